From an optimization exercise on the open Yosys and OpenROAD flow, aimed at small area, a short achievable clock period and few clock cycles per item; shortcuts taken in it are not production practice. RTL that was checked went through simulation tests only; none was proved equivalent to the original. Order is by start time. A run may have started before the one above it ended, and the first run may already hold edits. Not every run is shown, and edits may drop behaviour that the tests do not exercise. The RTL of runs 1 to 3, 7 to 11, 15, 21, 23, 26, 27, 30, 32 to 34, 38, 40, 41 and 46 was laid out without a check of its function. Power is estimated from default activity; no workload was simulated.

==> run.sh <==
#!/bin/bash
# synth_recipe.tcl (not shown) runs the flow's synth.tcl, then flattens the netlist and writes it again
# the make line also repeats each setting of config.mk as NAME=value (left out here)
make -C /OpenROAD-flow-scripts/flow DESIGN_CONFIG=/design/flow/config.mk WORK_HOME=/design/flow/orfs CLKGATE_MAP_FILE= SYNTH_SCRIPT=/design/flow/synth_recipe.tcl finish
==> config.mk <==
export PLATFORM = sky130hd
export DESIGN_NAME = multiplier
export DESIGN_NICKNAME = multiplier
export VERILOG_FILES = /design/flow/design.v
export SDC_FILE = /design/flow/constraint.sdc
export NUM_CORES = 4
export LEC_CHECK = 0
export CAP_MARGIN = 20
export CORE_MARGIN = 2
export CORE_UTILIZATION = 40
export SLEW_MARGIN = 20
==> constraint.sdc <==
create_clock -name core_clock -period 8.0 [get_ports {clk}]
set_input_delay 1.6000 -clock core_clock [delete_from_list [all_inputs] [get_ports {clk}]]
set_output_delay 1.6000 -clock core_clock [all_outputs]
set_load 0.01 [all_outputs]
==> design.v <==
module multiplier #(MANT_BITS=23, EXP_BITS=8)(
	input wire clk,
	input wire reset_n,
	input wire input_valid,
	input logic [EXP_BITS+MANT_BITS:0] in_a,
	input logic [EXP_BITS+MANT_BITS:0] in_b,
	output logic [EXP_BITS+MANT_BITS:0] data_out,
	output logic output_valid
);
enum logic [2:0]{
	WAIT 		= 3'b000,
	INIT 		= 3'b001,
	CALC_EXP 	= 3'b010,
	INC_EXP 	= 3'b011,
	OVERFLOW 	= 3'b100,
	DATA_OUT 	= 3'b101,
	CHECK		= 3'b110,
	CALC_MANT 	= 3'b111
} ps, ns;
logic [EXP_BITS+MANT_BITS:0] data_a;
logic [EXP_BITS+MANT_BITS:0] data_b;
logic [EXP_BITS:0] exp;  
logic [((MANT_BITS+1)*2)-1:0] mant;	 
wire exp_a_0;
wire exp_b_0;
wire need_to_shift;
logic signed [EXP_BITS+1:0] e1;  
logic signed [EXP_BITS+1:0] e2;	 
always_ff @ (posedge clk)
begin
	if(ps == WAIT)
		output_valid <= 0;
	else if(ps == INIT)
	begin
		data_a <= in_a;
		data_b <= in_b;
		exp <= 0;
		mant <= 0;
	end
	else if(ps == CALC_MANT)
	begin
		mant <= {exp_a_0,data_a[MANT_BITS-1:0]} * {exp_b_0,data_b[MANT_BITS-1:0]};
	end
	else if(ps == CALC_EXP)
	begin
		if(((e1 + e2) >= 2**(EXP_BITS-1)) || (e1 == 2**(EXP_BITS-1)) || (e2 == 2**(EXP_BITS-1)))
			exp <= 2**(EXP_BITS+1)-1;
		else if(mant == 0 && (data_a[EXP_BITS+MANT_BITS-1:MANT_BITS] == 0 || data_b[EXP_BITS+MANT_BITS-1:MANT_BITS] == 0))
			exp <= 0;
		else if(((e1+e2) > 2-2**(EXP_BITS-1)) && ((e1+e2) < 2**(EXP_BITS))) 
			exp <= e1 + e2 + 2**(EXP_BITS-1)-1;
		else if(((e1 + e2) == 2-2**(EXP_BITS-1)) && (mant[((MANT_BITS+1)*2)-1:((MANT_BITS+1)*2)-2] == 2'b00))
			exp <= 0;
		else if(((e1 + e2) == 2-2**(EXP_BITS-1)) && (mant[((MANT_BITS+1)*2)-1:((MANT_BITS+1)*2)-2] != 2'b00))
			exp <= 1;
		else
		begin
			exp <= 0;
			mant <= 0;
		end
		data_out[EXP_BITS+MANT_BITS] <= data_a[EXP_BITS+MANT_BITS] ^ data_b[EXP_BITS+MANT_BITS];
	end
	else if(ps == INC_EXP)
	begin
		if(mant[((MANT_BITS+1)*2)-1] == 1)
		begin
			exp <= exp + 1;
			mant <= mant >> 1;
		end
		else
		begin
			exp <= exp - 1;
			mant <= mant << 1;
		end
	end
	else if(ps == OVERFLOW)
	begin
		exp <= 2**(EXP_BITS)-1;
		mant <= 0;
	end
	else if(ps == DATA_OUT)
	begin
		data_out[EXP_BITS+MANT_BITS-1:0] <= {exp[EXP_BITS-1:0],mant[(MANT_BITS*2)-1:MANT_BITS]};
		output_valid <= 1;
	end
end
always_comb
begin
	if(data_a[EXP_BITS+MANT_BITS-1:MANT_BITS] != 0)
		e1 = data_a[EXP_BITS+MANT_BITS-1:MANT_BITS] - (2**(EXP_BITS-1)-1);
	else
		e1 = 2-2**(EXP_BITS-1);
end
always_comb
begin
	if(data_b[EXP_BITS+MANT_BITS-1:MANT_BITS] != 0)
		e2 = data_b[EXP_BITS+MANT_BITS-1:MANT_BITS] - (2**(EXP_BITS-1)-1);
	else
		e2 = 2-2**(EXP_BITS-1);
end
assign need_to_shift = ((mant[((MANT_BITS+1)*2)-1:((MANT_BITS+1)*2)-2] != 2'b01) && (exp[EXP_BITS-1:0] != 0)) || ((mant[((MANT_BITS+1)*2)-1:((MANT_BITS+1)*2)-2] != 2'b00) && (exp[EXP_BITS-1:0] == 0));
assign exp_a_0 = | data_a[EXP_BITS+MANT_BITS-1:MANT_BITS];
assign exp_b_0 = | data_b[EXP_BITS+MANT_BITS-1:MANT_BITS];
always_comb
begin
	case(ps)
		WAIT:
			if(input_valid)
				ns = INIT;
			else
				ns = WAIT;
		INIT:
			ns = CALC_MANT;
		CALC_MANT:
			ns = CALC_EXP;
		CALC_EXP:
			ns = CHECK;
		CHECK:
			if(need_to_shift && !exp[EXP_BITS])
				ns = INC_EXP;
			else if(exp[EXP_BITS])
				ns = OVERFLOW;
			else
				ns = DATA_OUT;
		INC_EXP:
			if(exp[EXP_BITS])
				ns = OVERFLOW;
			else if(need_to_shift && !exp[EXP_BITS] && !((mant[((MANT_BITS+1)*2)-1:((MANT_BITS+1)*2)-3] == 3'b001) || (mant[((MANT_BITS+1)*2)-1] == 1)))
				ns = INC_EXP;
			else
				ns = DATA_OUT;
		OVERFLOW:
			ns = DATA_OUT;
		DATA_OUT:	
			ns = WAIT;
	endcase
end
always_ff @ (posedge clk, negedge reset_n)
begin
	if(!reset_n)
		ps <= WAIT;
	else
		ps <= ns;
end
endmodule
==> flow_metrics.tcl, run 1 <==
set metrics [dict create \
    tns_ns 0 \
    cts.sinks 157 \
    overflow 0 \
    drt_iter0_drc 1264 \
    place_hpwl_mm 56.1 \
    synth-edff-count 153 \
    slew_headroom_pct 34.2 \
    setup_slack_ns 0.366 \
    nNetsFinal 3525 \
    clk_latency_ns 0.51 \
    grt_max_degree 60 \
    cp_slowest_cell "edfxtp_1" \
    postLayoutCoreUtil_pct 44.8 \
    dp_slack_ns 0.246 \
    path_clk_slew_ns 0.08 \
    synth_cell_types 79 \
    ff2ff_setup_slack_ns 0.37 \
    drv_cap 0 \
    crit_path_end_kind "register" \
    dieArea_um2 67700 \
    outcome "finished clean" \
    worst_slew_pin_slew_ns 0.986 \
    holdBufCountCts 0 \
    antenna_found_initial 0 \
    wl_per_cell_um 18.7 \
    netlist_instances 2719 \
    via_count 18921 \
    start_util_pct 40.6 \
    holdCritStartpoint "output_valid" \
    crit_type "reg2reg" \
    antennaDiodeCount 0 \
    cts_max_level 4 \
    crit_fanout 16 \
    place_area_um2 28400 \
    seq_area_frac_synth_pct 17.9 \
    crit_arrival_ns 7.87 \
    cts_buffer_depth 2 \
    path_cells "buf_4 > nand2_1 > fa_1 > inv_1 > fa_1 > inv_1 > fa_1 > fa_1 > fa_1 > fa_1 > fa_1 > inv_1 > ha_1 > nand4_1 > nor4_4 > nand3_1 > o221ai_2 > o211a_1 > nand2_1 > o41ai_2 > mux2i_1 > o221ai_1" \
    ff2ff_path_depth 22 \
    cp.required_ns 8.23 \
    place.gp.congestion 0.864 \
    fillerInstances 6217 \
    io_pins 100 \
    numCtsBuffers 17 \
    setup_viol 0 \
    syn-cell-area_um2 26300 \
    holdPathEnd "output_valid" \
    reg2reg_from "data_b[9]" \
    finalWirelength_mm 68.1 \
    hold_viol 0 \
    drtPass1Iterations 5 \
    rows 93 \
    grt_pass1_vias 20891 \
    timing.fmax_mhz 131 \
    fin_skew_ns 0.0179 \
    cp_common_cell "fa_1" \
    numPortBuffers 99 \
    rr_endpoint "mant[47]" \
    ys_ff_latch 157 \
    dieWidth_um 260 \
    drive_gt1_share_pct 5.09 \
    max_stage_delay_ns 0.80 \
    seqCellArea_um2 4690 \
    final_max_slew_viol_count 0 \
    drtAntennaViolNets 0 \
    crit_start "data_b[9]" \
    via_per_inst 5.19 \
    grt_pass1_wl_mm 112 \
    critPathLaunchType "register" \
    drc 0 \
    synthFlopType "edfxtp_1" \
    cts_root_buffer "clkbuf_16" \
    hold_depth 2 \
    ys_async_sr_fraction_pct 1.91 \
    fp.dieH_um 260 \
    syn_area_per_cell_um2 9.66 \
    finalCritPeriodShare_pct 95.4 \
    area_growth_pct 10.5 \
    multiInputGateArea_um2 19100 \
    hold_path.class "reg2reg" \
    min_period_ns 7.63 \
    cts_tree "done" \
    grt_use_total_pct 21.3 \
    synth_warnings 1 \
    fin_area_um2 29000 \
    coreArea_um2 64700 \
]
layout by cell type (no fill, tap or decap), drive strengths merged, types with 10 or more instances in the layout:
master	Yosys	routed
inv	533	539
fa	484	484
nand2	412	412
and2	219	219
ha	196	196
edfxtp	153	153
clkdlybuf4s50	0	99
buf	11	76
a21oi	70	70
nor2	61	61
o21ai	52	52
xnor2	43	43
mux2i	40	40
a21o	35	35
nand3	27	27
xor2	27	27
o22ai	26	26
a211oi	23	23
nor4	20	20
clkbuf	124	18
nor2b	15	15
nand2b	14	14
nor3	13	13
nand4	11	11
a31oi	10	10
layout make-up:
type / count / area share [%]
timing repair buffer: 175 / 5.42
multi-input combinational: 1894 / 65.9
sequential: 157 / 16.2
clock buffer: 18 / 1.48
tap: 855 / 3.69
clock inverter: 14 / 0.466
inverter: 533 / 6.90
registers in the layout (all words and copies together) (netlist names):
register      flops
ps                3
data_b           32
data_out         32
output_valid      1
mant             48
exp               9
data_a           32
routing by layer:
metal,global-route usage (%),vias up,part of all wire [%]
li1,-,8594,-
met5,0,-,0
met1,27.3,9817,42
met4,6.65,0,2.3
met2,37.7,428,52
met3,2.37,82,4.2
worst max-delay path, delay by kind of cell (launching register included):
| family | cells | cell delay, ns |
|---|---|---|
| flip-flops | 1 | 0.80 |
| AO/OA/AOI/OAI | 4 | 0.97 |
| adder cells (fa/ha/maj) | 8 | 3.97 |
| AND/OR/NAND/NOR | 5 | 0.91 |
| multiplexers | 1 | 0.24 |
| buffers and inverters | 4 | 0.48 |
what timing repair did:
item | CTS | global route
setup buffers | 0 | 2
setup endpoints to repair | 0 | 1
gates resized for setup | 0 | 4
cells in the mapped netlist (3+ instances only):
master    instances  area, um^2
a31oi_1          10        62.6
nand2b_1         14        87.6
xnor2_1          42         368
o221ai_1          5        43.8
buf_2             5        25.0
clkbuf_1        124         465
o21bai_1          8        60.1
nand4_1          11        68.8
or2_2             4        25.0
nor3_1           13        65.1
edfxtp_1        153        4590
o31ai_1           3        22.5
a21oi_1          70         350
xor2_1           27         236
buf_1             6        22.5
mux2i_1          40         400
o21a_1            6        45.0
o22ai_1          25         156
and3_1            6        37.5
ha_1            196        2450
nor4_1           18         113
and4_1            3        26.3
a221o_1           3        30.0
a211o_1           3        26.3
o211a_1           4        40.0
o21ai_1          10        50.1
a21o_1           35         263
and2_1          219        1370
o21ai_0          40         200
nand2_1         410        1540
o211ai_1          3        22.5
inv_1           533        2000
nor3b_1           4        30.0
dfrtp_1           3        75.1
nor2b_1          15        93.8
mux2_2            5        56.3
fa_1            484        9690
nand3_1          27         135
a211oi_1         22         165
nor2_1           59         221
metrics by stage:
step	cells	hold slack, ns
floorplan	2719	0.457
global placement	3611	0.460
detailed placement	3612	0.476
CTS	3644	0.490
global route	3646	0.520
finish	3646	0.486
logic make-up (layout without fill, tap and decap cells):
family	after synthesis	count (layout)	share of synthesized area, %
xor+xnor	70	70	2.36
simple gates	820	820	15.1
flops	157	157	17.9
buf+inv	668	740	9.57
mux	45	45	1.74
fa+ha+maj	680	680	46.2
compound gates	279	279	7.18
how the worst max path moves through the flow:
stage | endpoint | slack, ns | cells after the start
after detailed placement | mant[47] | 0.25 | 25
final | mant[47] | 0.37 | 22
after CTS | mant[47] | 0.27 | 25
after floorplan | mant[47] | 0.54 | 26
after global placement | mant[47] | 0.36 | 25
after global routing | mant[47] | -0.05 | 25
Power of run 1 is left out: the tool's default activity adds up to more than one toggle a clock period on the data nets, which glitch-free logic cannot reach.
==> inputs of run 2 (changes only) <==
==> design.v (replaced) <==
module multiplier #(MANT_BITS=23, EXP_BITS=8)(
	input wire clk,
	input wire reset_n,
	input wire input_valid,
	input logic [EXP_BITS+MANT_BITS:0] in_a,
	input logic [EXP_BITS+MANT_BITS:0] in_b,
	output logic [EXP_BITS+MANT_BITS:0] data_out,
	output logic output_valid
);
logic [7:0] ea, eb;
logic za, zb;
logic [23:0] ma, mb;
logic [9:0] esum;           
logic [4:0] la, lb, k;
logic [8:0] cap;
logic [47:0] p;
logic [23:0] sa, sb;
logic inf, zero, s126;
logic [7:0] eo;
logic [22:0] mo;
assign ea = in_a[30:23];
assign eb = in_b[30:23];
assign za = (ea == 0);
assign zb = (eb == 0);
assign ma = {~za, in_a[22:0]};
assign mb = {~zb, in_b[22:0]};
assign esum = {2'b0, ea | {7'b0, za}} + {2'b0, eb | {7'b0, zb}};
always_comb begin
	la = 0;
	for (int i = 0; i < 24; i++) if (ma[i]) la = 5'(23 - i);
	lb = 0;
	for (int i = 0; i < 24; i++) if (mb[i]) lb = 5'(23 - i);
end
assign s126 = (esum == 128);
assign cap = s126 ? 9'd0 : 9'(esum - 126);    
assign k = 5'((za ? la : lb) > cap ? cap : (za ? la : lb));
assign sa = ma << (za ? k : 5'd0);
assign sb = mb << (za ? 5'd0 : k);
assign p = sa * sb;
assign inf = (ea == 8'hff) || (eb == 8'hff) || (esum >= 382);
assign zero = (za && in_a[22:0] == 0) || (zb && in_b[22:0] == 0) || (esum < 128);
assign eo = (s126 && !p[47] && !p[46]) ? 8'd0 : 8'(esum - 127 - k + p[47]);
assign mo = p[47] ? p[46:24] : p[45:23];
always_ff @(posedge clk) begin
	data_out[31] <= in_a[31] ^ in_b[31];
	data_out[30:0] <= inf ? {8'hff, 23'd0} : zero ? 31'd0 : {eo, mo};
end
always_ff @(posedge clk, negedge reset_n) begin
	if (!reset_n)
		output_valid <= 1'b0;
	else
		output_valid <= input_valid;
end
endmodule
==> run 2 against run 1 <==
Now fails the layout checks on negative setup slack. Core utilization rose by 12 points. Flip-flop and latch count down 124. Sequential share of layout area shrank 14 points. Design area rose by 13%. Critical endpoint is now data_out[30]. Highest routed layer unchanged.
==> flow_metrics.tcl, run 2 <==
set metrics [dict create \
    layout_common_cells "buf_4 (701), inv_1 (547), fa_1 (462), nand2_1 (377), nor2_1 (327)" \
    via_per_inst 5.15 \
    grt_pass1_vias 24589 \
    fp.dieH_um 245 \
    ys_async_sr_fraction_pct 3.03 \
    crit_type "in2reg" \
    hold_path.class "in2async" \
    worst_slew_pin_slew_ns 0.917 \
    synth_cell_types 85 \
    holdBufCountCts 0 \
    path_clk_slew_ns 0.05 \
    dieArea_um2 60200 \
    reg.largest.list "data_out: 32 flops, output_valid: 1 flops" \
    via_count 22532 \
    yosys.area_share.simple_pct 18.4 \
    cp.required_ns 8.11 \
    syn-cell-area_um2 23300 \
    antenna_found_initial 0 \
    yosys-top-cells-count "inv_1 (560), fa_1 (484), nand2_1 (389)" \
    ys_ff_latch 33 \
    drc 0 \
    place_hpwl_mm 72.3 \
    cts.sinks 33 \
    final_max_slew_viol_count 0 \
    max_stage_delay_ns 0.56 \
    synth_top_area_share_pct 41.6 \
    finalCritPeriodShare_pct 180 \
    numPortBuffers 99 \
    synth_warnings 1 \
    start_util_pct 40.4 \
    dp_slack_ns -7.58 \
    io_pins 100 \
    hold_viol 0 \
    area_growth_pct 40.7 \
    cts_buffer_depth 2 \
    drt_iter0_drc 1466 \
    synth_top_area_cell "fa_1" \
    crit_arrival_ns 14.53 \
    drtPass1Iterations 5 \
    crit_path_end_kind "register" \
    layout_commonest_cell "buf_4" \
    timing.critical_path.buf_inv 15 \
    grt_max_degree 30 \
    synthFlopType "dfxtp_1" \
    cp_common_cell "inv_2" \
    place_area_um2 30400 \
    cts_tree "done" \
    netlist_instances 2864 \
    synth_xor_area_share_pct 1.35 \
    crit_fanout 4 \
    cp_slowest_cell "fa_1" \
    grt_use_total_pct 28.5 \
    rows 88 \
    overflow 0 \
    seq_area_frac_synth_pct 2.85 \
    check-failures "negative setup slack" \
    outcome "failed layout checks" \
    timing.fmax_mhz 69.4 \
    drive_gt1_share_pct 30.5 \
    critPathLaunchType "primary input" \
    synthAdderAreaFrac_pct 52.2 \
    rsz0062_at_grt "yes" \
    synth_top_family_by_area "adder cells" \
    place.gp.congestion 0.990 \
    coreArea_um2 57700 \
    grt_pass1_wl_mm 134 \
    setup_viol 31 \
    slew_headroom_pct 38.4 \
    min_period_ns 14.42 \
    cts_root_buffer "clkbuf_16" \
    regMostFlops "data_out" \
    cts_max_level 2 \
    drtAntennaViolNets 0 \
    yosysMostFrequentCell "inv_1" \
    synth-edff-count 0 \
    setup_slack_ns -6.42 \
    drv_cap 0 \
    finalWirelength_mm 84.2 \
    synth_area_leaders "fa_1 (42%), ha_1 (11%), inv_1 (9.0%)" \
    largest_register_ffs 32 \
    nNetsFinal 4356 \
    postLayoutCoreUtil_pct 56.8 \
    dieWidth_um 245 \
    numCtsBuffers 5 \
    antennaDiodeCount 0 \
    wl_per_cell_um 19.3 \
    syn_area_per_cell_um2 8.14 \
    synth_compound_area_share_pct 8.73 \
    cpLargestDelayFamily "adder cells" \
    fin_area_um2 32800 \
    synth.area.mux_share_pct 5.09 \
]
==> run 2: cell count changes after synthesis, moves of 23 or more <==
cell      delta
a21oi_1     +27
and2_1     -199
dfxtp_1     +31
edfxtp_1   -153
inv_1       +27
mux2i_1     +64
nand2b_1    +24
nor2_1     +308
o22ai_1     -23
==> run 2: cells by family after synthesis <==
kind of cell / count (synthesis)
compound gates: 308
xor+xnor: 35
fa+ha+maj: 682
buf+inv: 697
flops: 33
mux: 116
simple gates: 993
==> run 2: timing repair <==
action                     in CTS  in global routing
resized for setup             297                111
pin swaps                     131                118
setup endpoints to repair      31                 31
cloned                          3                  0
setup buffers                  75                 32
==> run 2: worst paths after layout <==
kind	slack [ns]	depth (start not counted)	to	start
max in group asynchronous	6.44	1	output_valid	reset_n
min	1.46	1	output_valid	reset_n
max	-6.42	73	data_out[30]	in_b[23]
min in group core_clock	1.77	1	output_valid	input_valid
==> run 2: cell type report <==
| cell class | count | area (um^2) |
|---|---|---|
| timing repair buffer | 870 | 7350 |
| clock inverter | 2 | 10.0 |
| inverter | 563 | 2110 |
| clock buffer | 6 | 129 |
| tap | 765 | 957 |
| sequential | 33 | 666 |
| fill | 5241 | 24900 |
| multi-input combinational | 2134 | 21600 |
==> run 2: per-stage QoR <==
stage	std cells	TNS [ns]	hold WS (ns)
floorplan	2864	-174.11	1.30
global placement	4264	-201.50	1.75
detailed placement	4264	-211.04	1.75
CTS	4347	-172.41	1.46
global route	4373	-189.70	1.46
finish	4373	-174.94	1.46
==> run 2: per-layer routing <==
metal / vias up / track usage, % / routed length [um]
met5: - / 0 / 0
met4: 0 / 8.79 / 3320
met3: 182 / 3.23 / 5410
met2: 752 / 48.6 / 40000
met1: 11271 / 37.8 / 35500
li1: 10327 / - / -
Power of run 2 is left out for the same reason.
## Run 3: large edit since run 2, in outline
design.v: 54 -> 1041 lines; modules unchanged: 0
  multiplier: edited, 54 -> 1041 lines, shown in part
==> module multiplier, changes in run 3, first 55 of 1069 lines <==
@@ -7,48 +7,1035 @@
 	output logic [EXP_BITS+MANT_BITS:0] data_out,
 	output logic output_valid
 );
+localparam [1:0] IDLE = 2'd0, SHIFT = 2'd1, MUL = 2'd2;
+logic [1:0] st;
 logic [7:0] ea, eb;
 logic za, zb;
-logic [23:0] ma, mb;
-logic [9:0] esum;           
-logic [4:0] la, lb, k;
-logic [8:0] cap;
-logic [47:0] p;
-logic [23:0] sa, sb;
-logic inf, zero, s126;
-logic [7:0] eo;
-logic [22:0] mo;
+logic [9:0] esum;               
+logic slow;
 assign ea = in_a[30:23];
 assign eb = in_b[30:23];
-assign za = (ea == 0);
-assign zb = (eb == 0);
-assign ma = {~za, in_a[22:0]};
-assign mb = {~zb, in_b[22:0]};
+assign za = (ea == 8'd0);
+assign zb = (eb == 8'd0);
 assign esum = {2'b0, ea | {7'b0, za}} + {2'b0, eb | {7'b0, zb}};
-always_comb begin
-	la = 0;
-	for (int i = 0; i < 24; i++) if (ma[i]) la = 5'(23 - i);
-	lb = 0;
-	for (int i = 0; i < 24; i++) if (mb[i]) lb = 5'(23 - i);
+assign slow = (za & ~zb & (|in_a[22:0])) | (zb & ~za & (|in_b[22:0]));
+logic [23:0] sh;                
+logic        sh_a;              
+logic [8:0]  e;                 
+logic        s126_r;
+wire shifting = (st == SHIFT) && !sh[23] && !e[8] && !s126_r;
+always_ff @(posedge clk) begin
+	if (st == IDLE) begin
+		sh <= {1'b0, za ? in_a[22:0] : in_b[22:0]};
+		sh_a <= za;
+	end else if (shifting)
+		sh <= sh << 1;
 end
-assign s126 = (esum == 128);
-assign cap = s126 ? 9'd0 : 9'(esum - 126);    
-assign k = 5'((za ? la : lb) > cap ? cap : (za ? la : lb));
-assign sa = ma << (za ? k : 5'd0);
-assign sb = mb << (za ? 5'd0 : k);
-assign p = sa * sb;
-assign inf = (ea == 8'hff) || (eb == 8'hff) || (esum >= 382);
-assign zero = (za && in_a[22:0] == 0) || (zb && in_b[22:0] == 0) || (esum < 128);
-assign eo = (s126 && !p[47] && !p[46]) ? 8'd0 : 8'(esum - 127 - k + p[47]);
==> run 3 against run 2 <==
Now clean on timing, DRC and antenna. Synthesized cell count is 8.9% higher. Setup slack better by 7.2 ns. Worst hold slack worse by 0.85 ns. Highest routed layer unchanged. Non-clock buffer count is 598 lower. Sequential share of layout area is 6.4 points higher. Critical path depth is 54 lower.
==> flow_metrics.tcl, run 3 <==
set metrics [dict create \
    reg.largest.list "ra: 25 flops, rb: 25 flops, sh: 24 flops" \
    via_per_inst 6.88 \
    synth_cell_types 77 \
    stdcell_count 3825 \
    antenna_found_initial 2 \
    numCtsBuffers 9 \
    numPortBuffers 99 \
    fp.dieH_um 247 \
    timing.fmax_mhz 138 \
    place_hpwl_mm 81.2 \
    outcome "finished clean" \
    ir_drop_uv 369 \
    cts.sinks 92 \
    grt_use_total_pct 35.4 \
    finalCritPeriodShare_pct 90.6 \
    cts_max_level 3 \
    grt_pass1_vias 24720 \
    rows 89 \
    grt_max_degree 57 \
    ff2ff_setup_slack_ns 0.91 \
    hold_viol 0 \
    leakage_nw 10.3 \
    tns_ns 0 \
    postCtsResizedCells 0 \
    nNetsFinal 3463 \
    dieArea_um2 61000 \
    synth_top_area_cell "fa_1" \
    io_pins 100 \
    critPathLaunchType "primary input" \
    overflow 0 \
    path_clk_slew_ns 0.10 \
    crit_fanout 26 \
    place.gp.congestion 1.05 \
    via_count 26325 \
    start_util_pct 40.3 \
    synthFlopType "dfxtp_1" \
    fin_total_pwr_mw 7.59 \
    drtPass1Iterations 9 \
    hold_path.class "reg2reg" \
    syn_area_per_cell_um2 7.58 \
    place_inst 3807 \
    postCtsSetupBuffers 0 \
    powerDensity_nw_per_um2 292 \
    drc 0 \
    cts_buffer_depth 2 \
    synth_top_area_share_pct 20.6 \
    drive_gt1_share_pct 9.93 \
    drt_iter0_drc 3955 \
    fin_skew_ns 0.0310 \
    grt_pass1_wl_mm 162 \
    ys_async_sr_fraction_pct 3.26 \
    final_max_slew_viol_count 0 \
    layout_common_cells "a21oi_1 (442), o21ai_0 (323), inv_1 (262), fa_1 (243), o22ai_1 (210)" \
    crit_arrival_ns 7.60 \
    worst_slew_pin_slew_ns 0.999 \
    yosys-top-cells-count "a21oi_1 (443), o21ai_0 (324), inv_1 (262)" \
    rsz0062_at_grt "no" \
    finalWirelength_mm 109 \
    antennaDiodeCount 0 \
    seq_area_frac_synth_pct 9.30 \
    synth_warnings 1 \
    cts_root_buffer "clkbuf_16" \
    netlist_instances 3118 \
    clk_latency_ns 0.42 \
    layout_commonest_cell "a21oi_1" \
    slew_headroom_pct 33.4 \
    crit_path_end_kind "register" \
    ys_ff_latch 92 \
    drv_cap 0 \
    wl_per_cell_um 28.6 \
    synth-edff-count 34 \
    cp.required_ns 8.36 \
    coreArea_um2 58700 \
    area_growth_pct 10.0 \
    yosysMostFrequentCell "a21oi_1" \
    drtAntennaViolNets 0 \
    crit_type "in2reg" \
    setup_viol 0 \
    synth_area_leaders "fa_1 (21%), a21oi_1 (9.4%), o21ai_0 (6.9%)" \
    dieWidth_um 247 \
    cts_tree "done" \
    holdBufCountCts 0 \
    min_period_ns 7.25 \
    syn-cell-area_um2 23600 \
]
[run 3: critical path: stages]
cell             delay, ns
clkdlybuf4s50_1       0.54
mux2i_4               0.12
inv_2                 0.50
nor2_1                0.27
a221oi_1              0.64
fa_1                  0.53
fa_1                  0.44
fa_1                  0.54
inv_1                 0.09
fa_1                  0.55
inv_1                 0.04
ha_1                  0.28
ha_1                  0.29
nand3_1               0.08
nor2_1                0.14
nand3_1               0.11
a2111oi_0             0.46
o221ai_1              0.20
a21oi_1               0.15
[run 3: final cells by class]
| class | count | area (um^2) |
|---|---|---|
| multi-input combinational | 2402 | 19100 |
| clock inverter | 6 | 72.6 |
| sequential | 92 | 2200 |
| inverter | 270 | 1010 |
| tap | 773 | 967 |
| timing repair buffer | 272 | 2350 |
| clock buffer | 10 | 250 |
| fill | 5904 | 32700 |
[run 3: kinds of logic (layout without fill, tap and decap cells)]
| logic type | Yosys count | in the layout | share of synthesized area (%) |
|---|---|---|---|
| AOI/OAI and AO/OA | 1342 | 1342 | 34.7 |
| xor gates and xnor gates | 77 | 77 | 2.89 |
| adders and majority gates | 349 | 349 | 26.2 |
| buffers and inverters | 624 | 558 | 11.0 |
| DFF | 92 | 92 | 9.30 |
| muxes | 130 | 130 | 6.27 |
| and+or+nand+nor | 504 | 504 | 9.65 |
[run 3: final timing paths]
path / endpoint / start / depth (start not counted)
max in group asynchronous: st[1] / reset_n / 1
min: sh[23] / sh[23] / 2
max: rc / in_b[1] / 19
max reg2reg: rc / st[0] / 21
min in group asynchronous: st[0] / reset_n / 1
min reg2reg: sh[23] / sh[23] / 2
[run 3: layer usage]
| metal | track usage [%] | wire, um | up-vias | part of all wire (%) |
|---|---|---|---|---|
| met5 | 0 | 0 | - | 0 |
| met4 | 21.7 | 8200 | 0 | 7.5 |
| met3 | 7.45 | 12800 | 442 | 12 |
| met2 | 53.2 | 46400 | 2044 | 42 |
| met1 | 46.4 | 42100 | 12597 | 38 |
| li1 | - | - | 11242 | - |
[run 3: per-stage QoR]
| stage | cell area, um^2 | worst slack, ns | hold WS (ns) | util, % |
|---|---|---|---|---|
| after floorplan | 23600 | 1.40 | 0.513 | - |
| after global routing | 26000 | 0.507 | 0.648 | 44.3 |
| after CTS | 25900 | 0.781 | 0.612 | 44.2 |
| final | 26000 | 0.755 | 0.613 | 44.3 |
| after detailed placement | 25600 | 0.327 | 0.598 | 43.6 |
| after global placement | 25600 | 0.539 | 0.583 | 43.6 |
[run 3: power breakdown]
group | internal [mW] | switching (mW)
combinational | 2.69 | 3.62
clock | 0.266 | 0.227
sequential | 0.702 | 0.0878
total | 3.65 | 3.93
## Run 4: large edit since run 3, in outline
design.v: 1041 -> 1661 lines; modules unchanged: 0
  multiplier: edited, 1041 -> 1661 lines, shown in part
==> module multiplier as of run 4, first 60 of 1661 lines <==
module multiplier #(MANT_BITS=23, EXP_BITS=8)(
	input wire clk,
	input wire reset_n,
	input wire input_valid,
	input logic [EXP_BITS+MANT_BITS:0] in_a,
	input logic [EXP_BITS+MANT_BITS:0] in_b,
	output logic [EXP_BITS+MANT_BITS:0] data_out,
	output logic output_valid
);
localparam [1:0] IDLE = 2'd0, SHIFT = 2'd1, MUL = 2'd2;
logic [1:0] st;
logic [7:0] ea, eb;
logic za, zb;
logic [9:0] esum;               
logic slow;
assign ea = in_a[30:23];
assign eb = in_b[30:23];
assign za = (ea == 8'd0);
assign zb = (eb == 8'd0);
assign esum = {2'b0, ea | {7'b0, za}} + {2'b0, eb | {7'b0, zb}};
assign slow = (za & ~zb & (|in_a[22:0])) | (zb & ~za & (|in_b[22:0]));
logic [23:0] sh;                
logic        sh_a;              
logic [8:0]  e;                 
logic        s126_r;
wire shifting = (st == SHIFT) && !sh[23] && !e[8] && !s126_r;
always_ff @(posedge clk) begin
	if (st == IDLE) begin
		sh <= {1'b0, za ? in_a[22:0] : in_b[22:0]};
		sh_a <= za;
	end else if (shifting)
		sh <= sh << 1;
end
wire use_sh = (st == MUL);
wire [23:0] x = (use_sh && sh_a) ? sh : {~za, in_a[22:0]};
wire [23:0] y = (use_sh && !sh_a) ? sh : {~zb, in_b[22:0]};
	wire pp1 = x[0] & y[0];
	wire pp2 = x[0] & y[1];
	wire pp3 = x[0] & y[2];
	wire pp4 = x[0] & y[3];
	wire pp5 = x[0] & y[4];
	wire pp6 = x[0] & y[5];
	wire pp7 = x[0] & y[6];
	wire pp8 = x[0] & y[7];
	wire pp9 = x[0] & y[8];
	wire pp10 = x[0] & y[9];
	wire pp11 = x[0] & y[10];
	wire pp12 = x[0] & y[11];
	wire pp13 = x[0] & y[12];
	wire pp14 = x[0] & y[13];
	wire pp15 = x[0] & y[14];
	wire pp16 = x[0] & y[15];
	wire pp17 = x[0] & y[16];
	wire pp18 = x[0] & y[17];
	wire pp19 = x[0] & y[18];
	wire pp20 = x[0] & y[19];
	wire pp21 = x[0] & y[20];
	wire pp22 = x[0] & y[21];
	wire pp23 = x[0] & y[22];
	wire pp24 = x[0] & y[23];
==> run 4 against run 3 <==
Setup slack better by 0.053 ns. Worst hold slack worse by 0.025 ns. Clock skew is 0.0072 ns lower.
==> flow_metrics.tcl, run 4 <==
set metrics [dict create \
    reg2reg_from "st[1]" \
    dieWidth_um 235 \
    drv_cap 0 \
    cp_common_cell "fa_1" \
    postCtsSetupBuffers 0 \
    io_pins 100 \
    min_period_ns 7.19 \
    coreArea_um2 52600 \
    cts_max_level 3 \
    ff2ff_setup_slack_ns 1.32 \
    timing.fmax_mhz 139 \
    nNetsFinal 3148 \
    grt_max_degree 56 \
    finalCritPeriodShare_pct 89.9 \
    antenna_found_initial 0 \
    postCtsResizedCells 0 \
    yosysMostFrequentCell "inv_1" \
    ys_ff_latch 90 \
    drt_iter0_drc 1715 \
    tns_ns 0 \
    holdPathEnd "sh[23]" \
    cts_tree "done" \
    synth_cell_types 72 \
    cp_slowest_cell "mux2i_2" \
    cts_root_buffer "clkbuf_16" \
    slew_headroom_pct 35.0 \
    overflow 0 \
    cts_buffer_depth 2 \
    wl_per_cell_um 23.5 \
    hold_viol 0 \
    drc 0 \
    crit_arrival_ns 7.45 \
    numPortBuffers 99 \
    drive_gt1_share_pct 6.43 \
    crit_type "in2reg" \
    holdCritStartpoint "sh[23]" \
    grt_pass1_wl_mm 116 \
    synth-edff-count 34 \
    place_hpwl_mm 58.1 \
    ys_async_sr_fraction_pct 3.33 \
    max_stage_delay_ns 0.57 \
    path_clk_slew_ns 0.08 \
    rr_endpoint "rc" \
    drtPass1Iterations 6 \
    clk_latency_ns 0.38 \
    netlist_instances 2437 \
    finalWirelength_mm 75.3 \
    crit_fanout 14 \
    cp.required_ns 8.26 \
    reg.largest.list "ra: 24 flops, rb: 24 flops, sh: 24 flops" \
    cts.sinks 90 \
    ff2ff_path_depth 19 \
    area_growth_pct 10.9 \
    hold_path.class "reg2reg" \
    start_util_pct 40.5 \
    final_max_slew_viol_count 0 \
    stdcell_count 3209 \
    holdBufCountCts 0 \
    layout_common_cells "inv_1 (512), fa_1 (486), nor2_1 (470), nand2_1 (264), clkdlybuf4s50_1 (99)" \
    timing.hold.ws_ns 0.588 \
    fin_skew_ns 0.0237 \
    place.gp.congestion 0.999 \
    dieArea_um2 55000 \
    synth_area_leaders "fa_1 (46%), inv_1 (9.0%), nor2_1 (8.3%)" \
    place_inst 3192 \
    grt_pass1_vias 19146 \
    yosys-top-cells-count "inv_1 (512), fa_1 (486), nor2_1 (470)" \
    via_per_inst 5.49 \
    worst_slew_pin_slew_ns 0.971 \
    synth_warnings 1 \
    drtAntennaViolNets 0 \
    syn-cell-area_um2 21300 \
    synthFlopType "dfxtp_1" \
    postLayoutCoreUtil_pct 44.9 \
    syn_area_per_cell_um2 8.72 \
    hold_depth 2 \
    seq_area_frac_synth_pct 10.1 \
    synth_top_area_share_pct 45.8 \
    critPathLaunchType "primary input" \
    layout_commonest_cell "inv_1" \
    crit_path_end_kind "register" \
    rsz0062_at_grt "no" \
    rows 84 \
    grt_use_total_pct 28.8 \
    path_cells "clkdlybuf4s50_1 > mux2i_2 > buf_4 > nor2_1 > fa_1 > inv_1 > fa_1 > fa_1 > fa_1 > inv_1 > fa_1 > inv_1 > fa_1 > inv_1 > ha_1 > ha_1 > a2111oi_0 > a21oi_1" \
    synth_top_area_cell "fa_1" \
    setup_viol 0 \
    fp.dieH_um 235 \
    via_count 17610 \
    numCtsBuffers 9 \
    outcome "finished clean" \
]
## run 4: cell types whose count changed after synthesis, moves of 54 or more
cell      previous run  this run
a21oi_1            443        56
nor2_1             149       470
o21ai_0            324        16
inv_1              262       512
fa_1               243       486
o22ai_1            210         3
clkbuf_1           190        74
o221ai_1           115         0
buf_2              119        19
a221oi_1            77         0
nand2_1            193       264
a22oi_1             54         0
## run 4: worst max path at each step
stage | from | to | slack, ns
final | in_b[12] | rc | 0.81
after global routing | in_b[12] | rc | 0.56
after CTS | in_b[5] | rc | 0.82
after detailed placement | in_b[5] | rc | 0.43
after global placement | in_b[12] | rc | 0.44
after floorplan | in_a[19] | rc | 1.30
## run 4: metal layers
layer | routed length [um] | global-route usage [%]
met1 | 29600 | 37.0
met2 | 34800 | 46.5
met3 | 7220 | 6.61
met4 | 3670 | 12.7
met5 | 0 | 0
## run 4: final cells by class
type,instances,area [um^2]
clock buffer,10,230
tap,688,861
clock inverter,6,66.3
antenna,1,2.50
timing repair buffer,165,1500
multi-input combinational,1734,16800
sequential,90,2160
inverter,515,1930
fill,5124,29000
## run 4: stage by stage
stage / cell area [um^2] / setup WS [ns]
after floorplan: 21300 / 1.30
after global placement: 23300 / 0.442
after detailed placement: 23300 / 0.434
after CTS: 23600 / 0.818
after global routing: 23600 / 0.559
final: 23600 / 0.807
## run 4: cell families after synthesis
| kind of cell | share of synthesized area [%] |
|---|---|
| flops | 10.1 |
| xor+xnor | 1.61 |
| mux | 4.65 |
| fa+ha+maj | 50.5 |
| simple gates | 16.6 |
| compound gates | 5.57 |
| buf+inv | 11.0 |
## run 4: worst max-delay path: cells and delay by family
family | cells | cell delay [ns]
and+or+nand+nor | 1 | 0.11
buffers and inverters | 6 | 1.10
muxes | 1 | 0.57
adders and majority gates | 8 | 3.55
AOI/OAI and AO/OA | 2 | 0.49
Testbench counts for the RTL of run 4, summed over its fixed seeds: cycles 3,200, items 3,200.
Power of run 4 is not shown: the default activity estimate is doubtful for this run.
==> inputs of run 5 (changes only) <==
--- a/config.mk
+++ b/config.mk
@@ -8,4 +8,5 @@
 export CAP_MARGIN = 20
 export CORE_MARGIN = 2
 export CORE_UTILIZATION = 40
+export SETUP_SLACK_MARGIN = 1.0
 export SLEW_MARGIN = 20
==> run 5 against run 4 <==
Sequential share of layout area fell by 0.066 points. Cell count barely moved. Clock skew rose by 0.00098 ns. Synthesized cell count did not move. Routed wire length barely moved. Non-clock buffer count rose by 2. Clock-buffer cell count did not move. Global-route usage barely moved. Critical path type unchanged.
==> flow_metrics.tcl, run 5 <==
set metrics [dict create \
    synthFlopType "dfxtp_1" \
    hold_path.class "reg2reg" \
    via_count 17650 \
    ff2ff_setup_slack_ns 1.53 \
    top_layer_used "met4" \
    io_pins 100 \
    crit_type "in2reg" \
    layout_commonest_cell "inv_1" \
    grt_max_degree 56 \
    seqCellArea_um2 2160 \
    crit_arrival_ns 7.17 \
    synth-edff-count 34 \
    fin_skew_ns 0.0247 \
    path_cells "clkdlybuf4s50_1 > mux2i_1 > nor2_1 > fa_1 > inv_1 > fa_1 > fa_1 > fa_1 > fa_1 > inv_1 > ha_1 > ha_1 > ha_1 > a21o_1 > a21oi_1 > nor2b_1 > o311ai_1 > a21oi_1" \
    numCtsBuffers 9 \
    finalWirelength_mm 75.3 \
    wl_per_cell_um 23.5 \
    postLayoutCoreUtil_pct 45.2 \
    reg2reg_from "st[0]" \
    fp.dieH_um 235 \
    holdCritStartpoint "sh[23]" \
    crit_fanout 4 \
    netlist_instances 2437 \
    drt_iter0_drc 1671 \
    fillerInstances 5110 \
    dp_slack_ns 0.434 \
    synth_warnings 1 \
    multiInputGateArea_um2 17000 \
    numPortBuffers 99 \
    nNetsFinal 3150 \
    ys_async_sr_fraction_pct 3.33 \
    cp_common_cell "fa_1" \
    rsz0062_at_grt "yes" \
    min_period_ns 6.91 \
    synth_area_leaders "fa_1 (46%), inv_1 (9.0%), nor2_1 (8.3%)" \
    max_stage_delay_ns 0.58 \
    antenna_found_initial 0 \
    timing.fmax_mhz 145 \
    yosys-top-cells-count "inv_1 (512), fa_1 (486), nor2_1 (470)" \
    place_hpwl_mm 58.1 \
    drive_gt1_share_pct 6.70 \
    drc 0 \
    via_per_inst 5.50 \
    yosysMostFrequentCell "inv_1" \
    worst_slew_pin_slew_ns 0.956 \
    seq_area_frac_synth_pct 10.1 \
    timing.critical_path.buf_inv 3 \
    cts_max_level 3 \
    cpLargestDelayFamily "adder cells" \
    finalCritPeriodShare_pct 86.3 \
    crit_path_end_kind "register" \
    hold_viol 0 \
    path_clk_slew_ns 0.08 \
    cts_root_buffer "clkbuf_16" \
    start_util_pct 40.5 \
    synth_top_area_share_pct 45.8 \
    critPathLaunchType "primary input" \
    place.gp.congestion 0.999 \
    area_growth_pct 11.7 \
    clk_latency_ns 0.39 \
    drtAntennaViolNets 0 \
    tns_ns 0 \
    final_max_slew_viol_count 0 \
    cp.required_ns 8.26 \
    setup_viol 0 \
    grt_pass1_wl_mm 116 \
    syn_area_per_cell_um2 8.72 \
    grt_use_total_pct 28.8 \
    crit_start "in_b[14]" \
    timing.hold.ws_ns 0.585 \
    synth_top_area_cell "fa_1" \
    setup_slack_ns 1.09 \
    cts.sinks 90 \
    dr_wl_met2_mm 34.8 \
    layout_common_cells "inv_1 (512), fa_1 (486), nor2_1 (470), nand2_1 (264), clkdlybuf4s50_1 (98)" \
    dieWidth_um 235 \
    reg.largest.list "ra: 24 flops, rb: 24 flops, sh: 24 flops" \
    outcome "finished clean" \
    cts_tree "done" \
    cts_buffer_depth 2 \
    holdBufCountCts 0 \
    drv_cap 0 \
    slew_headroom_pct 36.0 \
    grt_pass1_vias 19155 \
    overflow 0 \
    wl_met3_mm 7.29 \
    rows 84 \
    ys_ff_latch 90 \
    coreArea_um2 52600 \
    m1WireLength_mm 29.4 \
    cp_slowest_cell "fa_1" \
    dieArea_um2 55000 \
    syn-cell-area_um2 21300 \
    synth_cell_types 72 \
    drtPass1Iterations 5 \
]
run 5: cell count changes in the layout (fill, tap and decap cells not counted), sizes merged:
cell,change
buf,+2
clkdlybuf4s50,-1
dlymetal6s2s,+1
run 5: worst paths after layout:
kind | cells after the start | end
worst min register to register | 2 | sh[23]
min in group asynchronous | 1 | output_valid
worst max-delay path | 18 | rc
worst min-delay path | 2 | sh[23]
max in group asynchronous | 1 | st[1]
worst max register to register | 19 | rc
run 5: stage by stage:
step | instance area [um^2] | std cells
after floorplan | 21300 | 2437
after global placement | 23300 | 3192
after detailed placement | 23300 | 3192
after CTS | 23600 | 3208
after global routing | 23700 | 3210
final | 23700 | 3211
run 5: layout make-up:
class	instances	area share (%)
timing repair buffer	167	6.50
clock buffer	10	0.970
clock inverter	6	0.279
tap	688	3.63
multi-input combinational	1734	71.4
antenna	1	0.0105
sequential	90	9.09
inverter	515	8.14
run 5: timing repair:
| action | in CTS | in global routing |
|---|---|---|
| gates resized for setup | 2 | 29 |
| buffers inserted | 0 | 2 |
| pin swaps | 0 | 0 |
| endpoints found under the setup margin | 1 | 4 |
| cloned | 0 | 0 |
run 5: cells by family (layout without fill, tap and decap cells):
family,after synthesis,after routing,synth area share [%]
adder cells (fa/ha/maj),566,566,50.5
XOR/XNOR,39,39,1.61
flip-flops,90,90,10.1
multiplexers,93,93,4.65
AND/OR/NAND/NOR,858,858,16.6
buffers and inverters,613,698,11.0
AO/OA/AOI/OAI,178,178,5.57
other,0,1,0
run 5: layer usage:
metal | vias to the layer above | global-route usage (%)
met4 | 0 | 12.8
met3 | 229 | 6.61
li1 | 7487 | -
met2 | 957 | 46.4
met5 | - | 0
met1 | 8977 | 37.0
run 5: tightest hold or removal path, stage by stage (launching register included):
cell and delay [ns]:
dfxtp_1 0.37, nor2_1 0.13, nor2_1 0.04
Power of run 5 is not shown: the default activity estimate is doubtful for this run.
==> inputs of run 6 (changes only) <==
--- a/config.mk
+++ b/config.mk
@@ -8,5 +8,5 @@
 export CAP_MARGIN = 20
 export CORE_MARGIN = 2
 export CORE_UTILIZATION = 40
-export SETUP_SLACK_MARGIN = 1.0
+export SETUP_SLACK_MARGIN = 2.0
 export SLEW_MARGIN = 20
==> run 6 against run 5 <==
Via count grew 5.2%. Worst hold slack lost 0.0084 ns. Synthesized cell count is the same. Maximum frequency grew 14%. Routed wire length grew 1.1%. Cell count grew 5.5%. Non-clock buffer count grew 175. Critical path depth shrank 2. Design area grew 11%. Clock-buffer cell count is the same.
==> flow_metrics.tcl, run 6 <==
set metrics [dict create \
    via_count 18572 \
    dieWidth_um 235 \
    grt_use_total_pct 29.0 \
    crit_type "in2reg" \
    overflow 0 \
    critPathLaunchType "primary input" \
    via_per_inst 5.48 \
    max_stage_delay_ns 0.55 \
    fp.dieH_um 235 \
    grt_pass1_vias 20161 \
    cts_max_level 3 \
    drc 0 \
    holdCritStartpoint "st[1]" \
    drtAntennaViolNets 0 \
    reg2reg_from "st[1]" \
    wl_per_cell_um 22.5 \
    holdPathEnd "st[1]" \
    synth.area.mux_share_pct 4.65 \
    path_clk_slew_ns 0.09 \
    cp_slowest_cell "fa_1" \
    ff2ff_setup_slack_ns 2.02 \
    seq_area_frac_synth_pct 10.1 \
    drtPass1Iterations 6 \
    ys_ff_latch 90 \
    grt_pass1_wl_mm 118 \
    dieArea_um2 55000 \
    drive_gt1_share_pct 18.0 \
    hold_viol 0 \
    drt_iter0_drc 1701 \
    finalWirelength_mm 76.2 \
    setup_viol 0 \
    coreArea_um2 52600 \
    drv_cap 0 \
    cts_root_buffer "clkbuf_16" \
    reg.largest.list "ra: 24 flops, rb: 24 flops, sh: 24 flops" \
    numCtsBuffers 9 \
    tns_ns 0 \
    place.gp.congestion 1.01 \
    crit_fanout 8 \
    ys_async_sr_fraction_pct 3.33 \
    synth_top_family_by_area "adder cells" \
    rsz0062_at_grt "yes" \
    rows 84 \
    path_cells "clkdlybuf4s15_2 > mux2_4 > nand2_1 > fa_1 > fa_1 > fa_1 > inv_1 > fa_2 > fa_1 > inv_1 > fa_1 > inv_2 > ha_4 > ha_4 > a2111oi_4 > a21oi_1" \
    io_pins 100 \
    min_period_ns 6.07 \
    synth_cell_types 72 \
    clk_latency_ns 0.41 \
    holdBufCountCts 0 \
    netlist_instances 2437 \
    fin_skew_ns 0.0211 \
    cp_common_cell "fa_1" \
    synth_warnings 1 \
    rr_endpoint "rc" \
    hold_depth 1 \
    cts.sinks 90 \
    finalCritPeriodShare_pct 75.8 \
    antenna_found_initial 2 \
    slew_headroom_pct 37.3 \
    synth_top_area_share_pct 45.8 \
    synth_xor_area_share_pct 1.61 \
    yosys.area_share.simple_pct 16.6 \
    crit_path_end_kind "register" \
    synth_top_area_cell "fa_1" \
    crit_arrival_ns 6.36 \
    worst_slew_pin_slew_ns 0.939 \
    yosys-top-cells-count "inv_1 (512), fa_1 (486), nor2_1 (470)" \
    synth_compound_area_share_pct 5.57 \
    layout_common_cells "inv_1 (507), nor2_1 (459), fa_1 (450), nand2_1 (263), buf_4 (186)" \
    cts_tree "done" \
    fillerInstances 4845 \
    synth-edff-count 34 \
    nNetsFinal 3328 \
    timing.fmax_mhz 165 \
    synth_area_leaders "fa_1 (46%), inv_1 (9.0%), nor2_1 (8.3%)" \
    syn_area_per_cell_um2 8.72 \
    final_max_slew_viol_count 0 \
    synthFlopType "dfxtp_1" \
    outcome "finished clean" \
    yosysMostFrequentCell "inv_1" \
    place_hpwl_mm 56.4 \
    grt_max_degree 56 \
    layout_commonest_cell "inv_1" \
    cp.required_ns 8.29 \
    start_util_pct 40.5 \
    ff2ff_path_depth 20 \
    cts_buffer_depth 2 \
    numPortBuffers 99 \
    synthAdderAreaFrac_pct 50.5 \
    hold_path.class "reg2reg" \
    area_growth_pct 24.0 \
    syn-cell-area_um2 21300 \
]
run 6: layout make-up:
type	instances	area (um^2)	share of cell area (%)
multi-input combinational	1736	17800	67.5
sequential	90	2160	8.19
clock buffer	10	229	0.868
timing repair buffer	342	3270	12.4
tap	688	861	3.26
antenna	1	2.50	0.00949
clock inverter	6	97.6	0.370
timing repair inverter	1	6.26	0.0237
inverter	515	1950	7.38
run 6: per-stage QoR:
step	instances	instance area, um^2	util [%]	worst slack (ns)	hold WS (ns)
after detailed placement	3180	23800	45.2	0.764	0.564
after global routing	3388	26400	50.2	1.79	0.597
final	3389	26400	50.2	1.93	0.577
after floorplan	2437	22300	-	1.94	0.485
after global placement	3180	23800	45.2	0.786	0.553
after CTS	3361	26000	49.5	1.91	0.578
run 6: repair_timing:
item,CTS,global route
pin swaps,17,29
buffers inserted,162,25
endpoints found under the hold margin,0,0
resized for setup,169,104
setup endpoints to repair,33,17
gates cloned,3,2
run 6: worst max-delay path by stage:
stage,slack [ns],from,to
detailed placement,0.76,in_b[5],rc
global placement,0.79,in_b[5],rc
finish,1.93,in_a[1],rc
floorplan,1.94,in_b[20],rc
CTS,1.91,in_a[18],rc
global route,1.79,st[1],rc
run 6: kinds of logic (layout without fill, tap and decap cells):
group                      Yosys count  after routing
AOI/OAI and AO/OA                  178            178
muxes                               93             95
other                                0              1
adders and majority gates          566            566
buffers and inverters              613            874
and+or+nand+nor                    858            858
DFF                                 90             90
xor gates and xnor gates            39             39
run 6: critical path, delay by kind of cell:
family	cells	cell delay, ns
muxes	1	0.30
and+or+nand+nor	1	0.09
buffers and inverters	4	0.49
AOI/OAI and AO/OA	2	0.45
adders and majority gates	8	3.42
run 6: routing by layer:
layer  vias to the layer above  global-route usage [%]  share of wire (%)
met3                       265                    6.98                9.8
met4                         4                    15.2                6.3
met2                      1022                    47.3                 46
met1                      9407                    35.9                 37
met5                         -                       0              0.033
li1                       7874                       -                  -
Power of run 6 is not shown: the default activity estimate is doubtful for this run.
## Run 7: large edit since run 6, in outline
design.v: 1661 -> 1671 lines; modules unchanged: 0
  multiplier: edited, 1661 -> 1663 lines, shown in part
  mul_fa: new, 4 lines
  mul_ha: new, 4 lines
==> module multiplier as of run 7, first 60 of 1663 lines <==
module multiplier #(MANT_BITS=23, EXP_BITS=8)(
	input wire clk,
	input wire reset_n,
	input wire input_valid,
	input logic [EXP_BITS+MANT_BITS:0] in_a,
	input logic [EXP_BITS+MANT_BITS:0] in_b,
	output logic [EXP_BITS+MANT_BITS:0] data_out,
	output logic output_valid
);
localparam [1:0] IDLE = 2'd0, SHIFT = 2'd1, MUL = 2'd2;
logic [1:0] st;
logic [7:0] ea, eb;
logic za, zb;
logic [9:0] esum;               
logic slow;
assign ea = in_a[30:23];
assign eb = in_b[30:23];
assign za = (ea == 8'd0);
assign zb = (eb == 8'd0);
assign esum = {2'b0, ea | {7'b0, za}} + {2'b0, eb | {7'b0, zb}};
assign slow = (za & ~zb & (|in_a[22:0])) | (zb & ~za & (|in_b[22:0]));
logic [23:0] sh;                
logic        sh_a;              
logic [8:0]  e;                 
logic        s126_r;
wire shifting = (st == SHIFT) && !sh[23] && !e[8] && !s126_r;
always_ff @(posedge clk) begin
	if (st == IDLE) begin
		sh <= {1'b0, za ? in_a[22:0] : in_b[22:0]};
		sh_a <= za;
	end else if (shifting)
		sh <= sh << 1;
end
wire use_sh = (st == MUL);
wire [23:0] x = (use_sh && sh_a) ? sh : {~za, in_a[22:0]};
wire [23:0] y = (use_sh && !sh_a) ? sh : {~zb, in_b[22:0]};
	wire pp1 = x[0] & y[0];
	wire pp2 = x[0] & y[1];
	wire pp3 = x[0] & y[2];
	wire pp4 = x[0] & y[3];
	wire pp5 = x[0] & y[4];
	wire pp6 = x[0] & y[5];
	wire pp7 = x[0] & y[6];
	wire pp8 = x[0] & y[7];
	wire pp9 = x[0] & y[8];
	wire pp10 = x[0] & y[9];
	wire pp11 = x[0] & y[10];
	wire pp12 = x[0] & y[11];
	wire pp13 = x[0] & y[12];
	wire pp14 = x[0] & y[13];
	wire pp15 = x[0] & y[14];
	wire pp16 = x[0] & y[15];
	wire pp17 = x[0] & y[16];
	wire pp18 = x[0] & y[17];
	wire pp19 = x[0] & y[18];
	wire pp20 = x[0] & y[19];
	wire pp21 = x[0] & y[20];
	wire pp22 = x[0] & y[21];
	wire pp23 = x[0] & y[22];
	wire pp24 = x[0] & y[23];
==> module mul_fa as of run 7 <==
module mul_fa(input a, input b, input c, output s, output co);
	assign s = a ^ b ^ c;
	assign co = (a & b) | (a & c) | (b & c);
endmodule
==> module mul_ha as of run 7 <==
module mul_ha(input a, input b, output s, output co);
	assign s = a ^ b;
	assign co = a & b;
endmodule
--- a/config.mk
+++ b/config.mk
@@ -8,5 +8,5 @@
 export CAP_MARGIN = 20
 export CORE_MARGIN = 2
 export CORE_UTILIZATION = 40
-export SETUP_SLACK_MARGIN = 2.0
 export SLEW_MARGIN = 20
+export SYNTH_HIERARCHICAL = 1
==> run 7 against run 6 <==
Still clean on timing, DRC and antenna. Clock-buffer cell count did not move. Sequential share of layout area increased by 3.1 points. Setup slack worse by 0.74 ns. Non-clock buffer count fell by 175. Clock skew fell by 0.0017 ns. Flip-flop and latch count is 14 higher. Worst hold slack gained 0.012 ns. Global-route usage fell by 3.4 points. Cell count shrank 23%. Critical path type unchanged. Critical endpoint is now rb[11].
==> flow_metrics.tcl, run 7 <==
set metrics [dict create \
    layout_commonest_cell "nor2_1" \
    cts_max_level 3 \
    drtAntennaViolNets 0 \
    place.gp.congestion 0.888 \
    worst_slew_pin_slew_ns 0.961 \
    yosys-top-cells-count "nor2_1 (634), fa_1 (484), clkbuf_1 (122)" \
    reg.largest.list "ra: 31 flops, rb: 31 flops, sh: 24 flops" \
    synth.area.mux_share_pct 3.67 \
    multiInputGateArea_um2 16600 \
    dieArea_um2 50300 \
    postCtsResizedCells 0 \
    hold_path.class "reg2reg" \
    postCtsSetupBuffers 0 \
    swShare_pct 49.3 \
    crit_arrival_ns 7.08 \
    final_max_slew_viol_count 0 \
    numPortBuffers 99 \
    finalWirelength_mm 62.6 \
    synth_xor_area_share_pct 1.63 \
    grt_pass1_wl_mm 97.1 \
    synth_warnings 7 \
    synth-edff-count 34 \
    seqCellArea_um2 2440 \
    synth_area_leaders "fa_1 (50%), nor2_1 (12%), dfxtp_1 (6.9%)" \
    hold_viol 0 \
    synth_cell_types 70 \
    crit_path_end_kind "register" \
    grt_use_total_pct 25.6 \
    ys_async_sr_fraction_pct 2.88 \
    slew_headroom_pct 34.7 \
    finalCritPeriodShare_pct 85.0 \
    synth_top_area_share_pct 50.0 \
    drc 0 \
    syn-cell-area_um2 19400 \
    grt_max_degree 61 \
    via_count 15376 \
    fillerInstances 4406 \
    setup_viol 0 \
    crit_fanout 23 \
    critPathLaunchType "primary input" \
    drive_gt1_share_pct 7.65 \
    setup_slack_ns 1.20 \
    fp.dieH_um 224 \
    synth_compound_area_share_pct 6.76 \
    syn_area_per_cell_um2 10.0 \
    fin_skew_ns 0.0194 \
    clk_latency_ns 0.41 \
    antenna_found_initial 0 \
    grt_pass1_vias 16560 \
    tns_ns 0 \
    netlist_instances 1937 \
    rows 80 \
    cts_buffer_depth 2 \
    place_hpwl_mm 46.9 \
    holdBufCountCts 0 \
    dieWidth_um 224 \
    numCtsBuffers 9 \
    synth_top_family_by_area "adder cells" \
    powerDensity_nw_per_um2 316 \
    cp.required_ns 8.27 \
    path_clk_slew_ns 0.09 \
    synthFlopType "dfxtp_1" \
    synthAdderAreaFrac_pct 55.1 \
    cts_tree "done" \
    fin_total_pwr_mw 6.84 \
    via_per_inst 5.91 \
    start_util_pct 40.6 \
    postLayoutCoreUtil_pct 45.4 \
    drt_iter0_drc 1509 \
    layout_common_cells "nor2_1 (633), fa_1 (484), clkdlybuf4s50_1 (99), a21oi_1 (83), ha_1 (80)" \
    ys_ff_latch 104 \
    dp_slack_ns 0.675 \
    yosys.area_share.simple_pct 17.2 \
    rsz0062_at_grt "no" \
    wl_per_cell_um 24.1 \
    nNetsFinal 2612 \
    clkPwrFrac_pct 6.8 \
    synth_top_area_cell "fa_1" \
    leakage_nw 9.26 \
    overflow 0 \
    drv_cap 0 \
    area_growth_pct 11.7 \
    seq_area_frac_synth_pct 12.6 \
    cts.sinks 104 \
    timing.fmax_mhz 147 \
    ir_drop_uv 258 \
    drtPass1Iterations 7 \
    seqPwrFrac_pct 13.3 \
    cts_root_buffer "clkbuf_16" \
    outcome "finished clean" \
    crit_type "in2reg" \
    intPower_mw 3.47 \
    power_switching_mw 3.38 \
    min_period_ns 6.80 \
    yosysMostFrequentCell "nor2_1" \
    io_pins 100 \
    antennaDiodeCount 0 \
    p_comb_share_pct 79.9 \
    coreArea_um2 47700 \
]
## run 7: cell types whose count changed in the layout (fill, tap and decap cells not counted), moves of 29 or more
cell and change:
mux2_4 -37, buf_4 -119, nand2_1 -210, mux2i_2 +42
inv_1 -489, clkdlybuf4s50_1 +66, fa_1 +34, a21oi_1 +29
mux2i_4 -40, fa_2 -36, buf_12 -38, nor2_1 +174
## run 7: logic make-up (layout without fill, tap and decap cells)
kind of cell               count (synthesis)  in the layout
DFF                                      104            104
xor gates and xnor gates                  36             36
and+or+nand+nor                          807            807
AOI/OAI and AO/OA                        202            202
adders and majority gates                564            564
buffers and inverters                    153            202
muxes                                     71             71
## run 7: path summary, 6_finish.rpt
kind                       depth (start not counted)           end  slack [ns]  startpoint
max                                               13        rb[11]        1.20    in_b[28]
min in group asynchronous                          1         st[0]        1.37     reset_n
min                                                1         st[0]        0.59       st[1]
max reg2reg                                       12         rb[9]        1.62       st[0]
min reg2reg                                        1         st[0]        0.59       st[1]
max in group asynchronous                          1  output_valid        6.47     reset_n
## run 7: critical path: stages
cell and delay (ns):
clkdlybuf4s50_1 0.47, nor4_1 0.72, nand2_1 0.30, mux2i_2 0.28, buf_4 0.35, nor2_1 0.13
fa_1 0.47, fa_1 0.54, fa_1 0.44, fa_1 0.47, fa_1 0.40, fa_1 0.51
fa_1 0.40
## run 7: modules after synthesis (local to each module, per instance)
module      flip-flops and latches  cell area (um^2)  times used
multiplier                     104              9430           1
mul_fa                           0              20.0         483
mul_ha                           0              12.5          23
## run 7: through the flow
step                cell area [um^2]  hold WS, ns  instances
global placement               21300        0.568       2584
global route                   21700        0.631       2601
CTS                            21600        0.591       2600
floorplan                      19400        0.478       1937
finish                         21700        0.589       2601
detailed placement             21300        0.574       2584
## run 7: layout make-up
class	instances	area share, %
Clock buffer	10	1.06
Inverter	19	0.329
Timing Repair Buffer	167	7.03
Sequential cell	104	11.3
Clock inverter	6	0.283
Tap cell	615	3.55
Multi-Input combinational cell	1680	76.5
## run 7: power groups by stage
stage | sequential [mW] | clock [mW] | combinational, mW
floorplan | 0.878 | 0 | 3.73
global placement | 0.928 | 0 | 5.32
detailed placement | 0.929 | 0 | 5.46
CTS | 0.918 | 0.480 | 5.51
global route | 0.929 | 0.491 | 6.26
finish | 0.914 | 0.463 | 5.47
## run 7: metal layers
metal  vias to the layer above  routed length, um  GRT usage (%)
met5                         -                  0              0
met1                      8060              26600           36.2
met2                       854              28400           38.8
met4                         0               1260           7.33
li1                       6369                  -              -
met3                        93               6340           6.96
==> inputs of run 8 (changes only) <==
--- a/config.mk
+++ b/config.mk
@@ -8,5 +8,6 @@
 export CAP_MARGIN = 20
 export CORE_MARGIN = 2
 export CORE_UTILIZATION = 40
+export SETUP_SLACK_MARGIN = 1.5
 export SLEW_MARGIN = 20
 export SYNTH_HIERARCHICAL = 1
==> run 8 against run 7 <==
Via count up 0.95%. Total power is 0.20% higher. Critical path type unchanged. Cell count grew 0.23%. Clock skew fell by 0.0083 ns. Synthesized cell count is the same. Setup slack improved by 0.40 ns. Area after synthesis unchanged. Design area increased by 0.71%.
==> flow_metrics.tcl, run 8 <==
set metrics [dict create \
    overflow 0 \
    fin_skew_ns 0.0111 \
    synth_compound_area_share_pct 6.76 \
    via_per_inst 5.95 \
    synth.area.mux_share_pct 3.67 \
    yosysMostFrequentCell "nor2_1" \
    cp_slowest_cell "clkdlybuf4s50_1" \
    ir_drop_uv 230 \
    clk_latency_ns 0.41 \
    dp_slack_ns 0.538 \
    synth_area_leaders "fa_1 (50%), nor2_1 (12%), dfxtp_1 (6.9%)" \
    io_pins 100 \
    hold_path.class "reg2reg" \
    powerDensity_nw_per_um2 314 \
    dieArea_um2 50300 \
    grt_use_total_pct 25.8 \
    synth_top_family_by_area "adder cells" \
    cp_common_cell "fa_1" \
    reg2reg_from "st[1]" \
    synth_cell_types 70 \
    synth_xor_area_share_pct 1.63 \
    fin_area_um2 21800 \
    synth-edff-count 34 \
    tns_ns 0 \
    fp.dieH_um 224 \
    coreArea_um2 47700 \
    numCtsBuffers 9 \
    holdCritStartpoint "st[1]" \
    fin_total_pwr_mw 6.86 \
    antenna_found_initial 0 \
    max_stage_delay_ns 0.51 \
    synth_top_area_share_pct 50.0 \
    final_max_slew_viol_count 0 \
    netlist_instances 1937 \
    synth_warnings 7 \
    area_growth_pct 12.5 \
    rows 80 \
    timing.hold.ws_ns 0.588 \
    syn-cell-area_um2 19400 \
    drt_iter0_drc 1526 \
    numPortBuffers 99 \
    via_count 15522 \
    holdBufCountCts 0 \
    critPathLaunchType "primary input" \
    path_cells "clkdlybuf4s50_1 > nor4_4 > nand2_2 > mux2i_4 > buf_6 > nor2_1 > fa_1 > fa_1 > fa_1 > fa_1 > fa_1 > fa_1 > fa_1" \
    drtPass1Iterations 5 \
    crit_path_end_kind "register" \
    place_hpwl_mm 47.1 \
    yosys-top-cells-count "nor2_1 (634), fa_1 (484), clkbuf_1 (122)" \
    synthFlopType "dfxtp_1" \
    seq_area_frac_synth_pct 12.6 \
    dieWidth_um 224 \
    cts.sinks 104 \
    postLayoutCoreUtil_pct 45.7 \
    crit_arrival_ns 6.68 \
    place_inst 2583 \
    crit_fanout 23 \
    fillerInstances 4354 \
    layout_commonest_cell "nor2_1" \
    path_clk_slew_ns 0.08 \
    place_area_um2 21300 \
    drtAntennaViolNets 0 \
    setup_viol 0 \
    rsz0062_at_grt "no" \
    start_util_pct 40.6 \
    antennaDiodeCount 0 \
    reg.largest.list "ra: 31 flops, rb: 31 flops, sh: 24 flops" \
    slew_headroom_pct 32.2 \
    yosys.area_share.simple_pct 17.2 \
    setup_slack_ns 1.60 \
    outcome "finished clean" \
    timing.fmax_mhz 156 \
    seqCellArea_um2 2440 \
    grt_max_degree 61 \
    worst_slew_pin_slew_ns 1.02 \
    multiInputGateArea_um2 16700 \
    finalWirelength_mm 63.3 \
    crit_start "in_b[24]" \
    place.gp.congestion 0.934 \
    ys_async_sr_fraction_pct 2.88 \
    syn_area_per_cell_um2 10.0 \
    wl_per_cell_um 24.3 \
    cp.required_ns 8.28 \
    drv_cap 0 \
    grt_pass1_vias 16665 \
    synth_top_area_cell "fa_1" \
    drc 0 \
    cts_max_level 3 \
    leakage_nw 9.30 \
    ys_ff_latch 104 \
    grt_pass1_wl_mm 97.4 \
    cts_tree "done" \
    nNetsFinal 2618 \
    drive_gt1_share_pct 8.08 \
    crit_type "in2reg" \
    cts_root_buffer "clkbuf_16" \
    layout_common_cells "nor2_1 (633), fa_1 (484), clkdlybuf4s50_1 (99), a21oi_1 (83), ha_1 (80)" \
    finalCritPeriodShare_pct 80.0 \
    hold_viol 0 \
    min_period_ns 6.40 \
    cts_buffer_depth 2 \
    synthAdderAreaFrac_pct 55.1 \
    stdcell_count 2607 \
]
[run 8: cell counts after synthesis]
No cell type changed its count.
[run 8: per-module statistics from Yosys (local to each module, per instance)]
| module | cells inside | copies in the design |
|---|---|---|
| mul_ha | 1 | 23 |
| multiplier | 1431 | 1 |
| mul_fa | 1 | 483 |
[run 8: kinds of logic after synthesis]
family	after synthesis
XOR/XNOR	36
adder cells (fa/ha/maj)	564
AO/OA/AOI/OAI	202
multiplexers	71
buffers and inverters	153
flip-flops	104
AND/OR/NAND/NOR	807
[run 8: per-layer routing]
metal	part of all wire [%]	up-vias	wire length [um]	GRT usage (%)
met1	41	8084	26000	35.6
met2	45	928	28600	39.6
met4	2.8	0	1780	8.74
li1	-	6376	-	-
met3	11	134	6880	6.89
met5	0	-	0	0
[run 8: report_power, final]
part,total (mW),internal (mW),leakage [nW],switching [mW]
clock network,0.453,0.214,0.137,0.239
registers,0.915,0.820,0.964,0.0946
logic,5.49,2.44,8.20,3.05
[run 8: area by class of cell]
class                      instances  share of cell area [%]
multi-input combinational       1680                    76.4
inverter                          19                   0.327
clock inverter                     7                   0.247
sequential                       104                    11.2
tap                              615                    3.53
clock buffer                       9                    1.03
timing repair buffer             173                    7.33
[run 8: critical path: cells and delay by family]
kind	cells	cell delay, ns
adders and majority gates	7	3.21
buffers and inverters	2	0.79
and+or+nand+nor	3	0.79
muxes	1	0.29
[run 8: final timing paths]
kind	depth (start not counted)	endpoint	slack, ns
min reg2reg	1	st[0]	0.59
min in group asynchronous	1	output_valid	1.39
max reg2reg	13	rb[13]	1.90
min	1	st[0]	0.59
max	13	rb[12]	1.60
max in group asynchronous	1	st[1]	6.42
[run 8: what timing repair did]
item,4_1_cts,5_1_grt
buffers inserted,0,7
resized for setup,7,8
cloned,0,0
endpoints found under the hold margin,0,0
setup endpoints to repair,27,11
==> run 9: too many edits to list; what changed since run 8 <==
design.v: 1671 -> 1330 lines; modules unchanged: 2
  multiplier: edited, 1663 -> 1319 lines, shown in part
  mul_bpp: new, 3 lines
==> module multiplier as of run 9, first 55 of 1319 lines <==
module multiplier #(MANT_BITS=23, EXP_BITS=8)(
	input wire clk,
	input wire reset_n,
	input wire input_valid,
	input logic [EXP_BITS+MANT_BITS:0] in_a,
	input logic [EXP_BITS+MANT_BITS:0] in_b,
	output logic [EXP_BITS+MANT_BITS:0] data_out,
	output logic output_valid
);
localparam [1:0] IDLE = 2'd0, SHIFT = 2'd1, MUL = 2'd2;
logic [1:0] st;
logic [7:0] ea, eb;
logic za, zb;
logic [9:0] esum;               
logic slow;
assign ea = in_a[30:23];
assign eb = in_b[30:23];
assign za = (ea == 8'd0);
assign zb = (eb == 8'd0);
assign esum = {2'b0, ea | {7'b0, za}} + {2'b0, eb | {7'b0, zb}};
assign slow = (za & ~zb & (|in_a[22:0])) | (zb & ~za & (|in_b[22:0]));
logic [23:0] sh;                
logic        sh_a;              
logic [8:0]  e;                 
logic        s126_r;
wire shifting = (st == SHIFT) && !sh[23] && !e[8] && !s126_r;
always_ff @(posedge clk) begin
	if (st == IDLE) begin
		sh <= {1'b0, za ? in_a[22:0] : in_b[22:0]};
		sh_a <= za;
	end else if (shifting)
		sh <= sh << 1;
end
wire use_sh = (st == MUL);
wire [23:0] x = (use_sh && sh_a) ? sh : {~za, in_a[22:0]};
wire [23:0] y = (use_sh && !sh_a) ? sh : {~zb, in_b[22:0]};
	wire one0 = y[0] ^ 1'b0;
	wire two0 = (y[1] & ~y[0] & ~1'b0) | (~y[1] & y[0] & 1'b0);
	wire neg0 = y[1];
	wire pp1 = ((one0 & x[0]) | (two0 & 1'b0)) ^ neg0;
	wire pp2;
	mul_bpp upp2 (one0, two0, neg0, x[1], x[0], pp2);
	wire pp3;
	mul_bpp upp3 (one0, two0, neg0, x[2], x[1], pp3);
	wire pp4;
	mul_bpp upp4 (one0, two0, neg0, x[3], x[2], pp4);
	wire pp5;
	mul_bpp upp5 (one0, two0, neg0, x[4], x[3], pp5);
	wire pp6;
	mul_bpp upp6 (one0, two0, neg0, x[5], x[4], pp6);
	wire pp7;
	mul_bpp upp7 (one0, two0, neg0, x[6], x[5], pp7);
	wire pp8;
	mul_bpp upp8 (one0, two0, neg0, x[7], x[6], pp8);
	wire pp9;
==> module mul_bpp as of run 9 <==
module mul_bpp(input one, input two, input neg, input xi, input xim, output pp);
	assign pp = ((one & xi) | (two & xim)) ^ neg;
endmodule
--- a/config.mk
+++ b/config.mk
@@ -8,6 +8,5 @@
 export CAP_MARGIN = 20
 export CORE_MARGIN = 2
 export CORE_UTILIZATION = 40
-export SETUP_SLACK_MARGIN = 1.5
 export SLEW_MARGIN = 20
 export SYNTH_HIERARCHICAL = 1
==> run 9 against run 8 <==
Die area rose by 1.0%. Highest routed layer unchanged. Sequential power is 4.3% higher. Critical endpoint is now rb[17]. Critical path type unchanged. Flip-flop and latch count grew 2. Clock power grew 6.2%. Register-to-register slack got worse by 0.25 ns.
==> flow_metrics.tcl, run 9 <==
set metrics [dict create \
    hold_path.class "reg2reg" \
    seq_area_frac_synth_pct 12.6 \
    synthFlopType "dfxtp_1" \
    crit_path_end_kind "register" \
    crit_arrival_ns 7.02 \
    synth_top_area_share_pct 27.1 \
    setup_viol 0 \
    reg.largest.list "ra: 32 flops, rb: 32 flops, sh: 24 flops" \
    grt_max_degree 65 \
    synth-edff-count 34 \
    io_pins 100 \
    synth_area_leaders "fa_1 (27%), a22oi_2 (18%), xnor2_1 (14%)" \
    rr_endpoint "rc" \
    crit_fanout 26 \
    ff2ff_setup_slack_ns 1.65 \
    syn-cell-area_um2 19600 \
    cp.required_ns 8.28 \
    cts.sinks 106 \
    synth_cell_types 70 \
    stdcell_count 2578 \
    clk_latency_ns 0.41 \
    wl_per_cell_um 24.4 \
    final_max_slew_viol_count 0 \
    timing.fmax_mhz 148 \
    min_period_ns 6.74 \
    drtAntennaViolNets 0 \
    netlist_instances 1804 \
    drtPass1Iterations 5 \
    setup_slack_ns 1.26 \
    start_util_pct 40.3 \
    grt_pass1_wl_mm 99.5 \
    critPathLaunchType "primary input" \
    drv_cap 0 \
    via_per_inst 6.05 \
    ir_drop_uv 270 \
    holdPathEnd "sh[23]" \
    cpLargestDelayFamily "adder cells" \
    drt_iter0_drc 1109 \
    syn_area_per_cell_um2 10.9 \
    rsz0062_at_grt "no" \
    path_cells "clkdlybuf4s50_1 > mux2i_1 > buf_4 > clkinv_1 > buf_4 > nand3_1 > o21ai_2 > buf_4 > a22oi_2 > xnor2_1 > fa_1 > fa_1 > fa_1 > fa_1 > fa_1 > fa_1" \
    leakage_nw 7.79 \
    timing.critical_path.buf_inv 5 \
    grt_pass1_vias 16451 \
    antennaDiodeCount 0 \
    drc 0 \
    slew_headroom_pct 27.9 \
    ff2ff_path_depth 20 \
    rows 81 \
    area_growth_pct 13.8 \
    yosys-top-cells-count "xnor2_1 (319), a22oi_2 (276), fa_1 (265)" \
    overflow 0 \
    ys_ff_latch 106 \
    layout_commonest_cell "xnor2_1" \
    max_stage_delay_ns 0.56 \
    fin_skew_ns 0.0152 \
    synth_top_area_cell "fa_1" \
    cts_buffer_depth 2 \
    hold_depth 2 \
    yosysMostFrequentCell "xnor2_1" \
    layout_common_cells "xnor2_1 (308), a22oi_2 (276), fa_1 (265), nand2_1 (106), clkdlybuf4s50_1 (99)" \
    drive_gt1_share_pct 22.0 \
    cts_tree "done" \
    postCtsSetupBuffers 0 \
    nNetsFinal 2374 \
    finalWirelength_mm 62.9 \
    cp_common_cell "fa_1" \
    numCtsBuffers 9 \
    dieWidth_um 225 \
    cp_slowest_cell "clkdlybuf4s50_1" \
    powerDensity_nw_per_um2 358 \
    cts_max_level 3 \
    place_hpwl_mm 46.2 \
    postCtsResizedCells 0 \
    reg2reg_from "st[1]" \
    place_inst 2561 \
    synth_warnings 7 \
    coreArea_um2 48600 \
    antenna_found_initial 0 \
    dieArea_um2 50800 \
    grt_use_total_pct 25.8 \
    fin_total_pwr_mw 7.98 \
    dp_slack_ns 0.820 \
    holdCritStartpoint "sh[23]" \
    finalCritPeriodShare_pct 84.3 \
    place.gp.congestion 0.899 \
    via_count 15607 \
    ys_async_sr_fraction_pct 2.83 \
    outcome "finished clean" \
    holdBufCountCts 0 \
    fp.dieH_um 225 \
    path_clk_slew_ns 0.08 \
    cts_root_buffer "clkbuf_16" \
    hold_viol 0 \
    postLayoutCoreUtil_pct 45.8 \
    worst_slew_pin_slew_ns 1.08 \
    crit_type "in2reg" \
    numPortBuffers 99 \
]
run 9: tightest hold or removal path, cell delays in order (launching register included):
cell,delay (ns)
dfxtp_1,0.41
a31oi_1,0.06
nor2_1,0.08
run 9: power by group:
part / switching [mW] / internal [mW]
registers: 0.0868 / 0.867
clock network: 0.237 / 0.244
logic: 3.53 / 3.02
run 9: kinds of logic (layout without fill, tap and decap cells):
family                   count (synthesis)  count (layout)  synth area share, %
AO/OA/AOI/OAI                          517             517                 25.5
XOR/XNOR                               334             334                 14.9
adder cells (fa/ha/maj)                356             356                 32.9
buffers and inverters                   78             219                 1.72
flip-flops                             106             106                 12.6
multiplexers                            66              66                 3.52
other                                    1              12               0.0191
AND/OR/NAND/NOR                        346             346                 8.76
run 9: layout make-up:
type,count,area (um^2)
flip-flops and latches,106,2480
clock inverters,7,72.6
inverters,32,120
fillers,4551,26400
multi-input cells,1631,17100
repair buffers,171,1550
well taps,622,778
clock buffers,9,225
run 9: worst max path at each step:
stage	start	end	slack [ns]	cells past startpoint
after floorplan	in_b[1]	rc	-0.07	16
after global placement	in_b[3]	rc	0.87	18
after detailed placement	in_b[3]	rc	0.82	18
after CTS	in_b[3]	rc	1.25	18
after global routing	in_b[11]	rc	0.97	19
final	in_b[15]	rb[17]	1.26	16
run 9: stage by stage:
step,instance area (um^2),setup TNS [ns],hold slack [ns]
finish,22300,0,0.585
global route,22300,0,0.654
CTS,22300,0,0.584
detailed placement,22000,0,0.566
global placement,22000,0,0.543
floorplan,19700,-0.0683,0.491
run 9: per-module statistics from Yosys (local to each module, per instance):
module      area [um^2]  flops+latches  copies in the design  cells inside
mul_fa             20.0              0                   264             1
multiplier         8010            106                     1           954
mul_ha             12.5              0                    34             1
mul_bpp            21.3              0                   276             2
run 9: routing by layer:
metal  part of all wire, %  track usage (%)
met3                   5.5             3.94
met2                    48             42.8
met4                   5.1             12.6
met1                    42             32.9
met5                     0                0
==> inputs of run 10 (changes only) <==
==> design.v: back to that of run 7 <==
--- a/config.mk
+++ b/config.mk
@@ -8,5 +8,6 @@
 export CAP_MARGIN = 20
 export CORE_MARGIN = 2
 export CORE_UTILIZATION = 40
+export SETUP_SLACK_MARGIN = 2.5
 export SLEW_MARGIN = 20
 export SYNTH_HIERARCHICAL = 1
==> run 10 against run 9 <==
Core utilization is 8.9 points higher. Worst hold slack lost 0.035 ns. Total power is 0.72% lower. Synthesized cell count increased by 7.4%. Non-clock buffer count rose by 251. Global-route usage increased by 3.5 points. First-iteration DRC count rose by 81%. Maximum frequency increased by 18%. Flip-flop and latch count decreased by 2. Register-to-register slack better by 0.82 ns. Critical path depth up 2. Largest power group unchanged.
==> flow_metrics.tcl, run 10 <==
set metrics [dict create \
    start_util_pct 40.6 \
    grt_use_total_pct 29.3 \
    via_per_inst 6.04 \
    drt_iter0_drc 2003 \
    antenna_found_initial 1 \
    final_max_slew_viol_count 0 \
    leakage_nw 11.1 \
    numCtsBuffers 9 \
    synth_area_leaders "fa_1 (50%), nor2_1 (12%), dfxtp_1 (6.9%)" \
    path_clk_slew_ns 0.09 \
    synth_top_area_share_pct 50.0 \
    reg.largest.list "ra: 31 flops, rb: 31 flops, sh: 24 flops" \
    fillerInstances 3867 \
    fin_skew_ns 0.0203 \
    timing.hold.ws_ns 0.551 \
    outcome "finished clean" \
    nNetsFinal 2868 \
    crit_arrival_ns 5.98 \
    finalCritPeriodShare_pct 71.2 \
    setup_viol 0 \
    crit_type "in2reg" \
    cts.sinks 104 \
    syn_area_per_cell_um2 10.0 \
    drive_gt1_share_pct 29.2 \
    max_stage_delay_ns 0.57 \
    drtAntennaViolNets 0 \
    synth_top_area_cell "fa_1" \
    synthFlopType "dfxtp_1" \
    powerDensity_nw_per_um2 303 \
    yosys-top-cells-count "nor2_1 (634), fa_1 (484), clkbuf_1 (122)" \
    finalWirelength_mm 74.2 \
    cp_slowest_cell "fa_2" \
    rows 80 \
    synth_warnings 7 \
    drtPass1Iterations 6 \
    fin_total_pwr_mw 7.92 \
    clk_latency_ns 0.41 \
    crit_fanout 5 \
    ys_async_sr_fraction_pct 2.88 \
    numPortBuffers 99 \
    coreArea_um2 47700 \
    path_cells "buf_2 > mux2i_4 > buf_12 > buf_12 > buf_4 > nor2_1 > fa_1 > fa_2 > fa_2 > fa_1 > ha_4 > ha_4 > a21o_1 > a21oi_4 > nor2b_4 > o21ai_2 > nand2b_1 > a221o_1" \
    crit_path_end_kind "register" \
    place.gp.congestion 0.926 \
    dp_slack_ns 0.812 \
    fp.dieH_um 224 \
    grt_max_degree 61 \
    ff2ff_setup_slack_ns 2.47 \
    tns_ns 0 \
    critPathLaunchType "primary input" \
    syn-cell-area_um2 19400 \
    ys_ff_latch 104 \
    seq_area_frac_synth_pct 12.6 \
    rsz0062_at_grt "yes" \
    synth_cell_types 70 \
    grt_pass1_vias 18342 \
    layout_commonest_cell "nor2_1" \
    drv_cap 0 \
    place_area_um2 21500 \
    layout_common_cells "nor2_1 (611), fa_1 (349), buf_4 (201), fa_2 (135), a21oi_1 (79)" \
    slew_headroom_pct 29.9 \
    hold_path.class "reg2reg" \
    setup_slack_ns 2.31 \
    place_hpwl_mm 46.2 \
    area_growth_pct 34.8 \
    grt_pass1_wl_mm 109 \
    cts_max_level 3 \
    overflow 0 \
    fin_area_um2 26100 \
    wl_per_cell_um 26.0 \
    cts_buffer_depth 2 \
    ir_drop_uv 407 \
    cts_root_buffer "clkbuf_16" \
    holdBufCountCts 0 \
    cts_tree "done" \
    drc 0 \
    dieWidth_um 224 \
    worst_slew_pin_slew_ns 1.05 \
    hold_viol 0 \
    dieArea_um2 50300 \
    synth-edff-count 34 \
    io_pins 100 \
    netlist_instances 1937 \
    cp.required_ns 8.29 \
    min_period_ns 5.69 \
    yosysMostFrequentCell "nor2_1" \
    via_count 17253 \
    timing.fmax_mhz 176 \
]
-- run 10: cell count changes in the layout (fill, tap and decap cells not counted), moves of 23 or more --
| cell | change |
|---|---|
| mux2i_4 | +45 |
| a22oi_2 | -276 |
| clkdlybuf4s50_1 | -63 |
| fa_2 | +135 |
| mux2_2 | -23 |
| fa_1 | +84 |
| ha_1 | -29 |
| nand2_1 | -55 |
| nor2_1 | +547 |
| buf_4 | +130 |
| xnor2_1 | -284 |
| buf_12 | +60 |
| buf_6 | +37 |
-- run 10: final timing paths --
kind	from	to	cells after the start
worst max-delay path	in_b[3]	rc	18
worst min-delay path	st[1]	st[0]	1
worst max register to register	st[0]	rb[9]	17
worst min register to register	st[1]	st[0]	1
max in group asynchronous	reset_n	st[1]	1
min in group asynchronous	reset_n	st[0]	1
-- run 10: cell type report --
class / instances / area (um^2) / area share (%)
clock buffer: 10 / 229 / 0.876
clock inverter: 6 / 48.8 / 0.187
multi-input combinational: 1681 / 17700 / 67.8
sequential: 104 / 2440 / 9.34
timing repair buffer: 422 / 4840 / 18.5
inverter: 19 / 71.3 / 0.273
tap: 615 / 769 / 2.94
antenna: 1 / 2.50 / 0.00958
-- run 10: logic make-up after synthesis --
kind of cell	synth area share [%]
AND/OR/NAND/NOR	17.2
adder cells (fa/ha/maj)	55.1
AO/OA/AOI/OAI	6.76
buffers and inverters	3.09
flip-flops	12.6
multiplexers	3.67
XOR/XNOR	1.63
-- run 10: worst max-delay path: cells and delay by family --
kind	cells	cell delay (ns)
mux	1	0.09
simple gates	3	0.38
compound gates	4	0.83
fa+ha+maj	6	2.49
buf+inv	4	0.57
-- run 10: where the power goes --
part,switching [mW],internal [mW],total (mW)
combinational,3.40,3.13,6.53
clock,0.253,0.217,0.471
sequential,0.106,0.821,0.927
total,3.76,4.16,7.92
-- run 10: timing repair --
| action | 4_1_cts | 5_1_grt |
|---|---|---|
| pin swaps | 82 | 79 |
| gates cloned | 28 | 1 |
| buffers inserted | 173 | 47 |
| gates resized for setup | 416 | 140 |
| endpoints found under the setup margin | 78 | 38 |
| hold endpoints to repair | 0 | 0 |
-- run 10: routing by layer --
metal	part of all wire [%]	global-route usage (%)	vias to the layer above
met5	0	0	-
met4	5.7	15.6	0
met3	12	8.26	331
met2	45	45.2	1265
met1	37	37.6	8742
li1	-	-	6915
-- run 10: through the flow --
stage          util, %  std cells
6_report          54.7       2858
5_1_grt           54.7       2857
4_1_cts           53.1       2808
3_5_place_dp      45.1       2591
3_3_place_gp      45.1       2591
2_1_floorplan        -       1937
-- run 10: modules after synthesis (local to each module, per instance) --
module      area, um^2  cells  flops+latches
mul_fa            20.0      1              0
mul_ha            12.5      1              0
multiplier        9430   1431            104
==> inputs of run 11 (changes only) <==
--- a/config.mk
+++ b/config.mk
@@ -8,6 +8,6 @@
 export CAP_MARGIN = 20
 export CORE_MARGIN = 2
 export CORE_UTILIZATION = 40
-export SETUP_SLACK_MARGIN = 2.5
+export SETUP_SLACK_MARGIN = 3.5
 export SLEW_MARGIN = 20
 export SYNTH_HIERARCHICAL = 1
==> run 11 against run 10 <==
Still clean on timing, DRC and antenna. Clock-buffer cell count unchanged. Core utilization increased by 4.7 points. First-iteration DRC count is 9.5% higher. Synthesized cell count unchanged. Critical path type unchanged. Critical endpoint is now rb[12]. Highest routed layer unchanged.
==> flow_metrics.tcl, run 11 <==
set metrics [dict create \
    fin_area_um2 28400 \
    seq_area_frac_synth_pct 12.6 \
    cts_root_buffer "clkbuf_16" \
    slew_headroom_pct 30.7 \
    final_max_slew_viol_count 0 \
    numCtsBuffers 9 \
    antenna_found_initial 1 \
    drc 0 \
    grt_max_degree 61 \
    synth_top_area_cell "fa_1" \
    drtAntennaViolNets 0 \
    netlist_instances 1937 \
    synthFlopType "dfxtp_1" \
    fin_skew_ns 0.0139 \
    critPathLaunchType "primary input" \
    reg2reg_from "sh_a" \
    numPortBuffers 99 \
    ff2ff_setup_slack_ns 2.48 \
    clk_latency_ns 0.41 \
    hold_depth 2 \
    place.gp.congestion 0.934 \
    drt_iter0_drc 2193 \
    place_hpwl_mm 45.5 \
    worst_slew_pin_slew_ns 1.04 \
    place_area_um2 21600 \
    syn-cell-area_um2 19400 \
    crit_start "in_a[23]" \
    path_clk_slew_ns 0.09 \
    hold_path.class "reg2reg" \
    via_count 18282 \
    ir_drop_uv 281 \
    overflow 0 \
    dp_slack_ns 1.01 \
    synth_warnings 7 \
    yosys-top-cells-count "nor2_1 (634), fa_1 (484), clkbuf_1 (122)" \
    timing.fmax_mhz 178 \
    layout_commonest_cell "nor2_1" \
    holdPathEnd "output_valid" \
    holdBufCountCts 0 \
    coreArea_um2 47700 \
    reg.largest.list "ra: 31 flops, rb: 31 flops, sh: 24 flops" \
    cp.required_ns 8.29 \
    fp.dieH_um 224 \
    drive_gt1_share_pct 44.0 \
    dieArea_um2 50300 \
    powerDensity_nw_per_um2 315 \
    drtPass1Iterations 6 \
    layout_common_cells "nor2_1 (558), fa_2 (247), fa_1 (237), buf_4 (212), buf_6 (116)" \
    hold_viol 0 \
    drv_cap 0 \
    ys_async_sr_fraction_pct 2.88 \
    place_inst 2585 \
    ff2ff_path_depth 15 \
    crit_fanout 4 \
    synth-edff-count 34 \
    nNetsFinal 2977 \
    synth_top_area_share_pct 50.0 \
    area_growth_pct 46.3 \
    tns_ns 0 \
    syn_area_per_cell_um2 10.0 \
    outcome "finished clean" \
    setup_viol 0 \
    grt_pass1_vias 19315 \
    rr_endpoint "rb[9]" \
    grt_pass1_wl_mm 118 \
    yosysMostFrequentCell "nor2_1" \
    synth_area_leaders "fa_1 (50%), nor2_1 (12%), dfxtp_1 (6.9%)" \
    rows 80 \
    wl_per_cell_um 27.3 \
    cts_buffer_depth 2 \
    rsz0062_at_grt "yes" \
    leakage_nw 11.8 \
    cts_tree "done" \
    io_pins 100 \
    synth_cell_types 70 \
    start_util_pct 40.6 \
    crit_path_end_kind "register" \
    setup_slack_ns 2.39 \
    holdCritStartpoint "st[1]" \
    finalCritPeriodShare_pct 70.1 \
    fillerInstances 3478 \
    via_per_inst 6.16 \
    min_period_ns 5.61 \
    dieWidth_um 224 \
    ys_ff_latch 104 \
    cts_max_level 3 \
    grt_use_total_pct 31.8 \
    finalWirelength_mm 81.0 \
    cts.sinks 104 \
    crit_type "in2reg" \
    crit_arrival_ns 5.90 \
    timing.hold.ws_ns 0.587 \
    stdcell_count 2967 \
]
-- run 11: cell types whose count changed in the layout (fill, tap and decap cells not counted), sizes merged --
| cell | delta |
|---|---|
| buf | +171 |
| clkdlybuf4s50 | -30 |
| bufbuf | -13 |
| clkbuf | -11 |
| dlygate4sd2 | -4 |
| clkdlybuf4s15 | -3 |
| clkinv | +2 |
| dlymetal6s2s | -2 |
| inv | -2 |
| a21o | +1 |
-- run 11: final cells by class --
cell class	instances	area, um^2	share of cell area (%)
clock inverter	6	65.1	0.229
sequential	104	2450	8.63
antenna	1	2.50	0.00882
timing repair buffer	530	6050	21.4
inverter	19	71.3	0.251
multi-input combinational	1682	18700	65.9
clock buffer	10	250	0.882
tap	615	769	2.71
-- run 11: how the worst max path moves through the flow --
stage	endpoint	slack, ns	cells past startpoint
after global routing	rc	2.33	22
after floorplan	rb[9]	1.99	13
final	rb[12]	2.39	14
after detailed placement	rc	1.01	16
after CTS	rb[9]	2.41	13
after global placement	rc	1.12	14
-- run 11: kinds of logic (layout without fill, tap and decap cells) --
logic type,Yosys count,count (layout),synth area share (%)
fa+ha+maj,564,564,55.1
other cells,0,1,0
mux,71,71,3.67
compound gates,202,204,6.76
xor+xnor,36,36,1.63
flops,104,104,12.6
simple gates,807,807,17.2
buf+inv,153,565,3.09
-- run 11: Yosys stat by module (local to each module, per instance) --
module | copies in the design | flip-flops and latches | cells inside
multiplier | 1 | 104 | 1431
mul_ha | 23 | 0 | 1
mul_fa | 483 | 0 | 1
-- run 11: where the power goes --
part           switching (mW)  internal [mW]
combinational            3.88           3.60
sequential              0.123          0.825
clock                   0.262          0.240
-- run 11: routing by layer --
metal	GRT usage (%)	part of all wire (%)	up-vias
li1	-	-	7147
met1	39.6	35	9186
met2	48.3	45	1517
met3	10.7	13	432
met4	18.3	7.3	0
met5	0.196	0	-
-- run 11: critical path: stages --
cell	delay, ns
clkdlybuf4s15_1	0.21
or4_4	0.45
nor2_4	0.12
nand2_2	0.07
o21ai_4	0.12
buf_6	0.17
nor2_4	0.04
fa_2	0.48
fa_2	0.43
fa_2	0.41
fa_2	0.44
fa_2	0.38
fa_2	0.54
fa_2	0.43
-- run 11: per-stage QoR --
step | utilization, % | power [mW]
after CTS | 57.2 | 7.98
final | 59.4 | 8.93
after global placement | 45.1 | 6.44
after global routing | 59.4 | 9.69
after floorplan | - | 4.73
after detailed placement | 45.1 | 6.52
-- run 11: repair_timing --
action                                  4_1_cts  5_1_grt
gates resized for setup                     982      165
endpoints found under the setup margin      100       94
pin swaps                                   188      152
cloned                                       33        1
buffers inserted                            287       43
--- run 12: outline of the changes from run 11 ---
design.v: 1671 -> 1677 lines; modules unchanged: 2
  multiplier: edited, 1663 -> 1663 lines, shown in part
  mul_bsel: new, 3 lines
  mul_bpp: new, 3 lines
==> module multiplier, changes in run 12, first 47 of 1534 lines <==
@@ -611,1024 +611,1024 @@
 	wire pp575 = x[23] & y[22];
 	wire pp576 = x[23] & y[23];
 	wire s577, c578;
-	mul_ha us577 (pp26, pp3, s577, c578);
+	mul_ha us577 (pp112, pp135, s577, c578);
 	wire s579, c580;
-	mul_fa us579 (pp27, pp4, pp50, s579, c580);
+	mul_fa us579 (pp113, pp136, pp159, s579, c580);
 	wire s581, c582;
-	mul_ha us581 (pp73, c578, s581, c582);
+	mul_ha us581 (pp182, pp205, s581, c582);
 	wire s583, c584;
-	mul_fa us583 (pp28, pp5, pp51, s583, c584);
+	mul_fa us583 (pp114, pp137, pp160, s583, c584);
 	wire s585, c586;
-	mul_fa us585 (pp74, pp97, c580, s585, c586);
+	mul_fa us585 (pp183, pp206, pp22, s585, c586);
 	wire s587, c588;
-	mul_ha us587 (c582, s583, s587, c588);
+	mul_ha us587 (pp229, pp252, s587, c588);
 	wire s589, c590;
-	mul_fa us589 (pp121, pp29, pp52, s589, c590);
+	mul_fa us589 (pp115, pp138, pp161, s589, c590);
 	wire s591, c592;
-	mul_fa us591 (pp6, pp75, pp98, s591, c592);
+	mul_fa us591 (pp184, pp207, pp23, s591, c592);
 	wire s593, c594;
-	mul_fa us593 (c584, s589, s591, s593, c594);
+	mul_fa us593 (pp230, pp253, pp276, s593, c594);
 	wire s595, c596;
-	mul_ha us595 (c588, c586, s595, c596);
+	mul_ha us595 (pp299, pp322, s595, c596);
 	wire s597, c598;
-	mul_fa us597 (pp122, pp145, pp30, s597, c598);
+	mul_fa us597 (pp116, pp139, pp162, s597, c598);
 	wire s599, c600;
-	mul_fa us599 (pp53, pp7, pp76, s599, c600);
+	mul_fa us599 (pp185, pp208, pp231, s599, c600);
 	wire s601, c602;
-	mul_fa us601 (pp99, c590, c592, s601, c602);
+	mul_fa us601 (pp24, pp254, pp277, s601, c602);
 	wire s603, c604;
-	mul_fa us603 (s597, s599, c594, s603, c604);
+	mul_fa us603 (pp300, pp323, pp346, s603, c604);
 	wire s605, c606;
-	mul_ha us605 (s601, c596, s605, c606);
==> module mul_bsel as of run 12 <==
module mul_bsel(input one, input two, input xi, input xim, output tn);
	assign tn = ~((one & xi) | (two & xim));
endmodule
==> module mul_bpp as of run 12 <==
module mul_bpp(input one, input two, input neg, input xi, input xim, output pp);
	assign pp = ((one & xi) | (two & xim)) ^ neg;
endmodule
--- a/config.mk
+++ b/config.mk
@@ -8,6 +8,6 @@
 export CAP_MARGIN = 20
 export CORE_MARGIN = 2
 export CORE_UTILIZATION = 40
-export SETUP_SLACK_MARGIN = 3.5
+export SETUP_SLACK_MARGIN = 1.5
 export SLEW_MARGIN = 20
 export SYNTH_HIERARCHICAL = 1
==> run 12 against run 11 <==
Critical endpoint is now rb[10]. Sequential power decreased by 3.1%. Worst hold slack improved by 0.0037 ns. Register-to-register slack got worse by 0.46 ns. Area after synthesis unchanged. Core utilization decreased by 14 points. Via count decreased by 17%. Still clean. Flip-flop and latch count unchanged.
==> flow_metrics.tcl, run 12 <==
set metrics [dict create \
    clk_latency_ns 0.41 \
    coreArea_um2 47700 \
    antennaDiodeCount 0 \
    setup_slack_ns 1.71 \
    timing.fmax_mhz 159 \
    ff2ff_path_depth 17 \
    min_period_ns 6.29 \
    finalWirelength_mm 62.4 \
    reg2reg_from "st[1]" \
    numCtsBuffers 9 \
    rsz0062_at_grt "no" \
    cts_root_buffer "clkbuf_16" \
    wl_per_cell_um 23.9 \
    grt_max_degree 61 \
    cp.required_ns 8.28 \
    cts.sinks 104 \
    dieWidth_um 224 \
    synth_top_area_cell "fa_1" \
    critPathLaunchType "primary input" \
    finalCritPeriodShare_pct 78.6 \
    ir_drop_uv 245 \
    seqCellArea_um2 2440 \
    drtAntennaViolNets 0 \
    place.gp.congestion 0.919 \
    layout_common_cells "nor2_1 (633), fa_1 (484), clkdlybuf4s50_1 (99), a21oi_1 (83), ha_1 (80)" \
    drc 0 \
    drive_gt1_share_pct 8.13 \
    cts_buffer_depth 2 \
    synth_top_area_share_pct 50.0 \
    reg.largest.list "ra: 31 flops, rb: 31 flops, sh: 24 flops" \
    worst_slew_pin_slew_ns 1.06 \
    dieArea_um2 50300 \
    grt_use_total_pct 25.8 \
    cts_max_level 3 \
    via_count 15242 \
    place_hpwl_mm 47.1 \
    final_max_slew_viol_count 0 \
    synth_warnings 7 \
    synthFlopType "dfxtp_1" \
    synth_xor_area_share_pct 1.63 \
    rows 80 \
    synth-edff-count 34 \
    outcome "finished clean" \
    yosys.area_share.simple_pct 17.2 \
    leakage_nw 9.29 \
    fillerInstances 4449 \
    seq_area_frac_synth_pct 12.6 \
    fin_area_um2 21700 \
    synth_area_leaders "fa_1 (50%), nor2_1 (12%), dfxtp_1 (6.9%)" \
    drv_cap 0 \
    synth_top_family_by_area "adder cells" \
    synth_compound_area_share_pct 6.76 \
    multiInputGateArea_um2 16600 \
    holdPathEnd "st[0]" \
    cts_tree "done" \
    ys_ff_latch 104 \
    syn-cell-area_um2 19400 \
    start_util_pct 40.6 \
    rr_endpoint "rc" \
    synth.area.mux_share_pct 3.67 \
    holdBufCountCts 0 \
    synthAdderAreaFrac_pct 55.1 \
    hold_depth 1 \
    antenna_found_initial 0 \
    drt_iter0_drc 1338 \
    path_clk_slew_ns 0.09 \
    tns_ns 0 \
    io_pins 100 \
    numPortBuffers 99 \
    dp_slack_ns 1.26 \
    powerDensity_nw_per_um2 306 \
    fp.dieH_um 224 \
    hold_path.class "reg2reg" \
    grt_pass1_vias 16780 \
    slew_headroom_pct 27.8 \
    holdCritStartpoint "st[1]" \
    synth_cell_types 70 \
    fin_skew_ns 0.0188 \
    area_growth_pct 12.1 \
    ys_async_sr_fraction_pct 2.88 \
    drtPass1Iterations 5 \
    crit_path_end_kind "register" \
    netlist_instances 1937 \
    overflow 0 \
    crit_fanout 17 \
    ff2ff_setup_slack_ns 2.02 \
    setup_viol 0 \
    place_area_um2 21400 \
    crit_arrival_ns 6.57 \
    yosys-top-cells-count "nor2_1 (634), fa_1 (484), clkbuf_1 (122)" \
    postLayoutCoreUtil_pct 45.5 \
    layout_commonest_cell "nor2_1" \
    syn_area_per_cell_um2 10.0 \
    grt_pass1_wl_mm 97.4 \
    via_per_inst 5.85 \
    hold_viol 0 \
    nNetsFinal 2618 \
    crit_type "in2reg" \
    yosysMostFrequentCell "nor2_1" \
]
==> run 12: cell counts after synthesis <==
Identical to the previous run, type by type.
==> run 12: how the worst max path moves through the flow <==
stage / start / endpoint / slack (ns) / cells past startpoint
2_1_floorplan: in_a[26] / rb[11] / 1.71 / 12
3_3_place_gp: in_b[28] / rb[13] / 1.40 / 13
3_5_place_dp: in_b[28] / rb[9] / 1.26 / 13
4_1_cts: in_b[28] / rb[9] / 1.69 / 13
5_1_grt: in_b[28] / rb[9] / 1.54 / 13
6_report: in_a[4] / rb[10] / 1.71 / 11
==> run 12: area by class of cell <==
type | instances | share of cell area, %
inverters | 19 | 0.328
well taps | 615 | 3.54
clock buffers | 9 | 1.04
flip-flops and latches | 104 | 11.2
clock inverters | 7 | 0.368
multi-input cells | 1680 | 76.3
repair buffers | 173 | 7.21
==> run 12: where the power goes <==
group	leakage [nW]	internal, mW	switching [mW]
Combinational	8.18	2.38	2.87
Clock	0.146	0.225	0.258
Sequential	0.965	0.814	0.106
==> run 12: worst max-delay path, cell delays in order <==
cell,delay [ns]
clkdlybuf4s50_1,0.49
mux2i_2,0.57
buf_4,0.40
nor2_1,0.13
fa_1,0.53
fa_1,0.46
fa_1,0.58
fa_1,0.45
fa_1,0.41
fa_1,0.53
fa_1,0.40
==> run 12: cell families after synthesis <==
logic type / count (synthesis)
and+or+nand+nor: 807
adders and majority gates: 564
AOI/OAI and AO/OA: 202
buffers and inverters: 153
DFF: 104
muxes: 71
xor gates and xnor gates: 36
==> run 12: per-module statistics from Yosys (local to each module, per instance) <==
module      flip-flops and latches  times used  cells inside  cell area [um^2]
mul_ha                           0          23             1              12.5
mul_fa                           0         483             1              20.0
multiplier                     104           1          1431              9430
==> run 12: metal layers <==
layer  track usage [%]  part of all wire (%)
met1              34.4                    41
met3              5.01                   8.2
met2              42.2                    48
met4              8.74                   3.0
met5                 0                     0
==> run 12: what timing repair did <==
item	4_1_cts	5_1_grt
buffers inserted	0	5
endpoints found under the setup margin	0	7
hold endpoints to repair	0	0
resized for setup	0	3
==> run 12: metrics by stage <==
step           total power [mW]  instances  hold WS (ns)
2_1_floorplan              4.48       1937         0.478
3_3_place_gp               6.14       2585         0.563
3_5_place_dp               6.22       2585         0.585
4_1_cts                    6.77       2601         0.600
5_1_grt                    7.40       2607         0.635
6_report                   6.66       2607         0.591
Testbench counts for the RTL of run 12, summed over its fixed seeds: cycles 3,200, items 3,200.
==> inputs of run 13 (changes only) <==
--- a/config.mk
+++ b/config.mk
@@ -8,6 +8,6 @@
 export CAP_MARGIN = 20
 export CORE_MARGIN = 2
 export CORE_UTILIZATION = 40
-export SETUP_SLACK_MARGIN = 1.5
+export SETUP_SLACK_MARGIN = 2.0
 export SLEW_MARGIN = 20
 export SYNTH_HIERARCHICAL = 1
==> run 13 against run 12 <==
Sequential share of layout area is 0.22 points lower. Clock-buffer cell count unchanged. Global-route usage about the same. Core utilization up 0.90 points. Total power decreased by 0.84%. Combinational power is 1% lower. Critical path depth up 3. Clock power rose by 3%. Critical path type unchanged. Critical endpoint is now rc. Largest cell class unchanged. Largest power group unchanged. Highest routed layer unchanged.
==> flow_metrics.tcl, run 13 <==
set metrics [dict create \
    outcome "finished clean" \
    drtPass1Iterations 5 \
    finalCritPeriodShare_pct 75.5 \
    numPortBuffers 99 \
    timing.fmax_mhz 166 \
    via_count 15380 \
    swShare_pct 48.7 \
    start_util_pct 40.6 \
    place_inst 2584 \
    grt_max_degree 61 \
    grt_pass1_wl_mm 97.9 \
    layout_common_cells "nor2_1 (632), fa_1 (482), clkdlybuf4s50_1 (95), a21oi_1 (83)" \
    nNetsFinal 2634 \
    seq_area_frac_synth_pct 12.6 \
    drc 0 \
    fin_skew_ns 0.0215 \
    leakage_nw 9.45 \
    hold_path.class "reg2reg" \
    reg.largest.list "ra: 31 flops, rb: 31 flops, sh: 24 flops" \
    hold_viol 0 \
    crit_path_end_kind "register" \
    critPathLaunchType "primary input" \
    max_stage_delay_ns 0.53 \
    synth_area_leaders "fa_1 (50%), nor2_1 (12%), dfxtp_1 (6.9%)" \
    ys_async_sr_fraction_pct 2.88 \
    rsz0062_at_grt "yes" \
    grt_pass1_vias 16913 \
    antenna_found_initial 1 \
    syn-cell-area_um2 19400 \
    stdcell_count 2624 \
    cp.required_ns 8.31 \
    via_per_inst 5.86 \
    place_hpwl_mm 47.1 \
    io_pins 100 \
    p_comb_share_pct 78.5 \
    drt_iter0_drc 1187 \
    setup_slack_ns 1.96 \
    coreArea_um2 47700 \
    ys_ff_latch 104 \
    powerDensity_nw_per_um2 298 \
    power_switching_mw 3.22 \
    synthFlopType "dfxtp_1" \
    dp_slack_ns 1.14 \
    cp_common_cell "fa_1" \
    ir_drop_uv 215 \
    ff2ff_setup_slack_ns 2.10 \
    netlist_instances 1937 \
    final_max_slew_viol_count 0 \
    crit_type "in2reg" \
    cts_root_buffer "clkbuf_16" \
    synth_warnings 7 \
    min_period_ns 6.04 \
    cp_slowest_cell "clkdlybuf4s50_1" \
    fin_total_pwr_mw 6.60 \
    clk_latency_ns 0.41 \
    synth_top_area_cell "fa_1" \
    drive_gt1_share_pct 9.21 \
    synth_top_area_share_pct 50.0 \
    place.gp.congestion 0.894 \
    layout_commonest_cell "nor2_1" \
    synth_cell_types 70 \
    overflow 0 \
    cts_tree "done" \
    slew_headroom_pct 34.6 \
    area_growth_pct 14.3 \
    synth-edff-count 34 \
    fp.dieH_um 224 \
    cpLargestDelayFamily "adder cells" \
    cts_buffer_depth 2 \
    seqPwrFrac_pct 14.0 \
    timing.critical_path.buf_inv 2 \
    dieArea_um2 50300 \
    dieWidth_um 224 \
    fillerInstances 4379 \
    cts.sinks 104 \
    drv_cap 0 \
    crit_arrival_ns 6.35 \
    worst_slew_pin_slew_ns 0.980 \
    tns_ns 0 \
    drtAntennaViolNets 0 \
    setup_viol 0 \
    syn_area_per_cell_um2 10.0 \
    path_clk_slew_ns 0.10 \
    numCtsBuffers 9 \
    cts_max_level 3 \
    yosysMostFrequentCell "nor2_1" \
    crit_fanout 16 \
    intPower_mw 3.39 \
    wl_per_cell_um 24.0 \
    grt_use_total_pct 25.8 \
    clkPwrFrac_pct 7.5 \
    finalWirelength_mm 62.8 \
    yosys-top-cells-count "nor2_1 (634), fa_1 (484), clkbuf_1 (122)" \
    path_cells "clkdlybuf4s50_1 > mux2i_4 > buf_4 > nor2_1 > fa_1 > fa_1 > fa_1 > fa_1 > fa_1 > ha_1 > nor2b_1 > o21ai_0 > nand2b_1 > a221o_1" \
    rows 80 \
]
## run 13: cell types whose count changed in the layout (fill, tap and decap cells not counted), sizes merged
cell           previous run  this run
clkdlybuf4s50            99        95
o21ai                    28        29
clkinv                    1         4
dlygate4sd2               0         1
inv                      24        22
diode                     0         1
dlymetal6s2s              0         3
buf                      74        89
clkinvlp                  1         0
## run 13: per-stage QoR
step	hold WS (ns)	utilization, %	cell area [um^2]
after floorplan	0.478	-	19400
after global placement	0.556	44.7	21400
after detailed placement	0.570	44.7	21400
after CTS	0.587	46.0	21900
after global routing	0.601	46.4	22200
final	0.582	46.4	22200
## run 13: final timing paths
kind / startpoint / cells after the start / end
min: st[1] / 1 / st[0]
min reg2reg: st[1] / 1 / st[0]
max reg2reg: st[1] / 16 / rc
min in group asynchronous: reset_n / 1 / st[1]
max: in_b[4] / 14 / rc
max in group asynchronous: reset_n / 1 / st[0]
## run 13: cells by family after synthesis
| group | share of synthesized area [%] |
|---|---|
| compound gates | 6.76 |
| xor+xnor | 1.63 |
| simple gates | 17.2 |
| flops | 12.6 |
| fa+ha+maj | 55.1 |
| mux | 3.67 |
| buf+inv | 3.09 |
## run 13: power by group through the flow
stage / clock network (mW) / logic (mW) / registers [mW]
floorplan: 0 / 3.61 / 0.873
global placement: 0 / 5.08 / 0.930
detailed placement: 0 / 5.22 / 0.931
CTS: 0.510 / 5.26 / 0.923
global route: 0.526 / 5.87 / 0.938
finish: 0.496 / 5.18 / 0.925
## run 13: Yosys stat by module, one instance, submodules excluded
module | area [um^2] | flops+latches
multiplier | 9430 | 104
mul_fa | 20.0 | 0
mul_ha | 12.5 | 0
## run 13: routing by layer
metal,vias to the layer above,share of wire [%],track usage [%]
met5,-,0,0
met1,8002,40,33.7
li1,6422,-,-
met4,0,3.2,9.31
met3,151,9.1,6.49
met2,805,48,41.7
## run 13: area by class of cell
type | instances | area, um^2 | share of cell area (%)
clock inverters | 7 | 91.3 | 0.412
multi-input cells | 1681 | 16800 | 75.9
repair buffers | 188 | 1740 | 7.86
well taps | 615 | 769 | 3.47
inverters | 19 | 71.3 | 0.322
flip-flops and latches | 104 | 2440 | 11.0
clock buffers | 9 | 225 | 1.02
diodes | 1 | 2.50 | 0.0113
## run 13: timing repair
| item | 4_1_cts | 5_1_grt |
|---|---|---|
| endpoints found under the setup margin | 32 | 29 |
| hold endpoints to repair | 0 | 0 |
| pin swaps | 2 | 2 |
| resized for setup | 28 | 13 |
| buffers inserted | 7 | 13 |
| hold buffers | 0 | 0 |
| gates cloned | 0 | 1 |
==> inputs of run 14 (changes only) <==
==> flow/run.sh (new file) <==
#!/bin/bash
set -euo pipefail
export BUFFER_PORTS_ARGS="-buffer_cell sky130_fd_sc_hd__buf_4"
bash standard.sh > standard.log 2>&1
==> standard.sh (new file) <==
#!/bin/bash
# synth_recipe.tcl (not shown) runs the flow's synth.tcl, then flattens the netlist and writes it again
# the make line also repeats each setting of config.mk as NAME=value (left out here)
make -C /OpenROAD-flow-scripts/flow DESIGN_CONFIG=/design/flow/config.mk WORK_HOME=/design/flow/orfs CLKGATE_MAP_FILE= SYNTH_SCRIPT=/design/flow/synth_recipe.tcl "${@:-finish}"
removed: run.sh
==> run 14 against run 13 <==
Sequential share of layout area is 0.24 points higher. Register-to-register slack better by 0.32 ns. Cell count down 0.46%. Non-clock buffer count decreased by 11. Critical path depth is 1 lower. Critical endpoint is now rb[9]. Clock skew rose by 0.0014 ns. First-iteration DRC count shrank 0.59%. Clock power down 7.5%. Still clean on timing, DRC and antenna. Core utilization fell by 0.99 points. Area after synthesis unchanged. Maximum frequency is 2.7% higher.
==> flow_metrics.tcl, run 14 <==
set metrics [dict create \
    dr_wl_met2_mm 29.3 \
    dieArea_um2 50300 \
    syn-cell-area_um2 19400 \
    numCtsBuffers 9 \
    top_layer_used "met4" \
    synth_area_leaders "fa_1 (50%), nor2_1 (12%), dfxtp_1 (6.9%)" \
    holdBufCountCts 0 \
    fin_skew_ns 0.0229 \
    cp_common_cell "fa_1" \
    antenna_found_initial 0 \
    max_stage_delay_ns 0.58 \
    timing.hold.ws_ns 0.591 \
    seq_area_frac_synth_pct 12.6 \
    grt_max_degree 61 \
    numPortBuffers 99 \
    synth_warnings 7 \
    io_pins 100 \
    crit_type "in2reg" \
    min_period_ns 5.88 \
    timing.fmax_mhz 170 \
    final_max_slew_viol_count 0 \
    synth-edff-count 34 \
    wl_per_cell_um 23.8 \
    drc 0 \
    cp.required_ns 8.27 \
    start_util_pct 40.6 \
    cts_buffer_depth 2 \
    crit_arrival_ns 6.15 \
    yosys-top-cells-count "nor2_1 (634), fa_1 (484), clkbuf_1 (122)" \
    layout_common_cells "nor2_1 (633), fa_1 (484), buf_4 (170), a21oi_1 (83), ha_1 (80)" \
    critPathLaunchType "primary input" \
    reg.largest.list "ra: 31 flops, rb: 31 flops, sh: 24 flops" \
    via_per_inst 5.86 \
    hold_depth 1 \
    synth_cell_types 70 \
    synthFlopType "dfxtp_1" \
    fillerInstances 4452 \
    leakage_nw 9.45 \
    synth_top_area_cell "fa_1" \
    tns_ns 0 \
    fp.dieH_um 224 \
    coreArea_um2 47700 \
    cts_root_buffer "clkbuf_16" \
    path_clk_slew_ns 0.08 \
    grt_pass1_wl_mm 97.3 \
    wl_met3_mm 6.06 \
    dieWidth_um 224 \
    path_cells "buf_4 > nor4_2 > nand2_1 > mux2i_2 > buf_8 > nor2_1 > fa_1 > fa_1 > fa_1 > fa_1 > fa_1 > fa_1 > fa_1" \
    place_hpwl_mm 46.2 \
    drt_iter0_drc 1180 \
    area_growth_pct 11.9 \
    worst_slew_pin_slew_ns 1.00 \
    ff2ff_path_depth 17 \
    synth_top_area_share_pct 50.0 \
    syn_area_per_cell_um2 10.0 \
    slew_headroom_pct 31.7 \
    setup_viol 0 \
    hold_viol 0 \
    grt_pass1_vias 17048 \
    cp_slowest_cell "fa_1" \
    rsz0062_at_grt "no" \
    layout_commonest_cell "nor2_1" \
    ys_async_sr_fraction_pct 2.88 \
    grt_use_total_pct 25.7 \
    outcome "finished clean" \
    finalCritPeriodShare_pct 73.5 \
    cts_tree "done" \
    m1WireLength_mm 24.5 \
    finalWirelength_mm 62.1 \
    yosysMostFrequentCell "nor2_1" \
    drv_cap 0 \
    rows 80 \
    place.gp.congestion 0.898 \
    drive_gt1_share_pct 13.2 \
    nNetsFinal 2622 \
    crit_fanout 24 \
    via_count 15315 \
    crit_path_end_kind "register" \
    ir_drop_uv 215 \
    overflow 0 \
    cts.sinks 104 \
    cts_max_level 3 \
    hold_path.class "reg2reg" \
    drtAntennaViolNets 0 \
    powerDensity_nw_per_um2 300 \
    drtPass1Iterations 6 \
    ys_ff_latch 104 \
    netlist_instances 1937 \
    clk_latency_ns 0.40 \
]
[run 14: cell counts after synthesis]
Identical to the previous run, type by type.
[run 14: stage by stage]
stage | area [um^2] | setup slack (ns) | cells | util, % | total power [mW]
after global routing | 21700 | 2.02 | 2611 | 45.4 | 7.28
after detailed placement | 21100 | 1.54 | 2581 | 44.2 | 6.10
after global placement | 21100 | 1.57 | 2581 | 44.1 | 6.00
after CTS | 21500 | 1.98 | 2603 | 45.0 | 6.61
final | 21700 | 2.12 | 2612 | 45.4 | 6.51
after floorplan | 19400 | 2.02 | 1937 | - | 4.48
[run 14: repair_timing]
item / in CTS / in global routing
resized for setup: 3 / 13
setup endpoints to repair: 24 / 32
pin swaps: 1 / 1
buffers inserted: 6 / 7
hold endpoints to repair: 0 / 0
[run 14: per-module statistics from Yosys, one instance, submodules excluded]
| module | area (um^2) | cells | flops+latches | times used |
|---|---|---|---|---|
| mul_ha | 12.5 | 1 | 0 | 23 |
| mul_fa | 20.0 | 1 | 0 | 483 |
| multiplier | 9430 | 1431 | 104 | 1 |
[run 14: worst paths after layout]
path	from	to	slack, ns
worst max register to register	st[1]	rc	2.42
max in group asynchronous	reset_n	st[1]	6.90
worst max-delay path	in_b[24]	rb[9]	2.12
min in group asynchronous	reset_n	output_valid	0.99
worst min-delay path	st[1]	st[0]	0.59
worst min register to register	st[1]	st[0]	0.59
[run 14: cells by family (layout without fill, tap and decap cells)]
family	after synthesis	in the layout	synth area share [%]
buf+inv	153	212	3.09
other cells	0	1	0
fa+ha+maj	564	564	55.1
simple gates	807	807	17.2
xor+xnor	36	36	1.63
flops	104	104	12.6
compound gates	202	202	6.76
mux	71	71	3.67
[run 14: where the power goes]
part / leakage (nW) / internal [mW] / total (mW) / switching (mW)
Combinational: 8.34 / 2.28 / 5.13 / 2.85
Clock: 0.142 / 0.220 / 0.459 / 0.239
Sequential: 0.965 / 0.814 / 0.928 / 0.113
Total: 9.45 / 3.31 / 6.51 / 3.20
[run 14: cell type report]
class	count	area (um^2)	area share (%)
clock buffer	10	229	1.06
inverter	19	71.3	0.329
timing repair buffer	177	1410	6.50
clock inverter	6	62.6	0.288
antenna	1	2.50	0.0115
tap	615	769	3.55
sequential	104	2440	11.2
multi-input combinational	1680	16700	77.0
[run 14: routing by layer]
metal | vias to the layer above | GRT usage [%]
met4 | 0 | 10.4
met3 | 167 | 7.75
met5 | - | 0
li1 | 6392 | -
met1 | 7939 | 33.1
met2 | 817 | 40.6
[run 14: worst max-delay path, delay by kind of cell]
kind / cells / cell delay [ns]
buffers and inverters: 2 / 0.35
adder cells (fa/ha/maj): 7 / 3.29
multiplexers: 1 / 0.21
AND/OR/NAND/NOR: 3 / 0.67
==> inputs of run 15 (changes only) <==
--- a/design.v
+++ b/design.v
@@ -1622,14 +1622,14 @@
 	mul_fa us1585 (c1416, s1499, c1498, s1585, c1586);
 	wire s1587, c1588;
 	mul_fa us1587 (pp552, pp575, c1500, s1587, c1588);
-wire [16:0] lo_sum = {1'b0, {c1526, c1524, c1522, c1520, c1518, c1516, c1514, c1512, c1510, c1508, c1506, c1504, c1502, pp49, pp2, pp1}} + {1'b0, {s1527, s1525, s1523, s1521, s1519, s1517, s1515, s1513, s1511, s1509, s1507, s1505, s1503, s1501, pp25, 1'b0}};
-logic [31:0] ra, rb;
+wire [12:0] lo_sum = {1'b0, {c1518, c1516, c1514, c1512, c1510, c1508, c1506, c1504, c1502, pp49, pp2, pp1}} + {1'b0, {s1519, s1517, s1515, s1513, s1511, s1509, s1507, s1505, s1503, s1501, pp25, 1'b0}};
+logic [35:0] ra, rb;
 logic rc;
 logic sgn, inf_r, zero_r;
 always_ff @(posedge clk) begin
-	ra <= {1'b0, pp576, s1587, s1585, c1582, s1581, c1578, c1576, c1574, s1573, c1570, c1568, c1566, c1564, c1562, s1561, c1558, c1556, c1554, c1552, c1550, c1548, c1546, c1544, c1542, c1540, c1538, c1536, c1534, c1532, c1530, c1528};
-	rb <= {1'b0, c1588, c1586, c1584, s1583, c1580, s1579, s1577, s1575, c1572, s1571, s1569, s1567, s1565, s1563, c1560, s1559, s1557, s1555, s1553, s1551, s1549, s1547, s1545, s1543, s1541, s1539, s1537, s1535, s1533, s1531, s1529};
-	rc <= lo_sum[16];
+	ra <= {1'b0, pp576, s1587, s1585, c1582, s1581, c1578, c1576, c1574, s1573, c1570, c1568, c1566, c1564, c1562, s1561, c1558, c1556, c1554, c1552, c1550, c1548, c1546, c1544, c1542, c1540, c1538, c1536, c1534, c1532, c1530, c1528, c1526, c1524, c1522, c1520};
+	rb <= {1'b0, c1588, c1586, c1584, s1583, c1580, s1579, s1577, s1575, c1572, s1571, s1569, s1567, s1565, s1563, c1560, s1559, s1557, s1555, s1553, s1551, s1549, s1547, s1545, s1543, s1541, s1539, s1537, s1535, s1533, s1531, s1529, s1527, s1525, s1523, s1521};
+	rc <= lo_sum[12];
 	sgn <= in_a[31] ^ in_b[31];
 	inf_r <= (ea == 8'hff) || (eb == 8'hff) || (esum >= 10'd382);
 	zero_r <= (za && in_a[22:0] == 0) || (zb && in_b[22:0] == 0) || (esum < 10'd128);
@@ -1652,11 +1652,11 @@
 		endcase
 	end
 end
-wire [32:0] ps = {ra, 1'b1} + {rb, rc};    
-wire [31:0] p = ps[32:1];                     
-wire p47 = p[31];
-wire p46 = p[30];
-wire [22:0] mo = p47 ? p[30:8] : p[29:7];
+wire [36:0] ps = {ra, 1'b1} + {rb, rc};    
+wire [35:0] p = ps[36:1];                     
+wire p47 = p[35];
+wire p46 = p[34];
+wire [22:0] mo = p47 ? p[34:12] : p[33:11];
 wire [7:0] e1 = e[7:0] + 8'd1;
 wire [7:0] eo = p47 ? e1 : (s126_r && !p46) ? 8'd0 : e[7:0];
 assign data_out = {sgn, inf_r ? {8'hff, 23'd0} : zero_r ? 31'd0 : {eo, mo}};
--- a/config.mk
+++ b/config.mk
@@ -7,7 +7,7 @@
 export LEC_CHECK = 0
 export CAP_MARGIN = 20
 export CORE_MARGIN = 2
-export CORE_UTILIZATION = 40
+export CORE_UTILIZATION = 65
 export SETUP_SLACK_MARGIN = 2.0
 export SLEW_MARGIN = 20
 export SYNTH_HIERARCHICAL = 1
==> run 15 against run 14 <==
Critical path type unchanged. Design area about the same. Sequential power increased by 9%. Non-clock buffer count decreased by 10. Largest cell class unchanged. Flip-flop and latch count increased by 8. Synthesized cell count increased by 1.4%. Routed wire length decreased by 2.1%. Clock-buffer cell count unchanged. Worst hold slack improved by 0.033 ns. Die area decreased by 37%.
==> flow_metrics.tcl, run 15 <==
set metrics [dict create \
    ff2ff_setup_slack_ns 2.13 \
    reg2reg_from "st[1]" \
    worst_slew_pin_slew_ns 1.08 \
    yosysMostFrequentCell "nor2_1" \
    synth.area.mux_share_pct 3.69 \
    cts.sinks 112 \
    synth_top_area_share_pct 49.0 \
    cp.required_ns 8.28 \
    holdCritStartpoint "sh[23]" \
    max_stage_delay_ns 0.84 \
    cts_buffer_depth 2 \
    grt_pass1_vias 17261 \
    path_cells "buf_4 > mux2i_2 > buf_4 > nor2_1 > fa_1 > fa_1 > fa_1 > fa_1 > fa_1 > fa_1 > fa_1" \
    powerDensity_nw_per_um2 311 \
    timing.critical_path.buf_inv 2 \
    drtPass1Iterations 5 \
    crit_arrival_ns 6.20 \
    hold_path.class "reg2reg" \
    yosys.area_share.simple_pct 16.9 \
    drv_cap 0 \
    synth_cell_types 83 \
    fin_area_um2 21700 \
    layout_common_cells "nor2_1 (647), fa_1 (484), buf_4 (163), ha_1 (80), a21oi_1 (77)" \
    crit_type "in2reg" \
    drc 0 \
    fillerInstances 2178 \
    critPathLaunchType "primary input" \
    outcome "finished clean" \
    yosys-top-cells-count "nor2_1 (648), fa_1 (484), clkbuf_1 (118)" \
    tns_ns 0 \
    synth_top_family_by_area "adder cells" \
    synth_xor_area_share_pct 1.55 \
    stdcell_count 2406 \
    drtAntennaViolNets 0 \
    cp_slowest_cell "mux2i_2" \
    overflow 0 \
    synth-edff-count 34 \
    place_inst 2388 \
    synth_top_area_cell "fa_1" \
    finalWirelength_mm 60.8 \
    synth_warnings 7 \
    area_growth_pct 9.61 \
    timing.fmax_mhz 169 \
    setup_viol 0 \
    syn_area_per_cell_um2 10.1 \
    cp_common_cell "fa_1" \
    ys_async_sr_fraction_pct 2.68 \
    wl_per_cell_um 25.3 \
    reg.largest.list "ra: 35 flops, rb: 35 flops, sh: 24 flops" \
    synthFlopType "dfxtp_1" \
    synthAdderAreaFrac_pct 54.0 \
    numPortBuffers 99 \
    slew_headroom_pct 26.7 \
    via_count 16014 \
    cts_tree "done" \
    fin_skew_ns 0.0192 \
    layout_commonest_cell "nor2_1" \
    netlist_instances 1964 \
    start_util_pct 66.4 \
    ys_ff_latch 112 \
    io_pins 100 \
    cts_root_buffer "clkbuf_16" \
    via_per_inst 6.66 \
    path_clk_slew_ns 0.09 \
    ir_drop_uv 240 \
    synth_area_leaders "fa_1 (49%), nor2_1 (12%), dfxtp_1 (7.6%)" \
    synth_compound_area_share_pct 7.66 \
    final_max_slew_viol_count 0 \
    place_hpwl_mm 45.7 \
    drive_gt1_share_pct 13.0 \
    place_area_um2 21200 \
    clk_latency_ns 0.40 \
    syn-cell-area_um2 19800 \
    rsz0062_at_grt "yes" \
    fp.dieH_um 178 \
    antenna_found_initial 0 \
    dieArea_um2 31800 \
    holdPathEnd "sh[23]" \
    finalCritPeriodShare_pct 73.9 \
    grt_pass1_wl_mm 95.0 \
    numCtsBuffers 9 \
    antennaDiodeCount 0 \
    ff2ff_path_depth 12 \
    cpLargestDelayFamily "adder cells" \
    rows 63 \
    rr_endpoint "rb[11]" \
    seq_area_frac_synth_pct 13.1 \
    dp_slack_ns 1.65 \
    min_period_ns 5.91 \
    hold_viol 0 \
    fin_total_pwr_mw 6.74 \
    nNetsFinal 2642 \
    dieWidth_um 178 \
    grt_max_degree 46 \
    crit_path_end_kind "register" \
    coreArea_um2 29800 \
    setup_slack_ns 2.09 \
    hold_depth 2 \
    cts_max_level 3 \
    leakage_nw 9.50 \
    crit_fanout 13 \
    drt_iter0_drc 1383 \
    place.gp.congestion 0.950 \
    grt_use_total_pct 40.4 \
]
## run 15: cell types whose count changed in the layout (fill, tap and decap cells not counted), sizes merged, moves of 4 or more
cell	previous run	this run
buf	177	167
dfxtp	67	75
xnor2	24	20
o31a	1	5
nor3	10	18
nor2	634	649
nand2b	12	8
nand2	53	41
a211oi	10	14
a21oi	85	81
o21ai	28	35
## run 15: worst max-delay path by stage
stage	from	to	slack, ns	cells past startpoint
after global routing	st[1]	rb[11]	1.99	12
after floorplan	in_b[24]	rb[14]	2.03	12
after detailed placement	in_b[28]	rb[14]	1.65	13
final	in_a[7]	rb[16]	2.09	11
after CTS	in_b[28]	rb[14]	2.07	13
after global placement	in_a[28]	rb[15]	1.70	14
## run 15: tightest hold or removal path, stage by stage (launching register included)
cell	delay, ns
dfxtp_1	0.37
a31oi_1	0.16
nor2_1	0.05
## run 15: kinds of logic after synthesis
family,Yosys count
adder cells (fa/ha/maj),564
multiplexers,73
AO/OA/AOI/OAI,219
flip-flops,112
XOR/XNOR,35
AND/OR/NAND/NOR,809
buffers and inverters,152
## run 15: metal layers
| metal | up-vias | GRT usage (%) | share of wire, % |
|---|---|---|---|
| li1 | 6513 | - | - |
| met1 | 8039 | 51.6 | 36 |
| met2 | 1179 | 60.4 | 45 |
| met3 | 279 | 15.0 | 13 |
| met4 | 4 | 20.8 | 6.1 |
| met5 | - | 1.28 | 0.094 |
## run 15: metrics by stage
step           hold WS (ns)  utilization (%)
2_1_floorplan         0.497                -
5_1_grt               0.663             72.8
3_5_place_dp          0.586             71.3
6_report              0.624             72.8
3_3_place_gp          0.569             71.3
4_1_cts               0.602             72.3
## run 15: modules after synthesis (local to each module, per instance)
module | copies in the design | cells
mul_fa | 483 | 1
mul_ha | 23 | 1
multiplier | 1 | 1458
## run 15: cell type report
| class | instances | area, um^2 | area share, % |
|---|---|---|---|
| clock buffer | 10 | 229 | 1.06 |
| clock inverter | 6 | 60.1 | 0.277 |
| inverter | 21 | 78.8 | 0.364 |
| multi-input combinational | 1700 | 16900 | 78.0 |
| sequential | 112 | 2600 | 12.0 |
| tap | 390 | 488 | 2.25 |
| timing repair buffer | 167 | 1310 | 6.06 |
## run 15: power by group
part	leakage, nW	switching (mW)	total, mW	internal, mW
clock	0.141	0.258	0.478	0.220
combinational	8.33	2.97	5.25	2.29
sequential	1.03	0.131	1.01	0.879
total	9.50	3.36	6.74	3.39
## run 15: repair_timing
item                                    in CTS  in global routing
resized for setup                            0                 12
endpoints found under the setup margin       0                 17
hold buffers                                 0                  0
buffers inserted                             0                  0
==> inputs of run 16 (changes only) <==
==> design.v: back to that of run 12 <==
==> run 16 against run 15 <==
Core utilization fell by 0.092 points. Sequential share of layout area shrank 0.60 points. Largest cell class unchanged. Critical endpoint is now rb[11]. Still clean on timing, DRC and antenna. Maximum frequency up 1.3%. Sequential power down 9.6%. Clock power shrank 6.3%. Via count is 1.7% lower. Non-clock buffer count increased by 4. Critical path depth increased by 2. Clock-buffer cell count unchanged.
==> flow_metrics.tcl, run 16 <==
set metrics [dict create \
    stdcell_count 2382 \
    fin_skew_ns 0.0147 \
    cts_buffer_depth 2 \
    crit_arrival_ns 6.09 \
    grt_pass1_vias 16916 \
    synth-edff-count 34 \
    ir_drop_uv 254 \
    drtAntennaViolNets 0 \
    place_hpwl_mm 43.8 \
    wl_per_cell_um 25.2 \
    powerDensity_nw_per_um2 314 \
    grt_use_total_pct 39.6 \
    setup_viol 0 \
    leakage_nw 9.40 \
    syn_area_per_cell_um2 10.0 \
    fp.dieH_um 177 \
    crit_fanout 24 \
    synth_top_area_share_pct 50.0 \
    crit_type "in2reg" \
    cts_tree "done" \
    drt_iter0_drc 1694 \
    intPower_mw 3.38 \
    finalCritPeriodShare_pct 72.9 \
    place_inst 2352 \
    grt_use_met3_pct 12.5 \
    path_clk_slew_ns 0.07 \
    power_switching_mw 3.34 \
    io_pins 100 \
    synth_top_area_cell "fa_1" \
    synthFlopType "dfxtp_1" \
    drtPass1Iterations 8 \
    netlist_instances 1937 \
    area_growth_pct 10.5 \
    cts_root_buffer "clkbuf_16" \
    p_comb_share_pct 79.8 \
    grt_max_degree 61 \
    dieArea_um2 31200 \
    seq_area_frac_synth_pct 12.6 \
    swShare_pct 49.7 \
    yosysMostFrequentCell "nor2_1" \
    synth_warnings 7 \
    top_usage_layer "met2" \
    setup_slack_ns 2.17 \
    cts_max_level 3 \
    finalWirelength_mm 59.9 \
    dieWidth_um 177 \
    final_max_slew_viol_count 0 \
    drive_gt1_share_pct 12.9 \
    coreArea_um2 29500 \
    hold_path.class "reg2reg" \
    tns_ns 0 \
    syn-cell-area_um2 19400 \
    ys_ff_latch 104 \
    synth_cell_types 70 \
    slew_headroom_pct 20.8 \
    hold_viol 0 \
    fillerInstances 2225 \
    overflow 0 \
    via_count 15747 \
    drv_cap 0 \
    reg.largest.list "ra: 31 flops, rb: 31 flops, sh: 24 flops" \
    ys_async_sr_fraction_pct 2.88 \
    cp.required_ns 8.25 \
    grt_pass1_wl_mm 92.2 \
    yosys-top-cells-count "nor2_1 (634), fa_1 (484), clkbuf_1 (122)" \
    seqPwrFrac_pct 13.6 \
    antennaDiodeCount 0 \
    outcome "finished clean" \
    layout_common_cells "nor2_1 (633), fa_1 (484), buf_4 (165), a21oi_1 (83), ha_1 (80)" \
    place.gp.congestion 0.916 \
    synth_area_leaders "fa_1 (50%), nor2_1 (12%), dfxtp_1 (6.9%)" \
    rsz0062_at_grt "no" \
    antenna_found_initial 0 \
    critPathLaunchType "primary input" \
    drc 0 \
    clkPwrFrac_pct 6.7 \
    numPortBuffers 99 \
    via_per_inst 6.61 \
    met2_usage_pct 61.4 \
    worst_slew_pin_slew_ns 1.16 \
    timing.fmax_mhz 171 \
    crit_path_end_kind "register" \
    min_period_ns 5.83 \
    rows 63 \
    nNetsFinal 2618 \
    grtUsageMet1_pct 51.4 \
    start_util_pct 65.8 \
    dp_slack_ns 1.58 \
    numCtsBuffers 9 \
    clk_latency_ns 0.39 \
    layout_commonest_cell "nor2_1" \
    cts.sinks 104 \
]
==> run 16: changes by cell type after synthesis, moves of 6 or more <==
cell and delta:
dfxtp_1 -8, nand2_1 +13, nor2_1 -14, a21oi_1 +6, nor3_1 -7
==> run 16: kinds of logic after synthesis <==
logic type / after synthesis / synth area share [%]
mux: 71 / 3.67
buf+inv: 153 / 3.09
flops: 104 / 12.6
fa+ha+maj: 564 / 55.1
simple gates: 807 / 17.2
compound gates: 202 / 6.76
xor+xnor: 36 / 1.63
==> run 16: through the flow <==
stage	cell area [um^2]	total power [mW]	hold WS (ns)	utilization, %
2_1_floorplan	19400	4.48	0.478	-
3_3_place_gp	20800	6.02	0.559	70.5
3_5_place_dp	20800	6.24	0.580	70.5
4_1_cts	21200	6.71	0.595	71.8
5_1_grt	21400	7.36	0.634	72.7
6_report	21400	6.72	0.598	72.7
==> run 16: cell type report <==
type                       instances  area [um^2]  area share, %
clock buffer                      10          229           1.07
tap                              390          488           2.28
timing repair buffer             171         1350           6.31
clock inverter                     6         43.8          0.204
inverter                          19         71.3          0.333
sequential                       104         2440           11.4
multi-input combinational       1682        16800           78.4
==> run 16: final timing paths <==
| path | start | end | slack (ns) | depth (start not counted) |
|---|---|---|---|---|
| worst max-delay path | in_a[26] | rb[11] | 2.17 | 13 |
| worst min-delay path | st[1] | st[0] | 0.60 | 1 |
| worst max register to register | st[1] | rb[13] | 2.20 | 13 |
| worst min register to register | st[1] | st[0] | 0.60 | 1 |
| max in group asynchronous | reset_n | st[0] | 6.92 | 1 |
| min in group asynchronous | reset_n | st[1] | 0.99 | 1 |
==> run 16: Yosys stat by module, one instance, submodules excluded <==
module	copies in the design	flip-flops and latches	cells inside	cell area, um^2
mul_fa	483	0	1	20.0
mul_ha	23	0	1	12.5
multiplier	1	104	1431	9430
==> run 16: worst max-delay path: stages <==
cell	delay, ns
buf_4	0.12
or4_1	0.57
nor2_4	0.13
nand2_1	0.07
o21ai_2	0.05
buf_4	0.36
nor2_1	0.12
fa_1	0.46
fa_1	0.52
fa_1	0.62
fa_1	0.47
fa_1	0.56
fa_1	0.42
==> run 16: per-layer routing <==
layer  share of wire, %  routed length (um)
met2                 46               27900
met1                 37               21900
met3                 12                7340
met5                  0                   0
met4                4.7                2800
==> run 16: power by group through the flow <==
| stage | Clock (mW) | Sequential (mW) | Combinational [mW] |
|---|---|---|---|
| finish | 0.448 | 0.913 | 5.36 |
| CTS | 0.449 | 0.912 | 5.35 |
| global route | 0.466 | 0.928 | 5.97 |
| floorplan | 0 | 0.873 | 3.61 |
| global placement | 0 | 0.922 | 5.09 |
| detailed placement | 0 | 0.922 | 5.32 |
==> run 16: timing repair <==
action	in CTS	in global routing
setup buffers	0	11
gates cloned	1	1
hold buffers	0	0
gates resized for setup	9	13
endpoints found under the setup margin	5	33
Testbench counts for the RTL of run 16, summed over its fixed seeds: cycles 3,200, items 3,200.
==> inputs of run 17 (changes only) <==
--- a/design.v
+++ b/design.v
@@ -635,11 +635,11 @@
 	wire s599, c600;
 	mul_fa us599 (pp185, pp208, pp231, s599, c600);
 	wire s601, c602;
-	mul_fa us601 (pp24, pp254, pp277, s601, c602);
+	mul_fa us601 (pp254, pp277, pp300, s601, c602);
 	wire s603, c604;
-	mul_fa us603 (pp300, pp323, pp346, s603, c604);
+	mul_fa us603 (pp323, pp346, pp369, s603, c604);
 	wire s605, c606;
-	mul_ha us605 (pp369, pp392, s605, c606);
+	mul_ha us605 (pp392, pp415, s605, c606);
 	wire s607, c608;
 	mul_fa us607 (pp117, pp140, pp163, s607, c608);
 	wire s609, c610;
@@ -665,11 +665,11 @@
 	wire s629, c630;
 	mul_fa us629 (pp257, pp280, pp303, s629, c630);
 	wire s631, c632;
-	mul_fa us631 (pp120, pp143, pp166, s631, c632);
+	mul_fa us631 (pp143, pp166, pp189, s631, c632);
 	wire s633, c634;
-	mul_fa us633 (pp189, pp212, pp235, s633, c634);
+	mul_fa us633 (pp212, pp235, pp258, s633, c634);
 	wire s635, c636;
-	mul_fa us635 (pp144, pp167, pp190, s635, c636);
+	mul_fa us635 (pp167, pp190, pp213, s635, c636);
 	wire s637, c638;
 	mul_ha us637 (pp106, pp129, s637, c638);
 	wire s639, c640;
@@ -761,25 +761,25 @@
 	wire s725, c726;
 	mul_fa us725 (c586, s589, s591, s725, c726);
 	wire s727, c728;
-	mul_fa us727 (pp415, pp438, pp461, s727, c728);
+	mul_fa us727 (pp438, pp461, pp47, s727, c728);
 	wire s729, c730;
-	mul_fa us729 (pp47, pp484, pp507, s729, c730);
+	mul_fa us729 (pp484, pp507, pp530, s729, c730);
 	wire s731, c732;
-	mul_fa us731 (pp530, pp553, pp70, s731, c732);
+	mul_fa us731 (pp70, pp93, c596, s731, c732);
 	wire s733, c734;
-	mul_fa us733 (pp93, c596, s605, s733, c734);
+	mul_fa us733 (s605, pp24, pp553, s733, c734);
 	wire s735, c736;
 	mul_fa us735 (c590, c592, c594, s735, c736);
 	wire s737, c738;
 	mul_fa us737 (s597, s599, s601, s737, c738);
 	wire s739, c740;
-	mul_fa us739 (pp439, pp462, pp48, s739, c740);
+	mul_fa us739 (pp439, pp462, pp485, s739, c740);
 	wire s741, c742;
-	mul_fa us741 (pp485, pp508, pp531, s741, c742);
+	mul_fa us741 (pp508, pp531, pp71, s741, c742);
 	wire s743, c744;
-	mul_fa us743 (pp554, pp71, pp94, s743, c744);
+	mul_fa us743 (pp94, c606, s615, s743, c744);
 	wire s745, c746;
-	mul_fa us745 (c606, s615, c598, s745, c746);
+	mul_fa us745 (pp48, pp554, c598, s745, c746);
 	wire s747, c748;
 	mul_fa us747 (c600, c602, c604, s747, c748);
 	wire s749, c750;
@@ -789,9 +789,9 @@
 	wire s753, c754;
 	mul_fa us753 (pp463, pp486, pp509, s753, c754);
 	wire s755, c756;
-	mul_fa us755 (pp532, pp555, pp72, s755, c756);
+	mul_fa us755 (pp532, pp95, c616, s755, c756);
 	wire s757, c758;
-	mul_fa us757 (pp95, c616, c608, s757, c758);
+	mul_fa us757 (pp555, pp72, c608, s757, c758);
 	wire s759, c760;
 	mul_fa us759 (c610, c612, c614, s759, c760);
 	wire s761, c762;
@@ -809,71 +809,71 @@
 	wire s773, c774;
 	mul_fa us773 (c624, s625, s627, s773, c774);
 	wire s775, c776;
-	mul_fa us775 (pp258, pp281, pp304, s775, c776);
+	mul_fa us775 (pp281, pp304, pp327, s775, c776);
 	wire s777, c778;
-	mul_fa us777 (pp327, pp350, pp373, s777, c778);
+	mul_fa us777 (pp350, pp373, pp396, s777, c778);
 	wire s779, c780;
-	mul_fa us779 (pp396, pp419, pp442, s779, c780);
+	mul_fa us779 (pp419, pp442, pp465, s779, c780);
 	wire s781, c782;
-	mul_fa us781 (pp465, pp488, pp511, s781, c782);
+	mul_fa us781 (pp488, pp511, pp534, s781, c782);
 	wire s783, c784;
-	mul_fa us783 (pp534, pp557, c626, s783, c784);
+	mul_fa us783 (pp120, pp557, c626, s783, c784);
 	wire s785, c786;
 	mul_fa us785 (c628, c630, s631, s785, c786);
 	wire s787, c788;
-	mul_fa us787 (pp213, pp236, pp259, s787, c788);
+	mul_fa us787 (pp236, pp259, pp282, s787, c788);
 	wire s789, c790;
-	mul_fa us789 (pp282, pp305, pp328, s789, c790);
+	mul_fa us789 (pp305, pp328, pp351, s789, c790);
 	wire s791, c792;
-	mul_fa us791 (pp351, pp374, pp397, s791, c792);
+	mul_fa us791 (pp374, pp397, pp420, s791, c792);
 	wire s793, c794;
-	mul_fa us793 (pp420, pp443, pp466, s793, c794);
+	mul_fa us793 (pp443, pp466, pp489, s793, c794);
 	wire s795, c796;
-	mul_fa us795 (pp489, pp512, pp535, s795, c796);
+	mul_fa us795 (pp512, pp535, pp144, s795, c796);
 	wire s797, c798;
 	mul_fa us797 (pp558, c632, c634, s797, c798);
 	wire s799, c800;
-	mul_fa us799 (pp168, pp191, pp214, s799, c800);
+	mul_fa us799 (pp191, pp214, pp237, s799, c800);
 	wire s801, c802;
-	mul_fa us801 (pp237, pp260, pp283, s801, c802);
+	mul_fa us801 (pp260, pp283, pp306, s801, c802);
 	wire s803, c804;
-	mul_fa us803 (pp306, pp329, pp352, s803, c804);
+	mul_fa us803 (pp329, pp352, pp375, s803, c804);
 	wire s805, c806;
-	mul_fa us805 (pp375, pp398, pp421, s805, c806);
+	mul_fa us805 (pp398, pp421, pp444, s805, c806);
 	wire s807, c808;
-	mul_fa us807 (pp444, pp467, pp490, s807, c808);
+	mul_fa us807 (pp467, pp490, pp513, s807, c808);
 	wire s809, c810;
-	mul_fa us809 (pp513, pp536, pp559, s809, c810);
+	mul_fa us809 (pp536, pp168, pp559, s809, c810);
 	wire s811, c812;
-	mul_fa us811 (pp192, pp215, pp238, s811, c812);
+	mul_fa us811 (pp215, pp238, pp261, s811, c812);
 	wire s813, c814;
-	mul_fa us813 (pp261, pp284, pp307, s813, c814);
+	mul_fa us813 (pp284, pp307, pp330, s813, c814);
 	wire s815, c816;
-	mul_fa us815 (pp330, pp353, pp376, s815, c816);
+	mul_fa us815 (pp353, pp376, pp399, s815, c816);
 	wire s817, c818;
-	mul_fa us817 (pp399, pp422, pp445, s817, c818);
+	mul_fa us817 (pp422, pp445, pp468, s817, c818);
 	wire s819, c820;
-	mul_fa us819 (pp468, pp491, pp514, s819, c820);
+	mul_fa us819 (pp491, pp514, pp537, s819, c820);
 	wire s821, c822;
-	mul_fa us821 (pp216, pp239, pp262, s821, c822);
+	mul_fa us821 (pp239, pp262, pp285, s821, c822);
 	wire s823, c824;
-	mul_fa us823 (pp285, pp308, pp331, s823, c824);
+	mul_fa us823 (pp308, pp331, pp354, s823, c824);
 	wire s825, c826;
-	mul_fa us825 (pp354, pp377, pp400, s825, c826);
+	mul_fa us825 (pp377, pp400, pp423, s825, c826);
 	wire s827, c828;
-	mul_fa us827 (pp423, pp446, pp469, s827, c828);
+	mul_fa us827 (pp446, pp469, pp492, s827, c828);
 	wire s829, c830;
-	mul_fa us829 (pp240, pp263, pp286, s829, c830);
+	mul_fa us829 (pp263, pp286, pp309, s829, c830);
 	wire s831, c832;
-	mul_fa us831 (pp309, pp332, pp355, s831, c832);
+	mul_fa us831 (pp332, pp355, pp378, s831, c832);
 	wire s833, c834;
-	mul_fa us833 (pp378, pp401, pp424, s833, c834);
+	mul_fa us833 (pp401, pp424, pp447, s833, c834);
 	wire s835, c836;
-	mul_fa us835 (pp264, pp287, pp310, s835, c836);
+	mul_fa us835 (pp287, pp310, pp333, s835, c836);
 	wire s837, c838;
-	mul_fa us837 (pp333, pp356, pp379, s837, c838);
+	mul_fa us837 (pp356, pp379, pp402, s837, c838);
 	wire s839, c840;
-	mul_fa us839 (pp288, pp311, pp334, s839, c840);
+	mul_fa us839 (pp311, pp334, pp357, s839, c840);
 	wire s841, c842;
 	mul_ha us841 (pp10, pp102, s841, c842);
 	wire s843, c844;
@@ -983,35 +983,35 @@
 	wire s947, c948;
 	mul_fa us947 (c724, c726, s735, s947, c948);
 	wire s949, c950;
-	mul_fa us949 (c728, c730, c732, s949, c950);
+	mul_fa us949 (c728, c730, s613, s949, c950);
 	wire s951, c952;
-	mul_fa us951 (s613, s739, s741, s951, c952);
+	mul_fa us951 (s739, s741, c732, s951, c952);
 	wire s953, c954;
 	mul_fa us953 (s743, c734, c736, s953, c954);
 	wire s955, c956;
 	mul_fa us955 (c738, s745, s747, s955, c956);
 	wire s957, c958;
-	mul_fa us957 (c740, c742, c744, s957, c958);
+	mul_fa us957 (c740, c742, s623, s957, c958);
 	wire s959, c960;
-	mul_fa us959 (s623, s751, s753, s959, c960);
+	mul_fa us959 (s751, s753, s755, s959, c960);
 	wire s961, c962;
-	mul_fa us961 (s755, c746, c748, s961, c962);
+	mul_fa us961 (c744, c746, c748, s961, c962);
 	wire s963, c964;
 	mul_fa us963 (c750, s757, s759, s963, c964);
 	wire s965, c966;
-	mul_fa us965 (c752, c754, c756, s965, c966);
+	mul_fa us965 (c752, c754, s629, s965, c966);
 	wire s967, c968;
-	mul_fa us967 (s629, s763, s765, s967, c968);
+	mul_fa us967 (s763, s765, s767, s967, c968);
 	wire s969, c970;
-	mul_fa us969 (s767, s769, c758, s969, c970);
+	mul_fa us969 (c756, s769, c758, s969, c970);
 	wire s971, c972;
 	mul_fa us971 (c760, c762, s771, s971, c972);
 	wire s973, c974;
 	mul_fa us973 (c764, c766, c768, s973, c974);
 	wire s975, c976;
-	mul_fa us975 (c770, s633, s775, s975, c976);
+	mul_fa us975 (s633, s775, s777, s975, c976);
 	wire s977, c978;
-	mul_fa us977 (s777, s779, s781, s977, c978);
+	mul_fa us977 (s779, s781, c770, s977, c978);
 	wire s979, c980;
 	mul_fa us979 (c772, c774, s783, s979, c980);
 	wire s981, c982;
@@ -1025,21 +1025,21 @@
 	wire s989, c990;
 	mul_fa us989 (c636, c788, c790, s989, c990);
 	wire s991, c992;
-	mul_fa us991 (c792, c794, c796, s991, c992);
+	mul_fa us991 (c792, c794, s799, s991, c992);
 	wire s993, c994;
-	mul_fa us993 (s799, s801, s803, s993, c994);
+	mul_fa us993 (s801, s803, s805, s993, c994);
 	wire s995, c996;
-	mul_fa us995 (s805, s807, s809, s995, c996);
+	mul_fa us995 (s807, c796, s809, s995, c996);
 	wire s997, c998;
-	mul_fa us997 (pp537, pp560, c800, s997, c998);
+	mul_fa us997 (pp192, pp560, c800, s997, c998);
 	wire s999, c1000;
 	mul_fa us999 (c802, c804, c806, s999, c1000);
 	wire s1001, c1002;
-	mul_fa us1001 (c808, c810, s811, s1001, c1002);
+	mul_fa us1001 (c808, s811, s813, s1001, c1002);
 	wire s1003, c1004;
-	mul_fa us1003 (s813, s815, s817, s1003, c1004);
+	mul_fa us1003 (s815, s817, s819, s1003, c1004);
 	wire s1005, c1006;
-	mul_fa us1005 (pp492, pp515, pp538, s1005, c1006);
+	mul_fa us1005 (pp515, pp538, pp216, s1005, c1006);
 	wire s1007, c1008;
 	mul_fa us1007 (pp561, c812, c814, s1007, c1008);
 	wire s1009, c1010;
@@ -1047,49 +1047,49 @@
 	wire s1011, c1012;
 	mul_fa us1011 (s821, s823, s825, s1011, c1012);
 	wire s1013, c1014;
-	mul_fa us1013 (pp447, pp470, pp493, s1013, c1014);
+	mul_fa us1013 (pp470, pp493, pp516, s1013, c1014);
 	wire s1015, c1016;
-	mul_fa us1015 (pp516, pp539, pp562, s1015, c1016);
+	mul_fa us1015 (pp539, pp240, pp562, s1015, c1016);
 	wire s1017, c1018;
 	mul_fa us1017 (c822, c824, c826, s1017, c1018);
 	wire s1019, c1020;
 	mul_fa us1019 (c828, s829, s831, s1019, c1020);
 	wire s1021, c1022;
-	mul_fa us1021 (pp402, pp425, pp448, s1021, c1022);
+	mul_fa us1021 (pp425, pp448, pp471, s1021, c1022);
 	wire s1023, c1024;
-	mul_fa us1023 (pp471, pp494, pp517, s1023, c1024);
+	mul_fa us1023 (pp494, pp517, pp540, s1023, c1024);
 	wire s1025, c1026;
-	mul_fa us1025 (pp540, pp563, c830, s1025, c1026);
+	mul_fa us1025 (pp264, pp563, c830, s1025, c1026);
 	wire s1027, c1028;
 	mul_fa us1027 (c832, c834, s835, s1027, c1028);
 	wire s1029, c1030;
-	mul_fa us1029 (pp357, pp380, pp403, s1029, c1030);
+	mul_fa us1029 (pp380, pp403, pp426, s1029, c1030);
 	wire s1031, c1032;
-	mul_fa us1031 (pp426, pp449, pp472, s1031, c1032);
+	mul_fa us1031 (pp449, pp472, pp495, s1031, c1032);
 	wire s1033, c1034;
-	mul_fa us1033 (pp495, pp518, pp541, s1033, c1034);
+	mul_fa us1033 (pp518, pp541, pp288, s1033, c1034);
 	wire s1035, c1036;
 	mul_fa us1035 (pp564, c836, c838, s1035, c1036);
 	wire s1037, c1038;
-	mul_fa us1037 (pp312, pp335, pp358, s1037, c1038);
+	mul_fa us1037 (pp335, pp358, pp381, s1037, c1038);
 	wire s1039, c1040;
-	mul_fa us1039 (pp381, pp404, pp427, s1039, c1040);
+	mul_fa us1039 (pp404, pp427, pp450, s1039, c1040);
 	wire s1041, c1042;
-	mul_fa us1041 (pp450, pp473, pp496, s1041, c1042);
+	mul_fa us1041 (pp473, pp496, pp519, s1041, c1042);
 	wire s1043, c1044;
-	mul_fa us1043 (pp519, pp542, pp565, s1043, c1044);
+	mul_fa us1043 (pp542, pp312, pp565, s1043, c1044);
 	wire s1045, c1046;
-	mul_fa us1045 (pp336, pp359, pp382, s1045, c1046);
+	mul_fa us1045 (pp359, pp382, pp405, s1045, c1046);
 	wire s1047, c1048;
-	mul_fa us1047 (pp405, pp428, pp451, s1047, c1048);
+	mul_fa us1047 (pp428, pp451, pp474, s1047, c1048);
 	wire s1049, c1050;
-	mul_fa us1049 (pp474, pp497, pp520, s1049, c1050);
+	mul_fa us1049 (pp497, pp520, pp543, s1049, c1050);
 	wire s1051, c1052;
-	mul_fa us1051 (pp360, pp383, pp406, s1051, c1052);
+	mul_fa us1051 (pp383, pp406, pp429, s1051, c1052);
 	wire s1053, c1054;
-	mul_fa us1053 (pp429, pp452, pp475, s1053, c1054);
+	mul_fa us1053 (pp452, pp475, pp498, s1053, c1054);
 	wire s1055, c1056;
-	mul_fa us1055 (pp384, pp407, pp430, s1055, c1056);
+	mul_fa us1055 (pp407, pp430, pp453, s1055, c1056);
 	wire s1057, c1058;
 	mul_ha us1057 (pp122, pp145, s1057, c1058);
 	wire s1059, c1060;
@@ -1199,15 +1199,15 @@
 	wire s1163, c1164;
 	mul_fa us1163 (c948, s953, s955, s1163, c1164);
 	wire s1165, c1166;
-	mul_fa us1165 (c950, c952, s761, s1165, c1166);
+	mul_fa us1165 (c950, s761, s957, s1165, c1166);
 	wire s1167, c1168;
-	mul_fa us1167 (s957, s959, c954, s1167, c1168);
+	mul_fa us1167 (c952, s959, c954, s1167, c1168);
 	wire s1169, c1170;
 	mul_fa us1169 (c956, s961, s963, s1169, c1170);
 	wire s1171, c1172;
-	mul_fa us1171 (c958, c960, s773, s1171, c1172);
+	mul_fa us1171 (c958, s773, s965, s1171, c1172);
 	wire s1173, c1174;
-	mul_fa us1173 (s965, s967, c962, s1173, c1174);
+	mul_fa us1173 (s967, c960, c962, s1173, c1174);
 	wire s1175, c1176;
 	mul_fa us1175 (c964, s969, s971, s1175, c1176);
 	wire s1177, c1178;
@@ -1217,11 +1217,11 @@
 	wire s1181, c1182;
 	mul_fa us1181 (c970, c972, s979, s1181, c1182);
 	wire s1183, c1184;
-	mul_fa us1183 (c974, c976, c978, s1183, c1184);
+	mul_fa us1183 (c974, c976, s797, s1183, c1184);
 	wire s1185, c1186;
-	mul_fa us1185 (s797, s981, s983, s1185, c1186);
+	mul_fa us1185 (s981, s983, s985, s1185, c1186);
 	wire s1187, c1188;
-	mul_fa us1187 (s985, c980, s987, s1187, c1188);
+	mul_fa us1187 (c978, c980, s987, s1187, c1188);
 	wire s1189, c1190;
 	mul_fa us1189 (c798, c982, c984, s1189, c1190);
 	wire s1191, c1192;
@@ -1229,71 +1229,71 @@
 	wire s1193, c1194;
 	mul_fa us1193 (s993, s995, c988, s1193, c1194);
 	wire s1195, c1196;
-	mul_fa us1195 (s819, c990, c992, s1195, c1196);
+	mul_fa us1195 (c810, c990, c992, s1195, c1196);
 	wire s1197, c1198;
-	mul_fa us1197 (c994, c996, s1001, s1197, c1198);
+	mul_fa us1197 (c994, s1001, s1003, s1197, c1198);
 	wire s1199, c1200;
-	mul_fa us1199 (s1003, s997, s999, s1199, c1200);
+	mul_fa us1199 (s997, s999, c996, s1199, c1200);
 	wire s1201, c1202;
-	mul_fa us1201 (s1005, s827, c1000, s1201, c1202);
+	mul_fa us1201 (s827, s1005, c1000, s1201, c1202);
 	wire s1203, c1204;
 	mul_fa us1203 (c1002, c1004, c998, s1203, c1204);
 	wire s1205, c1206;
 	mul_fa us1205 (s1007, s1009, s1011, s1205, c1206);
 	wire s1207, c1208;
-	mul_fa us1207 (c1006, s1013, s1015, s1207, c1208);
+	mul_fa us1207 (s1013, s833, c1006, s1207, c1208);
 	wire s1209, c1210;
-	mul_fa us1209 (s833, c1008, c1010, s1209, c1210);
+	mul_fa us1209 (s1015, c1008, c1010, s1209, c1210);
 	wire s1211, c1212;
 	mul_fa us1211 (c1012, s1017, s1019, s1211, c1212);
 	wire s1213, c1214;
-	mul_fa us1213 (c1014, c1016, s1021, s1213, c1214);
+	mul_fa us1213 (c1014, s1021, s1023, s1213, c1214);
 	wire s1215, c1216;
-	mul_fa us1215 (s1023, s837, c1018, s1215, c1216);
+	mul_fa us1215 (s837, c1016, c1018, s1215, c1216);
 	wire s1217, c1218;
 	mul_fa us1217 (c1020, s1025, s1027, s1217, c1218);
 	wire s1219, c1220;
 	mul_fa us1219 (c1022, c1024, s1029, s1219, c1220);
 	wire s1221, c1222;
-	mul_fa us1221 (s1031, s1033, s839, s1221, c1222);
+	mul_fa us1221 (s1031, s839, s1033, s1221, c1222);
 	wire s1223, c1224;
 	mul_fa us1223 (c1026, c1028, s1035, s1223, c1224);
 	wire s1225, c1226;
-	mul_fa us1225 (c1030, c1032, c1034, s1225, c1226);
+	mul_fa us1225 (c1030, c1032, c840, s1225, c1226);
 	wire s1227, c1228;
-	mul_fa us1227 (c840, s1037, s1039, s1227, c1228);
+	mul_fa us1227 (s1037, s1039, s1041, s1227, c1228);
 	wire s1229, c1230;
-	mul_fa us1229 (s1041, s1043, c1036, s1229, c1230);
+	mul_fa us1229 (c1034, s1043, c1036, s1229, c1230);
 	wire s1231, c1232;
-	mul_fa us1231 (pp543, pp566, c1038, s1231, c1232);
+	mul_fa us1231 (pp336, pp566, c1038, s1231, c1232);
 	wire s1233, c1234;
-	mul_fa us1233 (c1040, c1042, c1044, s1233, c1234);
+	mul_fa us1233 (c1040, c1042, s1045, s1233, c1234);
 	wire s1235, c1236;
-	mul_fa us1235 (s1045, s1047, s1049, s1235, c1236);
+	mul_fa us1235 (s1047, s1049, c1044, s1235, c1236);
 	wire s1237, c1238;
-	mul_fa us1237 (pp498, pp521, pp544, s1237, c1238);
+	mul_fa us1237 (pp521, pp544, pp360, s1237, c1238);
 	wire s1239, c1240;
 	mul_fa us1239 (pp567, c1046, c1048, s1239, c1240);
 	wire s1241, c1242;
 	mul_fa us1241 (c1050, s1051, s1053, s1241, c1242);
 	wire s1243, c1244;
-	mul_fa us1243 (pp453, pp476, pp499, s1243, c1244);
+	mul_fa us1243 (pp476, pp499, pp522, s1243, c1244);
 	wire s1245, c1246;
-	mul_fa us1245 (pp522, pp545, pp568, s1245, c1246);
+	mul_fa us1245 (pp545, pp384, pp568, s1245, c1246);
 	wire s1247, c1248;
 	mul_fa us1247 (c1052, c1054, s1055, s1247, c1248);
 	wire s1249, c1250;
-	mul_fa us1249 (pp408, pp431, pp454, s1249, c1250);
+	mul_fa us1249 (pp431, pp454, pp477, s1249, c1250);
 	wire s1251, c1252;
-	mul_fa us1251 (pp477, pp500, pp523, s1251, c1252);
+	mul_fa us1251 (pp500, pp523, pp546, s1251, c1252);
 	wire s1253, c1254;
-	mul_fa us1253 (pp546, pp569, c1056, s1253, c1254);
+	mul_fa us1253 (pp408, pp569, c1056, s1253, c1254);
 	wire s1255, c1256;
-	mul_fa us1255 (pp432, pp455, pp478, s1255, c1256);
+	mul_fa us1255 (pp455, pp478, pp501, s1255, c1256);
 	wire s1257, c1258;
-	mul_fa us1257 (pp501, pp524, pp547, s1257, c1258);
+	mul_fa us1257 (pp524, pp547, pp432, s1257, c1258);
 	wire s1259, c1260;
-	mul_fa us1259 (pp456, pp479, pp502, s1259, c1260);
+	mul_fa us1259 (pp479, pp502, pp525, s1259, c1260);
 	wire s1261, c1262;
 	mul_ha us1261 (pp28, pp5, s1261, c1262);
 	wire s1263, c1264;
@@ -1389,9 +1389,9 @@
 	wire s1353, c1354;
 	mul_fa us1353 (c1174, c1176, s1181, s1353, c1354);
 	wire s1355, c1356;
-	mul_fa us1355 (c1178, c1180, s1183, s1355, c1356);
+	mul_fa us1355 (c1178, s1183, s1185, s1355, c1356);
 	wire s1357, c1358;
-	mul_fa us1357 (s1185, c1182, s1187, s1357, c1358);
+	mul_fa us1357 (c1180, c1182, s1187, s1357, c1358);
 	wire s1359, c1360;
 	mul_fa us1359 (c1184, c1186, s1189, s1359, c1360);
 	wire s1361, c1362;
@@ -1401,15 +1401,15 @@
 	wire s1365, c1366;
 	mul_fa us1365 (s1197, s1199, c1194, s1365, c1366);
 	wire s1367, c1368;
-	mul_fa us1367 (c1196, c1198, c1200, s1367, c1368);
+	mul_fa us1367 (c1196, c1198, s1201, s1367, c1368);
 	wire s1369, c1370;
-	mul_fa us1369 (s1201, s1203, s1205, s1369, c1370);
+	mul_fa us1369 (s1203, s1205, c1200, s1369, c1370);
 	wire s1371, c1372;
 	mul_fa us1371 (s1207, c1202, c1204, s1371, c1372);
 	wire s1373, c1374;
 	mul_fa us1373 (c1206, s1209, s1211, s1373, c1374);
 	wire s1375, c1376;
-	mul_fa us1375 (c1208, s1213, c1210, s1375, c1376);
+	mul_fa us1375 (s1213, c1208, c1210, s1375, c1376);
 	wire s1377, c1378;
 	mul_fa us1377 (c1212, s1215, s1217, s1377, c1378);
 	wire s1379, c1380;
@@ -1417,9 +1417,9 @@
 	wire s1381, c1382;
 	mul_fa us1381 (c1216, c1218, s1223, s1381, c1382);
 	wire s1383, c1384;
-	mul_fa us1383 (c1220, c1222, s1225, s1383, c1384);
+	mul_fa us1383 (c1220, s1225, s1227, s1383, c1384);
 	wire s1385, c1386;
-	mul_fa us1385 (s1227, c1224, s1229, s1385, c1386);
+	mul_fa us1385 (c1222, c1224, s1229, s1385, c1386);
 	wire s1387, c1388;
 	mul_fa us1387 (c1226, c1228, s1231, s1387, c1388);
 	wire s1389, c1390;
@@ -1427,29 +1427,29 @@
 	wire s1391, c1392;
 	mul_fa us1391 (s1237, c1232, c1234, s1391, c1392);
 	wire s1393, c1394;
-	mul_fa us1393 (c1236, s1239, s1241, s1393, c1394);
+	mul_fa us1393 (s1239, s1241, c1236, s1393, c1394);
 	wire s1395, c1396;
-	mul_fa us1395 (c1238, s1243, s1245, s1395, c1396);
+	mul_fa us1395 (s1243, c1238, s1245, s1395, c1396);
 	wire s1397, c1398;
 	mul_fa us1397 (c1240, c1242, s1247, s1397, c1398);
 	wire s1399, c1400;
-	mul_fa us1399 (c1244, c1246, s1249, s1399, c1400);
+	mul_fa us1399 (c1244, s1249, s1251, s1399, c1400);
 	wire s1401, c1402;
-	mul_fa us1401 (s1251, c1248, s1253, s1401, c1402);
+	mul_fa us1401 (c1246, c1248, s1253, s1401, c1402);
 	wire s1403, c1404;
 	mul_fa us1403 (pp570, c1250, c1252, s1403, c1404);
 	wire s1405, c1406;
 	mul_fa us1405 (s1255, s1257, c1254, s1405, c1406);
 	wire s1407, c1408;
-	mul_fa us1407 (pp525, pp548, pp571, s1407, c1408);
+	mul_fa us1407 (pp548, pp456, pp571, s1407, c1408);
 	wire s1409, c1410;
-	mul_fa us1409 (c1256, c1258, s1259, s1409, c1410);
+	mul_fa us1409 (c1256, s1259, c1258, s1409, c1410);
 	wire s1411, c1412;
-	mul_fa us1411 (pp480, pp503, pp526, s1411, c1412);
+	mul_fa us1411 (pp503, pp526, pp549, s1411, c1412);
 	wire s1413, c1414;
-	mul_fa us1413 (pp549, pp572, c1260, s1413, c1414);
+	mul_fa us1413 (pp480, pp572, c1260, s1413, c1414);
 	wire s1415, c1416;
-	mul_fa us1415 (pp504, pp527, pp550, s1415, c1416);
+	mul_fa us1415 (pp527, pp550, pp504, s1415, c1416);
 	wire s1417, c1418;
 	mul_ha us1417 (pp27, pp4, s1417, c1418);
 	wire s1419, c1420;
@@ -1501,7 +1501,7 @@
 	wire s1465, c1466;
 	mul_fa us1465 (s1351, c1348, c1350, s1465, c1466);
 	wire s1467, c1468;
-	mul_fa us1467 (c1352, s1355, c1354, s1467, c1468);
+	mul_fa us1467 (s1355, c1352, c1354, s1467, c1468);
 	wire s1469, c1470;
 	mul_fa us1469 (c1356, s1359, c1358, s1469, c1470);
 	wire s1471, c1472;
@@ -1509,31 +1509,31 @@
 	wire s1473, c1474;
 	mul_fa us1473 (c1364, s1367, s1369, s1473, c1474);
 	wire s1475, c1476;
-	mul_fa us1475 (c1368, c1370, s1371, s1475, c1476);
+	mul_fa us1475 (c1368, s1371, s1373, s1475, c1476);
 	wire s1477, c1478;
 	mul_fa us1477 (c1372, c1374, s1375, s1477, c1478);
 	wire s1479, c1480;
 	mul_fa us1479 (s1379, c1376, c1378, s1479, c1480);
 	wire s1481, c1482;
-	mul_fa us1481 (c1380, s1383, c1382, s1481, c1482);
+	mul_fa us1481 (s1383, c1380, c1382, s1481, c1482);
 	wire s1483, c1484;
 	mul_fa us1483 (c1384, s1387, c1386, s1483, c1484);
 	wire s1485, c1486;
 	mul_fa us1485 (c1388, s1391, s1393, s1485, c1486);
 	wire s1487, c1488;
-	mul_fa us1487 (s1395, c1392, c1394, s1487, c1488);
+	mul_fa us1487 (s1395, c1392, s1397, s1487, c1488);
 	wire s1489, c1490;
-	mul_fa us1489 (c1396, s1399, c1398, s1489, c1490);
+	mul_fa us1489 (s1399, c1396, c1398, s1489, c1490);
 	wire s1491, c1492;
 	mul_fa us1491 (c1400, s1403, c1402, s1491, c1492);
 	wire s1493, c1494;
 	mul_fa us1493 (s1407, c1404, s1409, s1493, c1494);
 	wire s1495, c1496;
-	mul_fa us1495 (c1408, s1411, c1410, s1495, c1496);
+	mul_fa us1495 (s1411, c1408, s1413, s1495, c1496);
 	wire s1497, c1498;
 	mul_fa us1497 (pp573, c1412, s1415, s1497, c1498);
 	wire s1499, c1500;
-	mul_fa us1499 (pp528, pp551, pp574, s1499, c1500);
+	mul_fa us1499 (pp551, pp528, pp574, s1499, c1500);
 	wire s1501, c1502;
 	mul_ha us1501 (pp26, pp3, s1501, c1502);
 	wire s1503, c1504;
@@ -1595,7 +1595,7 @@
 	wire s1559, c1560;
 	mul_fa us1559 (c1366, s1473, c1472, s1559, c1560);
 	wire s1561, c1562;
-	mul_fa us1561 (s1373, c1474, s1475, s1561, c1562);
+	mul_fa us1561 (c1370, s1475, c1474, s1561, c1562);
 	wire s1563, c1564;
 	mul_fa us1563 (s1377, c1476, s1477, s1563, c1564);
 	wire s1565, c1566;
@@ -1607,7 +1607,7 @@
 	wire s1571, c1572;
 	mul_fa us1571 (c1390, s1485, c1484, s1571, c1572);
 	wire s1573, c1574;
-	mul_fa us1573 (s1397, c1486, s1487, s1573, c1574);
+	mul_fa us1573 (c1394, s1487, c1486, s1573, c1574);
 	wire s1575, c1576;
 	mul_fa us1575 (s1401, c1488, s1489, s1575, c1576);
 	wire s1577, c1578;
@@ -1615,7 +1615,7 @@
 	wire s1579, c1580;
 	mul_fa us1579 (c1406, s1493, c1492, s1579, c1580);
 	wire s1581, c1582;
-	mul_fa us1581 (s1413, c1494, s1495, s1581, c1582);
+	mul_fa us1581 (c1410, s1495, c1494, s1581, c1582);
 	wire s1583, c1584;
 	mul_fa us1583 (c1414, s1497, c1496, s1583, c1584);
 	wire s1585, c1586;
@@ -1627,8 +1627,8 @@
 logic rc;
 logic sgn, inf_r, zero_r;
 always_ff @(posedge clk) begin
-	ra <= {1'b0, pp576, s1587, s1585, c1582, s1581, c1578, c1576, c1574, s1573, c1570, c1568, c1566, c1564, c1562, s1561, c1558, c1556, c1554, c1552, c1550, c1548, c1546, c1544, c1542, c1540, c1538, c1536, c1534, c1532, c1530, c1528};
-	rb <= {1'b0, c1588, c1586, c1584, s1583, c1580, s1579, s1577, s1575, c1572, s1571, s1569, s1567, s1565, s1563, c1560, s1559, s1557, s1555, s1553, s1551, s1549, s1547, s1545, s1543, s1541, s1539, s1537, s1535, s1533, s1531, s1529};
+	ra <= {1'b0, pp576, s1587, s1585, s1583, s1581, c1578, c1576, s1575, s1573, c1570, c1568, c1566, c1564, s1563, s1561, c1558, c1556, c1554, c1552, c1550, c1548, c1546, c1544, c1542, c1540, c1538, c1536, c1534, c1532, c1530, c1528};
+	rb <= {1'b0, c1588, c1586, c1584, c1582, c1580, s1579, s1577, c1574, c1572, s1571, s1569, s1567, s1565, c1562, c1560, s1559, s1557, s1555, s1553, s1551, s1549, s1547, s1545, s1543, s1541, s1539, s1537, s1535, s1533, s1531, s1529};
 	rc <= lo_sum[16];
 	sgn <= in_a[31] ^ in_b[31];
 	inf_r <= (ea == 8'hff) || (eb == 8'hff) || (esum >= 10'd382);
==> run 17 against run 16 <==
Combinational power increased by 1%. Clock skew about the same. First-iteration DRC count decreased by 3.8%. Design area decreased by 1.1%. Global-route usage decreased by 0.14 points. Sequential power decreased by 0.7%. Sequential share of layout area increased by 0.12 points. Register-to-register slack about the same. Synthesized cell count unchanged. Critical path type unchanged. Critical endpoint is now rc. Largest power group unchanged. Highest routed layer unchanged.
==> flow_metrics.tcl, run 17 <==
set metrics [dict create \
    outcome "finished clean" \
    critPathLaunchType "primary input" \
    hold_path.class "reg2reg" \
    synthFlopType "dfxtp_1" \
    holdPathEnd "st[0]" \
    crit_type "in2reg" \
    max_stage_delay_ns 0.64 \
    synth_top_area_share_pct 50.0 \
    synth-edff-count 34 \
    timing.hold.ws_ns 0.584 \
    worst_slew_pin_slew_ns 1.01 \
    path_clk_slew_ns 0.08 \
    drt_iter0_drc 1630 \
    place.gp.congestion 0.930 \
    crit_path_end_kind "register" \
    netlist_instances 1937 \
    syn-cell-area_um2 19400 \
    cts_max_level 3 \
    wl_per_cell_um 24.8 \
    dp_slack_ns 1.76 \
    grt_use_total_pct 39.5 \
    synth_warnings 7 \
    timing.critical_path.buf_inv 2 \
    place_hpwl_mm 43.5 \
    fp.dieH_um 177 \
    rsz0062_at_grt "no" \
    holdCritStartpoint "st[1]" \
    synth_area_leaders "fa_1 (50%), nor2_1 (12%), dfxtp_1 (6.9%)" \
    clk_latency_ns 0.39 \
    grt_max_degree 61 \
    drv_cap 0 \
    drive_gt1_share_pct 12.7 \
    ir_drop_uv 251 \
    grt_pass1_vias 16774 \
    nNetsFinal 2614 \
    io_pins 100 \
    yosys-top-cells-count "nor2_1 (634), fa_1 (484), clkbuf_1 (122)" \
    min_period_ns 5.91 \
    slew_headroom_pct 31.4 \
    numPortBuffers 99 \
    place_inst 2353 \
    finalWirelength_mm 58.9 \
    reg.largest.list "ra: 31 flops, rb: 31 flops, sh: 24 flops" \
    place_area_um2 20800 \
    seq_area_frac_synth_pct 12.6 \
    cp_slowest_cell "mux2i_2" \
    drc 0 \
    synth_top_area_cell "fa_1" \
    drtAntennaViolNets 0 \
    finalCritPeriodShare_pct 73.9 \
    coreArea_um2 29500 \
    timing.fmax_mhz 169 \
    rows 63 \
    via_per_inst 6.59 \
    crit_fanout 11 \
    fin_skew_ns 0.0144 \
    ff2ff_path_depth 13 \
    setup_slack_ns 2.09 \
    drtPass1Iterations 6 \
    via_count 15665 \
    hold_depth 1 \
    fin_area_um2 21200 \
    cts_buffer_depth 2 \
    syn_area_per_cell_um2 10.0 \
    grt_pass1_wl_mm 91.8 \
    cts.sinks 104 \
    ys_async_sr_fraction_pct 2.88 \
    numCtsBuffers 9 \
    dieArea_um2 31200 \
    rr_endpoint "rb[10]" \
    area_growth_pct 9.33 \
    dieWidth_um 177 \
    cts_tree "done" \
    antennaDiodeCount 0 \
    yosysMostFrequentCell "nor2_1" \
    path_cells "buf_4 > mux2i_2 > buf_4 > nor2_1 > fa_1 > fa_1 > fa_1 > fa_1 > fa_1 > ha_1 > nor2b_1 > o21ai_0 > nand2b_1 > a221o_1" \
    cp_common_cell "fa_1" \
    ys_ff_latch 104 \
    cp.required_ns 8.28 \
    layout_commonest_cell "nor2_1" \
    ff2ff_setup_slack_ns 2.19 \
    leakage_nw 9.39 \
    tns_ns 0 \
    synth_cell_types 70 \
    cts_root_buffer "clkbuf_16" \
    powerDensity_nw_per_um2 320 \
    setup_viol 0 \
    antenna_found_initial 0 \
    stdcell_count 2378 \
    final_max_slew_viol_count 0 \
    layout_common_cells "nor2_1 (633), fa_1 (484), buf_4 (167), a21oi_1 (83), ha_1 (80)" \
    reg2reg_from "st[1]" \
    hold_viol 0 \
    cpLargestDelayFamily "adder cells" \
    crit_arrival_ns 6.20 \
    start_util_pct 65.8 \
    overflow 0 \
]
## run 17: cell count changes in the layout (fill, tap and decap cells not counted), sizes merged
cell      delta
mux2i        -2
inv          +3
clkbuf       +1
clkinvlp     -3
clkinv       -1
buf          -2
## run 17: layout make-up
type	instances	area [um^2]
Clock inverter	5	35.0
Clock buffer	11	264
Inverter	19	71.3
Fill cell	2250	8280
Multi-Input combinational cell	1680	16600
Sequential cell	104	2440
Tap cell	390	488
Timing Repair Buffer	169	1300
## run 17: per-layer routing
metal / vias up / wire length, um / track usage, %
met3: 283 / 6930 / 11.5
met5: - / 0 / 0
met1: 7840 / 21300 / 50.5
met4: 0 / 3370 / 19.9
met2: 1180 / 27300 / 61.9
li1: 6362 / - / -
## run 17: kinds of logic (layout without fill, tap and decap cells)
family | after synthesis | count (layout) | share of synthesized area (%)
and+or+nand+nor | 807 | 807 | 17.2
adders and majority gates | 564 | 564 | 55.1
AOI/OAI and AO/OA | 202 | 202 | 6.76
buffers and inverters | 153 | 204 | 3.09
DFF | 104 | 104 | 12.6
muxes | 71 | 71 | 3.67
xor gates and xnor gates | 36 | 36 | 1.63
## run 17: per-module statistics from Yosys, one instance, submodules excluded
module      times used  flops+latches
multiplier           1            104
mul_fa             483              0
mul_ha              23              0
## run 17: worst max path at each step
stage / to / cells past startpoint / start / slack, ns
2_1_floorplan: rb[10] / 12 / in_a[26] / 2.02
3_3_place_gp: rc / 16 / in_a[4] / 1.78
3_5_place_dp: rc / 16 / in_a[4] / 1.76
4_1_cts: rb[10] / 13 / st[1] / 1.98
5_1_grt: rc / 14 / in_b[3] / 2.03
6_report: rc / 14 / in_a[0] / 2.09
## run 17: what timing repair did
item,4_1_cts,5_1_grt
hold buffers,0,0
setup buffers,4,4
cloned,0,0
resized for setup,1,3
pin swaps,1,1
endpoints found under the setup margin,6,28
## run 17: per-stage QoR
| step | power, mW | util [%] |
|---|---|---|
| 6_report | 6.79 | 71.9 |
| 5_1_grt | 7.42 | 71.9 |
| 3_3_place_gp | 6.10 | 70.5 |
| 4_1_cts | 6.81 | 71.6 |
| 2_1_floorplan | 4.49 | - |
| 3_5_place_dp | 6.30 | 70.5 |
## run 17: power by group
group / leakage, nW / total [mW] / switching [mW] / internal, mW
logic: 8.27 / 5.42 / 3.04 / 2.38
registers: 0.965 / 0.907 / 0.0921 / 0.815
clock network: 0.153 / 0.468 / 0.227 / 0.240
total: 9.39 / 6.79 / 3.36 / 3.43
Testbench counts for the RTL of run 17, summed over its fixed seeds: cycles 3,200, items 3,200.
==> inputs of run 18 (changes only) <==
--- a/config.mk
+++ b/config.mk
@@ -8,6 +8,6 @@
 export CAP_MARGIN = 20
 export CORE_MARGIN = 2
 export CORE_UTILIZATION = 65
-export SETUP_SLACK_MARGIN = 2.0
+export SETUP_SLACK_MARGIN = 3.0
 export SLEW_MARGIN = 20
 export SYNTH_HIERARCHICAL = 1
==> run 18 against run 17 <==
The run now fails in global routing. Area after synthesis is the same. Synthesized cell count unchanged.
==> flow_metrics.tcl, run 18 <==
set metrics [dict create \
    rows 63 \
    yosys-top-cells-count "nor2_1 (634), fa_1 (484), clkbuf_1 (122)" \
    synth_area_leaders "fa_1 (50%), nor2_1 (12%), dfxtp_1 (6.9%)" \
    fp.dieH_um 177 \
    dieWidth_um 177 \
    synth_top_area_share_pct 50.0 \
    grt_use_total_pct 68.4 \
    numPortBuffers 99 \
    yosysMostFrequentCell "nor2_1" \
    ys_ff_latch 104 \
    outcome.stop_stage "global routing" \
    place_hpwl_mm 43.2 \
    outcome "did not finish" \
    overflow 73 \
    holdBufCountCts 0 \
    syn_area_per_cell_um2 10.0 \
    firstError "[ERROR GRT-0232] Routing congestion too high. Check the congestion heatmap in the GUI." \
    cts_root_buffer "clkbuf_16" \
    seq_area_frac_synth_pct 12.6 \
    place.gp.congestion 0.938 \
    synth_warnings 7 \
    netlist_instances 1937 \
    synth-edff-count 34 \
    synth_cell_types 70 \
    ys_async_sr_fraction_pct 2.88 \
    synth_top_area_cell "fa_1" \
    numCtsBuffers 9 \
    worst_endpoint_kind "sequential cell input" \
    worstEndpointGrtRepair "rc$_DFF_P_/D" \
    cts.sinks 104 \
    cts_max_level 3 \
    start_util_pct 65.8 \
    io_pins 100 \
    synthFlopType "dfxtp_1" \
    syn-cell-area_um2 19400 \
    grt_max_degree 61 \
    cts_buffer_depth 2 \
]
## run 18: cell counts after synthesis
Identical to the previous run, type by type.
## run 18: layer usage
metal | overflow | track usage (%)
met2 | 43 | 86.0
met1 | 1 | 70.1
met5 | 0 | 34.5
met3 | 0 | 49.7
met4 | 29 | 64.4
## run 18: through the flow
| step | setup slack (ns) | instance area (um^2) | instances |
|---|---|---|---|
| CTS | 2.74 | 24400 | 2536 |
| floorplan | 2.31 | 20300 | 1937 |
| global placement | 1.53 | 21000 | 2342 |
| detailed placement | 1.50 | 21000 | 2342 |
## run 18: how the worst max path moves through the flow
stage	from	to	cells past startpoint
4_1_cts	in_a[4]	rc	16
3_5_place_dp	in_b[28]	rb[8]	11
3_3_place_gp	in_b[28]	rb[8]	11
2_1_floorplan	in_a[24]	rb[11]	12
## run 18: kinds of logic after synthesis
| group | count (synthesis) | synth area share (%) |
|---|---|---|
| muxes | 71 | 3.67 |
| xor gates and xnor gates | 36 | 1.63 |
| and+or+nand+nor | 807 | 17.2 |
| AOI/OAI and AO/OA | 202 | 6.76 |
| buffers and inverters | 153 | 3.09 |
| adders and majority gates | 564 | 55.1 |
| DFF | 104 | 12.6 |
## run 18: Yosys stat by module (local to each module, per instance)
module,cells,times used
multiplier,1431,1
mul_fa,1,483
mul_ha,1,23
## run 18: what timing repair did
action                                 4_1_cts
pin swaps                                   85
resized for setup                          246
buffers inserted                           150
setup endpoints to repair                   88
endpoints found under the hold margin        0
cloned                                      28
==> inputs of run 19 (changes only) <==
--- a/config.mk
+++ b/config.mk
@@ -8,6 +8,6 @@
 export CAP_MARGIN = 20
 export CORE_MARGIN = 2
 export CORE_UTILIZATION = 65
-export SETUP_SLACK_MARGIN = 3.0
+export SETUP_SLACK_MARGIN = 3.5
 export SLEW_MARGIN = 20
 export SYNTH_HIERARCHICAL = 1
==> run 19 against run 18 <==
The flow again stops in global routing. Synthesized cell count unchanged. Area after synthesis stayed put.
==> flow_metrics.tcl, run 19 <==
set metrics [dict create \
    synth_top_area_share_pct 50.0 \
    netlist_instances 1937 \
    holdBufCountCts 0 \
    place_hpwl_mm 44.0 \
    outcome.stop_stage "global routing" \
    grt_max_degree 61 \
    synth-edff-count 34 \
    synth_top_area_cell "fa_1" \
    place.gp.congestion 0.942 \
    io_pins 100 \
    overflow 12 \
    cts_max_level 3 \
    rows 63 \
    cts_buffer_depth 2 \
    syn_area_per_cell_um2 10.0 \
    yosysMostFrequentCell "nor2_1" \
    worstEndpointGrtRepair "rb[8]$_DFF_P_/D" \
    synthFlopType "dfxtp_1" \
    yosys-top-cells-count "nor2_1 (634), fa_1 (484), clkbuf_1 (122)" \
    firstError "[ERROR GRT-0232] Routing congestion too high. Check the congestion heatmap in the GUI." \
    numCtsBuffers 9 \
    dp_slack_ns 1.68 \
    worst_endpoint_kind "sequential cell input" \
    start_util_pct 65.8 \
    cts.sinks 104 \
    ys_async_sr_fraction_pct 2.88 \
    numPortBuffers 99 \
    ys_ff_latch 104 \
    synth_cell_types 70 \
    synth_area_leaders "fa_1 (50%), nor2_1 (12%), dfxtp_1 (6.9%)" \
    cts_root_buffer "clkbuf_16" \
    fp.dieH_um 177 \
    grt_use_total_pct 70.4 \
    seq_area_frac_synth_pct 12.6 \
    outcome "did not finish" \
    synth_warnings 7 \
    syn-cell-area_um2 19400 \
    dieWidth_um 177 \
]
[run 19: layer usage]
metal  overflow  GRT usage [%]
met5          0           29.3
met4          8           68.0
met3          0           51.4
met2          4           89.8
met1          0           70.7
[run 19: how the worst min path moves through the flow]
stage | end | slack, ns | cells past startpoint
CTS | st[0] | 0.52 | 1
global placement | st[0] | 0.56 | 1
floorplan | st[0] | 0.48 | 1
detailed placement | st[0] | 0.56 | 1
[run 19: logic make-up after synthesis]
logic type	count (synthesis)	synth area share, %
simple gates	807	17.2
mux	71	3.67
xor+xnor	36	1.63
fa+ha+maj	564	55.1
flops	104	12.6
compound gates	202	6.76
buf+inv	153	3.09
[run 19: metrics by stage]
stage	utilization, %	cells	cell area, um^2
4_1_cts	87.0	2602	25600
3_5_place_dp	71.8	2338	21200
3_3_place_gp	71.8	2338	21200
2_1_floorplan	-	1937	20700
[run 19: per-module statistics from Yosys (local to each module, per instance)]
module	copies in the design	flip-flops and latches	cell area (um^2)
mul_fa	483	0	20.0
multiplier	1	104	9430
mul_ha	23	0	12.5
[run 19: what timing repair did]
action                     CTS
setup buffers              222
cloned                      26
gates resized for setup    345
setup endpoints to repair   96
pin swaps                  125
==> inputs of run 20 (changes only) <==
--- a/config.mk
+++ b/config.mk
@@ -7,7 +7,7 @@
 export LEC_CHECK = 0
 export CAP_MARGIN = 20
 export CORE_MARGIN = 2
-export CORE_UTILIZATION = 65
-export SETUP_SLACK_MARGIN = 3.5
+export CORE_UTILIZATION = 45
+export SETUP_SLACK_MARGIN = 3.0
 export SLEW_MARGIN = 20
 export SYNTH_HIERARCHICAL = 1
==> run 20 against run 19 <==
Synthesized cell count stayed put. Now clean on timing, DRC and antenna. Area after synthesis unchanged.
==> flow_metrics.tcl, run 20 <==
set metrics [dict create \
    outcome "finished clean" \
    path_clk_slew_ns 0.09 \
    drive_gt1_share_pct 28.9 \
    clk_latency_ns 0.41 \
    grt_pass1_vias 17699 \
    synthFlopType "dfxtp_1" \
    via_per_inst 6.16 \
    cts_tree "done" \
    finalCritPeriodShare_pct 66.4 \
    fin_total_pwr_mw 7.30 \
    ys_ff_latch 104 \
    grt_use_total_pct 32.0 \
    syn-cell-area_um2 19400 \
    antenna_found_initial 1 \
    min_period_ns 5.31 \
    worst_slew_pin_slew_ns 1.05 \
    finalWirelength_mm 71.6 \
    start_util_pct 45.3 \
    synth_warnings 7 \
    setup_viol 0 \
    crit_fanout 8 \
    fp.dieH_um 212 \
    cts_buffer_depth 2 \
    synth_cell_types 70 \
    holdBufCountCts 0 \
    layout_common_cells "nor2_1 (614), fa_1 (372), buf_4 (243), fa_2 (112), a21oi_1 (79)" \
    timing.fmax_mhz 188 \
    ir_drop_uv 241 \
    final_max_slew_viol_count 0 \
    numCtsBuffers 9 \
    rows 76 \
    fin_skew_ns 0.0149 \
    crit_type "in2reg" \
    crit_path_end_kind "register" \
    overflow 0 \
    grt_max_degree 61 \
    hold_path.class "reg2reg" \
    cts_root_buffer "clkbuf_16" \
    hold_viol 0 \
    yosys-top-cells-count "nor2_1 (634), fa_1 (484), clkbuf_1 (122)" \
    tns_ns 0 \
    timing.critical_path.buf_inv 3 \
    via_count 16888 \
    cts.sinks 104 \
    wl_per_cell_um 26.1 \
    critPathLaunchType "primary input" \
    crit_arrival_ns 5.61 \
    synth_top_area_share_pct 50.0 \
    place_hpwl_mm 44.8 \
    syn_area_per_cell_um2 10.0 \
    ys_async_sr_fraction_pct 2.88 \
    cp_common_cell "fa_1" \
    place.gp.congestion 0.868 \
    drv_cap 0 \
    dieWidth_um 212 \
    antennaDiodeCount 0 \
    leakage_nw 10.8 \
    synth_area_leaders "fa_1 (50%), nor2_1 (12%), dfxtp_1 (6.9%)" \
    powerDensity_nw_per_um2 287 \
    netlist_instances 1937 \
    rsz0062_at_grt "yes" \
    drc 0 \
    yosysMostFrequentCell "nor2_1" \
    reg.largest.list "ra: 31 flops, rb: 31 flops, sh: 24 flops" \
    cp_slowest_cell "fa_1" \
    cp.required_ns 8.30 \
    cpLargestDelayFamily "adder cells" \
    drt_iter0_drc 1734 \
    stdcell_count 2742 \
    place_inst 2495 \
    area_growth_pct 31.0 \
    synth-edff-count 34 \
    path_cells "buf_4 > mux2i_4 > buf_12 > buf_4 > nor2_1 > fa_1 > fa_1 > fa_1 > fa_1 > fa_1 > ha_4 > nand4_1 > nor2_1 > a221o_1" \
    layout_commonest_cell "nor2_1" \
    drtPass1Iterations 6 \
    timing.hold.ws_ns 0.519 \
    seq_area_frac_synth_pct 12.6 \
    grt_pass1_wl_mm 105 \
    nNetsFinal 2822 \
    cts_max_level 3 \
    slew_headroom_pct 30.3 \
    dieArea_um2 44800 \
    coreArea_um2 42800 \
    io_pins 100 \
    drtAntennaViolNets 0 \
    numPortBuffers 99 \
    synth_top_area_cell "fa_1" \
    max_stage_delay_ns 0.58 \
]
run 20: cell counts after synthesis:
No cell type changed its count.
run 20: worst paths after layout:
path / from / endpoint / slack [ns] / cells after the start
setup / recovery: in_b[14] / rc / 2.69 / 14
hold / removal: st[1] / st[0] / 0.52 / 1
setup reg to reg: st[1] / rc / 2.78 / 16
hold reg to reg: st[1] / st[0] / 0.52 / 1
max in group asynchronous: reset_n / st[1] / 6.92 / 1
min in group asynchronous: reset_n / output_valid / 0.97 / 1
run 20: modules after synthesis, one instance, submodules excluded:
module / cells / times used
multiplier: 1431 / 1
mul_ha: 1 / 23
mul_fa: 1 / 483
run 20: routing by layer:
| layer | vias up | share of wire (%) | track usage (%) |
|---|---|---|---|
| met1 | 8567 | 37 | 40.5 |
| met2 | 1174 | 45 | 49.5 |
| met5 | - | 0.018 | 0 |
| met3 | 307 | 13 | 11.0 |
| li1 | 6838 | - | - |
| met4 | 2 | 5.8 | 15.2 |
run 20: stage by stage:
stage          util [%]  setup WS (ns)  cell area [um^2]
5_1_grt            59.4           2.59             25400
2_1_floorplan         -           2.31             20300
4_1_cts            56.6           2.73             24200
3_5_place_dp       49.5           1.69             21200
3_3_place_gp       49.5           1.71             21200
6_report           59.4           2.69             25400
run 20: report_power, final:
part           switching (mW)  internal (mW)  total, mW
combinational            3.09           2.78       5.87
clock                   0.244          0.249      0.493
sequential              0.127          0.816      0.942
run 20: kinds of logic after synthesis:
| kind of cell | synth area share (%) |
|---|---|
| buf+inv | 3.09 |
| xor+xnor | 1.63 |
| compound gates | 6.76 |
| simple gates | 17.2 |
| flops | 12.6 |
| fa+ha+maj | 55.1 |
| mux | 3.67 |
run 20: area by class of cell:
type / instances / area [um^2]
multi-input combinational: 1692 / 17900
fill: 3406 / 17400
timing repair buffer: 365 / 4020
sequential: 104 / 2440
tap: 546 / 683
clock buffer: 9 / 225
clock inverter: 7 / 87.6
inverter: 19 / 71.3
run 20: timing repair:
action,4_1_cts,5_1_grt
setup endpoints to repair,90,59
pin swaps,37,72
resized for setup,176,123
gates cloned,19,5
buffers inserted,148,58
--- run 21: outline of the changes from run 20 ---
design.v: 1677 -> 1687 lines; modules unchanged: 4
  multiplier: edited, 1663 -> 1673 lines, shown in part
==> module multiplier, changes in run 21, first 47 of 1544 lines <==
@@ -611,1024 +611,1034 @@
 	wire pp575 = x[23] & y[22];
 	wire pp576 = x[23] & y[23];
 	wire s577, c578;
-	mul_ha us577 (pp112, pp135, s577, c578);
+	mul_fa us577 (pp27, pp4, pp50, s577, c578);
 	wire s579, c580;
-	mul_fa us579 (pp113, pp136, pp159, s579, c580);
+	mul_fa us579 (pp28, pp5, pp51, s579, c580);
 	wire s581, c582;
-	mul_ha us581 (pp182, pp205, s581, c582);
+	mul_fa us581 (pp121, pp29, pp52, s581, c582);
 	wire s583, c584;
-	mul_fa us583 (pp114, pp137, pp160, s583, c584);
+	mul_fa us583 (pp6, pp75, pp98, s583, c584);
 	wire s585, c586;
-	mul_fa us585 (pp183, pp206, pp22, s585, c586);
+	mul_fa us585 (pp122, pp145, pp30, s585, c586);
 	wire s587, c588;
-	mul_ha us587 (pp229, pp252, s587, c588);
+	mul_fa us587 (pp53, pp7, pp76, s587, c588);
 	wire s589, c590;
-	mul_fa us589 (pp115, pp138, pp161, s589, c590);
+	mul_fa us589 (pp100, pp123, pp146, s589, c590);
 	wire s591, c592;
-	mul_fa us591 (pp184, pp207, pp23, s591, c592);
+	mul_fa us591 (pp169, pp31, pp54, s591, c592);
 	wire s593, c594;
-	mul_fa us593 (pp230, pp253, pp276, s593, c594);
+	mul_fa us593 (pp101, pp124, pp147, s593, c594);
 	wire s595, c596;
-	mul_ha us595 (pp299, pp322, s595, c596);
+	mul_fa us595 (pp170, pp193, pp32, s595, c596);
 	wire s597, c598;
-	mul_fa us597 (pp116, pp139, pp162, s597, c598);
+	mul_fa us597 (pp55, pp78, pp9, s597, c598);
 	wire s599, c600;
-	mul_fa us599 (pp185, pp208, pp231, s599, c600);
+	mul_fa us599 (pp10, pp102, pp125, s599, c600);
 	wire s601, c602;
-	mul_fa us601 (pp254, pp277, pp300, s601, c602);
+	mul_fa us601 (pp148, pp171, pp194, s601, c602);
 	wire s603, c604;
-	mul_fa us603 (pp323, pp346, pp369, s603, c604);
+	mul_fa us603 (pp217, pp33, pp56, s603, c604);
 	wire s605, c606;
-	mul_ha us605 (pp392, pp415, s605, c606);
--- a/config.mk
+++ b/config.mk
@@ -7,7 +7,7 @@
 export LEC_CHECK = 0
 export CAP_MARGIN = 20
 export CORE_MARGIN = 2
-export CORE_UTILIZATION = 45
-export SETUP_SLACK_MARGIN = 3.0
+export CORE_UTILIZATION = 55
+export SETUP_SLACK_MARGIN = 2.5
 export SLEW_MARGIN = 20
 export SYNTH_HIERARCHICAL = 1
==> run 21 against run 20 <==
Combinational power barely moved. Non-clock buffer count fell by 128. First-iteration DRC count fell by 4.7%. Sequential share of layout area rose by 1.1 points. Register-to-register slack got worse by 0.30 ns. Clock-buffer cell count rose by 2. Clock power fell by 2%. Worst hold slack got worse by 0.00090 ns. Design area fell by 11%. Highest routed layer is now met4.
==> flow_metrics.tcl, run 21 <==
set metrics [dict create \
    outcome "finished clean" \
    path_cells "buf_4 > mux2i_4 > buf_8 > nor2_1 > fa_1 > fa_1 > fa_1 > fa_1 > fa_1 > ha_1 > ha_1 > nand4_1 > nor2_1 > a221o_1" \
    cts_max_level 3 \
    top_layer_used "met4" \
    yosys-top-cells-count "nor2_1 (634), fa_1 (484), clkbuf_1 (122)" \
    dr_wl_met2_mm 28.0 \
    seq_area_frac_synth_pct 12.5 \
    coreArea_um2 34700 \
    reg.largest.list "ra: 31 flops, rb: 31 flops, sh: 24 flops" \
    fp.dieH_um 192 \
    antenna_found_initial 0 \
    drt_iter0_drc 1653 \
    synth_top_area_cell "fa_1" \
    antennaDiodeCount 0 \
    place_area_um2 21100 \
    fin_skew_ns 0.0175 \
    cp_slowest_cell "fa_1" \
    crit_fanout 23 \
    cts_root_buffer "clkbuf_16" \
    tns_ns 0 \
    via_per_inst 6.27 \
    crit_path_end_kind "register" \
    path_clk_slew_ns 0.08 \
    grt_max_degree 61 \
    slew_headroom_pct 32.9 \
    final_max_slew_viol_count 0 \
    ir_drop_uv 485 \
    drtPass1Iterations 5 \
    dieWidth_um 192 \
    yosysMostFrequentCell "nor2_1" \
    numCtsBuffers 9 \
    timing.critical_path.buf_inv 2 \
    ys_ff_latch 104 \
    synth_warnings 7 \
    overflow 0 \
    fin_area_um2 22700 \
    drtAntennaViolNets 0 \
    dieArea_um2 36900 \
    rsz0062_at_grt "yes" \
    netlist_instances 1942 \
    nNetsFinal 2696 \
    numPortBuffers 99 \
    layout_commonest_cell "nor2_1" \
    drv_cap 0 \
    cts_buffer_depth 2 \
    crit_arrival_ns 5.91 \
    critPathLaunchType "primary input" \
    start_util_pct 56.0 \
    cpLargestDelayFamily "adder cells" \
    holdBufCountCts 0 \
    min_period_ns 5.61 \
    place.gp.congestion 0.910 \
    synthFlopType "dfxtp_1" \
    hold_path.class "reg2reg" \
    drc 0 \
    grt_pass1_vias 16628 \
    syn-cell-area_um2 19500 \
    wl_met3_mm 8.87 \
    layout_common_cells "nor2_1 (632), fa_1 (458), buf_4 (195), ha_1 (85), a21oi_1 (81)" \
    worst_slew_pin_slew_ns 0.986 \
    wl_per_cell_um 25.6 \
    via_count 15806 \
    synth_cell_types 70 \
    postLayoutCoreUtil_pct 65.3 \
    leakage_nw 9.93 \
    area_growth_pct 16.6 \
    finalWirelength_mm 64.6 \
    crit_type "in2reg" \
    ys_async_sr_fraction_pct 2.88 \
    powerDensity_nw_per_um2 319 \
    synth_top_area_share_pct 49.8 \
    max_stage_delay_ns 0.56 \
    synth_area_leaders "fa_1 (50%), nor2_1 (12%), dfxtp_1 (6.9%)" \
    hold_viol 0 \
    setup_viol 0 \
    place_hpwl_mm 45.7 \
    drive_gt1_share_pct 17.6 \
    timing.fmax_mhz 178 \
    syn_area_per_cell_um2 10.0 \
    m1WireLength_mm 26.0 \
    cts_tree "done" \
    grt_use_total_pct 36.6 \
    cts.sinks 104 \
    cp.required_ns 8.30 \
    io_pins 100 \
    finalCritPeriodShare_pct 70.2 \
    cp_common_cell "fa_1" \
    rows 68 \
    synth-edff-count 34 \
    clk_latency_ns 0.40 \
    grt_pass1_wl_mm 97.7 \
]
-- run 21: cell count changes after synthesis --
cell,before,now
ha_1,80,85
-- run 21: path summary, 6_finish.rpt --
| kind | from | end | slack, ns | cells after the start |
|---|---|---|---|---|
| hold / removal | st[1] | st[0] | 0.52 | 1 |
| setup reg to reg | st[0] | rc | 2.48 | 16 |
| min in group asynchronous | reset_n | output_valid | 0.98 | 1 |
| max in group asynchronous | reset_n | st[1] | 6.92 | 1 |
| hold reg to reg | st[1] | st[0] | 0.52 | 1 |
| setup / recovery | in_b[9] | rc | 2.39 | 14 |
-- run 21: report_power, final --
part | switching, mW | total (mW) | leakage (nW) | internal, mW
combinational | 3.33 | 5.84 | 8.82 | 2.51
clock | 0.231 | 0.484 | 0.146 | 0.253
sequential | 0.0968 | 0.913 | 0.961 | 0.816
-- run 21: layer usage --
metal	vias to the layer above	global-route usage [%]
met5	-	0
met4	0	11.5
met3	123	16.0
met2	945	53.0
met1	8185	49.9
li1	6553	-
-- run 21: cells by family (layout without fill, tap and decap cells) --
logic type / count (synthesis) / in the layout / synth area share, %
simple gates: 807 / 807 / 17.1
fa+ha+maj: 569 / 569 / 55.3
compound gates: 202 / 202 / 6.73
buf+inv: 153 / 272 / 3.08
flops: 104 / 104 / 12.5
mux: 71 / 75 / 3.65
xor+xnor: 36 / 36 / 1.62
-- run 21: per-module statistics from Yosys, one instance, submodules excluded --
module | flops+latches | times used | cell area (um^2) | cells inside
mul_ha | 0 | 28 | 12.5 | 1
multiplier | 104 | 1 | 9430 | 1431
mul_fa | 0 | 483 | 20.0 | 1
-- run 21: stage by stage --
stage	worst slack (ns)	hold slack [ns]	total power, mW	std cells
2_1_floorplan	2.31	0.478	4.65	1942
3_3_place_gp	1.47	0.548	6.42	2413
3_5_place_dp	1.36	0.566	6.53	2413
4_1_cts	2.34	0.524	7.13	2501
5_1_grt	2.26	0.541	7.91	2520
6_report	2.39	0.518	7.24	2520
-- run 21: what timing repair did --
item	4_1_cts	5_1_grt
pin swaps	2	5
buffers inserted	67	16
endpoints found under the setup margin	59	46
gates resized for setup	27	37
gates cloned	5	2
-- run 21: area by class of cell --
cell class,count,area [um^2]
Sequential cell,104,2440
Multi-Input combinational cell,1689,17100
Tap cell,455,569
Inverter,19,71.3
Clock inverter,5,63.8
Timing Repair Buffer,237,2230
Clock buffer,11,243
Fill cell,2755,12000
==> inputs of run 22 (changes only) <==
==> design.v: back to that of run 17 <==
--- a/config.mk
+++ b/config.mk
@@ -7,7 +7,7 @@
 export LEC_CHECK = 0
 export CAP_MARGIN = 20
 export CORE_MARGIN = 2
-export CORE_UTILIZATION = 55
+export CORE_UTILIZATION = 65
 export SETUP_SLACK_MARGIN = 2.5
 export SLEW_MARGIN = 20
 export SYNTH_HIERARCHICAL = 1
==> run 22 against run 21 <==
Setup slack better by 0.11 ns. Core utilization up 8.5 points. Register-to-register slack gained 0.10 ns. Maximum frequency grew 1.9%. Still clean. Combinational power fell by 5.1%. Largest cell class unchanged. Cell count shrank 4.9%. Total power is 4.5% lower.
==> flow_metrics.tcl, run 22 <==
set metrics [dict create \
    slew_headroom_pct 32.0 \
    path_cells "buf_4 > mux2i_2 > buf_6 > nor2_1 > fa_1 > fa_1 > fa_1 > fa_1 > fa_1 > ha_1 > a21o_1 > a21oi_1 > nor2b_1 > o21ai_0 > nand2b_1 > a221o_1" \
    grtUsageMet1_pct 51.7 \
    syn_area_per_cell_um2 10.0 \
    postLayoutCoreUtil_pct 73.8 \
    io_pins 100 \
    crit_type "in2reg" \
    min_period_ns 5.51 \
    fin_skew_ns 0.0244 \
    fin_area_um2 21800 \
    timing.fmax_mhz 182 \
    finalWirelength_mm 61.8 \
    crit_arrival_ns 5.81 \
    area_growth_pct 12.2 \
    cts_max_level 3 \
    setup_viol 0 \
    seq_area_frac_synth_pct 12.6 \
    cp_common_cell "fa_1" \
    place_hpwl_mm 43.8 \
    fp.dieH_um 177 \
    drive_gt1_share_pct 14.6 \
    grt_pass1_vias 17050 \
    power_switching_mw 3.45 \
    nNetsFinal 2632 \
    drtAntennaViolNets 0 \
    cp_slowest_cell "fa_1" \
    syn-cell-area_um2 19400 \
    synth-edff-count 34 \
    finalCritPeriodShare_pct 68.9 \
    via_count 15933 \
    antenna_found_initial 0 \
    outcome "finished clean" \
    cpLargestDelayFamily "adder cells" \
    overflow 0 \
    leakage_nw 9.55 \
    ys_async_sr_fraction_pct 2.88 \
    grt_use_total_pct 40.4 \
    synth.area.mux_share_pct 3.67 \
    hold_viol 0 \
    dieArea_um2 31200 \
    cp.required_ns 8.30 \
    drv_cap 0 \
    numCtsBuffers 9 \
    path_clk_slew_ns 0.09 \
    netlist_instances 1937 \
    hold_path.class "reg2reg" \
    critPathLaunchType "primary input" \
    synth_area_leaders "fa_1 (50%), nor2_1 (12%), dfxtp_1 (6.9%)" \
    ir_drop_uv 270 \
    drtPass1Iterations 8 \
    grt_use_met3_pct 13.3 \
    intPower_mw 3.46 \
    synth_top_area_cell "fa_1" \
    yosys.area_share.simple_pct 17.2 \
    clkPwrFrac_pct 6.5 \
    start_util_pct 65.8 \
    final_max_slew_viol_count 0 \
    numPortBuffers 99 \
    antennaDiodeCount 0 \
    synth_xor_area_share_pct 1.63 \
    clk_latency_ns 0.40 \
    swShare_pct 49.9 \
    synth_compound_area_share_pct 6.76 \
    cts_root_buffer "clkbuf_16" \
    p_comb_share_pct 80.2 \
    layout_common_cells "nor2_1 (633), fa_1 (468), buf_4 (149), a21oi_1 (83), ha_1 (80)" \
    yosysMostFrequentCell "nor2_1" \
    powerDensity_nw_per_um2 317 \
    seqPwrFrac_pct 13.3 \
    place_area_um2 20800 \
    synthFlopType "dfxtp_1" \
    cts.sinks 104 \
    max_stage_delay_ns 0.56 \
    wl_per_cell_um 25.8 \
    via_per_inst 6.65 \
    synth_warnings 7 \
    synth_cell_types 70 \
    synth_top_family_by_area "adder cells" \
    drt_iter0_drc 1993 \
    crit_fanout 24 \
    synthAdderAreaFrac_pct 55.1 \
    yosys-top-cells-count "nor2_1 (634), fa_1 (484), clkbuf_1 (122)" \
    rows 63 \
    dieWidth_um 177 \
    tns_ns 0 \
    coreArea_um2 29500 \
    cts_tree "done" \
    crit_path_end_kind "register" \
    grt_max_degree 61 \
    layout_commonest_cell "nor2_1" \
    grt_pass1_wl_mm 93.6 \
    worst_slew_pin_slew_ns 1.02 \
    ys_ff_latch 104 \
    reg.largest.list "ra: 31 flops, rb: 31 flops, sh: 24 flops" \
    drc 0 \
    met2_usage_pct 62.5 \
    fillerInstances 2152 \
    place.gp.congestion 0.931 \
    holdBufCountCts 0 \
    top_usage_layer "met2" \
    synth_top_area_share_pct 50.0 \
    timing.critical_path.buf_inv 2 \
    cts_buffer_depth 2 \
    rsz0062_at_grt "yes" \
]
run 22: area by class of cell:
class                           count  area, um^2  share of cell area, %
Inverter                           19        71.3                  0.328
Clock buffer                       10         229                   1.05
Clock inverter                      6        51.3                  0.236
Timing Repair Buffer              183        1640                   7.52
Sequential cell                   104        2440                   11.2
Tap cell                          390         488                   2.24
Multi-Input combinational cell   1684       16800                   77.4
run 22: cell families (layout without fill, tap and decap cells):
logic type | count (synthesis) | in the layout
DFF | 104 | 104
and+or+nand+nor | 807 | 807
muxes | 71 | 75
AOI/OAI and AO/OA | 202 | 202
adders and majority gates | 564 | 564
xor gates and xnor gates | 36 | 36
buffers and inverters | 153 | 218
run 22: metal layers:
metal	share of wire [%]	routed length, um
met1	36	22000
met4	5.1	3150
met5	0	0
met3	13	8240
met2	46	28400
run 22: worst reg2reg max path, delay by kind of cell, from the launching register on:
family                     cells  cell delay [ns]
adders and majority gates      6             2.61
and+or+nand+nor                4             0.47
muxes                          1             0.31
AOI/OAI and AO/OA              4             0.75
DFF                            1             0.47
buffers and inverters          3             0.74
run 22: power groups by stage:
stage                     clock network, mW  logic (mW)  registers, mW
final                                 0.452        5.54          0.916
after global routing                  0.481        6.09          0.933
after CTS                             0.461        5.47          0.918
after detailed placement                  0        5.41          0.929
after global placement                    0        5.22          0.925
after floorplan                           0        3.66          0.874
run 22: final timing paths:
path | from | endpoint | slack, ns | cells after the start
worst max-delay path | in_b[10] | rc | 2.49 | 16
worst min-delay path | st[1] | st[0] | 0.59 | 1
worst max register to register | st[1] | rc | 2.58 | 18
worst min register to register | st[1] | st[0] | 0.59 | 1
max in group asynchronous | reset_n | st[0] | 6.92 | 1
min in group asynchronous | reset_n | st[1] | 0.98 | 1
run 22: modules after synthesis (local to each module, per instance):
| module | flip-flops and latches | copies in the design | cells inside |
|---|---|---|---|
| mul_fa | 0 | 483 | 1 |
| mul_ha | 0 | 23 | 1 |
| multiplier | 104 | 1 | 1431 |
run 22: through the flow:
step	hold slack, ns	power (mW)	worst slack (ns)	std cells
finish	0.594	6.91	2.49	2396
global route	0.629	7.50	2.39	2396
CTS	0.571	6.85	2.49	2373
detailed placement	0.560	6.34	1.55	2347
global placement	0.557	6.14	1.64	2347
floorplan	0.478	4.53	2.30	1937
run 22: what timing repair did:
action,4_1_cts,5_1_grt
gates cloned,1,3
setup endpoints to repair,56,28
gates resized for setup,17,27
setup buffers,9,19
pin swaps,0,0
Testbench counts for the RTL of run 22, summed over its fixed seeds: cycles 3,200, items 3,200.
==> run 23: too many edits to list; what changed since run 22 <==
design.v: 1677 -> 1609 lines; modules unchanged: 4
  multiplier: edited, 1663 -> 1595 lines, shown in part
==> module multiplier as of run 23, first 57 of 1595 lines <==
module multiplier #(MANT_BITS=23, EXP_BITS=8)(
	input wire clk,
	input wire reset_n,
	input wire input_valid,
	input logic [EXP_BITS+MANT_BITS:0] in_a,
	input logic [EXP_BITS+MANT_BITS:0] in_b,
	output logic [EXP_BITS+MANT_BITS:0] data_out,
	output logic output_valid
);
localparam [1:0] IDLE = 2'd0, SHIFT = 2'd1, MUL = 2'd2;
logic [1:0] st;
logic [7:0] ea, eb;
logic za, zb;
logic [9:0] esum;               
logic slow;
assign ea = in_a[30:23];
assign eb = in_b[30:23];
assign za = (ea == 8'd0);
assign zb = (eb == 8'd0);
assign esum = {2'b0, ea | {7'b0, za}} + {2'b0, eb | {7'b0, zb}};
assign slow = (za & ~zb & (|in_a[22:0])) | (zb & ~za & (|in_b[22:0]));
logic [23:0] sh;                
logic        sh_a;              
logic [8:0]  e;                 
logic        s126_r;
wire shifting = (st == SHIFT) && !sh[23] && !e[8] && !s126_r;
always_ff @(posedge clk) begin
	if (st == IDLE) begin
		sh <= {1'b0, za ? in_a[22:0] : in_b[22:0]};
		sh_a <= za;
	end else if (shifting)
		sh <= sh << 1;
end
wire use_sh = (st == MUL);
wire [23:0] x = (use_sh && sh_a) ? sh : {~za, in_a[22:0]};
wire [23:0] y = (use_sh && !sh_a) ? sh : {~zb, in_b[22:0]};
	wire one0 = y[0] ^ 1'b0;
	wire two0 = (y[1] & ~y[0] & ~1'b0) | (~y[1] & y[0] & 1'b0);
	wire neg0 = y[1];
	wire pp1 = ((one0 & x[0]) | (two0 & 1'b0)) ^ neg0;
	wire pp2n;
	mul_bsel upp2 (one0, two0, x[1], x[0], pp2n);
	wire pp2 = pp2n ^ ~neg0;
	wire pp3n;
	mul_bsel upp3 (one0, two0, x[2], x[1], pp3n);
	wire pp3 = pp3n ^ ~neg0;
	wire pp4n;
	mul_bsel upp4 (one0, two0, x[3], x[2], pp4n);
	wire pp4 = pp4n ^ ~neg0;
	wire pp5n;
	mul_bsel upp5 (one0, two0, x[4], x[3], pp5n);
	wire pp5 = pp5n ^ ~neg0;
	wire pp6n;
	mul_bsel upp6 (one0, two0, x[5], x[4], pp6n);
	wire pp6 = pp6n ^ ~neg0;
	wire pp7n;
	mul_bsel upp7 (one0, two0, x[6], x[5], pp7n);
--- a/config.mk
+++ b/config.mk
@@ -7,7 +7,7 @@
 export LEC_CHECK = 0
 export CAP_MARGIN = 20
 export CORE_MARGIN = 2
-export CORE_UTILIZATION = 65
+export CORE_UTILIZATION = 55
 export SETUP_SLACK_MARGIN = 2.5
 export SLEW_MARGIN = 20
 export SYNTH_HIERARCHICAL = 1
==> run 23 against run 22 <==
Still clean. Non-clock buffer count rose by 64. Setup slack better by 0.083 ns. Synthesized cell count shrank 7.0%. Register-to-register slack better by 0.15 ns. Combinational power increased by 19%. Design area up 6.4%. Worst hold slack got worse by 0.024 ns. Clock skew hardly changed. Critical endpoint unchanged. Largest power group unchanged.
==> flow_metrics.tcl, run 23 <==
set metrics [dict create \
    outcome "finished clean" \
    yosys-top-cells-count "xnor2_1 (281), a22oi_2 (276), fa_1 (265)" \
    hold_viol 0 \
    drive_gt1_share_pct 33.8 \
    grt_pass1_wl_mm 96.5 \
    dr_wl_met2_mm 28.4 \
    p_comb_share_pct 82.4 \
    place.gp.congestion 0.913 \
    cts_buffer_depth 2 \
    min_period_ns 5.43 \
    setup_viol 0 \
    dp_slack_ns 1.40 \
    powerDensity_nw_per_um2 346 \
    drv_cap 0 \
    wl_per_cell_um 26.1 \
    slew_headroom_pct 24.3 \
    critPathLaunchType "primary input" \
    drc 0 \
    ys_ff_latch 106 \
    cts_max_level 3 \
    m1WireLength_mm 26.9 \
    coreArea_um2 34700 \
    crit_arrival_ns 5.71 \
    place_hpwl_mm 43.3 \
    path_cells "buf_4 > mux2i_4 > inv_1 > buf_12 > nand2_1 > o21ai_4 > buf_12 > a22oi_2 > xnor2_1 > ha_1 > fa_1 > fa_1 > fa_1 > ha_1 > nor2b_1 > o21ai_0 > nand2b_1 > a21oi_1 > o21ai_0 > nor3_1 > a21oi_1" \
    stdcell_count 2461 \
    postLayoutCoreUtil_pct 66.7 \
    fin_total_pwr_mw 8.02 \
    antenna_found_initial 1 \
    clk_latency_ns 0.39 \
    final_max_slew_viol_count 0 \
    wl_met3_mm 6.48 \
    synthFlopType "dfxtp_1" \
    timing.fmax_mhz 184 \
    swShare_pct 48.8 \
    top_layer_used "met5" \
    tns_ns 0 \
    grt_max_degree 51 \
    cpLargestDelayFamily "adder cells" \
    antennaDiodeCount 0 \
    cp_common_cell "fa_1" \
    power_switching_mw 3.92 \
    path_clk_slew_ns 0.10 \
    synth_cell_types 69 \
    leakage_nw 8.49 \
    fp.dieH_um 192 \
    via_count 16002 \
    fillerInstances 2770 \
    nNetsFinal 2424 \
    clkPwrFrac_pct 5.7 \
    yosysMostFrequentCell "xnor2_1" \
    via_per_inst 6.50 \
    overflow 0 \
    synth_top_area_share_pct 27.2 \
    ys_async_sr_fraction_pct 2.83 \
    cts_tree "done" \
    crit_fanout 29 \
    cts_root_buffer "clkbuf_16" \
    area_growth_pct 18.7 \
    syn_area_per_cell_um2 10.8 \
    synth_area_leaders "fa_1 (27%), a22oi_2 (18%), xnor2_1 (13%)" \
    drt_iter0_drc 1399 \
    max_stage_delay_ns 0.51 \
    synth-edff-count 34 \
    netlist_instances 1802 \
    numCtsBuffers 9 \
    cp.required_ns 8.28 \
    cp_slowest_cell "fa_1" \
    rsz0062_at_grt "yes" \
    fin_skew_ns 0.0242 \
    synth_top_area_cell "fa_1" \
    synth_warnings 7 \
    grt_pass1_vias 16272 \
    intPower_mw 4.10 \
    syn-cell-area_um2 19500 \
    ir_drop_uv 420 \
    grt_use_total_pct 35.0 \
    seqPwrFrac_pct 11.9 \
    numPortBuffers 99 \
    drtAntennaViolNets 0 \
    hold_path.class "reg2reg" \
    rows 68 \
    finalCritPeriodShare_pct 67.8 \
    dieArea_um2 37000 \
    crit_path_end_kind "register" \
    start_util_pct 56.2 \
    layout_common_cells "a22oi_2 (276), xnor2_1 (270), fa_1 (244), buf_4 (217), nand2_1 (107)" \
    place_inst 2336 \
    worst_slew_pin_slew_ns 1.14 \
    seq_area_frac_synth_pct 12.7 \
    timing.critical_path.buf_inv 4 \
    finalWirelength_mm 64.2 \
    cts.sinks 106 \
    setup_slack_ns 2.57 \
    reg.largest.list "ra: 32 flops, rb: 32 flops, sh: 24 flops" \
    layout_commonest_cell "a22oi_2" \
    holdBufCountCts 0 \
    drtPass1Iterations 5 \
    io_pins 100 \
    crit_type "in2reg" \
    dieWidth_um 192 \
]
==> run 23: cell count changes in the layout (fill, tap and decap cells not counted), moves of 52 or more <==
| cell | before | now |
|---|---|---|
| xnor2_1 | 24 | 270 |
| nor2_1 | 633 | 86 |
| buf_4 | 149 | 217 |
| nand2_1 | 53 | 107 |
| fa_1 | 468 | 244 |
| a22oi_2 | 0 | 276 |
| xor2_1 | 12 | 64 |
==> run 23: repair_timing <==
| item | in CTS | in global routing |
|---|---|---|
| pin swaps | 28 | 8 |
| resized for setup | 40 | 33 |
| hold endpoints to repair | 0 | 0 |
| gates cloned | 4 | 5 |
| endpoints found under the setup margin | 82 | 33 |
| buffers inserted | 76 | 24 |
==> run 23: area by class of cell <==
cell class / instances / area (um^2) / share of cell area [%]
clock buffer: 10 / 229 / 0.989
clock inverter: 6 / 46.3 / 0.200
inverter: 34 / 161 / 0.697
multi-input combinational: 1601 / 17400 / 75.3
sequential: 106 / 2480 / 10.7
tap: 455 / 569 / 2.46
timing repair buffer: 247 / 2230 / 9.61
timing repair inverter: 2 / 13.8 / 0.0594
==> run 23: layer usage <==
layer,global-route usage (%),up-vias
met5,0,-
met4,12.3,2
met3,7.89,182
met2,53.7,885
met1,48.6,8043
li1,-,6890
==> run 23: metrics by stage <==
step / cell area, um^2 / hold slack [ns]
floorplan: 20100 / 0.509
global placement: 21500 / 0.569
detailed placement: 21500 / 0.598
CTS: 22700 / 0.609
global route: 23200 / 0.595
finish: 23200 / 0.570
==> run 23: path summary, 6_finish.rpt <==
path	start	end	slack, ns	depth (start not counted)
worst max-delay path	in_b[7]	rc	2.57	21
max in group asynchronous	reset_n	st[0]	6.91	1
worst max register to register	st[0]	rc	2.73	23
min in group asynchronous	reset_n	st[1]	0.99	1
worst min register to register	st[1]	st[0]	0.57	1
worst min-delay path	st[1]	st[0]	0.57	1
==> run 23: power groups by stage <==
stage               sequential (mW)  clock [mW]  combinational [mW]
global route                  0.972       0.485                7.39
floorplan                     0.922           0                4.52
detailed placement            0.963           0                6.39
finish                        0.953       0.458                6.61
CTS                           0.952       0.467                6.54
global placement              0.960           0                6.27
==> run 23: logic make-up (layout without fill, tap and decap cells) <==
family / count (synthesis) / in the layout / share of synthesized area, %
multiplexers: 68 / 69 / 3.64
buffers and inverters: 110 / 299 / 2.46
flip-flops: 106 / 106 / 12.7
AO/OA/AOI/OAI: 464 / 464 / 23.9
adder cells (fa/ha/maj): 356 / 356 / 33.0
other: 1 / 12 / 0.0192
XOR/XNOR: 349 / 350 / 15.7
AND/OR/NAND/NOR: 348 / 350 / 8.64
==> run 23: modules after synthesis (local to each module, per instance) <==
module | copies in the design | cells inside | cell area [um^2]
mul_fa | 264 | 1 | 20.0
mul_bsel | 276 | 1 | 12.5
mul_ha | 34 | 1 | 12.5
multiplier | 1 | 1228 | 10400
==> inputs of run 24 (changes only) <==
==> design.v: back to that of run 17 <==
==> flow/run.sh (replaced) <==
#!/bin/bash
set -euo pipefail
export BUFFER_PORTS_ARGS="-buffer_cell sky130_fd_sc_hd__buf_2"
bash standard.sh > standard.log 2>&1
--- a/config.mk
+++ b/config.mk
@@ -7,7 +7,7 @@
 export LEC_CHECK = 0
 export CAP_MARGIN = 20
 export CORE_MARGIN = 2
-export CORE_UTILIZATION = 55
+export CORE_UTILIZATION = 65
 export SETUP_SLACK_MARGIN = 2.5
 export SLEW_MARGIN = 20
 export SYNTH_HIERARCHICAL = 1
==> run 24 against run 23 <==
Maximum frequency decreased by 1.3%. Design area down 3.8%. Via count increased by 1.7%. Routed wire length decreased by 2.5%. Clock power fell by 3%. Die area shrank 16%. Synthesized cell count increased by 7.5%. Core utilization increased by 8.9 points. Clock-buffer cell count down 1. Setup slack worse by 0.071 ns. First-iteration DRC count is 26% higher. Non-clock buffer count shrank 13. Critical path type unchanged. Largest power group unchanged. Highest routed layer unchanged.
==> flow_metrics.tcl, run 24 <==
set metrics [dict create \
    outcome "finished clean" \
    swShare_pct 49.9 \
    crit_fanout 15 \
    nNetsFinal 2680 \
    path_cells "buf_2 > mux2i_4 > buf_4 > nor2_1 > fa_1 > fa_1 > fa_1 > fa_1 > fa_1 > fa_1" \
    crit_type "in2reg" \
    io_pins 100 \
    synth-edff-count 34 \
    timing.fmax_mhz 182 \
    cts_max_level 3 \
    synth_area_leaders "fa_1 (50%), nor2_1 (12%), dfxtp_1 (6.9%)" \
    via_per_inst 6.66 \
    layout_commonest_cell "nor2_1" \
    synth_top_area_share_pct 50.0 \
    timing.hold.ws_ns 0.525 \
    holdPathEnd "st[0]" \
    ff2ff_setup_slack_ns 2.59 \
    synth_cell_types 70 \
    syn_area_per_cell_um2 10.0 \
    cpLargestDelayFamily "adder cells" \
    final_max_slew_viol_count 0 \
    area_growth_pct 14.9 \
    drtAntennaViolNets 0 \
    max_stage_delay_ns 0.61 \
    powerDensity_nw_per_um2 303 \
    hold_path.class "reg2reg" \
    reg2reg_from "st[0]" \
    critPathLaunchType "primary input" \
    synth_warnings 7 \
    via_count 16275 \
    reg.largest.list "ra: 31 flops, rb: 31 flops, sh: 24 flops" \
    p_comb_share_pct 79.9 \
    cts_root_buffer "clkbuf_16" \
    ys_ff_latch 104 \
    yosys-top-cells-count "nor2_1 (634), fa_1 (484), clkbuf_1 (122)" \
    numCtsBuffers 9 \
    dp_slack_ns 1.40 \
    clk_latency_ns 0.39 \
    overflow 0 \
    place.gp.congestion 0.915 \
    cts_buffer_depth 2 \
    yosysMostFrequentCell "nor2_1" \
    start_util_pct 65.8 \
    rsz0062_at_grt "yes" \
    holdCritStartpoint "st[1]" \
    grt_pass1_wl_mm 94.0 \
    seqPwrFrac_pct 13.5 \
    netlist_instances 1937 \
    cts_tree "done" \
    postLayoutCoreUtil_pct 75.6 \
    min_period_ns 5.50 \
    hold_depth 1 \
    finalWirelength_mm 62.6 \
    antenna_found_initial 2 \
    dieArea_um2 31200 \
    path_clk_slew_ns 0.08 \
    numPortBuffers 99 \
    syn-cell-area_um2 19400 \
    ir_drop_uv 243 \
    clkPwrFrac_pct 6.6 \
    holdBufCountCts 0 \
    leakage_nw 9.82 \
    ff2ff_path_depth 12 \
    fin_skew_ns 0.00874 \
    fp.dieH_um 177 \
    cts.sinks 104 \
    setup_viol 0 \
    slew_headroom_pct 29.1 \
    power_switching_mw 3.37 \
    cp_slowest_cell "fa_1" \
    drv_cap 0 \
    seq_area_frac_synth_pct 12.6 \
    intPower_mw 3.38 \
    grt_max_degree 61 \
    drc 0 \
    place_hpwl_mm 43.7 \
    cp.required_ns 8.26 \
    fillerInstances 1994 \
    rr_endpoint "rb[15]" \
    crit_arrival_ns 5.76 \
    wl_per_cell_um 25.6 \
    drtPass1Iterations 8 \
    worst_slew_pin_slew_ns 1.06 \
    grt_pass1_vias 16952 \
    hold_viol 0 \
    grt_use_total_pct 40.4 \
    drive_gt1_share_pct 16.9 \
    layout_common_cells "nor2_1 (632), fa_1 (464), buf_2 (99), buf_4 (87), a21oi_1 (83)" \
    finalCritPeriodShare_pct 68.7 \
    cp_common_cell "fa_1" \
    ys_async_sr_fraction_pct 2.88 \
    rows 63 \
    synthFlopType "dfxtp_1" \
    dieWidth_um 177 \
    coreArea_um2 29500 \
    crit_path_end_kind "register" \
    tns_ns 0 \
    fin_total_pwr_mw 6.75 \
    setup_slack_ns 2.50 \
    drt_iter0_drc 1764 \
    timing.critical_path.buf_inv 2 \
    crit_start "in_b[18]" \
    synth_top_area_cell "fa_1" \
]
## run 24: kinds of logic after synthesis
group           share of synthesized area (%)
xor+xnor                                 1.63
fa+ha+maj                                55.1
buf+inv                                  3.09
compound gates                           6.76
mux                                      3.67
flops                                    12.6
simple gates                             17.2
## run 24: power by group through the flow
stage               sequential (mW)  clock (mW)  combinational [mW]
detailed placement            0.919           0                5.25
global route                  0.929       0.469                6.01
floorplan                     0.874           0                3.66
finish                        0.911       0.442                5.39
global placement              0.914           0                5.09
CTS                           0.911       0.453                5.31
## run 24: how the worst max path moves through the flow
stage             end  slack (ns)  depth (start not counted)
2_1_floorplan  rb[11]        2.30                         12
3_3_place_gp    rb[8]        1.40                         11
3_5_place_dp    rb[8]        1.40                         11
4_1_cts            rc        2.47                         16
5_1_grt            rc        2.41                         16
6_report       rb[15]        2.50                         10
## run 24: final cells by class
type / instances / area, um^2 / share of cell area, %
timing repair buffer: 234 / 2060 / 9.24
multi-input combinational: 1681 / 16900 / 76.0
clock inverter: 7 / 53.8 / 0.241
tap: 390 / 488 / 2.19
antenna: 1 / 2.50 / 0.0112
inverter: 19 / 71.3 / 0.320
sequential: 104 / 2440 / 10.9
clock buffer: 9 / 225 / 1.01
## run 24: through the flow
| stage | cells | area (um^2) |
|---|---|---|
| after floorplan | 1937 | 19600 |
| after detailed placement | 2356 | 20600 |
| after global placement | 2356 | 20600 |
| after global routing | 2444 | 22300 |
| final | 2445 | 22300 |
| after CTS | 2399 | 21400 |
## run 24: metal layers
layer  global-route usage (%)  vias up  wire length (um)
met5                        0        -                67
met2                     63.5     1208             29000
met4                     19.8        4              3930
met1                     51.2     8212             21600
met3                     12.8      332              7970
li1                         -     6519                 -
## run 24: Yosys stat by module, one instance, submodules excluded
module | flops+latches | times used | cells inside | cell area, um^2
mul_ha | 0 | 23 | 1 | 12.5
mul_fa | 0 | 483 | 1 | 20.0
multiplier | 104 | 1 | 1431 | 9430
## run 24: repair_timing
item,CTS,global route
endpoints found under the hold margin,0,0
setup buffers,26,38
resized for setup,26,57
cloned,1,6
endpoints found under the setup margin,50,23
pin swaps,1,2
Testbench counts for the RTL of run 24, summed over its fixed seeds: cycles 3,200, items 3,200.
==> inputs of run 25 (changes only) <==
==> flow/run.sh (replaced) <==
#!/bin/bash
set -euo pipefail
export BUFFER_PORTS_ARGS="-buffer_cell sky130_fd_sc_hd__buf_4"
bash standard.sh > standard.log 2>&1
--- a/config.mk
+++ b/config.mk
@@ -8,6 +8,6 @@
 export CAP_MARGIN = 20
 export CORE_MARGIN = 2
 export CORE_UTILIZATION = 65
-export SETUP_SLACK_MARGIN = 2.5
+export SETUP_SLACK_MARGIN = 2.2
 export SLEW_MARGIN = 20
 export SYNTH_HIERARCHICAL = 1
==> run 25 against run 24 <==
Sequential power hardly changed. Core utilization is 3.0 points lower. Routed wire length is 6.1% lower. Register-to-register slack worse by 0.24 ns. Die area stayed put. Area after synthesis stayed put. Flip-flop and latch count stayed put. Largest cell class unchanged. Highest routed layer unchanged.
==> flow_metrics.tcl, run 25 <==
set metrics [dict create \
    numCtsBuffers 9 \
    start_util_pct 65.8 \
    fin_skew_ns 0.0158 \
    synthFlopType "dfxtp_1" \
    cp.required_ns 8.26 \
    cts_buffer_depth 2 \
    ys_ff_latch 104 \
    setup_viol 0 \
    clk_latency_ns 0.39 \
    place_hpwl_mm 43.4 \
    synth_cell_types 70 \
    path_cells "buf_4 > mux2i_2 > nor2_1 > fa_1 > fa_1 > fa_1 > fa_1 > fa_1 > fa_1 > fa_1" \
    cp_common_cell "fa_1" \
    synth_top_area_cell "fa_1" \
    via_count 15557 \
    grt_pass1_wl_mm 91.0 \
    p_comb_share_pct 79.0 \
    grt_pass1_vias 16583 \
    rows 63 \
    fp.dieH_um 177 \
    drtPass1Iterations 6 \
    max_stage_delay_ns 0.75 \
    antenna_found_initial 1 \
    cts_root_buffer "clkbuf_16" \
    crit_path_end_kind "register" \
    drc 0 \
    place.gp.congestion 0.920 \
    fillerInstances 2171 \
    drive_gt1_share_pct 13.0 \
    slew_headroom_pct 29.4 \
    ff2ff_setup_slack_ns 2.35 \
    synth_warnings 7 \
    cts_tree "done" \
    dieWidth_um 177 \
    place_area_um2 20800 \
    synth-edff-count 34 \
    finalWirelength_mm 58.8 \
    critPathLaunchType "primary input" \
    drtAntennaViolNets 0 \
    synth_top_area_share_pct 50.0 \
    area_growth_pct 10.4 \
    yosysMostFrequentCell "nor2_1" \
    leakage_nw 9.44 \
    io_pins 100 \
    finalCritPeriodShare_pct 71.8 \
    via_per_inst 6.53 \
    grt_use_total_pct 39.3 \
    yosys-top-cells-count "nor2_1 (634), fa_1 (484), clkbuf_1 (122)" \
    hold_path.class "reg2reg" \
    seqCellArea_um2 2440 \
    reg.largest.list "ra: 31 flops, rb: 31 flops, sh: 24 flops" \
    dieArea_um2 31200 \
    intPower_mw 3.48 \
    final_max_slew_viol_count 0 \
    syn-cell-area_um2 19400 \
    drt_iter0_drc 1564 \
    multiInputGateArea_um2 16700 \
    outcome "finished clean" \
    worst_slew_pin_slew_ns 1.04 \
    clkPwrFrac_pct 7.6 \
    path_clk_slew_ns 0.08 \
    powerDensity_nw_per_um2 319 \
    rsz0062_at_grt "yes" \
    synth_area_leaders "fa_1 (50%), nor2_1 (12%), dfxtp_1 (6.9%)" \
    tns_ns 0 \
    antennaDiodeCount 0 \
    cts.sinks 104 \
    cp_slowest_cell "mux2i_2" \
    overflow 0 \
    layout_commonest_cell "nor2_1" \
    grt_max_degree 61 \
    wl_per_cell_um 24.6 \
    syn_area_per_cell_um2 10.0 \
    drv_cap 0 \
    seq_area_frac_synth_pct 12.6 \
    min_period_ns 5.74 \
    fin_area_um2 21400 \
    power_switching_mw 3.35 \
    crit_type "in2reg" \
    numPortBuffers 99 \
    seqPwrFrac_pct 13.4 \
    crit_fanout 10 \
    hold_viol 0 \
    cts_max_level 3 \
    timing.fmax_mhz 174 \
    ys_async_sr_fraction_pct 2.88 \
    crit_arrival_ns 6.01 \
    swShare_pct 49.0 \
    nNetsFinal 2620 \
    netlist_instances 1937 \
    layout_common_cells "nor2_1 (633), fa_1 (484), buf_4 (171), a21oi_1 (83), ha_1 (80)" \
    coreArea_um2 29500 \
    ir_drop_uv 299 \
]
[run 25: routing by layer]
metal	track usage [%]	wire length [um]	vias up
li1	-	-	6389
met1	49.7	21400	7856
met2	62.1	27600	1085
met3	12.6	6920	225
met4	18.4	2800	2
met5	0	12	-
[run 25: Yosys stat by module (local to each module, per instance)]
module	cells	copies in the design	flops+latches	cell area, um^2
multiplier	1431	1	104	9430
mul_fa	1	483	0	20.0
mul_ha	1	23	0	12.5
[run 25: worst paths after layout]
path | startpoint | endpoint | cells past startpoint
max | in_b[15] | rb[10] | 10
min reg2reg | st[1] | st[0] | 1
max reg2reg | st[0] | rb[5] | 11
max in group asynchronous | reset_n | st[0] | 1
min in group asynchronous | reset_n | output_valid | 1
min | st[1] | st[0] | 1
[run 25: kinds of logic after synthesis]
group | synth area share (%)
buf+inv | 3.09
flops | 12.6
fa+ha+maj | 55.1
compound gates | 6.76
simple gates | 17.2
mux | 3.67
xor+xnor | 1.63
[run 25: final cells by class]
class	count	share of cell area [%]
Multi-Input combinational cell	1680	78.1
Sequential cell	104	11.4
Timing Repair Buffer	175	6.40
Tap cell	390	2.28
Clock buffer	10	1.07
Clock inverter	6	0.462
Inverter	19	0.333
[run 25: stage by stage]
step | power [mW] | cells | setup slack, ns | utilization, % | hold slack, ns
finish | 6.82 | 2384 | 2.26 | 72.6 | 0.581
global route | 7.45 | 2384 | 2.17 | 72.6 | 0.608
CTS | 6.83 | 2379 | 2.22 | 72.2 | 0.576
detailed placement | 6.26 | 2355 | 1.53 | 70.5 | 0.565
global placement | 6.04 | 2355 | 1.62 | 70.5 | 0.560
floorplan | 4.49 | 1937 | 2.21 | - | 0.478
[run 25: worst max-delay path: cells and delay by family]
family | cells | cell delay, ns
and+or+nand+nor | 1 | 0.18
buffers and inverters | 1 | 0.13
adders and majority gates | 7 | 3.34
muxes | 1 | 0.75
[run 25: power by group through the flow]
stage	Combinational, mW	Sequential [mW]	Clock (mW)
6_report	5.39	0.913	0.518
5_1_grt	5.98	0.929	0.542
4_1_cts	5.39	0.915	0.524
3_5_place_dp	5.34	0.924	0
3_3_place_gp	5.12	0.919	0
2_1_floorplan	3.62	0.873	0
[run 25: what timing repair did]
action,4_1_cts,5_1_grt
endpoints found under the hold margin,0,0
cloned,0,0
setup endpoints to repair,44,9
pin swaps,1,0
hold buffers,0,0
resized for setup,8,7
setup buffers,8,4
==> inputs of run 26 (changes only) <==
--- a/design.v
+++ b/design.v
@@ -1622,14 +1622,14 @@
 	mul_fa us1585 (c1416, s1499, c1498, s1585, c1586);
 	wire s1587, c1588;
 	mul_fa us1587 (pp552, pp575, c1500, s1587, c1588);
-wire [16:0] lo_sum = {1'b0, {c1526, c1524, c1522, c1520, c1518, c1516, c1514, c1512, c1510, c1508, c1506, c1504, c1502, pp49, pp2, pp1}} + {1'b0, {s1527, s1525, s1523, s1521, s1519, s1517, s1515, s1513, s1511, s1509, s1507, s1505, s1503, s1501, pp25, 1'b0}};
-logic [31:0] ra, rb;
+wire [14:0] lo_sum = {1'b0, {c1522, c1520, c1518, c1516, c1514, c1512, c1510, c1508, c1506, c1504, c1502, pp49, pp2, pp1}} + {1'b0, {s1523, s1521, s1519, s1517, s1515, s1513, s1511, s1509, s1507, s1505, s1503, s1501, pp25, 1'b0}};
+logic [33:0] ra, rb;
 logic rc;
 logic sgn, inf_r, zero_r;
 always_ff @(posedge clk) begin
-	ra <= {1'b0, pp576, s1587, s1585, s1583, s1581, c1578, c1576, s1575, s1573, c1570, c1568, c1566, c1564, s1563, s1561, c1558, c1556, c1554, c1552, c1550, c1548, c1546, c1544, c1542, c1540, c1538, c1536, c1534, c1532, c1530, c1528};
-	rb <= {1'b0, c1588, c1586, c1584, c1582, c1580, s1579, s1577, c1574, c1572, s1571, s1569, s1567, s1565, c1562, c1560, s1559, s1557, s1555, s1553, s1551, s1549, s1547, s1545, s1543, s1541, s1539, s1537, s1535, s1533, s1531, s1529};
-	rc <= lo_sum[16];
+	ra <= {1'b0, pp576, s1587, s1585, s1583, s1581, c1578, c1576, s1575, s1573, c1570, c1568, c1566, c1564, s1563, s1561, c1558, c1556, c1554, c1552, c1550, c1548, c1546, c1544, c1542, c1540, c1538, c1536, c1534, c1532, c1530, c1528, c1526, c1524};
+	rb <= {1'b0, c1588, c1586, c1584, c1582, c1580, s1579, s1577, c1574, c1572, s1571, s1569, s1567, s1565, c1562, c1560, s1559, s1557, s1555, s1553, s1551, s1549, s1547, s1545, s1543, s1541, s1539, s1537, s1535, s1533, s1531, s1529, s1527, s1525};
+	rc <= lo_sum[14];
 	sgn <= in_a[31] ^ in_b[31];
 	inf_r <= (ea == 8'hff) || (eb == 8'hff) || (esum >= 10'd382);
 	zero_r <= (za && in_a[22:0] == 0) || (zb && in_b[22:0] == 0) || (esum < 10'd128);
@@ -1652,11 +1652,11 @@
 		endcase
 	end
 end
-wire [32:0] ps = {ra, 1'b1} + {rb, rc};    
-wire [31:0] p = ps[32:1];                     
-wire p47 = p[31];
-wire p46 = p[30];
-wire [22:0] mo = p47 ? p[30:8] : p[29:7];
+wire [34:0] ps = {ra, 1'b1} + {rb, rc};    
+wire [33:0] p = ps[34:1];                     
+wire p47 = p[33];
+wire p46 = p[32];
+wire [22:0] mo = p47 ? p[32:10] : p[31:9];
 wire [7:0] e1 = e[7:0] + 8'd1;
 wire [7:0] eo = p47 ? e1 : (s126_r && !p46) ? 8'd0 : e[7:0];
 assign data_out = {sgn, inf_r ? {8'hff, 23'd0} : zero_r ? 31'd0 : {eo, mo}};
--- a/config.mk
+++ b/config.mk
@@ -8,6 +8,6 @@
 export CAP_MARGIN = 20
 export CORE_MARGIN = 2
 export CORE_UTILIZATION = 65
-export SETUP_SLACK_MARGIN = 2.2
+export SETUP_SLACK_MARGIN = 2.5
 export SLEW_MARGIN = 20
 export SYNTH_HIERARCHICAL = 1
==> run 26 against run 25 <==
Core utilization up 2.3 points. Design area up 4.5%. Clock power down 2%. Routed wire length up 7.8%. Flip-flop and latch count up 4. Clock-buffer cell count unchanged. First-iteration DRC count up 14%. Total power up 3.2%. Highest routed layer unchanged. Critical path depth up 1. Sequential power up 7.8%. Synthesized cell count up 2.3%. Register-to-register slack better by 0.29 ns.
==> flow_metrics.tcl, run 26 <==
set metrics [dict create \
    yosys-top-cells-count "nor2_1 (643), fa_1 (484), clkbuf_1 (123)" \
    grt_use_total_pct 41.3 \
    wl_met3_mm 8.65 \
    powerDensity_nw_per_um2 315 \
    leakage_nw 9.82 \
    via_count 16469 \
    crit_fanout 24 \
    clkPwrFrac_pct 7.2 \
    syn-cell-area_um2 19800 \
    crit_path_end_kind "register" \
    syn_area_per_cell_um2 10.0 \
    grt_pass1_vias 17494 \
    overflow 0 \
    intPower_mw 3.52 \
    nNetsFinal 2687 \
    via_per_inst 6.72 \
    timing.critical_path.buf_inv 2 \
    worst_slew_pin_slew_ns 0.920 \
    max_stage_delay_ns 0.55 \
    synth_top_family_by_area "adder cells" \
    drtPass1Iterations 6 \
    grt_max_degree 46 \
    area_growth_pct 12.8 \
    drv_cap 0 \
    cts_root_buffer "clkbuf_16" \
    place.gp.congestion 0.924 \
    timing.fmax_mhz 183 \
    setup_viol 0 \
    reg2reg_from "st[0]" \
    drtAntennaViolNets 0 \
    synth.area.mux_share_pct 4.39 \
    hold_viol 0 \
    synth_compound_area_share_pct 7.01 \
    dieWidth_um 179 \
    numPortBuffers 99 \
    netlist_instances 1981 \
    rsz0062_at_grt "no" \
    final_max_slew_viol_count 0 \
    swShare_pct 50.1 \
    seqPwrFrac_pct 14.0 \
    cp.required_ns 8.25 \
    finalCritPeriodShare_pct 68.2 \
    cts_buffer_depth 2 \
    top_layer_used "met5" \
    ir_drop_uv 234 \
    slew_headroom_pct 38.7 \
    ys_ff_latch 108 \
    p_comb_share_pct 78.8 \
    cp_slowest_cell "fa_1" \
    cts.sinks 108 \
    rows 63 \
    synthAdderAreaFrac_pct 53.9 \
    cpLargestDelayFamily "adder cells" \
    tns_ns 0 \
    synth-edff-count 34 \
    ys_async_sr_fraction_pct 2.78 \
    cp_common_cell "fa_1" \
    worstSetupPathDepth 11 \
    synth_xor_area_share_pct 1.68 \
    m1WireLength_mm 22.7 \
    drive_gt1_share_pct 14.5 \
    yosysMostFrequentCell "nor2_1" \
    synth_top_area_share_pct 48.8 \
    grt_pass1_wl_mm 97.2 \
    fillerInstances 2125 \
    dieArea_um2 31900 \
    io_pins 100 \
    holdCritStartpoint "st[1]" \
    layout_commonest_cell "nor2_1" \
    place_hpwl_mm 45.2 \
    path_cells "buf_4 > mux2i_2 > buf_6 > nor2_1 > fa_1 > fa_1 > fa_1 > fa_1 > fa_1 > fa_1 > fa_1" \
    dp_slack_ns 1.51 \
    fin_total_pwr_mw 7.04 \
    finalWirelength_mm 63.3 \
    seq_area_frac_synth_pct 12.7 \
    antenna_found_initial 2 \
    synthFlopType "dfxtp_1" \
    setup_slack_ns 2.54 \
    path_clk_slew_ns 0.09 \
    critPathLaunchType "primary input" \
    synth_warnings 7 \
    outcome "finished clean" \
    min_period_ns 5.46 \
    clk_latency_ns 0.38 \
    coreArea_um2 29900 \
    numCtsBuffers 9 \
    crit_type "in2reg" \
    layout_common_cells "nor2_1 (642), fa_1 (484), buf_4 (171), ha_1 (80), dfxtp_1 (71)" \
    dr_wl_met2_mm 28.4 \
    start_util_pct 66.4 \
    synth_cell_types 71 \
    rr_endpoint "rb[6]" \
    cts_tree "done" \
    postLayoutCoreUtil_pct 74.9 \
    drt_iter0_drc 1779 \
    synth_area_leaders "fa_1 (49%), nor2_1 (12%), dfxtp_1 (7.2%)" \
    crit_arrival_ns 5.71 \
    cts_max_level 3 \
    ff2ff_setup_slack_ns 2.64 \
    yosys.area_share.simple_pct 17.3 \
    power_switching_mw 3.53 \
    reg.largest.list "ra: 33 flops, rb: 33 flops, sh: 24 flops" \
    fin_skew_ns 0.0171 \
    hold_path.class "reg2reg" \
    wl_per_cell_um 25.8 \
    ff2ff_path_depth 12 \
    hold_depth 1 \
    fp.dieH_um 179 \
    drc 0 \
    synth_top_area_cell "fa_1" \
    holdPathEnd "st[0]" \
]
run 26: stage by stage:
stage	instances	area [um^2]	hold slack, ns
final	2452	22400	0.585
after global routing	2451	22400	0.603
after CTS	2429	21900	0.631
after detailed placement	2399	21300	0.582
after global placement	2399	21300	0.573
after floorplan	1981	20000	0.513
run 26: Yosys stat by module, one instance, submodules excluded:
module      copies in the design  cells  flip-flops and latches
mul_ha                        23      1                       0
mul_fa                       483      1                       0
multiplier                     1   1475                     108
run 26: worst register-to-register path, cell delays in order, from the launching register on:
cell	delay, ns
dfrtp_2	0.49
nor3b_2	0.26
clkbuf_16	0.35
mux2i_4	0.46
buf_4	0.27
buf_4	0.20
nor2_1	0.08
fa_1	0.41
fa_1	0.54
fa_1	0.45
fa_1	0.46
fa_1	0.63
fa_1	0.61
run 26: how the worst max path moves through the flow:
stage | startpoint | end
6_report | in_b[10] | rb[12]
5_1_grt | in_b[19] | rb[12]
4_1_cts | in_b[19] | rb[12]
3_5_place_dp | in_a[28] | rb[12]
3_3_place_gp | in_a[28] | rb[12]
2_1_floorplan | in_b[24] | rb[12]
run 26: cells by family after synthesis:
kind of cell / Yosys count
xor+xnor: 38
simple gates: 822
fa+ha+maj: 564
buf+inv: 158
mux: 87
flops: 108
compound gates: 204
run 26: timing repair:
item	4_1_cts	5_1_grt
gates cloned	1	1
gates resized for setup	29	31
endpoints found under the hold margin	0	0
buffers inserted	13	20
pin swaps	1	0
hold buffers	0	0
endpoints found under the setup margin	41	58
run 26: cell type report:
type,count,area (um^2),share of cell area [%]
Antenna cell,1,2.50,0.0112
Clock buffer,10,229,1.02
Clock inverter,6,82.6,0.369
Inverter,20,82.6,0.369
Multi-Input combinational cell,1715,17200,76.8
Sequential cell,108,2520,11.3
Tap cell,390,488,2.18
Timing Repair Buffer,201,1780,7.97
Timing Repair inverter,1,6.26,0.0280
run 26: power by group through the flow:
stage / logic, mW / registers (mW) / clock network, mW
finish: 5.55 / 0.984 / 0.506
global route: 6.20 / 0.999 / 0.527
CTS: 5.42 / 0.983 / 0.509
detailed placement: 5.35 / 0.993 / 0
global placement: 5.15 / 0.992 / 0
floorplan: 3.77 / 0.915 / 0
run 26: routing by layer:
| layer | vias up | global-route usage [%] |
|---|---|---|
| met2 | 1309 | 61.6 |
| met4 | 2 | 20.4 |
| li1 | 6628 | - |
| met3 | 296 | 16.2 |
| met5 | - | 0 |
| met1 | 8234 | 53.0 |
==> run 27: too many edits to list; what changed since run 26 <==
design.v: 1677 -> 1681 lines; modules unchanged: 4
  multiplier: edited, 1663 -> 1667 lines, shown in part
==> module multiplier, changes in run 27, first 47 of 1558 lines <==
@@ -611,1025 +611,1029 @@
 	wire pp575 = x[23] & y[22];
 	wire pp576 = x[23] & y[23];
 	wire s577, c578;
-	mul_ha us577 (pp112, pp135, s577, c578);
+	mul_fa us577 (pp27, pp4, pp50, s577, c578);
 	wire s579, c580;
-	mul_fa us579 (pp113, pp136, pp159, s579, c580);
+	mul_fa us579 (pp28, pp5, pp51, s579, c580);
 	wire s581, c582;
-	mul_ha us581 (pp182, pp205, s581, c582);
+	mul_fa us581 (pp121, pp29, pp52, s581, c582);
 	wire s583, c584;
-	mul_fa us583 (pp114, pp137, pp160, s583, c584);
+	mul_fa us583 (pp6, pp75, pp98, s583, c584);
 	wire s585, c586;
-	mul_fa us585 (pp183, pp206, pp22, s585, c586);
+	mul_fa us585 (pp122, pp145, pp30, s585, c586);
 	wire s587, c588;
-	mul_ha us587 (pp229, pp252, s587, c588);
+	mul_fa us587 (pp53, pp7, pp76, s587, c588);
 	wire s589, c590;
-	mul_fa us589 (pp115, pp138, pp161, s589, c590);
+	mul_fa us589 (pp100, pp123, pp146, s589, c590);
 	wire s591, c592;
-	mul_fa us591 (pp184, pp207, pp23, s591, c592);
+	mul_fa us591 (pp169, pp31, pp54, s591, c592);
 	wire s593, c594;
-	mul_fa us593 (pp230, pp253, pp276, s593, c594);
+	mul_fa us593 (pp101, pp124, pp147, s593, c594);
 	wire s595, c596;
-	mul_ha us595 (pp299, pp322, s595, c596);
+	mul_fa us595 (pp170, pp193, pp32, s595, c596);
 	wire s597, c598;
-	mul_fa us597 (pp116, pp139, pp162, s597, c598);
+	mul_fa us597 (pp55, pp78, pp9, s597, c598);
 	wire s599, c600;
-	mul_fa us599 (pp185, pp208, pp231, s599, c600);
+	mul_fa us599 (pp10, pp102, pp125, s599, c600);
 	wire s601, c602;
-	mul_fa us601 (pp254, pp277, pp300, s601, c602);
+	mul_fa us601 (pp148, pp171, pp194, s601, c602);
 	wire s603, c604;
-	mul_fa us603 (pp323, pp346, pp369, s603, c604);
+	mul_fa us603 (pp217, pp33, pp56, s603, c604);
 	wire s605, c606;
-	mul_ha us605 (pp392, pp415, s605, c606);
==> run 27 against run 26 <==
Largest power group unchanged. Combinational power rose by 9.4%. Highest routed layer unchanged. Maximum frequency fell by 6.3%. Cell count rose by 0.45%. Critical endpoint is now rc. Total power rose by 4.9%. Still clean on timing, DRC and antenna.
==> flow_metrics.tcl, run 27 <==
set metrics [dict create \
    final_max_slew_viol_count 0 \
    finalWirelength_mm 67.4 \
    cts_max_level 3 \
    synth_area_leaders "fa_1 (51%), nor2_1 (13%), dfxtp_1 (6.2%)" \
    synth_top_area_cell "fa_1" \
    fin_area_um2 23200 \
    drv_cap 0 \
    wl_met3_mm 10.2 \
    grt_pass1_wl_mm 101 \
    yosysMostFrequentCell "nor2_1" \
    timing.fmax_mhz 172 \
    io_pins 100 \
    crit_arrival_ns 6.11 \
    fin_total_pwr_mw 7.39 \
    drtAntennaViolNets 0 \
    m1WireLength_mm 22.0 \
    synth_top_area_share_pct 50.5 \
    synth-edff-count 34 \
    setup_viol 0 \
    dieWidth_um 176 \
    drc 0 \
    grt_max_degree 35 \
    timing.hold.ws_ns 0.500 \
    dieArea_um2 30900 \
    synthFlopType "dfxtp_1" \
    critPathLaunchType "primary input" \
    crit_path_end_kind "register" \
    ir_drop_uv 294 \
    hold_viol 0 \
    ys_ff_latch 96 \
    tns_ns 0 \
    synth_warnings 7 \
    leakage_nw 10.1 \
    top_layer_used "met5" \
    syn_area_per_cell_um2 10.0 \
    path_clk_slew_ns 0.09 \
    synth_cell_types 71 \
    rsz0062_at_grt "yes" \
    powerDensity_nw_per_um2 319 \
    hold_path.class "reg2reg" \
    antenna_found_initial 2 \
    area_growth_pct 20.7 \
    place_area_um2 20800 \
    crit_type "in2reg" \
    numPortBuffers 99 \
    clk_latency_ns 0.40 \
    setup_slack_ns 2.18 \
    nNetsFinal 2705 \
    cts_buffer_depth 2 \
    yosys-top-cells-count "nor2_1 (646), fa_1 (484), clkbuf_1 (111)" \
    fin_skew_ns 0.0247 \
    netlist_instances 1909 \
    worst_slew_pin_slew_ns 0.972 \
    syn-cell-area_um2 19200 \
    start_util_pct 66.5 \
    grt_pass1_vias 17912 \
    layout_common_cells "nor2_1 (644), fa_1 (450), buf_4 (202), ha_1 (82), a21oi_1 (73)" \
    drive_gt1_share_pct 19.7 \
    min_period_ns 5.82 \
    cts.sinks 96 \
    wl_per_cell_um 27.4 \
    finalCritPeriodShare_pct 72.8 \
    dp_slack_ns 1.34 \
    place.gp.congestion 0.954 \
    numCtsBuffers 9 \
    overflow 0 \
    cts_root_buffer "clkbuf_16" \
    cts_tree "done" \
    fillerInstances 1735 \
    slew_headroom_pct 33.8 \
    outcome "finished clean" \
    via_per_inst 6.90 \
    rows 62 \
    drt_iter0_drc 2330 \
    dr_wl_met2_mm 29.9 \
    fp.dieH_um 176 \
    grt_use_total_pct 44.6 \
    ys_async_sr_fraction_pct 3.13 \
    cp.required_ns 8.29 \
    drtPass1Iterations 12 \
    seq_area_frac_synth_pct 11.9 \
    reg.largest.list "ra: 27 flops, rb: 27 flops, sh: 24 flops" \
    crit_fanout 3 \
    place_hpwl_mm 44.0 \
    layout_commonest_cell "nor2_1" \
    via_count 16991 \
    coreArea_um2 28900 \
]
## run 27: critical path, cell delays in order
cell and delay [ns]:
buf_4 0.13, mux2i_4 0.29, buf_6 0.19, nor2_1 0.06, fa_1 0.52, fa_2 0.40
fa_1 0.49, fa_1 0.53, fa_2 0.36, fa_1 0.44, ha_1 0.29, ha_1 0.27
o21a_1 0.17, o211ai_1 0.15, nand2_1 0.09, o21ai_1 0.08, a21oi_1 0.05
## run 27: repair_timing
| action | 4_1_cts | 5_1_grt |
|---|---|---|
| resized for setup | 64 | 33 |
| pin swaps | 5 | 4 |
| gates cloned | 13 | 2 |
| buffers inserted | 104 | 14 |
| endpoints found under the setup margin | 37 | 21 |
| hold buffers | 0 | 0 |
## run 27: worst paths after layout
check / from / to / slack [ns] / cells after the start
hold reg to reg: st[1] / st[0] / 0.50 / 1
max in group asynchronous: reset_n / st[0] / 6.90 / 1
hold / removal: st[1] / st[0] / 0.50 / 1
setup reg to reg: sh_a / rc / 2.25 / 20
setup / recovery: in_b[13] / rc / 2.18 / 17
min in group asynchronous: reset_n / output_valid / 0.99 / 1
## run 27: metal layers
layer	GRT usage, %	vias up
li1	-	6543
met1	52.8	8386
met2	66.8	1544
met3	20.7	506
met4	25.4	12
met5	5.93	-
## run 27: modules after synthesis (local to each module, per instance)
module      area, um^2  flip-flops and latches  cells  times used
mul_fa            20.0                       0      1         483
multiplier        9200                      96   1401           1
mul_ha            12.5                       0      1          25
## run 27: stage by stage
step	utilization, %	cells
after detailed placement	72.2	2311
final	80.2	2463
after floorplan	-	1909
after CTS	79.0	2444
after global placement	72.2	2311
after global routing	80.2	2462
## run 27: layout make-up
cell class | instances | area (um^2) | area share (%)
timing repair buffer | 271 | 2770 | 11.9
clock inverter | 5 | 56.3 | 0.243
sequential | 96 | 2280 | 9.84
clock buffer | 11 | 243 | 1.05
antenna | 2 | 5.00 | 0.0216
tap | 384 | 480 | 2.07
multi-input combinational | 1678 | 17300 | 74.6
inverter | 16 | 60.1 | 0.259
## run 27: cells by family after synthesis
family	count (synthesis)	synth area share, %
adder cells (fa/ha/maj)	566	55.9
XOR/XNOR	40	1.83
AO/OA/AOI/OAI	179	6.32
AND/OR/NAND/NOR	809	17.2
buffers and inverters	146	3.08
flip-flops	96	11.9
multiplexers	73	3.82
## run 27: power by group
part	internal [mW]	switching, mW	total, mW
logic	2.72	3.35	6.07
registers	0.750	0.0997	0.850
clock network	0.252	0.218	0.470
==> inputs of run 28 (changes only) <==
==> design.v: back to that of run 17 <==
--- a/config.mk
+++ b/config.mk
@@ -11,3 +11,4 @@
 export SETUP_SLACK_MARGIN = 2.5
 export SLEW_MARGIN = 20
 export SYNTH_HIERARCHICAL = 1
+export TNS_END_PERCENT = 10
==> run 28 against run 27 <==
Critical path type unchanged. Non-clock buffer count decreased by 84. First-iteration DRC count decreased by 36%. Area after synthesis increased by 1.1%. Cell count decreased by 2.7%. Clock power increased by 4.3%. Critical endpoint unchanged.
==> flow_metrics.tcl, run 28 <==
set metrics [dict create \
    outcome "finished clean" \
    fin_skew_ns 0.0140 \
    cts_buffer_depth 2 \
    ir_drop_uv 282 \
    power_switching_mw 3.31 \
    ys_ff_latch 104 \
    cts_root_buffer "clkbuf_16" \
    numCtsBuffers 9 \
    final_max_slew_viol_count 0 \
    grt_pass1_vias 16680 \
    dieWidth_um 177 \
    clk_latency_ns 0.39 \
    rr_endpoint "rc" \
    timing.fmax_mhz 180 \
    start_util_pct 65.8 \
    syn_area_per_cell_um2 10.0 \
    tns_ns 0 \
    dieArea_um2 31200 \
    drc 0 \
    cts.sinks 104 \
    place.gp.congestion 0.932 \
    path_clk_slew_ns 0.08 \
    yosys-top-cells-count "nor2_1 (634), fa_1 (484), clkbuf_1 (122)" \
    crit_type "in2reg" \
    setup_viol 0 \
    overflow 0 \
    cts_max_level 3 \
    finalCritPeriodShare_pct 69.4 \
    crit_fanout 24 \
    synth-edff-count 34 \
    grt_use_total_pct 39.2 \
    via_per_inst 6.50 \
    rows 63 \
    netlist_instances 1937 \
    hold_viol 0 \
    crit_path_end_kind "register" \
    drtAntennaViolNets 0 \
    intPower_mw 3.44 \
    ys_async_sr_fraction_pct 2.88 \
    clkPwrFrac_pct 7.3 \
    powerDensity_nw_per_um2 312 \
    grt_pass1_wl_mm 91.2 \
    seq_area_frac_synth_pct 12.6 \
    fp.dieH_um 177 \
    drt_iter0_drc 1485 \
    hold_path.class "reg2reg" \
    synthFlopType "dfxtp_1" \
    holdPathEnd "st[0]" \
    drv_cap 0 \
    antennaDiodeCount 0 \
    p_comb_share_pct 79.2 \
    stdcell_count 2396 \
    seqPwrFrac_pct 13.6 \
    place_hpwl_mm 42.7 \
    synth_top_area_cell "fa_1" \
    rsz0062_at_grt "yes" \
    swShare_pct 49.0 \
    synth_top_area_share_pct 50.0 \
    leakage_nw 9.53 \
    io_pins 100 \
    grt_max_degree 61 \
    finalWirelength_mm 58.1 \
    holdCritStartpoint "st[1]" \
    antenna_found_initial 0 \
    coreArea_um2 29500 \
    ff2ff_setup_slack_ns 2.60 \
    cts_tree "done" \
    cp.required_ns 8.28 \
    layout_common_cells "nor2_1 (633), fa_1 (477), buf_4 (170), a21oi_1 (83), ha_1 (80)" \
    slew_headroom_pct 33.8 \
    crit_arrival_ns 5.83 \
    layout_commonest_cell "nor2_1" \
    synth_warnings 7 \
    numPortBuffers 99 \
    synth_area_leaders "fa_1 (50%), nor2_1 (12%), dfxtp_1 (6.9%)" \
    reg2reg_from "st[1]" \
    nNetsFinal 2632 \
    synth_cell_types 70 \
    ff2ff_path_depth 20 \
    drive_gt1_share_pct 14.1 \
    yosysMostFrequentCell "nor2_1" \
    reg.largest.list "ra: 31 flops, rb: 31 flops, sh: 24 flops" \
    worst_slew_pin_slew_ns 0.992 \
    drtPass1Iterations 6 \
    area_growth_pct 11.6 \
    critPathLaunchType "primary input" \
    wl_per_cell_um 24.3 \
    hold_depth 1 \
    syn-cell-area_um2 19400 \
    min_period_ns 5.55 \
    via_count 15567 \
    place_inst 2353 \
]
run 28: logic make-up (layout without fill, tap and decap cells):
| kind of cell | Yosys count | count (layout) | share of synthesized area, % |
|---|---|---|---|
| flops | 104 | 104 | 12.6 |
| fa+ha+maj | 564 | 564 | 55.1 |
| mux | 71 | 71 | 3.67 |
| simple gates | 807 | 807 | 17.2 |
| xor+xnor | 36 | 36 | 1.63 |
| buf+inv | 153 | 222 | 3.09 |
| compound gates | 202 | 202 | 6.76 |
run 28: how the worst max path moves through the flow:
stage             start  endpoint  slack [ns]  depth (start not counted)
6_report        in_b[2]        rc        2.45                         17
5_1_grt         in_a[4]        rc        2.32                         16
4_1_cts         in_b[2]        rc        2.51                         17
3_5_place_dp    in_a[0]        rc        1.62                         14
3_3_place_gp    in_a[0]        rc        1.67                         14
2_1_floorplan  in_a[24]    rb[11]        2.29                         12
run 28: per-module statistics from Yosys, one instance, submodules excluded:
module / cells inside / copies in the design
multiplier: 1431 / 1
mul_fa: 1 / 483
mul_ha: 1 / 23
run 28: through the flow:
step / power (mW) / setup WS, ns / hold slack (ns) / area, um^2 / utilization (%)
2_1_floorplan: 4.51 / 2.29 / 0.478 / 19400 / -
3_3_place_gp: 6.01 / 1.67 / 0.564 / 20800 / 70.6
3_5_place_dp: 6.21 / 1.62 / 0.574 / 20800 / 70.6
4_1_cts: 6.78 / 2.51 / 0.598 / 21600 / 73.2
5_1_grt: 7.40 / 2.32 / 0.559 / 21600 / 73.4
6_report: 6.75 / 2.45 / 0.534 / 21600 / 73.4
run 28: layer usage:
metal,routed length [um],GRT usage (%),share of wire [%],vias to the layer above
met5,0,0,0,-
met4,3360,20.1,5.8,0
met3,6580,10.7,11,240
met2,26700,61.2,46,1109
met1,21400,50.8,37,7807
li1,-,-,-,6411
run 28: cell type report:
type,instances,area [um^2]
clock buffers,10,229
well taps,390,488
repair buffers,187,1570
fillers,2129,7850
multi-input cells,1680,16700
flip-flops and latches,104,2440
clock inverters,6,86.3
inverters,19,71.3
run 28: repair_timing:
| item | in CTS | in global routing |
|---|---|---|
| endpoints found under the setup margin | 45 | 28 |
| pin swaps | 1 | 0 |
| gates resized for setup | 28 | 6 |
| setup buffers | 26 | 0 |
| endpoints found under the hold margin | 0 | 0 |
| hold buffers | 0 | 0 |
run 28: power groups by stage:
| stage | logic (mW) | clock network [mW] | registers [mW] |
|---|---|---|---|
| 2_1_floorplan | 3.63 | 0 | 0.873 |
| 3_3_place_gp | 5.08 | 0 | 0.924 |
| 3_5_place_dp | 5.29 | 0 | 0.926 |
| 4_1_cts | 5.36 | 0.500 | 0.916 |
| 5_1_grt | 5.96 | 0.517 | 0.929 |
| 6_report | 5.34 | 0.490 | 0.916 |
run 28: worst max-delay path, cell delays in order:
cell and delay, ns:
buf_4 0.14, mux2i_4 0.14, buf_4 0.42, nor2_1 0.13
fa_1 0.47, fa_1 0.43, fa_1 0.55, fa_1 0.43
ha_1 0.32, a21o_1 0.18, a21o_1 0.17, a21o_1 0.17
a21oi_1 0.14, nor2b_1 0.05, o21ai_0 0.14, nand2b_1 0.07
a221o_1 0.29
Testbench counts for the RTL of run 28, summed over its fixed seeds: cycles 3,200, items 3,200.
==> inputs of run 29 (changes only) <==
--- a/config.mk
+++ b/config.mk
@@ -8,7 +8,7 @@
 export CAP_MARGIN = 20
 export CORE_MARGIN = 2
 export CORE_UTILIZATION = 65
-export SETUP_SLACK_MARGIN = 2.5
+export SETUP_SLACK_MARGIN = 3.0
 export SLEW_MARGIN = 20
 export SYNTH_HIERARCHICAL = 1
 export TNS_END_PERCENT = 10
==> run 29 against run 28 <==
Still clean. Via count grew 8.7%. Clock skew grew 0.0053 ns. Total power grew 6.1%. Critical path depth shrank 1. First-iteration DRC count grew 45%. Routed wire length grew 15%. Non-clock buffer count grew 81. Largest cell class unchanged. Largest power group unchanged.
==> flow_metrics.tcl, run 29 <==
set metrics [dict create \
    path_clk_slew_ns 0.08 \
    synthFlopType "dfxtp_1" \
    io_pins 100 \
    critPathLaunchType "primary input" \
    top_layer_used "met4" \
    seq_area_frac_synth_pct 12.6 \
    dieArea_um2 31200 \
    fp.dieH_um 177 \
    start_util_pct 65.8 \
    cp_slowest_cell "fa_1" \
    place_inst 2354 \
    drc 0 \
    via_per_inst 6.83 \
    hold_path.class "reg2reg" \
    grt_pass1_wl_mm 98.1 \
    setup_slack_ns 2.41 \
    finalWirelength_mm 66.9 \
    p_comb_share_pct 80.3 \
    numCtsBuffers 9 \
    antennaDiodeCount 0 \
    clk_latency_ns 0.40 \
    dr_wl_met2_mm 29.7 \
    syn-cell-area_um2 19400 \
    synth_top_area_cell "fa_1" \
    yosys-top-cells-count "nor2_1 (634), fa_1 (484), clkbuf_1 (122)" \
    fillerInstances 1843 \
    synth_area_leaders "fa_1 (50%), nor2_1 (12%), dfxtp_1 (6.9%)" \
    netlist_instances 1937 \
    ys_async_sr_fraction_pct 2.88 \
    fin_area_um2 23300 \
    wl_per_cell_um 27.0 \
    via_count 16927 \
    cp_common_cell "fa_1" \
    max_stage_delay_ns 0.58 \
    numPortBuffers 99 \
    drive_gt1_share_pct 19.3 \
    antenna_found_initial 0 \
    drt_iter0_drc 2157 \
    stdcell_count 2479 \
    timing.hold.ws_ns 0.590 \
    drv_cap 0 \
    place.gp.congestion 0.910 \
    synth_cell_types 70 \
    final_max_slew_viol_count 0 \
    yosysMostFrequentCell "nor2_1" \
    syn_area_per_cell_um2 10.0 \
    place_hpwl_mm 43.2 \
    m1WireLength_mm 22.3 \
    rows 63 \
    drtPass1Iterations 5 \
    path_cells "buf_4 > mux2i_4 > buf_8 > nor2_1 > fa_1 > fa_1 > fa_2 > fa_1 > fa_1 > ha_1 > a21o_1 > a21oi_1 > nor2b_1 > o21ai_1 > nand2b_1 > a221o_1" \
    slew_headroom_pct 32.2 \
    layout_commonest_cell "nor2_1" \
    coreArea_um2 29500 \
    intPower_mw 3.66 \
    swShare_pct 48.8 \
    reg.largest.list "ra: 31 flops, rb: 31 flops, sh: 24 flops" \
    clkPwrFrac_pct 7.0 \
    layout_common_cells "nor2_1 (627), fa_1 (458), buf_4 (190), a21oi_1 (81), ha_1 (77)" \
    grt_pass1_vias 17511 \
    worst_slew_pin_slew_ns 1.02 \
    cts_max_level 3 \
    grt_max_degree 61 \
    leakage_nw 10.2 \
    powerDensity_nw_per_um2 307 \
    seqPwrFrac_pct 12.7 \
    outcome "finished clean" \
    grt_use_total_pct 42.6 \
    rsz0062_at_grt "yes" \
    place_area_um2 20800 \
    power_switching_mw 3.49 \
    tns_ns 0 \
    setup_viol 0 \
    hold_viol 0 \
    holdBufCountCts 0 \
    wl_met3_mm 9.59 \
    synth_top_area_share_pct 50.0 \
    cts_root_buffer "clkbuf_16" \
    cts_tree "done" \
    cp.required_ns 8.28 \
    ys_ff_latch 104 \
    drtAntennaViolNets 0 \
    fin_total_pwr_mw 7.16 \
    crit_fanout 4 \
    postLayoutCoreUtil_pct 79.1 \
    synth_warnings 7 \
    synth-edff-count 34 \
    cts_buffer_depth 2 \
    ir_drop_uv 283 \
    dp_slack_ns 1.59 \
    timing.fmax_mhz 179 \
    crit_path_end_kind "register" \
    fin_skew_ns 0.0193 \
    min_period_ns 5.59 \
    crit_arrival_ns 5.87 \
    overflow 0 \
    nNetsFinal 2715 \
    area_growth_pct 20.2 \
    cts.sinks 104 \
    dieWidth_um 177 \
    finalCritPeriodShare_pct 69.8 \
    crit_type "in2reg" \
]
## run 29: cell type report
cell class                      count  area (um^2)  area share (%)
Multi-Input combinational cell   1682        17100            73.3
Sequential cell                   104         2440            10.5
Clock inverter                      5         67.6           0.290
Clock buffer                       11          255            1.09
Tap cell                          390          488            2.09
Inverter                           19         71.3           0.306
Timing Repair Buffer              268         2900            12.5
## run 29: critical path: cells and delay by family
family	cells	cell delay, ns
buffers and inverters	2	0.32
AO/OA/AOI/OAI	4	0.75
adder cells (fa/ha/maj)	6	2.74
AND/OR/NAND/NOR	3	0.19
multiplexers	1	0.26
## run 29: worst paths after layout
kind	to	slack, ns	cells past startpoint	startpoint
worst max-delay path	rc	2.41	16	in_a[5]
worst min-delay path	output_valid	0.59	1	st[0]
worst max register to register	rc	2.54	18	st[1]
worst min register to register	output_valid	0.59	1	st[0]
max in group asynchronous	st[1]	6.91	1	reset_n
min in group asynchronous	output_valid	0.98	1	reset_n
## run 29: routing by layer
metal | track usage (%) | vias to the layer above
li1 | - | 6590
met1 | 52.6 | 8298
met2 | 65.3 | 1564
met3 | 14.5 | 475
met4 | 25.8 | 0
met5 | 0 | -
## run 29: timing repair
action	in CTS	in global routing
buffers inserted	58	33
gates cloned	13	4
endpoints found under the setup margin	85	79
resized for setup	129	52
pin swaps	28	19
## run 29: per-module statistics from Yosys (local to each module, per instance)
module,cells,times used,area (um^2)
multiplier,1431,1,9430
mul_fa,1,483,20.0
mul_ha,1,23,12.5
## run 29: cell families after synthesis
group,after synthesis,share of synthesized area [%]
AND/OR/NAND/NOR,807,17.2
flip-flops,104,12.6
buffers and inverters,153,3.09
adder cells (fa/ha/maj),564,55.1
multiplexers,71,3.67
AO/OA/AOI/OAI,202,6.76
XOR/XNOR,36,1.63
## run 29: power by group through the flow
stage	clock, mW	combinational [mW]	sequential, mW
final	0.503	5.74	0.910
after floorplan	0	3.63	0.873
after CTS	0.511	5.54	0.911
after global placement	0	5.20	0.915
after detailed placement	0	5.37	0.918
after global routing	0.527	6.29	0.930
==> run 30: too many edits to list; what changed since run 29 <==
design.v: 1677 -> 1612 lines; modules unchanged: 4
  multiplier: edited, 1663 -> 1595 lines, shown in part
  mul_bselp: new, 3 lines
==> module multiplier as of run 30, first 57 of 1595 lines <==
module multiplier #(MANT_BITS=23, EXP_BITS=8)(
	input wire clk,
	input wire reset_n,
	input wire input_valid,
	input logic [EXP_BITS+MANT_BITS:0] in_a,
	input logic [EXP_BITS+MANT_BITS:0] in_b,
	output logic [EXP_BITS+MANT_BITS:0] data_out,
	output logic output_valid
);
localparam [1:0] IDLE = 2'd0, SHIFT = 2'd1, MUL = 2'd2;
logic [1:0] st;
logic [7:0] ea, eb;
logic za, zb;
logic [9:0] esum;               
logic slow;
assign ea = in_a[30:23];
assign eb = in_b[30:23];
assign za = (ea == 8'd0);
assign zb = (eb == 8'd0);
assign esum = {2'b0, ea | {7'b0, za}} + {2'b0, eb | {7'b0, zb}};
assign slow = (za & ~zb & (|in_a[22:0])) | (zb & ~za & (|in_b[22:0]));
logic [23:0] sh;                
logic        sh_a;              
logic [8:0]  e;                 
logic        s126_r;
wire shifting = (st == SHIFT) && !sh[23] && !e[8] && !s126_r;
always_ff @(posedge clk) begin
	if (st == IDLE) begin
		sh <= {1'b0, za ? in_a[22:0] : in_b[22:0]};
		sh_a <= za;
	end else if (shifting)
		sh <= sh << 1;
end
wire use_sh = (st == MUL);
wire [23:0] x = (use_sh && sh_a) ? sh : {~za, in_a[22:0]};
wire [23:0] y = (use_sh && !sh_a) ? sh : {~zb, in_b[22:0]};
	wire one0 = y[0] ^ 1'b0;
	wire two0 = (y[1] & ~y[0] & ~1'b0) | (~y[1] & y[0] & 1'b0);
	wire neg0 = y[1];
	wire pp1 = ((one0 & x[0]) | (two0 & 1'b0)) ^ neg0;
	wire pp2t;
	mul_bselp upp2 (one0, two0, x[1], x[0], pp2t);
	wire pp2 = pp2t ^ neg0;
	wire pp3t;
	mul_bselp upp3 (one0, two0, x[2], x[1], pp3t);
	wire pp3 = pp3t ^ neg0;
	wire pp4t;
	mul_bselp upp4 (one0, two0, x[3], x[2], pp4t);
	wire pp4 = pp4t ^ neg0;
	wire pp5t;
	mul_bselp upp5 (one0, two0, x[4], x[3], pp5t);
	wire pp5 = pp5t ^ neg0;
	wire pp6t;
	mul_bselp upp6 (one0, two0, x[5], x[4], pp6t);
	wire pp6 = pp6t ^ neg0;
	wire pp7t;
	mul_bselp upp7 (one0, two0, x[6], x[5], pp7t);
==> module mul_bselp as of run 30 <==
module mul_bselp(input one, input two, input xi, input xim, output t);
	assign t = (one & xi) | (two & xim);
endmodule
--- a/config.mk
+++ b/config.mk
@@ -7,8 +7,7 @@
 export LEC_CHECK = 0
 export CAP_MARGIN = 20
 export CORE_MARGIN = 2
-export CORE_UTILIZATION = 65
-export SETUP_SLACK_MARGIN = 3.0
+export CORE_UTILIZATION = 60
+export SETUP_SLACK_MARGIN = 2.5
 export SLEW_MARGIN = 20
 export SYNTH_HIERARCHICAL = 1
-export TNS_END_PERCENT = 10
==> run 30 against run 29 <==
Synthesized cell count fell by 7.4%. Critical path depth is 2 lower. Clock-buffer cell count down 1. Clock power is 9.1% lower. Critical endpoint is now rb[11]. Combinational power grew 12%. Flip-flop and latch count up 2. Clock skew rose by 0.0081 ns. Maximum frequency grew 2.5%. Setup slack gained 0.14 ns. Global-route usage decreased by 6.0 points.
==> flow_metrics.tcl, run 30 <==
set metrics [dict create \
    outcome "finished clean" \
    synth_cell_types 70 \
    syn_area_per_cell_um2 10.3 \
    start_util_pct 60.7 \
    synth_top_area_cell "fa_1" \
    power_switching_mw 3.79 \
    clk_latency_ns 0.38 \
    synth_warnings 7 \
    layout_commonest_cell "xnor2_1" \
    seqPwrFrac_pct 12.2 \
    holdBufCountCts 0 \
    synthFlopType "dfxtp_1" \
    layout_common_cells "xnor2_1 (308), a22o_1 (276), fa_1 (254), buf_4 (185), nand2_1 (106)" \
    drtPass1Iterations 8 \
    synth_area_leaders "fa_1 (29%), xnor2_1 (15%), a22o_1 (13%)" \
    fillerInstances 2252 \
    grt_max_degree 50 \
    hold_viol 0 \
    stdcell_count 2386 \
    io_pins 100 \
    ir_drop_uv 200 \
    dp_slack_ns 1.62 \
    place.gp.congestion 0.883 \
    postLayoutCoreUtil_pct 72.8 \
    worst_slew_pin_slew_ns 1.04 \
    path_clk_slew_ns 0.08 \
    grt_pass1_vias 15992 \
    cts.sinks 106 \
    fin_total_pwr_mw 7.83 \
    hold_path.class "reg2reg" \
    place_inst 2263 \
    setup_viol 0 \
    place_area_um2 20200 \
    crit_fanout 9 \
    clkPwrFrac_pct 5.8 \
    rsz0062_at_grt "yes" \
    cts_root_buffer "clkbuf_16" \
    timing.fmax_mhz 184 \
    rows 64 \
    ys_async_sr_fraction_pct 2.83 \
    numPortBuffers 99 \
    cp.required_ns 8.24 \
    cts_tree "done" \
    crit_path_end_kind "register" \
    multiInputGateArea_um2 16600 \
    drv_cap 0 \
    crit_type "in2reg" \
    intPower_mw 4.04 \
    nNetsFinal 2408 \
    setup_slack_ns 2.55 \
    antenna_found_initial 0 \
    syn-cell-area_um2 18500 \
    dieWidth_um 179 \
    final_max_slew_viol_count 0 \
    powerDensity_nw_per_um2 354 \
    synth_top_area_share_pct 28.7 \
    numCtsBuffers 9 \
    drc 0 \
    wl_per_cell_um 26.7 \
    antennaDiodeCount 0 \
    fp.dieH_um 179 \
    min_period_ns 5.45 \
    cts_max_level 3 \
    fin_area_um2 22200 \
    grt_use_total_pct 36.6 \
    grt_pass1_wl_mm 91.6 \
    tns_ns 0 \
    slew_headroom_pct 30.5 \
    place_hpwl_mm 40.5 \
    cts_buffer_depth 2 \
    seqCellArea_um2 2480 \
    yosysMostFrequentCell "xnor2_1" \
    yosys-top-cells-count "xnor2_1 (326), a22o_1 (276), fa_1 (265)" \
    overflow 0 \
    via_per_inst 6.83 \
    ys_ff_latch 106 \
    drtAntennaViolNets 0 \
    netlist_instances 1794 \
    drt_iter0_drc 1995 \
    reg.largest.list "ra: 32 flops, rb: 32 flops, sh: 24 flops" \
    p_comb_share_pct 82.0 \
    fin_skew_ns 0.0274 \
    timing.hold.ws_ns 0.594 \
    leakage_nw 8.66 \
    swShare_pct 48.4 \
    via_count 16303 \
    dieArea_um2 32200 \
    finalWirelength_mm 63.7 \
    finalCritPeriodShare_pct 68.1 \
    coreArea_um2 30400 \
    seq_area_frac_synth_pct 13.4 \
    synth-edff-count 34 \
    drive_gt1_share_pct 19.4 \
    area_growth_pct 19.9 \
    critPathLaunchType "primary input" \
    crit_arrival_ns 5.69 \
]
run 30: cell types whose count changed after synthesis, moves of 23 or more:
cell	change
fa_1	-219
xnor2_1	+302
a21oi_1	-36
nand2_1	+58
mux2i_1	-35
mux2_2	+23
nor2_1	-545
clkbuf_1	-85
a22o_1	+275
run 30: final cells by class:
cell class | count | share of cell area [%]
multi-input cells | 1615 | 75.0
flip-flops and latches | 106 | 11.2
repair buffers | 221 | 9.56
well taps | 396 | 2.24
clock buffers | 10 | 1.03
inverters | 32 | 0.734
clock inverters | 6 | 0.215
run 30: modules after synthesis, one instance, submodules excluded:
| module | cells | flops+latches | area (um^2) |
|---|---|---|---|
| multiplier | 1220 | 106 | 10300 |
| mul_ha | 1 | 0 | 12.5 |
| mul_fa | 1 | 0 | 20.0 |
| mul_bselp | 1 | 0 | 8.76 |
run 30: per-layer routing:
layer | GRT usage [%] | wire length, um
met2 | 54.3 | 27700
met3 | 10.9 | 8880
met1 | 50.3 | 24600
met5 | 0 | 53
met4 | 15.2 | 2490
run 30: cells by family (layout without fill, tap and decap cells):
kind of cell	count (synthesis)	count (layout)	share of synthesized area (%)
adder cells (fa/ha/maj)	356	356	34.9
other	1	12	0.0203
multiplexers	68	68	4.02
buffers and inverters	100	269	2.30
AND/OR/NAND/NOR	354	358	9.27
AO/OA/AOI/OAI	460	465	19.5
XOR/XNOR	349	356	16.6
flip-flops	106	106	13.4
run 30: final timing paths:
check / from / cells past startpoint / slack, ns / to
setup / recovery: in_b[29] / 14 / 2.55 / rb[11]
hold / removal: st[1] / 1 / 0.59 / st[0]
setup reg to reg: st[0] / 13 / 2.65 / rb[4]
hold reg to reg: st[1] / 1 / 0.59 / st[0]
max in group asynchronous: reset_n / 1 / 6.88 / st[1]
min in group asynchronous: reset_n / 1 / 1.01 / st[0]
run 30: power groups by stage:
| stage | registers (mW) | clock network (mW) | logic, mW |
|---|---|---|---|
| after global routing | 0.969 | 0.479 | 7.22 |
| after floorplan | 0.922 | 0 | 4.43 |
| final | 0.954 | 0.457 | 6.42 |
| after CTS | 0.952 | 0.458 | 6.24 |
| after detailed placement | 0.963 | 0 | 6.20 |
| after global placement | 0.960 | 0 | 5.98 |
run 30: timing repair:
| action | CTS | global route |
|---|---|---|
| setup buffers | 9 | 72 |
| pin swaps | 11 | 23 |
| gates cloned | 8 | 18 |
| gates resized for setup | 26 | 83 |
| setup endpoints to repair | 46 | 40 |
| hold endpoints to repair | 0 | 0 |
run 30: critical path, cell delays in order:
cell     delay, ns
buf_4         0.13
nor4_4        0.33
nand2_2       0.13
mux2i_4       0.28
inv_4         0.06
or3_4         0.41
nand2_8       0.15
a22o_1        0.19
xnor2_2       0.09
fa_2          0.59
fa_2          0.47
fa_2          0.37
fa_1          0.50
fa_1          0.40
==> inputs of run 31 (changes only) <==
==> design.v: back to that of run 17 <==
--- a/config.mk
+++ b/config.mk
@@ -7,7 +7,7 @@
 export LEC_CHECK = 0
 export CAP_MARGIN = 20
 export CORE_MARGIN = 2
-export CORE_UTILIZATION = 60
+export CORE_UTILIZATION = 50
 export SETUP_SLACK_MARGIN = 2.5
 export SLEW_MARGIN = 20
 export SYNTH_HIERARCHICAL = 1
==> run 31 against run 30 <==
First-iteration DRC count decreased by 28%. Largest cell class unchanged. Critical path depth shrank 4. Setup slack worse by 0.042 ns. Clock-buffer cell count unchanged. Sequential power shrank 4.3%. Still clean on timing, DRC and antenna. Clock skew decreased by 0.0023 ns.
==> flow_metrics.tcl, run 31 <==
set metrics [dict create \
    fin_skew_ns 0.0251 \
    cp.required_ns 8.26 \
    cts_root_buffer "clkbuf_16" \
    hold_path.class "reg2reg" \
    timing.hold.ws_ns 0.574 \
    cts.sinks 104 \
    critPathLaunchType "primary input" \
    synth_cell_types 70 \
    grt_max_degree 61 \
    antennaDiodeCount 0 \
    crit_type "in2reg" \
    worst_slew_pin_slew_ns 0.976 \
    dieArea_um2 40400 \
    leakage_nw 9.84 \
    synth-edff-count 34 \
    place_area_um2 21000 \
    cpLargestDelayFamily "adder cells" \
    ir_drop_uv 213 \
    start_util_pct 50.4 \
    synth_top_area_cell "fa_1" \
    power_switching_mw 3.26 \
    synth_top_area_share_pct 50.0 \
    area_growth_pct 16.5 \
    antenna_found_initial 0 \
    place.gp.congestion 0.884 \
    cp_common_cell "fa_1" \
    fp.dieH_um 201 \
    cts_tree "done" \
    timing.critical_path.buf_inv 1 \
    reg.largest.list "ra: 31 flops, rb: 31 flops, sh: 24 flops" \
    finalCritPeriodShare_pct 68.6 \
    syn_area_per_cell_um2 10.0 \
    drive_gt1_share_pct 16.4 \
    ys_ff_latch 104 \
    drtPass1Iterations 5 \
    swShare_pct 48.9 \
    ys_async_sr_fraction_pct 2.88 \
    final_max_slew_viol_count 0 \
    clkPwrFrac_pct 7.0 \
    crit_fanout 11 \
    fillerInstances 3243 \
    yosys-top-cells-count "nor2_1 (634), fa_1 (484), clkbuf_1 (122)" \
    layout_commonest_cell "nor2_1" \
    wl_per_cell_um 24.1 \
    numPortBuffers 99 \
    grt_pass1_vias 16551 \
    netlist_instances 1937 \
    cp_slowest_cell "fa_1" \
    min_period_ns 5.49 \
    numCtsBuffers 9 \
    rows 72 \
    drtAntennaViolNets 0 \
    layout_common_cells "nor2_1 (633), fa_1 (466), buf_4 (185), a21oi_1 (83), ha_1 (80)" \
    via_count 15537 \
    path_clk_slew_ns 0.09 \
    seqPwrFrac_pct 13.7 \
    clk_latency_ns 0.40 \
    outcome "finished clean" \
    stdcell_count 2564 \
    synth_area_leaders "fa_1 (50%), nor2_1 (12%), dfxtp_1 (6.9%)" \
    place_inst 2484 \
    synth_warnings 7 \
    powerDensity_nw_per_um2 295 \
    crit_arrival_ns 5.75 \
    setup_viol 0 \
    hold_viol 0 \
    seq_area_frac_synth_pct 12.6 \
    rsz0062_at_grt "yes" \
    fin_total_pwr_mw 6.67 \
    path_cells "buf_4 > mux2i_4 > nor2_1 > fa_1 > fa_1 > fa_1 > fa_2 > fa_2 > fa_2 > fa_1" \
    grt_use_total_pct 31.0 \
    io_pins 100 \
    synthFlopType "dfxtp_1" \
    via_per_inst 6.06 \
    nNetsFinal 2672 \
    fin_area_um2 22600 \
    tns_ns 0 \
    coreArea_um2 38500 \
    drt_iter0_drc 1433 \
    yosysMostFrequentCell "nor2_1" \
    dp_slack_ns 1.61 \
    place_hpwl_mm 45.8 \
    drv_cap 0 \
    syn-cell-area_um2 19400 \
    postLayoutCoreUtil_pct 58.7 \
    drc 0 \
    timing.fmax_mhz 182 \
    setup_slack_ns 2.51 \
    cts_buffer_depth 2 \
    intPower_mw 3.41 \
    finalWirelength_mm 61.9 \
    grt_pass1_wl_mm 94.7 \
    max_stage_delay_ns 0.62 \
    cts_max_level 3 \
    slew_headroom_pct 33.7 \
    crit_path_end_kind "register" \
    overflow 0 \
    p_comb_share_pct 79.3 \
    dieWidth_um 201 \
]
run 31: worst reg2reg max path, stage by stage, from the launching register on:
cell and delay [ns]:
dfrtp_1 0.47, inv_1 0.14, nor3_4 0.24, buf_12 0.26
mux2i_4 0.60, nor2_1 0.17, fa_1 0.55, fa_1 0.42
fa_1 0.62, fa_2 0.48, fa_2 0.35, fa_2 0.53
fa_1 0.40
run 31: final timing paths:
| kind | start | end | slack [ns] | cells after the start |
|---|---|---|---|---|
| min | st[1] | st[0] | 0.57 | 1 |
| max | in_b[15] | rb[8] | 2.51 | 10 |
| min in group asynchronous | reset_n | st[0] | 0.97 | 1 |
| max reg2reg | st[1] | rb[8] | 2.62 | 12 |
| min reg2reg | st[1] | st[0] | 0.57 | 1 |
| max in group asynchronous | reset_n | st[0] | 6.92 | 1 |
run 31: cell type report:
cell class / instances / area, um^2 / area share (%)
clock inverters: 6 / 58.8 / 0.260
multi-input cells: 1681 / 17000 / 75.0
inverters: 19 / 71.3 / 0.316
clock buffers: 10 / 229 / 1.01
repair buffers: 226 / 2200 / 9.72
well taps: 518 / 648 / 2.87
flip-flops and latches: 104 / 2440 / 10.8
run 31: metal layers:
| metal | vias up | wire (um) | track usage, % |
|---|---|---|---|
| met5 | - | 0 | 0 |
| met4 | 0 | 2160 | 10.1 |
| met1 | 7986 | 24200 | 41.0 |
| li1 | 6500 | - | - |
| met2 | 888 | 29200 | 49.8 |
| met3 | 163 | 6380 | 8.67 |
run 31: power by group through the flow:
stage               Clock (mW)  Combinational (mW)  Sequential [mW]
floorplan                    0                3.66            0.874
detailed placement           0                5.28            0.926
CTS                      0.480                5.34            0.917
finish                   0.466                5.29            0.913
global placement             0                5.15            0.924
global route             0.500                6.00            0.934
run 31: timing repair:
action | 4_1_cts | 5_1_grt
gates cloned | 3 | 4
hold buffers | 0 | 0
setup endpoints to repair | 52 | 21
resized for setup | 36 | 44
buffers inserted | 13 | 43
pin swaps | 2 | 7
run 31: cell families (layout without fill, tap and decap cells):
family,Yosys count,in the layout,synth area share [%]
AND/OR/NAND/NOR,807,807,17.2
adder cells (fa/ha/maj),564,564,55.1
AO/OA/AOI/OAI,202,202,6.76
buffers and inverters,153,261,3.09
flip-flops,104,104,12.6
multiplexers,71,72,3.67
XOR/XNOR,36,36,1.63
run 31: modules after synthesis, one instance, submodules excluded:
module	cells inside	area, um^2
multiplier	1431	9430
mul_fa	1	20.0
mul_ha	1	12.5
Testbench counts for the RTL of run 31, summed over its fixed seeds: cycles 3,200, items 3,200.
==> inputs of run 32 (changes only) <==
==> design.v: back to that of run 30 <==
--- a/config.mk
+++ b/config.mk
@@ -7,7 +7,7 @@
 export LEC_CHECK = 0
 export CAP_MARGIN = 20
 export CORE_MARGIN = 2
-export CORE_UTILIZATION = 50
+export CORE_UTILIZATION = 70
 export SETUP_SLACK_MARGIN = 2.5
 export SLEW_MARGIN = 20
 export SYNTH_HIERARCHICAL = 1
==> run 32 against run 31 <==
Global-route usage up 12 points. Critical path type unchanged. Still clean. Core utilization grew 25 points. Via count up 8.8%. Die area decreased by 31%.
==> flow_metrics.tcl, run 32 <==
set metrics [dict create \
    yosysMostFrequentCell "xnor2_1" \
    synth_cell_types 70 \
    via_count 16899 \
    synth_top_area_cell "fa_1" \
    layout_commonest_cell "xnor2_1" \
    grt_pass1_vias 16708 \
    seqCellArea_um2 2480 \
    drive_gt1_share_pct 19.5 \
    wl_per_cell_um 27.2 \
    antenna_found_initial 0 \
    path_clk_slew_ns 0.09 \
    critPathLaunchType "primary input" \
    outcome "finished clean" \
    rsz0062_at_grt "yes" \
    slew_headroom_pct 28.5 \
    rr_endpoint "rb[7]" \
    holdBufCountCts 0 \
    drtPass1Iterations 8 \
    yosys-top-cells-count "xnor2_1 (326), a22o_1 (276), fa_1 (265)" \
    powerDensity_nw_per_um2 366 \
    drt_iter0_drc 2510 \
    crit_type "in2reg" \
    ff2ff_path_depth 15 \
    drv_cap 0 \
    via_per_inst 7.26 \
    fin_total_pwr_mw 8.00 \
    io_pins 100 \
    drtAntennaViolNets 0 \
    grt_max_degree 65 \
    postLayoutCoreUtil_pct 84.1 \
    setup.worst_path.end "rb[7]" \
    place_hpwl_mm 40.2 \
    ir_drop_uv 511 \
    cts_max_level 3 \
    rows 59 \
    seq_area_frac_synth_pct 13.4 \
    fp.dieH_um 166 \
    drc 0 \
    cp_common_cell "fa_1" \
    numPortBuffers 99 \
    crit_arrival_ns 5.94 \
    area_growth_pct 18.3 \
    grt_pass1_wl_mm 92.1 \
    cts_tree "done" \
    cts_buffer_depth 2 \
    dieWidth_um 166 \
    leakage_nw 8.58 \
    grt_use_total_pct 42.6 \
    ff2ff_setup_slack_ns 2.38 \
    numCtsBuffers 9 \
    crit_fanout 8 \
    fillerInstances 1498 \
    synthFlopType "dfxtp_1" \
    fin_skew_ns 0.0269 \
    max_stage_delay_ns 0.55 \
    crit_path_end_kind "register" \
    synth_warnings 7 \
    cp_slowest_cell "fa_1" \
    worst_slew_pin_slew_ns 1.07 \
    timing.hold.ws_ns 0.578 \
    cts.sinks 106 \
    ys_ff_latch 106 \
    synth-edff-count 34 \
    hold_viol 0 \
    syn-cell-area_um2 18500 \
    reg.largest.list "ra: 32 flops, rb: 32 flops, sh: 24 flops" \
    crit_start "in_b[7]" \
    layout_common_cells "xnor2_1 (313), a22o_1 (276), fa_1 (255), buf_4 (207), nand2_1 (106)" \
    multiInputGateArea_um2 16500 \
    timing.fmax_mhz 176 \
    min_period_ns 5.68 \
    netlist_instances 1794 \
    coreArea_um2 26000 \
    hold_path.class "reg2reg" \
    finalWirelength_mm 63.3 \
    cts_root_buffer "clkbuf_16" \
    finalCritPeriodShare_pct 71.1 \
    dieArea_um2 27700 \
    place.gp.congestion 0.937 \
    path_cells "buf_4 > mux2i_4 > clkinv_4 > nand2_2 > o21ai_4 > buf_4 > buf_4 > a22o_1 > xnor2_1 > fa_1 > fa_1 > fa_1 > fa_1 > fa_1" \
    final_max_slew_viol_count 0 \
    tns_ns 0 \
    overflow 0 \
    start_util_pct 71.1 \
    synth_area_leaders "fa_1 (29%), xnor2_1 (15%), a22o_1 (13%)" \
    antennaDiodeCount 0 \
    syn_area_per_cell_um2 10.3 \
    clk_latency_ns 0.40 \
    ys_async_sr_fraction_pct 2.83 \
    setup_viol 0 \
    synth_top_area_share_pct 28.7 \
    nNetsFinal 2410 \
    cp.required_ns 8.26 \
    reg2reg_from "st[0]" \
]
run 32: cells by family after synthesis:
family	synth area share, %
other	0.0203
AOI/OAI and AO/OA	19.5
xor gates and xnor gates	16.6
and+or+nand+nor	9.27
buffers and inverters	2.30
adders and majority gates	34.9
muxes	4.02
DFF	13.4
run 32: timing repair:
action / 4_1_cts / 5_1_grt
pin swaps: 13 / 24
resized for setup: 34 / 58
setup buffers: 25 / 64
cloned: 7 / 9
endpoints found under the setup margin: 43 / 27
run 32: cell type report:
type | instances | area share, %
timing repair buffer | 228 | 9.03
clock inverter | 7 | 0.321
inverter | 32 | 0.762
tap | 335 | 1.92
clock buffer | 9 | 1.03
multi-input combinational | 1609 | 75.6
sequential | 106 | 11.3
timing repair inverter | 1 | 0.0229
run 32: through the flow:
step	instance area, um^2	cells	worst slack, ns
after global placement	20100	2206	1.77
after detailed placement	20100	2206	1.70
after CTS	20900	2254	2.47
final	21800	2327	2.32
after floorplan	19000	1805	2.47
after global routing	21800	2327	2.16
run 32: modules after synthesis (local to each module, per instance):
| module | cell area (um^2) | flops+latches | times used |
|---|---|---|---|
| mul_bselp | 8.76 | 0 | 276 |
| mul_fa | 20.0 | 0 | 264 |
| mul_ha | 12.5 | 0 | 34 |
| multiplier | 10300 | 106 | 1 |
run 32: where the power goes:
| part | switching [mW] | total, mW | internal (mW) |
|---|---|---|---|
| logic | 3.56 | 6.56 | 3.00 |
| registers | 0.104 | 0.958 | 0.854 |
| clock network | 0.260 | 0.481 | 0.221 |
run 32: worst min path at each step:
stage | start | endpoint | slack (ns) | cells after the start
final | st[1] | st[0] | 0.58 | 1
after global routing | st[1] | st[0] | 0.60 | 1
after CTS | sh[22] | sh[23] | 0.59 | 2
after detailed placement | sh[22] | sh[23] | 0.56 | 2
after global placement | sh[22] | sh[23] | 0.54 | 2
after floorplan | sh[22] | sh[23] | 0.51 | 2
run 32: worst max-delay path: cells and delay by family:
family,cells,cell delay (ns)
xor gates and xnor gates,1,0.49
buffers and inverters,4,0.59
AOI/OAI and AO/OA,2,0.36
muxes,1,0.25
and+or+nand+nor,1,0.19
adders and majority gates,5,2.45
run 32: per-layer routing:
layer | track usage, % | share of wire [%] | vias to the layer above
li1 | - | - | 6884
met1 | 55.6 | 35 | 8078
met5 | 0 | 0.12 | -
met2 | 64.2 | 42 | 1480
met4 | 19.0 | 7.0 | 2
met3 | 15.5 | 16 | 455
==> inputs of run 33 (changes only) <==
--- a/config.mk
+++ b/config.mk
@@ -7,7 +7,7 @@
 export LEC_CHECK = 0
 export CAP_MARGIN = 20
 export CORE_MARGIN = 2
-export CORE_UTILIZATION = 70
-export SETUP_SLACK_MARGIN = 2.5
+export CORE_UTILIZATION = 60
+export SETUP_SLACK_MARGIN = 2.0
 export SLEW_MARGIN = 20
 export SYNTH_HIERARCHICAL = 1
==> run 33 against run 32 <==
Highest routed layer is now met4. Critical path depth decreased by 2. Synthesized cell count is the same. Total power fell by 3.7%. Setup slack worse by 0.18 ns. Area after synthesis is the same. Largest cell class unchanged. Still clean on timing, DRC and antenna. Core utilization is 16 points lower. Clock power increased by 2%. Cell count is 0.17% higher.
==> flow_metrics.tcl, run 33 <==
set metrics [dict create \
    cts_buffer_depth 2 \
    grt_use_total_pct 36.0 \
    finalWirelength_mm 59.1 \
    cpLargestDelayFamily "adder cells" \
    start_util_pct 60.7 \
    dieWidth_um 179 \
    place.gp.congestion 0.952 \
    nNetsFinal 2353 \
    drtAntennaViolNets 0 \
    cp.required_ns 8.23 \
    numCtsBuffers 9 \
    setup_viol 0 \
    timing.fmax_mhz 170 \
    crit_fanout 14 \
    cts_root_buffer "clkbuf_16" \
    min_period_ns 5.87 \
    cp_slowest_cell "xnor2_2" \
    drive_gt1_share_pct 14.4 \
    slew_headroom_pct 31.5 \
    antennaDiodeCount 0 \
    yosys-top-cells-count "xnor2_1 (326), a22o_1 (276), fa_1 (265)" \
    drc 0 \
    fin_total_pwr_mw 7.70 \
    synth_top_area_share_pct 28.7 \
    dieArea_um2 32200 \
    synth_top_area_cell "fa_1" \
    synth_cell_types 70 \
    holdBufCountCts 0 \
    via_count 15506 \
    finalCritPeriodShare_pct 73.3 \
    syn_area_per_cell_um2 10.3 \
    place_hpwl_mm 41.3 \
    clkPwrFrac_pct 6.4 \
    overflow 0 \
    synth_area_leaders "fa_1 (29%), xnor2_1 (15%), a22o_1 (13%)" \
    wl_per_cell_um 25.3 \
    hold_path.class "reg2reg" \
    swShare_pct 48.4 \
    timing.hold.ws_ns 0.577 \
    reg.largest.list "ra: 32 flops, rb: 32 flops, sh: 24 flops" \
    crit_type "in2reg" \
    grt_pass1_vias 15469 \
    seqPwrFrac_pct 12.3 \
    layout_commonest_cell "xnor2_1" \
    seq_area_frac_synth_pct 13.4 \
    syn-cell-area_um2 18500 \
    place_inst 2280 \
    area_growth_pct 12.8 \
    drt_iter0_drc 1855 \
    intPower_mw 3.97 \
    grt_max_degree 50 \
    grt_pass1_wl_mm 90.6 \
    crit_path_end_kind "register" \
    cts.sinks 106 \
    netlist_instances 1794 \
    crit_arrival_ns 6.10 \
    outcome "finished clean" \
    power_switching_mw 3.73 \
    cp_common_cell "fa_1" \
    max_stage_delay_ns 0.93 \
    fp.dieH_um 179 \
    powerDensity_nw_per_um2 370 \
    antenna_found_initial 0 \
    leakage_nw 8.13 \
    path_cells "buf_4 > mux2i_4 > clkinv_1 > xnor2_2 > buf_4 > a22o_1 > xnor2_1 > ha_1 > fa_1 > fa_1 > fa_1 > fa_1" \
    clk_latency_ns 0.37 \
    io_pins 100 \
    synth-edff-count 34 \
    path_clk_slew_ns 0.09 \
    hold_viol 0 \
    p_comb_share_pct 81.3 \
    ys_ff_latch 106 \
    ys_async_sr_fraction_pct 2.83 \
    numPortBuffers 99 \
    stdcell_count 2331 \
    drtPass1Iterations 6 \
    final_max_slew_viol_count 0 \
    fin_skew_ns 0.0243 \
    synth_warnings 7 \
    via_per_inst 6.65 \
    drv_cap 0 \
    cts_tree "done" \
    synthFlopType "dfxtp_1" \
    rsz0062_at_grt "no" \
    critPathLaunchType "primary input" \
    rows 64 \
    worst_slew_pin_slew_ns 1.02 \
    yosysMostFrequentCell "xnor2_1" \
    tns_ns 0 \
    cts_max_level 3 \
    layout_common_cells "xnor2_1 (316), a22o_1 (276), fa_1 (265), buf_4 (167), nand2_1 (109)" \
    ir_drop_uv 314 \
    coreArea_um2 30400 \
    timing.critical_path.buf_inv 3 \
]
-- run 33: logic make-up after synthesis --
| logic type | Yosys count | synth area share [%] |
|---|---|---|
| adders and majority gates | 356 | 34.9 |
| xor gates and xnor gates | 349 | 16.6 |
| buffers and inverters | 100 | 2.30 |
| and+or+nand+nor | 354 | 9.27 |
| AOI/OAI and AO/OA | 460 | 19.5 |
| other | 1 | 0.0203 |
| DFF | 106 | 13.4 |
| muxes | 68 | 4.02 |
-- run 33: through the flow --
step,area [um^2],utilization (%),setup WS (ns)
after detailed placement,20000,65.8,1.37
after global placement,20000,65.8,1.53
after global routing,20800,68.5,1.99
after CTS,20400,67.0,2.01
after floorplan,18600,-,1.89
final,20800,68.5,2.13
-- run 33: layout make-up --
cell class | instances | area [um^2]
Timing Repair Buffer | 178 | 1440
Multi-Input combinational cell | 1602 | 16000
Sequential cell | 106 | 2480
Inverter | 32 | 145
Timing Repair inverter | 1 | 5.00
Clock inverter | 6 | 81.3
Tap cell | 396 | 495
Fill cell | 2435 | 9600
Clock buffer | 10 | 229
-- run 33: timing repair --
item,4_1_cts,5_1_grt
setup buffers,0,30
cloned,0,5
setup endpoints to repair,26,17
endpoints found under the hold margin,0,0
gates resized for setup,10,35
pin swaps,0,3
-- run 33: power by group through the flow --
stage	registers, mW	logic [mW]	clock network [mW]
final	0.947	6.26	0.493
after detailed placement	0.958	6.17	0
after floorplan	0.921	4.39	0
after CTS	0.947	6.21	0.501
after global placement	0.957	5.92	0
after global routing	0.967	7.04	0.522
-- run 33: worst paths after layout --
check	from	to	slack, ns	depth (start not counted)
max in group asynchronous	reset_n	st[1]	6.90	1
worst max register to register	st[0]	rb[15]	2.21	13
worst min-delay path	st[1]	st[0]	0.58	1
min in group asynchronous	reset_n	output_valid	1.00	1
worst min register to register	st[1]	st[0]	0.58	1
worst max-delay path	in_b[15]	rb[15]	2.13	12
-- run 33: per-layer routing --
| layer | routed length, um | global-route usage (%) |
|---|---|---|
| met5 | 0 | 0 |
| met4 | 1450 | 9.92 |
| met1 | 24100 | 51.2 |
| met3 | 8310 | 12.3 |
| met2 | 25100 | 52.7 |
-- run 33: per-module statistics from Yosys (local to each module, per instance) --
| module | flops+latches | cell area, um^2 | cells inside |
|---|---|---|---|
| mul_fa | 0 | 20.0 | 1 |
| mul_bselp | 0 | 8.76 | 1 |
| mul_ha | 0 | 12.5 | 1 |
| multiplier | 106 | 10300 | 1220 |
-- run 33: worst register-to-register path: cells and delay by family (launching register included) --
kind                     cells  cell delay, ns
AND/OR/NAND/NOR              1            0.30
multiplexers                 1            0.32
buffers and inverters        3            1.01
AO/OA/AOI/OAI                1            0.18
flip-flops                   1            0.51
XOR/XNOR                     2            1.08
adder cells (fa/ha/maj)      5            2.25
## Run 34: large edit since run 33, in outline
design.v: 1612 -> 1682 lines; modules unchanged: 5
  multiplier: edited, 1595 -> 1665 lines, shown in part
==> module multiplier, changes in run 34, first 58 of 2979 lines <==
@@ -7,7 +7,7 @@
 	output logic [EXP_BITS+MANT_BITS:0] data_out,
 	output logic output_valid
 );
-localparam [1:0] IDLE = 2'd0, SHIFT = 2'd1, MUL = 2'd2;
+localparam [1:0] IDLE = 2'd0, SHIFT = 2'd1, MUL = 2'd2, LOAD = 2'd3;
 logic [1:0] st;
 logic [7:0] ea, eb;
 logic za, zb;
@@ -25,1542 +25,1611 @@
 logic        s126_r;
 wire shifting = (st == SHIFT) && !sh[23] && !e[8] && !s126_r;
 always_ff @(posedge clk) begin
-	if (st == IDLE) begin
-		sh <= {1'b0, za ? in_a[22:0] : in_b[22:0]};
+	if (st == IDLE)
 		sh_a <= za;
-	end else if (shifting)
+	if (st == LOAD)
+		sh <= {1'b0, sh_a ? in_a[22:0] : in_b[22:0]};
+	else if (shifting)
 		sh <= sh << 1;
 end
 wire use_sh = (st == MUL);
 wire [23:0] x = (use_sh && sh_a) ? sh : {~za, in_a[22:0]};
 wire [23:0] y = (use_sh && !sh_a) ? sh : {~zb, in_b[22:0]};
-	wire one0 = y[0] ^ 1'b0;
-	wire two0 = (y[1] & ~y[0] & ~1'b0) | (~y[1] & y[0] & 1'b0);
-	wire neg0 = y[1];
-	wire pp1 = ((one0 & x[0]) | (two0 & 1'b0)) ^ neg0;
-	wire pp2t;
-	mul_bselp upp2 (one0, two0, x[1], x[0], pp2t);
-	wire pp2 = pp2t ^ neg0;
-	wire pp3t;
-	mul_bselp upp3 (one0, two0, x[2], x[1], pp3t);
-	wire pp3 = pp3t ^ neg0;
-	wire pp4t;
-	mul_bselp upp4 (one0, two0, x[3], x[2], pp4t);
-	wire pp4 = pp4t ^ neg0;
-	wire pp5t;
-	mul_bselp upp5 (one0, two0, x[4], x[3], pp5t);
-	wire pp5 = pp5t ^ neg0;
-	wire pp6t;
-	mul_bselp upp6 (one0, two0, x[5], x[4], pp6t);
-	wire pp6 = pp6t ^ neg0;
-	wire pp7t;
-	mul_bselp upp7 (one0, two0, x[6], x[5], pp7t);
-	wire pp7 = pp7t ^ neg0;
-	wire pp8t;
-	mul_bselp upp8 (one0, two0, x[7], x[6], pp8t);
-	wire pp8 = pp8t ^ neg0;
-	wire pp9t;
-	mul_bselp upp9 (one0, two0, x[8], x[7], pp9t);
-	wire pp9 = pp9t ^ neg0;
-	wire pp10t;
-	mul_bselp upp10 (one0, two0, x[9], x[8], pp10t);
-	wire pp10 = pp10t ^ neg0;
-	wire pp11t;
--- a/config.mk
+++ b/config.mk
@@ -7,7 +7,7 @@
 export LEC_CHECK = 0
 export CAP_MARGIN = 20
 export CORE_MARGIN = 2
-export CORE_UTILIZATION = 60
-export SETUP_SLACK_MARGIN = 2.0
+export CORE_UTILIZATION = 65
+export SETUP_SLACK_MARGIN = 2.5
 export SLEW_MARGIN = 20
 export SYNTH_HIERARCHICAL = 1
==> run 34 against run 33 <==
Via count rose by 7.6%. Synthesized cell count rose by 7.8%. Sequential share of layout area fell by 1.1 points. Clock skew fell by 0.0044 ns. Flip-flop and latch count fell by 2. Critical path type unchanged.
==> flow_metrics.tcl, run 34 <==
set metrics [dict create \
    outcome "finished clean" \
    syn-cell-area_um2 19400 \
    slew_headroom_pct 32.2 \
    crit_type "in2reg" \
    ys_ff_latch 104 \
    yosys-top-cells-count "nor2_1 (636), fa_1 (484), clkbuf_1 (113)" \
    critPathLaunchType "primary input" \
    drtPass1Iterations 8 \
    dieArea_um2 31300 \
    crit_fanout 4 \
    cts_root_buffer "clkbuf_16" \
    crit_arrival_ns 5.87 \
    netlist_instances 1934 \
    grt_use_total_pct 42.2 \
    grt_pass1_wl_mm 97.1 \
    via_count 16688 \
    cp.required_ns 8.32 \
    seq_area_frac_synth_pct 12.6 \
    grt_max_degree 48 \
    numPortBuffers 99 \
    cts_tree "done" \
    overflow 0 \
    place_hpwl_mm 46.1 \
    drt_iter0_drc 2246 \
    nNetsFinal 2691 \
    drc 0 \
    syn_area_per_cell_um2 10.0 \
    ff2ff_setup_slack_ns 2.48 \
    fin_skew_ns 0.0199 \
    ys_async_sr_fraction_pct 2.88 \
    tns_ns 0 \
    start_util_pct 65.7 \
    worstSetupPathDepth 14 \
    grt_pass1_vias 17583 \
    synth_cell_types 71 \
    max_stage_delay_ns 0.55 \
    antennaDiodeCount 0 \
    final_max_slew_viol_count 0 \
    crit_start "in_b[7]" \
    via_per_inst 6.81 \
    numCtsBuffers 9 \
    dieWidth_um 177 \
    path_cells "buf_4 > mux2i_4 > buf_12 > buf_4 > nor2_1 > fa_1 > fa_1 > fa_1 > fa_1 > fa_1 > ha_1 > nand4_1 > or4_1 > o2111ai_2" \
    rsz0062_at_grt "yes" \
    cts_buffer_depth 2 \
    layout_commonest_cell "nor2_1" \
    holdBufCountCts 0 \
    finalWirelength_mm 65.5 \
    drv_cap 0 \
    min_period_ns 5.55 \
    rows 63 \
    drive_gt1_share_pct 16.3 \
    synthFlopType "dfxtp_1" \
    place.gp.congestion 0.963 \
    reg.largest.list "ra: 31 flops, rb: 31 flops, sh: 24 flops" \
    cts_max_level 3 \
    synth_warnings 7 \
    cp_common_cell "fa_1" \
    setup.worst_path.end "rc" \
    coreArea_um2 29600 \
    fp.dieH_um 177 \
    drtAntennaViolNets 0 \
    synth_top_area_share_pct 49.9 \
    setup_viol 0 \
    synth-edff-count 34 \
    path_clk_slew_ns 0.10 \
    cts.sinks 104 \
    timing.fmax_mhz 180 \
    area_growth_pct 16.5 \
    cpLargestDelayFamily "adder cells" \
    synth_top_area_cell "fa_1" \
    wl_per_cell_um 26.7 \
    cp_slowest_cell "or4_1" \
    ff2ff_path_depth 17 \
    reg2reg_from "st[0]" \
    worst_slew_pin_slew_ns 1.02 \
    timing.critical_path.buf_inv 3 \
    antenna_found_initial 0 \
    finalCritPeriodShare_pct 69.4 \
    hold_path.class "reg2reg" \
    timing.hold.ws_ns 0.612 \
    synth_area_leaders "fa_1 (50%), nor2_1 (12%), dfxtp_1 (6.9%)" \
    yosysMostFrequentCell "nor2_1" \
    layout_common_cells "nor2_1 (636), fa_1 (482), buf_4 (193), ha_1 (83), a21oi_1 (76)" \
    crit_path_end_kind "register" \
    clk_latency_ns 0.41 \
    hold_viol 0 \
    rr_endpoint "rc" \
    io_pins 100 \
]
run 34: routing by layer:
metal	vias up	wire length (um)	global-route usage (%)
met5	-	0	0
met4	0	4620	25.5
met3	371	8770	11.8
met2	1442	29100	62.6
met1	8311	23000	55.7
li1	6564	-	-
run 34: how the worst min path moves through the flow:
stage / from / to / depth (start not counted)
after floorplan: sh[23] / sh[23] / 2
after global placement: st[1] / st[1] / 2
after detailed placement: sh[22] / sh[23] / 2
after CTS: sh[23] / sh[23] / 2
after global routing: sh[23] / sh[23] / 2
final: sh[23] / sh[23] / 2
run 34: what timing repair did:
| action | in CTS | in global routing |
|---|---|---|
| endpoints found under the setup margin | 58 | 28 |
| gates resized for setup | 47 | 38 |
| pin swaps | 0 | 5 |
| cloned | 4 | 5 |
| buffers inserted | 43 | 28 |
run 34: cells by family after synthesis:
logic type,count (synthesis),synth area share [%]
simple gates,811,17.1
fa+ha+maj,568,55.3
compound gates,197,6.76
buf+inv,149,3.05
flops,104,12.6
mux,71,3.66
xor+xnor,34,1.53
run 34: area by class of cell:
| type | instances | area, um^2 |
|---|---|---|
| Clock buffer | 11 | 254 |
| Clock inverter | 5 | 55.1 |
| Fill cell | 2008 | 6940 |
| Inverter | 21 | 78.8 |
| Multi-Input combinational cell | 1685 | 17100 |
| Sequential cell | 104 | 2440 |
| Tap cell | 390 | 488 |
| Timing Repair Buffer | 235 | 2230 |
run 34: metrics by stage:
| step | cells | worst slack [ns] | util, % | cell area (um^2) |
|---|---|---|---|---|
| 3_3_place_gp | 2355 | 1.69 | 70.6 | 20900 |
| 4_1_cts | 2418 | 2.43 | 74.4 | 22000 |
| 5_1_grt | 2451 | 2.32 | 76.5 | 22600 |
| 3_5_place_dp | 2355 | 1.63 | 70.6 | 20900 |
| 6_report | 2451 | 2.45 | 76.5 | 22600 |
| 2_1_floorplan | 1934 | 2.47 | - | 19800 |
run 34: worst min-delay path: stages, from the launching register on:
cell and delay (ns):
dfxtp_1 0.39, a21oi_1 0.14, nor2_1 0.04
run 34: modules after synthesis (local to each module, per instance):
module | area, um^2 | cells inside | flops+latches | times used
multiplier | 9460 | 1428 | 104 | 1
mul_fa | 20.0 | 1 | 0 | 483
mul_ha | 12.5 | 1 | 0 | 23
Power of run 34 is left out: the tool's default activity adds up to more than one toggle a clock period on the data nets, which glitch-free logic cannot reach.
==> run 35: too many edits to list; what changed since run 34 <==
design.v: 1682 -> 1610 lines; modules unchanged: 5
  multiplier: edited, 1665 -> 1593 lines, shown in part
==> module multiplier as of run 35, first 57 of 1593 lines <==
module multiplier #(MANT_BITS=23, EXP_BITS=8)(
	input wire clk,
	input wire reset_n,
	input wire input_valid,
	input logic [EXP_BITS+MANT_BITS:0] in_a,
	input logic [EXP_BITS+MANT_BITS:0] in_b,
	output logic [EXP_BITS+MANT_BITS:0] data_out,
	output logic output_valid
);
localparam [1:0] IDLE = 2'd0, SHIFT = 2'd1, MUL = 2'd2, LOAD = 2'd3;
logic [1:0] st;
logic [7:0] ea, eb;
logic za, zb;
logic [9:0] esum;               
logic slow;
assign ea = in_a[30:23];
assign eb = in_b[30:23];
assign za = (ea == 8'd0);
assign zb = (eb == 8'd0);
assign esum = {2'b0, ea | {7'b0, za}} + {2'b0, eb | {7'b0, zb}};
assign slow = (za & ~zb & (|in_a[22:0])) | (zb & ~za & (|in_b[22:0]));
logic [23:0] sh;                
logic        sh_a;              
logic [8:0]  e;                 
logic        s126_r;
wire shifting = (st == SHIFT) && !sh[23] && !e[8] && !s126_r;
always_ff @(posedge clk) begin
	if (st == IDLE)
		sh_a <= za;
	if (st == LOAD)
		sh <= {1'b0, sh_a ? in_a[22:0] : in_b[22:0]};
	else if (shifting)
		sh <= sh << 1;
end
wire use_sh = (st == MUL);
wire [23:0] x = (use_sh && sh_a) ? sh : {~za, in_a[22:0]};
wire [23:0] y = (use_sh && !sh_a) ? sh : {~zb, in_b[22:0]};
	wire one0 = y[0] ^ 1'b0;
	wire two0 = (y[1] & ~y[0] & ~1'b0) | (~y[1] & y[0] & 1'b0);
	wire neg0 = y[1];
	wire pp1 = ((one0 & x[0]) | (two0 & 1'b0)) ^ neg0;
	wire pp2t;
	mul_bselp upp2 (one0, two0, x[1], x[0], pp2t);
	wire pp2 = pp2t ^ neg0;
	wire pp3t;
	mul_bselp upp3 (one0, two0, x[2], x[1], pp3t);
	wire pp3 = pp3t ^ neg0;
	wire pp4t;
	mul_bselp upp4 (one0, two0, x[3], x[2], pp4t);
	wire pp4 = pp4t ^ neg0;
	wire pp5t;
	mul_bselp upp5 (one0, two0, x[4], x[3], pp5t);
	wire pp5 = pp5t ^ neg0;
	wire pp6t;
	mul_bselp upp6 (one0, two0, x[5], x[4], pp6t);
	wire pp6 = pp6t ^ neg0;
	wire pp7t;
--- a/config.mk
+++ b/config.mk
@@ -7,7 +7,7 @@
 export LEC_CHECK = 0
 export CAP_MARGIN = 20
 export CORE_MARGIN = 2
-export CORE_UTILIZATION = 65
+export CORE_UTILIZATION = 60
 export SETUP_SLACK_MARGIN = 2.5
 export SLEW_MARGIN = 20
 export SYNTH_HIERARCHICAL = 1
==> run 35 against run 34 <==
Area after synthesis shrank 4.1%. Global-route usage fell by 4.5 points. Critical path depth is 3 lower. Largest cell class unchanged.
==> flow_metrics.tcl, run 35 <==
set metrics [dict create \
    syn-cell-area_um2 18600 \
    cts.sinks 106 \
    path_clk_slew_ns 0.08 \
    timing.fmax_mhz 184 \
    rsz0062_at_grt "yes" \
    cp.required_ns 8.25 \
    wl_per_cell_um 26.1 \
    ys_ff_latch 106 \
    drtPass1Iterations 6 \
    tns_ns 0 \
    syn_area_per_cell_um2 10.5 \
    numCtsBuffers 9 \
    outcome "finished clean" \
    reg.largest.list "ra: 32 flops, rb: 32 flops, sh: 24 flops" \
    worst_slew_pin_slew_ns 1.01 \
    drtAntennaViolNets 0 \
    finalCritPeriodShare_pct 68.1 \
    drv_cap 0 \
    cts_buffer_depth 2 \
    coreArea_um2 30600 \
    synth_warnings 7 \
    yosysMostFrequentCell "xnor2_1" \
    crit_type "in2reg" \
    drive_gt1_share_pct 18.8 \
    holdCritStartpoint "sh[22]" \
    setup.worst_path.end "rb[13]" \
    synth_top_area_share_pct 28.5 \
    area_growth_pct 16.9 \
    seq_area_frac_synth_pct 13.3 \
    synth_cell_types 69 \
    hold_path.class "reg2reg" \
    drc 0 \
    fin_skew_ns 0.0167 \
    via_count 15951 \
    cts_tree "done" \
    slew_headroom_pct 31.2 \
    via_per_inst 6.76 \
    crit_start "in_b[22]" \
    setup_viol 0 \
    numPortBuffers 99 \
    nNetsFinal 2385 \
    min_period_ns 5.45 \
    ff2ff_path_depth 14 \
    crit_fanout 14 \
    start_util_pct 60.9 \
    yosys-top-cells-count "xnor2_1 (326), a22o_1 (276), fa_1 (265)" \
    rr_endpoint "rb[13]" \
    synth-edff-count 34 \
    synth_top_area_cell "fa_1" \
    dieArea_um2 32500 \
    final_max_slew_viol_count 0 \
    layout_commonest_cell "xnor2_1" \
    ys_async_sr_fraction_pct 2.83 \
    overflow 0 \
    netlist_instances 1781 \
    cts_max_level 3 \
    fp.dieH_um 180 \
    layout_common_cells "xnor2_1 (313), a22o_1 (276), fa_1 (256), buf_4 (189)" \
    place_hpwl_mm 42.6 \
    grt_pass1_vias 15908 \
    crit_arrival_ns 5.70 \
    stdcell_count 2361 \
    ff2ff_setup_slack_ns 2.65 \
    place.gp.congestion 0.943 \
    io_pins 100 \
    reg2reg_from "sh_a" \
    grt_pass1_wl_mm 94.7 \
    critPathLaunchType "primary input" \
    place_inst 2258 \
    synthFlopType "dfxtp_1" \
    clk_latency_ns 0.38 \
    fillerInstances 2273 \
    hold_viol 0 \
    synth_area_leaders "fa_1 (28%), xnor2_1 (15%), a22o_1 (13%)" \
    cts_root_buffer "clkbuf_16" \
    rows 64 \
    dieWidth_um 180 \
    antennaDiodeCount 0 \
    grt_max_degree 51 \
    finalWirelength_mm 61.7 \
    antenna_found_initial 1 \
    grt_use_total_pct 37.7 \
    holdBufCountCts 0 \
    drt_iter0_drc 1854 \
    crit_path_end_kind "register" \
]
## run 35: worst min-delay path by stage
| stage | depth (start not counted) | to |
|---|---|---|
| floorplan | 2 | sh[23] |
| global placement | 2 | sh[23] |
| detailed placement | 2 | sh[23] |
| CTS | 2 | sh[23] |
| global route | 2 | st[1] |
| finish | 2 | sh[23] |
## run 35: modules after synthesis, one instance, submodules excluded
module / times used / cells
mul_bselp: 276 / 1
mul_fa: 264 / 1
mul_ha: 32 / 1
multiplier: 1 / 1209
## run 35: per-stage QoR
stage	hold WS, ns	setup WS, ns	cell area [um^2]	util, %
detailed placement	0.591	1.42	20200	66.0
global placement	0.540	1.44	20200	66.0
finish	0.614	2.55	21800	71.2
CTS	0.605	2.48	21100	69.0
global route	0.659	2.46	21800	71.2
floorplan	0.496	2.47	19000	-
## run 35: kinds of logic (layout without fill, tap and decap cells)
group                    Yosys count  in the layout  share of synthesized area, %
flip-flops                       106            106                          13.3
adder cells (fa/ha/maj)          358            358                          34.7
other                              1             10                        0.0201
XOR/XNOR                         341            345                          16.0
buffers and inverters            103            268                          2.61
AND/OR/NAND/NOR                  298            300                          7.86
AO/OA/AOI/OAI                    479            482                          19.8
multiplexers                      95             96                          5.60
## run 35: layout make-up
cell class | instances | area, um^2 | share of cell area (%)
Clock buffer | 9 | 225 | 1.03
Clock inverter | 7 | 85.1 | 0.391
Inverter | 41 | 173 | 0.793
Multi-Input combinational cell | 1591 | 16500 | 76.0
Sequential cell | 106 | 2480 | 11.4
Tap cell | 396 | 495 | 2.28
Timing Repair Buffer | 211 | 1770 | 8.13
## run 35: what timing repair did
action / in CTS / in global routing
endpoints found under the hold margin: 0 / 0
gates cloned: 8 / 2
setup endpoints to repair: 53 / 32
buffers inserted: 29 / 48
pin swaps: 14 / 18
gates resized for setup: 38 / 56
## run 35: critical path, cell delays in order
cell and delay, ns:
buf_4 0.13, mux2i_2 0.48, xor2_4 0.50, buf_4 0.31, a22o_1 0.19, xnor2_1 0.15
fa_1 0.46, fa_1 0.42, fa_1 0.47, fa_1 0.55, fa_1 0.42
## run 35: metal layers
layer | up-vias | track usage, % | part of all wire [%]
li1 | 6816 | - | -
met1 | 7868 | 49.9 | 38
met2 | 1054 | 60.1 | 46
met3 | 211 | 9.44 | 11
met4 | 2 | 14.0 | 4.4
met5 | - | 0 | 0.019
Testbench counts for the RTL of run 35, summed over its fixed seeds: cycles 3,200, items 3,200.
Power of run 35 is left out for the same reason.
==> inputs of run 36 (changes only) <==
--- a/config.mk
+++ b/config.mk
@@ -8,6 +8,6 @@
 export CAP_MARGIN = 20
 export CORE_MARGIN = 2
 export CORE_UTILIZATION = 60
-export SETUP_SLACK_MARGIN = 2.5
+export SETUP_SLACK_MARGIN = 2.7
 export SLEW_MARGIN = 20
 export SYNTH_HIERARCHICAL = 1
==> run 36 against run 35 <==
Via count is 1.3% higher. Critical path type unchanged. Register-to-register slack better by 0.02 ns. Flip-flop and latch count stayed put. Highest routed layer is now met4. Cell count is 0.42% higher. Clock skew is 0.0049 ns higher. Sequential share of layout area is 0.24 points lower. Area after synthesis stayed put. Routed wire length is 2.2% higher. Still clean on timing, DRC and antenna. Non-clock buffer count is 2 higher. Maximum frequency is 0.92% higher.
==> flow_metrics.tcl, run 36 <==
set metrics [dict create \
    area_growth_pct 19.4 \
    crit_path_end_kind "register" \
    start_util_pct 60.9 \
    syn_area_per_cell_um2 10.5 \
    fin_skew_ns 0.0216 \
    cp.required_ns 8.25 \
    min_period_ns 5.40 \
    wl_per_cell_um 26.6 \
    numCtsBuffers 9 \
    seqCellArea_um2 2480 \
    nNetsFinal 2395 \
    antennaDiodeCount 0 \
    layout_commonest_cell "xnor2_1" \
    stdcell_count 2371 \
    synth_cell_types 69 \
    cts_root_buffer "clkbuf_16" \
    dieArea_um2 32500 \
    path_clk_slew_ns 0.08 \
    cts_max_level 3 \
    crit_arrival_ns 5.64 \
    hold_viol 0 \
    crit_fanout 6 \
    finalCritPeriodShare_pct 67.5 \
    synth_area_leaders "fa_1 (28%), xnor2_1 (15%), a22o_1 (13%)" \
    dr_wl_met2_mm 28.2 \
    rsz0062_at_grt "yes" \
    fillerInstances 2296 \
    drt_iter0_drc 2159 \
    yosys-top-cells-count "xnor2_1 (326), a22o_1 (276), fa_1 (265)" \
    drv_cap 0 \
    wl_met3_mm 7.85 \
    multiInputGateArea_um2 16800 \
    layout_common_cells "xnor2_1 (306), a22o_1 (276), fa_1 (230), buf_4 (186)" \
    dieWidth_um 180 \
    m1WireLength_mm 24.1 \
    drive_gt1_share_pct 21.4 \
    worst_slew_pin_slew_ns 0.878 \
    ys_ff_latch 106 \
    drtPass1Iterations 7 \
    grt_use_total_pct 39.0 \
    syn-cell-area_um2 18600 \
    via_count 16156 \
    finalWirelength_mm 63.0 \
    reg.largest.list "ra: 32 flops, rb: 32 flops, sh: 24 flops" \
    ys_async_sr_fraction_pct 2.83 \
    top_layer_used "met4" \
    drtAntennaViolNets 0 \
    rows 64 \
    tns_ns 0 \
    yosysMostFrequentCell "xnor2_1" \
    place_inst 2250 \
    via_per_inst 6.81 \
    timing.fmax_mhz 185 \
    critPathLaunchType "primary input" \
    synth-edff-count 34 \
    place_hpwl_mm 41.9 \
    cts.sinks 106 \
    hold_path.class "reg2reg" \
    slew_headroom_pct 41.5 \
    synth_top_area_share_pct 28.5 \
    fp.dieH_um 180 \
    final_max_slew_viol_count 0 \
    grt_max_degree 51 \
    numPortBuffers 99 \
    crit_type "in2reg" \
    synth_top_area_cell "fa_1" \
    antenna_found_initial 0 \
    place.gp.congestion 0.933 \
    outcome "finished clean" \
    cts_tree "done" \
    seq_area_frac_synth_pct 13.3 \
    timing.hold.ws_ns 0.628 \
    coreArea_um2 30600 \
    io_pins 100 \
    holdBufCountCts 0 \
    grt_pass1_wl_mm 97.2 \
    overflow 0 \
    setup_viol 0 \
    drc 0 \
    grt_pass1_vias 16347 \
    clk_latency_ns 0.39 \
    synthFlopType "dfxtp_1" \
    cts_buffer_depth 2 \
    netlist_instances 1781 \
    synth_warnings 7 \
]
## run 36: final cells by class
cell class / instances / share of cell area, %
Timing Repair Buffer: 213 / 8.66
Sequential cell: 106 / 11.1
Clock buffer: 9 / 1.01
Inverter: 41 / 0.794
Multi-Input combinational cell: 1598 / 75.8
Timing Repair inverter: 1 / 0.0281
Tap cell: 396 / 2.23
Clock inverter: 7 / 0.338
## run 36: timing repair
action,4_1_cts,5_1_grt
resized for setup,70,50
setup buffers,67,16
endpoints found under the setup margin,54,41
cloned,20,2
pin swaps,25,15
hold endpoints to repair,0,0
## run 36: routing by layer
layer	vias to the layer above	track usage (%)
met2	1180	60.6
met3	232	9.26
met1	7885	53.0
met4	0	15.2
li1	6859	-
met5	-	0
## run 36: cells by family after synthesis
logic type | synth area share [%]
compound gates | 19.8
xor+xnor | 16.0
fa+ha+maj | 34.7
buf+inv | 2.61
flops | 13.3
mux | 5.60
other cells | 0.0201
simple gates | 7.86
## run 36: final timing paths
kind / startpoint / endpoint / slack, ns / cells past startpoint
min: sh[22] / sh[23] / 0.63 / 2
max in group asynchronous: reset_n / st[0] / 6.91 / 1
max: in_b[27] / rb[10] / 2.60 / 14
min reg2reg: sh[22] / sh[23] / 0.63 / 2
max reg2reg: st[0] / rb[13] / 2.67 / 16
min in group asynchronous: reset_n / output_valid / 0.99 / 1
## run 36: critical path, cell delays in order
cell and delay, ns:
buf_8 0.10, nor4_4 0.38, nand3_2 0.17, o21ai_4 0.13, inv_2 0.08, or3_4 0.41
nand2_8 0.11, a22o_1 0.15, xnor2_1 0.10, fa_2 0.60, fa_2 0.44, fa_2 0.36
fa_1 0.55, fa_2 0.45
## run 36: per-module statistics from Yosys (local to each module, per instance)
| module | cells inside | flip-flops and latches | times used |
|---|---|---|---|
| mul_fa | 1 | 0 | 264 |
| multiplier | 1209 | 106 | 1 |
| mul_ha | 1 | 0 | 32 |
| mul_bselp | 1 | 0 | 276 |
## run 36: through the flow
step	util, %	area, um^2	worst slack [ns]
final	72.7	22200	2.60
after global routing	72.7	22200	2.48
after CTS	71.3	21800	2.65
after detailed placement	66.3	20300	1.54
after global placement	66.3	20300	1.60
after floorplan	-	19200	2.56
Power of run 36 is left out for the same reason.
==> inputs of run 37 (changes only) <==
--- a/config.mk
+++ b/config.mk
@@ -8,6 +8,6 @@
 export CAP_MARGIN = 20
 export CORE_MARGIN = 2
 export CORE_UTILIZATION = 60
-export SETUP_SLACK_MARGIN = 2.7
+export SETUP_SLACK_MARGIN = 2.3
 export SLEW_MARGIN = 20
 export SYNTH_HIERARCHICAL = 1
==> run 37 against run 36 <==
Design area decreased by 4.8%. Core utilization decreased by 3.5 points. Cell count decreased by 2.1%. Maximum frequency is 4.3% lower. Die area stayed put. Area after synthesis unchanged. Clock-buffer cell count increased by 1. Routed wire length fell by 3.7%. First-iteration DRC count decreased by 24%. Sequential share of layout area increased by 0.56 points. Register-to-register slack worse by 0.17 ns. Worst hold slack got worse by 0.014 ns. Critical path type unchanged. Critical endpoint is now rb[11]. Highest routed layer unchanged.
==> flow_metrics.tcl, run 37 <==
set metrics [dict create \
    grt_max_degree 51 \
    ys_async_sr_fraction_pct 2.83 \
    netlist_instances 1781 \
    seq_area_frac_synth_pct 13.3 \
    via_per_inst 6.65 \
    drtAntennaViolNets 0 \
    dieWidth_um 180 \
    fin_skew_ns 0.0163 \
    reg.largest.list "ra: 32 flops, rb: 32 flops, sh: 24 flops" \
    ff2ff_setup_slack_ns 2.50 \
    drt_iter0_drc 1639 \
    rows 64 \
    cp.required_ns 8.25 \
    layout_commonest_cell "xnor2_1" \
    overflow 0 \
    cts_tree "done" \
    layout_common_cells "xnor2_1 (313), a22o_1 (276), fa_1 (262), buf_4 (160)" \
    crit_fanout 6 \
    finalCritPeriodShare_pct 70.5 \
    crit_type "in2reg" \
    finalWirelength_mm 60.7 \
    timing.fmax_mhz 177 \
    ys_ff_latch 106 \
    critPathLaunchType "primary input" \
    hold_path.class "reg2reg" \
    synth_area_leaders "fa_1 (28%), xnor2_1 (15%), a22o_1 (13%)" \
    yosysMostFrequentCell "xnor2_1" \
    start_util_pct 60.9 \
    place.gp.congestion 0.916 \
    crit_path_end_kind "register" \
    synthFlopType "dfxtp_1" \
    rsz0062_at_grt "yes" \
    drtPass1Iterations 5 \
    worst_slew_pin_slew_ns 0.820 \
    synth-edff-count 34 \
    grt_pass1_vias 15772 \
    final_max_slew_viol_count 0 \
    cts_buffer_depth 2 \
    synth_warnings 7 \
    tns_ns 0 \
    grt_pass1_wl_mm 92.6 \
    path_clk_slew_ns 0.08 \
    crit_start "in_a[24]" \
    synth.area.mux_share_pct 5.60 \
    clk_latency_ns 0.38 \
    min_period_ns 5.64 \
    antennaDiodeCount 0 \
    via_count 15446 \
    fp.dieH_um 180 \
    holdBufCountCts 0 \
    antenna_found_initial 0 \
    area_growth_pct 13.7 \
    synth_top_area_share_pct 28.5 \
    wl_per_cell_um 26.2 \
    cts_max_level 3 \
    cts.sinks 106 \
    synth_top_area_cell "fa_1" \
    syn-cell-area_um2 18600 \
    yosys.area_share.simple_pct 7.86 \
    synthAdderAreaFrac_pct 34.7 \
    yosys-top-cells-count "xnor2_1 (326), a22o_1 (276), fa_1 (265)" \
    holdCritStartpoint "sh[22]" \
    drc 0 \
    cts_root_buffer "clkbuf_16" \
    place_hpwl_mm 41.7 \
    drv_cap 0 \
    crit_arrival_ns 5.89 \
    drive_gt1_share_pct 16.1 \
    dieArea_um2 32500 \
    setup_viol 0 \
    outcome "finished clean" \
    grt_use_total_pct 37.0 \
    hold_viol 0 \
    synth_top_family_by_area "adder cells" \
    synth_compound_area_share_pct 19.8 \
    io_pins 100 \
    nNetsFinal 2345 \
    numCtsBuffers 9 \
    reg2reg_from "st[0]" \
    slew_headroom_pct 45.3 \
    synth_xor_area_share_pct 16.0 \
    coreArea_um2 30600 \
    synth_cell_types 69 \
    numPortBuffers 99 \
    syn_area_per_cell_um2 10.5 \
]
-- run 37: kinds of logic (layout without fill, tap and decap cells) --
group,after synthesis,in the layout
flip-flops,106,106
adder cells (fa/ha/maj),358,358
XOR/XNOR,341,341
multiplexers,95,95
buffers and inverters,103,237
AND/OR/NAND/NOR,298,299
other,1,10
AO/OA/AOI/OAI,479,479
-- run 37: path summary, 6_finish.rpt --
| kind | end | depth (start not counted) |
|---|---|---|
| max | rb[11] | 15 |
| min reg2reg | sh[23] | 2 |
| min | sh[23] | 2 |
| min in group asynchronous | st[0] | 1 |
| max in group asynchronous | st[1] | 1 |
| max reg2reg | rb[11] | 16 |
-- run 37: critical path, stage by stage --
cell and delay (ns):
buf_4 0.13, or4_4 0.55, nor2_4 0.19, nand2_2 0.09
o21ai_4 0.18, clkinvlp_4 0.20, buf_4 0.20, buf_4 0.15
a21oi_1 0.12, a21o_1 0.17, fa_1 0.45, fa_1 0.40
fa_1 0.48, fa_1 0.54, fa_1 0.42
-- run 37: repair_timing --
item                                   CTS  global route
pin swaps                                1             8
gates resized for setup                 26            47
setup endpoints to repair               53            30
gates cloned                             1             3
setup buffers                           15            19
endpoints found under the hold margin    0             0
-- run 37: final cells by class --
type                            instances  area [um^2]
Multi-Input combinational cell       1582        16200
Inverter                               41          158
Tap cell                              396          495
Sequential cell                       106         2480
Fill cell                            2432         9420
Clock inverter                          6         70.1
Clock buffer                           10          229
Timing Repair Buffer                  179         1530
Timing Repair inverter                  1         7.51
-- run 37: metal layers --
| layer | vias to the layer above | GRT usage (%) | part of all wire, % |
|---|---|---|---|
| li1 | 6726 | - | - |
| met1 | 7642 | 50.1 | 39 |
| met2 | 916 | 58.0 | 46 |
| met3 | 162 | 8.41 | 11 |
| met4 | 0 | 14.7 | 3.9 |
| met5 | - | 0 | 0 |
-- run 37: modules after synthesis, one instance, submodules excluded --
| module | times used | area (um^2) | cells inside | flops+latches |
|---|---|---|---|---|
| mul_fa | 264 | 20.0 | 1 | 0 |
| mul_bselp | 276 | 8.76 | 1 | 0 |
| multiplier | 1 | 10500 | 1209 | 106 |
| mul_ha | 32 | 12.5 | 1 | 0 |
-- run 37: metrics by stage --
step	setup slack, ns	instances	instance area [um^2]	utilization (%)	hold slack, ns
floorplan	2.24	1790	18800	-	0.496
global placement	1.29	2266	20100	65.8	0.551
detailed placement	1.24	2267	20100	65.8	0.577
CTS	2.30	2299	20700	67.7	0.602
global route	2.25	2321	21200	69.2	0.651
finish	2.36	2321	21200	69.2	0.615
Power of run 37 is left out for the same reason.
--- run 38: outline of the changes from run 37 ---
design.v: 1610 -> 1612 lines; modules unchanged: 5
  multiplier: edited, 1593 -> 1595 lines, shown in part
==> module multiplier, changes in run 38, first 48 of 906 lines <==
@@ -960,604 +960,606 @@
 	wire pp335 = y[23] & x[22];
 	wire pp336 = y[23] & x[23];
 	wire s337, c338;
-	mul_ha us337 (neg8, pp113, s337, c338);
+	mul_fa us337 (neg2, pp29, pp5, s337, c338);
 	wire s339, c340;
-	mul_ha us339 (pp114, pp138, s339, c340);
+	mul_fa us339 (pp30, pp54, pp6, s339, c340);
 	wire s341, c342;
-	mul_fa us341 (neg9, pp115, pp139, s341, c342);
+	mul_fa us341 (neg3, pp31, pp55, s341, c342);
 	wire s343, c344;
-	mul_ha us343 (pp163, pp187, s343, c344);
+	mul_fa us343 (pp32, pp56, pp8, s343, c344);
 	wire s345, c346;
-	mul_fa us345 (pp116, pp140, pp164, s345, c346);
+	mul_fa us345 (neg4, pp105, pp33, s345, c346);
 	wire s347, c348;
-	mul_ha us347 (pp188, pp20, s347, c348);
+	mul_fa us347 (pp57, pp81, pp9, s347, c348);
 	wire s349, c350;
-	mul_fa us349 (neg10, pp117, pp141, s349, c350);
+	mul_fa us349 (pp10, pp106, pp34, s349, c350);
 	wire s351, c352;
-	mul_fa us351 (pp165, pp189, pp21, s351, c352);
+	mul_fa us351 (neg5, pp107, pp11, s351, c352);
 	wire s353, c354;
-	mul_ha us353 (pp213, pp237, s353, c354);
+	mul_fa us353 (pp131, pp35, pp59, s353, c354);
 	wire s355, c356;
-	mul_fa us355 (pp118, pp142, pp166, s355, c356);
+	mul_fa us355 (pp108, pp12, pp132, s355, c356);
 	wire s357, c358;
-	mul_fa us357 (pp190, pp214, pp22, s357, c358);
+	mul_fa us357 (pp36, pp60, pp84, s357, c358);
 	wire s359, c360;
-	mul_ha us359 (pp238, pp262, s359, c360);
+	mul_fa us359 (neg6, pp109, pp13, s359, c360);
 	wire s361, c362;
-	mul_fa us361 (neg11, pp119, pp143, s361, c362);
+	mul_fa us361 (pp133, pp157, pp37, s361, c362);
 	wire s363, c364;
-	mul_fa us363 (pp167, pp191, pp215, s363, c364);
+	mul_fa us363 (pp110, pp134, pp14, s363, c364);
 	wire s365, c366;
-	mul_fa us365 (pp23, pp239, pp263, s365, c366);
+	mul_fa us365 (pp158, pp38, pp62, s365, c366);
==> run 38 against run 37 <==
Clock-buffer cell count unchanged. Maximum frequency fell by 0.27%. First-iteration DRC count rose by 12%. Critical path type unchanged. Via count up 4.2%. Global-route usage is 0.33 points higher. Area after synthesis is essentially flat. Still clean on timing, DRC and antenna. Die area is essentially flat.
==> flow_metrics.tcl, run 38 <==
set metrics [dict create \
    outcome "finished clean" \
    antennaDiodeCount 0 \
    synth-edff-count 34 \
    ys_ff_latch 106 \
    nNetsFinal 2384 \
    cpLargestDelayFamily "adder cells" \
    grt_use_total_pct 37.3 \
    rows 64 \
    postLayoutCoreUtil_pct 71.1 \
    yosys-top-cells-count "xnor2_1 (326), a22o_1 (276), fa_1 (265)" \
    synth_warnings 7 \
    start_util_pct 60.9 \
    dieWidth_um 180 \
    drt_iter0_drc 1833 \
    ys_async_sr_fraction_pct 2.83 \
    cts_root_buffer "clkbuf_16" \
    layout_commonest_cell "xnor2_1" \
    io_pins 100 \
    clk_latency_ns 0.39 \
    reg.largest.list "ra: 32 flops, rb: 32 flops, sh: 24 flops" \
    tns_ns 0 \
    seq_area_frac_synth_pct 13.3 \
    synthFlopType "dfxtp_1" \
    hold_path.class "reg2reg" \
    critPathLaunchType "primary input" \
    netlist_instances 1782 \
    antenna_found_initial 0 \
    place_inst 2255 \
    coreArea_um2 30600 \
    finalCritPeriodShare_pct 70.7 \
    drive_gt1_share_pct 18.3 \
    max_stage_delay_ns 0.59 \
    cp_common_cell "fa_1" \
    drc 0 \
    grtUsageMet1_pct 51.5 \
    rsz0062_at_grt "yes" \
    numCtsBuffers 9 \
    top_usage_layer "met2" \
    syn-cell-area_um2 18600 \
    drtAntennaViolNets 0 \
    hold_viol 0 \
    cts_tree "done" \
    overflow 0 \
    final_max_slew_viol_count 0 \
    dieArea_um2 32500 \
    worst_slew_pin_slew_ns 1.09 \
    timing.fmax_mhz 177 \
    yosysMostFrequentCell "xnor2_1" \
    cp_slowest_cell "fa_1" \
    holdBufCountCts 0 \
    cp.required_ns 8.29 \
    crit_arrival_ns 5.95 \
    layout_common_cells "xnor2_1 (312), a22o_1 (276), fa_1 (259), buf_4 (183), nor2_1 (93)" \
    grt_pass1_vias 15868 \
    place_hpwl_mm 41.1 \
    finalWirelength_mm 61.9 \
    cts.sinks 106 \
    met2_usage_pct 56.2 \
    grt_pass1_wl_mm 94.0 \
    crit_fanout 5 \
    syn_area_per_cell_um2 10.5 \
    cts_max_level 3 \
    crit_path_end_kind "register" \
    grt_use_met3_pct 11.2 \
    path_cells "buf_4 > mux2i_4 > clkinv_4 > or3_4 > nand2_4 > buf_4 > a22o_1 > xnor2_1 > fa_1 > fa_1 > fa_2 > fa_1 > ha_1 > ha_4 > a21oi_1 > o21ai_1 > nor3_1 > a21oi_1" \
    synth_top_area_cell "fa_1" \
    numPortBuffers 99 \
    timing.critical_path.buf_inv 3 \
    stdcell_count 2359 \
    via_count 16100 \
    place.gp.congestion 0.908 \
    multiInputGateArea_um2 16500 \
    path_clk_slew_ns 0.11 \
    grt_max_degree 51 \
    crit_type "in2reg" \
    setup_viol 0 \
    via_per_inst 6.82 \
    cts_buffer_depth 2 \
    slew_headroom_pct 27.2 \
    drv_cap 0 \
    seqCellArea_um2 2480 \
    wl_per_cell_um 26.2 \
    fin_skew_ns 0.0318 \
    fp.dieH_um 180 \
    synth_top_area_share_pct 28.5 \
    fillerInstances 2333 \
    drtPass1Iterations 7 \
    min_period_ns 5.66 \
    synth_cell_types 69 \
    synth_area_leaders "fa_1 (28%), xnor2_1 (15%), a22o_1 (13%)" \
    area_growth_pct 16.7 \
]
[run 38: Yosys stat by module (local to each module, per instance)]
module,cells inside,flops+latches
mul_ha,1,0
mul_bselp,1,0
mul_fa,1,0
multiplier,1209,106
[run 38: repair_timing]
action | CTS | global route
resized for setup | 40 | 63
buffers inserted | 34 | 38
cloned | 12 | 4
endpoints found under the setup margin | 55 | 27
pin swaps | 11 | 12
[run 38: layer usage]
metal | share of wire [%] | vias to the layer above | wire length, um
li1 | - | 6830 | -
met1 | 39 | 7863 | 23800
met2 | 44 | 1203 | 27100
met3 | 14 | 204 | 8480
met4 | 4.0 | 0 | 2470
met5 | 0 | - | 0
[run 38: final timing paths]
path                            depth (start not counted)    start  slack, ns            to
max in group asynchronous                               1  reset_n       6.92         st[0]
worst min register to register                          2    st[1]       0.64         st[1]
worst max-delay path                                   18  in_b[3]       2.34            rc
worst min-delay path                                    2    st[1]       0.64         st[1]
min in group asynchronous                               1  reset_n       0.99  output_valid
worst max register to register                         17     sh_a       2.47         rb[7]
[run 38: through the flow]
step | hold slack (ns) | cell area, um^2 | setup slack (ns)
after floorplan | 0.496 | 19000 | 2.22
after global placement | 0.556 | 20100 | 1.33
after detailed placement | 0.571 | 20100 | 1.33
after CTS | 0.603 | 21100 | 2.26
after global routing | 0.653 | 21800 | 2.15
final | 0.637 | 21800 | 2.34
[run 38: layout make-up]
type	count	share of cell area, %
multi-input cells	1594	75.8
flip-flops and latches	106	11.4
repair buffers	205	8.23
well taps	396	2.28
clock buffers	10	1.05
inverters	41	0.823
clock inverters	6	0.380
repair inverters	1	0.0230
[run 38: cells by family (layout without fill, tap and decap cells)]
kind of cell    after synthesis  count (layout)  synth area share [%]
xor+xnor                    341             346                  16.0
simple gates                298             300                  7.86
mux                          95              95                  5.60
buf+inv                     103             263                  2.61
fa+ha+maj                   359             359                  34.8
compound gates              479             484                  19.8
other cells                   1              10                0.0201
flops                       106             106                  13.3
[run 38: worst reg2reg max path: stages (launching register included)]
cell and delay (ns):
edfxtp_1 0.35, buf_6 0.29, nand2b_4 0.27, buf_12 0.16, buf_4 0.25, mux2i_4 0.30, buf_12 0.26, inv_1 0.26
nand3_1 0.12, o21ai_1 0.07, buf_4 0.25, a22o_1 0.26, xnor2_1 0.20, fa_1 0.46, fa_1 0.53, fa_1 0.42
fa_1 0.54, fa_1 0.41
Power of run 38 is left out for the same reason.
==> inputs of run 39 (changes only) <==
==> design.v: back to that of run 35 <==
--- a/config.mk
+++ b/config.mk
@@ -7,7 +7,7 @@
 export LEC_CHECK = 0
 export CAP_MARGIN = 20
 export CORE_MARGIN = 2
-export CORE_UTILIZATION = 60
+export CORE_UTILIZATION = 55
 export SETUP_SLACK_MARGIN = 2.3
 export SLEW_MARGIN = 20
 export SYNTH_HIERARCHICAL = 1
==> run 39 against run 38 <==
Setup slack better by 0.066 ns. Routed wire length increased by 0.16%. Still clean. Core utilization decreased by 7.1 points. Clock skew shrank 0.0036 ns. Critical path depth is 4 lower. Worst hold slack lost 0.037 ns. Area after synthesis is essentially flat.
==> flow_metrics.tcl, run 39 <==
set metrics [dict create \
    timing.critical_path.buf_inv 2 \
    cts_tree "done" \
    via_count 15483 \
    grt_use_total_pct 34.7 \
    crit_path_end_kind "register" \
    cpLargestDelayFamily "adder cells" \
    numCtsBuffers 9 \
    seq_area_frac_synth_pct 13.3 \
    layout_common_cells "xnor2_1 (314), a22o_1 (276), fa_1 (263), buf_4 (161)" \
    clk_latency_ns 0.39 \
    cts_buffer_depth 2 \
    worst_slew_pin_slew_ns 0.936 \
    dr_wl_met2_mm 28.5 \
    hold_viol 0 \
    synth_area_leaders "fa_1 (28%), xnor2_1 (15%), a22o_1 (13%)" \
    cp.required_ns 8.26 \
    cts_max_level 3 \
    cts.sinks 106 \
    fin_skew_ns 0.0282 \
    coreArea_um2 33400 \
    drtPass1Iterations 5 \
    synth_cell_types 69 \
    synthFlopType "dfxtp_1" \
    path_cells "buf_4 > nor4_4 > nand3_1 > o21ai_4 > inv_1 > or3_4 > nand2_8 > a22o_1 > xnor2_1 > fa_1 > fa_1 > fa_1 > fa_1 > fa_1" \
    wl_met3_mm 6.66 \
    place_area_um2 20200 \
    crit_type "in2reg" \
    numPortBuffers 99 \
    synth_warnings 7 \
    netlist_instances 1781 \
    timing.fmax_mhz 179 \
    place.gp.congestion 0.914 \
    min_period_ns 5.59 \
    top_layer_used "met4" \
    synth-edff-count 34 \
    drive_gt1_share_pct 16.6 \
    area_growth_pct 15.0 \
    dieArea_um2 35300 \
    hold_path.class "reg2reg" \
    reg.largest.list "ra: 32 flops, rb: 32 flops, sh: 24 flops" \
    synth_top_area_cell "fa_1" \
    start_util_pct 55.7 \
    drv_cap 0 \
    drt_iter0_drc 1565 \
    finalWirelength_mm 62.0 \
    setup_viol 0 \
    layout_commonest_cell "xnor2_1" \
    outcome "finished clean" \
    drtAntennaViolNets 0 \
    drc 0 \
    max_stage_delay_ns 0.60 \
    overflow 0 \
    syn-cell-area_um2 18600 \
    cts_root_buffer "clkbuf_16" \
    crit_arrival_ns 5.85 \
    wl_per_cell_um 26.0 \
    finalCritPeriodShare_pct 69.9 \
    final_max_slew_viol_count 0 \
    ys_async_sr_fraction_pct 2.83 \
    fp.dieH_um 188 \
    syn_area_per_cell_um2 10.5 \
    rows 67 \
    nNetsFinal 2353 \
    grt_max_degree 51 \
    grt_pass1_wl_mm 94.0 \
    ys_ff_latch 106 \
    dieWidth_um 188 \
    place_hpwl_mm 43.2 \
    yosysMostFrequentCell "xnor2_1" \
    rsz0062_at_grt "no" \
    antenna_found_initial 0 \
    io_pins 100 \
    fin_area_um2 21400 \
    yosys-top-cells-count "xnor2_1 (326), a22o_1 (276), fa_1 (265)" \
    crit_fanout 12 \
    antennaDiodeCount 0 \
    cp_slowest_cell "fa_1" \
    cp_common_cell "fa_1" \
    m1WireLength_mm 24.9 \
    grt_pass1_vias 15711 \
    slew_headroom_pct 37.6 \
    critPathLaunchType "primary input" \
    via_per_inst 6.50 \
    tns_ns 0 \
    synth_top_area_share_pct 28.5 \
    path_clk_slew_ns 0.09 \
]
==> run 39: routing by layer <==
metal	GRT usage [%]	vias up
met1	47.8	7683
met4	12.1	0
li1	-	6743
met3	6.72	133
met5	0	-
met2	55.0	924
==> run 39: metrics by stage <==
step	hold slack, ns	worst slack (ns)	std cells	utilization [%]
CTS	0.577	2.28	2348	61.9
floorplan	0.496	2.24	1790	-
finish	0.599	2.41	2381	64.1
global route	0.675	2.30	2381	64.1
global placement	0.538	1.46	2321	60.4
detailed placement	0.554	1.37	2321	60.4
==> run 39: tightest hold or removal path, cell delays in order (launching register included) <==
cell and delay [ns]:
edfxtp_1 0.41, a21oi_1 0.08, nor2_1 0.08
==> run 39: cells by family (layout without fill, tap and decap cells) <==
group / after synthesis / in the layout / synth area share [%]
xor gates and xnor gates: 341 / 342 / 16.0
muxes: 95 / 95 / 5.60
DFF: 106 / 106 / 13.3
buffers and inverters: 103 / 243 / 2.61
adders and majority gates: 358 / 358 / 34.7
other: 1 / 10 / 0.0201
and+or+nand+nor: 298 / 300 / 7.86
AOI/OAI and AO/OA: 479 / 479 / 19.8
==> run 39: layout make-up <==
cell class	count	area, um^2
sequential	106	2480
clock inverter	6	65.1
multi-input combinational	1584	16300
fill	2755	12000
inverter	41	169
timing repair inverter	1	7.51
timing repair buffer	185	1630
clock buffer	10	239
tap	448	561
==> run 39: per-module statistics from Yosys, one instance, submodules excluded <==
module | cell area (um^2) | copies in the design | flip-flops and latches
multiplier | 10500 | 1 | 106
mul_bselp | 8.76 | 276 | 0
mul_ha | 12.5 | 32 | 0
mul_fa | 20.0 | 264 | 0
==> run 39: worst paths after layout <==
| path | from | to | slack [ns] | depth (start not counted) |
|---|---|---|---|---|
| max in group asynchronous | reset_n | st[0] | 6.92 | 1 |
| min | sh[22] | sh[23] | 0.60 | 2 |
| min in group asynchronous | reset_n | output_valid | 0.98 | 1 |
| max | in_b[29] | rb[10] | 2.41 | 14 |
| min reg2reg | sh[22] | sh[23] | 0.60 | 2 |
| max reg2reg | sh_a | rb[8] | 2.54 | 15 |
==> run 39: repair_timing <==
item,in CTS,in global routing
setup endpoints to repair,51,33
hold buffers,0,0
gates cloned,1,6
buffers inserted,10,26
gates resized for setup,19,72
endpoints found under the hold margin,0,0
pin swaps,0,9
Testbench counts for the RTL of run 39, summed over its fixed seeds: cycles 3,200, items 3,200.
Power of run 39 is left out for the same reason.
==> inputs of run 40 (changes only) <==
--- a/design.v
+++ b/design.v
@@ -1582,8 +1582,139 @@
 		endcase
 	end
 end
-wire [32:0] ps = {ra, 1'b1} + {rb, rc};    
-wire [31:0] p = ps[32:1];                     
+wire [31:0] ag = ra & rb;
+wire [31:0] ap = ra ^ rb;
+wire sg0_0 = ag[0] | (ap[0] & rc);
+wire sg1_1 = ag[1] | (ap[1] & sg0_0);
+wire sg1_3 = ag[3] | (ap[3] & ag[2]);
+wire sp1_3 = ap[3] & ap[2];
+wire sg1_5 = ag[5] | (ap[5] & ag[4]);
+wire sp1_5 = ap[5] & ap[4];
+wire sg1_7 = ag[7] | (ap[7] & ag[6]);
+wire sp1_7 = ap[7] & ap[6];
+wire sg1_9 = ag[9] | (ap[9] & ag[8]);
+wire sp1_9 = ap[9] & ap[8];
+wire sg1_11 = ag[11] | (ap[11] & ag[10]);
+wire sp1_11 = ap[11] & ap[10];
+wire sg1_13 = ag[13] | (ap[13] & ag[12]);
+wire sp1_13 = ap[13] & ap[12];
+wire sg1_15 = ag[15] | (ap[15] & ag[14]);
+wire sp1_15 = ap[15] & ap[14];
+wire sg1_17 = ag[17] | (ap[17] & ag[16]);
+wire sp1_17 = ap[17] & ap[16];
+wire sg1_19 = ag[19] | (ap[19] & ag[18]);
+wire sp1_19 = ap[19] & ap[18];
+wire sg1_21 = ag[21] | (ap[21] & ag[20]);
+wire sp1_21 = ap[21] & ap[20];
+wire sg1_23 = ag[23] | (ap[23] & ag[22]);
+wire sp1_23 = ap[23] & ap[22];
+wire sg1_25 = ag[25] | (ap[25] & ag[24]);
+wire sp1_25 = ap[25] & ap[24];
+wire sg1_27 = ag[27] | (ap[27] & ag[26]);
+wire sp1_27 = ap[27] & ap[26];
+wire sg1_29 = ag[29] | (ap[29] & ag[28]);
+wire sp1_29 = ap[29] & ap[28];
+wire sg1_31 = ag[31] | (ap[31] & ag[30]);
+wire sp1_31 = ap[31] & ap[30];
+wire sg2_2 = ag[2] | (ap[2] & sg1_1);
+wire sg2_3 = sg1_3 | (sp1_3 & sg1_1);
+wire sg2_6 = ag[6] | (ap[6] & sg1_5);
+wire sp2_6 = ap[6] & sp1_5;
+wire sg2_7 = sg1_7 | (sp1_7 & sg1_5);
+wire sp2_7 = sp1_7 & sp1_5;
+wire sg2_10 = ag[10] | (ap[10] & sg1_9);
+wire sp2_10 = ap[10] & sp1_9;
+wire sg2_11 = sg1_11 | (sp1_11 & sg1_9);
+wire sp2_11 = sp1_11 & sp1_9;
+wire sg2_14 = ag[14] | (ap[14] & sg1_13);
+wire sp2_14 = ap[14] & sp1_13;
+wire sg2_15 = sg1_15 | (sp1_15 & sg1_13);
+wire sp2_15 = sp1_15 & sp1_13;
+wire sg2_18 = ag[18] | (ap[18] & sg1_17);
+wire sp2_18 = ap[18] & sp1_17;
+wire sg2_19 = sg1_19 | (sp1_19 & sg1_17);
+wire sp2_19 = sp1_19 & sp1_17;
+wire sg2_22 = ag[22] | (ap[22] & sg1_21);
+wire sp2_22 = ap[22] & sp1_21;
+wire sg2_23 = sg1_23 | (sp1_23 & sg1_21);
+wire sp2_23 = sp1_23 & sp1_21;
+wire sg2_26 = ag[26] | (ap[26] & sg1_25);
+wire sp2_26 = ap[26] & sp1_25;
+wire sg2_27 = sg1_27 | (sp1_27 & sg1_25);
+wire sp2_27 = sp1_27 & sp1_25;
+wire sg2_30 = ag[30] | (ap[30] & sg1_29);
+wire sp2_30 = ap[30] & sp1_29;
+wire sg2_31 = sg1_31 | (sp1_31 & sg1_29);
+wire sp2_31 = sp1_31 & sp1_29;
+wire sg3_4 = ag[4] | (ap[4] & sg2_3);
+wire sg3_5 = sg1_5 | (sp1_5 & sg2_3);
+wire sg3_6 = sg2_6 | (sp2_6 & sg2_3);
+wire sg3_7 = sg2_7 | (sp2_7 & sg2_3);
+wire sg3_12 = ag[12] | (ap[12] & sg2_11);
+wire sp3_12 = ap[12] & sp2_11;
+wire sg3_13 = sg1_13 | (sp1_13 & sg2_11);
+wire sp3_13 = sp1_13 & sp2_11;
+wire sg3_14 = sg2_14 | (sp2_14 & sg2_11);
+wire sp3_14 = sp2_14 & sp2_11;
+wire sg3_15 = sg2_15 | (sp2_15 & sg2_11);
+wire sp3_15 = sp2_15 & sp2_11;
+wire sg3_20 = ag[20] | (ap[20] & sg2_19);
+wire sp3_20 = ap[20] & sp2_19;
+wire sg3_21 = sg1_21 | (sp1_21 & sg2_19);
+wire sp3_21 = sp1_21 & sp2_19;
+wire sg3_22 = sg2_22 | (sp2_22 & sg2_19);
+wire sp3_22 = sp2_22 & sp2_19;
+wire sg3_23 = sg2_23 | (sp2_23 & sg2_19);
+wire sp3_23 = sp2_23 & sp2_19;
+wire sg3_28 = ag[28] | (ap[28] & sg2_27);
+wire sp3_28 = ap[28] & sp2_27;
+wire sg3_29 = sg1_29 | (sp1_29 & sg2_27);
+wire sp3_29 = sp1_29 & sp2_27;
+wire sg3_30 = sg2_30 | (sp2_30 & sg2_27);
+wire sp3_30 = sp2_30 & sp2_27;
+wire sg3_31 = sg2_31 | (sp2_31 & sg2_27);
+wire sp3_31 = sp2_31 & sp2_27;
+wire sg4_8 = ag[8] | (ap[8] & sg3_7);
+wire sg4_9 = sg1_9 | (sp1_9 & sg3_7);
+wire sg4_10 = sg2_10 | (sp2_10 & sg3_7);
+wire sg4_11 = sg2_11 | (sp2_11 & sg3_7);
+wire sg4_12 = sg3_12 | (sp3_12 & sg3_7);
+wire sg4_13 = sg3_13 | (sp3_13 & sg3_7);
+wire sg4_14 = sg3_14 | (sp3_14 & sg3_7);
+wire sg4_15 = sg3_15 | (sp3_15 & sg3_7);
+wire sg4_24 = ag[24] | (ap[24] & sg3_23);
+wire sp4_24 = ap[24] & sp3_23;
+wire sg4_25 = sg1_25 | (sp1_25 & sg3_23);
+wire sp4_25 = sp1_25 & sp3_23;
+wire sg4_26 = sg2_26 | (sp2_26 & sg3_23);
+wire sp4_26 = sp2_26 & sp3_23;
+wire sg4_27 = sg2_27 | (sp2_27 & sg3_23);
+wire sp4_27 = sp2_27 & sp3_23;
+wire sg4_28 = sg3_28 | (sp3_28 & sg3_23);
+wire sp4_28 = sp3_28 & sp3_23;
+wire sg4_29 = sg3_29 | (sp3_29 & sg3_23);
+wire sp4_29 = sp3_29 & sp3_23;
+wire sg4_30 = sg3_30 | (sp3_30 & sg3_23);
+wire sp4_30 = sp3_30 & sp3_23;
+wire sg4_31 = sg3_31 | (sp3_31 & sg3_23);
+wire sp4_31 = sp3_31 & sp3_23;
+wire sg5_16 = ag[16] | (ap[16] & sg4_15);
+wire sg5_17 = sg1_17 | (sp1_17 & sg4_15);
+wire sg5_18 = sg2_18 | (sp2_18 & sg4_15);
+wire sg5_19 = sg2_19 | (sp2_19 & sg4_15);
+wire sg5_20 = sg3_20 | (sp3_20 & sg4_15);
+wire sg5_21 = sg3_21 | (sp3_21 & sg4_15);
+wire sg5_22 = sg3_22 | (sp3_22 & sg4_15);
+wire sg5_23 = sg3_23 | (sp3_23 & sg4_15);
+wire sg5_24 = sg4_24 | (sp4_24 & sg4_15);
+wire sg5_25 = sg4_25 | (sp4_25 & sg4_15);
+wire sg5_26 = sg4_26 | (sp4_26 & sg4_15);
+wire sg5_27 = sg4_27 | (sp4_27 & sg4_15);
+wire sg5_28 = sg4_28 | (sp4_28 & sg4_15);
+wire sg5_29 = sg4_29 | (sp4_29 & sg4_15);
+wire sg5_30 = sg4_30 | (sp4_30 & sg4_15);
+wire sg5_31 = sg4_31 | (sp4_31 & sg4_15);
+wire [31:0] p = {ap[31] ^ sg5_30, ap[30] ^ sg5_29, ap[29] ^ sg5_28, ap[28] ^ sg5_27, ap[27] ^ sg5_26, ap[26] ^ sg5_25, ap[25] ^ sg5_24, ap[24] ^ sg5_23, ap[23] ^ sg5_22, ap[22] ^ sg5_21, ap[21] ^ sg5_20, ap[20] ^ sg5_19, ap[19] ^ sg5_18, ap[18] ^ sg5_17, ap[17] ^ sg5_16, ap[16] ^ sg4_15, ap[15] ^ sg4_14, ap[14] ^ sg4_13, ap[13] ^ sg4_12, ap[12] ^ sg4_11, ap[11] ^ sg4_10, ap[10] ^ sg4_9, ap[9] ^ sg4_8, ap[8] ^ sg3_7, ap[7] ^ sg3_6, ap[6] ^ sg3_5, ap[5] ^ sg3_4, ap[4] ^ sg2_3, ap[3] ^ sg2_2, ap[2] ^ sg1_1, ap[1] ^ sg0_0, ap[0] ^ rc};
 wire p47 = p[31];
 wire p46 = p[30];
 wire [22:0] mo = p47 ? p[30:8] : p[29:7];
--- a/config.mk
+++ b/config.mk
@@ -7,7 +7,7 @@
 export LEC_CHECK = 0
 export CAP_MARGIN = 20
 export CORE_MARGIN = 2
-export CORE_UTILIZATION = 55
+export CORE_UTILIZATION = 60
 export SETUP_SLACK_MARGIN = 2.3
 export SLEW_MARGIN = 20
 export SYNTH_HIERARCHICAL = 1
==> run 40 against run 39 <==
Core utilization increased by 6.1 points. Cell count decreased by 3.3%. Worst hold slack improved by 0.011 ns. Global-route usage increased by 3.2 points. Sequential share of layout area increased by 0.077 points. Setup slack got worse by 0.046 ns. Synthesized cell count decreased by 1.5%. Area after synthesis decreased by 1.5%. Routed wire length decreased by 2.3%. First-iteration DRC count increased by 7.5%.
==> flow_metrics.tcl, run 40 <==
set metrics [dict create \
    outcome "finished clean" \
    layout_common_cells "xnor2_1 (301), a22o_1 (276), fa_1 (266), buf_4 (164), ha_1 (93)" \
    crit_path_end_kind "register" \
    ys_async_sr_fraction_pct 2.83 \
    cts.sinks 106 \
    final_max_slew_viol_count 0 \
    top_layer_used "met4" \
    synth_cell_types 77 \
    worst_slew_pin_slew_ns 1.11 \
    critPathLaunchType "primary input" \
    crit_type "in2reg" \
    slew_headroom_pct 25.9 \
    area_growth_pct 16.0 \
    via_count 15637 \
    setup_viol 0 \
    nNetsFinal 2329 \
    reg.largest.list "ra: 32 flops, rb: 32 flops, sh: 24 flops" \
    fp.dieH_um 179 \
    grt_pass1_wl_mm 90.8 \
    wl_met3_mm 8.10 \
    clk_latency_ns 0.39 \
    io_pins 100 \
    cp.required_ns 8.26 \
    m1WireLength_mm 24.1 \
    wl_per_cell_um 26.3 \
    drive_gt1_share_pct 16.9 \
    numCtsBuffers 9 \
    drc 0 \
    netlist_instances 1755 \
    via_per_inst 6.79 \
    synth-edff-count 34 \
    cts_max_level 3 \
    ys_ff_latch 106 \
    synth_top_area_cell "fa_1" \
    min_period_ns 5.64 \
    yosys-top-cells-count "xnor2_1 (310), a22o_1 (276), fa_1 (267)" \
    grt_pass1_vias 15375 \
    crit_fanout 12 \
    grt_max_degree 51 \
    timing.fmax_mhz 177 \
    crit_start "in_b[29]" \
    drtPass1Iterations 5 \
    yosysMostFrequentCell "xnor2_1" \
    rsz0062_at_grt "yes" \
    dieWidth_um 179 \
    hold_viol 0 \
    fin_skew_ns 0.0183 \
    finalWirelength_mm 60.5 \
    synth_top_area_share_pct 29.1 \
    cts_buffer_depth 2 \
    coreArea_um2 30300 \
    cts_tree "done" \
    crit_arrival_ns 5.89 \
    synth_area_leaders "fa_1 (29%), xnor2_1 (15%), a22o_1 (13%)" \
    grt_use_total_pct 37.9 \
    seq_area_frac_synth_pct 13.5 \
    drv_cap 0 \
    layout_commonest_cell "xnor2_1" \
    dr_wl_met2_mm 25.9 \
    antenna_found_initial 0 \
    cts_root_buffer "clkbuf_16" \
    place.gp.congestion 0.966 \
    syn-cell-area_um2 18300 \
    holdCritStartpoint "sh[22]" \
    reg2reg_from "st[0]" \
    drtAntennaViolNets 0 \
    dieArea_um2 32000 \
    numPortBuffers 99 \
    rows 64 \
    synthFlopType "dfxtp_1" \
    tns_ns 0 \
    start_util_pct 60.5 \
    hold_path.class "reg2reg" \
    finalCritPeriodShare_pct 70.5 \
    drt_iter0_drc 1682 \
    overflow 0 \
    syn_area_per_cell_um2 10.5 \
    path_clk_slew_ns 0.08 \
    antennaDiodeCount 0 \
    place_hpwl_mm 40.8 \
    synth_warnings 7 \
]
[run 40: cells by family (layout without fill, tap and decap cells)]
group / count (synthesis) / in the layout / synth area share [%]
DFF: 106 / 106 / 13.5
buffers and inverters: 110 / 245 / 2.40
other: 1 / 10 / 0.0204
adders and majority gates: 360 / 360 / 35.5
xor gates and xnor gates: 332 / 336 / 15.8
AOI/OAI and AO/OA: 468 / 469 / 19.9
and+or+nand+nor: 303 / 306 / 8.49
muxes: 75 / 75 / 4.42
[run 40: per-stage QoR]
step	hold slack (ns)	std cells	instance area [um^2]	setup slack (ns)	util [%]
finish	0.610	2303	21300	2.36	70.1
global route	0.631	2303	21300	2.19	70.1
CTS	0.586	2264	20800	2.26	68.4
detailed placement	0.566	2229	20100	1.51	66.1
global placement	0.569	2229	20100	1.54	66.1
floorplan	0.476	1764	18800	2.27	-
[run 40: routing by layer]
| layer | global-route usage, % | vias up |
|---|---|---|
| met5 | 0 | - |
| met4 | 14.0 | 0 |
| met3 | 11.0 | 201 |
| met2 | 56.0 | 1068 |
| met1 | 53.0 | 7701 |
| li1 | - | 6667 |
[run 40: path summary, 6_finish.rpt]
path | end | slack (ns) | cells past startpoint
min reg2reg | sh[23] | 0.61 | 2
min | sh[23] | 0.61 | 2
max reg2reg | rb[10] | 2.50 | 17
max in group asynchronous | output_valid | 6.93 | 1
max | rb[11] | 2.36 | 14
min in group asynchronous | st[0] | 0.98 | 1
[run 40: area by class of cell]
cell class / instances / area, um^2
multi-input combinational: 1556 / 16200
fill: 2344 / 9060
sequential: 106 / 2480
timing repair buffer: 185 / 1620
tap: 396 / 495
clock buffer: 9 / 225
inverter: 44 / 188
clock inverter: 7 / 87.6
[run 40: what timing repair did]
action / CTS / global route
buffers inserted: 13 / 32
gates resized for setup: 31 / 35
cloned: 6 / 7
setup endpoints to repair: 48 / 23
pin swaps: 6 / 12
hold buffers: 0 / 0
[run 40: per-module statistics from Yosys (local to each module, per instance)]
module,cells inside,times used,flip-flops and latches
mul_ha,1,32,0
mul_fa,1,264,0
mul_bselp,1,276,0
multiplier,1183,1,106
[run 40: worst max-delay path, stage by stage]
cell	delay (ns)
buf_4	0.13
nor4_4	0.37
nand3_2	0.17
o21ai_4	0.10
inv_1	0.16
or3_4	0.46
nand2_8	0.13
a22o_1	0.17
xnor2_1	0.10
fa_1	0.69
fa_1	0.47
fa_1	0.40
fa_1	0.53
fa_1	0.41
Power of run 40 is left out for the same reason.
==> inputs of run 41 (changes only) <==
--- a/config.mk
+++ b/config.mk
@@ -7,7 +7,7 @@
 export LEC_CHECK = 0
 export CAP_MARGIN = 20
 export CORE_MARGIN = 2
-export CORE_UTILIZATION = 60
+export CORE_UTILIZATION = 65
 export SETUP_SLACK_MARGIN = 2.3
 export SLEW_MARGIN = 20
 export SYNTH_HIERARCHICAL = 1
==> run 41 against run 40 <==
Routed wire length fell by 0.27%. Worst hold slack got worse by 0.0053 ns. Cell count fell by 1.6%. Maximum frequency is 0.48% lower. Synthesized cell count unchanged. Clock skew rose by 0.0094 ns. First-iteration DRC count up 15%. Non-clock buffer count fell by 17. Critical path type unchanged. Critical endpoint is now rc.
==> flow_metrics.tcl, run 41 <==
set metrics [dict create \
    grt_use_total_pct 39.8 \
    cts_tree "done" \
    synthFlopType "dfxtp_1" \
    finalWirelength_mm 60.4 \
    hold_viol 0 \
    drtPass1Iterations 6 \
    antennaDiodeCount 0 \
    via_per_inst 6.99 \
    drt_iter0_drc 1937 \
    tns_ns 0 \
    fp.dieH_um 172 \
    timing.fmax_mhz 177 \
    outcome "finished clean" \
    drtAntennaViolNets 0 \
    layout_common_cells "xnor2_1 (298), a22o_1 (276), fa_1 (265), buf_4 (147), ha_1 (93)" \
    grt_max_degree 51 \
    final_max_slew_viol_count 0 \
    path_cells "buf_4 > mux2i_4 > clkbuf_8 > nand3_1 > o21ai_4 > buf_6 > a22o_1 > xnor2_1 > fa_1 > fa_1 > fa_1 > ha_1 > a21o_1 > a21oi_1 > nor2b_1 > o21ai_0 > nand2b_1 > a221oi_1 > o21ai_0" \
    dieArea_um2 29600 \
    cpLargestDelayFamily "adder cells" \
    finalCritPeriodShare_pct 70.8 \
    rows 61 \
    syn_area_per_cell_um2 10.5 \
    stdcell_count 2267 \
    yosysMostFrequentCell "xnor2_1" \
    dp_slack_ns 1.33 \
    rr_endpoint "rc" \
    ff2ff_setup_slack_ns 2.43 \
    path_clk_slew_ns 0.09 \
    cp_common_cell "fa_1" \
    worst_slew_pin_slew_ns 1.00 \
    synth_cell_types 77 \
    crit_arrival_ns 5.93 \
    critPathLaunchType "primary input" \
    clk_latency_ns 0.39 \
    area_growth_pct 14.7 \
    reg2reg_from "sh_a" \
    max_stage_delay_ns 0.51 \
    timing.hold.ws_ns 0.605 \
    ys_async_sr_fraction_pct 2.83 \
    cts_buffer_depth 2 \
    seq_area_frac_synth_pct 13.5 \
    fin_skew_ns 0.0278 \
    cts_root_buffer "clkbuf_16" \
    drc 0 \
    coreArea_um2 27800 \
    yosys-top-cells-count "xnor2_1 (310), a22o_1 (276), fa_1 (267)" \
    ff2ff_path_depth 21 \
    wl_per_cell_um 26.6 \
    setup_viol 0 \
    synth-edff-count 34 \
    via_count 15852 \
    holdPathEnd "sh[23]" \
    syn-cell-area_um2 18300 \
    reg.largest.list "ra: 32 flops, rb: 32 flops, sh: 24 flops" \
    io_pins 100 \
    rsz0062_at_grt "yes" \
    fillerInstances 2001 \
    seqCellArea_um2 2480 \
    crit_type "in2reg" \
    place_hpwl_mm 39.8 \
    netlist_instances 1755 \
    antenna_found_initial 0 \
    drive_gt1_share_pct 16.4 \
    hold_path.class "reg2reg" \
    crit_fanout 25 \
    layout_commonest_cell "xnor2_1" \
    hold_depth 2 \
    dieWidth_um 172 \
    grt_pass1_vias 15639 \
    overflow 0 \
    synth_top_area_share_pct 29.1 \
    slew_headroom_pct 32.4 \
    setup_slack_ns 2.34 \
    place.gp.congestion 0.930 \
    crit_path_end_kind "register" \
    holdCritStartpoint "sh[22]" \
    synth_area_leaders "fa_1 (29%), xnor2_1 (15%), a22o_1 (13%)" \
    drv_cap 0 \
    cp_slowest_cell "fa_1" \
    multiInputGateArea_um2 16200 \
    min_period_ns 5.66 \
    ys_ff_latch 106 \
    nNetsFinal 2311 \
    numPortBuffers 99 \
    place_inst 2215 \
    cts.sinks 106 \
    start_util_pct 66.0 \
    cp.required_ns 8.27 \
    cts_max_level 3 \
    synth_top_area_cell "fa_1" \
    synth_warnings 7 \
    grt_pass1_wl_mm 88.3 \
    timing.critical_path.buf_inv 3 \
    numCtsBuffers 9 \
]
==> run 41: final cells by class <==
cell class / instances / area share, %
repair buffers: 168 / 6.81
clock inverters: 6 / 0.285
inverters: 44 / 0.868
well taps: 378 / 2.25
clock buffers: 10 / 1.09
multi-input cells: 1555 / 76.9
flip-flops and latches: 106 / 11.8
==> run 41: metal layers <==
metal	vias up	global-route usage (%)	part of all wire [%]
met5	-	0	0
met4	0	18.7	5.0
met3	269	10.5	14
met2	1209	60.6	43
met1	7743	53.5	37
li1	6631	-	-
==> run 41: how the worst max path moves through the flow <==
stage,startpoint,end,slack (ns),cells past startpoint
after floorplan,in_b[3],rc,2.27,19
after CTS,st[0],rc,2.14,23
after global routing,in_b[5],rc,2.18,19
after global placement,in_b[7],rc,1.48,19
after detailed placement,in_b[7],rc,1.33,16
final,in_b[5],rc,2.34,19
==> run 41: metrics by stage <==
step / util [%] / cell area [um^2]
final: 75.8 / 21000
after global routing: 75.8 / 21000
after CTS: 73.8 / 20500
after detailed placement: 72.3 / 20100
after global placement: 72.2 / 20100
after floorplan: - / 18800
==> run 41: repair_timing <==
item / CTS / global route
hold endpoints to repair: 0 / 0
hold buffers: 0 / 0
pin swaps: 2 / 9
cloned: 1 / 9
setup buffers: 3 / 22
endpoints found under the setup margin: 34 / 30
resized for setup: 16 / 49
==> run 41: cell families (layout without fill, tap and decap cells) <==
| kind of cell | after synthesis | count (layout) | synth area share, % |
|---|---|---|---|
| AO/OA/AOI/OAI | 468 | 468 | 19.9 |
| buffers and inverters | 110 | 228 | 2.40 |
| adder cells (fa/ha/maj) | 360 | 360 | 35.5 |
| flip-flops | 106 | 106 | 13.5 |
| other | 1 | 10 | 0.0204 |
| AND/OR/NAND/NOR | 303 | 306 | 8.49 |
| multiplexers | 75 | 75 | 4.42 |
| XOR/XNOR | 332 | 336 | 15.8 |
==> run 41: worst reg2reg max path, cell delays in order (launching register included) <==
cell and delay, ns:
edfxtp_1 0.35, buf_6 0.30, nand2b_4 0.28, buf_6 0.22, mux2i_4 0.32, clkbuf_8 0.37
nand3_1 0.20, o21ai_4 0.18, buf_6 0.29, a22o_1 0.18, xnor2_1 0.10, fa_1 0.42
fa_1 0.51, fa_1 0.43, ha_1 0.32, a21o_1 0.18, a21oi_1 0.15, nor2b_1 0.07
o21ai_0 0.15, nand2b_1 0.07, a221oi_1 0.26, o21ai_0 0.13
==> run 41: modules after synthesis, one instance, submodules excluded <==
module	times used	area [um^2]
multiplier	1	10200
mul_ha	32	12.5
mul_fa	264	20.0
mul_bselp	276	8.76
Power of run 41 is left out for the same reason.
==> inputs of run 42 (changes only) <==
==> design.v: back to that of run 35 <==
==> run 42 against run 41 <==
Via count about the same. Cell count increased by 1.7%. Global-route usage decreased by 0.57 points. Flip-flop and latch count unchanged. Setup slack improved by 0.089 ns. Still clean. Highest routed layer unchanged. Largest cell class unchanged. Die area increased by 1.5%. Worst hold slack got worse by 0.0038 ns. Critical endpoint is now rb[10]. Area after synthesis increased by 1.5%. Maximum frequency increased by 1.6%.
==> flow_metrics.tcl, run 42 <==
set metrics [dict create \
    path_clk_slew_ns 0.08 \
    min_period_ns 5.57 \
    place_hpwl_mm 41.5 \
    ys_async_sr_fraction_pct 2.83 \
    hold_path.class "reg2reg" \
    slew_headroom_pct 32.3 \
    dieArea_um2 30000 \
    synth_area_leaders "fa_1 (28%), xnor2_1 (15%), a22o_1 (13%)" \
    layout_common_cells "xnor2_1 (315), a22o_1 (276), fa_1 (265), buf_4 (169)" \
    synth-edff-count 34 \
    fp.dieH_um 173 \
    cts_max_level 3 \
    synth_warnings 7 \
    ys_ff_latch 106 \
    place.gp.congestion 0.952 \
    syn-cell-area_um2 18600 \
    cts_buffer_depth 2 \
    area_growth_pct 13.2 \
    ff2ff_path_depth 12 \
    drc 0 \
    start_util_pct 66.5 \
    dieWidth_um 173 \
    cts_tree "done" \
    via_per_inst 6.88 \
    crit_path_end_kind "register" \
    finalCritPeriodShare_pct 69.7 \
    hold_depth 2 \
    clk_latency_ns 0.37 \
    fillerInstances 2035 \
    grt_max_degree 51 \
    yosys-top-cells-count "xnor2_1 (326), a22o_1 (276), fa_1 (265)" \
    via_count 15856 \
    crit_arrival_ns 5.81 \
    rsz0062_at_grt "no" \
    antenna_found_initial 0 \
    crit_fanout 25 \
    yosysMostFrequentCell "xnor2_1" \
    reg.largest.list "ra: 32 flops, rb: 32 flops, sh: 24 flops" \
    fin_skew_ns 0.0210 \
    finalWirelength_mm 59.8 \
    numCtsBuffers 9 \
    grt_use_total_pct 39.3 \
    timing.fmax_mhz 179 \
    overflow 0 \
    coreArea_um2 28000 \
    layout_commonest_cell "xnor2_1" \
    numPortBuffers 99 \
    cts.sinks 106 \
    drtAntennaViolNets 0 \
    holdBufCountCts 0 \
    grt_pass1_vias 15836 \
    drv_cap 0 \
    worst_slew_pin_slew_ns 1.01 \
    wl_per_cell_um 25.9 \
    final_max_slew_viol_count 0 \
    setup_viol 0 \
    drt_iter0_drc 2135 \
    outcome "finished clean" \
    grt_pass1_wl_mm 91.2 \
    synthFlopType "dfxtp_1" \
    seq_area_frac_synth_pct 13.3 \
    syn_area_per_cell_um2 10.5 \
    critPathLaunchType "register" \
    synth_top_area_cell "fa_1" \
    tns_ns 0 \
    netlist_instances 1781 \
    hold_viol 0 \
    drive_gt1_share_pct 16.0 \
    crit_type "reg2reg" \
    cts_root_buffer "clkbuf_16" \
    nNetsFinal 2348 \
    io_pins 100 \
    rows 61 \
    drtPass1Iterations 6 \
    synth_top_area_share_pct 28.5 \
    synth_cell_types 69 \
    antennaDiodeCount 0 \
    cp.required_ns 8.23 \
]
[run 42: cell types whose count changed after synthesis, sizes merged, moves of 7 or more]
| cell | change |
|---|---|
| a211oi | -7 |
| a21o | -7 |
| a21oi | +15 |
| buf | +25 |
| clkbuf | -29 |
| clkinv | -8 |
| mux2i | +21 |
| nand2 | -14 |
| nor2 | +31 |
| o21a | +9 |
| xnor2 | +16 |
| xor2 | -7 |
[run 42: cells by family (layout without fill, tap and decap cells)]
logic type,count (synthesis),in the layout,share of synthesized area (%)
buffers and inverters,103,238,2.61
AO/OA/AOI/OAI,479,479,19.8
XOR/XNOR,341,343,16.0
adder cells (fa/ha/maj),358,358,34.7
other,1,10,0.0201
multiplexers,95,95,5.60
flip-flops,106,106,13.3
AND/OR/NAND/NOR,298,299,7.86
[run 42: final timing paths]
| path | startpoint | end | slack (ns) |
|---|---|---|---|
| max in group asynchronous | reset_n | st[0] | 6.90 |
| max | sh_a | rb[10] | 2.43 |
| min in group asynchronous | reset_n | output_valid | 1.01 |
| max reg2reg | sh_a | rb[10] | 2.43 |
| min | sh[22] | sh[23] | 0.60 |
| min reg2reg | sh[22] | sh[23] | 0.60 |
[run 42: final cells by class]
type	count	area [um^2]	area share, %
Clock buffer	9	225	1.07
Inverter	41	161	0.766
Tap cell	378	473	2.24
Timing Repair inverter	1	7.51	0.0356
Sequential cell	106	2480	11.8
Timing Repair Buffer	180	1450	6.90
Clock inverter	7	92.6	0.439
Multi-Input combinational cell	1584	16200	76.8
[run 42: Yosys stat by module, one instance, submodules excluded]
module / flops+latches / cells inside
mul_bselp: 0 / 1
mul_fa: 0 / 1
mul_ha: 0 / 1
multiplier: 106 / 1209
[run 42: stage by stage]
stage | instance area (um^2) | cells | hold slack [ns] | util, % | setup WS, ns
after floorplan | 18800 | 1790 | 0.496 | - | 2.24
after global placement | 20100 | 2245 | 0.553 | 71.7 | 1.26
after detailed placement | 20100 | 2245 | 0.583 | 71.7 | 1.21
after CTS | 20700 | 2280 | 0.607 | 73.8 | 2.26
after global routing | 21100 | 2306 | 0.618 | 75.3 | 2.29
final | 21100 | 2306 | 0.601 | 75.3 | 2.43
[run 42: what timing repair did]
action,CTS,global route
setup endpoints to repair,53,30
gates resized for setup,21,35
pin swaps,1,8
setup buffers,18,23
gates cloned,1,3
[run 42: per-layer routing]
metal,vias to the layer above,routed length (um),track usage [%]
met5,-,0,0
met4,0,2530,15.3
met3,221,7680,9.28
met2,1129,27100,62.4
met1,7770,22500,52.5
li1,6736,-,-
[run 42: worst max-delay path: stages, from the launching register on]
cell and delay, ns:
edfxtp_1 0.35, buf_6 0.29, nand2b_4 0.32, buf_4 0.32, mux2i_1 0.75, xor2_2 0.61, a22o_1 0.28, xnor2_1 0.11
fa_1 0.60, fa_1 0.45, fa_1 0.40, fa_1 0.54, fa_1 0.40
Testbench counts for the RTL of run 42, summed over its fixed seeds: cycles 3,200, items 3,200.
Power of run 42 is left out for the same reason.
==> inputs of run 43 (changes only) <==
--- a/config.mk
+++ b/config.mk
@@ -8,6 +8,7 @@
 export CAP_MARGIN = 20
 export CORE_MARGIN = 2
 export CORE_UTILIZATION = 65
+export GPL_ROUTABILITY_DRIVEN = 0
 export SETUP_SLACK_MARGIN = 2.3
 export SLEW_MARGIN = 20
 export SYNTH_HIERARCHICAL = 1
==> run 43 against run 42 <==
Maximum frequency fell by 1.5%. Global-route usage about the same. Clock skew fell by 0.0035 ns. Non-clock buffer count up 8. Die area stayed put. First-iteration DRC count fell by 6.3%. Cell count increased by 0.35%. Sequential share of layout area is 0.053 points lower. Register-to-register slack better by 0.03 ns. Clock-buffer cell count is the same. Critical endpoint is now rb[15]. Highest routed layer unchanged.
==> flow_metrics.tcl, run 43 <==
set metrics [dict create \
    critPathLaunchType "primary input" \
    via_count 15805 \
    dieArea_um2 30000 \
    crit_type "in2reg" \
    dieWidth_um 173 \
    synth_warnings 7 \
    netlist_instances 1781 \
    path_clk_slew_ns 0.09 \
    synth_area_leaders "fa_1 (28%), xnor2_1 (15%), a22o_1 (13%)" \
    finalWirelength_mm 59.6 \
    coreArea_um2 28000 \
    drive_gt1_share_pct 16.6 \
    grt_pass1_vias 15943 \
    yosys-top-cells-count "xnor2_1 (326), a22o_1 (276), fa_1 (265)" \
    syn-cell-area_um2 18600 \
    numPortBuffers 99 \
    fin_area_um2 21200 \
    via_per_inst 6.83 \
    synth_top_area_share_pct 28.5 \
    slew_headroom_pct 32.9 \
    cp_slowest_cell "or4_4" \
    reg.largest.list "ra: 32 flops, rb: 32 flops, sh: 24 flops" \
    crit_arrival_ns 5.90 \
    timing.fmax_mhz 177 \
    cts.sinks 106 \
    max_stage_delay_ns 0.54 \
    cp_common_cell "fa_1" \
    crit_path_end_kind "register" \
    setup_viol 0 \
    wl_per_cell_um 25.8 \
    synthFlopType "dfxtp_1" \
    rsz0062_at_grt "yes" \
    layout_commonest_cell "xnor2_1" \
    cpLargestDelayFamily "adder cells" \
    holdBufCountCts 0 \
    seq_area_frac_synth_pct 13.3 \
    cp.required_ns 8.24 \
    tns_ns 0 \
    synth-edff-count 34 \
    antennaDiodeCount 0 \
    cts_tree "done" \
    finalCritPeriodShare_pct 70.7 \
    drt_iter0_drc 2000 \
    layout_common_cells "xnor2_1 (314), a22o_1 (276), fa_1 (261), buf_4 (169)" \
    cts_root_buffer "clkbuf_16" \
    drv_cap 0 \
    io_pins 100 \
    clk_latency_ns 0.37 \
    numCtsBuffers 9 \
    fillerInstances 2014 \
    nNetsFinal 2356 \
    cts_max_level 3 \
    fp.dieH_um 173 \
    overflow 0 \
    path_cells "buf_4 > or4_4 > nor2_4 > nand2_1 > o21ai_4 > clkinvlp_4 > buf_6 > and3_1 > nor2_1 > fa_1 > fa_1 > fa_1 > fa_1 > fa_1" \
    antenna_found_initial 0 \
    hold_path.class "reg2reg" \
    timing.critical_path.buf_inv 3 \
    synth_top_area_cell "fa_1" \
    worst_slew_pin_slew_ns 1.00 \
    min_period_ns 5.66 \
    grt_max_degree 51 \
    fin_skew_ns 0.0175 \
    grt_use_total_pct 39.3 \
    place_area_um2 20100 \
    drtPass1Iterations 7 \
    area_growth_pct 13.7 \
    yosysMostFrequentCell "xnor2_1" \
    cts_buffer_depth 2 \
    hold_viol 0 \
    ys_ff_latch 106 \
    drc 0 \
    drtAntennaViolNets 0 \
    crit_fanout 15 \
    ys_async_sr_fraction_pct 2.83 \
    rows 61 \
    synth_cell_types 69 \
    place_hpwl_mm 41.3 \
    start_util_pct 66.5 \
    syn_area_per_cell_um2 10.5 \
    final_max_slew_viol_count 0 \
    outcome "finished clean" \
    grt_pass1_wl_mm 91.4 \
]
[run 43: per-stage QoR]
step / worst slack [ns] / utilization [%] / instances / hold slack, ns
after floorplan: 2.24 / - / 1790 / 0.496
after global placement: 1.30 / 71.7 / 2246 / 0.538
after detailed placement: 1.19 / 71.7 / 2246 / 0.561
after CTS: 2.30 / 73.8 / 2281 / 0.613
after global routing: 2.23 / 75.6 / 2314 / 0.645
final: 2.34 / 75.6 / 2314 / 0.610
[run 43: worst paths after layout]
| path | slack (ns) | end | depth (start not counted) | from |
|---|---|---|---|---|
| hold / removal | 0.61 | sh[23] | 2 | sh[22] |
| hold reg to reg | 0.61 | sh[23] | 2 | sh[22] |
| setup / recovery | 2.34 | rb[15] | 14 | in_a[24] |
| max in group asynchronous | 6.91 | st[1] | 1 | reset_n |
| setup reg to reg | 2.46 | rb[12] | 18 | st[0] |
| min in group asynchronous | 1.00 | output_valid | 1 | reset_n |
[run 43: logic make-up (layout without fill, tap and decap cells)]
logic type / count (synthesis) / count (layout) / synth area share (%)
adders and majority gates: 358 / 358 / 34.7
xor gates and xnor gates: 341 / 343 / 16.0
and+or+nand+nor: 298 / 299 / 7.86
DFF: 106 / 106 / 13.3
buffers and inverters: 103 / 246 / 2.61
muxes: 95 / 95 / 5.60
other: 1 / 10 / 0.0201
AOI/OAI and AO/OA: 479 / 479 / 19.8
[run 43: per-module statistics from Yosys, one instance, submodules excluded]
module,copies in the design,cell area [um^2],flops+latches
multiplier,1,10500,106
mul_fa,264,20.0,0
mul_ha,32,12.5,0
mul_bselp,276,8.76,0
[run 43: area by class of cell]
cell class | count | area [um^2] | share of cell area, %
clock buffers | 9 | 225 | 1.06
clock inverters | 7 | 88.8 | 0.420
inverters | 41 | 164 | 0.774
multi-input cells | 1584 | 16200 | 76.6
flip-flops and latches | 106 | 2480 | 11.7
well taps | 378 | 473 | 2.23
repair buffers | 188 | 1530 | 7.22
repair inverters | 1 | 5.00 | 0.0236
[run 43: repair_timing]
| item | 4_1_cts | 5_1_grt |
|---|---|---|
| cloned | 1 | 3 |
| setup buffers | 18 | 30 |
| setup endpoints to repair | 52 | 25 |
| pin swaps | 2 | 11 |
| resized for setup | 24 | 46 |
[run 43: worst min-delay path: cells and delay by family (launching register included)]
| family | cells | cell delay [ns] |
|---|---|---|
| flops | 1 | 0.41 |
| compound gates | 1 | 0.09 |
| simple gates | 1 | 0.08 |
[run 43: per-layer routing]
metal | vias up | GRT usage [%] | part of all wire [%] | routed length (um)
met5 | - | 0 | 0 | 0
met4 | 0 | 14.0 | 3.9 | 2300
met3 | 197 | 10.8 | 12 | 7450
met2 | 1111 | 62.8 | 46 | 27300
met1 | 7747 | 51.7 | 38 | 22600
li1 | 6750 | - | - | -
Power of run 43 is left out for the same reason.
==> inputs of run 44 (changes only) <==
--- a/config.mk
+++ b/config.mk
@@ -8,7 +8,6 @@
 export CAP_MARGIN = 20
 export CORE_MARGIN = 2
 export CORE_UTILIZATION = 65
-export GPL_ROUTABILITY_DRIVEN = 0
-export SETUP_SLACK_MARGIN = 2.3
+export SETUP_SLACK_MARGIN = 2.4
 export SLEW_MARGIN = 20
 export SYNTH_HIERARCHICAL = 1
==> run 44 against run 43 <==
Via count increased by 0.70%. Setup slack improved by 0.094 ns. Worst hold slack improved by 0.035 ns. Design area increased by 0.96%. Sequential share of layout area decreased by 0.11 points. Core utilization increased by 0.73 points. Die area unchanged. Critical path depth unchanged. Routed wire length increased by 2.4%.
==> flow_metrics.tcl, run 44 <==
set metrics [dict create \
    cts.sinks 106 \
    synth_cell_types 69 \
    synth_top_area_share_pct 28.5 \
    critPathLaunchType "primary input" \
    synth_top_area_cell "fa_1" \
    synth_xor_area_share_pct 16.0 \
    cts_root_buffer "clkbuf_16" \
    synth_warnings 7 \
    crit_fanout 13 \
    cts_max_level 3 \
    crit_type "in2reg" \
    setup_viol 0 \
    timing.fmax_mhz 180 \
    setup_slack_ns 2.44 \
    cts_tree "done" \
    synthAdderAreaFrac_pct 34.7 \
    crit_arrival_ns 5.81 \
    layout_commonest_cell "xnor2_1" \
    synthFlopType "dfxtp_1" \
    fin_skew_ns 0.0204 \
    fp.dieH_um 173 \
    io_pins 100 \
    drtPass1Iterations 5 \
    drive_gt1_share_pct 17.3 \
    clk_latency_ns 0.38 \
    yosys.area_share.simple_pct 7.86 \
    dp_slack_ns 1.39 \
    antennaDiodeCount 0 \
    syn-cell-area_um2 18600 \
    drtAntennaViolNets 0 \
    dieWidth_um 173 \
    reg.largest.list "ra: 32 flops, rb: 32 flops, sh: 24 flops" \
    min_period_ns 5.56 \
    via_per_inst 6.88 \
    tns_ns 0 \
    syn_area_per_cell_um2 10.5 \
    ff2ff_setup_slack_ns 2.55 \
    antenna_found_initial 1 \
    seq_area_frac_synth_pct 13.3 \
    yosysMostFrequentCell "xnor2_1" \
    finalWirelength_mm 61.0 \
    area_growth_pct 14.8 \
    drv_cap 0 \
    drc 0 \
    grt_use_total_pct 39.9 \
    coreArea_um2 28000 \
    outcome "finished clean" \
    dieArea_um2 30000 \
    start_util_pct 66.5 \
    rows 61 \
    synth_area_leaders "fa_1 (28%), xnor2_1 (15%), a22o_1 (13%)" \
    via_count 15915 \
    drt_iter0_drc 2033 \
    netlist_instances 1781 \
    numPortBuffers 99 \
    finalCritPeriodShare_pct 69.5 \
    final_max_slew_viol_count 0 \
    grt_pass1_vias 15878 \
    worst_slew_pin_slew_ns 0.896 \
    path_clk_slew_ns 0.08 \
    synth_compound_area_share_pct 19.8 \
    hold_viol 0 \
    synth-edff-count 34 \
    synth.area.mux_share_pct 5.60 \
    place_hpwl_mm 41.6 \
    wl_per_cell_um 26.4 \
    slew_headroom_pct 40.0 \
    layout_common_cells "xnor2_1 (313), a22o_1 (276), fa_1 (257), buf_4 (167)" \
    place.gp.congestion 0.978 \
    ys_async_sr_fraction_pct 2.83 \
    overflow 0 \
    cp.required_ns 8.24 \
    holdBufCountCts 0 \
    crit_path_end_kind "register" \
    grt_max_degree 51 \
    nNetsFinal 2356 \
    cts_buffer_depth 2 \
    ys_ff_latch 106 \
    synth_top_family_by_area "adder cells" \
    grt_pass1_wl_mm 92.0 \
    rsz0062_at_grt "yes" \
    numCtsBuffers 9 \
    hold_path.class "reg2reg" \
    yosys-top-cells-count "xnor2_1 (326), a22o_1 (276), fa_1 (265)" \
]
[run 44: critical path: stages]
cell	delay (ns)
buf_4	0.13
or4_4	0.54
nor2_4	0.17
nand2_2	0.09
o21ai_4	0.13
clkinvlp_4	0.22
buf_6	0.20
a22o_1	0.24
xnor2_2	0.20
fa_2	0.48
fa_1	0.40
fa_1	0.41
fa_1	0.57
fa_1	0.42
[run 44: cell type report]
cell class	count	area [um^2]
repair inverters	1	7.51
inverters	41	165
flip-flops and latches	106	2480
clock buffers	9	225
clock inverters	7	78.8
well taps	378	473
repair buffers	182	1500
fillers	1946	6630
multi-input cells	1590	16400
[run 44: through the flow]
step / instances / hold WS (ns) / area [um^2] / util [%]
6_report: 2314 / 0.644 / 21400 / 76.3
5_1_grt: 2314 / 0.689 / 21400 / 76.3
4_1_cts: 2284 / 0.638 / 20900 / 74.5
3_5_place_dp: 2238 / 0.586 / 20100 / 71.7
3_3_place_gp: 2238 / 0.560 / 20100 / 71.7
2_1_floorplan: 1790 / 0.496 / 18900 / -
[run 44: final timing paths]
kind,from,end,cells past startpoint
max in group asynchronous,reset_n,st[0],1
max,in_a[24],rb[11],14
max reg2reg,st[0],rb[11],16
min in group asynchronous,reset_n,output_valid,1
min,sh[22],sh[23],2
min reg2reg,sh[22],sh[23],2
[run 44: Yosys stat by module (local to each module, per instance)]
module / copies in the design / flops+latches / area, um^2
mul_bselp: 276 / 0 / 8.76
mul_fa: 264 / 0 / 20.0
mul_ha: 32 / 0 / 12.5
multiplier: 1 / 106 / 10500
[run 44: cells by family after synthesis]
| kind of cell | Yosys count |
|---|---|
| adders and majority gates | 358 |
| DFF | 106 |
| muxes | 95 |
| other | 1 |
| xor gates and xnor gates | 341 |
| AOI/OAI and AO/OA | 479 |
| and+or+nand+nor | 298 |
| buffers and inverters | 103 |
[run 44: metal layers]
layer  vias up  GRT usage, %  wire length, um
met3       221          10.4             7410
met4         2          15.9             2830
li1       6774             -                -
met5         -             0               15
met1      7772          52.8            23100
met2      1146          62.9            27600
[run 44: timing repair]
item | 4_1_cts | 5_1_grt
setup buffers | 24 | 25
setup endpoints to repair | 49 | 37
resized for setup | 35 | 55
pin swaps | 8 | 19
gates cloned | 6 | 5
Power of run 44 is left out for the same reason.
==> inputs of run 45 (changes only) <==
--- a/config.mk
+++ b/config.mk
@@ -8,6 +8,6 @@
 export CAP_MARGIN = 20
 export CORE_MARGIN = 2
 export CORE_UTILIZATION = 65
-export SETUP_SLACK_MARGIN = 2.4
+export SETUP_SLACK_MARGIN = 2.2
 export SLEW_MARGIN = 20
 export SYNTH_HIERARCHICAL = 1
==> run 45 against run 44 <==
Synthesized cell count is the same. Critical path type unchanged. Register-to-register slack got worse by 0.20 ns. Worst hold slack got worse by 0.062 ns.
==> flow_metrics.tcl, run 45 <==
set metrics [dict create \
    area_growth_pct 12.9 \
    timing.critical_path.buf_inv 2 \
    setup_viol 0 \
    drv_cap 0 \
    grtUsageMet1_pct 53.1 \
    cts_tree "done" \
    start_util_pct 66.5 \
    numCtsBuffers 9 \
    yosysMostFrequentCell "xnor2_1" \
    cp_slowest_cell "fa_1" \
    cp_common_cell "fa_1" \
    dieWidth_um 173 \
    drtPass1Iterations 7 \
    final_max_slew_viol_count 0 \
    fp.dieH_um 173 \
    nNetsFinal 2345 \
    max_stage_delay_ns 0.53 \
    place_hpwl_mm 42.1 \
    rsz0062_at_grt "no" \
    seq_area_frac_synth_pct 13.3 \
    outcome "finished clean" \
    via_count 15957 \
    fin_area_um2 21000 \
    cts_root_buffer "clkbuf_16" \
    drive_gt1_share_pct 15.4 \
    antenna_found_initial 1 \
    stdcell_count 2304 \
    numPortBuffers 99 \
    cts.sinks 106 \
    timing.fmax_mhz 175 \
    synth_warnings 7 \
    dieArea_um2 30000 \
    cpLargestDelayFamily "adder cells" \
    wl_per_cell_um 26.6 \
    yosys-top-cells-count "xnor2_1 (326), a22o_1 (276), fa_1 (265)" \
    drtAntennaViolNets 0 \
    critPathLaunchType "primary input" \
    place_area_um2 20100 \
    clk_latency_ns 0.37 \
    tns_ns 0 \
    cts_max_level 3 \
    path_clk_slew_ns 0.09 \
    grt_use_met3_pct 9.23 \
    overflow 0 \
    slew_headroom_pct 39.7 \
    hold_path.class "reg2reg" \
    drt_iter0_drc 2126 \
    grt_pass1_vias 15850 \
    cts_buffer_depth 2 \
    met2_usage_pct 62.7 \
    ff2ff_setup_slack_ns 2.35 \
    grt_max_degree 51 \
    finalCritPeriodShare_pct 71.6 \
    holdBufCountCts 0 \
    netlist_instances 1781 \
    ys_async_sr_fraction_pct 2.83 \
    fin_skew_ns 0.0154 \
    rows 61 \
    ys_ff_latch 106 \
    synth_area_leaders "fa_1 (28%), xnor2_1 (15%), a22o_1 (13%)" \
    min_period_ns 5.73 \
    grt_pass1_wl_mm 92.2 \
    synth_top_area_cell "fa_1" \
    cp.required_ns 8.23 \
    syn_area_per_cell_um2 10.5 \
    crit_path_end_kind "register" \
    layout_common_cells "xnor2_1 (315), a22o_1 (276), fa_1 (265), buf_4 (164)" \
    io_pins 100 \
    place.gp.congestion 0.945 \
    hold_viol 0 \
    synth_top_area_share_pct 28.5 \
    synth_cell_types 69 \
    crit_fanout 12 \
    synth-edff-count 34 \
    postLayoutCoreUtil_pct 75.1 \
    syn-cell-area_um2 18600 \
    top_usage_layer "met2" \
    crit_type "in2reg" \
    finalWirelength_mm 61.3 \
    crit_arrival_ns 5.96 \
    layout_commonest_cell "xnor2_1" \
    reg.largest.list "ra: 32 flops, rb: 32 flops, sh: 24 flops" \
    drc 0 \
    synthFlopType "dfxtp_1" \
    worst_slew_pin_slew_ns 0.901 \
    via_per_inst 6.93 \
    coreArea_um2 28000 \
    grt_use_total_pct 39.8 \
    place_inst 2247 \
    path_cells "buf_4 > nor4_4 > nand3_1 > o21ai_4 > inv_1 > nand3_1 > nand2_8 > a22o_1 > xnor2_1 > fa_1 > fa_1 > fa_1 > fa_1 > fa_1" \
]
## run 45: per-layer routing
metal / wire length [um] / vias up
met4: 3020 / 2
met3: 7830 / 266
li1: - / 6716
met2: 27500 / 1170
met1: 22900 / 7803
met5: 9 / -
## run 45: area by class of cell
class | instances | area (um^2)
clock buffers | 9 | 225
fillers | 2078 | 6990
clock inverters | 7 | 88.8
well taps | 378 | 473
diodes | 1 | 2.50
repair inverters | 2 | 12.5
inverters | 41 | 161
flip-flops and latches | 106 | 2480
multi-input cells | 1585 | 16200
repair buffers | 175 | 1400
## run 45: kinds of logic after synthesis
family | after synthesis | share of synthesized area (%)
AO/OA/AOI/OAI | 479 | 19.8
XOR/XNOR | 341 | 16.0
adder cells (fa/ha/maj) | 358 | 34.7
buffers and inverters | 103 | 2.61
flip-flops | 106 | 13.3
multiplexers | 95 | 5.60
other | 1 | 0.0201
AND/OR/NAND/NOR | 298 | 7.86
## run 45: final timing paths
path	start	end	cells past startpoint
worst max-delay path	in_b[27]	rb[11]	14
min in group asynchronous	reset_n	output_valid	1
worst min-delay path	sh[22]	sh[23]	2
worst min register to register	sh[22]	sh[23]	2
max in group asynchronous	reset_n	st[1]	1
worst max register to register	st[0]	rb[11]	15
## run 45: through the flow
stage          hold WS, ns  setup WS (ns)
3_5_place_dp         0.567           1.20
5_1_grt              0.670           2.19
3_3_place_gp         0.555           1.23
4_1_cts              0.588           2.16
6_report             0.582           2.27
2_1_floorplan        0.496           2.22
## run 45: worst min-delay path: stages (launching register included)
cell	delay, ns
edfxtp_1	0.40
a21oi_1	0.08
nor2_1	0.07
## run 45: modules after synthesis, one instance, submodules excluded
module,flip-flops and latches,times used,cells
multiplier,106,1,1209
mul_fa,0,264,1
mul_ha,0,32,1
mul_bselp,0,276,1
## run 45: repair_timing
action                     CTS  global route
setup buffers               10            24
resized for setup           16            35
pin swaps                    1             5
gates cloned                 2             4
setup endpoints to repair   51            32
Power of run 45 is left out for the same reason.
==> inputs of run 46 (changes only) <==
--- a/design.v
+++ b/design.v
@@ -1551,14 +1551,14 @@
 	mul_fa us925 (s835, pp311, c834, s925, c926);
 	wire s927, c928;
 	mul_fa us927 (pp336, pp312, c836, s927, c928);
-wire [16:0] lo_sum = {1'b0, {c862, c860, c858, c856, c854, c852, c850, c848, c846, c844, c842, c840, c838, pp3, pp2, neg0}} + {1'b0, {s863, s861, s859, s857, s855, s853, s851, s849, s847, s845, s843, s841, s839, s837, 1'b0, pp1}};
-logic [31:0] ra, rb;
+wire [18:0] lo_sum = {1'b0, {c866, c864, c862, c860, c858, c856, c854, c852, c850, c848, c846, c844, c842, c840, c838, pp3, pp2, neg0}} + {1'b0, {s867, s865, s863, s861, s859, s857, s855, s853, s851, s849, s847, s845, s843, s841, s839, s837, 1'b0, pp1}};
+logic [29:0] ra, rb;
 logic rc;
 logic sgn, inf_r, zero_r;
 always_ff @(posedge clk) begin
-	ra <= {s927, s925, s923, c920, c918, s917, c914, c912, c910, c908, s907, c904, c902, c900, c898, c896, c894, c892, c890, c888, c886, c884, c882, c880, c878, c876, c874, c872, c870, c868, c866, c864};
-	rb <= {c926, c924, c922, s921, s919, c916, s915, s913, s911, s909, c906, s905, s903, s901, s899, s897, s895, s893, s891, s889, s887, s885, s883, s881, s879, s877, s875, s873, s871, s869, s867, s865};
-	rc <= lo_sum[16];
+	ra <= {s927, s925, s923, c920, c918, s917, c914, c912, c910, c908, s907, c904, c902, c900, c898, c896, c894, c892, c890, c888, c886, c884, c882, c880, c878, c876, c874, c872, c870, c868};
+	rb <= {c926, c924, c922, s921, s919, c916, s915, s913, s911, s909, c906, s905, s903, s901, s899, s897, s895, s893, s891, s889, s887, s885, s883, s881, s879, s877, s875, s873, s871, s869};
+	rc <= lo_sum[18];
 	sgn <= in_a[31] ^ in_b[31];
 	inf_r <= (ea == 8'hff) || (eb == 8'hff) || (esum >= 10'd382);
 	zero_r <= (za && in_a[22:0] == 0) || (zb && in_b[22:0] == 0) || (esum < 10'd128);
@@ -1582,11 +1582,11 @@
 		endcase
 	end
 end
-wire [32:0] ps = {ra, 1'b1} + {rb, rc};    
-wire [31:0] p = ps[32:1];                     
-wire p47 = p[31];
-wire p46 = p[30];
-wire [22:0] mo = p47 ? p[30:8] : p[29:7];
+wire [30:0] ps = {ra, 1'b1} + {rb, rc};    
+wire [29:0] p = ps[30:1];                     
+wire p47 = p[29];
+wire p46 = p[28];
+wire [22:0] mo = p47 ? p[28:6] : p[27:5];
 wire [7:0] e1 = e[7:0] + 8'd1;
 wire [7:0] eo = p47 ? e1 : (s126_r && !p46) ? 8'd0 : e[7:0];
 assign data_out = {sgn, inf_r ? {8'hff, 23'd0} : zero_r ? 31'd0 : {eo, mo}};
--- a/config.mk
+++ b/config.mk
@@ -8,6 +8,6 @@
 export CAP_MARGIN = 20
 export CORE_MARGIN = 2
 export CORE_UTILIZATION = 65
-export SETUP_SLACK_MARGIN = 2.2
+export SETUP_SLACK_MARGIN = 2.3
 export SLEW_MARGIN = 20
 export SYNTH_HIERARCHICAL = 1
==> run 46 against run 45 <==
Routed wire length up 1.2%. Critical path type unchanged. Via count grew 2.2%. Still clean on timing, DRC and antenna. Setup slack improved by 0.033 ns. Cell count rose by 1.5%. Sequential share of layout area is 0.65 points lower. Clock skew increased by 0.0051 ns. Critical endpoint is now rc. Design area rose by 2.4%.
==> flow_metrics.tcl, run 46 <==
set metrics [dict create \
    tns_ns 0 \
    syn-cell-area_um2 18500 \
    crit_fanout 5 \
    place.gp.congestion 0.918 \
    numPortBuffers 99 \
    via_per_inst 6.97 \
    crit_arrival_ns 5.97 \
    postLayoutCoreUtil_pct 77.1 \
    layout_commonest_cell "xnor2_1" \
    dieWidth_um 173 \
    drtAntennaViolNets 0 \
    cts_max_level 3 \
    synth_area_leaders "fa_1 (29%), xnor2_1 (15%), a22o_1 (13%)" \
    reg2reg_from "st[0]" \
    hold_path.class "reg2reg" \
    wl_per_cell_um 26.5 \
    crit_type "in2reg" \
    finalCritPeriodShare_pct 71.2 \
    drt_iter0_drc 2056 \
    cts_tree "done" \
    outcome "finished clean" \
    synth_cell_types 70 \
    coreArea_um2 27900 \
    synth_warnings 7 \
    fin_skew_ns 0.0204 \
    fp.dieH_um 173 \
    ff2ff_path_depth 22 \
    grt_pass1_vias 15955 \
    grt_use_total_pct 40.2 \
    place_hpwl_mm 40.2 \
    rows 61 \
    multiInputGateArea_um2 16400 \
    dieArea_um2 29800 \
    ys_ff_latch 102 \
    final_max_slew_viol_count 0 \
    crit_path_end_kind "register" \
    yosys-top-cells-count "xnor2_1 (316), a22o_1 (277), fa_1 (265)" \
    layout_common_cells "xnor2_1 (303), a22o_1 (277), fa_1 (261), buf_4 (184), a21oi_1 (104)" \
    holdPathEnd "sh[23]" \
    start_util_pct 66.2 \
    seqCellArea_um2 2400 \
    antenna_found_initial 2 \
    drv_cap 0 \
    holdCritStartpoint "sh[22]" \
    rr_endpoint "rc" \
    syn_area_per_cell_um2 10.3 \
    area_growth_pct 16.3 \
    synth-edff-count 34 \
    reg.largest.list "ra: 30 flops, rb: 30 flops, sh: 24 flops" \
    synth_top_area_share_pct 28.7 \
    worst_slew_pin_slew_ns 1.01 \
    hold_depth 2 \
    drc 0 \
    grt_max_degree 51 \
    overflow 0 \
    cts_buffer_depth 2 \
    cp.required_ns 8.27 \
    cts_root_buffer "clkbuf_16" \
    synthFlopType "dfxtp_1" \
    path_clk_slew_ns 0.09 \
    ys_async_sr_fraction_pct 2.94 \
    slew_headroom_pct 32.6 \
    finalWirelength_mm 62.1 \
    fillerInstances 1979 \
    timing.fmax_mhz 176 \
    yosysMostFrequentCell "xnor2_1" \
    ff2ff_setup_slack_ns 2.38 \
    clk_latency_ns 0.38 \
    hold_viol 0 \
    setup_viol 0 \
    min_period_ns 5.70 \
    critPathLaunchType "primary input" \
    io_pins 100 \
    holdBufCountCts 0 \
    synth_top_area_cell "fa_1" \
    via_count 16305 \
    grt_pass1_wl_mm 93.0 \
    numCtsBuffers 9 \
    nNetsFinal 2380 \
    rsz0062_at_grt "yes" \
    seq_area_frac_synth_pct 13.0 \
    drtPass1Iterations 6 \
    drive_gt1_share_pct 18.2 \
    cts.sinks 102 \
    netlist_instances 1790 \
]
## run 46: changes by cell type in the layout (fill, tap and decap cells not counted), moves of 12 or more
cell,previous run,this run
a21oi_1,89,104
nand2_1,54,84
xnor2_1,315,303
buf_4,164,184
nor2_1,93,71
mux2i_1,56,34
## run 46: repair_timing
item / CTS / global route
pin swaps: 6 / 18
buffers inserted: 29 / 41
resized for setup: 40 / 49
setup endpoints to repair: 53 / 40
cloned: 9 / 5
## run 46: worst max-delay path: stages
cell      delay (ns)
buf_4           0.13
mux2i_4         0.24
clkinv_4        0.16
nand2_2         0.19
o21ai_4         0.11
a22o_1          0.23
xnor2_1         0.23
fa_1            0.46
fa_2            0.35
fa_1            0.50
fa_1            0.45
ha_1            0.33
nand4_1         0.12
nor2_1          0.08
a221oi_2        0.20
o221ai_1        0.15
a21o_1          0.20
a21oi_1         0.12
o21ai_0         0.11
## run 46: Yosys stat by module (local to each module, per instance)
module      cell area, um^2  cells inside  flip-flops and latches
mul_bselp              8.76             1                       0
mul_fa                 20.0             1                       0
mul_ha                 12.5             1                       0
multiplier            10400          1218                     102
## run 46: worst max path at each step
stage	cells past startpoint	slack (ns)	end	start
2_1_floorplan	17	2.14	rc	in_b[7]
3_3_place_gp	18	1.25	rc	in_b[0]
3_5_place_dp	18	1.26	rc	in_b[0]
4_1_cts	14	2.21	rc	in_b[12]
5_1_grt	19	2.17	rc	in_b[7]
6_report	19	2.30	rc	in_b[7]
## run 46: cell families (layout without fill, tap and decap cells)
family / after synthesis / count (layout) / share of synthesized area [%]
simple gates: 310 / 313 / 8.30
other cells: 1 / 11 / 0.0203
buf+inv: 106 / 257 / 2.66
flops: 102 / 102 / 13.0
xor+xnor: 341 / 346 / 16.1
compound gates: 494 / 496 / 20.3
mux: 78 / 78 / 4.70
fa+ha+maj: 358 / 358 / 35.0
## run 46: per-layer routing
| metal | GRT usage, % | wire [um] |
|---|---|---|
| met4 | 16.4 | 2840 |
| met2 | 58.4 | 26500 |
| met5 | 0 | 50 |
| met3 | 12.1 | 8660 |
| met1 | 56.4 | 24000 |
## run 46: metrics by stage
stage | hold WS (ns) | instance area (um^2) | setup WS (ns) | cells
2_1_floorplan | 0.482 | 18800 | 2.14 | 1799
3_3_place_gp | 0.558 | 20000 | 1.25 | 2238
3_5_place_dp | 0.559 | 20000 | 1.26 | 2238
4_1_cts | 0.582 | 20800 | 2.21 | 2292
5_1_grt | 0.655 | 21500 | 2.17 | 2338
6_report | 0.590 | 21500 | 2.30 | 2339
## run 46: final cells by class
type	count	area share, %
sequential	102	11.1
tap	378	2.20
inverter	34	0.750
antenna	1	0.0116
timing repair inverter	2	0.0465
clock buffer	10	1.16
clock inverter	6	0.279
multi-input combinational	1601	76.2
timing repair buffer	205	8.25
Power of run 46 is left out for the same reason.

[afterwards: timing with drivers on the ports]
Ports are ideal in the flow. The routed layouts listed here were re-timed in OpenROAD.
Step 1 (the two cells are an assumption about what drives the block):
set clk [get_ports {clk}]
set_driving_cell -lib_cell sky130_fd_sc_hd__clkbuf_16 $clk
set_driving_cell -lib_cell sky130_fd_sc_hd__buf_2 [delete_from_list [all_inputs] $clk]
Step 2 also shifts input and output timing later by t, the mid clock arrival at the registers, as if the neighbouring blocks saw the same clock.
Slacks: ideal / step 1 / step 2; pairs: ideal / step 1.
run	t (ns)	slack for setup (ns)	latest minus earliest clock arrival (ns)	worst slew at a driven data input, ns
run 1	0.556	0.366 / 0.366 / 0.366	0.021 / 0.022	0.06
run 2	0.306	-6.419 / -6.419 / -6.725	0.004 / 0.004	0.05
run 3	0.464	0.755 / 0.789 / 0.326	0.031 / 0.031	0.06
run 4	0.422	0.807 / 0.815 / 0.393	0.024 / 0.024	0.07
run 5	0.421	1.094 / 1.117 / 0.696	0.024 / 0.025	0.07
run 6	0.459	1.933 / 1.966 / 1.507	0.022 / 0.022	0.05
run 7	0.450	1.198 / 1.227 / 0.777	0.020 / 0.020	0.06
run 8	0.456	1.597 / 1.624 / 1.168	0.013 / 0.013	0.07
run 9	0.459	1.259 / 1.263 / 0.804	0.015 / 0.015	0.08
run 10	0.453	2.307 / 2.253 / 1.800	0.020 / 0.020	0.10
run 11	0.462	2.393 / 2.409 / 1.947	0.014 / 0.014	0.06
run 12	0.455	1.714 / 1.743 / 1.288	0.019 / 0.018	0.08
run 13	0.458	1.962 / 1.992 / 1.534	0.022 / 0.021	0.09
run 14	0.445	2.120 / 2.150 / 1.706	0.025 / 0.025	0.08
run 15	0.441	2.088 / 2.107 / 1.666	0.020 / 0.021	0.06
run 16	0.436	2.165 / 2.195 / 1.760	0.018 / 0.018	0.04
run 17	0.444	2.089 / 2.125 / 1.681	0.015 / 0.014	0.05
run 20	0.453	2.692 / 2.704 / 2.251	0.015 / 0.015	0.06
run 21	0.448	2.386 / 2.421 / 1.973	0.018 / 0.018	0.04
run 22	0.445	2.491 / 2.519 / 2.075	0.025 / 0.025	0.05
run 23	0.434	2.575 / 2.607 / 2.172	0.033 / 0.033	0.07
run 24	0.440	2.504 / 2.540 / 2.100	0.015 / 0.014	0.04
run 25	0.440	2.259 / 2.287 / 1.848	0.017 / 0.017	0.05
run 26	0.422	2.545 / 2.549 / 2.127	0.018 / 0.018	0.08
run 27	0.440	2.177 / 2.192 / 1.752	0.025 / 0.025	0.05
run 28	0.438	2.449 / 2.482 / 2.044	0.014 / 0.014	0.06
run 29	0.440	2.414 / 2.438 / 1.998	0.019 / 0.019	0.06
run 30	0.426	2.550 / 2.583 / 2.156	0.028 / 0.027	0.05
run 31	0.437	2.508 / 2.537 / 2.100	0.025 / 0.026	0.05
run 32	0.438	2.316 / 2.347 / 1.910	0.027 / 0.027	0.06
run 33	0.419	2.134 / 2.152 / 1.733	0.029 / 0.029	0.05
run 34	0.446	2.446 / 2.473 / 2.028	0.021 / 0.021	0.06
run 35	0.421	2.553 / 2.574 / 2.153	0.018 / 0.017	0.04
run 36	0.426	2.603 / 2.610 / 2.184	0.024 / 0.025	0.05
run 37	0.423	2.359 / 2.386 / 1.963	0.017 / 0.017	0.05
run 38	0.430	2.343 / 2.374 / 1.944	0.032 / 0.032	0.06
run 39	0.424	2.409 / 2.431 / 2.007	0.028 / 0.029	0.04
run 40	0.440	2.364 / 2.384 / 1.958	0.018 / 0.018	0.04
run 41	0.435	2.337 / 2.368 / 1.933	0.028 / 0.028	0.05
run 42	0.406	2.426 / 2.426 / 2.053	0.021 / 0.021	0.05
run 43	0.406	2.342 / 2.360 / 1.953	0.018 / 0.019	0.04
run 44	0.413	2.436 / 2.452 / 2.039	0.020 / 0.020	0.04
run 45	0.412	2.272 / 2.299 / 1.887	0.016 / 0.017	0.04
run 46	0.424	2.305 / 2.335 / 1.910	0.026 / 0.025	0.06
For run 10, which loses most, drivers alone change the setup slack by -0.054 ns; drivers and shift together by -0.507 ns.
